From an optimization exercise on the open Yosys and OpenROAD flow, aimed at small area; shortcuts taken in it are not production practice. RTL that was checked went through simulation tests only; none was proved equivalent to the original. Runs are listed by start time; runs that overlapped did not see each other's results, and the first one shown may already differ from the original design. Some runs may be left out. An edit can pass the tests and still lose a function that they never use. Only the layout flow was run in runs 6, 7, 24 to 26 and 29; the RTL was not checked for function there. In runs 10 to 15 and 17 to 29 the design's own scripts or RTL, not TritonCTS, make the clock network. No driver is modelled on the clock port, so clock power and skew are understated where the tree is cut down; a real chip needs a root buffer or a tree.

==> flow/config.mk <==
export PLATFORM = sky130hd
export DESIGN_NAME = psram_controller
export DESIGN_NICKNAME = psram_controller
export VERILOG_FILES = /design/flow/design.v
export SDC_FILE = /design/flow/constraint.sdc
export NUM_CORES = 4
export LEC_CHECK = 0
export CAP_MARGIN = 20
export CORE_MARGIN = 2
export CORE_UTILIZATION = 40
export PLACE_DENSITY = 0.6
export SLEW_MARGIN = 20
==> flow/constraint.sdc <==
create_clock -name core_clock -period 5.0 [get_ports {ram_clk}]
set_input_delay 1.0000 -clock core_clock [delete_from_list [all_inputs] [get_ports {ram_clk}]]
set_output_delay 1.0000 -clock core_clock [all_outputs]
set_load 0.01 [all_outputs]
==> flow/design.v <==
module psram_controller #(
    parameter PSRAM_FRE  = 200_000_000,
    parameter LATENCY    = 5,
    parameter BIT_WIDTH  = 16,
    parameter BURST_LEN  = 32,
    parameter WARP_MODE  = "Wrap",
    parameter RW_METHOD  = "Linear"
) (
    input                               ram_clk,
    input                               ram_rst,
    input                               ram_en,       
    input                               rw_ctrl,      
    input   [31:0]                      addr_in,      
    input   [BIT_WIDTH * 2 - 1 : 0]     ram_data_in,  
    output  reg                         init_cable_complete,  
    output  reg                         ctrl_idle,    
    output  reg                         psram_clk,
    output  reg                         psram_ce,
    output  reg                         dq_en,
    output  reg [BIT_WIDTH - 1 : 0]     dq_out_hi,  
    output  reg [BIT_WIDTH - 1 : 0]     dq_out_lo,  
    input       [BIT_WIDTH - 1 : 0]     dq_in_hi,   
    input       [BIT_WIDTH - 1 : 0]     dq_in_lo,   
    output  reg                         dm_en,
    output  reg [1 : 0]                 dm_out_hi, 
    output  reg [1 : 0]                 dm_out_lo, 
    input       [1 : 0]                 dm_in_hi,   
    input       [1 : 0]                 dm_in_lo,   
    output  reg [BIT_WIDTH * 2 - 1 : 0] ram_data_out,  
    output  reg                         ram_rd_valid,  
    output                              ram_wr_valid   
);
localparam TPU  = ((PSRAM_FRE / 1000) * 160) / 1000;  
localparam TRST = ((PSRAM_FRE / 1000) * 3) / 1000;  
localparam TCPH = 5;                
localparam IDLE        = 4'd0;
localparam RESET       = 4'd1;
localparam RESET_WAIT  = 4'd2;
localparam CONFIG      = 4'd3;
localparam CONFIG_DONE = 4'd4;
localparam CONFIG_WAIT = 4'd5;
localparam WAIT        = 4'd6;
localparam INIT        = 4'd7;
localparam WRITE       = 4'd8;
localparam READ        = 4'd9;
localparam DONE        = 4'd10;
reg [3:0] state_now;
reg [3:0] state_next;
reg [15:0] init_cnt;    
reg [3:0]  clk_cnt;    
reg [9:0]  rst_cnt;    
reg [2:0]  cph_cnt;    
reg [1:0]  mr_cnt;     
reg [11:0] data_cnt;   
reg        r_psram_clk;
wire [2:0] rlc_config;  
wire [2:0] wlc_config;  
reg  [7:0] command_config;  
wire       bit_config;      
wire       wrap_config;     
wire [1:0] bl_config;       
reg        r_rw_ctrl;
assign     rlc_config = (LATENCY == 3) ? 3'b000 :
                        (LATENCY == 4) ? 3'b001 :
                        (LATENCY == 5) ? 3'b010 :
                        (LATENCY == 6) ? 3'b011 :
                        (LATENCY == 7) ? 3'b100 : 3'b010;
assign     wlc_config = (LATENCY == 3) ? 3'b000 :
                        (LATENCY == 4) ? 3'b100 :
                        (LATENCY == 5) ? 3'b010 :
                        (LATENCY == 6) ? 3'b110 :
                        (LATENCY == 7) ? 3'b001 : 3'b010;
assign     bit_config     = (BIT_WIDTH == 8)        ? 1'b0 : 1'b1;
assign     wrap_config    = (WARP_MODE == "Wrap")   ? 1'b0 : 1'b1;
assign     bl_config      = (BURST_LEN == 16)   ? 2'b00 :
                            (BURST_LEN == 32)   ? 2'b01 :
                            (BURST_LEN == 64)   ? 2'b10 : 
                            (BURST_LEN == 2048) ? 2'b11 : 2'b00;
always @(posedge ram_clk or negedge ram_rst) begin
    if(ram_rst == 1'b0)begin
        r_rw_ctrl <= 1'b0;
    end
    else if(ram_en)begin
        r_rw_ctrl <= rw_ctrl;
    end
    else begin
        r_rw_ctrl <= r_rw_ctrl;
    end
end
generate if(RW_METHOD == "Linear") begin : Linear_rw_config
    always @(posedge ram_clk or negedge ram_rst) begin
        if(ram_rst == 1'b0)begin
            command_config <= 8'hff;
        end
        else if(ram_en)begin
            command_config <= {rw_ctrl,7'b010_0000};
        end
        else begin
            command_config <= command_config;
        end
    end
end
endgenerate
generate if(RW_METHOD == "Sync") begin : Sync_rw_config
    always @(posedge ram_clk or negedge ram_rst) begin
        if(ram_rst == 1'b0)begin
            command_config <= 8'hff;
        end
        else if(ram_en)begin
            command_config <= {rw_ctrl,7'b000_0000};
        end
        else begin
            command_config <= command_config;
        end
    end
end
endgenerate
always @(posedge ram_clk or negedge ram_rst) begin
    if(ram_rst == 1'b0)begin
        init_cnt <= 16'd0;
    end
    else if(init_cnt < TPU - 1'b1)begin
        init_cnt <= init_cnt + 1'b1;
    end
    else begin
        init_cnt <= init_cnt;
    end
end
always @(posedge ram_clk or negedge ram_rst) begin
    if(ram_rst == 1'b0)begin
        clk_cnt <= 4'd0;
    end
    else if(state_now == RESET || state_now == CONFIG || state_now == INIT)begin
        clk_cnt <= clk_cnt + 1'b1;
    end
    else begin
        clk_cnt <= 4'd0;
    end
end
always @(posedge ram_clk or negedge ram_rst) begin
    if(ram_rst == 1'b0)begin
        rst_cnt <= 10'd0;
    end
    else if(state_now == RESET_WAIT)begin
        if(rst_cnt < TRST - 1'b1)begin
            rst_cnt <= rst_cnt + 1'b1;
        end
        else begin
            rst_cnt <= rst_cnt;
        end
    end
    else begin
        rst_cnt <= rst_cnt;
    end
end
always @(posedge ram_clk or negedge ram_rst) begin
    if(ram_rst == 1'b0)begin
        cph_cnt <= 3'd0;
    end
    else if(state_now == CONFIG_WAIT || state_now == DONE)begin
        if(cph_cnt < TCPH - 1'b1)begin
            cph_cnt <= cph_cnt + 1'b1;
        end
        else begin
            cph_cnt <= cph_cnt;
        end
    end
    else begin
        cph_cnt <= 3'd0;
    end
end
always @(posedge ram_clk or negedge ram_rst) begin
    if(ram_rst == 1'b0)begin
        mr_cnt <= 2'd0;
    end
    else if(state_now == CONFIG_DONE)begin
        mr_cnt <= mr_cnt + 1'b1;
    end
    else begin
        mr_cnt <= mr_cnt;
    end
end
always @(posedge ram_clk or negedge ram_rst) begin
    if(ram_rst == 1'b0)begin
        data_cnt <= 12'd0;
    end
    else if(ram_wr_valid | ram_rd_valid)begin
        if(data_cnt < BURST_LEN - 2)begin
            data_cnt <= data_cnt + 2'd2;
        end
        else begin
            data_cnt <= data_cnt;
        end
    end
    else begin
        data_cnt <= 12'd0;
    end
end
always @(posedge ram_clk or negedge ram_rst) begin
    if(ram_rst == 1'b0)begin
        state_now <= IDLE;
    end
    else begin
        state_now <= state_next;
    end
end
always @(*) begin
    if(ram_rst == 1'b0)begin
        state_next <= IDLE;
    end
    else begin
        case(state_now)
            IDLE:begin
                if(init_cnt == TPU - 1'b1)begin
                    state_next <= RESET;
                end
                else begin
                    state_next <= IDLE;
                end
            end
            RESET:begin
                if(clk_cnt == 4'd3)begin
                    state_next <= RESET_WAIT;
                end
                else begin
                    state_next <= RESET;
                end
            end
            RESET_WAIT:begin
                if(rst_cnt == TRST - 1'b1)begin
                    state_next <= CONFIG;
                end
                else begin
                    state_next <= RESET_WAIT;
                end
            end
            CONFIG:begin
                if(clk_cnt == 4'd3)begin
                    state_next <= CONFIG_DONE;
                end
                else begin
                    state_next <= CONFIG;
                end
            end
            CONFIG_DONE:begin
                state_next <= CONFIG_WAIT;
            end
            CONFIG_WAIT:begin
                if(cph_cnt == TCPH - 1'b1 && mr_cnt == 2'd3)begin
                    state_next <= WAIT;
                end
                else if(cph_cnt == TCPH - 1'b1 && mr_cnt < 2'd3)begin
                    state_next <= CONFIG;
                end
                else begin
                    state_next <= CONFIG_WAIT;
                end
            end
            WAIT:begin
                if(ram_en)begin
                    state_next <= INIT;
                end
                else begin
                    state_next <= WAIT;
                end
            end
            INIT:begin
                if(r_rw_ctrl == 1'b1)begin
                    if(clk_cnt == LATENCY + 1)begin
                        state_next <= WRITE;
                    end
                    else begin
                        state_next <= INIT;
                    end
                end
                else begin
                    if(clk_cnt == 4'd2)begin
                        state_next <= READ;
                    end
                    else begin
                        state_next <= INIT;
                    end
                end
            end
            WRITE:begin
                if(data_cnt == BURST_LEN - 2)begin
                    state_next <= DONE;
                end
                else begin
                    state_next <= WRITE;
                end
            end
            READ:begin
                if(data_cnt == BURST_LEN - 2)begin
                    state_next <= DONE;
                end
                else begin
                    state_next <= READ;
                end
            end
            DONE:begin
                if(cph_cnt == TCPH - 1'b1)begin
                    state_next <= WAIT;
                end
                else begin
                    state_next <= DONE;
                end
            end
            default:begin
                state_next <= IDLE;
            end
        endcase
    end
end
always @(posedge ram_clk or negedge ram_rst) begin
    if(ram_rst == 1'b0)begin
        psram_clk <= 1'b0;
    end
    else begin
        psram_clk <= r_psram_clk;
    end
end
always @(posedge ram_clk or negedge ram_rst) begin
    if(ram_rst == 1'b0)begin
        r_psram_clk <= 1'b0;
    end
    else begin
        case(state_now)
            IDLE:begin
                r_psram_clk <= 1'b0;
            end
            CONFIG_DONE:begin
                r_psram_clk <= 1'b0;
            end
            CONFIG_WAIT:begin
                r_psram_clk <= 1'b0;
            end
            WAIT:begin
                r_psram_clk <= 1'b0;
            end
            DONE:begin
                r_psram_clk <= 1'b0;
            end
            default:begin
                r_psram_clk <= 1'b1;
            end
        endcase
    end
end
always @(posedge ram_clk or negedge ram_rst) begin
    if(ram_rst == 1'b0)begin
        dq_en <= 1'b0;
    end
    else begin
        case(state_now)
            RESET:begin
                if(clk_cnt == 4'd0)begin
                    dq_en <= 1'b1;
                end
                else begin
                    dq_en <= 1'b0;
                end
            end
            CONFIG:begin
                dq_en <= 1'b1;
            end
            INIT:begin
                if(clk_cnt <= 4'd2)begin
                    dq_en <= 1'b1;
                end
                else begin
                    dq_en <= 1'b0;
                end
            end
            WRITE:begin
                dq_en <= 1'b1;
            end
            default:begin
                dq_en <= 1'b0;
            end
        endcase
    end
end
always @(posedge ram_clk or negedge ram_rst) begin
    if(ram_rst == 1'b0)begin
        dm_en <= 1'b0;
    end
    else if(state_now == WRITE)begin
        dm_en <= 1'b1; 
    end
    else begin
        dm_en <= 1'b0;
    end
end
always @(posedge ram_clk or negedge ram_rst) begin
    if(ram_rst == 1'b0)begin
        dq_out_hi <= 8'h00;
        dq_out_lo <= 8'h00;
    end
    else begin
        case(state_now)
            IDLE:begin
                dq_out_hi <= 8'h00;
                dq_out_lo <= 8'h00;
            end
            RESET:begin
                dq_out_hi <= 8'hff;
                dq_out_lo <= 8'hff;
            end
            RESET_WAIT:begin
                dq_out_hi <= dq_out_hi;
                dq_out_lo <= dq_out_lo;
            end
            CONFIG:begin
                case(mr_cnt)
                    2'd0:begin
                        case(clk_cnt)
                            4'd0:begin
                                dq_out_hi <= 8'hc0;
                                dq_out_lo <= 8'hc0;
                            end
                            4'd1:begin
                                dq_out_hi <= 8'h00;
                                dq_out_lo <= 8'h00;
                            end
                            4'd2:begin
                                dq_out_hi <= 8'h00;
                                dq_out_lo <= 8'h00;
                            end
                            4'd3:begin
                                dq_out_hi <= {3'b000,rlc_config,2'b01};
                                dq_out_lo <= {3'b000,rlc_config,2'b01};
                            end
                            default:begin
                                dq_out_hi <= 8'h00;
                                dq_out_lo <= 8'h00;
                            end
                        endcase
                    end
                    2'd1:begin
                        case(clk_cnt)
                            4'd0:begin
                                dq_out_hi <= 8'hc0;
                                dq_out_lo <= 8'hc0;
                            end
                            4'd1:begin
                                dq_out_hi <= 8'h00;
                                dq_out_lo <= 8'h00;
                            end
                            4'd2:begin
                                dq_out_hi <= 8'h04;
                                dq_out_lo <= 8'h04;
                            end
                            4'd3:begin
                                dq_out_hi <= {wlc_config,2'b00,3'b000};
                                dq_out_lo <= {wlc_config,2'b00,3'b000};
                            end
                            default:begin
                                dq_out_hi <= 8'h00;
                                dq_out_lo <= 8'h00;
                            end
                        endcase
                    end
                    2'd2:begin
                        case(clk_cnt)
                            4'd0:begin
                                dq_out_hi <= 8'hc0;
                                dq_out_lo <= 8'hc0;
                            end
                            4'd1:begin
                                dq_out_hi <= 8'h00;
                                dq_out_lo <= 8'h00;
                            end
                            4'd2:begin
                                dq_out_hi <= 8'h08;
                                dq_out_lo <= 8'h08;
                            end
                            4'd3:begin
                                dq_out_hi <= {1'b0,bit_config,2'b00,1'b0,wrap_config,bl_config};
                                dq_out_lo <= {1'b0,bit_config,2'b00,1'b0,wrap_config,bl_config};
                            end
                            default:begin
                                dq_out_hi <= 8'h00;
                                dq_out_lo <= 8'h00;
                            end
                        endcase
                    end
                    default:begin
                        dq_out_hi <= 8'h00;
                        dq_out_lo <= 8'h00;
                    end
                endcase
                end
            CONFIG_DONE:begin
                dq_out_hi <= 8'h00;
                dq_out_lo <= 8'h00;
            end
            CONFIG_WAIT:begin
                dq_out_hi <= 8'h00;
                dq_out_lo <= 8'h00;
            end
            WAIT:begin
                dq_out_hi <= 8'h00;
                dq_out_lo <= 8'h00;
            end
            INIT:begin
                case(clk_cnt)
                    4'd0:begin
                        dq_out_hi <= command_config;
                        dq_out_lo <= command_config;
                    end
                    4'd1:begin
                        dq_out_hi <= addr_in[31:24];
                        dq_out_lo <= addr_in[23:16];
                    end
                    4'd2:begin
                        dq_out_hi <= addr_in[15:8];
                        dq_out_lo <= addr_in[7:0];
                    end
                    default:begin
                        dq_out_hi <= 8'h00;
                        dq_out_lo <= 8'h00;
                    end
                endcase
                end
            WRITE:begin
                dq_out_hi <= ram_data_in[BIT_WIDTH * 2 - 1 : BIT_WIDTH];
                dq_out_lo <= ram_data_in[BIT_WIDTH - 1 : 0];
            end
            READ:begin
                dq_out_hi <= 8'h00;
                dq_out_lo <= 8'h00;
            end
            DONE:begin
                dq_out_hi <= 8'h00;
                dq_out_lo <= 8'h00;
            end
            default:begin
                dq_out_hi <= 8'h00;
                dq_out_lo <= 8'h00;
            end
        endcase
    end
end
always @(posedge ram_clk or negedge ram_rst) begin
    if(ram_rst == 1'b0)begin
        dm_out_hi <= 2'b00;
        dm_out_lo <= 2'b00;
    end
    else begin
        dm_out_hi <= 2'b00;
        dm_out_lo <= 2'b00;
    end
end
always @(posedge ram_clk or negedge ram_rst) begin
    if(ram_rst == 1'b0)begin
        psram_ce <= 1'b1;
    end
    else begin
        case(state_now)
            IDLE:begin
                psram_ce <= 1'b1;
            end
            RESET:begin
                psram_ce <= 1'b0;
            end
            RESET_WAIT:begin
                psram_ce <= 1'b1;
            end
            CONFIG:begin
                psram_ce <= 1'b0;
            end
            CONFIG_DONE:begin
                psram_ce <= 1'b1;
            end
            CONFIG_WAIT:begin
                psram_ce <= 1'b1;
            end
            WAIT:begin
                psram_ce <= 1'b1;
            end
            INIT:begin
                psram_ce <= 1'b0;
            end
            WRITE:begin
                psram_ce <= 1'b0;
            end
            READ:begin
                psram_ce <= 1'b0;
            end
            DONE:begin
                psram_ce <= 1'b1;
            end
            default:begin
                psram_ce <= 1'b1;
            end
        endcase
    end
end
always @(posedge ram_clk or negedge ram_rst) begin
    if(ram_rst == 1'b0)begin
        init_cable_complete <= 1'b0;
    end
    else if(state_now == WAIT)begin
        init_cable_complete <= 1'b1;
    end
    else begin
        init_cable_complete <= init_cable_complete;
    end
end
always @(posedge ram_clk or negedge ram_rst) begin
    if(ram_rst == 1'b0)begin
        ctrl_idle <= 1'b1;
    end
    else if(state_now == INIT || state_now == WRITE || state_now == READ || state_now == DONE)begin
        ctrl_idle <= 1'b0;
    end
    else begin
        ctrl_idle <= 1'b1;
    end
end
assign ram_wr_valid = (state_now == WRITE) ? 1'b1 : 1'b0;
always @(posedge ram_clk or negedge ram_rst) begin
    if(ram_rst == 1'b0)begin
        ram_rd_valid <= 1'b0;
    end
    else if(state_now == READ)begin
        if(dm_in_lo[0] ^ dm_in_lo[1])begin
            ram_rd_valid <= 1'b1;
        end
        else begin
            ram_rd_valid <= 1'b0;
        end
    end
    else begin
        ram_rd_valid <= 1'b0;
    end
end
always @(posedge ram_clk or negedge ram_rst) begin
    if(ram_rst == 1'b0)begin
        ram_data_out <= 1'b0;
    end
    else if(state_now == READ)begin
        if(dm_in_lo[0] ^ dm_in_lo[1])begin
            ram_data_out <= {dq_in_hi,dq_in_lo};
        end
        else begin
            ram_data_out <= ram_data_out;
        end
    end
    else begin
        ram_data_out <= ram_data_out;
    end
end
endmodule   
==> flow/run.sh <==
#!/bin/bash
# synth_recipe.tcl (not shown) runs the flow's synth.tcl, then flattens the netlist and writes it again
# the make line also repeats each setting of config.mk as NAME=value (left out here)
make -C /OpenROAD-flow-scripts/flow DESIGN_CONFIG=/design/flow/config.mk WORK_HOME=/design/flow/orfs CLKGATE_MAP_FILE= SYNTH_SCRIPT=/design/flow/synth_recipe.tcl finish
==> results of run 1 <==
==> area by class of cell <==
class,count,area (um^2),area share (%)
clock inverters,11,119,1.43
multi-input cells,349,2540,30.6
flip-flops and latches,125,3130,37.8
repair buffers,178,1770,21.3
clock buffers,19,453,5.46
inverters,14,52.6,0.634
well taps,184,230,2.78
==> routing by layer <==
| layer | wire length (um) | global-route usage, % |
|---|---|---|
| met3 | 787 | 4.94 |
| met5 | 0 | 0 |
| met4 | 439 | 8.82 |
| met1 | 6950 | 26.8 |
| met2 | 8230 | 36.6 |
==> worst max-delay path: cells and delay by family, from the launching register on <==
family / cells / cell delay, ns
buffers and inverters: 1 / 0.62
DFF: 1 / 0.59
and+or+nand+nor: 2 / 0.48
==> logic make-up after synthesis <==
family	count (synthesis)	synth area share, %
AND/OR/NAND/NOR	142	13.4
AO/OA/AOI/OAI	126	15.6
flip-flops	125	53.6
buffers and inverters	43	3.49
multiplexers	36	6.89
XOR/XNOR	28	4.19
adder cells (fa/ha/maj)	13	2.78
other	1	0.0641
==> sequential cells by signal (all words and copies together), names as in the netlist, 2 cells and up <==
| name | cells |
|---|---|
| data_cnt | 11 |
| dq_out_hi | 16 |
| init_cnt | 16 |
| state_now | 4 |
| cph_cnt | 3 |
| mr_cnt | 2 |
| clk_cnt | 4 |
| rst_cnt | 10 |
| dq_out_lo | 16 |
| command_config | 2 |
| ram_data_out | 32 |
==> cell usage in the layout (no fill, tap or decap), types with 4 or more instances in the layout <==
cell,netlist,routed
clkdlybuf4s50_1,0,172
dfrtp_1,121,121
nor2_1,38,38
mux2_2,34,34
nand2_1,26,26
a22o_1,23,23
o21ai_0,18,18
xor2_1,18,18
a21oi_1,17,17
clkbuf_16,0,17
inv_1,14,14
ha_1,13,13
nor2b_1,11,11
nor3_1,11,11
nand4_1,11,11
a22oi_1,11,11
xnor2_1,10,10
a31oi_1,9,9
a221oi_1,9,9
nand3_1,8,8
o211ai_1,8,8
and3_1,7,7
and2_1,6,6
buf_4,6,6
clkinv_2,0,5
and4_1,4,4
conb_1,1,4
dfstp_2,4,4
==> worst min path at each step <==
stage	slack, ns	depth (start not counted)	endpoint
finish	0.35	0	psram_clk$_DFF_PN0_
global route	0.37	0	psram_clk$_DFF_PN0_
CTS	0.36	0	psram_clk$_DFF_PN0_
detailed placement	0.35	0	psram_clk$_DFF_PN0_
global placement	0.34	0	psram_clk$_DFF_PN0_
floorplan	0.33	0	psram_clk$_DFF_PN0_
==> per-stage QoR <==
stage               instance area (um^2)  setup WS (ns)  hold WS (ns)  std cells  utilization, %
global route                        8290           1.78         0.365        880            57.5
CTS                                 8280           1.87         0.357        880            57.4
global placement                    7710           2.11         0.344        850            53.5
floorplan                           5860           2.75         0.331        517               -
finish                              8290           1.89         0.355        880            57.5
detailed placement                  7710           2.09         0.347        850            53.5
==> summary.md, run 1 <==
| Metric | Value |
|---|---|
| Post-CTS sizing | 0 |
| Max cap viols | 0 |
| Vias post-DR | 4766 |
| Status | complete, no violations |
| Worst-path clk slew | 0.06 ns |
| Predominant post-synthesis flop cell | dfrtp_1 |
| Top cell type's share of synthesized area | 51.8% |
| Clock Sinks | 125 |
| Initial antenna violation count | 0 |
| Initial DRC count | 278 |
| Final cycle utilization of the critical path | 62.1% |
| CP Capture Type | output port |
| Total Wirelength | 16400 um |
| Final worst path period need | 3.11 ns |
| Vias per cell | 5.42 |
| Endpoints failing setup | 0 |
| Worst flop-to-flop path startpoint | clk_cnt[0]$_DFF_PN0_ |
| Fin nets | 802 |
| Top-count cell post-synth | dfrtp_1 |
| Mapped Cells | 514 |
| Yosys reg bits | 125 |
| Antenna fix cells | 0 |
| Die area | 15600 um^2 |
| Post-CTS Setup Inserts | 0 |
| CP Capture Point | ram_wr_valid |
| Synthesized area | 5850 um^2 |
| Reg-to-reg endpoint | dq_out_lo[2]$_DFFE_PN0N_ |
| Site Rows | 44 |
| Fin. Hold Viols | 0 |
| IO Port Bufs | 173 |
| Initial core utilization | 40.5% |
| Crit path launch | state_now[2]$_DFF_PN0_ |
| Crit-path max FO | 18 |
| Clock buffer depth | 2 |
| Sequential share of the synthesized area | 53.6% |
| Wirelength per Cell | 18.6 um |
| Worst skew pair latency | 0.41 ns |
| Gpl congestion | 0.857 |
| Ys Warns | 1 |
| Startpoint types | register |
| Cells along the critical path | nand2b_1 -> nor3_4 -> clkdlybuf4s50_1 |
| Area leader, netlist | dfrtp_1 |
| Die outline height | 125 um |
| Setup TNS | 0 ns |
| Cts-stage hold buffer count | 0 |
| I/O Pins | 180 |
| Area delta synth->final | 41.8% |
| Number of global-route vias before repair | 4873 |
| Slew @ Worst Pin | 0.805 ns |
| Post-DRT Antenna Nets | 0 |
| Core box area | 14400 um^2 |
| GR Overflow Total | 0 |
| Largest net degree at the start of global routing | 67 |
| Most frequent cells after synthesis | dfrtp_1 (121), nor2_1 (38), mux2_2 (34) |
| Post-detail-place hpwl | 12200 um |
| Die width | 125 um |
| Hold Crit Start | r_psram_clk$_DFF_PN0_ |
| Drt drc | 0 |
| Filler cells | 1220 |
| Fmax | 0.322 GHz |
| Min-delay worst type | reg -> reg |
| Slew Viols, Final | 0 |
| Synth cell types | 59 |
| CTS Root Cell | clkbuf_16 |
| Required time of the critical path | 4.00 ns |
| WP data arrival | 2.11 ns |
| RSZ-0062 raised after global routing | false |
| R2R depth | 6 |
| CTS Buf Count | 17 |
| Mapped Avg Cell Area | 11.4 um^2 |
| Kind of critical path | reg -> out |
| All-Layer GR Usage | 21.6% |
| Crit path largest cell delay | 0.62 ns |
| Layout cells sized above 1 | 12.4% |
| Ranking of synthesized cells by area | dfrtp_1 (52%), mux2_2 (6.5%), a22o_1 (3.4%) |
| Final Skew | 0.00595 ns |
| R2R setup slack | 2.60 ns |
| CTS tree | yes |
| First-pass GRT wire length | 26400 um |
| Relative slew margins | 46.3% |
| Post-synth EDFFs | 0 |
| Async set or reset register ratio after synthesis | 100% |
| TritonRoute pass-1 iters | 5 |
| CP max-delay cell | clkdlybuf4s50_1 |
| H-tree lvl count | 4 |
Power of run 1 is not shown: the default activity estimate is doubtful for this run.
==> inputs of run 2 (changes only) <==
==> flow/design.v (replaced) <==
module psram_controller #(
    parameter PSRAM_FRE  = 200_000_000,
    parameter LATENCY    = 5,
    parameter BIT_WIDTH  = 16,
    parameter BURST_LEN  = 32,
    parameter WARP_MODE  = "Wrap",
    parameter RW_METHOD  = "Linear"
) (
    input                               ram_clk,
    input                               ram_rst,
    input                               ram_en,
    input                               rw_ctrl,
    input   [31:0]                      addr_in,
    input   [BIT_WIDTH * 2 - 1 : 0]     ram_data_in,
    output  reg                         init_cable_complete,
    output  reg                         ctrl_idle,
    output  reg                         psram_clk,
    output  reg                         psram_ce,
    output  reg                         dq_en,
    output  reg [BIT_WIDTH - 1 : 0]     dq_out_hi,
    output  reg [BIT_WIDTH - 1 : 0]     dq_out_lo,
    input       [BIT_WIDTH - 1 : 0]     dq_in_hi,
    input       [BIT_WIDTH - 1 : 0]     dq_in_lo,
    output  reg                         dm_en,
    output      [1 : 0]                 dm_out_hi,
    output      [1 : 0]                 dm_out_lo,
    input       [1 : 0]                 dm_in_hi,
    input       [1 : 0]                 dm_in_lo,
    output  reg [BIT_WIDTH * 2 - 1 : 0] ram_data_out,
    output  reg                         ram_rd_valid,
    output                              ram_wr_valid
);
localparam [14:0] L_RST = 15'h7db6;
localparam [3:0] S_IDLE = 4'd0;
localparam [3:0] S_RST  = 4'd1;
localparam [3:0] S_RW   = 4'd2;
localparam [3:0] S_C0   = 4'd4;
localparam [3:0] S_C1   = 4'd5;
localparam [3:0] S_C2   = 4'd6;
localparam [3:0] S_WAIT = 4'd3;
localparam [3:0] S_INIT = 4'd8;
localparam [3:0] S_WR   = 4'd10;
localparam [3:0] S_RD   = 4'd11;
localparam [3:0] S_DONE = 4'd9;
reg [3:0]  st;
reg [14:0] lf;
reg        rw;
reg        r_psram_clk;
wire idle_s = (st == S_IDLE);
wire rst_s  = (st == S_RST);
wire rw_s   = (st == S_RW);
wire c0_s   = (st == S_C0);
wire c1_s   = (st == S_C1);
wire c2_s   = (st == S_C2);
wire cfg_s  = c0_s | c1_s | c2_s;
wire wait_s = (st == S_WAIT);
wire init_s = (st == S_INIT);
wire wr_s   = (st == S_WR);
wire rd_s   = (st == S_RD);
wire done_s = (st == S_DONE);
wire idle_end = idle_s & (&lf[11:0]);
wire rst_end  = rst_s & ~lf[1];
wire rw_end   = rw_s & ((lf & 15'h2c83) == 15'h0481);
wire cfg_end  = cfg_s & lf[8];
wire init_end = init_s & (rw ? lf[5] : lf[1]);
wire xfer_end = (wr_s | rd_s) & lf[14];
wire done_end = done_s & lf[3];
wire lf_clr = rw_end | cfg_end | wait_s | init_end | xfer_end | done_end |
              (rd_s & ~ram_rd_valid);
wire [14:0] lf_step = {lf[13:0], ~(lf[14] ^ lf[13])};
reg [3:0] st_nx;
always @(*) begin
    st_nx = st;
    case (st)
        S_IDLE: if (idle_end) st_nx = S_RST;
        S_RST:  if (rst_end)  st_nx = S_RW;
        S_RW:   if (rw_end)   st_nx = S_C0;
        S_C0:   if (cfg_end)  st_nx = S_C1;
        S_C1:   if (cfg_end)  st_nx = S_C2;
        S_C2:   if (cfg_end)  st_nx = S_WAIT;
        S_WAIT: if (ram_en)   st_nx = S_INIT;
        S_INIT: if (init_end) st_nx = rw ? S_WR : S_RD;
        S_WR:   if (xfer_end) st_nx = S_DONE;
        S_RD:   if (xfer_end) st_nx = S_DONE;
        S_DONE: if (done_end) st_nx = S_WAIT;
        default: st_nx = S_IDLE;
    endcase
end
wire cs0 = ~lf[0];
wire cs1 = lf[0] & ~lf[1];
wire cs2 = lf[1] & ~lf[2];
wire cs3 = lf[2] & ~lf[3];
wire cfg_act = cfg_s & ~lf[3];
wire [7:0] kbyte =
    ({8{rst_s | rw_s}} & 8'hff) |
    ({8{cfg_s & cs0}} & 8'hc0) |
    ({8{c1_s & cs2}} & 8'h04) |
    ({8{c2_s & cs2}} & 8'h08) |
    ({8{c0_s & cs3}} & 8'h09) |
    ({8{c1_s & cs3}} & 8'h40) |
    ({8{c2_s & cs3}} & 8'h41) |
    ({8{init_s & cs0}} & {rw, 7'h20});
wire a1 = init_s & cs1;
wire a2 = init_s & cs2;
wire [15:0] dqh_nx = {ram_data_in[31:24] & {8{wr_s}},
                      kbyte | ({8{a1}} & addr_in[31:24]) | ({8{a2}} & addr_in[15:8]) |
                      ({8{wr_s}} & ram_data_in[23:16])};
wire [15:0] dql_nx = {ram_data_in[15:8] & {8{wr_s}},
                      kbyte | ({8{a1}} & addr_in[23:16]) | ({8{a2}} & addr_in[7:0]) |
                      ({8{wr_s}} & ram_data_in[7:0])};
wire beat = rd_s & (dm_in_lo[0] ^ dm_in_lo[1]);
always @(posedge ram_clk or negedge ram_rst) begin
    if (!ram_rst) begin
        st <= S_IDLE;
        lf <= L_RST;
        rw <= 1'b0;
        init_cable_complete <= 1'b0;
        ctrl_idle <= 1'b1;
        psram_clk <= 1'b0;
        psram_ce <= 1'b1;
        dq_en <= 1'b0;
        dm_en <= 1'b0;
        dq_out_hi <= 16'd0;
        dq_out_lo <= 16'd0;
        ram_rd_valid <= 1'b0;
    end else begin
        st <= st_nx;
        lf <= lf_clr ? 15'd0 : lf_step;
        if (ram_en) rw <= rw_ctrl;
        init_cable_complete <= init_cable_complete | wait_s;
        ctrl_idle <= ~(init_s | wr_s | rd_s | done_s);
        psram_clk <= r_psram_clk;
        psram_ce <= ~(rst_s | cfg_act | init_s | wr_s | rd_s);
        dq_en <= (rst_s & ~lf[13]) | cfg_act | (init_s & ~lf[2]) | wr_s;
        dm_en <= wr_s;
        dq_out_hi <= dqh_nx;
        dq_out_lo <= dql_nx;
        ram_rd_valid <= beat;
    end
end
always @(posedge ram_clk or negedge ram_rst) begin
    if (!ram_rst) r_psram_clk <= 1'b0;
    else r_psram_clk <= rst_s | rw_s | cfg_act | init_s | wr_s | rd_s;
end
always @(posedge ram_clk or negedge ram_rst) begin
    if (!ram_rst) ram_data_out <= 32'd0;
    else if (beat) ram_data_out <= {dq_in_hi, dq_in_lo};
end
assign ram_wr_valid = wr_s;
assign dm_out_hi = 2'b00;
assign dm_out_lo = 2'b00;
endmodule
==> run 2 against run 1 <==
Against the previous run: first-iteration DRC count decreased by 14%; design area decreased by 28%; largest cell class unchanged; maximum frequency shrank 19%; die area down 31%; sequential cell count fell by 33; still clean; routed wire length down 29%; via count down 32%.
==> summary.md, run 2 <==
| Metric | Value |
|---|---|
| I/O Pins | 180 (unchanged) |
| Wl on met1 | 4940 um (was 6950 um) |
| Post-DRT Antenna Nets | 0 (unchanged) |
| Area leader, netlist | dfrtp_1 (unchanged) |
| Reg-to-reg endpoint | dq_out_hi[7]$_DFF_PN0_ (was dq_out_lo[2]$_DFFE_PN0N_) |
| Status | complete, no violations (unchanged) |
| Synth Area in XOR/XNOR | 0.443% (was 4.19%) |
| Filler cells | 789 (was 1220) |
| RSZ-0062 raised after global routing | false (unchanged) |
| Fmax | 0.262 GHz (was 0.322 GHz) |
| All-Layer GR Usage | 21.6% (about the same) |
| Biggest register | ram_data_out (unchanged) |
| CTS tree | yes (unchanged) |
| Initial core utilization | 40.9% (was 40.5%) |
| Die outline height | 103 um (was 125 um) |
| Vias per cell | 5.03 (was 5.42) |
| Mapped Avg Cell Area | 11.5 um^2 (was 11.4 um^2) |
| CTS Buf Count | 9 (was 17) |
| Yosys reg bits | 92 (was 125) |
| Die area | 10700 um^2 (was 15600 um^2) |
| Highest Signal Layer | met4 (unchanged) |
| Main combinational cell family by area after synthesis | simple AND/OR/NAND/NOR gates (was compound AO/OA/AOI/OAI gates) |
| Post-detail-place hpwl | 8470 um (was 12200 um) |
| Hold Path Depth | 0 (unchanged) |
| WP data arrival | 2.82 ns (was 2.11 ns) |
| Post-synth EDFFs | 0 (unchanged) |
| H-tree lvl count | 3 (was 4) |
| Top cell type's share of synthesized area | 50.0% (was 51.8%) |
| Wirelength per Cell | 17.9 um (was 18.6 um) |
| Predominant post-synthesis flop cell | dfrtp_1 (unchanged) |
| Register area | 2320 um^2 (was 3130 um^2) |
| Met2 wire length | 5560 um (was 8230 um) |
| Synthesized area | 3960 um^2 (was 5850 um^2) |
| Largest net degree at the start of global routing | 61 (was 67) |
| Proportion of synthesized area in mux cells | 9.93% (was 6.89%) |
| Worst-path clk slew | 0.09 ns (was 0.06 ns) |
| GR Overflow Total | 0 (unchanged) |
| Startpoint types | register (unchanged) |
| Max cap viols | 0 (unchanged) |
| Async set or reset register ratio after synthesis | 100% (unchanged) |
| Multi-input gate area | 1500 um^2 (was 2540 um^2) |
| Metal3 WL | 820 um (was 787 um) |
| Final WS setup | 1.18 ns (was 1.89 ns) |
| Gpl congestion | 0.876 (was 0.857) |
| Synth cell types | 52 (was 59) |
| CTS Root Cell | clkbuf_8 (was clkbuf_16) |
| Most frequent cells in the layout | clkdlybuf4s50_1 (172), dfrtp_1 (79), nand2_1 (42) (was clkdlybuf4s50_1 (172), dfrtp_1 (121), nor2_1 (38)) |
| Hold Crit Start | r_psram_clk$_DFF_PN0_ (unchanged) |
| Worst slack, placed | 1.58 ns (was 2.09 ns) |
| Kind of critical path | reg -> out (unchanged) |
| Total Wirelength | 11600 um (was 16400 um) |
| Fin. Hold Viols | 0 (unchanged) |
| Clock buffer depth | 2 (unchanged) |
| Final worst path period need | 3.82 ns (was 3.11 ns) |
| Initial antenna violation count | 0 (unchanged) |
| IO Port Bufs | 173 (unchanged) |
| Die width | 103 um (was 125 um) |
| Fin nets | 613 (was 802) |
| Crit-path max FO | 24 (was 18) |
| Post-CTS sizing | 0 (unchanged) |
| Final Skew | 0.00697 ns (was 0.00595 ns) |
| First-pass GRT wire length | 17200 um (was 26400 um) |
| Area delta synth->final | 51.4% (was 41.8%) |
| Final cycle utilization of the critical path | 76.4% (was 62.1%) |
| R2R depth | 5 (was 6) |
| Drt drc | 0 (unchanged) |
| Slew @ Worst Pin | 0.784 ns (was 0.805 ns) |
| Leading cell type in the layout, fill and taps excluded | clkdlybuf4s50_1 (unchanged) |
| Vias post-DR | 3254 (was 4766) |
| Endpoints failing setup | 0 (unchanged) |
| Initial DRC count | 239 (was 278) |
| Core box area | 9680 um^2 (was 14400 um^2) |
| Cts-stage hold buffer count | 0 (unchanged) |
| Required time of the critical path | 4.00 ns (about the same) |
| Antenna fix cells | 0 (unchanged) |
| Most frequent cells after synthesis | dfrtp_1 (79), nand2_1 (42), mux2_2 (34) (was dfrtp_1 (121), nor2_1 (38), mux2_2 (34)) |
| Site Rows | 36 (was 44) |
| Layout cells sized above 1 | 15.6% (was 12.4%) |
| Mapped Cells | 343 (was 514) |
| CP Capture Type | output port (unchanged) |
| Min-delay worst type | reg -> reg (unchanged) |
| Hold Path End | psram_clk$_DFF_PN0_ (unchanged) |
| Number of global-route vias before repair | 3201 (was 4873) |
| Simple-gate share of the synthesized area | 14.7% (was 13.4%) |
| Sequential share of the synthesized area | 58.6% (was 53.6%) |
| Relative slew margins | 47.7% (was 46.3%) |
| TritonRoute pass-1 iters | 5 (unchanged) |
| Max reg flops | 32 (unchanged) |
| Slew Viols, Final | 0 (unchanged) |
| R2R setup slack | 2.24 ns (was 2.60 ns) |
| Largest registers | ram_data_out x32, dq_out_hi x16, dq_out_lo x16 |
| Ys Warns | 1 (unchanged) |
| Worst flop-to-flop path startpoint | st[2]$_DFFE_PN0P_ (was clk_cnt[0]$_DFF_PN0_) |
| Post-CTS Setup Inserts | 0 (unchanged) |
| Setup TNS | 0 ns (unchanged) |
| Ranking of synthesized cells by area | dfrtp_1 (50%), mux2_2 (9.7%), dfstp_2 (8.6%) (was dfrtp_1 (52%), mux2_2 (6.5%), a22o_1 (3.4%)) |
| Compound-Gate Fraction of Synth Area | 12.3% (was 15.6%) |
| Synth Area in Adders | 0% (was 2.78%) |
| Top-count cell post-synth | dfrtp_1 (unchanged) |
| Clock Sinks | 92 (was 125) |
| Worst skew pair latency | 0.36 ns (was 0.41 ns) |
==> run 2: layout make-up <==
cell class              count  area share, %
clock buffers              10           2.30
clock inverters             6           1.46
inverters                   5          0.313
multi-input cells         223           25.0
flip-flops and latches     92           38.7
well taps                 133           2.78
repair buffers            178           29.5
==> run 2: critical path, stage by stage, from the launching register on <==
cell	delay [ns]
dfrtp_1	0.67
and2b_1	0.81
and2_1	0.22
buf_4	0.19
clkdlybuf4s50_1	0.56
==> run 2: logic make-up (layout without fill, tap and decap cells) <==
group	count (synthesis)	in the layout
muxes	35	35
other	1	4
and+or+nand+nor	117	117
DFF	92	92
xor gates and xnor gates	2	2
AOI/OAI and AO/OA	65	65
buffers and inverters	31	199
==> run 2: routing by layer <==
layer | global-route usage (%) | vias to the layer above
li1 | - | 1536
met2 | 33.9 | 135
met1 | 29.4 | 1565
met5 | 0 | -
met4 | 7.29 | 0
met3 | 5.44 | 18
==> run 2: worst max path at each step <==
stage | startpoint | endpoint | slack (ns)
finish | st[2]$_DFFE_PN0P_ | ram_wr_valid | 1.18
detailed placement | st[2]$_DFFE_PN0P_ | ram_wr_valid | 1.58
floorplan | st[3]$_DFFE_PN0P_ | ram_wr_valid | 2.74
global route | st[2]$_DFFE_PN0P_ | ram_wr_valid | 1.01
global placement | st[2]$_DFFE_PN0P_ | ram_wr_valid | 1.59
CTS | st[2]$_DFFE_PN0P_ | ram_wr_valid | 1.18
==> run 2: per-stage QoR <==
| stage | hold slack, ns | utilization, % | instance area, um^2 | instances |
|---|---|---|---|---|
| 2_1_floorplan | 0.331 | - | 3970 | 346 |
| 3_3_place_gp | 0.333 | 59.5 | 5760 | 631 |
| 3_5_place_dp | 0.343 | 59.5 | 5770 | 631 |
| 4_1_cts | 0.361 | 61.9 | 5990 | 647 |
| 5_1_grt | 0.384 | 61.9 | 5990 | 647 |
| 6_report | 0.359 | 61.9 | 5990 | 647 |
Power of run 2 is not shown: the default activity estimate is doubtful for this run.
==> inputs of run 3 (changes only) <==
==> flow/flow/run.sh (new file) <==
#!/bin/bash
# Standard ORFS layout, with the I/O port buffers made from buf_1 cells and a
# clock tree built from smaller buffers without dummy loads.
set -euo pipefail
bash standard.sh \
  "BUFFER_PORTS_ARGS=-buffer_cell sky130_fd_sc_hd__buf_1" \
  "CTS_ARGS=-sink_clustering_enable -repair_clock_nets -dont_use_dummy_load -buf_list sky130_fd_sc_hd__clkbuf_8 -sink_clustering_size 30 -sink_clustering_max_diameter 60" \
  finish > make_finish.log 2>&1
==> flow/standard.sh (new file) <==
#!/bin/bash
# synth_recipe.tcl (not shown) runs the flow's synth.tcl, then flattens the netlist and writes it again
# the make line also repeats each setting of config.mk as NAME=value (left out here)
make -C /OpenROAD-flow-scripts/flow DESIGN_CONFIG=/design/flow/config.mk WORK_HOME=/design/flow/orfs CLKGATE_MAP_FILE= SYNTH_SCRIPT=/design/flow/synth_recipe.tcl "${@:-finish}"
removed: flow/run.sh
==> run 3 against run 2 <==
Against the previous run: critical path depth is 1 lower; maximum frequency up 7.8%; non-clock buffer count unchanged; core utilization fell by 12 points; design area is 20% lower; sequential cell count did not move; clock skew increased by 0.019 ns; area after synthesis did not move; routed wire length is 12% lower; first-iteration DRC count up 2.5%; setup slack better by 0.28 ns; critical path type unchanged; highest routed layer unchanged.
==> summary.md, run 3 <==
| Metric | Value |
|---|---|
| Area leader, netlist | dfrtp_1 (unchanged) |
| Die area | 10700 um^2 (unchanged) |
| Initial core utilization | 40.9% (unchanged) |
| Layout cells sized above 1 | 14.2% (was 15.6%) |
| Fin nets | 613 (unchanged) |
| Kind of critical path | reg -> out (unchanged) |
| Slew Viols, Final | 0 (unchanged) |
| Hold Crit Start | r_psram_clk$_DFF_PN0_ (unchanged) |
| Final cycle utilization of the critical path | 70.9% (was 76.4%) |
| Biggest register | ram_data_out (unchanged) |
| Crit path launch | st[2]$_DFFE_PN0P_ (unchanged) |
| Final worst path period need | 3.54 ns (was 3.82 ns) |
| H-tree lvl count | 3 (unchanged) |
| TritonRoute pass-1 iters | 7 (was 5) |
| CTS tree | yes (unchanged) |
| Wirelength per Cell | 16.0 um (was 17.9 um) |
| Synth cell types | 52 (unchanged) |
| Post-synth EDFFs | 0 (unchanged) |
| Cts-stage hold buffer count | 0 (unchanged) |
| Drt drc | 0 (unchanged) |
| Number of global-route vias before repair | 2970 (was 3201) |
| Endpoints failing setup | 0 (unchanged) |
| Mapped Avg Cell Area | 11.5 um^2 (unchanged) |
| Leading cell type in the layout, fill and taps excluded | buf_1 (was clkdlybuf4s50_1) |
| Vias post-DR | 3299 (was 3254) |
| Post-CTS Setup Inserts | 0 (unchanged) |
| Worst skew pair latency | 0.36 ns (about the same) |
| Relative slew margins | 48.3% (was 47.7%) |
| Status | complete, no violations (unchanged) |
| Largest registers | ram_data_out x32, dq_out_hi x16, dq_out_lo x16 (unchanged) |
| Worst-path clk slew | 0.09 ns (about the same) |
| Gpl congestion | 0.828 (was 0.876) |
| Post-CTS sizing | 0 (unchanged) |
| Clock Sinks | 92 (unchanged) |
| Die outline height | 103 um (unchanged) |
| Initial antenna violation count | 0 (unchanged) |
| GR Overflow Total | 0 (unchanged) |
| Antenna fix cells | 0 (unchanged) |
| Worst flop-to-flop path startpoint | st[2]$_DFFE_PN0P_ (unchanged) |
| Post-DRT Antenna Nets | 0 (unchanged) |
| CTS Buf Count | 9 (unchanged) |
| Min-delay worst type | reg -> reg (unchanged) |
| Area delta synth->final | 21.7% (was 51.4%) |
| Most frequent cells in the layout | buf_1 (172), dfrtp_1 (79), nand2_1 (42) (was clkdlybuf4s50_1 (172), dfrtp_1 (79), nand2_1 (42)) |
| Mapped Cells | 343 (unchanged) |
| Max cap viols | 0 (unchanged) |
| Max reg flops | 32 (unchanged) |
| Fin. Hold Viols | 0 (unchanged) |
| WP data arrival | 2.54 ns (was 2.82 ns) |
| Register area | 2320 um^2 (unchanged) |
| CP Capture Type | output port (unchanged) |
| Die width | 103 um (unchanged) |
| Synthesized area | 3960 um^2 (unchanged) |
| Top cell type's share of synthesized area | 50.0% (unchanged) |
| Clock buffer depth | 2 (unchanged) |
| Largest net degree at the start of global routing | 50 (was 61) |
| IO Port Bufs | 173 (unchanged) |
| Top-count cell post-synth | dfrtp_1 (unchanged) |
| Ranking of synthesized cells by area | dfrtp_1 (50%), mux2_2 (9.7%), dfstp_2 (8.6%) (unchanged) |
| Setup TNS | 0 ns (unchanged) |
| Async set or reset register ratio after synthesis | 100% (unchanged) |
| Core box area | 9680 um^2 (unchanged) |
| Slew @ Worst Pin | 0.773 ns (was 0.784 ns) |
| Required time of the critical path | 4.00 ns (about the same) |
| Startpoint types | register (unchanged) |
| All-Layer GR Usage | 18.3% (was 21.6%) |
| RSZ-0062 raised after global routing | false (unchanged) |
| Yosys reg bits | 92 (unchanged) |
| Multi-input gate area | 1490 um^2 (was 1500 um^2) |
| Vias per cell | 5.15 (was 5.03) |
| First-pass GRT wire length | 15000 um (was 17200 um) |
| Site Rows | 36 (unchanged) |
| Ys Warns | 1 (unchanged) |
| Sequential share of the synthesized area | 58.6% (unchanged) |
| Filler cells | 937 (was 789) |
| Fmax | 0.282 GHz (was 0.262 GHz) |
| Total Wirelength | 10200 um (was 11600 um) |
| Predominant post-synthesis flop cell | dfrtp_1 (unchanged) |
| Post-detail-place hpwl | 7530 um (was 8470 um) |
| Crit-path max FO | 24 (unchanged) |
| Final Skew | 0.0258 ns (was 0.00697 ns) |
| Initial DRC count | 245 (was 239) |
| CTS Root Cell | clkbuf_8 (unchanged) |
| Most frequent cells after synthesis | dfrtp_1 (79), nand2_1 (42), mux2_2 (34) (unchanged) |
| I/O Pins | 180 (unchanged) |
==> run 3: cell counts after synthesis <==
Identical to the previous run, type by type.
==> run 3: stage by stage <==
stage | area (um^2) | hold WS (ns) | cells | utilization (%) | worst slack [ns]
after global placement | 4680 | 0.334 | 630 | 48.3 | 1.89
final | 4820 | 0.386 | 640 | 49.7 | 1.46
after CTS | 4820 | 0.396 | 640 | 49.7 | 1.41
after global routing | 4820 | 0.404 | 640 | 49.7 | 1.27
after floorplan | 3970 | 0.331 | 346 | - | 2.74
after detailed placement | 4690 | 0.350 | 631 | 48.4 | 1.85
==> run 3: kinds of logic (layout without fill, tap and decap cells) <==
family	after synthesis	in the layout	share of synthesized area (%)
buffers and inverters	31	192	3.95
AND/OR/NAND/NOR	117	117	14.7
flip-flops	92	92	58.6
XOR/XNOR	2	2	0.443
multiplexers	35	35	9.93
AO/OA/AOI/OAI	65	65	12.3
other	1	4	0.0948
==> run 3: metal layers <==
layer	wire, um	GRT usage [%]	share of wire (%)
met2	4990	29.7	49
met4	196	6.58	1.9
met3	923	4.77	9.0
met5	0	0	0
met1	4120	23.8	40
==> run 3: final cells by class <==
cell class                 instances  share of cell area, %
clock buffer                       9                   2.57
multi-input combinational        223                   31.0
tap                              133                   3.46
sequential                        92                   48.1
inverter                           5                  0.390
timing repair buffer             178                   14.4
==> run 3: critical path, cell delays in order (launching register included) <==
cell     delay [ns]
dfrtp_1        0.67
and2b_1        0.77
and2_1         0.54
buf_1          0.20
==> run 3: worst paths after layout <==
| check | to | slack, ns | cells after the start |
|---|---|---|---|
| hold reg to reg | psram_clk$_DFF_PN0_ | 0.39 | 0 |
| setup reg to reg | dq_out_hi[7]$_DFF_PN0_ | 2.24 | 6 |
| max in group asynchronous | lf[1]$_DFF_PN1_ | 3.28 | 2 |
| setup / recovery | ram_wr_valid | 1.46 | 3 |
| hold / removal | psram_clk$_DFF_PN0_ | 0.39 | 0 |
| min in group asynchronous | ram_data_out[30]$_DFFE_PN0P_ | 0.69 | 1 |
Power of run 3 is not shown: the default activity estimate is doubtful for this run.
==> inputs of run 4 (changes only) <==
==> flow/design.v (replaced) <==
module psram_controller #(
    parameter PSRAM_FRE  = 200_000_000,
    parameter LATENCY    = 5,
    parameter BIT_WIDTH  = 16,
    parameter BURST_LEN  = 32,
    parameter WARP_MODE  = "Wrap",
    parameter RW_METHOD  = "Linear"
) (
    input                               ram_clk,
    input                               ram_rst,
    input                               ram_en,
    input                               rw_ctrl,
    input   [31:0]                      addr_in,
    input   [BIT_WIDTH * 2 - 1 : 0]     ram_data_in,
    output                              init_cable_complete,
    output                              ctrl_idle,
    output  reg                         psram_clk,
    output                              psram_ce,
    output                              dq_en,
    output      [BIT_WIDTH - 1 : 0]     dq_out_hi,
    output      [BIT_WIDTH - 1 : 0]     dq_out_lo,
    input       [BIT_WIDTH - 1 : 0]     dq_in_hi,
    input       [BIT_WIDTH - 1 : 0]     dq_in_lo,
    output                              dm_en,
    output      [1 : 0]                 dm_out_hi,
    output      [1 : 0]                 dm_out_lo,
    input       [1 : 0]                 dm_in_hi,
    input       [1 : 0]                 dm_in_lo,
    output  reg [BIT_WIDTH * 2 - 1 : 0] ram_data_out,
    output  reg                         ram_rd_valid,
    output                              ram_wr_valid
);
localparam [14:0] L_RST = 15'h3edb;
localparam [3:0] S_IDLE  = 4'b0000;
localparam [3:0] S_RST   = 4'b0001;
localparam [3:0] S_RW    = 4'b0011;
localparam [3:0] S_C0    = 4'b0100;
localparam [3:0] S_C1    = 4'b0101;
localparam [3:0] S_C2    = 4'b0110;
localparam [3:0] S_WAIT  = 4'b0111;
localparam [3:0] S_INITR = 4'b1100;
localparam [3:0] S_INITW = 4'b1101;
localparam [3:0] S_RD    = 4'b1110;
localparam [3:0] S_WR    = 4'b1111;
localparam [3:0] S_DONE  = 4'b1000;
reg [3:0]  st;
reg [14:0] lf;
reg        en_d, rw_d, v_d;
reg [31:0] wd;
wire idle_s  = (st == S_IDLE);
wire rst_s   = (st == S_RST);
wire rw_s    = (st == S_RW);
wire c0_s    = (st == S_C0);
wire c1_s    = (st == S_C1);
wire c2_s    = (st == S_C2);
wire cfg_s   = c0_s | c1_s | c2_s;
wire wait_s  = (st == S_WAIT);
wire initr_s = (st == S_INITR);
wire initw_s = (st == S_INITW);
wire init_s  = initr_s | initw_s;
wire wr_s    = (st == S_WR);
wire rd_s    = (st == S_RD);
wire done_s  = (st == S_DONE);
wire idle_end = idle_s & (&lf[11:0]);
wire rst_end  = rst_s & ~lf[1];
wire rw_end   = rw_s & ((lf & 15'h2c83) == 15'h0481);
wire cfg_end  = cfg_s & lf[8];
wire init_end = (initw_s & lf[5]) | (initr_s & lf[1]);
wire xfer_end = (wr_s | rd_s) & lf[14];
wire done_end = done_s & lf[3];
wire lf_clr = rw_end | cfg_end | wait_s | init_end | xfer_end | done_end |
              (rd_s & ~v_d);
wire [14:0] lf_nx = lf_clr ? 15'd0 : {lf[13:0], ~(lf[14] ^ lf[13])};
reg [3:0] st_nx;
always @(*) begin
    st_nx = st;
    case (st)
        S_IDLE:  if (idle_end) st_nx = S_RST;
        S_RST:   if (rst_end)  st_nx = S_RW;
        S_RW:    if (rw_end)   st_nx = S_C0;
        S_C0:    if (cfg_end)  st_nx = S_C1;
        S_C1:    if (cfg_end)  st_nx = S_C2;
        S_C2:    if (cfg_end)  st_nx = S_WAIT;
        S_WAIT:  if (en_d)     st_nx = rw_d ? S_INITW : S_INITR;
        S_INITR: if (init_end) st_nx = S_RD;
        S_INITW: if (init_end) st_nx = S_WR;
        S_WR:    if (xfer_end) st_nx = S_DONE;
        S_RD:    if (xfer_end) st_nx = S_DONE;
        S_DONE:  if (done_end) st_nx = S_WAIT;
        default: st_nx = S_IDLE;
    endcase
end
wire cs0 = ~lf[0];
wire cs1 = lf[0] & ~lf[1];
wire cs2 = lf[1] & ~lf[2];
wire cs3 = lf[2] & ~lf[3];
wire cfg_act = cfg_s & ~lf[3];
wire [7:0] kbyte =
    ({8{rst_s | rw_s}} & 8'hff) |
    ({8{cfg_s & cs0}} & 8'hc0) |
    ({8{c1_s & cs2}} & 8'h04) |
    ({8{c2_s & cs2}} & 8'h08) |
    ({8{c0_s & cs3}} & 8'h09) |
    ({8{c1_s & cs3}} & 8'h40) |
    ({8{c2_s & cs3}} & 8'h41) |
    ({8{init_s & cs0}} & 8'h20) |
    ({8{initw_s & cs0}} & 8'h80);
wire a1 = init_s & cs1;
wire a2 = init_s & cs2;
assign dm_en = wr_s;
assign dq_out_hi = {wd[31:24] & {8{dm_en}},
                    (wd[23:16] & {8{dm_en}}) | kbyte |
                    ({8{a1}} & addr_in[31:24]) | ({8{a2}} & addr_in[15:8])};
assign dq_out_lo = {wd[15:8] & {8{dm_en}},
                    (wd[7:0] & {8{dm_en}}) | kbyte |
                    ({8{a1}} & addr_in[23:16]) | ({8{a2}} & addr_in[7:0])};
assign ctrl_idle = ~(init_s | wr_s | rd_s | done_s);
assign init_cable_complete = wait_s | ~ctrl_idle;
assign psram_ce = ~(rst_s | cfg_act | init_s | wr_s | rd_s);
assign dq_en = (rst_s & ~lf[13]) | cfg_act | (init_s & ~lf[2]) | wr_s;
wire rd_nx = (st_nx == S_RD);
assign ram_wr_valid = (st_nx == S_WR);
wire beat = rd_nx & (dm_in_lo[0] ^ dm_in_lo[1]);
always @(posedge ram_clk or negedge ram_rst) begin
    if (!ram_rst) begin
        st <= S_IDLE;
        lf <= L_RST;
        psram_clk <= 1'b0;
        ram_rd_valid <= 1'b0;
    end else begin
        st <= st_nx;
        lf <= lf_nx;
        psram_clk <= ~psram_ce | rw_s;
        ram_rd_valid <= beat;
    end
end
always @(posedge ram_clk) begin
    en_d <= ram_en;
    rw_d <= rw_ctrl;
    v_d  <= ram_rd_valid;
    wd   <= ram_data_in;
end
always @(posedge ram_clk or negedge ram_rst) begin
    if (!ram_rst) ram_data_out <= 32'd0;
    else if (beat) ram_data_out <= {dq_in_hi, dq_in_lo};
end
assign dm_out_hi = 2'b00;
assign dm_out_lo = 2'b00;
endmodule
==> run 4 against run 3 <==
Against the previous run: critical path type unchanged; still clean; die area shrank 9.5%; via count shrank 10%; largest cell class unchanged; critical endpoint unchanged; maximum frequency shrank 4.9%; routed wire length shrank 12%.
==> summary.md, run 4 <==
| Metric | Value |
|---|---|
| Fmax | 0.268 GHz (was 0.282 GHz) |
| IO Port Bufs | 173 (unchanged) |
| Post-DRT Antenna Nets | 0 (unchanged) |
| Hold Path End | v_d$_DFF_P_ (was psram_clk$_DFF_PN0_) |
| Gpl congestion | 0.901 (was 0.828) |
| Wirelength per Cell | 15.3 um (was 16.0 um) |
| Ys Warns | 1 (unchanged) |
| Sequential share of the synthesized area | 57.2% (was 58.6%) |
| Final cell count without fillers | 591 (was 640) |
| R2R setup slack | 1.76 ns (was 2.24 ns) |
| Post-CTS Setup Inserts | 0 (unchanged) |
| H-tree lvl count | 3 (unchanged) |
| Clock Sinks | 88 (was 92) |
| Area delta synth->final | 23.2% (was 21.7%) |
| CTS tree | yes (unchanged) |
| Final cycle utilization of the critical path | 74.6% (was 70.9%) |
| Fin nets | 589 (was 613) |
| Worst path top cell family by delay | simple AND/OR/NAND/NOR gates (unchanged) |
| All-Layer GR Usage | 18.5% (was 18.3%) |
| Ranking of synthesized cells by area | dfrtp_1 (29%), dfxtp_1 (20%), mux2_2 (9.2%) (was dfrtp_1 (50%), mux2_2 (9.7%), dfstp_2 (8.6%)) |
| Fin. Hold Viols | 0 (unchanged) |
| CTS Buf Count | 9 (unchanged) |
| Min-delay worst type | reg -> reg (unchanged) |
| Post-synth EDFFs | 0 (unchanged) |
| First-pass GRT wire length | 14400 um (was 15000 um) |
| Most common cell on crit path | nor2b_1 |
| Initial DRC count | 155 (was 245) |
| Synthesized area | 3570 um^2 (was 3960 um^2) |
| Synth cell types | 44 (was 52) |
| CP Capture Type | output port (unchanged) |
| Most frequent cells in the layout | buf_1 (172), dfrtp_1 (42), dfxtp_1 (35) (was buf_1 (172), dfrtp_1 (79), nand2_1 (42)) |
| RSZ-0062 raised after global routing | false (unchanged) |
| Relative slew margins | 48.2% (was 48.3%) |
| Largest registers | ram_data_out x32, wd x32, lf x15 (was ram_data_out x32, dq_out_hi x16, dq_out_lo x16) |
| Kind of critical path | reg -> out (unchanged) |
| WP data arrival | 2.73 ns (was 2.54 ns) |
| Top cell type's share of synthesized area | 29.5% (was 50.0%) |
| Crit-path max FO | 18 (was 24) |
| Hold Path Depth | 0 (unchanged) |
| Post-CTS sizing | 0 (unchanged) |
| Hold slack | 0.411 ns (was 0.386 ns) |
| Top-count cell post-synth | dfrtp_1 (unchanged) |
| Worst-path clk slew | 0.09 ns (about the same) |
| Required time of the critical path | 4.00 ns (about the same) |
| CP Buf/Inv Count | 1 (unchanged) |
| Cells along the critical path | nor2b_1 -> nand2_1 -> o31ai_1 -> a2111o_1 -> nor2b_1 -> buf_1 (was and2b_1 -> and2_1 -> buf_1) |
| Area leader, netlist | dfrtp_1 (unchanged) |
| Drt drc | 0 (unchanged) |
| Crit path largest cell delay | 0.73 ns (was 0.77 ns) |
| Clock buffer depth | 2 (unchanged) |
| Filler cells | 867 (was 937) |
| Async set or reset register ratio after synthesis | 60.2% (was 100%) |
| Worst flop-to-flop path startpoint | st[0]$_DFF_PN0_ (was st[2]$_DFFE_PN0P_) |
| Cts-stage hold buffer count | 0 (unchanged) |
| Register area | 2040 um^2 (was 2320 um^2) |
| Yosys reg bits | 88 (was 92) |
| CTS Root Cell | clkbuf_8 (unchanged) |
| Status | complete, no violations (unchanged) |
| Die area | 9690 um^2 (was 10700 um^2) |
| Placed cells | 582 (was 631) |
| Number of global-route vias before repair | 2979 (was 2970) |
| Total Wirelength | 9050 um (was 10200 um) |
| Endpoints failing setup | 0 (unchanged) |
| R2R depth | 7 (was 6) |
| Final Skew | 0.0259 ns (was 0.0258 ns) |
| Worst skew pair latency | 0.34 ns (was 0.36 ns) |
| Initial core utilization | 41.1% (was 40.9%) |
| Mapped Cells | 314 (was 343) |
| Initial antenna violation count | 0 (unchanged) |
| GR Overflow Total | 0 (unchanged) |
| TritonRoute pass-1 iters | 7 (unchanged) |
| Most frequent cells after synthesis | dfrtp_1 (42), dfxtp_1 (35), nand2_1 (32) (was dfrtp_1 (79), nand2_1 (42), mux2_2 (34)) |
| Crit path launch | st[0]$_DFF_PN0_ (was st[2]$_DFFE_PN0P_) |
| Max cap viols | 0 (unchanged) |
| Multi-input gate area | 1370 um^2 (was 1490 um^2) |
| CP max-delay cell | dfrtp_1 (was and2b_1) |
| Slew @ Worst Pin | 0.777 ns (was 0.773 ns) |
| Vias per cell | 5.02 (was 5.15) |
| Leading cell type in the layout, fill and taps excluded | buf_1 (unchanged) |
| Site Rows | 34 (was 36) |
| Largest net degree at the start of global routing | 54 (was 50) |
| Final worst path period need | 3.73 ns (was 3.54 ns) |
| Hold Crit Start | ram_rd_valid$_DFF_PN0_ (was r_psram_clk$_DFF_PN0_) |
| Die width | 98.4 um (was 103 um) |
| Antenna fix cells | 0 (unchanged) |
| I/O Pins | 180 (unchanged) |
| Predominant post-synthesis flop cell | dfrtp_1 (unchanged) |
| Slew Viols, Final | 0 (unchanged) |
| Post-detail-place hpwl | 6650 um (was 7530 um) |
| Die outline height | 98.4 um (was 103 um) |
| Core box area | 8680 um^2 (was 9680 um^2) |
| Setup TNS | 0 ns (unchanged) |
| Layout cells sized above 1 | 12.2% (was 14.2%) |
| Vias post-DR | 2967 (was 3299) |
| Startpoint types | register (unchanged) |
| Reg-to-reg endpoint | ram_data_out[21]$_DFFE_PN0P_ (was dq_out_hi[7]$_DFF_PN0_) |
| Mapped Avg Cell Area | 11.4 um^2 (was 11.5 um^2) |
run 4: through the flow:
| step | util [%] | setup WS [ns] | instance area (um^2) |
|---|---|---|---|
| after floorplan | - | 2.30 | 3580 |
| after global placement | 49.2 | 1.73 | 4270 |
| after detailed placement | 49.2 | 1.70 | 4270 |
| after CTS | 50.6 | 1.30 | 4400 |
| after global routing | 50.6 | 0.965 | 4400 |
| final | 50.6 | 1.27 | 4400 |
run 4: worst register-to-register path, stage by stage (launching register included):
cell and delay, ns:
dfrtp_1 0.73, nor2b_1 0.42, nand2_1 0.25, o31ai_1 0.43, o31ai_1 0.23, nor4b_4 0.28
buf_4 0.40, mux2_1 0.38
run 4: area by class of cell:
class	count	share of cell area, %
sequential	88	46.4
timing repair buffer	178	15.7
tap	108	3.07
multi-input combinational	199	31.3
inverter	9	0.769
clock buffer	9	2.82
run 4: kinds of logic (layout without fill, tap and decap cells):
family | count (synthesis) | after routing | share of synthesized area [%]
AO/OA/AOI/OAI | 52 | 52 | 10.3
buffers and inverters | 30 | 196 | 4.73
XOR/XNOR | 2 | 2 | 0.491
flip-flops | 88 | 88 | 57.2
other | 1 | 4 | 0.105
multiplexers | 34 | 34 | 10.7
AND/OR/NAND/NOR | 107 | 107 | 16.5
run 4: how the worst max path moves through the flow:
stage	to	cells past startpoint	slack, ns
floorplan	dq_out_hi[0]	6	2.30
global placement	ram_wr_valid	6	1.73
detailed placement	ram_wr_valid	6	1.70
CTS	ram_wr_valid	6	1.30
global route	ram_wr_valid	6	0.96
finish	ram_wr_valid	6	1.27
run 4: layer usage:
metal | wire, um | GRT usage, % | part of all wire (%)
met5 | 0 | 0 | 0
met4 | 39 | 4.32 | 0.43
met3 | 864 | 8.01 | 9.5
met2 | 4340 | 28.6 | 48
met1 | 3810 | 24.4 | 42
Power of run 4 is not shown: the default activity estimate is doubtful for this run.
==> inputs of run 5 (changes only) <==
==> flow/flow/run.sh (replaced) <==
#!/bin/bash
set -euo pipefail
bash standard.sh \
  "BUFFER_PORTS_ARGS=-buffer_cell sky130_fd_sc_hd__buf_1" \
  "CTS_ARGS=-sink_clustering_enable -repair_clock_nets -dont_use_dummy_load -buf_list sky130_fd_sc_hd__clkbuf_16 -sink_clustering_size 100 -sink_clustering_max_diameter 1000" \
  finish > make_finish.log 2>&1
==> run 5 against run 4 <==
Against the previous run: area after synthesis is the same; sequential cell count is the same; sequential share of layout area shrank 1.0 points; clock skew fell by 0.0082 ns; still clean; non-clock buffer count is the same; critical path type unchanged; global-route usage is 0.34 points higher.
==> summary.md, run 5 <==
| Metric | Value |
|---|---|
| Crit-path max FO | 18 (unchanged) |
| Setup TNS | 0 ns (unchanged) |
| Largest registers | ram_data_out x32, wd x32, lf x15 (unchanged) |
| Initial DRC count | 142 (was 155) |
| Area leader, netlist | dfrtp_1 (unchanged) |
| Final WS setup | 1.29 ns (was 1.27 ns) |
| H-tree lvl count | 3 (unchanged) |
| Hold Path Depth | 0 (unchanged) |
| Final Skew | 0.0177 ns (was 0.0259 ns) |
| Fmax | 0.269 GHz (was 0.268 GHz) |
| Post-DRT Antenna Nets | 0 (unchanged) |
| CTS Root Cell | clkbuf_16 (was clkbuf_8) |
| Post-CTS Setup Inserts | 0 (unchanged) |
| Relative slew margins | 44.0% (was 48.2%) |
| First-pass GRT wire length | 14600 um (was 14400 um) |
| Compound-Gate Fraction of Synth Area | 10.3% (unchanged) |
| Main combinational cell family by area after synthesis | simple AND/OR/NAND/NOR gates (unchanged) |
| Ranking of synthesized cells by area | dfrtp_1 (29%), dfxtp_1 (20%), mux2_2 (9.2%) (unchanged) |
| Initial core utilization | 41.1% (unchanged) |
| Gpl congestion | 0.901 (unchanged) |
| R2R depth | 7 (unchanged) |
| Slew Viols, Final | 0 (unchanged) |
| WP data arrival | 2.71 ns (was 2.73 ns) |
| Mapped Cells | 314 (unchanged) |
| Hold slack | 0.394 ns (was 0.411 ns) |
| Kind of critical path | reg -> out (unchanged) |
| Predominant post-synthesis flop cell | dfrtp_1 (unchanged) |
| Die outline height | 98.4 um (unchanged) |
| I/O Pins | 180 (unchanged) |
| Sequential share of the synthesized area | 57.2% (unchanged) |
| Die width | 98.4 um (unchanged) |
| Fin nets | 589 (unchanged) |
| Antenna fix cells | 0 (unchanged) |
| Yosys reg bits | 88 (unchanged) |
| Top-count cell post-synth | dfrtp_1 (unchanged) |
| Fin. Hold Viols | 0 (unchanged) |
| Drt drc | 0 (unchanged) |
| CTS Buf Count | 9 (unchanged) |
| Largest net degree at the start of global routing | 54 (unchanged) |
| Die area | 9690 um^2 (unchanged) |
| Vias post-DR | 3002 (was 2967) |
| Worst-path clk slew | 0.06 ns (was 0.09 ns) |
| TritonRoute pass-1 iters | 5 (was 7) |
| Worst slack, placed | 1.70 ns (unchanged) |
| Worst skew pair latency | 0.33 ns (was 0.34 ns) |
| Post-synth EDFFs | 0 (unchanged) |
| Proportion of synthesized area in mux cells | 10.7% (unchanged) |
| Crit path launch | st[0]$_DFF_PN0_ (unchanged) |
| CTS tree | yes (unchanged) |
| Clock Sinks | 88 (unchanged) |
| Clock buffer depth | 2 (unchanged) |
| Simple-gate share of the synthesized area | 16.5% (unchanged) |
| Synthesized area | 3570 um^2 (unchanged) |
| CP Capture Type | output port (unchanged) |
| Most frequent cells in the layout | buf_1 (172), dfrtp_1 (42), dfxtp_1 (35) (unchanged) |
| Initial antenna violation count | 0 (unchanged) |
| Worst flop-to-flop path startpoint | st[0]$_DFF_PN0_ (unchanged) |
| IO Port Bufs | 173 (unchanged) |
| GR Overflow Total | 0 (unchanged) |
| Cts-stage hold buffer count | 0 (unchanged) |
| Core box area | 8680 um^2 (unchanged) |
| Vias per cell | 5.08 (was 5.02) |
| RSZ-0062 raised after global routing | false (unchanged) |
| Synth cell types | 44 (unchanged) |
| Max cap viols | 0 (unchanged) |
| Status | complete, no violations (unchanged) |
| Async set or reset register ratio after synthesis | 60.2% (unchanged) |
| Mapped Avg Cell Area | 11.4 um^2 (unchanged) |
| Final cycle utilization of the critical path | 74.3% (was 74.6%) |
| Most frequent cells after synthesis | dfrtp_1 (42), dfxtp_1 (35), nand2_1 (32) (unchanged) |
| Site Rows | 34 (unchanged) |
| Post-detail-place hpwl | 6650 um (unchanged) |
| Wirelength per Cell | 15.6 um (was 15.3 um) |
| Slew @ Worst Pin | 0.840 ns (was 0.777 ns) |
| Min-delay worst type | reg -> reg (unchanged) |
| Startpoint types | register (unchanged) |
| Final worst path period need | 3.71 ns (was 3.73 ns) |
| Number of global-route vias before repair | 3025 (was 2979) |
| Total Wirelength | 9200 um (was 9050 um) |
| Leading cell type in the layout, fill and taps excluded | buf_1 (unchanged) |
| Top cell type's share of synthesized area | 29.5% (unchanged) |
| Synth Area in Adders | 0% (unchanged) |
| Hold Crit Start | ram_rd_valid$_DFF_PN0_ (unchanged) |
| Post-CTS sizing | 0 (unchanged) |
| All-Layer GR Usage | 18.9% (was 18.5%) |
| Layout cells sized above 1 | 12.2% (unchanged) |
| Ys Warns | 1 (unchanged) |
| Synth Area in XOR/XNOR | 0.491% (unchanged) |
| Area delta synth->final | 26.1% (was 23.2%) |
| Endpoints failing setup | 0 (unchanged) |
| Required time of the critical path | 4.00 ns (about the same) |
[run 5: path summary, 6_finish.rpt]
| check | to | slack (ns) |
|---|---|---|
| min in group asynchronous | ram_data_out[10]$_DFFE_PN0P_ | 0.77 |
| min reg2reg | v_d$_DFF_P_ | 0.39 |
| max | ram_wr_valid | 1.29 |
| max in group asynchronous | st[1]$_DFF_PN0_ | 3.79 |
| max reg2reg | ram_data_out[18]$_DFFE_PN0P_ | 1.78 |
| min | v_d$_DFF_P_ | 0.39 |
[run 5: cell families after synthesis]
family,after synthesis
compound gates,52
simple gates,107
xor+xnor,2
other cells,1
flops,88
buf+inv,30
mux,34
[run 5: layout make-up]
cell class	count	area (um^2)
clock buffers	9	225
multi-input cells	199	1370
repair buffers	178	688
flip-flops and latches	88	2040
inverters	9	33.8
well taps	108	135
fillers	854	4180
[run 5: worst max-delay path, stage by stage (launching register included)]
cell,delay [ns]
dfrtp_1,0.72
nor2b_1,0.42
nand2_1,0.25
o31ai_1,0.42
a2111o_1,0.23
nor2b_1,0.14
buf_1,0.19
[run 5: through the flow]
step                      std cells  utilization [%]  area (um^2)
after floorplan                 317                -         3580
after global placement          582             49.2         4270
after detailed placement        582             49.2         4270
after CTS                       591             51.8         4500
after global routing            591             51.8         4500
final                           591             51.8         4500
[run 5: per-layer routing]
layer / up-vias / global-route usage [%] / part of all wire, %
li1: 1427 / - / -
met4: 0 / 7.27 / 1.2
met3: 9 / 7.16 / 8.9
met1: 1439 / 24.6 / 43
met2: 127 / 28.8 / 47
met5: - / 0 / 0
Power of run 5 is not shown: the default activity estimate is doubtful for this run.
==> inputs of run 6 (changes only) <==
--- a/flow/design.v
+++ b/flow/design.v
@@ -37,15 +37,17 @@
 localparam [3:0] S_C0    = 4'b0100;
 localparam [3:0] S_C1    = 4'b0101;
 localparam [3:0] S_C2    = 4'b0110;
-localparam [3:0] S_WAIT  = 4'b0111;
-localparam [3:0] S_INITR = 4'b1100;
-localparam [3:0] S_INITW = 4'b1101;
-localparam [3:0] S_RD    = 4'b1110;
-localparam [3:0] S_WR    = 4'b1111;
-localparam [3:0] S_DONE  = 4'b1000;
+localparam [3:0] S_WAIT  = 4'b1000;
+localparam [3:0] S_W2IR  = 4'b1010;
+localparam [3:0] S_W2IW  = 4'b1011;
+localparam [3:0] S_INITR = 4'b1110;
+localparam [3:0] S_INITW = 4'b1111;
+localparam [3:0] S_RD    = 4'b1100;
+localparam [3:0] S_WR    = 4'b1101;
+localparam [3:0] S_DONE  = 4'b1001;
 reg [3:0]  st;
 reg [14:0] lf;
-reg        en_d, rw_d, v_d;
+reg        v_d;
 reg [31:0] wd;
 wire idle_s  = (st == S_IDLE);
 wire rst_s   = (st == S_RST);
@@ -55,6 +57,8 @@
 wire c2_s    = (st == S_C2);
 wire cfg_s   = c0_s | c1_s | c2_s;
 wire wait_s  = (st == S_WAIT);
+wire w2ir_s  = (st == S_W2IR);
+wire w2iw_s  = (st == S_W2IW);
 wire initr_s = (st == S_INITR);
 wire initw_s = (st == S_INITW);
 wire init_s  = initr_s | initw_s;
@@ -68,7 +72,7 @@
 wire init_end = (initw_s & lf[5]) | (initr_s & lf[1]);
 wire xfer_end = (wr_s | rd_s) & lf[14];
 wire done_end = done_s & lf[3];
-wire lf_clr = rw_end | cfg_end | wait_s | init_end | xfer_end | done_end |
+wire lf_clr = rw_end | cfg_end | wait_s | w2ir_s | w2iw_s | init_end | xfer_end | done_end |
               (rd_s & ~v_d);
 wire [14:0] lf_nx = lf_clr ? 15'd0 : {lf[13:0], ~(lf[14] ^ lf[13])};
 reg [3:0] st_nx;
@@ -81,7 +85,9 @@
         S_C0:    if (cfg_end)  st_nx = S_C1;
         S_C1:    if (cfg_end)  st_nx = S_C2;
         S_C2:    if (cfg_end)  st_nx = S_WAIT;
-        S_WAIT:  if (en_d)     st_nx = rw_d ? S_INITW : S_INITR;
+        S_WAIT:  if (ram_en)   st_nx = rw_ctrl ? S_W2IW : S_W2IR;
+        S_W2IR:  st_nx = S_INITR;
+        S_W2IW:  st_nx = S_INITW;
         S_INITR: if (init_end) st_nx = S_RD;
         S_INITW: if (init_end) st_nx = S_WR;
         S_WR:    if (xfer_end) st_nx = S_DONE;
@@ -115,7 +121,7 @@
                     (wd[7:0] & {8{dm_en}}) | kbyte |
                     ({8{a1}} & addr_in[23:16]) | ({8{a2}} & addr_in[7:0])};
 assign ctrl_idle = ~(init_s | wr_s | rd_s | done_s);
-assign init_cable_complete = wait_s | ~ctrl_idle;
+assign init_cable_complete = wait_s | w2ir_s | w2iw_s | ~ctrl_idle;
 assign psram_ce = ~(rst_s | cfg_act | init_s | wr_s | rd_s);
 assign dq_en = (rst_s & ~lf[13]) | cfg_act | (init_s & ~lf[2]) | wr_s;
 wire rd_nx = (st_nx == S_RD);
@@ -135,8 +141,6 @@
     end
 end
 always @(posedge ram_clk) begin
-    en_d <= ram_en;
-    rw_d <= rw_ctrl;
     v_d  <= ram_rd_valid;
     wd   <= ram_data_in;
 end
==> flow/flow/run.sh (replaced) <==
#!/bin/bash
# Standard ORFS layout, with the I/O port buffers made from buf_1 cells, a
# clock tree built from clkbuf_8 cells without dummy loads, and non-critical
# gates downsized after global routing.
set -euo pipefail
bash standard.sh \
  "BUFFER_PORTS_ARGS=-buffer_cell sky130_fd_sc_hd__buf_1" \
  "CTS_ARGS=-sink_clustering_enable -repair_clock_nets -dont_use_dummy_load -buf_list sky130_fd_sc_hd__clkbuf_8" \
  "RECOVER_POWER=100" \
  finish > make_finish.log 2>&1
--- a/flow/config.mk
+++ b/flow/config.mk
@@ -7,6 +7,6 @@
 export LEC_CHECK = 0
 export CAP_MARGIN = 20
 export CORE_MARGIN = 2
-export CORE_UTILIZATION = 40
-export PLACE_DENSITY = 0.6
+export CORE_UTILIZATION = 70
+export PLACE_DENSITY = 0.8
 export SLEW_MARGIN = 20
==> run 6 against run 5 <==
Against the previous run: die area fell by 42%; clock skew rose by 0.012 ns; now fails the layout checks on max-capacitance violations, max-slew violations; design area fell by 4.8%; sequential share of layout area rose by 1.3 points; critical path depth did not move; core utilization rose by 37 points; non-clock buffer count fell by 1; setup slack got worse by 0.35 ns; maximum frequency fell by 8.6%; sequential cell count fell by 2.
==> summary.md, run 6 <==
| Metric | Value |
|---|---|
| Slew @ Worst Pin | 2.75 ns (was 0.840 ns) |
| Vias post-DR | 3337 (was 3002) |
| Mapped Cells | 314 (unchanged) |
| Post-CTS Setup Inserts | 0 (unchanged) |
| Gpl congestion | 0.846 (was 0.901) |
| Hold Crit Start | ram_rd_valid$_DFF_PN0_ (unchanged) |
| Wirelength per Cell | 20.9 um (was 15.6 um) |
| Clock Sinks | 86 (was 88) |
| Slew Viols, Final | 88 (was 0) |
| Initial antenna violation count | 0 (unchanged) |
| Setup TNS | 0 ns (unchanged) |
| CP Buf/Inv Count | 2 (was 1) |
| Cts-stage hold buffer count | 0 (unchanged) |
| Final Skew | 0.0299 ns (was 0.0177 ns) |
| IO Port Bufs | 173 (unchanged) |
| Post-CTS sizing | 0 (unchanged) |
| Clock buffer depth | 2 (unchanged) |
| Final worst path period need | 4.06 ns (was 3.71 ns) |
| Mapped Avg Cell Area | 11.3 um^2 (was 11.4 um^2) |
| Initial core utilization | 73.6% (was 41.1%) |
| Worst-path clk slew | 0.07 ns (was 0.06 ns) |
| Predominant post-synthesis flop cell | dfrtp_1 (unchanged) |
| Synth cell types | 46 (was 44) |
| Post-synth EDFFs | 0 (unchanged) |
| Fin nets | 585 (was 589) |
| Ranking of synthesized cells by area | dfrtp_1 (30%), dfxtp_1 (19%), mux2_2 (8.6%) (was dfrtp_1 (29%), dfxtp_1 (20%), mux2_2 (9.2%)) |
| Crit path launch | st[2]$_DFF_PN0_ (was st[0]$_DFF_PN0_) |
| Status | finished with violations (was complete, no violations) |
| Crit-path max FO | 31 (was 18) |
| Worst path top cell family by delay | buffers and inverters (was simple AND/OR/NAND/NOR gates) |
| Final cycle utilization of the critical path | 81.3% (was 74.3%) |
| CP max-delay cell | dfrtp_1 (unchanged) |
| Number of global-route vias before repair | 3239 (was 3025) |
| Synthesized area | 3540 um^2 (was 3570 um^2) |
| Min-delay worst type | reg -> reg (unchanged) |
| Crit path largest cell delay | 0.89 ns (was 0.72 ns) |
| Site Rows | 25 (was 34) |
| Cells along the critical path | nand2_1 -> nor2_1 -> clkbuf_1 -> a222oi_1 -> nand2b_1 -> buf_1 (was nor2b_1 -> nand2_1 -> o31ai_1 -> a2111o_1 -> nor2b_1 -> buf_1) |
| Worst flop-to-flop path startpoint | st[2]$_DFF_PN0_ (was st[0]$_DFF_PN0_) |
| Vias per cell | 6.11 (was 5.08) |
| Most frequent cells in the layout | buf_1 (172), dfrtp_1 (42), dfxtp_1 (33) (was buf_1 (172), dfrtp_1 (42), dfxtp_1 (35)) |
| CTS Root Cell | clkbuf_8 (was clkbuf_16) |
| Post-DRT Antenna Nets | 0 (unchanged) |
| Largest net degree at the start of global routing | 54 (unchanged) |
| Die width | 75.1 um (was 98.4 um) |
| H-tree lvl count | 3 (unchanged) |
| Area leader, netlist | dfrtp_1 (unchanged) |
| Top-count cell post-synth | dfrtp_1 (unchanged) |
| Post-detail-place hpwl | 7210 um (was 6650 um) |
| Largest registers | ram_data_out x32, wd x32, lf x15 (unchanged) |
| CTS Buf Count | 9 (unchanged) |
| TritonRoute pass-1 iters | 6 (was 5) |
| Worst skew pair latency | 0.35 ns (was 0.33 ns) |
| Drt drc | 0 (unchanged) |
| RSZ-0062 raised after global routing | false (unchanged) |
| Max cap viols | 2 (was 0) |
| Antenna fix cells | 0 (unchanged) |
| Ys Warns | 1 (unchanged) |
| Async set or reset register ratio after synthesis | 61.6% (was 60.2%) |
| Most frequent cells after synthesis | dfrtp_1 (42), dfxtp_1 (33), and2_1 (31) (was dfrtp_1 (42), dfxtp_1 (35), nand2_1 (32)) |
| Layout cells sized above 1 | 10.2% (was 12.2%) |
| Die area | 5650 um^2 (was 9690 um^2) |
| Endpoints failing setup | 0 (unchanged) |
| Fin. Hold Viols | 0 (unchanged) |
| Area delta synth->final | 20.9% (was 26.1%) |
| Top cell type's share of synthesized area | 29.7% (was 29.5%) |
| GR Overflow Total | 0 (unchanged) |
| Relative slew margins | -83.5% (was 44.0%) |
| I/O Pins | 180 (unchanged) |
| First-pass GRT wire length | 16200 um (was 14600 um) |
| Die outline height | 75.1 um (was 98.4 um) |
| Required time of the critical path | 4.00 ns (about the same) |
| Total Wirelength | 11400 um (was 9200 um) |
| CTS tree | yes (unchanged) |
| R2R setup slack | 1.04 ns (was 1.78 ns) |
| Core box area | 4820 um^2 (was 8680 um^2) |
| Leading cell type in the layout, fill and taps excluded | buf_1 (unchanged) |
| All-Layer GR Usage | 40.3% (was 18.9%) |
| Kind of critical path | reg -> out (unchanged) |
| CP Capture Type | output port (unchanged) |
| Initial DRC count | 384 (was 142) |
| WP data arrival | 3.06 ns (was 2.71 ns) |
| Startpoint types | register (unchanged) |
| Layout check failures | max-capacitance violations, max-slew violations |
| Sequential share of the synthesized area | 56.5% (was 57.2%) |
| Fmax | 0.246 GHz (was 0.269 GHz) |
| Yosys reg bits | 86 (was 88) |
run 6: final timing paths:
path | end | cells past startpoint
setup / recovery | dq_out_lo[7] | 6
hold / removal | v_d$_DFF_P_ | 0
setup reg to reg | ram_data_out[27]$_DFFE_PN0P_ | 7
hold reg to reg | v_d$_DFF_P_ | 0
max in group asynchronous | lf[14]$_DFF_PN0_ | 2
min in group asynchronous | ram_data_out[23]$_DFFE_PN0P_ | 2
run 6: kinds of logic (layout without fill, tap and decap cells):
family	after synthesis	in the layout	synth area share [%]
buf+inv	26	188	3.99
mux	34	34	10.8
flops	86	86	56.5
compound gates	55	55	10.4
other cells	1	4	0.106
simple gates	110	110	17.8
xor+xnor	2	2	0.494
run 6: layout make-up:
| cell class | count | area (um^2) |
|---|---|---|
| Tap cell | 67 | 83.8 |
| Timing Repair Buffer | 177 | 669 |
| Inverter | 2 | 7.51 |
| Sequential cell | 86 | 2000 |
| Clock buffer | 9 | 124 |
| Multi-Input combinational cell | 205 | 1400 |
| Fill cell | 229 | 534 |
run 6: through the flow:
stage	setup WS, ns	util, %	instance area (um^2)	hold slack (ns)	std cells
6_report	0.935	88.9	4280	0.385	546
5_1_grt	0.657	88.9	4280	0.396	546
4_1_cts	1.17	89.5	4310	0.389	546
3_5_place_dp	1.55	86.9	4190	0.374	537
3_3_place_gp	1.62	86.9	4190	0.351	537
2_1_floorplan	2.27	-	3550	0.410	317
run 6: metal layers:
metal / wire (um) / GRT usage [%] / share of wire, % / vias up
met4: 672 / 29.0 / 5.9 / 0
li1: - / - / - / 1431
met1: 3820 / 43.5 / 34 / 1594
met2: 5900 / 67.3 / 52 / 252
met5: 0 / 0 / 0 / -
met3: 994 / 11.9 / 8.7 / 60
run 6: worst register-to-register path: cells and delay by family, from the launching register on:
family	cells	cell delay, ns
AOI/OAI and AO/OA	1	0.18
DFF	1	0.89
and+or+nand+nor	4	0.99
muxes	1	0.47
buffers and inverters	1	1.33
Power of run 6 is not shown: the default activity estimate is doubtful for this run.
==> inputs of run 7 (changes only) <==
--- a/flow/config.mk
+++ b/flow/config.mk
@@ -7,6 +7,6 @@
 export LEC_CHECK = 0
 export CAP_MARGIN = 20
 export CORE_MARGIN = 2
-export CORE_UTILIZATION = 70
-export PLACE_DENSITY = 0.8
+export CORE_UTILIZATION = 40
+export PLACE_DENSITY = 0.6
 export SLEW_MARGIN = 20
==> run 7 against run 6 <==
Against the previous run: the layout still fails its checks (max-capacitance violations, max-slew violations); synthesized cell count unchanged; hold slack better by 0.0086 ns; non-clock buffer count rose by 2; die area is 70% higher; setup slack better by 0.19 ns.
==> summary.md, run 7 <==
| Metric | Value |
|---|---|
| Fmax | 0.258 GHz (was 0.246 GHz) |
| Clock buffer depth | 2 (unchanged) |
| Worst slack, placed | 1.51 ns (was 1.55 ns) |
| Status | finished with violations (unchanged) |
| Synth cell types | 46 (unchanged) |
| Relative slew margins | -80.1% (was -83.5%) |
| Crit-path max FO | 24 (was 31) |
| Slew Viols, Final | 54 (was 88) |
| First-pass GRT wire length | 14400 um (was 16200 um) |
| Leading cell type in the layout, fill and taps excluded | buf_1 (unchanged) |
| CTS tree | yes (unchanged) |
| Die width | 98.1 um (was 75.1 um) |
| Post-CTS Setup Inserts | 0 (unchanged) |
| WP data arrival | 2.88 ns (was 3.06 ns) |
| Post-DRT Antenna Nets | 0 (unchanged) |
| Slew @ Worst Pin | 2.70 ns (was 2.75 ns) |
| CTS Buf Count | 9 (unchanged) |
| Initial DRC count | 177 (was 384) |
| Ranking of synthesized cells by area | dfrtp_1 (30%), dfxtp_1 (19%), mux2_2 (8.6%) (unchanged) |
| Wirelength per Cell | 15.3 um (was 20.9 um) |
| Layout check failures | max-capacitance violations, max-slew violations (unchanged) |
| Layout cells sized above 1 | 11.4% (was 10.2%) |
| Top cell type's share of synthesized area | 29.7% (unchanged) |
| Async set or reset register ratio after synthesis | 61.6% (unchanged) |
| Mapped Cells | 314 (unchanged) |
| Yosys reg bits | 86 (unchanged) |
| Largest registers | ram_data_out x32, wd x32, lf x15 (unchanged) |
| Clock Sinks | 86 (unchanged) |
| Mapped Avg Cell Area | 11.3 um^2 (unchanged) |
| Vias per cell | 5.07 (was 6.11) |
| Startpoint types | register (unchanged) |
| Setup TNS | 0 ns (unchanged) |
| Post-detail-place hpwl | 6560 um (was 7210 um) |
| R2R depth | 8 (was 7) |
| Worst skew pair latency | 0.34 ns (was 0.35 ns) |
| TritonRoute pass-1 iters | 5 (was 6) |
| Predominant post-synthesis flop cell | dfrtp_1 (unchanged) |
| Worst-path clk slew | 0.08 ns (was 0.07 ns) |
| IO Port Bufs | 173 (unchanged) |
| All-Layer GR Usage | 18.7% (was 40.3%) |
| H-tree lvl count | 3 (unchanged) |
| Die area | 9630 um^2 (was 5650 um^2) |
| Drt drc | 0 (unchanged) |
| Core box area | 8640 um^2 (was 4820 um^2) |
| Min-delay worst type | reg -> reg (unchanged) |
| Initial antenna violation count | 0 (unchanged) |
| Largest net degree at the start of global routing | 54 (unchanged) |
| Number of global-route vias before repair | 2975 (was 3239) |
| Most frequent cells after synthesis | dfrtp_1 (42), dfxtp_1 (33), and2_1 (31) (unchanged) |
| Area leader, netlist | dfrtp_1 (unchanged) |
| I/O Pins | 180 (unchanged) |
| Post-synth EDFFs | 0 (unchanged) |
| Final worst path period need | 3.88 ns (was 4.06 ns) |
| Final WS setup | 1.12 ns (was 0.935 ns) |
| RSZ-0062 raised after global routing | false (unchanged) |
| Fin nets | 587 (was 585) |
| GR Overflow Total | 0 (unchanged) |
| Required time of the critical path | 4.00 ns (about the same) |
| Endpoints failing setup | 0 (unchanged) |
| Die outline height | 98.1 um (was 75.1 um) |
| Max cap viols | 1 (was 2) |
| Sequential share of the synthesized area | 56.5% (unchanged) |
| R2R setup slack | 1.82 ns (was 1.04 ns) |
| Filler cells | 831 (was 229) |
| Hold Path Depth | 0 (unchanged) |
| Initial core utilization | 41.0% (was 73.6%) |
| Final cycle utilization of the critical path | 77.6% (was 81.3%) |
| Gpl congestion | 0.814 (was 0.846) |
| Kind of critical path | reg -> out (unchanged) |
| CTS Root Cell | clkbuf_8 (unchanged) |
| Vias post-DR | 2989 (was 3337) |
| Cts-stage hold buffer count | 0 (unchanged) |
| CP Capture Type | output port (unchanged) |
| Antenna fix cells | 0 (unchanged) |
| Site Rows | 34 (was 25) |
| Most frequent cells in the layout | buf_1 (172), dfrtp_1 (42), dfxtp_1 (33) (unchanged) |
| Area delta synth->final | 22.8% (was 20.9%) |
| Total Wirelength | 9030 um (was 11400 um) |
| Ys Warns | 1 (unchanged) |
| Fin. Hold Viols | 0 (unchanged) |
| Final Skew | 0.0156 ns (was 0.0299 ns) |
| Top-count cell post-synth | dfrtp_1 (unchanged) |
| Post-CTS sizing | 0 (unchanged) |
| Synthesized area | 3540 um^2 (unchanged) |
-- run 7: cell counts after synthesis --
Identical to the previous run, type by type.
-- run 7: final timing paths --
path                                        startpoint                      endpoint
worst max-delay path                   st[1]$_DFF_PN0_                  dq_out_hi[1]
worst min-delay path            ram_rd_valid$_DFF_PN0_                   v_d$_DFF_P_
worst max register to register         st[3]$_DFF_PN0_  ram_data_out[25]$_DFFE_PN0P_
worst min register to register  ram_rd_valid$_DFF_PN0_                   v_d$_DFF_P_
max in group asynchronous                      ram_rst  ram_data_out[25]$_DFFE_PN0P_
min in group asynchronous                      ram_rst  ram_data_out[13]$_DFFE_PN0P_
-- run 7: kinds of logic after synthesis --
group,synth area share (%)
AND/OR/NAND/NOR,17.8
flip-flops,56.5
AO/OA/AOI/OAI,10.4
multiplexers,10.8
buffers and inverters,3.99
XOR/XNOR,0.494
other,0.106
-- run 7: through the flow --
step	utilization, %	std cells	area [um^2]	hold WS, ns
2_1_floorplan	-	317	3550	0.410
3_3_place_gp	49.2	580	4250	0.358
3_5_place_dp	49.2	580	4250	0.364
4_1_cts	50.7	589	4380	0.392
5_1_grt	50.4	589	4350	0.411
6_report	50.4	589	4350	0.393
-- run 7: cell type report --
type                    count  area (um^2)  area share [%]
clock buffers               9          124            2.85
flip-flops and latches     86         2000            46.0
repair buffers            179          688            15.8
inverters                   2         7.51           0.172
multi-input cells         205         1400            32.1
well taps                 108          135            3.10
-- run 7: per-layer routing --
layer / vias to the layer above / global-route usage [%] / share of wire, %
li1: 1435 / - / -
met1: 1432 / 24.7 / 43
met2: 114 / 29.2 / 48
met3: 8 / 5.37 / 7.6
met4: 0 / 7.05 / 1.0
met5: - / 0 / 0
-- run 7: worst max-delay path, cell delays in order, from the launching register on --
cell and delay [ns]:
dfrtp_1 0.81, nand3_1 0.26, nor2_1 0.92, a22oi_1 0.25
o21ai_0 0.13, buf_1 0.17
Power of run 7 is not shown: the default activity estimate is doubtful for this run.
==> inputs of run 8 (changes only) <==
--- a/flow/design.v
+++ b/flow/design.v
@@ -31,6 +31,7 @@
     output                              ram_wr_valid
 );
 localparam [14:0] L_RST = 15'h3edb;
+localparam [14:0] L_INV = 15'h2aaa;
 localparam [3:0] S_IDLE  = 4'b0000;
 localparam [3:0] S_RST   = 4'b0001;
 localparam [3:0] S_RW    = 4'b0011;
@@ -46,7 +47,8 @@
 localparam [3:0] S_WR    = 4'b1101;
 localparam [3:0] S_DONE  = 4'b1001;
 reg [3:0]  st;
-reg [14:0] lf;
+reg [14:0] lq;
+wire [14:0] lf = lq ^ L_INV;
 reg        v_d;
 reg [31:0] wd;
 wire idle_s  = (st == S_IDLE);
@@ -130,12 +132,12 @@
 always @(posedge ram_clk or negedge ram_rst) begin
     if (!ram_rst) begin
         st <= S_IDLE;
-        lf <= L_RST;
+        lq <= L_RST ^ L_INV;
         psram_clk <= 1'b0;
         ram_rd_valid <= 1'b0;
     end else begin
         st <= st_nx;
-        lf <= lf_nx;
+        lq <= lf_nx ^ L_INV;
         psram_clk <= ~psram_ce | rw_s;
         ram_rd_valid <= beat;
     end
==> flow/flow/run.sh (replaced) <==
#!/bin/bash
# Layout flow: the standard ORFS flow (standard.sh) with three changes.
#  1. Synthesis is the standard one, except that ABC maps the logic with the
#     area-only script in flow/abc_area.script (no timing-driven buffering or
#     upsizing). It runs from a copy of the ORFS scripts folder that differs
#     only in that file.
#  2. The I/O port buffers are buf_1 cells.
#  3. The clock tree is built from clkbuf_8 cells, without dummy loads.
# Each make run writes its full output to a log file in this folder; the
# tools' own logs are under orfs/logs/.
set -euo pipefail
here=$(pwd)
rm -rf "$here/orfs_scripts"
cp -r "$FLOW_HOME/scripts" "$here/orfs_scripts"
cp "$here/flow/abc_area.script" "$here/orfs_scripts/abc_area.script"
bash standard.sh "SCRIPTS_DIR=$here/orfs_scripts" ABC_AREA=1 synth > make_synth.log 2>&1
bash standard.sh \
  "BUFFER_PORTS_ARGS=-buffer_cell sky130_fd_sc_hd__buf_1" \
  "CTS_ARGS=-sink_clustering_enable -repair_clock_nets -dont_use_dummy_load -buf_list sky130_fd_sc_hd__clkbuf_8" \
  finish > make_finish.log 2>&1
==> flow/flow/abc_area.script (new file) <==
strash
dc2
dc2
dc2
dch -f
amap
topo
--- a/flow/config.mk
+++ b/flow/config.mk
@@ -7,6 +7,6 @@
 export LEC_CHECK = 0
 export CAP_MARGIN = 20
 export CORE_MARGIN = 2
-export CORE_UTILIZATION = 40
-export PLACE_DENSITY = 0.6
+export CORE_UTILIZATION = 70
+export PLACE_DENSITY = 0.8
 export SLEW_MARGIN = 20
==> run 8 against run 7 <==
Against the previous run: the run now finishes clean; routed wire length rose by 32%; via count rose by 16%; design area fell by 6.9%; sequential cell count did not move; clock-buffer cell count did not move; clock skew rose by 0.0076 ns; die area fell by 47%; maximum frequency fell by 7.7%.
==> summary.md, run 8 <==
| Metric | Value |
|---|---|
| Hold Crit Start | ram_rd_valid$_DFF_PN0_ (unchanged) |
| Core box area | 4380 um^2 (was 8640 um^2) |
| Clock buffer depth | 2 (unchanged) |
| CP Capture Type | output port (unchanged) |
| Drt drc | 0 (unchanged) |
| WP data arrival | 3.20 ns (was 2.88 ns) |
| IO Port Bufs | 173 (unchanged) |
| Mapped Cells | 287 (was 314) |
| Largest registers | ram_data_out x32, wd x32, lq x15 (was ram_data_out x32, wd x32, lf x15) |
| Endpoints failing setup | 0 (unchanged) |
| CP Buf/Inv Count | 3 (was 1) |
| Ranking of synthesized cells by area | dfrtp_1 (37%), dfxtp_1 (21%), a22o_1 (8.8%) (was dfrtp_1 (30%), dfxtp_1 (19%), mux2_2 (8.6%)) |
| Worst slack, placed | 1.45 ns (was 1.51 ns) |
| Leading cell type in the layout, fill and taps excluded | buf_1 (unchanged) |
| Cts-stage hold buffer count | 0 (unchanged) |
| Area delta synth->final | 27.2% (was 22.8%) |
| Fin nets | 577 (was 587) |
| Worst path top cell family by delay | simple AND/OR/NAND/NOR gates (unchanged) |
| Top cell type's share of synthesized area | 36.9% (was 29.7%) |
| Initial antenna violation count | 0 (unchanged) |
| Final cycle utilization of the critical path | 84.0% (was 77.6%) |
| Worst-path clk slew | 0.07 ns (was 0.08 ns) |
| Final Skew | 0.0232 ns (was 0.0156 ns) |
| I/O Pins | 180 (unchanged) |
| First-pass GRT wire length | 18200 um (was 14400 um) |
| CTS Buf Count | 9 (unchanged) |
| Status | complete, no violations (was finished with violations) |
| Die outline height | 71.5 um (was 98.1 um) |
| Final WS setup | 0.798 ns (was 1.12 ns) |
| Setup TNS | 0 ns (unchanged) |
| Site Rows | 24 (was 34) |
| CP max-delay cell | nor2_1 (unchanged) |
| Final worst path period need | 4.20 ns (was 3.88 ns) |
| Top-count cell post-synth | dfrtp_1 (unchanged) |
| Min-delay worst type | reg -> reg (unchanged) |
| Layout cells sized above 1 | 4.46% (was 11.4%) |
| Most frequent cells after synthesis | dfrtp_1 (47), dfxtp_1 (33), a22o_1 (32) (was dfrtp_1 (42), dfxtp_1 (33), and2_1 (31)) |
| TritonRoute pass-1 iters | 5 (unchanged) |
| Predominant post-synthesis flop cell | dfrtp_1 (unchanged) |
| Yosys reg bits | 86 (unchanged) |
| Worst skew pair latency | 0.36 ns (was 0.34 ns) |
| Worst flop-to-flop path startpoint | st[3]$_DFF_PN0_ (unchanged) |
| Die width | 71.5 um (was 98.1 um) |
| Sequential share of the synthesized area | 62.6% (was 56.5%) |
| Mapped Avg Cell Area | 11.1 um^2 (was 11.3 um^2) |
| Die area | 5110 um^2 (was 9630 um^2) |
| Post-CTS Setup Inserts | 0 (unchanged) |
| Total Wirelength | 11900 um (was 9030 um) |
| H-tree lvl count | 3 (unchanged) |
| Crit path largest cell delay | 0.59 ns (was 0.92 ns) |
| Slew @ Worst Pin | 1.03 ns (was 2.70 ns) |
| Crit path launch | st[0]$_DFF_PN0_ (was st[1]$_DFF_PN0_) |
| Initial DRC count | 482 (was 177) |
| Fin. Hold Viols | 0 (unchanged) |
| Final cell count without fillers | 523 (was 589) |
| Initial core utilization | 72.7% (was 41.0%) |
| Required time of the critical path | 4.00 ns (about the same) |
| Ys Warns | 1 (unchanged) |
| Clock Sinks | 86 (unchanged) |
| Vias per cell | 6.65 (was 5.07) |
| Crit-path max FO | 9 (was 24) |
| Antenna fix cells | 0 (unchanged) |
| Async set or reset register ratio after synthesis | 61.6% (unchanged) |
| Startpoint types | register (unchanged) |
| Slew Viols, Final | 0 (was 54) |
| All-Layer GR Usage | 47.7% (was 18.7%) |
| Number of global-route vias before repair | 3498 (was 2975) |
| Post-synth EDFFs | 0 (unchanged) |
| Post-CTS sizing | 0 (unchanged) |
| Fmax | 0.238 GHz (was 0.258 GHz) |
| Most frequent cells in the layout | buf_1 (172), dfrtp_1 (47), dfxtp_1 (33) (was buf_1 (172), dfrtp_1 (42), dfxtp_1 (33)) |
| CTS tree | yes (unchanged) |
| Synth cell types | 37 (was 46) |
| Kind of critical path | reg -> out (unchanged) |
| RSZ-0062 raised after global routing | false (unchanged) |
| Post-detail-place hpwl | 7310 um (was 6560 um) |
| Synthesized area | 3190 um^2 (was 3540 um^2) |
| Relative slew margins | 31.1% (was -80.1%) |
| Post-DRT Antenna Nets | 0 (unchanged) |
| Max cap viols | 0 (was 1) |
| CTS Root Cell | clkbuf_8 (unchanged) |
| Cells along the critical path | clkinv_1 -> nor2_1 -> clkinv_1 -> nor2_1 -> a21oi_1 -> or4b_1 -> nand3b_1 -> nor2b_1 -> buf_1 (was nand3_1 -> nor2_1 -> a22oi_1 -> o21ai_0 -> buf_1) |
| Gpl congestion | 0.921 (was 0.814) |
| Placed cells | 514 (was 580) |
| Largest net degree at the start of global routing | 54 (unchanged) |
| GR Overflow Total | 0 (unchanged) |
| Area leader, netlist | dfrtp_1 (unchanged) |
| Vias post-DR | 3476 (was 2989) |
| Wirelength per Cell | 22.8 um (was 15.3 um) |
run 8: cell count changes after synthesis, sizes merged, moves of 10 or more:
cell and delta:
a22o +32, and2 -32, clkbuf -11, clkinv +19
mux2 -33, nor2 +10, nor2b +13
run 8: worst paths after layout:
path	end	slack [ns]	cells after the start
worst max-delay path	ram_wr_valid	0.80	9
worst min-delay path	v_d$_DFF_P_	0.37	0
worst max register to register	ram_data_out[2]$_DFFE_PN0P_	1.10	12
worst min register to register	v_d$_DFF_P_	0.37	0
max in group asynchronous	ram_data_out[0]$_DFFE_PN0P_	3.80	2
min in group asynchronous	lq[13]$_DFF_PN0_	0.76	2
run 8: kinds of logic after synthesis:
logic type	after synthesis	synth area share [%]
AO/OA/AOI/OAI	85	20.1
flip-flops	86	62.6
other	1	0.118
AND/OR/NAND/NOR	91	13.9
buffers and inverters	24	3.30
run 8: through the flow:
step / hold WS, ns / instance area, um^2 / utilization [%]
2_1_floorplan: 0.370 / 3220 / -
5_1_grt: 0.390 / 4050 / 92.5
3_3_place_gp: 0.352 / 3930 / 89.6
4_1_cts: 0.371 / 4050 / 92.5
6_report: 0.369 / 4050 / 92.5
3_5_place_dp: 0.353 / 3930 / 89.6
run 8: final cells by class:
type	instances	area (um^2)
Sequential cell	86	1990
Tap cell	52	65.1
Fill cell	160	330
Timing Repair Buffer	177	681
Clock buffer	9	124
Inverter	19	71.3
Multi-Input combinational cell	180	1120
run 8: metal layers:
metal  routed length, um  GRT usage [%]  share of wire [%]  vias up
met5                   0              0                  0        -
met4                 905           29.4                7.6        0
met3                1270           12.1                 11      104
met2                5910           80.0                 50      383
met1                3840           54.9                 32     1592
li1                    -              -                  -     1397
Power of run 8 is not shown: the default activity estimate is doubtful for this run.
==> inputs of run 9 (changes only) <==
--- a/flow/config.mk
+++ b/flow/config.mk
@@ -7,6 +7,6 @@
 export LEC_CHECK = 0
 export CAP_MARGIN = 20
 export CORE_MARGIN = 2
-export CORE_UTILIZATION = 70
-export PLACE_DENSITY = 0.8
+export CORE_UTILIZATION = 40
+export PLACE_DENSITY = 0.6
 export SLEW_MARGIN = 20
==> run 9 against run 8 <==
Against the previous run: via count fell by 17%; clock-buffer cell count did not move; sequential share of layout area fell by 0.66 points; critical path depth fell by 2; first-iteration DRC count fell by 69%; highest routed layer unchanged.
==> summary.md, run 9 <==
| Metric | Value |
|---|---|
| I/O Pins | 180 (unchanged) |
| Register area | 1990 um^2 (unchanged) |
| Post-DRT Antenna Nets | 0 (unchanged) |
| Endpoints failing setup | 0 (unchanged) |
| H-tree lvl count | 3 (unchanged) |
| Gpl congestion | 0.937 (was 0.921) |
| Fmax | 0.249 GHz (was 0.238 GHz) |
| Slew Viols, Final | 0 (unchanged) |
| Clock Sinks | 86 (unchanged) |
| Vias per cell | 5.06 (was 6.65) |
| Clock buffer depth | 2 (unchanged) |
| Mapped Avg Cell Area | 11.1 um^2 (unchanged) |
| Total Wirelength | 8070 um (was 11900 um) |
| Synthesized area | 3190 um^2 (unchanged) |
| Worst-path clk slew | 0.07 ns (about the same) |
| Relative slew margins | 30.2% (was 31.1%) |
| Async set or reset register ratio after synthesis | 61.6% (unchanged) |
| Antenna fix cells | 0 (unchanged) |
| Sequential share of the synthesized area | 62.6% (unchanged) |
| Crit path largest cell delay | 0.83 ns (was 0.59 ns) |
| Crit-path max FO | 15 (was 9) |
| Die area | 8700 um^2 (was 5110 um^2) |
| CTS Root Cell | clkbuf_8 (unchanged) |
| Worst path top cell family by delay | simple AND/OR/NAND/NOR gates (unchanged) |
| Initial antenna violation count | 0 (unchanged) |
| Filler cells | 754 (was 160) |
| CP Buf/Inv Count | 4 (was 3) |
| Initial DRC count | 151 (was 482) |
| Die width | 93.3 um (was 71.5 um) |
| Highest Signal Layer | met4 (unchanged) |
| Met2 wire length | 4040 um (was 5910 um) |
| Cells along the critical path | clkinv_1 -> nor2_1 -> clkinv_1 -> nor2_1 -> clkinv_1 -> o21ai_0 -> buf_1 (was clkinv_1 -> nor2_1 -> clkinv_1 -> nor2_1 -> a21oi_1 -> or4b_1 -> nand3b_1 -> nor2b_1 -> buf_1) |
| CP Capture Type | output port (unchanged) |
| Metal3 WL | 503 um (was 1270 um) |
| Multi-input gate area | 1120 um^2 (unchanged) |
| Leading cell type in the layout, fill and taps excluded | buf_1 (unchanged) |
| Cts-stage hold buffer count | 0 (unchanged) |
| Worst skew pair latency | 0.34 ns (was 0.36 ns) |
| Mapped Cells | 287 (unchanged) |
| Core box area | 7730 um^2 (was 4380 um^2) |
| Initial core utilization | 41.3% (was 72.7%) |
| Number of global-route vias before repair | 2750 (was 3498) |
| Post-CTS Setup Inserts | 0 (unchanged) |
| Most frequent cells after synthesis | dfrtp_1 (47), dfxtp_1 (33), a22o_1 (32) (unchanged) |
| Largest net degree at the start of global routing | 54 (unchanged) |
| CTS Buf Count | 9 (unchanged) |
| Required time of the critical path | 4.00 ns (about the same) |
| Vias post-DR | 2895 (was 3476) |
| Fin. Hold Viols | 0 (unchanged) |
| Placed cells | 563 (was 514) |
| Die outline height | 93.3 um (was 71.5 um) |
| Max cap viols | 0 (unchanged) |
| Final cell count without fillers | 572 (was 523) |
| TritonRoute pass-1 iters | 4 (was 5) |
| WP data arrival | 3.02 ns (was 3.20 ns) |
| Min-delay worst type | reg -> reg (unchanged) |
| Largest registers | ram_data_out x32, wd x32, lq x15 (unchanged) |
| IO Port Bufs | 173 (unchanged) |
| Most common cell on crit path | clkinv_1 |
| Synth cell types | 37 (unchanged) |
| Wirelength per Cell | 14.1 um (was 22.8 um) |
| Layout cells sized above 1 | 4.26% (was 4.46%) |
| Yosys reg bits | 86 (unchanged) |
| CTS tree | yes (unchanged) |
| Predominant post-synthesis flop cell | dfrtp_1 (unchanged) |
| Kind of critical path | reg -> out (unchanged) |
| All-Layer GR Usage | 18.9% (was 47.7%) |
| Fin nets | 576 (was 577) |
| Ranking of synthesized cells by area | dfrtp_1 (37%), dfxtp_1 (21%), a22o_1 (8.8%) (unchanged) |
| Drt drc | 0 (unchanged) |
| CP max-delay cell | nor2_1 (unchanged) |
| First-pass GRT wire length | 12800 um (was 18200 um) |
| Area delta synth->final | 28.9% (was 27.2%) |
| RSZ-0062 raised after global routing | false (unchanged) |
| Site Rows | 32 (was 24) |
| Wl on met1 | 3440 um (was 3840 um) |
| Ys Warns | 1 (unchanged) |
| Top cell type's share of synthesized area | 36.9% (unchanged) |
| Post-detail-place hpwl | 5870 um (was 7310 um) |
| Top-count cell post-synth | dfrtp_1 (unchanged) |
| Post-synth EDFFs | 0 (unchanged) |
| Startpoint types | register (unchanged) |
| Post-CTS sizing | 0 (unchanged) |
| Final Skew | 0.0215 ns (was 0.0232 ns) |
| Final worst path period need | 4.02 ns (was 4.20 ns) |
| Setup TNS | 0 ns (unchanged) |
| Slew @ Worst Pin | 1.04 ns (was 1.03 ns) |
| Most frequent cells in the layout | buf_1 (172), dfrtp_1 (47), dfxtp_1 (33) (unchanged) |
| Status | complete, no violations (unchanged) |
| Area leader, netlist | dfrtp_1 (unchanged) |
| GR Overflow Total | 0 (unchanged) |
| Final cycle utilization of the critical path | 80.3% (was 84.0%) |
==> run 9: changes by cell type in the layout (fill, tap and decap cells not counted), sizes merged <==
cell,delta
buf,-1
==> run 9: logic make-up after synthesis <==
family | count (synthesis) | share of synthesized area [%]
flip-flops | 86 | 62.6
other | 1 | 0.118
AND/OR/NAND/NOR | 91 | 13.9
buffers and inverters | 24 | 3.30
AO/OA/AOI/OAI | 85 | 20.1
==> run 9: layout make-up <==
class | count | share of cell area, %
inverters | 19 | 1.74
well taps | 102 | 3.11
repair buffers | 176 | 16.4
clock buffers | 9 | 3.01
flip-flops and latches | 86 | 48.5
multi-input cells | 180 | 27.2
==> run 9: metal layers <==
layer / vias to the layer above / global-route usage [%]
li1: 1396 / -
met1: 1382 / 24.2
met2: 110 / 31.4
met3: 7 / 3.71
met4: 0 / 7.72
met5: - / 0
==> run 9: worst register-to-register path: cells and delay by family, from the launching register on <==
| kind | cells | cell delay (ns) |
|---|---|---|
| DFF | 1 | 0.50 |
| and+or+nand+nor | 4 | 1.15 |
| AOI/OAI and AO/OA | 2 | 0.71 |
| buffers and inverters | 3 | 1.27 |
==> run 9: path summary, 6_finish.rpt <==
| kind | start | end | slack, ns | cells past startpoint |
|---|---|---|---|---|
| worst max-delay path | st[1]$_DFF_PN0_ | dq_out_hi[4] | 0.98 | 7 |
| worst min-delay path | ram_rd_valid$_DFF_PN0_ | v_d$_DFF_P_ | 0.39 | 0 |
| worst max register to register | st[0]$_DFF_PN0_ | ram_data_out[8]$_DFFE_PN0P_ | 1.26 | 9 |
| worst min register to register | ram_rd_valid$_DFF_PN0_ | v_d$_DFF_P_ | 0.39 | 0 |
| max in group asynchronous | ram_rst | psram_clk$_DFF_PN0_ | 3.77 | 2 |
| min in group asynchronous | ram_rst | ram_data_out[18]$_DFFE_PN0P_ | 0.77 | 2 |
==> run 9: stage by stage <==
step                instance area, um^2  worst slack (ns)  util [%]  hold slack (ns)
floorplan                          3220             0.781         -            0.370
global placement                   3990              1.26      51.6            0.353
detailed placement                 3990              1.26      51.6            0.362
CTS                                4110              1.01      53.2            0.385
global route                       4110             0.692      53.2            0.394
finish                             4110             0.985      53.2            0.385
Power of run 9 is not shown: the default activity estimate is doubtful for this run.
==> inputs of run 10 (changes only) <==
==> flow/flow/run.sh (replaced) <==
#!/bin/bash
# Layout flow: the standard ORFS flow (standard.sh), run from a copy of
# the ORFS scripts folder with two files changed:
#  - abc_area.script (from flow/abc_area.script): ABC maps the logic for
#    area only, with no timing-driven buffering or upsizing;
#  - cts.tcl: instead of TritonCTS, flow/clock_tree.tcl builds a two-level
#    clock tree (one root buffer, leaf buffers each driving a group of
#    nearby registers); the rest of the CTS step (legalisation, timing
#    repair) is unchanged.
# The I/O port buffers are buf_1 cells. Each make run writes its full output
# to a log file in this folder; the tools' own logs are under orfs/logs/.
set -euo pipefail
here=$(pwd)
s="$here/orfs_scripts"
rm -rf "$s"
cp -r "$FLOW_HOME/scripts" "$s"
cp "$here/flow/abc_area.script" "$s/abc_area.script"
cp "$here/flow/clock_tree.tcl" "$s/my_clock_tree.tcl"
sed -i 's|^log_cmd clock_tree_synthesis .*$|source $::env(SCRIPTS_DIR)/my_clock_tree.tcl|' "$s/cts.tcl"
grep -q '^source $::env(SCRIPTS_DIR)/my_clock_tree.tcl$' "$s/cts.tcl"
bash standard.sh "SCRIPTS_DIR=$s" ABC_AREA=1 synth > make_synth.log 2>&1
bash standard.sh "SCRIPTS_DIR=$s" \
  "BUFFER_PORTS_ARGS=-buffer_cell sky130_fd_sc_hd__buf_1" \
  finish > make_finish.log 2>&1
==> flow/flow/clock_tree.tcl (new file) <==
# A two-level clock tree: the registers are split into groups by position
# (k-means on their locations), each group driven by one leaf buffer at its
# centre, and the leaf buffers driven by one root buffer at their centre.
proc my_new_buf { block master name x y } {
  set b [odb::dbInst_create $block $master $name]
  $b setLocation [expr {int($x)}] [expr {int($y)}]
  $b setPlacementStatus PLACED
  return $b
}
proc my_clock_tree { root_cell leaf_cell k } {
  set block [ord::get_db_block]
  set clk [$block findNet ram_clk]
  set db [ord::get_db]
  set sinks {}
  foreach it [$clk getITerms] {
    set inst [$it getInst]
    set b [$inst getBBox]
    lappend sinks [list $it [expr {([$b xMin] + [$b xMax]) / 2.0}] [expr {([$b yMin] + [$b yMax]) / 2.0}]]
  }
  set n [llength $sinks]
  # k-means, seeded with evenly spaced sinks sorted by x
  set sorted [lsort -real -index 1 $sinks]
  set cents {}
  for {set i 0} {$i < $k} {incr i} {
    set s [lindex $sorted [expr {int(($i + 0.5) * $n / $k)}]]
    lappend cents [list [lindex $s 1] [lindex $s 2]]
  }
  for {set iter 0} {$iter < 50} {incr iter} {
    set assign {}
    foreach s $sinks {
      set best 0; set bd 1e30
      for {set i 0} {$i < $k} {incr i} {
        set c [lindex $cents $i]
        set d [expr {abs([lindex $s 1] - [lindex $c 0]) + abs([lindex $s 2] - [lindex $c 1])}]
        if {$d < $bd} { set bd $d; set best $i }
      }
      lappend assign $best
    }
    set new {}
    for {set i 0} {$i < $k} {incr i} {
      set sx 0; set sy 0; set m 0
      foreach s $sinks a $assign { if {$a == $i} { set sx [expr {$sx + [lindex $s 1]}]; set sy [expr {$sy + [lindex $s 2]}]; incr m } }
      if {$m == 0} { lappend new [lindex $cents $i] } else { lappend new [list [expr {$sx / $m}] [expr {$sy / $m}]] }
    }
    set cents $new
  }
  $clk setSigType CLOCK
  if {$root_cell eq "none"} {
    set root_net $clk
  } else {
    set root_net [odb::dbNet_create $block clknet_root]
    $root_net setSigType CLOCK
  }
  set rx 0; set ry 0
  foreach c $cents { set rx [expr {$rx + [lindex $c 0] / $k}]; set ry [expr {$ry + [lindex $c 1] / $k}] }
  if {$root_cell ne "none"} {
    set root [my_new_buf $block [$db findMaster $root_cell] clkbuf_root $rx $ry]
  }
  for {set i 0} {$i < $k} {incr i} {
    set c [lindex $cents $i]
    set leaf [my_new_buf $block [$db findMaster $leaf_cell] clkbuf_leaf_$i [lindex $c 0] [lindex $c 1]]
    set net [odb::dbNet_create $block clknet_leaf_$i]
    $net setSigType CLOCK
    foreach s $sinks a $assign {
      if {$a == $i} { set it [lindex $s 0]; $it disconnect; $it connect $net }
    }
    [$leaf findITerm A] connect $root_net
    [$leaf findITerm X] connect $net
  }
  if {$root_cell ne "none"} {
    [$root findITerm A] connect $clk
    [$root findITerm X] connect $root_net
  }
  global_connect
  puts "clock tree: $root_cell root, $k $leaf_cell leaves, $n sinks"
}

my_clock_tree sky130_fd_sc_hd__clkbuf_4 sky130_fd_sc_hd__clkbuf_8 6
==> run 10 against run 9 <==
Against the previous run: clock skew down 0.0068 ns; design area down 0.82%; routed wire length down 0.71%; core utilization shrank 0.44 points; maximum frequency down 2.1%; global-route usage shrank 1.3 points; synthesized cell count unchanged; setup slack got worse by 0.086 ns; first-iteration DRC count down 26%; die area stayed put; register-to-register slack about the same.
==> summary.md, run 10 <==
| Metric | Value |
|---|---|
| Kind of critical path | reg -> out (unchanged) |
| Drt drc | 0 (unchanged) |
| First-pass GRT wire length | 12800 um (about the same) |
| Startpoint types | register (unchanged) |
| R2R setup slack | 1.27 ns (was 1.26 ns) |
| Gpl congestion | 0.937 (unchanged) |
| Multi-input gate area | 1120 um^2 (unchanged) |
| Crit path largest cell delay | 0.81 ns (was 0.83 ns) |
| Register area | 1990 um^2 (unchanged) |
| Largest net degree at the start of global routing | 54 (unchanged) |
| Most common cell on crit path | clkinv_1 (unchanged) |
| Site Rows | 32 (unchanged) |
| Cells along the critical path | clkinv_1 -> nor2_1 -> clkinv_1 -> nor2_1 -> clkinv_1 -> o21ai_0 -> buf_1 (unchanged) |
| Worst-path clk slew | 0.10 ns (was 0.07 ns) |
| Status | complete, no violations (unchanged) |
| All-Layer GR Usage | 17.6% (was 18.9%) |
| RSZ-0062 raised after global routing | false (unchanged) |
| Core box area | 7730 um^2 (unchanged) |
| I/O Pins | 180 (unchanged) |
| Crit-path max FO | 15 (unchanged) |
| IO Port Bufs | 173 (unchanged) |
| Mapped Cells | 287 (unchanged) |
| Vias per cell | 5.03 (was 5.06) |
| WP data arrival | 3.10 ns (was 3.02 ns) |
| Slew @ Worst Pin | 1.02 ns (was 1.04 ns) |
| Sequential share of the synthesized area | 62.6% (unchanged) |
| Fin nets | 574 (was 576) |
| Total Wirelength | 8020 um (was 8070 um) |
| Worst path top cell family by delay | simple AND/OR/NAND/NOR gates (unchanged) |
| Largest registers | ram_data_out x32, wd x32, lq x15 (unchanged) |
| Cts-stage hold buffer count | 0 (unchanged) |
| Post-synth EDFFs | 0 (unchanged) |
| Endpoints failing setup | 0 (unchanged) |
| Filler cells | 753 (was 754) |
| Vias post-DR | 2869 (was 2895) |
| Leading cell type in the layout, fill and taps excluded | buf_1 (unchanged) |
| Async set or reset register ratio after synthesis | 61.6% (unchanged) |
| CP Capture Type | output port (unchanged) |
| Setup TNS | 0 ns (unchanged) |
| Ys Warns | 1 (unchanged) |
| Top cell type's share of synthesized area | 36.9% (unchanged) |
| Area leader, netlist | dfrtp_1 (unchanged) |
| Final worst path period need | 4.10 ns (was 4.02 ns) |
| Initial core utilization | 41.3% (unchanged) |
| Final cycle utilization of the critical path | 82.0% (was 80.3%) |
| Antenna fix cells | 0 (unchanged) |
| Top-count cell post-synth | dfrtp_1 (unchanged) |
| Post-CTS sizing | 0 (unchanged) |
| Min-delay worst type | reg -> reg (unchanged) |
| Die area | 8700 um^2 (unchanged) |
| Layout cells sized above 1 | 3.85% (was 4.26%) |
| Initial DRC count | 112 (was 151) |
| Most frequent cells after synthesis | dfrtp_1 (47), dfxtp_1 (33), a22o_1 (32) (unchanged) |
| Max cap viols | 0 (unchanged) |
| Initial antenna violation count | 0 (unchanged) |
| Area delta synth->final | 27.8% (was 28.9%) |
| Die outline height | 93.3 um (unchanged) |
| TritonRoute pass-1 iters | 4 (unchanged) |
| GR Overflow Total | 0 (unchanged) |
| Yosys reg bits | 86 (unchanged) |
| Number of global-route vias before repair | 2710 (was 2750) |
| Mapped Avg Cell Area | 11.1 um^2 (unchanged) |
| Final Skew | 0.0146 ns (was 0.0215 ns) |
| Die width | 93.3 um (unchanged) |
| Post-CTS Setup Inserts | 0 (unchanged) |
| Synthesized area | 3190 um^2 (unchanged) |
| Slew Viols, Final | 0 (unchanged) |
| Wirelength per Cell | 14.1 um (about the same) |
| Predominant post-synthesis flop cell | dfrtp_1 (unchanged) |
| CP Buf/Inv Count | 4 (unchanged) |
| Synth cell types | 37 (unchanged) |
| Required time of the critical path | 4.00 ns (about the same) |
| Hold slack | 0.379 ns (was 0.385 ns) |
| CP max-delay cell | nor2_1 (unchanged) |
| Worst skew pair latency | 0.42 ns (was 0.34 ns) |
| Most frequent cells in the layout | buf_1 (172), dfrtp_1 (47), dfxtp_1 (33) (unchanged) |
| Post-DRT Antenna Nets | 0 (unchanged) |
| Fin. Hold Viols | 0 (unchanged) |
| Fmax | 0.244 GHz (was 0.249 GHz) |
| Post-detail-place hpwl | 5870 um (unchanged) |
| Relative slew margins | 31.7% (was 30.2%) |
| Ranking of synthesized cells by area | dfrtp_1 (37%), dfxtp_1 (21%), a22o_1 (8.8%) (unchanged) |
run 10: cell counts after synthesis:
No cell type changed its count.
run 10: worst paths after layout:
check / start / endpoint / depth (start not counted)
setup / recovery: st[1]$_DFF_PN0_ / dq_out_hi[4] / 7
hold / removal: ram_rd_valid$_DFF_PN0_ / v_d$_DFF_P_ / 0
setup reg to reg: st[0]$_DFF_PN0_ / ram_data_out[17]$_DFFE_PN0P_ / 9
hold reg to reg: ram_rd_valid$_DFF_PN0_ / v_d$_DFF_P_ / 0
max in group asynchronous: ram_rst / psram_clk$_DFF_PN0_ / 2
min in group asynchronous: ram_rst / ram_data_out[14]$_DFFE_PN0P_ / 2
run 10: area by class of cell:
type                            count  share of cell area [%]
Tap cell                          102                    3.13
Inverter                           19                    1.75
Multi-Input combinational cell    180                    27.4
Buffer                              7                    2.21
Sequential cell                    86                    48.9
Timing Repair Buffer              176                    16.5
run 10: metrics by stage:
step / setup slack (ns) / area (um^2) / utilization [%] / instances
2_1_floorplan: 0.781 / 3220 / - / 290
3_3_place_gp: 1.26 / 3990 / 51.6 / 563
3_5_place_dp: 1.26 / 3990 / 51.6 / 563
4_1_cts: 1.23 / 4080 / 52.7 / 570
5_1_grt: 0.577 / 4080 / 52.7 / 570
6_report: 0.898 / 4080 / 52.7 / 570
run 10: metal layers:
metal	vias up	track usage, %	share of wire, %
met3	7	2.50	7.5
met5	-	0	0
li1	1394	-	-
met1	1354	23.3	42
met4	0	2.33	1.4
met2	114	31.5	49
run 10: kinds of logic (layout without fill, tap and decap cells):
family,count (synthesis),count (layout),share of synthesized area [%]
other,1,4,0.118
AO/OA/AOI/OAI,85,85,20.1
flip-flops,86,86,62.6
buffers and inverters,24,202,3.30
AND/OR/NAND/NOR,91,91,13.9
run 10: worst reg2reg max path: cells and delay by family, from the launching register on:
family | cells | cell delay, ns
flip-flops | 1 | 0.50
AND/OR/NAND/NOR | 4 | 1.12
AO/OA/AOI/OAI | 2 | 0.72
buffers and inverters | 3 | 1.28
Power of run 10 is not shown: the default activity estimate is doubtful for this run.
==> inputs of run 11 (changes only) <==
--- a/flow/flow/run.sh
+++ b/flow/flow/run.sh
@@ -20,5 +20,5 @@
 grep -q '^source $::env(SCRIPTS_DIR)/my_clock_tree.tcl$' "$s/cts.tcl"
 bash standard.sh "SCRIPTS_DIR=$s" ABC_AREA=1 synth > make_synth.log 2>&1
 bash standard.sh "SCRIPTS_DIR=$s" \
-  "BUFFER_PORTS_ARGS=-buffer_cell sky130_fd_sc_hd__buf_1" \
+  "BUFFER_PORTS_ARGS=-buffer_cell sky130_fd_sc_hd__buf_1" SKIP_REPAIR_TIE_FANOUT=1 \
   finish > make_finish.log 2>&1
==> flow/flow/abc_area.script (replaced) <==
strash
dc2
dc2
dc2
dch -f
amap -m -F 10 -A 10
topo
--- a/flow/flow/clock_tree.tcl
+++ b/flow/flow/clock_tree.tcl
@@ -58,7 +58,12 @@
   }
   for {set i 0} {$i < $k} {incr i} {
     set c [lindex $cents $i]
-    set leaf [my_new_buf $block [$db findMaster $leaf_cell] clkbuf_leaf_$i [lindex $c 0] [lindex $c 1]]
+    set m 0
+    foreach a $assign { if {$a == $i} { incr m } }
+    set cell $leaf_cell
+    if {[info exists ::my_small_leaf] && $m <= [lindex $::my_small_leaf 1]} { set cell [lindex $::my_small_leaf 0] }
+    set leaf [my_new_buf $block [$db findMaster $cell] clkbuf_leaf_$i [lindex $c 0] [lindex $c 1]]
+    puts "leaf $i: $cell, $m sinks"
     set net [odb::dbNet_create $block clknet_leaf_$i]
     $net setSigType CLOCK
     foreach s $sinks a $assign {
@@ -74,5 +79,4 @@
   global_connect
   puts "clock tree: $root_cell root, $k $leaf_cell leaves, $n sinks"
 }
-
-my_clock_tree sky130_fd_sc_hd__clkbuf_4 sky130_fd_sc_hd__clkbuf_8 6
+my_clock_tree sky130_fd_sc_hd__clkbuf_4 sky130_fd_sc_hd__clkbuf_8 5
==> run 11 against run 10 <==
Against the previous run: synthesized cell count decreased by 2.1%; via count grew 0.49%; critical path depth grew 2; maximum frequency is 4.8% lower; area after synthesis fell by 0.67%; hold slack hardly changed; die area shrank 0.64%; design area shrank 0.83%; sequential share of layout area increased by 0.41 points; sequential cell count unchanged; core utilization decreased by 0.16 points; global-route usage is 0.48 points higher; largest cell class unchanged.
==> summary.md, run 11 <==
| Metric | Value |
|---|---|
| CP Capture Type | output port (unchanged) |
| Most frequent cells after synthesis | dfrtp_1 (47), dfxtp_1 (33), a22o_1 (32) (unchanged) |
| Hold slack | 0.380 ns (was 0.379 ns) |
| Max cap viols | 0 (unchanged) |
| Leading cell type in the layout, fill and taps excluded | buf_1 (unchanged) |
| Mapped Cells | 281 (was 287) |
| Crit-path max FO | 16 (was 15) |
| Slew Viols, Final | 0 (unchanged) |
| Ys Warns | 1 (unchanged) |
| Die area | 8640 um^2 (was 8700 um^2) |
| Endpoints failing setup | 0 (unchanged) |
| First-pass GRT wire length | 13000 um (was 12800 um) |
| Initial DRC count | 152 (was 112) |
| Vias post-DR | 2883 (was 2869) |
| Filler cells | 760 (was 753) |
| Min-delay worst type | reg -> reg (unchanged) |
| Final WS setup | 0.690 ns (was 0.898 ns) |
| Sequential share of the synthesized area | 63.0% (was 62.6%) |
| GR Overflow Total | 0 (unchanged) |
| Final cycle utilization of the critical path | 86.2% (was 82.0%) |
| RSZ-0062 raised after global routing | false (unchanged) |
| R2R depth | 14 (was 9) |
| Post-DRT Antenna Nets | 0 (unchanged) |
| Worst slack, placed | 1.10 ns (was 1.26 ns) |
| Initial core utilization | 41.2% (was 41.3%) |
| Gpl congestion | 0.960 (was 0.937) |
| Setup TNS | 0 ns (unchanged) |
| Kind of critical path | reg -> out (unchanged) |
| WP data arrival | 3.31 ns (was 3.10 ns) |
| Status | complete, no violations (unchanged) |
| Core box area | 7690 um^2 (was 7730 um^2) |
| Layout cells sized above 1 | 4.14% (was 3.85%) |
| Register area | 1990 um^2 (unchanged) |
| Post-CTS Setup Inserts | 0 (unchanged) |
| Largest registers | ram_data_out x32, wd x32, lq x15 (unchanged) |
| Initial antenna violation count | 0 (unchanged) |
| Fin nets | 565 (was 574) |
| Vias per cell | 5.14 (was 5.03) |
| Antenna fix cells | 0 (unchanged) |
| Mapped Avg Cell Area | 11.3 um^2 (was 11.1 um^2) |
| Worst skew pair latency | 0.41 ns (was 0.42 ns) |
| Synth cell types | 30 (was 37) |
| Async set or reset register ratio after synthesis | 61.6% (unchanged) |
| Synthesized area | 3170 um^2 (was 3190 um^2) |
| Relative slew margins | 33.0% (was 31.7%) |
| Die outline height | 93.0 um (was 93.3 um) |
| Final worst path period need | 4.31 ns (was 4.10 ns) |
| All-Layer GR Usage | 18.1% (was 17.6%) |
| Top cell type's share of synthesized area | 37.1% (was 36.9%) |
| Hold Path Depth | 0 (unchanged) |
| TritonRoute pass-1 iters | 5 (was 4) |
| Top-count cell post-synth | dfrtp_1 (unchanged) |
| I/O Pins | 180 (unchanged) |
| IO Port Bufs | 173 (unchanged) |
| Most frequent cells in the layout | buf_1 (172), dfrtp_1 (47), dfxtp_1 (33) (unchanged) |
| Predominant post-synthesis flop cell | dfrtp_1 (unchanged) |
| Largest net degree at the start of global routing | 54 (unchanged) |
| Area leader, netlist | dfrtp_1 (unchanged) |
| Post-detail-place hpwl | 6240 um (was 5870 um) |
| Fmax | 0.232 GHz (was 0.244 GHz) |
| Slew @ Worst Pin | 1.00 ns (was 1.02 ns) |
| Worst-path clk slew | 0.12 ns (was 0.10 ns) |
| Final Skew | 0.0359 ns (was 0.0146 ns) |
| Post-synth EDFFs | 0 (unchanged) |
| Yosys reg bits | 86 (unchanged) |
| Multi-input gate area | 1090 um^2 (was 1120 um^2) |
| Wirelength per Cell | 14.7 um (was 14.1 um) |
| Startpoint types | register (unchanged) |
| Ranking of synthesized cells by area | dfrtp_1 (37%), dfxtp_1 (21%), a22o_1 (8.9%) (was dfrtp_1 (37%), dfxtp_1 (21%), a22o_1 (8.8%)) |
| Post-CTS sizing | 0 (unchanged) |
| Die width | 93.0 um (was 93.3 um) |
| Required time of the critical path | 4.00 ns (about the same) |
| Area delta synth->final | 27.6% (was 27.8%) |
| Site Rows | 32 (unchanged) |
| Fin. Hold Viols | 0 (unchanged) |
| Total Wirelength | 8220 um (was 8020 um) |
| Drt drc | 0 (unchanged) |
| Number of global-route vias before repair | 2765 (was 2710) |
| Cts-stage hold buffer count | 0 (unchanged) |
run 11: changes by cell type after synthesis, sizes merged, moves of 5 or more:
cell	previous run	this run
nand3	3	12
o21ai	14	6
nand2	29	22
a222oi	3	9
nor3	5	11
a21oi	9	4
a221oi	6	1
or2	2	7
run 11: stage by stage:
stage	instance area (um^2)	util (%)	instances
6_report	4040	52.6	561
2_1_floorplan	3190	-	281
3_3_place_gp	3970	51.6	555
5_1_grt	4040	52.6	561
3_5_place_dp	3970	51.6	555
4_1_cts	4040	52.6	561
run 11: kinds of logic (layout without fill, tap and decap cells):
group | count (synthesis) | count (layout) | share of synthesized area, %
flip-flops | 86 | 86 | 63.0
other | 1 | 1 | 0.118
AO/OA/AOI/OAI | 73 | 73 | 18.8
buffers and inverters | 25 | 203 | 3.44
AND/OR/NAND/NOR | 96 | 96 | 14.7
run 11: cell type report:
class                           instances  share of cell area [%]
Buffer                                  6                    1.89
Inverter                               20                    1.86
Multi-Input combinational cell        170                    26.9
Sequential cell                        86                    49.3
Tap cell                              102                    3.16
Timing Repair Buffer                  177                    16.8
run 11: critical path, cell delays in order, from the launching register on:
cell      delay [ns]
dfrtp_1         0.45
clkinv_1        0.15
nor2_1          0.31
clkinv_1        0.18
nor2_1          0.29
clkinv_1        0.20
nor3_2          0.78
a222oi_1        0.26
nand2_1         0.14
buf_1           0.17
run 11: final timing paths:
check	from	end	slack [ns]
worst max-delay path	st[3]$_DFF_PN0_	dq_out_hi[7]	0.69
worst min-delay path	ram_rd_valid$_DFF_PN0_	v_d$_DFF_P_	0.38
worst max register to register	lq[10]$_DFF_PN1_	ram_data_out[0]$_DFFE_PN0P_	1.39
worst min register to register	ram_rd_valid$_DFF_PN0_	v_d$_DFF_P_	0.38
max in group asynchronous	ram_rst	lq[8]$_DFF_PN0_	3.85
min in group asynchronous	ram_rst	lq[11]$_DFF_PN0_	0.70
run 11: metal layers:
layer  wire length, um  up-vias  GRT usage, %
met2              3950      144          31.2
li1                  -     1382             -
met1              3350     1336          23.9
met5                 0        -             0
met3               735       21          3.63
met4               178        0          3.31
Power of run 11 is not shown: the default activity estimate is doubtful for this run.
==> inputs of run 12 (changes only) <==
==> flow/flow/abc_area.script (replaced) <==
strash
dc2
dc2
dc2
dch -f
if -K 4 -a
mfs2 -a
strash
dch -f
amap
topo
==> run 12 against run 11 <==
Against the previous run: clock skew shrank 0.0043 ns; critical path depth grew 2; global-route usage grew 0.34 points; routed wire length grew 2.3%; sequential share of layout area grew 0.28 points; die area is essentially flat; final cell count grew 1.6%.
==> summary.md, run 12 <==
| Metric | Value |
|---|---|
| Total Wirelength | 8410 um (was 8220 um) |
| Async set or reset register ratio after synthesis | 61.6% (unchanged) |
| All-Layer GR Usage | 18.4% (was 18.1%) |
| Final cycle utilization of the critical path | 76.8% (was 86.2%) |
| Core box area | 7690 um^2 (unchanged) |
| Die outline height | 93.0 um (about the same) |
| Area delta synth->final | 27.0% (was 27.6%) |
| Post-synth EDFFs | 0 (unchanged) |
| Site Rows | 32 (unchanged) |
| WP data arrival | 4.10 ns (was 3.31 ns) |
| Vias per cell | 5.09 (was 5.14) |
| R2R setup slack | 1.16 ns (was 1.39 ns) |
| Fin nets | 574 (was 565) |
| Crit path largest cell delay | 0.79 ns (was 0.78 ns) |
| CP max-delay cell | clkinv_1 (was nor3_2) |
| Hold Path Depth | 0 (unchanged) |
| Post-DRT Antenna Nets | 0 (unchanged) |
| Worst flop-to-flop path startpoint | st[0]$_DFF_PN0_ (was lq[10]$_DFF_PN1_) |
| R2R depth | 11 (was 14) |
| Die area | 8640 um^2 (about the same) |
| First-pass GRT wire length | 13400 um (was 13000 um) |
| Setup TNS | 0 ns (unchanged) |
| Initial DRC count | 107 (was 152) |
| GR Overflow Total | 0 (unchanged) |
| Die width | 93.0 um (about the same) |
| Gpl congestion | 0.828 (was 0.960) |
| Fmax | 0.260 GHz (was 0.232 GHz) |
| Slew @ Worst Pin | 0.888 ns (was 1.00 ns) |
| I/O Pins | 180 (unchanged) |
| Wirelength per Cell | 14.8 um (was 14.7 um) |
| Top cell type's share of synthesized area | 37.2% (was 37.1%) |
| Mapped Avg Cell Area | 10.9 um^2 (was 11.3 um^2) |
| Startpoint types | register (unchanged) |
| Cts-stage hold buffer count | 0 (unchanged) |
| Most frequent cells in the layout | buf_1 (172), dfrtp_1 (47), nor2_1 (33), dfxtp_1 (33) (was buf_1 (172), dfrtp_1 (47), dfxtp_1 (33)) |
| Synthesized area | 3170 um^2 (about the same) |
| Drt drc | 0 (unchanged) |
| Cells along the critical path | clkinv_1 -> nor2_1 -> clkinv_1 -> nor2_1 -> nor2_1 -> o211ai_1 -> a211oi_1 -> nand3_1 -> buf_4 -> clkinv_1 -> o22a_1 (was clkinv_1 -> nor2_1 -> clkinv_1 -> nor2_1 -> clkinv_1 -> nor3_2 -> a222oi_1 -> nand2_1 -> buf_1) |
| Antenna fix cells | 0 (unchanged) |
| Relative slew margins | 40.4% (was 33.0%) |
| Final Util | 52.3% (was 52.6%) |
| Max cap viols | 0 (unchanged) |
| Worst-path clk slew | 0.12 ns (about the same) |
| Final cell count without fillers | 570 (was 561) |
| IO Port Bufs | 173 (unchanged) |
| RSZ-0062 raised after global routing | false (unchanged) |
| Post-CTS Setup Inserts | 0 (unchanged) |
| Hold Crit Start | ram_rd_valid$_DFF_PN0_ (unchanged) |
| Status | complete, no violations (unchanged) |
| Reg-to-reg endpoint | ram_data_out[6]$_DFFE_PN0P_ (was ram_data_out[0]$_DFFE_PN0P_) |
| Crit-path max FO | 33 (was 16) |
| Mapped Cells | 290 (was 281) |
| Sequential share of the synthesized area | 63.0% (about the same) |
| TritonRoute pass-1 iters | 6 (was 5) |
| Top-count cell post-synth | dfrtp_1 (unchanged) |
| Post-CTS sizing | 0 (unchanged) |
| Min-delay worst type | reg -> reg (unchanged) |
| Placed cells | 564 (was 555) |
| Final Skew | 0.0316 ns (was 0.0359 ns) |
| Leading cell type in the layout, fill and taps excluded | buf_1 (unchanged) |
| Synth cell types | 34 (was 30) |
| Required time of the critical path | 5.26 ns (was 4.00 ns) |
| Worst skew pair latency | 0.41 ns (about the same) |
| CP Buf/Inv Count | 4 (unchanged) |
| Layout cells sized above 1 | 3.85% (was 4.14%) |
| Largest registers | ram_data_out x32, wd x32, lq x15 (unchanged) |
| Hold Path End | v_d$_DFF_P_ (unchanged) |
| Vias post-DR | 2899 (was 2883) |
| Yosys reg bits | 86 (unchanged) |
| Ranking of synthesized cells by area | dfrtp_1 (37%), dfxtp_1 (21%), o22a_1 (8.9%) (was dfrtp_1 (37%), dfxtp_1 (21%), a22o_1 (8.9%)) |
| Final worst path period need | 3.84 ns (was 4.31 ns) |
| Post-detail-place hpwl | 6300 um (was 6240 um) |
| CP Capture Type | register (was output port) |
| Kind of critical path | reg -> reg (was reg -> out) |
| Most frequent cells after synthesis | dfrtp_1 (47), nor2_1 (34), dfxtp_1 (33) (was dfrtp_1 (47), dfxtp_1 (33), a22o_1 (32)) |
| Endpoints failing setup | 0 (unchanged) |
| Initial antenna violation count | 0 (unchanged) |
| Fin. Hold Viols | 0 (unchanged) |
| Worst path top cell family by delay | buffers and inverters (was simple AND/OR/NAND/NOR gates) |
| Ys Warns | 1 (unchanged) |
| Largest net degree at the start of global routing | 54 (unchanged) |
| Area leader, netlist | dfrtp_1 (unchanged) |
| Slew Viols, Final | 0 (unchanged) |
| Number of global-route vias before repair | 2852 (was 2765) |
| Predominant post-synthesis flop cell | dfrtp_1 (unchanged) |
| Initial core utilization | 41.2% (about the same) |
==> run 12: cell count changes in the layout (fill, tap and decap cells not counted), sizes merged, moves of 5 or more <==
cell    delta
a22o      -32
or2        -5
o22a      +32
nor3       -7
a21oi      +5
clkinv     -6
nor2      +13
nand2     +10
a222oi     -5
==> run 12: worst max path at each step <==
| stage | from | endpoint | slack [ns] | cells past startpoint |
|---|---|---|---|---|
| floorplan | st[0]$_DFF_PN0_ | ram_data_out[0]$_DFFE_PN0P_ | 1.11 | 12 |
| global placement | st[3]$_DFF_PN0_ | ram_data_out[21]$_DFFE_PN0P_ | 1.24 | 12 |
| detailed placement | st[3]$_DFF_PN0_ | ram_data_out[1]$_DFFE_PN0P_ | 1.20 | 12 |
| CTS | st[3]$_DFF_PN0_ | ram_data_out[1]$_DFFE_PN0P_ | 1.19 | 12 |
| global route | st[0]$_DFF_PN0_ | ram_data_out[7]$_DFFE_PN0P_ | 0.69 | 11 |
| finish | st[0]$_DFF_PN0_ | ram_data_out[6]$_DFFE_PN0P_ | 1.16 | 11 |
==> run 12: area by class of cell <==
cell class / count / area [um^2]
Sequential cell: 86 / 1990
Tap cell: 102 / 128
Timing Repair Buffer: 177 / 681
Fill cell: 777 / 3670
Buffer: 6 / 76.3
Multi-Input combinational cell: 185 / 1090
Inverter: 14 / 52.6
==> run 12: through the flow <==
| stage | hold slack (ns) | setup WS (ns) | instance area (um^2) |
|---|---|---|---|
| global placement | 0.355 | 1.24 | 3940 |
| floorplan | 0.360 | 1.11 | 3170 |
| detailed placement | 0.358 | 1.20 | 3940 |
| global route | 0.403 | 0.691 | 4020 |
| finish | 0.376 | 1.16 | 4020 |
| CTS | 0.358 | 1.19 | 4020 |
==> run 12: kinds of logic after synthesis <==
group | Yosys count | synth area share (%)
other | 1 | 0.118
buffers and inverters | 19 | 2.73
flip-flops | 86 | 63.0
AO/OA/AOI/OAI | 72 | 17.8
AND/OR/NAND/NOR | 112 | 16.4
==> run 12: routing by layer <==
layer	vias to the layer above	wire length (um)	track usage, %
met2	138	3960	30.7
met3	20	752	4.31
met4	0	189	4.04
met5	-	0	0
li1	1393	-	-
met1	1348	3510	24.5
==> run 12: worst reg2reg max path, cell delays in order, from the launching register on <==
cell,delay (ns)
dfrtp_1,0.44
clkinv_1,0.19
nor2_1,0.33
clkinv_1,0.35
nor2_1,0.36
nor2_1,0.10
o211ai_1,0.14
a211oi_1,0.07
nand3_1,0.09
buf_4,0.32
clkinv_1,0.80
o22a_1,0.50
Power of run 12 is not shown: the default activity estimate is doubtful for this run.
==> inputs of run 13 (changes only) <==
--- a/flow/flow/clock_tree.tcl
+++ b/flow/flow/clock_tree.tcl
@@ -79,4 +79,4 @@
   global_connect
   puts "clock tree: $root_cell root, $k $leaf_cell leaves, $n sinks"
 }
-my_clock_tree sky130_fd_sc_hd__clkbuf_4 sky130_fd_sc_hd__clkbuf_8 5
+my_clock_tree sky130_fd_sc_hd__clkbuf_4 sky130_fd_sc_hd__clkbuf_8 6
--- a/flow/config.mk
+++ b/flow/config.mk
@@ -5,8 +5,8 @@
 export SDC_FILE = /design/flow/constraint.sdc
 export NUM_CORES = 4
 export LEC_CHECK = 0
-export CAP_MARGIN = 20
+export CAP_MARGIN = 0
 export CORE_MARGIN = 2
 export CORE_UTILIZATION = 40
 export PLACE_DENSITY = 0.6
-export SLEW_MARGIN = 20
+export SLEW_MARGIN = 0
==> run 13 against run 12 <==
Against the previous run: final cell count increased by 0.18%; critical path depth decreased by 4; global-route usage increased by 0.12 points; setup slack got worse by 0.11 ns.
==> summary.md, run 13 <==
| Metric | Value |
|---|---|
| Hold Path Depth | 0 (unchanged) |
| Fin nets | 575 (was 574) |
| Final worst path period need | 3.95 ns (was 3.84 ns) |
| Worst-path clk slew | 0.09 ns (was 0.12 ns) |
| All-Layer GR Usage | 18.5% (was 18.4%) |
| Initial antenna violation count | 0 (unchanged) |
| Final cycle utilization of the critical path | 79.1% (was 76.8%) |
| Die area | 8640 um^2 (unchanged) |
| Setup TNS | 0 ns (unchanged) |
| Top cell type's share of synthesized area | 37.2% (unchanged) |
| CP max-delay cell | nor2_1 (was clkinv_1) |
| Fin. Hold Viols | 0 (unchanged) |
| Hold slack | 0.376 ns (about the same) |
| Gpl congestion | 0.828 (unchanged) |
| Crit-path max FO | 16 (was 33) |
| Fin area | 4030 um^2 (was 4020 um^2) |
| Initial core utilization | 41.2% (unchanged) |
| Post-CTS sizing | 0 (unchanged) |
| Die outline height | 93.0 um (unchanged) |
| Cts-stage hold buffer count | 0 (unchanged) |
| Sequential share of the synthesized area | 63.0% (unchanged) |
| Placed instance area | 3940 um^2 (unchanged) |
| Post-CTS Setup Inserts | 0 (unchanged) |
| Yosys reg bits | 86 (unchanged) |
| Most common cell on crit path | nor2_1 |
| Endpoints failing setup | 0 (unchanged) |
| Post-detail-place hpwl | 6300 um (unchanged) |
| GR Overflow Total | 0 (unchanged) |
| Synthesized area | 3170 um^2 (unchanged) |
| WP data arrival | 2.95 ns (was 4.10 ns) |
| Area leader, netlist | dfrtp_1 (unchanged) |
| Slew @ Worst Pin | 1.12 ns (was 0.888 ns) |
| Cells along the critical path | nand2_1 -> nor2_1 -> clkinv_1 -> nor2_1 -> a222oi_1 -> nand3_1 -> buf_1 (was clkinv_1 -> nor2_1 -> clkinv_1 -> nor2_1 -> nor2_1 -> o211ai_1 -> a211oi_1 -> nand3_1 -> buf_4 -> clkinv_1 -> o22a_1) |
| Placed cells | 564 (unchanged) |
| RSZ-0062 raised after global routing | false (unchanged) |
| Initial DRC count | 104 (was 107) |
| Post-DRT Antenna Nets | 0 (unchanged) |
| IO Port Bufs | 173 (unchanged) |
| Startpoint types | register (unchanged) |
| Mapped Avg Cell Area | 10.9 um^2 (unchanged) |
| Final Skew | 0.0394 ns (was 0.0316 ns) |
| Number of global-route vias before repair | 2861 (was 2852) |
| Top-count cell post-synth | dfrtp_1 (unchanged) |
| Relative slew margins | 25.4% (was 40.4%) |
| I/O Pins | 180 (unchanged) |
| Site Rows | 32 (unchanged) |
| Vias post-DR | 2911 (was 2899) |
| Worst skew pair latency | 0.42 ns (was 0.41 ns) |
| Core box area | 7690 um^2 (unchanged) |
| Async set or reset register ratio after synthesis | 61.6% (unchanged) |
| Mapped Cells | 290 (unchanged) |
| Antenna fix cells | 0 (unchanged) |
| Ys Warns | 1 (unchanged) |
| TritonRoute pass-1 iters | 4 (was 6) |
| Required time of the critical path | 4.00 ns (was 5.26 ns) |
| Predominant post-synthesis flop cell | dfrtp_1 (unchanged) |
| Status | complete, no violations (unchanged) |
| CP Capture Type | output port (was register) |
| Largest registers | ram_data_out x32, wd x32, lq x15 (unchanged) |
| Ranking of synthesized cells by area | dfrtp_1 (37%), dfxtp_1 (21%), o22a_1 (8.9%) (unchanged) |
| Most frequent cells after synthesis | dfrtp_1 (47), nor2_1 (34), dfxtp_1 (33) (unchanged) |
| Most frequent cells in the layout | buf_1 (172), dfrtp_1 (47), nor2_1 (34) (was buf_1 (172), dfrtp_1 (47), nor2_1 (33), dfxtp_1 (33)) |
| Drt drc | 0 (unchanged) |
| Fmax | 0.253 GHz (was 0.260 GHz) |
| Wirelength per Cell | 14.7 um (was 14.8 um) |
| Filler cells | 775 (was 777) |
| Die width | 93.0 um (unchanged) |
| Kind of critical path | reg -> out (was reg -> reg) |
| Total Wirelength | 8420 um (was 8410 um) |
| Largest net degree at the start of global routing | 54 (unchanged) |
| Vias per cell | 5.10 (was 5.09) |
| Layout cells sized above 1 | 3.84% (was 3.85%) |
| Final cell count without fillers | 571 (was 570) |
| Crit path largest cell delay | 0.87 ns (was 0.79 ns) |
| Area delta synth->final | 27.3% (was 27.0%) |
| Leading cell type in the layout, fill and taps excluded | buf_1 (unchanged) |
| Slew Viols, Final | 0 (unchanged) |
| Max cap viols | 0 (unchanged) |
| R2R depth | 11 (unchanged) |
| First-pass GRT wire length | 13500 um (was 13400 um) |
| Min-delay worst type | reg -> reg (unchanged) |
| Post-synth EDFFs | 0 (unchanged) |
| Synth cell types | 34 (unchanged) |
-- run 13: cell types whose count changed in the layout (fill, tap and decap cells not counted), sizes merged --
cell / before / now
clkbuf: 7 / 8
-- run 13: cell families (layout without fill, tap and decap cells) --
group / after synthesis / count (layout) / share of synthesized area [%]
and+or+nand+nor: 112 / 112 / 16.4
DFF: 86 / 86 / 63.0
AOI/OAI and AO/OA: 72 / 72 / 17.8
buffers and inverters: 19 / 198 / 2.73
other: 1 / 1 / 0.118
-- run 13: stage by stage --
stage / worst slack (ns) / utilization, %
2_1_floorplan: 1.11 / -
3_3_place_gp: 1.24 / 51.3
3_5_place_dp: 1.20 / 51.3
4_1_cts: 1.19 / 52.4
5_1_grt: 0.685 / 52.4
6_report: 1.05 / 52.4
-- run 13: final timing paths --
kind                                        start                           to  slack, ns
max                               st[3]$_DFF_PN0_                 dq_out_lo[7]       1.05
min                        ram_rd_valid$_DFF_PN0_                  v_d$_DFF_P_       0.38
max reg2reg                       st[0]$_DFF_PN0_  ram_data_out[7]$_DFFE_PN0P_       1.17
min reg2reg                ram_rd_valid$_DFF_PN0_                  v_d$_DFF_P_       0.38
max in group asynchronous                 ram_rst  ram_data_out[9]$_DFFE_PN0P_       3.85
min in group asynchronous                 ram_rst              st[0]$_DFF_PN0_       0.67
-- run 13: worst max-delay path: cells and delay by family (launching register included) --
| family | cells | cell delay, ns |
|---|---|---|
| and+or+nand+nor | 4 | 1.47 |
| AOI/OAI and AO/OA | 1 | 0.27 |
| buffers and inverters | 2 | 0.33 |
| DFF | 1 | 0.49 |
-- run 13: area by class of cell --
type,instances,area [um^2],share of cell area (%)
Tap cell,102,128,3.17
Inverter,14,52.6,1.30
Multi-Input combinational cell,185,1080,26.9
Sequential cell,86,1990,49.5
Buffer,7,90.1,2.24
Timing Repair Buffer,177,681,16.9
-- run 13: per-layer routing --
| metal | part of all wire [%] | vias to the layer above | routed length [um] | GRT usage (%) |
|---|---|---|---|---|
| met5 | 0 | - | 0 | 0 |
| met4 | 1.8 | 0 | 150 | 3.80 |
| met3 | 9.8 | 12 | 826 | 4.80 |
| met2 | 47 | 143 | 3980 | 30.7 |
| met1 | 41 | 1357 | 3470 | 24.7 |
| li1 | - | 1399 | - | - |
Power of run 13 is not shown: the default activity estimate is doubtful for this run.
==> inputs of run 14 (changes only) <==
--- a/flow/flow/run.sh
+++ b/flow/flow/run.sh
@@ -20,5 +20,5 @@
 grep -q '^source $::env(SCRIPTS_DIR)/my_clock_tree.tcl$' "$s/cts.tcl"
 bash standard.sh "SCRIPTS_DIR=$s" ABC_AREA=1 synth > make_synth.log 2>&1
 bash standard.sh "SCRIPTS_DIR=$s" \
-  "BUFFER_PORTS_ARGS=-buffer_cell sky130_fd_sc_hd__buf_1" SKIP_REPAIR_TIE_FANOUT=1 \
+  "BUFFER_PORTS_ARGS=-buffer_cell sky130_fd_sc_hd__buf_1" SKIP_REPAIR_TIE_FANOUT=1 MATCH_CELL_FOOTPRINT=0 \
   finish > make_finish.log 2>&1
==> run 14 against run 13 <==
Against the previous run: synthesized cell count unchanged; routed wire length unchanged; clock skew unchanged; hold slack unchanged; first-iteration DRC count unchanged; maximum frequency unchanged; sequential cell count unchanged; still clean on timing, DRC and antenna; via count unchanged; sequential share of layout area unchanged.
==> summary.md, run 14 <==
| Metric | Value |
|---|---|
| CP Capture Type | output port (unchanged) |
| Status | complete, no violations (unchanged) |
| Crit-path max FO | 16 (unchanged) |
| Top cell type's share of synthesized area | 37.2% (unchanged) |
| Most frequent cells in the layout | buf_1 (172), dfrtp_1 (47), nor2_1 (34) (unchanged) |
| Synthesized area | 3170 um^2 (unchanged) |
| Vias post-DR | 2911 (unchanged) |
| Core box area | 7690 um^2 (unchanged) |
| Area delta synth->final | 27.3% (unchanged) |
| Ys Warns | 1 (unchanged) |
| Max cap viols | 0 (unchanged) |
| Number of global-route vias before repair | 2861 (unchanged) |
| Predominant post-synthesis flop cell | dfrtp_1 (unchanged) |
| Post-synth EDFFs | 0 (unchanged) |
| Slew @ Worst Pin | 1.12 ns (unchanged) |
| Post-CTS sizing | 0 (unchanged) |
| Post-detail-place hpwl | 6300 um (unchanged) |
| Gpl congestion | 0.828 (unchanged) |
| Largest net degree at the start of global routing | 54 (unchanged) |
| Wirelength per Cell | 14.7 um (unchanged) |
| Die area | 8640 um^2 (unchanged) |
| First-pass GRT wire length | 13500 um (unchanged) |
| Die width | 93.0 um (unchanged) |
| TritonRoute pass-1 iters | 4 (unchanged) |
| Kind of critical path | reg -> out (unchanged) |
| Slew Viols, Final | 0 (unchanged) |
| Total Wirelength | 8420 um (unchanged) |
| I/O Pins | 180 (unchanged) |
| Layout cells sized above 1 | 3.84% (unchanged) |
| Min-delay worst type | reg -> reg (unchanged) |
| Worst skew pair latency | 0.42 ns (about the same) |
| WP data arrival | 2.95 ns (about the same) |
| GR Overflow Total | 0 (unchanged) |
| Synth cell types | 34 (unchanged) |
| Area leader, netlist | dfrtp_1 (unchanged) |
| Fin. Hold Viols | 0 (unchanged) |
| Setup TNS | 0 ns (unchanged) |
| Initial core utilization | 41.2% (unchanged) |
| Worst-path clk slew | 0.09 ns (about the same) |
| Vias per cell | 5.10 (unchanged) |
| Final Skew | 0.0394 ns (unchanged) |
| Hold slack | 0.376 ns (unchanged) |
| Final Util | 52.4% (unchanged) |
| Top-count cell post-synth | dfrtp_1 (unchanged) |
| Ranking of synthesized cells by area | dfrtp_1 (37%), dfxtp_1 (21%), o22a_1 (8.9%) (unchanged) |
| Fmax | 0.253 GHz (unchanged) |
| Die outline height | 93.0 um (unchanged) |
| Mapped Avg Cell Area | 10.9 um^2 (unchanged) |
| Post-DRT Antenna Nets | 0 (unchanged) |
| Fin nets | 575 (unchanged) |
| Sequential share of the synthesized area | 63.0% (unchanged) |
| Endpoints failing setup | 0 (unchanged) |
| Placed cells | 564 (unchanged) |
| Required time of the critical path | 4.00 ns (about the same) |
| Leading cell type in the layout, fill and taps excluded | buf_1 (unchanged) |
| Final worst path period need | 3.95 ns (unchanged) |
| Async set or reset register ratio after synthesis | 61.6% (unchanged) |
| Mapped Cells | 290 (unchanged) |
| Drt drc | 0 (unchanged) |
| IO Port Bufs | 173 (unchanged) |
| Most frequent cells after synthesis | dfrtp_1 (47), nor2_1 (34), dfxtp_1 (33) (unchanged) |
| Cts-stage hold buffer count | 0 (unchanged) |
| RSZ-0062 raised after global routing | false (unchanged) |
| Startpoint types | register (unchanged) |
| Final cycle utilization of the critical path | 79.1% (unchanged) |
| Initial antenna violation count | 0 (unchanged) |
| Antenna fix cells | 0 (unchanged) |
| Site Rows | 32 (unchanged) |
| Initial DRC count | 104 (unchanged) |
| Final cell count without fillers | 571 (unchanged) |
| Post-CTS Setup Inserts | 0 (unchanged) |
| Largest registers | ram_data_out x32, wd x32, lq x15 (unchanged) |
| Yosys reg bits | 86 (unchanged) |
| All-Layer GR Usage | 18.5% (unchanged) |
| Relative slew margins | 25.4% (unchanged) |
==> run 14: cell counts in the layout (fill, tap and decap cells not counted) <==
Identical to the previous run, type by type.
==> run 14: cell type report <==
type                            instances  area [um^2]
Multi-Input combinational cell        185         1080
Buffer                                  7         90.1
Fill cell                             775         3660
Inverter                               14         52.6
Tap cell                              102          128
Sequential cell                        86         1990
Timing Repair Buffer                  177          681
==> run 14: path summary, 6_finish.rpt <==
| path | start | end | slack (ns) | depth (start not counted) |
|---|---|---|---|---|
| setup / recovery | st[3]$_DFF_PN0_ | dq_out_lo[7] | 1.05 | 7 |
| hold / removal | ram_rd_valid$_DFF_PN0_ | v_d$_DFF_P_ | 0.38 | 0 |
| setup reg to reg | st[0]$_DFF_PN0_ | ram_data_out[7]$_DFFE_PN0P_ | 1.17 | 11 |
| hold reg to reg | ram_rd_valid$_DFF_PN0_ | v_d$_DFF_P_ | 0.38 | 0 |
| max in group asynchronous | ram_rst | ram_data_out[9]$_DFFE_PN0P_ | 3.85 | 2 |
| min in group asynchronous | ram_rst | st[0]$_DFF_PN0_ | 0.67 | 2 |
==> run 14: stage by stage <==
stage	setup slack, ns	instance area [um^2]
final	1.05	4030
after global routing	0.685	4030
after CTS	1.19	4030
after detailed placement	1.20	3940
after global placement	1.24	3940
after floorplan	1.11	3170
==> run 14: cell families (layout without fill, tap and decap cells) <==
group | Yosys count | count (layout) | synth area share [%]
other | 1 | 1 | 0.118
AND/OR/NAND/NOR | 112 | 112 | 16.4
flip-flops | 86 | 86 | 63.0
buffers and inverters | 19 | 198 | 2.73
AO/OA/AOI/OAI | 72 | 72 | 17.8
==> run 14: layer usage <==
metal  vias to the layer above  global-route usage (%)  routed length (um)
li1                       1399                       -                   -
met1                      1357                    24.7                3470
met5                         -                       0                   0
met3                        12                    4.80                 826
met2                       143                    30.7                3980
met4                         0                    3.80                 150
==> run 14: worst max-delay path, cell delays in order, from the launching register on <==
cell	delay (ns)
dfrtp_1	0.49
nand2_1	0.23
nor2_1	0.23
clkinv_1	0.16
nor2_1	0.87
a222oi_1	0.27
nand3_1	0.14
buf_1	0.17
Power of run 14 is not shown: the default activity estimate is doubtful for this run.
==> inputs of run 15 (changes only) <==
--- a/flow/flow/run.sh
+++ b/flow/flow/run.sh
@@ -20,5 +20,5 @@
 grep -q '^source $::env(SCRIPTS_DIR)/my_clock_tree.tcl$' "$s/cts.tcl"
 bash standard.sh "SCRIPTS_DIR=$s" ABC_AREA=1 synth > make_synth.log 2>&1
 bash standard.sh "SCRIPTS_DIR=$s" \
-  "BUFFER_PORTS_ARGS=-buffer_cell sky130_fd_sc_hd__buf_1" SKIP_REPAIR_TIE_FANOUT=1 MATCH_CELL_FOOTPRINT=0 \
+  "BUFFER_PORTS_ARGS=-buffer_cell sky130_fd_sc_hd__buf_1" SKIP_REPAIR_TIE_FANOUT=1 \
   finish > make_finish.log 2>&1
==> flow/flow/abc_area.script (replaced) <==
strash
dc2
dc2
dc2
dch -f
if -K 4 -a
mfs2 -a
strash
dch -f
amap -m -F 10 -A 10
topo
--- a/flow/flow/clock_tree.tcl
+++ b/flow/flow/clock_tree.tcl
@@ -26,15 +26,25 @@
     lappend cents [list [lindex $s 1] [lindex $s 2]]
   }
   for {set iter 0} {$iter < 50} {incr iter} {
-    set assign {}
+    # assign sinks to the nearest centre with room left (at most
+    # ceil(n / k) sinks per centre), closest pairs first
+    set cap [expr {($n + $k - 1) / $k}]
+    set pairs {}
+    set j 0
     foreach s $sinks {
-      set best 0; set bd 1e30
       for {set i 0} {$i < $k} {incr i} {
         set c [lindex $cents $i]
-        set d [expr {abs([lindex $s 1] - [lindex $c 0]) + abs([lindex $s 2] - [lindex $c 1])}]
-        if {$d < $bd} { set bd $d; set best $i }
+        lappend pairs [list [expr {abs([lindex $s 1] - [lindex $c 0]) + abs([lindex $s 2] - [lindex $c 1])}] $j $i]
       }
-      lappend assign $best
+      incr j
+    }
+    set assign [lrepeat $n -1]
+    set load [lrepeat $k 0]
+    foreach p [lsort -real -index 0 $pairs] {
+      lassign $p d j i
+      if {[lindex $assign $j] >= 0 || [lindex $load $i] >= $cap} continue
+      lset assign $j $i
+      lset load $i [expr {[lindex $load $i] + 1}]
     }
     set new {}
     for {set i 0} {$i < $k} {incr i} {
@@ -79,4 +89,5 @@
   global_connect
   puts "clock tree: $root_cell root, $k $leaf_cell leaves, $n sinks"
 }
+
 my_clock_tree sky130_fd_sc_hd__clkbuf_4 sky130_fd_sc_hd__clkbuf_8 6
--- a/flow/config.mk
+++ b/flow/config.mk
@@ -5,8 +5,8 @@
 export SDC_FILE = /design/flow/constraint.sdc
 export NUM_CORES = 4
 export LEC_CHECK = 0
-export CAP_MARGIN = 0
+export CAP_MARGIN = 20
 export CORE_MARGIN = 2
 export CORE_UTILIZATION = 40
 export PLACE_DENSITY = 0.6
-export SLEW_MARGIN = 0
+export SLEW_MARGIN = 20
==> run 15 against run 14 <==
Against the previous run: sequential cell count unchanged; routed wire length up 0.86%; final cell count is 1.8% lower; global-route usage grew 0.55 points; critical path depth rose by 2; area after synthesis down 0.36%; first-iteration DRC count grew 68%; design area barely moved; core utilization barely moved; clock skew fell by 0.030 ns.
==> summary.md, run 15 <==
| Metric | Value |
|---|---|
| I/O Pins | 180 (unchanged) |
| Final Skew | 0.00973 ns (was 0.0394 ns) |
| Synthesized area | 3150 um^2 (was 3170 um^2) |
| All-Layer GR Usage | 19.1% (was 18.5%) |
| Post-detail-place hpwl | 6250 um (was 6300 um) |
| Startpoint types | register (unchanged) |
| Most frequent cells after synthesis | dfrtp_1 (47), dfxtp_1 (33), o22a_1 (32) (was dfrtp_1 (47), nor2_1 (34), dfxtp_1 (33)) |
| Hold Path End | v_d$_DFF_P_ (unchanged) |
| Initial antenna violation count | 0 (unchanged) |
| Final worst path period need | 4.18 ns (was 3.95 ns) |
| Post-CTS Setup Inserts | 0 (unchanged) |
| Setup TNS | 0 ns (unchanged) |
| Post-synth EDFFs | 0 (unchanged) |
| Reg-to-reg endpoint | ram_data_out[4]$_DFFE_PN0P_ (was ram_data_out[7]$_DFFE_PN0P_) |
| WP data arrival | 3.18 ns (was 2.95 ns) |
| Initial DRC count | 175 (was 104) |
| Min-delay worst type | reg -> reg (unchanged) |
| Predominant post-synthesis flop cell | dfrtp_1 (unchanged) |
| Placed instance area | 3940 um^2 (about the same) |
| Top-count cell post-synth | dfrtp_1 (unchanged) |
| R2R depth | 10 (was 11) |
| Area delta synth->final | 27.9% (was 27.3%) |
| IO Port Bufs | 173 (unchanged) |
| Async set or reset register ratio after synthesis | 61.6% (unchanged) |
| Hold slack | 0.377 ns (was 0.376 ns) |
| Die width | 92.8 um (was 93.0 um) |
| Crit path launch | st[0]$_DFF_PN0_ (was st[3]$_DFF_PN0_) |
| Post-CTS sizing | 0 (unchanged) |
| Fin area | 4030 um^2 (about the same) |
| Mapped Cells | 278 (was 290) |
| Kind of critical path | reg -> out (unchanged) |
| Worst skew pair latency | 0.41 ns (was 0.42 ns) |
| Slew @ Worst Pin | 0.963 ns (was 1.12 ns) |
| Layout cells sized above 1 | 4.36% (was 3.84%) |
| Filler cells | 778 (was 775) |
| Die outline height | 92.8 um (was 93.0 um) |
| Crit-path max FO | 8 (was 16) |
| Final cell count without fillers | 561 (was 571) |
| Final cycle utilization of the critical path | 83.6% (was 79.1%) |
| Top cell type's share of synthesized area | 37.3% (was 37.2%) |
| Max cap viols | 0 (unchanged) |
| R2R setup slack | 1.03 ns (was 1.17 ns) |
| Wl on met1 | 3520 um (was 3470 um) |
| TritonRoute pass-1 iters | 5 (was 4) |
| Ranking of synthesized cells by area | dfrtp_1 (37%), dfxtp_1 (21%), o22a_1 (8.9%) (unchanged) |
| Total Wirelength | 8490 um (was 8420 um) |
| Metal3 WL | 816 um (was 826 um) |
| Fin. Hold Viols | 0 (unchanged) |
| Antenna fix cells | 0 (unchanged) |
| Largest registers | ram_data_out x32, wd x32, lq x15 (unchanged) |
| Status | complete, no violations (unchanged) |
| Met2 wire length | 3960 um (was 3980 um) |
| Yosys reg bits | 86 (unchanged) |
| First-pass GRT wire length | 13600 um (was 13500 um) |
| Wirelength per Cell | 15.1 um (was 14.7 um) |
| Slew Viols, Final | 0 (unchanged) |
| Post-DRT Antenna Nets | 0 (unchanged) |
| Fin nets | 565 (was 575) |
| Die area | 8610 um^2 (was 8640 um^2) |
| Site Rows | 32 (unchanged) |
| Highest Signal Layer | met4 (unchanged) |
| RSZ-0062 raised after global routing | false (unchanged) |
| Leading cell type in the layout, fill and taps excluded | buf_1 (unchanged) |
| Largest net degree at the start of global routing | 54 (unchanged) |
| Sequential share of the synthesized area | 63.2% (was 63.0%) |
| Vias post-DR | 2929 (was 2911) |
| Ys Warns | 1 (unchanged) |
| Relative slew margins | 35.3% (was 25.4%) |
| Fmax | 0.239 GHz (was 0.253 GHz) |
| Hold Path Depth | 0 (unchanged) |
| Drt drc | 0 (unchanged) |
| Gpl congestion | 0.910 (was 0.828) |
| Hold Crit Start | ram_rd_valid$_DFF_PN0_ (unchanged) |
| CP Capture Type | output port (unchanged) |
| Most frequent cells in the layout | buf_1 (172), dfrtp_1 (47), dfxtp_1 (33) (was buf_1 (172), dfrtp_1 (47), nor2_1 (34)) |
| Synth cell types | 32 (was 34) |
| Required time of the critical path | 4.00 ns (about the same) |
| Cts-stage hold buffer count | 0 (unchanged) |
| Worst flop-to-flop path startpoint | st[0]$_DFF_PN0_ (unchanged) |
| Mapped Avg Cell Area | 11.3 um^2 (was 10.9 um^2) |
| Worst-path clk slew | 0.09 ns (about the same) |
| Number of global-route vias before repair | 2837 (was 2861) |
| GR Overflow Total | 0 (unchanged) |
| Endpoints failing setup | 0 (unchanged) |
| Vias per cell | 5.22 (was 5.10) |
| Core box area | 7690 um^2 (unchanged) |
| Placed cells | 554 (was 564) |
| Initial core utilization | 41.0% (was 41.2%) |
| Area leader, netlist | dfrtp_1 (unchanged) |
## run 15: critical path, stage by stage, from the launching register on
cell	delay [ns]
dfrtp_1	0.44
clkinv_1	0.24
nor3_1	0.65
clkinv_1	0.46
nor2_1	0.32
a22oi_1	0.13
o2111ai_1	0.13
nor2_1	0.10
and3_1	0.17
buf_1	0.12
## run 15: per-layer routing
layer	up-vias	global-route usage (%)
met5	-	0
met3	23	4.64
met1	1369	26.5
met2	147	30.5
met4	0	4.29
li1	1390	-
## run 15: how the worst max path moves through the flow
stage / to
global route: ram_wr_valid
global placement: ram_data_out[21]$_DFFE_PN0P_
CTS: ram_data_out[5]$_DFFE_PN0P_
floorplan: ram_data_out[0]$_DFFE_PN0P_
detailed placement: ram_data_out[5]$_DFFE_PN0P_
finish: ram_wr_valid
## run 15: per-stage QoR
step / setup slack [ns] / utilization (%)
2_1_floorplan: 1.18 / -
3_3_place_gp: 1.05 / 51.3
3_5_place_dp: 1.08 / 51.3
4_1_cts: 1.08 / 52.5
5_1_grt: 0.480 / 52.5
6_report: 0.821 / 52.5
## run 15: kinds of logic after synthesis
group                  share of synthesized area [%]
AO/OA/AOI/OAI                                   19.2
buffers and inverters                           3.57
flip-flops                                      63.2
other                                          0.119
AND/OR/NAND/NOR                                 13.9
## run 15: layout make-up
cell class,count,area (um^2),area share [%]
Tap cell,102,128,3.16
Timing Repair Buffer,179,696,17.2
Buffer,7,90.1,2.23
Sequential cell,86,1990,49.4
Inverter,21,78.8,1.95
Multi-Input combinational cell,166,1050,26.0
Power of run 15 is not shown: the default activity estimate is doubtful for this run.
==> inputs of run 16 (changes only) <==
--- a/flow/flow/run.sh
+++ b/flow/flow/run.sh
@@ -1,8 +1,11 @@
 #!/bin/bash
 # Layout flow: the standard ORFS flow (standard.sh), run from a copy of
-# the ORFS scripts folder with two files changed:
+# the ORFS scripts folder with three files changed:
 #  - abc_area.script (from flow/abc_area.script): ABC maps the logic for
 #    area only, with no timing-driven buffering or upsizing;
+#  - global_place.tcl: after the port buffers are added, the reset port's
+#    buffer is made a buf_4 (flow/reset_buffer.tcl) so that it drives the
+#    registers' reset pins without a buffer tree;
 #  - cts.tcl: instead of TritonCTS, flow/clock_tree.tcl builds a two-level
 #    clock tree (one root buffer, leaf buffers each driving a group of
 #    nearby registers); the rest of the CTS step (legalisation, timing
@@ -18,6 +21,9 @@
 cp "$here/flow/clock_tree.tcl" "$s/my_clock_tree.tcl"
 sed -i 's|^log_cmd clock_tree_synthesis .*$|source $::env(SCRIPTS_DIR)/my_clock_tree.tcl|' "$s/cts.tcl"
 grep -q '^source $::env(SCRIPTS_DIR)/my_clock_tree.tcl$' "$s/cts.tcl"
+cp "$here/flow/reset_buffer.tcl" "$s/my_reset_buffer.tcl"
+sed -i 's|^\( *\)buffer_ports {\*}\[env_var_or_empty BUFFER_PORTS_ARGS\]$|&\n\1source $::env(SCRIPTS_DIR)/my_reset_buffer.tcl|' "$s/global_place.tcl"
+grep -q 'source $::env(SCRIPTS_DIR)/my_reset_buffer.tcl$' "$s/global_place.tcl"
 bash standard.sh "SCRIPTS_DIR=$s" ABC_AREA=1 synth > make_synth.log 2>&1
 bash standard.sh "SCRIPTS_DIR=$s" \
   "BUFFER_PORTS_ARGS=-buffer_cell sky130_fd_sc_hd__buf_1" SKIP_REPAIR_TIE_FANOUT=1 \
==> flow/flow/reset_buffer.tcl (new file) <==
# The input buffer of the reset port drives every register's reset pin:
# make it a buf_4 so that it can drive them without a buffer tree.
foreach pin [get_pins -of_objects [get_nets -of_objects [get_ports ram_rst]]] {
  set inst [get_cells -of_objects $pin]
  set cell [get_property $inst ref_name]
  if {[string match "sky130_fd_sc_hd__buf_*" $cell]} {
    puts "reset port buffer [get_full_name $inst]: $cell -> sky130_fd_sc_hd__buf_4"
    replace_cell $inst sky130_fd_sc_hd__buf_4
  }
}
==> run 16 against run 15 <==
Against the previous run: the flow now stops in global placement; synthesized cell count stayed put; area after synthesis stayed put.
==> summary.md, run 16 <==
| Metric | Value |
|---|---|
| Status | did not finish (was complete, no violations) |
| Failing step | global placement |
| Stop err | [ERROR STA-0100] unsupported object type Port. |
| Async set or reset register ratio after synthesis | 61.6% (unchanged) |
| Area leader, netlist | dfrtp_1 (unchanged) |
| Ranking of synthesized cells by area | dfrtp_1 (37%), dfxtp_1 (21%), o22a_1 (8.9%) (unchanged) |
| Synth cell types | 32 (unchanged) |
| IO Port Bufs | 173 (unchanged) |
| Die outline height | 92.8 um (unchanged) |
| I/O Pins | 180 (unchanged) |
| Die width | 92.8 um (unchanged) |
| Site Rows | 32 (unchanged) |
| Mapped Avg Cell Area | 11.3 um^2 (unchanged) |
| Top cell type's share of synthesized area | 37.3% (unchanged) |
| Ys Warns | 1 (unchanged) |
| Predominant post-synthesis flop cell | dfrtp_1 (unchanged) |
| Post-synth EDFFs | 0 (unchanged) |
| Sequential share of the synthesized area | 63.2% (unchanged) |
| Synthesized area | 3150 um^2 (unchanged) |
| Mapped Cells | 278 (unchanged) |
| Initial core utilization | 41.0% (unchanged) |
| Top-count cell post-synth | dfrtp_1 (unchanged) |
| Yosys reg bits | 86 (unchanged) |
| Most frequent cells after synthesis | dfrtp_1 (47), dfxtp_1 (33), o22a_1 (32) (unchanged) |
run 16: cells by family after synthesis:
kind of cell / after synthesis / synth area share (%)
buffers and inverters: 26 / 3.57
AOI/OAI and AO/OA: 74 / 19.2
other: 1 / 0.119
DFF: 86 / 63.2
and+or+nand+nor: 91 / 13.9
==> inputs of run 17 (changes only) <==
==> flow/flow/reset_buffer.tcl (replaced) <==
# The input buffer of the reset port drives every register's reset pin:
# make it a buf_4 so that it can drive them without a buffer tree.
set my_rst_net [[[ord::get_db_block] findBTerm ram_rst] getNet]
foreach my_it [$my_rst_net getITerms] {
  set my_inst [$my_it getInst]
  set my_cell [[$my_inst getMaster] getName]
  if {[string match "sky130_fd_sc_hd__buf_*" $my_cell]} {
    puts "reset port buffer [$my_inst getName]: $my_cell -> sky130_fd_sc_hd__buf_4"
    replace_cell [$my_inst getName] sky130_fd_sc_hd__buf_4
  }
}
==> run 17 against run 16 <==
Against the previous run: the run now finishes clean; synthesized cell count unchanged; area after synthesis unchanged.
==> summary.md, run 17 <==
| Metric | Value |
|---|---|
| Status | complete, no violations (was did not finish) |
| Site Rows | 32 (unchanged) |
| Worst skew pair latency | 0.40 ns |
| RSZ-0062 raised after global routing | false |
| Area delta synth->final | 27.7% |
| Vias per cell | 5.11 |
| Core box area | 7690 um^2 |
| Mapped Avg Cell Area | 11.3 um^2 (unchanged) |
| All-Layer GR Usage | 18.9% |
| Startpoint types | register |
| Die outline height | 92.8 um (unchanged) |
| Busiest layer in global routing | met2 |
| Final Skew | 0.00278 ns |
| Cells along the critical path | clkinv_1 -> nor3_1 -> clkinv_1 -> nor2_1 -> a22oi_1 -> o2111ai_1 -> nor2_1 -> and3_1 -> buf_1 |
| Most frequent cells in the layout | buf_1 (172), dfrtp_1 (47), dfxtp_1 (33) |
| Antenna fix cells | 0 |
| Final cycle utilization of the critical path | 83.4% |
| Number of global-route vias before repair | 2806 |
| TritonRoute pass-1 iters | 5 |
| Predominant post-synthesis flop cell | dfrtp_1 (unchanged) |
| Post-CTS sizing | 0 |
| First-pass GRT wire length | 13600 um |
| Final worst path period need | 4.17 ns |
| Gpl congestion | 0.896 |
| Filler cells | 746 |
| Fin. Hold Viols | 0 |
| Leading cell type in the layout, fill and taps excluded | buf_1 |
| Die area | 8610 um^2 |
| Post-CTS Setup Inserts | 0 |
| Post-synth EDFFs | 0 (unchanged) |
| Most frequent cells after synthesis | dfrtp_1 (47), dfxtp_1 (33), o22a_1 (32) (unchanged) |
| Total Wirelength | 8460 um |
| Global-route met1 utilization | 26.4% |
| Min-delay worst type | reg -> reg |
| Synth cell types | 32 (unchanged) |
| Mapped Cells | 278 (unchanged) |
| IO Port Bufs | 173 (unchanged) |
| Async set or reset register ratio after synthesis | 61.6% (unchanged) |
| Vias post-DR | 2863 |
| Endpoints failing setup | 0 |
| Wirelength per Cell | 15.1 um |
| Largest net degree at the start of global routing | 54 |
| Top-count cell post-synth | dfrtp_1 (unchanged) |
| Kind of critical path | reg -> out |
| Required time of the critical path | 4.00 ns |
| Drt drc | 0 |
| Ranking of synthesized cells by area | dfrtp_1 (37%), dfxtp_1 (21%), o22a_1 (8.9%) (unchanged) |
| Area leader, netlist | dfrtp_1 (unchanged) |
| Yosys reg bits | 86 (unchanged) |
| Relative slew margins | 34.9% |
| Initial core utilization | 41.0% (unchanged) |
| Layout cells sized above 1 | 4.15% |
| Fmax | 0.240 GHz |
| Initial antenna violation count | 0 |
| WP data arrival | 3.17 ns |
| Slew Viols, Final | 0 |
| Crit-path max FO | 8 |
| Setup TNS | 0 ns |
| Crit path largest cell delay | 0.66 ns |
| I/O Pins | 180 (unchanged) |
| Post-DRT Antenna Nets | 0 |
| Cts-stage hold buffer count | 0 |
| GR Util met2 | 30.4% |
| Synthesized area | 3150 um^2 (unchanged) |
| Fin nets | 564 |
| Sequential share of the synthesized area | 63.2% (unchanged) |
| Largest registers | ram_data_out x32, wd x32, lq x15 |
| Initial DRC count | 153 |
| Met3 Usage GRT | 5.21% |
| Ys Warns | 1 (unchanged) |
| Die width | 92.8 um (unchanged) |
| CP Capture Type | output port |
| CP max-delay cell | nor3_1 |
| Top cell type's share of synthesized area | 37.3% (unchanged) |
| GR Overflow Total | 0 |
| Max cap viols | 0 |
| Worst-path clk slew | 0.08 ns |
| Post-detail-place hpwl | 6230 um |
| Slew @ Worst Pin | 0.969 ns |
run 17: cell counts after synthesis:
No cell type changed its count.
run 17: worst max-delay path: cells and delay by family (launching register included):
kind | cells | cell delay, ns
AOI/OAI and AO/OA | 2 | 0.28
buffers and inverters | 3 | 0.81
and+or+nand+nor | 4 | 1.23
DFF | 1 | 0.44
run 17: final cells by class:
class	instances	area [um^2]	area share, %
Sequential cell	86	1990	49.5
Buffer	7	90.1	2.24
Multi-Input combinational cell	166	1050	26.0
Timing Repair Buffer	178	691	17.1
Inverter	21	78.8	1.96
Tap cell	102	128	3.17
run 17: kinds of logic (layout without fill, tap and decap cells):
| kind of cell | after synthesis | count (layout) | synth area share, % |
|---|---|---|---|
| and+or+nand+nor | 91 | 91 | 13.9 |
| DFF | 86 | 86 | 63.2 |
| AOI/OAI and AO/OA | 74 | 74 | 19.2 |
| buffers and inverters | 26 | 206 | 3.57 |
| other | 1 | 1 | 0.119 |
run 17: per-stage QoR:
stage	setup WS, ns	instance area [um^2]	hold slack [ns]	utilization (%)	std cells
after floorplan	1.18	3150	0.370	-	278
after global placement	1.06	3940	0.351	51.2	553
after detailed placement	1.10	3940	0.363	51.2	553
after CTS	1.08	4030	0.363	52.4	560
after global routing	0.448	4030	0.404	52.4	560
final	0.832	4030	0.380	52.4	560
run 17: path summary, 6_finish.rpt:
kind                                        start                           end  slack [ns]  cells after the start
hold / removal             ram_rd_valid$_DFF_PN0_                   v_d$_DFF_P_        0.38                      0
min in group asynchronous                 ram_rst  ram_data_out[19]$_DFFE_PN0P_        0.62                      1
setup / recovery                  st[0]$_DFF_PN0_                  ram_wr_valid        0.83                      9
setup reg to reg                  st[0]$_DFF_PN0_  ram_data_out[17]$_DFFE_PN0P_        1.03                     10
hold reg to reg            ram_rd_valid$_DFF_PN0_                   v_d$_DFF_P_        0.38                      0
max in group asynchronous                 ram_rst  ram_data_out[11]$_DFFE_PN0P_        3.95                      1
run 17: per-layer routing:
metal / part of all wire (%) / routed length [um]
met5: 0 / 0
met2: 47 / 3930
met4: 1.2 / 99
met1: 42 / 3570
met3: 10 / 850
Power of run 17 is not shown: the default activity estimate is doubtful for this run.
==> inputs of run 18 (changes only) <==
==> flow/flow/abc_area.script (replaced) <==
strash
dc2
dc2
dc2
dc2
dc2
dch -f
if -K 4 -a
mfs2 -a
strash
dch -f
if -K 4 -a
mfs2 -a
strash
dch
amap -m -F 10 -A 10
topo
==> run 18 against run 17 <==
Against the previous run: global-route usage is 0.77 points lower; clock skew is 0.0082 ns higher; final cell count is 0.71% higher; hold slack better by 0.013 ns; setup slack better by 0.31 ns; critical path depth is 1 higher; synthesized cell count is 1.1% higher; core utilization is 0.27 points higher; critical path type unchanged.
==> summary.md, run 18 <==
| Metric | Value |
|---|---|
| Total Wirelength | 8190 um (was 8460 um) |
| Relative slew margins | 56.6% (was 34.9%) |
| Setup TNS | 0 ns (unchanged) |
| Synthesized area | 3140 um^2 (was 3150 um^2) |
| Top-count cell post-synth | dfrtp_1 (unchanged) |
| Initial core utilization | 41.0% (about the same) |
| Ranking of synthesized cells by area | dfrtp_1 (37%), dfxtp_1 (21%), a22o_1 (8.9%) (was dfrtp_1 (37%), dfxtp_1 (21%), o22a_1 (8.9%)) |
| Startpoint types | register (unchanged) |
| Final worst path period need | 3.86 ns (was 4.17 ns) |
| Predominant post-synthesis flop cell | dfrtp_1 (unchanged) |
| Post-DRT Antenna Nets | 0 (unchanged) |
| Gpl congestion | 0.807 (was 0.896) |
| Required time of the critical path | 4.00 ns (about the same) |
| Crit path launch | st[3]$_DFF_PN0_ (was st[0]$_DFF_PN0_) |
| Max cap viols | 0 (unchanged) |
| Vias per cell | 5.11 (about the same) |
| Fin. Hold Viols | 0 (unchanged) |
| Filler cells | 751 (was 746) |
| Wirelength per Cell | 14.5 um (was 15.1 um) |
| Slew Viols, Final | 0 (unchanged) |
| Post-synth EDFFs | 0 (unchanged) |
| Most frequent cells in the layout | buf_1 (172), dfrtp_1 (47), dfxtp_1 (33) (unchanged) |
| Endpoints failing setup | 0 (unchanged) |
| Hold Path End | v_d$_DFF_P_ (unchanged) |
| Crit-path max FO | 16 (was 8) |
| Layout cells sized above 1 | 4.76% (was 4.15%) |
| Status | complete, no violations (unchanged) |
| Reg-to-reg endpoint | ram_data_out[30]$_DFFE_PN0P_ (was ram_data_out[17]$_DFFE_PN0P_) |
| Busiest layer in global routing | met2 (unchanged) |
| Register area | 1990 um^2 (unchanged) |
| All-Layer GR Usage | 18.1% (was 18.9%) |
| IO Port Bufs | 173 (unchanged) |
| Worst skew pair latency | 0.40 ns (about the same) |
| R2R setup slack | 1.65 ns (was 1.03 ns) |
| Fin nets | 568 (was 564) |
| TritonRoute pass-1 iters | 6 (was 5) |
| Ys Warns | 1 (unchanged) |
| Final Skew | 0.0110 ns (was 0.00278 ns) |
| Area leader, netlist | dfrtp_1 (unchanged) |
| Initial antenna violation count | 0 (unchanged) |
| Largest net degree at the start of global routing | 54 (unchanged) |
| GR Util met2 | 29.7% (was 30.4%) |
| First-pass GRT wire length | 12900 um (was 13600 um) |
| Antenna fix cells | 0 (unchanged) |
| Leading cell type in the layout, fill and taps excluded | buf_1 (unchanged) |
| CP Capture Type | output port (unchanged) |
| Synth cell types | 27 (was 32) |
| Slew @ Worst Pin | 0.651 ns (was 0.969 ns) |
| Yosys reg bits | 86 (unchanged) |
| I/O Pins | 180 (unchanged) |
| Fmax | 0.259 GHz (was 0.240 GHz) |
| RSZ-0062 raised after global routing | false (unchanged) |
| Sequential share of the synthesized area | 63.6% (was 63.2%) |
| Post-detail-place hpwl | 6010 um (was 6230 um) |
| Mapped Avg Cell Area | 11.2 um^2 (was 11.3 um^2) |
| Top cell type's share of synthesized area | 37.5% (was 37.3%) |
| Met3 Usage GRT | 3.58% (was 5.21%) |
| WP data arrival | 2.86 ns (was 3.17 ns) |
| Mapped Cells | 281 (was 278) |
| Most frequent cells after synthesis | dfrtp_1 (47), dfxtp_1 (33), a22o_1 (32) (was dfrtp_1 (47), dfxtp_1 (33), o22a_1 (32)) |
| Hold Path Depth | 0 (unchanged) |
| R2R depth | 12 (was 10) |
| Kind of critical path | reg -> out (unchanged) |
| Vias post-DR | 2882 (was 2863) |
| Final cycle utilization of the critical path | 77.1% (was 83.4%) |
| Min-delay worst type | reg -> reg (unchanged) |
| Cts-stage hold buffer count | 0 (unchanged) |
| Fin area | 4030 um^2 (unchanged) |
| GR Overflow Total | 0 (unchanged) |
| Multi-input gate area | 1020 um^2 (was 1050 um^2) |
| Drt drc | 0 (unchanged) |
| Placed instance area | 3940 um^2 (unchanged) |
| Number of global-route vias before repair | 2726 (was 2806) |
| Largest registers | ram_data_out x32, wd x32, lq x15 (unchanged) |
| Hold Crit Start | ram_rd_valid$_DFF_PN0_ (unchanged) |
| Global-route met1 utilization | 25.5% (was 26.4%) |
| Async set or reset register ratio after synthesis | 61.6% (unchanged) |
| Worst-path clk slew | 0.09 ns (was 0.08 ns) |
| Core box area | 7650 um^2 (was 7690 um^2) |
| Post-CTS Setup Inserts | 0 (unchanged) |
| Initial DRC count | 150 (was 153) |
| Die outline height | 92.6 um (was 92.8 um) |
| Post-CTS sizing | 0 (unchanged) |
| Die width | 92.6 um (was 92.8 um) |
| Area delta synth->final | 28.4% (was 27.7%) |
| Worst flop-to-flop path startpoint | st[0]$_DFF_PN0_ (unchanged) |
| Die area | 8570 um^2 (was 8610 um^2) |
| Site Rows | 32 (unchanged) |
-- run 18: worst max-delay path, stage by stage, from the launching register on --
cell      delay [ns]
dfrtp_1         0.49
clkinv_1        0.20
nor2_1          0.30
clkinv_1        0.18
nor2_1          0.28
clkinv_1        0.20
nor3_2          0.18
buf_4           0.24
a22oi_1         0.12
nand3_1         0.09
buf_1           0.17
-- run 18: through the flow --
stage               utilization [%]  std cells  hold slack [ns]  worst slack, ns
finish                         52.7        564            0.393             1.14
global route                   52.7        564            0.419            0.850
detailed placement             51.5        557            0.375             1.60
CTS                            52.7        564            0.377             1.59
floorplan                         -        281            0.370             1.41
global placement               51.5        557            0.353             1.57
-- run 18: logic make-up (layout without fill, tap and decap cells) --
logic type	after synthesis	after routing	share of synthesized area (%)
compound gates	73	73	18.8
buf+inv	31	212	4.19
flops	86	86	63.6
other cells	1	1	0.120
simple gates	90	90	13.3
-- run 18: layout make-up --
type | instances | area share, %
timing repair buffer | 179 | 17.3
tap | 102 | 3.17
inverter | 26 | 2.42
multi-input combinational | 164 | 25.3
buffer | 7 | 2.24
sequential | 86 | 49.5
-- run 18: layer usage --
layer  vias to the layer above  routed length, um
li1                       1381                  -
met1                      1332               3440
met2                       159               3860
met3                        10                789
met4                         0                109
met5                         -                  0
-- run 18: how the worst max path moves through the flow --
stage                          endpoint  cells after the start
after CTS                  dq_out_hi[5]                     10
after global routing      dq_out_lo[12]                      8
after floorplan            dq_out_hi[4]                      8
final                      dq_out_hi[5]                     10
after global placement     ram_wr_valid                      8
after detailed placement   dq_out_hi[5]                     10
Power of run 18 is not shown: the default activity estimate is doubtful for this run.
==> inputs of run 19 (changes only) <==
--- a/flow/config.mk
+++ b/flow/config.mk
@@ -5,8 +5,9 @@
 export SDC_FILE = /design/flow/constraint.sdc
 export NUM_CORES = 4
 export LEC_CHECK = 0
-export CAP_MARGIN = 20
+export CAP_MARGIN = 0
 export CORE_MARGIN = 2
 export CORE_UTILIZATION = 40
+export GPL_TIMING_DRIVEN = 0
 export PLACE_DENSITY = 0.6
-export SLEW_MARGIN = 20
+export SLEW_MARGIN = 0
==> run 19 against run 18 <==
Against the previous run: still clean on timing, DRC and antenna; register-to-register slack worse by 0.59 ns; first-iteration DRC count is 27% higher; global-route usage shrank 0.070 points; final cell count increased by 0.18%.
==> summary.md, run 19 <==
| Metric | Value |
|---|---|
| Startpoint types | register (unchanged) |
| Initial antenna violation count | 0 (unchanged) |
| TritonRoute pass-1 iters | 6 (unchanged) |
| Crit-path max FO | 16 (unchanged) |
| Fin area | 4050 um^2 (was 4030 um^2) |
| Kind of critical path | reg -> out (unchanged) |
| Die outline height | 92.6 um (unchanged) |
| Fin nets | 569 (was 568) |
| Gpl congestion | 0.840 (was 0.807) |
| Worst slack, placed | 0.0297 ns (was 1.60 ns) |
| Site Rows | 32 (unchanged) |
| Fin. Hold Viols | 0 (unchanged) |
| Slew @ Worst Pin | 1.00 ns (was 0.651 ns) |
| Post-detail-place hpwl | 6100 um (was 6010 um) |
| Final worst path period need | 4.46 ns (was 3.86 ns) |
| Multi-input gate area | 1030 um^2 (was 1020 um^2) |
| Required time of the critical path | 4.00 ns (about the same) |
| Fmax | 0.224 GHz (was 0.259 GHz) |
| Status | complete, no violations (unchanged) |
| I/O Pins | 180 (unchanged) |
| Max cap viols | 0 (unchanged) |
| Post-DRT Antenna Nets | 0 (unchanged) |
| Core box area | 7650 um^2 (unchanged) |
| RSZ-0062 raised after global routing | false (unchanged) |
| Vias per cell | 5.07 (was 5.11) |
| Post-CTS sizing | 0 (unchanged) |
| CP Capture Type | output port (unchanged) |
| Ranking of synthesized cells by area | dfrtp_1 (37%), dfxtp_1 (21%), a22o_1 (8.9%) (unchanged) |
| Slew Viols, Final | 0 (unchanged) |
| Worst-path clk slew | 0.08 ns (was 0.09 ns) |
| Synth cell types | 27 (unchanged) |
| Filler cells | 730 (was 751) |
| Yosys reg bits | 86 (unchanged) |
| First-pass GRT wire length | 12900 um (about the same) |
| Initial DRC count | 191 (was 150) |
| Largest net degree at the start of global routing | 54 (unchanged) |
| Sequential share of the synthesized area | 63.6% (unchanged) |
| Layout cells sized above 1 | 5.40% (was 4.76%) |
| Leading cell type in the layout, fill and taps excluded | buf_1 (unchanged) |
| Wirelength per Cell | 14.6 um (was 14.5 um) |
| Register area | 1990 um^2 (unchanged) |
| Drt drc | 0 (unchanged) |
| Die width | 92.6 um (unchanged) |
| Mapped Cells | 281 (unchanged) |
| Final cell count without fillers | 565 (was 564) |
| Crit path launch | st[3]$_DFF_PN0_ (unchanged) |
| Endpoints failing setup | 0 (unchanged) |
| Area leader, netlist | dfrtp_1 (unchanged) |
| R2R setup slack | 1.06 ns (was 1.65 ns) |
| Total Wirelength | 8250 um (was 8190 um) |
| Final Skew | 0.0210 ns (was 0.0110 ns) |
| Worst flop-to-flop path startpoint | st[0]$_DFF_PN0_ (unchanged) |
| Post-synth EDFFs | 0 (unchanged) |
| Worst skew pair latency | 0.41 ns (was 0.40 ns) |
| Async set or reset register ratio after synthesis | 61.6% (unchanged) |
| Relative slew margins | 32.9% (was 56.6%) |
| All-Layer GR Usage | 18.1% (about the same) |
| Number of global-route vias before repair | 2682 (was 2726) |
| Antenna fix cells | 0 (unchanged) |
| Synthesized area | 3140 um^2 (unchanged) |
| Reg-to-reg endpoint | ram_data_out[1]$_DFFE_PN0P_ (was ram_data_out[30]$_DFFE_PN0P_) |
| WP data arrival | 3.46 ns (was 2.86 ns) |
| Final cycle utilization of the critical path | 89.2% (was 77.1%) |
| Mapped Avg Cell Area | 11.2 um^2 (unchanged) |
| Min-delay worst type | reg -> reg (unchanged) |
| Vias post-DR | 2864 (was 2882) |
| Placed cells | 557 (unchanged) |
| Ys Warns | 1 (unchanged) |
| Predominant post-synthesis flop cell | dfrtp_1 (unchanged) |
| Setup TNS | 0 ns (unchanged) |
| Top-count cell post-synth | dfrtp_1 (unchanged) |
| Initial core utilization | 41.0% (unchanged) |
| GR Overflow Total | 0 (unchanged) |
| Cts-stage hold buffer count | 0 (unchanged) |
| Most frequent cells after synthesis | dfrtp_1 (47), dfxtp_1 (33), a22o_1 (32) (unchanged) |
| Final WS setup | 0.541 ns (was 1.14 ns) |
| Largest registers | ram_data_out x32, wd x32, lq x15 (unchanged) |
| Placed instance area | 3950 um^2 (was 3940 um^2) |
| CP Capture Point | dq_out_lo[1] (was dq_out_hi[5]) |
| Top cell type's share of synthesized area | 37.5% (unchanged) |
| Post-CTS Setup Inserts | 0 (unchanged) |
| Die area | 8570 um^2 (unchanged) |
| R2R depth | 10 (was 12) |
| Area delta synth->final | 29.0% (was 28.4%) |
| Most frequent cells in the layout | buf_1 (173), dfrtp_1 (47), dfxtp_1 (33) (was buf_1 (172), dfrtp_1 (47), dfxtp_1 (33)) |
| IO Port Bufs | 173 (unchanged) |
[run 19: cell types whose count changed in the layout (fill, tap and decap cells not counted), sizes merged]
| cell | delta |
|---|---|
| clkinvlp | +1 |
[run 19: cell families after synthesis]
logic type | count (synthesis) | share of synthesized area [%]
AOI/OAI and AO/OA | 73 | 18.8
DFF | 86 | 63.6
buffers and inverters | 31 | 4.19
other | 1 | 0.120
and+or+nand+nor | 90 | 13.3
[run 19: worst min path at each step]
stage                            end                    from  cells past startpoint  slack, ns
finish                   v_d$_DFF_P_  ram_rd_valid$_DFF_PN0_                      0       0.39
global route        lq[10]$_DFF_PN1_         lq[9]$_DFF_PN0_                      1       0.41
CTS                      v_d$_DFF_P_  ram_rd_valid$_DFF_PN0_                      0       0.37
detailed placement       v_d$_DFF_P_  ram_rd_valid$_DFF_PN0_                      0       0.37
global placement         v_d$_DFF_P_  ram_rd_valid$_DFF_PN0_                      0       0.35
floorplan           lq[10]$_DFF_PN1_         lq[9]$_DFF_PN0_                      1       0.37
[run 19: final cells by class]
type                    count  area share [%]
repair buffers            174            16.4
inverters                  26            2.41
repair inverters            1           0.124
multi-input cells         164            25.6
well taps                 102            3.15
flip-flops and latches     86            49.3
plain buffers              12            3.06
[run 19: metal layers]
layer	vias to the layer above	wire (um)	track usage, %	part of all wire (%)
li1	1389	-	-	-
met1	1316	3440	25.0	42
met2	147	3900	29.5	47
met3	12	812	4.23	9.8
met4	0	99	3.11	1.2
met5	-	0	0	0
[run 19: through the flow]
step	hold slack, ns	utilization, %
2_1_floorplan	0.370	-
3_3_place_gp	0.352	51.2
3_5_place_dp	0.368	51.6
4_1_cts	0.369	52.8
5_1_grt	0.411	52.9
6_report	0.393	52.9
[run 19: worst max-delay path: stages (launching register included)]
cell and delay [ns]:
dfrtp_1 0.49, clkinv_1 0.19, nor2_1 0.31, clkinv_1 0.20
nor2_1 0.33, clkinv_1 0.21, nor3_2 0.79, a222oi_1 0.28
nand2_1 0.11, buf_1 0.15
Power of run 19 is not shown: the default activity estimate is doubtful for this run.
==> inputs of run 20 (changes only) <==
--- a/flow/config.mk
+++ b/flow/config.mk
@@ -5,9 +5,9 @@
 export SDC_FILE = /design/flow/constraint.sdc
 export NUM_CORES = 4
 export LEC_CHECK = 0
-export CAP_MARGIN = 0
+export CAP_MARGIN = 20
 export CORE_MARGIN = 2
 export CORE_UTILIZATION = 40
 export GPL_TIMING_DRIVEN = 0
 export PLACE_DENSITY = 0.6
-export SLEW_MARGIN = 0
+export SLEW_MARGIN = 20
==> run 20 against run 19 <==
Against the previous run: sequential share of layout area about the same; setup slack better by 0.23 ns; core utilization about the same; clock skew down 0.0083 ns; highest routed layer unchanged.
==> summary.md, run 20 <==
| Metric | Value |
|---|---|
| GR Overflow Total | 0 (unchanged) |
| Startpoint types | register (unchanged) |
| Worst flop-to-flop path startpoint | st[0]$_DFF_PN0_ (unchanged) |
| Gpl congestion | 0.840 (unchanged) |
| Required time of the critical path | 4.00 ns (about the same) |
| Initial DRC count | 157 (was 191) |
| All-Layer GR Usage | 18.3% (was 18.1%) |
| Reg-to-reg endpoint | ram_data_out[25]$_DFFE_PN0P_ (was ram_data_out[1]$_DFFE_PN0P_) |
| Synthesized area | 3140 um^2 (unchanged) |
| Most frequent cells after synthesis | dfrtp_1 (47), dfxtp_1 (33), a22o_1 (32) (unchanged) |
| Status | complete, no violations (unchanged) |
| Yosys reg bits | 86 (unchanged) |
| Drt drc | 0 (unchanged) |
| Min-delay worst type | reg -> reg (unchanged) |
| Filler cells | 737 (was 730) |
| Die area | 8570 um^2 (unchanged) |
| Mapped Cells | 281 (unchanged) |
| Final Skew | 0.0127 ns (was 0.0210 ns) |
| Ranking of synthesized cells by area | dfrtp_1 (37%), dfxtp_1 (21%), a22o_1 (8.9%) (unchanged) |
| Largest net degree at the start of global routing | 54 (unchanged) |
| Most frequent cells in the layout | buf_1 (173), dfrtp_1 (47), dfxtp_1 (33) (unchanged) |
| Vias per cell | 5.03 (was 5.07) |
| Top cell type's share of synthesized area | 37.5% (unchanged) |
| Fin nets | 570 (was 569) |
| Site Rows | 32 (unchanged) |
| Worst skew pair latency | 0.40 ns (was 0.41 ns) |
| IO Port Bufs | 173 (unchanged) |
| Number of global-route vias before repair | 2734 (was 2682) |
| Relative slew margins | 40.4% (was 32.9%) |
| Initial core utilization | 41.0% (unchanged) |
| Fin. Hold Viols | 0 (unchanged) |
| Hold slack | 0.391 ns (was 0.393 ns) |
| Endpoints failing setup | 0 (unchanged) |
| Top-count cell post-synth | dfrtp_1 (unchanged) |
| Async set or reset register ratio after synthesis | 61.6% (unchanged) |
| First-pass GRT wire length | 13100 um (was 12900 um) |
| TritonRoute pass-1 iters | 8 (was 6) |
| Predominant post-synthesis flop cell | dfrtp_1 (unchanged) |
| Initial antenna violation count | 0 (unchanged) |
| Leading cell type in the layout, fill and taps excluded | buf_1 (unchanged) |
| Core box area | 7650 um^2 (unchanged) |
| Area leader, netlist | dfrtp_1 (unchanged) |
| Wirelength per Cell | 14.3 um (was 14.6 um) |
| WP data arrival | 3.23 ns (was 3.46 ns) |
| Crit-path max FO | 18 (was 16) |
| Area delta synth->final | 29.2% (was 29.0%) |
| Post-CTS Setup Inserts | 0 (unchanged) |
| Mapped Avg Cell Area | 11.2 um^2 (unchanged) |
| R2R depth | 10 (unchanged) |
| Layout cells sized above 1 | 5.60% (was 5.40%) |
| Placed cells | 559 (was 557) |
| Kind of critical path | reg -> out (unchanged) |
| Die outline height | 92.6 um (unchanged) |
| CP Capture Type | output port (unchanged) |
| Worst-path clk slew | 0.09 ns (was 0.08 ns) |
| Antenna fix cells | 0 (unchanged) |
| Post-detail-place hpwl | 6140 um (was 6100 um) |
| Max cap viols | 0 (unchanged) |
| Post-CTS sizing | 0 (unchanged) |
| I/O Pins | 180 (unchanged) |
| Synth cell types | 27 (unchanged) |
| Slew Viols, Final | 0 (unchanged) |
| RSZ-0062 raised after global routing | false (unchanged) |
| Cts-stage hold buffer count | 0 (unchanged) |
| Hold Path End | v_d$_DFF_P_ (unchanged) |
| Die width | 92.6 um (unchanged) |
| Final cycle utilization of the critical path | 84.6% (was 89.2%) |
| Total Wirelength | 8100 um (was 8250 um) |
| Ys Warns | 1 (unchanged) |
| Post-DRT Antenna Nets | 0 (unchanged) |
| Vias post-DR | 2845 (was 2864) |
| Sequential share of the synthesized area | 63.6% (unchanged) |
| R2R setup slack | 0.77 ns (was 1.06 ns) |
| Hold Crit Start | ram_rd_valid$_DFF_PN0_ (unchanged) |
| Slew @ Worst Pin | 0.888 ns (was 1.00 ns) |
| Fmax | 0.236 GHz (was 0.224 GHz) |
| Final cell count without fillers | 566 (was 565) |
| Post-synth EDFFs | 0 (unchanged) |
| Largest registers | ram_data_out x32, wd x32, lq x15 (unchanged) |
| Final worst path period need | 4.23 ns (was 4.46 ns) |
| Hold Path Depth | 0 (unchanged) |
run 20: stage by stage:
step | utilization [%] | area (um^2) | setup slack, ns | setup TNS, ns
2_1_floorplan | - | 3140 | 1.41 | 0
3_3_place_gp | 51.2 | 3920 | -0.00992 | -0.0367
3_5_place_dp | 51.8 | 3960 | 0.709 | 0
4_1_cts | 53.0 | 4050 | 0.735 | 0
5_1_grt | 53.0 | 4050 | 0.295 | 0
6_report | 53.0 | 4050 | 0.771 | 0
run 20: cell families after synthesis:
group | after synthesis | share of synthesized area, %
flops | 86 | 63.6
simple gates | 90 | 13.3
buf+inv | 31 | 4.19
other cells | 1 | 0.120
compound gates | 73 | 18.8
run 20: worst max path at each step:
stage,endpoint,from
CTS,ram_data_out[25]$_DFFE_PN0P_,st[0]$_DFF_PN0_
global route,ram_data_out[13]$_DFFE_PN0P_,st[0]$_DFF_PN0_
floorplan,dq_out_hi[4],st[3]$_DFF_PN0_
finish,dq_out_lo[15],st[3]$_DFF_PN0_
global placement,ram_data_out[0]$_DFFE_PN0P_,st[0]$_DFF_PN0_
detailed placement,ram_data_out[2]$_DFFE_PN0P_,st[0]$_DFF_PN0_
run 20: area by class of cell:
cell class                      count  area [um^2]  share of cell area (%)
Buffer                             12          124                    3.06
Sequential cell                    86         1990                    49.2
Inverter                           26         97.6                    2.41
Tap cell                          102          128                    3.15
Multi-Input combinational cell    164         1030                    25.5
Timing Repair Buffer              176          673                    16.6
run 20: worst max-delay path: stages (launching register included):
cell and delay (ns):
dfrtp_1 0.49, clkinv_1 0.19, nor2_1 0.30, clkinv_1 0.19, nor2_2 0.63, clkinv_1 0.61, nor2b_1 0.23, buf_1 0.19
run 20: routing by layer:
layer | vias up | share of wire [%] | wire [um] | track usage (%)
met5 | - | 0 | 0 | 0
met3 | 7 | 9.3 | 752 | 4.23
met4 | 0 | 0.91 | 74 | 2.49
li1 | 1391 | - | - | -
met2 | 133 | 47 | 3820 | 30.5
met1 | 1314 | 43 | 3450 | 25.0
Power of run 20 is not shown: the default activity estimate is doubtful for this run.
==> inputs of run 21 (changes only) <==
--- a/flow/flow/run.sh
+++ b/flow/flow/run.sh
@@ -26,5 +26,5 @@
 grep -q 'source $::env(SCRIPTS_DIR)/my_reset_buffer.tcl$' "$s/global_place.tcl"
 bash standard.sh "SCRIPTS_DIR=$s" ABC_AREA=1 synth > make_synth.log 2>&1
 bash standard.sh "SCRIPTS_DIR=$s" \
-  "BUFFER_PORTS_ARGS=-buffer_cell sky130_fd_sc_hd__buf_1" SKIP_REPAIR_TIE_FANOUT=1 \
+  "BUFFER_PORTS_ARGS=-buffer_cell sky130_fd_sc_hd__buf_1" SKIP_REPAIR_TIE_FANOUT=1 REMOVE_ABC_BUFFERS=1 \
   finish > make_finish.log 2>&1
==> run 21 against run 20 <==
Against the previous run: maximum frequency is 2.9% lower; synthesized cell count is the same; die area did not move; still clean on timing, DRC and antenna; final cell count is 0.88% lower.
==> summary.md, run 21 <==
| Metric | Value |
|---|---|
| Initial antenna violation count | 0 (unchanged) |
| Fin. Hold Viols | 0 (unchanged) |
| Top cell type's share of synthesized area | 37.5% (unchanged) |
| Die width | 92.6 um (unchanged) |
| Worst-path clk slew | 0.09 ns (about the same) |
| Total Wirelength | 8240 um (was 8100 um) |
| Die area | 8570 um^2 (unchanged) |
| Wirelength per Cell | 14.7 um (was 14.3 um) |
| Synth Area in XOR/XNOR | 0% (unchanged) |
| Max cap viols | 0 (unchanged) |
| Vias per cell | 5.08 (was 5.03) |
| Site Rows | 32 (unchanged) |
| Post-synth EDFFs | 0 (unchanged) |
| Kind of critical path | reg -> out (unchanged) |
| Filler cells | 736 (was 737) |
| GR Overflow Total | 0 (unchanged) |
| Post-CTS sizing | 0 (unchanged) |
| WP data arrival | 3.36 ns (was 3.23 ns) |
| Fmax | 0.229 GHz (was 0.236 GHz) |
| Sequential share of the synthesized area | 63.6% (unchanged) |
| Required time of the critical path | 4.00 ns (about the same) |
| Final Util | 52.5% (was 53.0%) |
| Post-detail-place hpwl | 6050 um (was 6140 um) |
| Post-CTS Setup Inserts | 0 (unchanged) |
| Area leader, netlist | dfrtp_1 (unchanged) |
| Mapped Avg Cell Area | 11.2 um^2 (unchanged) |
| Multi-input gate area | 1030 um^2 (unchanged) |
| Cts-stage hold buffer count | 0 (unchanged) |
| Final Skew | 0.0160 ns (was 0.0127 ns) |
| Min-delay worst type | reg -> reg (unchanged) |
| Synth Area in Adders | 0% (unchanged) |
| All-Layer GR Usage | 18.2% (was 18.3%) |
| Compound-Gate Fraction of Synth Area | 18.8% (unchanged) |
| Synthesized area | 3140 um^2 (unchanged) |
| Initial core utilization | 41.0% (unchanged) |
| Register area | 1990 um^2 (unchanged) |
| Slew @ Worst Pin | 0.900 ns (was 0.888 ns) |
| Crit-path max FO | 9 (was 18) |
| Most frequent cells after synthesis | dfrtp_1 (47), dfxtp_1 (33), a22o_1 (32) (unchanged) |
| Die outline height | 92.6 um (unchanged) |
| Ys Warns | 1 (unchanged) |
| I/O Pins | 180 (unchanged) |
| Most frequent cells in the layout | buf_1 (172), dfrtp_1 (47), dfxtp_1 (33) (was buf_1 (173), dfrtp_1 (47), dfxtp_1 (33)) |
| Slew Viols, Final | 0 (unchanged) |
| Ranking of synthesized cells by area | dfrtp_1 (37%), dfxtp_1 (21%), a22o_1 (8.9%) (unchanged) |
| Endpoints failing setup | 0 (unchanged) |
| Yosys reg bits | 86 (unchanged) |
| Core box area | 7650 um^2 (unchanged) |
| Synth cell types | 27 (unchanged) |
| First-pass GRT wire length | 13000 um (was 13100 um) |
| CP Capture Type | output port (unchanged) |
| Fin nets | 565 (was 570) |
| Proportion of synthesized area in mux cells | 0% (unchanged) |
| Antenna fix cells | 0 (unchanged) |
| Final worst path period need | 4.36 ns (was 4.23 ns) |
| Top-count cell post-synth | dfrtp_1 (unchanged) |
| Status | complete, no violations (unchanged) |
| Main combinational cell family by area after synthesis | compound AO/OA/AOI/OAI gates (unchanged) |
| Drt drc | 0 (unchanged) |
| Mapped Cells | 281 (unchanged) |
| Post-DRT Antenna Nets | 0 (unchanged) |
| Startpoint types | register (unchanged) |
| RSZ-0062 raised after global routing | false (unchanged) |
| Layout cells sized above 1 | 4.79% (was 5.60%) |
| Leading cell type in the layout, fill and taps excluded | buf_1 (unchanged) |
| TritonRoute pass-1 iters | 6 (was 8) |
| Async set or reset register ratio after synthesis | 61.6% (unchanged) |
| Number of global-route vias before repair | 2702 (was 2734) |
| Gpl congestion | 0.819 (was 0.840) |
| Largest net degree at the start of global routing | 54 (unchanged) |
| Vias post-DR | 2850 (was 2845) |
| Relative slew margins | 39.7% (was 40.4%) |
| Simple-gate share of the synthesized area | 13.3% (unchanged) |
| Predominant post-synthesis flop cell | dfrtp_1 (unchanged) |
| Worst skew pair latency | 0.40 ns (about the same) |
| IO Port Bufs | 173 (unchanged) |
| Final cycle utilization of the critical path | 87.2% (was 84.6%) |
| Area delta synth->final | 28.1% (was 29.2%) |
| Initial DRC count | 192 (was 157) |
| Largest registers | ram_data_out x32, wd x32, lq x15 (unchanged) |
## run 21: changes by cell type in the layout (fill, tap and decap cells not counted), sizes merged
cell / change
buf: -5
## run 21: final cells by class
cell class	instances	share of cell area (%)
timing repair buffer	176	16.8
buffer	7	2.24
tap	102	3.18
sequential	86	49.6
multi-input combinational	164	25.8
inverter	26	2.43
## run 21: metrics by stage
stage	std cells	worst slack [ns]	setup TNS [ns]	hold slack, ns	instance area [um^2]
CTS	561	0.672	0	0.357	4020
global placement	551	-0.0870	-2.51	0.353	3880
finish	561	0.642	0	0.376	4020
detailed placement	554	0.689	0	0.356	3930
floorplan	276	1.34	0	0.370	3100
global route	561	0.229	0	0.407	4020
## run 21: worst paths after layout
kind / startpoint / end / slack (ns) / cells after the start
max: st[3]$_DFF_PN0_ / dq_out_hi[5] / 0.64 / 10
min: ram_rd_valid$_DFF_PN0_ / v_d$_DFF_P_ / 0.38 / 0
max reg2reg: st[0]$_DFF_PN0_ / ram_data_out[29]$_DFFE_PN0P_ / 0.67 / 10
min reg2reg: ram_rd_valid$_DFF_PN0_ / v_d$_DFF_P_ / 0.38 / 0
max in group asynchronous: ram_rst / lq[7]$_DFF_PN0_ / 3.94 / 1
min in group asynchronous: ram_rst / psram_clk$_DFF_PN0_ / 0.62 / 1
## run 21: routing by layer
layer | track usage (%) | up-vias | routed length [um]
li1 | - | 1379 | -
met1 | 25.4 | 1308 | 3550
met2 | 30.5 | 153 | 3820
met3 | 3.09 | 10 | 765
met4 | 2.49 | 0 | 99
met5 | 0 | - | 0
## run 21: cells by family (layout without fill, tap and decap cells)
family	Yosys count	count (layout)
AO/OA/AOI/OAI	73	73
buffers and inverters	31	209
flip-flops	86	86
other	1	1
AND/OR/NAND/NOR	90	90
## run 21: worst max-delay path, cell delays in order, from the launching register on
cell and delay [ns]:
dfrtp_1 0.50, clkinv_1 0.20, nor2_1 0.30, clkinv_1 0.20, nor2_1 0.34, clkinv_1 0.23
nor3_2 0.51, buf_4 0.26, a22oi_1 0.12, nand3_1 0.12, buf_1 0.18
Power of run 21 is not shown: the default activity estimate is doubtful for this run.
==> inputs of run 22 (changes only) <==
--- a/flow/flow/run.sh
+++ b/flow/flow/run.sh
@@ -6,12 +6,6 @@
 #  - global_place.tcl: after the port buffers are added, the reset port's
 #    buffer is made a buf_4 (flow/reset_buffer.tcl) so that it drives the
 #    registers' reset pins without a buffer tree;
-#  - cts.tcl: instead of TritonCTS, flow/clock_tree.tcl builds a two-level
-#    clock tree (one root buffer, leaf buffers each driving a group of
-#    nearby registers); the rest of the CTS step (legalisation, timing
-#    repair) is unchanged.
-# The I/O port buffers are buf_1 cells. Each make run writes its full output
-# to a log file in this folder; the tools' own logs are under orfs/logs/.
 set -euo pipefail
 here=$(pwd)
 s="$here/orfs_scripts"
--- a/flow/flow/clock_tree.tcl
+++ b/flow/flow/clock_tree.tcl
@@ -90,4 +90,4 @@
   puts "clock tree: $root_cell root, $k $leaf_cell leaves, $n sinks"
 }
 
-my_clock_tree sky130_fd_sc_hd__clkbuf_4 sky130_fd_sc_hd__clkbuf_8 6
+my_clock_tree sky130_fd_sc_hd__clkbuf_2 sky130_fd_sc_hd__clkbuf_8 5
==> run 22 against run 21 <==
Against the previous run: sequential cell count did not move; global-route usage rose by 0.24 points; sequential share of layout area rose by 0.20 points; via count fell by 0.18%; clock skew fell by 0.0072 ns; area after synthesis did not move; setup slack got worse by 0.060 ns; hold slack barely moved; maximum frequency fell by 1.4%; final cell count fell by 0.18%; routed wire length rose by 2.1%; critical path type unchanged; highest routed layer unchanged.
==> summary.md, run 22 <==
| Metric | Value |
|---|---|
| Status | complete, no violations (unchanged) |
| Vias per cell | 5.08 (about the same) |
| CP Capture Type | output port (unchanged) |
| IO Port Bufs | 173 (unchanged) |
| Die outline height | 92.6 um (unchanged) |
| Drt drc | 0 (unchanged) |
| Initial antenna violation count | 0 (unchanged) |
| I/O Pins | 180 (unchanged) |
| Worst flop-to-flop path startpoint | st[0]$_DFF_PN0_ (unchanged) |
| Min-delay worst type | reg -> reg (unchanged) |
| Area leader, netlist | dfrtp_1 (unchanged) |
| Worst slack, placed | 0.689 ns (unchanged) |
| GR Overflow Total | 0 (unchanged) |
| RSZ-0062 raised after global routing | false (unchanged) |
| Synth cell types | 27 (unchanged) |
| First-pass GRT wire length | 13100 um (was 13000 um) |
| R2R depth | 10 (unchanged) |
| Top-count cell post-synth | dfrtp_1 (unchanged) |
| Wl on met1 | 3610 um (was 3550 um) |
| Register area | 1990 um^2 (unchanged) |
| Leading cell type in the layout, fill and taps excluded | buf_1 (unchanged) |
| Final cycle utilization of the critical path | 88.4% (was 87.2%) |
| Reg-to-reg endpoint | ram_data_out[19]$_DFFE_PN0P_ (was ram_data_out[29]$_DFFE_PN0P_) |
| Required time of the critical path | 4.00 ns (about the same) |
| Initial DRC count | 162 (was 192) |
| Top cell type's share of synthesized area | 37.5% (unchanged) |
| Kind of critical path | reg -> out (unchanged) |
| Worst-path clk slew | 0.11 ns (was 0.09 ns) |
| Endpoints failing setup | 0 (unchanged) |
| CP max-delay cell | dfrtp_1 (was nor3_2) |
| Fmax | 0.226 GHz (was 0.229 GHz) |
| Metal3 WL | 791 um (was 765 um) |
| Slew Viols, Final | 0 (unchanged) |
| Hold Path Depth | 0 (unchanged) |
| TritonRoute pass-1 iters | 5 (was 6) |
| Ranking of synthesized cells by area | dfrtp_1 (37%), dfxtp_1 (21%), a22o_1 (8.9%) (unchanged) |
| Mapped Avg Cell Area | 11.2 um^2 (unchanged) |
| Die width | 92.6 um (unchanged) |
| Met2 wire length | 3920 um (was 3820 um) |
| Site Rows | 32 (unchanged) |
| Ys Warns | 1 (unchanged) |
| Antenna fix cells | 0 (unchanged) |
| Mapped Cells | 281 (unchanged) |
| Cells along the critical path | clkinv_1 -> nor2_1 -> clkinv_1 -> nor2_1 -> clkinv_1 -> nor3_2 -> buf_4 -> a22oi_1 -> nand3_1 -> buf_1 (unchanged) |
| Placed instance area | 3930 um^2 (unchanged) |
| Layout cells sized above 1 | 4.59% (was 4.79%) |
| Post-synth EDFFs | 0 (unchanged) |
| Core box area | 7650 um^2 (unchanged) |
| R2R setup slack | 0.63 ns (was 0.67 ns) |
| Post-detail-place hpwl | 6050 um (unchanged) |
| Final worst path period need | 4.42 ns (was 4.36 ns) |
| Most frequent cells in the layout | buf_1 (172), dfrtp_1 (47), dfxtp_1 (33) (unchanged) |
| Highest Signal Layer | met4 (unchanged) |
| Wirelength per Cell | 15.0 um (was 14.7 um) |
| Slew @ Worst Pin | 0.909 ns (was 0.900 ns) |
| Cts-stage hold buffer count | 0 (unchanged) |
| Final WS setup | 0.582 ns (was 0.642 ns) |
| Hold Crit Start | ram_rd_valid$_DFF_PN0_ (unchanged) |
| Most frequent cells after synthesis | dfrtp_1 (47), dfxtp_1 (33), a22o_1 (32) (unchanged) |
| Fin area | 4000 um^2 (was 4020 um^2) |
| Number of global-route vias before repair | 2732 (was 2702) |
| Multi-input gate area | 1030 um^2 (unchanged) |
| Predominant post-synthesis flop cell | dfrtp_1 (unchanged) |
| Most common cell on crit path | clkinv_1 (unchanged) |
| Hold Path End | v_d$_DFF_P_ (unchanged) |
| Worst path top cell family by delay | simple AND/OR/NAND/NOR gates (unchanged) |
| CP Buf/Inv Count | 5 (unchanged) |
| Fin nets | 564 (was 565) |
| Post-CTS Setup Inserts | 0 (unchanged) |
| Post-DRT Antenna Nets | 0 (unchanged) |
| Async set or reset register ratio after synthesis | 61.6% (unchanged) |
| Sequential share of the synthesized area | 63.6% (unchanged) |
| Startpoint types | register (unchanged) |
| Largest net degree at the start of global routing | 54 (unchanged) |
| Worst skew pair latency | 0.47 ns (was 0.40 ns) |
| Total Wirelength | 8420 um (was 8240 um) |
| Area delta synth->final | 27.6% (was 28.1%) |
| Max cap viols | 0 (unchanged) |
| Fin. Hold Viols | 0 (unchanged) |
| Yosys reg bits | 86 (unchanged) |
| All-Layer GR Usage | 18.4% (was 18.2%) |
| Relative slew margins | 39.0% (was 39.7%) |
| Initial core utilization | 41.0% (unchanged) |
| Die area | 8570 um^2 (unchanged) |
| Vias post-DR | 2845 (was 2850) |
| Post-CTS sizing | 0 (unchanged) |
| Synthesized area | 3140 um^2 (unchanged) |
| WP data arrival | 3.42 ns (was 3.36 ns) |
| Gpl congestion | 0.819 (unchanged) |
| Final Skew | 0.00882 ns (was 0.0160 ns) |
| Filler cells | 735 (was 736) |
| Crit-path max FO | 9 (unchanged) |
| Largest registers | ram_data_out x32, wd x32, lq x15 (unchanged) |
| Crit path largest cell delay | 0.52 ns (was 0.51 ns) |
[run 22: cell types whose count changed in the layout (fill, tap and decap cells not counted)]
cell,change
clkbuf_2,+1
clkbuf_4,-1
clkbuf_8,-1
[run 22: metrics by stage]
step	instances	TNS [ns]	hold slack [ns]	utilization [%]
after detailed placement	554	0	0.356	51.3
after floorplan	276	0	0.370	-
final	560	0	0.376	52.3
after global placement	551	-2.51	0.353	50.8
after CTS	560	0	0.357	52.3
after global routing	560	0	0.405	52.3
[run 22: worst max-delay path by stage]
stage,startpoint,to,cells past startpoint
finish,st[3]$_DFF_PN0_,dq_out_hi[5],10
global route,st[0]$_DFF_PN0_,ram_data_out[28]$_DFFE_PN0P_,10
CTS,st[3]$_DFF_PN0_,dq_out_lo[12],7
detailed placement,st[0]$_DFF_PN0_,ram_data_out[12]$_DFFE_PN0P_,10
global placement,st[0]$_DFF_PN0_,ram_data_out[19]$_DFFE_PN0P_,10
floorplan,st[3]$_DFF_PN0_,dq_out_hi[4],8
[run 22: metal layers]
metal  vias up  GRT usage [%]
met1      1296           25.4
met2       164           31.5
met5         -              0
li1       1377              -
met4         0           2.49
met3         8           2.85
[run 22: logic make-up after synthesis]
group                  Yosys count  share of synthesized area (%)
and+or+nand+nor                 90                           13.3
DFF                             86                           63.6
AOI/OAI and AO/OA               73                           18.8
buffers and inverters           31                           4.19
other                            1                          0.120
[run 22: final cells by class]
type                            instances  share of cell area [%]
Buffer                                  6                    1.84
Inverter                               26                    2.44
Multi-Input combinational cell        164                    25.9
Sequential cell                        86                    49.8
Tap cell                              102                    3.19
Timing Repair Buffer                  176                    16.8
[run 22: worst register-to-register path, cell delays in order (launching register included)]
cell       delay [ns]
dfrtp_1          0.49
clkinv_1         0.20
nor3_1           0.51
clkinv_1         0.39
nor2_1           0.34
nor3_1           0.12
o2111ai_1        0.16
a211oi_1         0.10
nand3_2          0.49
clkinv_1         0.95
a22o_1           0.52
Power of run 22 is not shown: the default activity estimate is doubtful for this run.
==> inputs of run 23 (changes only) <==
--- a/flow/config.mk
+++ b/flow/config.mk
@@ -7,7 +7,7 @@
 export LEC_CHECK = 0
 export CAP_MARGIN = 20
 export CORE_MARGIN = 2
-export CORE_UTILIZATION = 40
+export CORE_UTILIZATION = 70
 export GPL_TIMING_DRIVEN = 0
-export PLACE_DENSITY = 0.6
+export PLACE_DENSITY = 0.85
 export SLEW_MARGIN = 20
==> run 23 against run 22 <==
Against the previous run: clock skew increased by 0.0049 ns; die area decreased by 41%; sequential share of layout area increased by 0.79 points; via count increased by 9.3%; hold slack improved by 0.013 ns; global-route usage increased by 18 points; sequential cell count unchanged; setup slack got worse by 0.064 ns; synthesized cell count unchanged; final cell count decreased by 8.9%; first-iteration DRC count increased by 110%; critical endpoint is now dq_out_hi[8].
==> summary.md, run 23 <==
| Metric | Value |
|---|---|
| Synthesized area | 3140 um^2 (unchanged) |
| Gpl congestion | 1.01 (was 0.819) |
| Most frequent cells in the layout | buf_1 (172), dfrtp_1 (47), dfxtp_1 (33) (unchanged) |
| Max cap viols | 0 (unchanged) |
| Hold Path End | v_d$_DFF_P_ (unchanged) |
| TritonRoute pass-1 iters | 8 (was 5) |
| Worst skew pair latency | 0.44 ns (was 0.47 ns) |
| Worst-path clk slew | 0.10 ns (was 0.11 ns) |
| Mapped Cells | 281 (unchanged) |
| Worst slack, placed | 0.193 ns (was 0.689 ns) |
| Startpoint types | register (unchanged) |
| Wirelength per Cell | 18.9 um (was 15.0 um) |
| R2R setup slack | 0.64 ns (was 0.63 ns) |
| I/O Pins | 180 (unchanged) |
| CP Capture Type | output port (unchanged) |
| Ys Warns | 1 (unchanged) |
| Setup TNS | 0 ns (unchanged) |
| R2R depth | 10 (unchanged) |
| Initial core utilization | 72.5% (was 41.0%) |
| Ranking of synthesized cells by area | dfrtp_1 (37%), dfxtp_1 (21%), a22o_1 (8.9%) (unchanged) |
| Sequential share of the synthesized area | 63.6% (unchanged) |
| Total Wirelength | 9620 um (was 8420 um) |
| Slew @ Worst Pin | 0.907 ns (was 0.909 ns) |
| Drt drc | 0 (unchanged) |
| Required time of the critical path | 4.00 ns (about the same) |
| Async set or reset register ratio after synthesis | 61.6% (unchanged) |
| Synth Area in Adders | 0% (unchanged) |
| Yosys reg bits | 86 (unchanged) |
| First-pass GRT wire length | 14700 um (was 13100 um) |
| Simple-gate share of the synthesized area | 13.3% (unchanged) |
| Post-synth EDFFs | 0 (unchanged) |
| Slew Viols, Final | 0 (unchanged) |
| Vias post-DR | 3110 (was 2845) |
| Largest registers | ram_data_out x32, wd x32, lq x15 (unchanged) |
| IO Port Bufs | 173 (unchanged) |
| Crit-path max FO | 18 (was 9) |
| Min-delay worst type | reg -> reg (unchanged) |
| Hold Path Depth | 0 (unchanged) |
| Post-DRT Antenna Nets | 0 (unchanged) |
| All-Layer GR Usage | 36.7% (was 18.4%) |
| Filler cells | 183 (was 735) |
| Leading cell type in the layout, fill and taps excluded | buf_1 (unchanged) |
| Site Rows | 24 (was 32) |
| Final Util | 91.1% (was 52.3%) |
| Most frequent cells after synthesis | dfrtp_1 (47), dfxtp_1 (33), a22o_1 (32) (unchanged) |
| Largest net degree at the start of global routing | 54 (unchanged) |
| Number of global-route vias before repair | 3056 (was 2732) |
| GR Overflow Total | 0 (unchanged) |
| Proportion of synthesized area in mux cells | 0% (unchanged) |
| Initial antenna violation count | 0 (unchanged) |
| Die area | 5030 um^2 (was 8570 um^2) |
| Reg-to-reg endpoint | ram_data_out[10]$_DFFE_PN0P_ (was ram_data_out[19]$_DFFE_PN0P_) |
| Hold slack | 0.389 ns (was 0.376 ns) |
| Fin. Hold Viols | 0 (unchanged) |
| Compound-Gate Fraction of Synth Area | 18.8% (unchanged) |
| WP data arrival | 3.48 ns (was 3.42 ns) |
| Cts-stage hold buffer count | 0 (unchanged) |
| Core box area | 4320 um^2 (was 7650 um^2) |
| Final Skew | 0.0138 ns (was 0.00882 ns) |
| Vias per cell | 6.10 (was 5.08) |
| Relative slew margins | 39.2% (was 39.0%) |
| Post-detail-place hpwl | 6850 um (was 6050 um) |
| RSZ-0062 raised after global routing | false (unchanged) |
| Worst flop-to-flop path startpoint | st[0]$_DFF_PN0_ (unchanged) |
| Post-CTS sizing | 0 (unchanged) |
| Mapped Avg Cell Area | 11.2 um^2 (unchanged) |
| Layout cells sized above 1 | 4.59% (unchanged) |
| Top-count cell post-synth | dfrtp_1 (unchanged) |
| Die width | 70.9 um (was 92.6 um) |
| Post-CTS Setup Inserts | 0 (unchanged) |
| Kind of critical path | reg -> out (unchanged) |
| Synth Area in XOR/XNOR | 0% (unchanged) |
| Status | complete, no violations (unchanged) |
| Initial DRC count | 340 (was 162) |
| Top cell type's share of synthesized area | 37.5% (unchanged) |
| Final cycle utilization of the critical path | 89.6% (was 88.4%) |
| Endpoints failing setup | 0 (unchanged) |
| Predominant post-synthesis flop cell | dfrtp_1 (unchanged) |
| Die outline height | 70.9 um (was 92.6 um) |
| Antenna fix cells | 0 (unchanged) |
| Fmax | 0.223 GHz (was 0.226 GHz) |
| Final worst path period need | 4.48 ns (was 4.42 ns) |
| Hold Crit Start | ram_rd_valid$_DFF_PN0_ (unchanged) |
| Area delta synth->final | 25.6% (was 27.6%) |
| Synth cell types | 27 (unchanged) |
| Main combinational cell family by area after synthesis | compound AO/OA/AOI/OAI gates (unchanged) |
| Final WS setup | 0.518 ns (was 0.582 ns) |
| Area leader, netlist | dfrtp_1 (unchanged) |
| Fin nets | 564 (unchanged) |
[run 23: cell counts after synthesis]
Identical to the previous run, type by type.
[run 23: final cells by class]
type / instances / area (um^2) / area share [%]
tap: 52 / 65.1 / 1.65
inverter: 26 / 97.6 / 2.48
buffer: 6 / 73.8 / 1.87
sequential: 86 / 1990 / 50.6
multi-input combinational: 164 / 1030 / 26.3
timing repair buffer: 176 / 673 / 17.1
[run 23: layer usage]
metal | vias up | routed length [um] | track usage [%]
li1 | 1371 | - | -
met1 | 1450 | 3440 | 46.9
met2 | 250 | 4980 | 64.6
met3 | 39 | 926 | 6.84
met4 | 0 | 278 | 10.5
met5 | - | 0 | 0
[run 23: worst max path at each step]
stage | startpoint | endpoint | slack (ns) | cells past startpoint
global placement | st[0]$_DFF_PN0_ | ram_data_out[31]$_DFFE_PN0P_ | 0.46 | 10
detailed placement | st[0]$_DFF_PN0_ | ram_data_out[7]$_DFFE_PN0P_ | 0.19 | 10
finish | st[3]$_DFF_PN0_ | dq_out_hi[8] | 0.52 | 7
global route | st[3]$_DFF_PN0_ | dq_out_hi[8] | 0.29 | 7
CTS | st[0]$_DFF_PN0_ | ram_data_out[10]$_DFFE_PN0P_ | 0.11 | 10
floorplan | st[3]$_DFF_PN0_ | dq_out_hi[4] | 1.34 | 8
[run 23: logic make-up (layout without fill, tap and decap cells)]
logic type | after synthesis | count (layout)
buf+inv | 31 | 208
other cells | 1 | 1
flops | 86 | 86
compound gates | 73 | 73
simple gates | 90 | 90
[run 23: worst max-delay path, cell delays in order, from the launching register on]
cell and delay, ns:
dfrtp_1 0.51, clkinv_1 0.20, nor2_1 0.31, clkinv_1 0.21, nor2_2 0.60, clkinv_1 0.64, nor2b_1 0.34, buf_1 0.24
[run 23: per-stage QoR]
stage / instances / area (um^2)
after floorplan: 276 / 3100
after global placement: 501 / 3820
after detailed placement: 504 / 3860
after CTS: 510 / 3930
after global routing: 510 / 3940
final: 510 / 3940
Power of run 23 is not shown: the default activity estimate is doubtful for this run.
==> inputs of run 24 (changes only) <==
--- a/flow/design.v
+++ b/flow/design.v
@@ -74,7 +74,7 @@
 wire init_end = (initw_s & lf[5]) | (initr_s & lf[1]);
 wire xfer_end = (wr_s | rd_s) & lf[14];
 wire done_end = done_s & lf[3];
-wire lf_clr = rw_end | cfg_end | wait_s | w2ir_s | w2iw_s | init_end | xfer_end | done_end |
+wire lf_clr = rw_end | cfg_end | w2ir_s | w2iw_s | init_end | xfer_end |
               (rd_s & ~v_d);
 wire [14:0] lf_nx = lf_clr ? 15'd0 : {lf[13:0], ~(lf[14] ^ lf[13])};
 reg [3:0] st_nx;
--- a/flow/config.mk
+++ b/flow/config.mk
@@ -7,7 +7,7 @@
 export LEC_CHECK = 0
 export CAP_MARGIN = 20
 export CORE_MARGIN = 2
-export CORE_UTILIZATION = 70
+export CORE_UTILIZATION = 40
 export GPL_TIMING_DRIVEN = 0
-export PLACE_DENSITY = 0.85
+export PLACE_DENSITY = 0.6
 export SLEW_MARGIN = 20
==> run 24 against run 23 <==
Against the previous run: final cell count up 9.6%; critical endpoint is now dq_out_hi[5]; global-route usage fell by 17 points; design area grew 2.5%; setup slack better by 0.14 ns; register-to-register slack better by 0.24 ns; largest cell class unchanged; via count down 6.5%; still clean on timing, DRC and antenna; maximum frequency rose by 3.3%.
==> summary.md, run 24 <==
| Metric | Value |
|---|---|
| Status | complete, no violations (unchanged) |
| GR Overflow Total | 0 (unchanged) |
| Startpoint types | register (unchanged) |
| CP max-delay cell | nor3_2 (was clkinv_1) |
| Reg-to-reg endpoint | ram_data_out[18]$_DFFE_PN0P_ (was ram_data_out[10]$_DFFE_PN0P_) |
| Kind of critical path | reg -> out (unchanged) |
| All-Layer GR Usage | 19.3% (was 36.7%) |
| Cells along the critical path | clkinv_1 -> nor2_1 -> clkinv_1 -> nor2_1 -> clkinv_1 -> nor3_2 -> buf_4 -> a222oi_1 -> nand2_1 -> buf_1 (was clkinv_1 -> nor2_1 -> clkinv_1 -> nor2_2 -> clkinv_1 -> nor2b_1 -> buf_1) |
| Endpoints failing setup | 0 (unchanged) |
| Post-detail-place hpwl | 6630 um (was 6850 um) |
| CP Capture Type | output port (unchanged) |
| IO Port Bufs | 173 (unchanged) |
| Mapped Cells | 275 (was 281) |
| Initial DRC count | 176 (was 340) |
| Ranking of synthesized cells by area | dfrtp_1 (37%), dfxtp_1 (21%), a22o_1 (8.9%) (unchanged) |
| Post-CTS Setup Inserts | 0 (unchanged) |
| Min-delay worst type | reg -> reg (unchanged) |
| Gpl congestion | 0.906 (was 1.01) |
| Hold Path End | v_d$_DFF_P_ (unchanged) |
| Drt drc | 0 (unchanged) |
| Fin. Hold Viols | 0 (unchanged) |
| Worst-path clk slew | 0.10 ns (about the same) |
| Top-count cell post-synth | dfrtp_1 (unchanged) |
| Top cell type's share of synthesized area | 37.5% (about the same) |
| Largest net degree at the start of global routing | 54 (unchanged) |
| Number of global-route vias before repair | 2744 (was 3056) |
| Fin nets | 563 (was 564) |
| Fmax | 0.231 GHz (was 0.223 GHz) |
| Yosys reg bits | 86 (unchanged) |
| Area leader, netlist | dfrtp_1 (unchanged) |
| Hold Crit Start | ram_rd_valid$_DFF_PN0_ (unchanged) |
| Most frequent cells in the layout | buf_1 (172), dfrtp_1 (47), dfxtp_1 (33) (unchanged) |
| Mapped Avg Cell Area | 11.4 um^2 (was 11.2 um^2) |
| Final cycle utilization of the critical path | 86.7% (was 89.6%) |
| Filler cells | 735 (was 183) |
| Site Rows | 32 (was 24) |
| Antenna fix cells | 0 (unchanged) |
| Post-synth EDFFs | 0 (unchanged) |
| Cts-stage hold buffer count | 0 (unchanged) |
| Die area | 8580 um^2 (was 5030 um^2) |
| Predominant post-synthesis flop cell | dfrtp_1 (unchanged) |
| Sequential share of the synthesized area | 63.5% (was 63.6%) |
| Placed instance area | 3960 um^2 (was 3860 um^2) |
| Die outline height | 92.6 um (was 70.9 um) |
| Vias post-DR | 2907 (was 3110) |
| Core box area | 7650 um^2 (was 4320 um^2) |
| R2R depth | 13 (was 10) |
| Crit path launch | st[3]$_DFF_PN0_ (unchanged) |
| Largest registers | ram_data_out x32, wd x32, lq x15 (unchanged) |
| First-pass GRT wire length | 13600 um (was 14700 um) |
| Layout cells sized above 1 | 5.69% (was 4.59%) |
| Initial core utilization | 41.1% (was 72.5%) |
| Most common cell on crit path | clkinv_1 (unchanged) |
| Worst skew pair latency | 0.47 ns (was 0.44 ns) |
| RSZ-0062 raised after global routing | false (unchanged) |
| Ys Warns | 1 (unchanged) |
| Relative slew margins | 46.7% (was 39.2%) |
| Worst flop-to-flop path startpoint | st[0]$_DFF_PN0_ (unchanged) |
| Vias per cell | 5.20 (was 6.10) |
| Post-DRT Antenna Nets | 0 (unchanged) |
| Die width | 92.6 um (was 70.9 um) |
| Hold Path Depth | 0 (unchanged) |
| I/O Pins | 180 (unchanged) |
| Most frequent cells after synthesis | dfrtp_1 (47), dfxtp_1 (33), a22o_1 (32) (unchanged) |
| Synthesized area | 3140 um^2 (about the same) |
| Synth cell types | 32 (was 27) |
| Required time of the critical path | 4.00 ns (about the same) |
| TritonRoute pass-1 iters | 8 (unchanged) |
| Max cap viols | 0 (unchanged) |
| Total Wirelength | 8670 um (was 9620 um) |
| Area delta synth->final | 28.5% (was 25.6%) |
| R2R setup slack | 0.88 ns (was 0.64 ns) |
| Crit-path max FO | 9 (was 18) |
| Final Skew | 0.0131 ns (was 0.0138 ns) |
| Post-CTS sizing | 0 (unchanged) |
| Leading cell type in the layout, fill and taps excluded | buf_1 (unchanged) |
| Async set or reset register ratio after synthesis | 61.6% (unchanged) |
| WP data arrival | 3.34 ns (was 3.48 ns) |
| Slew Viols, Final | 0 (unchanged) |
| Slew @ Worst Pin | 0.795 ns (was 0.907 ns) |
| Wirelength per Cell | 15.5 um (was 18.9 um) |
| Crit path largest cell delay | 0.57 ns (was 0.64 ns) |
| Final worst path period need | 4.34 ns (was 4.48 ns) |
| Fin area | 4040 um^2 (was 3940 um^2) |
| Initial antenna violation count | 0 (unchanged) |
-- run 24: changes by cell type in the layout (fill, tap and decap cells not counted), sizes merged, moves of 2 or more --
cell,before,now
nand2b,0,2
nand3,5,2
clkinv,26,23
o21ai,7,3
buf,176,181
nor2,23,20
-- run 24: how the worst max path moves through the flow --
stage | end | slack [ns] | depth (start not counted)
6_report | dq_out_hi[5] | 0.66 | 10
5_1_grt | dq_out_lo[5] | 0.33 | 10
4_1_cts | ram_data_out[18]$_DFFE_PN0P_ | 0.73 | 12
3_5_place_dp | ram_data_out[0]$_DFFE_PN0P_ | 0.73 | 12
3_3_place_gp | ram_data_out[24]$_DFFE_PN0P_ | -7.57 | 9
2_1_floorplan | ram_data_out[0]$_DFFE_PN0P_ | -3.93 | 8
-- run 24: metal layers --
layer  vias to the layer above  global-route usage (%)  routed length (um)
li1                       1374                       -                   -
met1                      1391                    28.3                3720
met2                       132                    31.2                4130
met3                        10                    2.77                 714
met4                         0                    2.74                 108
met5                         -                       0                   0
-- run 24: logic make-up (layout without fill, tap and decap cells) --
kind of cell	Yosys count	in the layout	share of synthesized area, %
AOI/OAI and AO/OA	74	74	19.6
buffers and inverters	28	210	3.82
DFF	86	86	63.5
other	1	1	0.119
and+or+nand+nor	86	86	12.9
-- run 24: final cells by class --
| type | count | area (um^2) | share of cell area (%) |
|---|---|---|---|
| inverter | 23 | 86.3 | 2.14 |
| timing repair buffer | 181 | 701 | 17.4 |
| sequential | 86 | 1990 | 49.4 |
| buffer | 6 | 73.8 | 1.83 |
| multi-input combinational | 161 | 1050 | 26.1 |
| tap | 102 | 128 | 3.16 |
-- run 24: worst max-delay path: cells and delay by family, from the launching register on --
| kind | cells | cell delay (ns) |
|---|---|---|
| flip-flops | 1 | 0.47 |
| AO/OA/AOI/OAI | 1 | 0.07 |
| buffers and inverters | 5 | 1.06 |
| AND/OR/NAND/NOR | 4 | 1.28 |
-- run 24: per-stage QoR --
step                      util, %  hold slack [ns]  std cells  TNS [ns]  setup WS [ns]
final                        52.8            0.394        559         0          0.663
after global routing         52.8            0.418        559         0          0.327
after CTS                    52.8            0.379        559         0          0.733
after detailed placement     51.8            0.378        553         0          0.735
after global placement       50.8            0.360        545   -245.91          -7.57
after floorplan                 -            0.370        270   -126.99          -3.93
Power of run 24 is not shown: the default activity estimate is doubtful for this run.
==> inputs of run 25 (changes only) <==
--- a/flow/design.v
+++ b/flow/design.v
@@ -31,7 +31,6 @@
     output                              ram_wr_valid
 );
 localparam [14:0] L_RST = 15'h3edb;
-localparam [14:0] L_INV = 15'h2aaa;
 localparam [3:0] S_IDLE  = 4'b0000;
 localparam [3:0] S_RST   = 4'b0001;
 localparam [3:0] S_RW    = 4'b0011;
@@ -47,8 +46,7 @@
 localparam [3:0] S_WR    = 4'b1101;
 localparam [3:0] S_DONE  = 4'b1001;
 reg [3:0]  st;
-reg [14:0] lq;
-wire [14:0] lf = lq ^ L_INV;
+reg [14:0] lf;
 reg        v_d;
 reg [31:0] wd;
 wire idle_s  = (st == S_IDLE);
@@ -74,7 +72,7 @@
 wire init_end = (initw_s & lf[5]) | (initr_s & lf[1]);
 wire xfer_end = (wr_s | rd_s) & lf[14];
 wire done_end = done_s & lf[3];
-wire lf_clr = rw_end | cfg_end | w2ir_s | w2iw_s | init_end | xfer_end |
+wire lf_clr = rw_end | cfg_end | wait_s | w2ir_s | w2iw_s | init_end | xfer_end | done_end |
               (rd_s & ~v_d);
 wire [14:0] lf_nx = lf_clr ? 15'd0 : {lf[13:0], ~(lf[14] ^ lf[13])};
 reg [3:0] st_nx;
@@ -132,12 +130,12 @@
 always @(posedge ram_clk or negedge ram_rst) begin
     if (!ram_rst) begin
         st <= S_IDLE;
-        lq <= L_RST ^ L_INV;
+        lf <= L_RST;
         psram_clk <= 1'b0;
         ram_rd_valid <= 1'b0;
     end else begin
         st <= st_nx;
-        lq <= lf_nx ^ L_INV;
+        lf <= lf_nx;
         psram_clk <= ~psram_ce | rw_s;
         ram_rd_valid <= beat;
     end
==> run 25 against run 24 <==
Against the previous run: core utilization hardly changed; maximum frequency is 3.5% lower; routed wire length is 1.8% higher; critical endpoint is now dq_out_hi[11]; final cell count is 0.54% higher; design area is 0.47% higher; via count is 0.10% lower; still clean; die area is 0.69% higher.
==> summary.md, run 25 <==
| Metric | Value |
|---|---|
| Status | complete, no violations (unchanged) |
| Area leader, netlist | dfrtp_1 (unchanged) |
| Async set or reset register ratio after synthesis | 61.6% (unchanged) |
| Mapped Avg Cell Area | 11.4 um^2 (about the same) |
| I/O Pins | 180 (unchanged) |
| Core box area | 7690 um^2 (was 7650 um^2) |
| Startpoint types | register (unchanged) |
| Post-detail-place hpwl | 6630 um (about the same) |
| Mapped Cells | 278 (was 275) |
| Top-count cell post-synth | dfrtp_1 (unchanged) |
| Worst slack, placed | 0.822 ns (was 0.735 ns) |
| IO Port Bufs | 173 (unchanged) |
| Slew Viols, Final | 0 (unchanged) |
| Synth cell types | 31 (was 32) |
| Yosys reg bits | 86 (unchanged) |
| Area delta synth->final | 28.2% (was 28.5%) |
| Endpoints failing setup | 0 (unchanged) |
| Worst flop-to-flop path startpoint | st[0]$_DFF_PN0_ (unchanged) |
| Largest registers | ram_data_out x32, wd x32, lf x15 (was ram_data_out x32, wd x32, lq x15) |
| Top cell type's share of synthesized area | 33.2% (was 37.5%) |
| Largest net degree at the start of global routing | 54 (unchanged) |
| Final WS setup | 0.505 ns (was 0.663 ns) |
| Initial antenna violation count | 0 (unchanged) |
| Number of global-route vias before repair | 2660 (was 2744) |
| Hold Path Depth | 0 (unchanged) |
| Drt drc | 0 (unchanged) |
| Antenna fix cells | 0 (unchanged) |
| Initial core utilization | 41.1% (about the same) |
| Relative slew margins | 46.0% (was 46.7%) |
| Fin nets | 566 (was 563) |
| Required time of the critical path | 4.00 ns (about the same) |
| Slew @ Worst Pin | 0.806 ns (was 0.795 ns) |
| Predominant post-synthesis flop cell | dfrtp_1 (unchanged) |
| Placed cells | 555 (was 553) |
| Ranking of synthesized cells by area | dfrtp_1 (33%), dfxtp_1 (21%), dfstp_2 (9.1%) (was dfrtp_1 (37%), dfxtp_1 (21%), a22o_1 (8.9%)) |
| Final Skew | 0.00843 ns (was 0.0131 ns) |
| Final Util | 52.8% (about the same) |
| Leading cell type in the layout, fill and taps excluded | buf_1 (unchanged) |
| Die width | 92.9 um (was 92.6 um) |
| Die area | 8640 um^2 (was 8580 um^2) |
| Synthesized area | 3160 um^2 (was 3140 um^2) |
| Ys Warns | 1 (unchanged) |
| Fin. Hold Viols | 0 (unchanged) |
| Hold Path End | v_d$_DFF_P_ (unchanged) |
| Most frequent cells in the layout | buf_1 (172), dfrtp_1 (42), dfxtp_1 (33) (was buf_1 (172), dfrtp_1 (47), dfxtp_1 (33)) |
| Crit-path max FO | 17 (was 9) |
| Final cycle utilization of the critical path | 89.9% (was 86.7%) |
| All-Layer GR Usage | 19.3% (about the same) |
| WP data arrival | 3.50 ns (was 3.34 ns) |
| First-pass GRT wire length | 13600 um (about the same) |
| Post-CTS sizing | 0 (unchanged) |
| Hold slack | 0.384 ns (was 0.394 ns) |
| Worst skew pair latency | 0.47 ns (about the same) |
| Filler cells | 771 (was 735) |
| Most frequent cells after synthesis | dfrtp_1 (42), dfxtp_1 (33), a22o_1 (32) (was dfrtp_1 (47), dfxtp_1 (33), a22o_1 (32)) |
| Cts-stage hold buffer count | 0 (unchanged) |
| Die outline height | 92.9 um (was 92.6 um) |
| Post-CTS Setup Inserts | 0 (unchanged) |
| Kind of critical path | reg -> out (unchanged) |
| Initial DRC count | 212 (was 176) |
| R2R depth | 12 (was 13) |
| RSZ-0062 raised after global routing | false (unchanged) |
| Vias post-DR | 2904 (was 2907) |
| Total Wirelength | 8820 um (was 8670 um) |
| Final worst path period need | 4.50 ns (was 4.34 ns) |
| Fmax | 0.222 GHz (was 0.231 GHz) |
| CP Capture Type | output port (unchanged) |
| R2R setup slack | 0.82 ns (was 0.88 ns) |
| GR Overflow Total | 0 (unchanged) |
| TritonRoute pass-1 iters | 6 (was 8) |
| Reg-to-reg endpoint | ram_data_out[20]$_DFFE_PN0P_ (was ram_data_out[18]$_DFFE_PN0P_) |
| Sequential share of the synthesized area | 63.3% (was 63.5%) |
| Hold Crit Start | ram_rd_valid$_DFF_PN0_ (unchanged) |
| Wirelength per Cell | 15.7 um (was 15.5 um) |
| Post-synth EDFFs | 0 (unchanged) |
| Min-delay worst type | reg -> reg (unchanged) |
| Layout cells sized above 1 | 6.52% (was 5.69%) |
| Post-DRT Antenna Nets | 0 (unchanged) |
| Site Rows | 32 (unchanged) |
| Gpl congestion | 0.921 (was 0.906) |
| Worst-path clk slew | 0.11 ns (was 0.10 ns) |
| Max cap viols | 0 (unchanged) |
| Final cell count without fillers | 562 (was 559) |
| Vias per cell | 5.17 (was 5.20) |
-- run 25: kinds of logic after synthesis --
family / Yosys count / synth area share [%]
simple gates: 88 / 13.5
flops: 86 / 63.3
compound gates: 73 / 19.1
buf+inv: 30 / 4.03
other cells: 1 / 0.119
-- run 25: worst max-delay path by stage --
stage | from | end | slack [ns] | depth (start not counted)
after global routing | st[3]$_DFF_PN0_ | dq_out_hi[11] | 0.08 | 7
after global placement | st[0]$_DFF_PN0_ | ram_data_out[14]$_DFFE_PN0P_ | -7.04 | 10
final | st[3]$_DFF_PN0_ | dq_out_hi[11] | 0.50 | 7
after detailed placement | st[3]$_DFF_PN0_ | ram_data_out[11]$_DFFE_PN0P_ | 0.82 | 9
after floorplan | ram_en | ram_data_out[0]$_DFFE_PN0P_ | -3.65 | 6
after CTS | st[0]$_DFF_PN0_ | ram_data_out[11]$_DFFE_PN0P_ | 0.81 | 12
-- run 25: per-stage QoR --
step           setup TNS (ns)  cell area [um^2]
3_3_place_gp          -231.72              3910
3_5_place_dp                0              3970
4_1_cts                     0              4050
5_1_grt                     0              4060
2_1_floorplan         -118.03              3130
6_report                    0              4060
-- run 25: layout make-up --
| cell class | instances | area (um^2) | share of cell area, % |
|---|---|---|---|
| multi-input cells | 162 | 1060 | 26.0 |
| well taps | 102 | 128 | 3.15 |
| repair buffers | 181 | 703 | 17.3 |
| inverters | 25 | 93.8 | 2.31 |
| flip-flops and latches | 86 | 2000 | 49.3 |
| plain buffers | 6 | 73.8 | 1.82 |
-- run 25: layer usage --
layer,wire [um],GRT usage [%],up-vias
met3,818,3.91,7
met5,0,0,-
met1,3690,27.0,1372
met2,4240,32.1,142
li1,-,-,1383
met4,82,1.96,0
-- run 25: critical path, cell delays in order (launching register included) --
cell and delay [ns]:
dfrtp_1 0.46, clkinv_1 0.17, nor2_1 0.42, clkinv_1 0.26, nor3_2 0.66, clkinv_1 0.62
nor2b_1 0.24, buf_1 0.19
Power of run 25 is not shown: the default activity estimate is doubtful for this run.
==> inputs of run 26 (changes only) <==
--- a/flow/design.v
+++ b/flow/design.v
@@ -30,8 +30,14 @@
     output  reg                         ram_rd_valid,
     output                              ram_wr_valid
 );
-localparam [14:0] L_RST = 15'h3edb;
+localparam [13:0] IDLE_MSK = 14'h17ff;
+localparam [13:0] IDLE_PAT = 14'h031f;
+localparam [13:0] RW_MSK   = 14'h30b8;
+localparam [13:0] RW_PAT   = 14'h1088;
+localparam [13:0] L_INV = 14'h2aaa;
 localparam [3:0] S_IDLE  = 4'b0000;
+localparam [3:0] S_IDLB  = 4'b0010;
+localparam [3:0] S_IDLC  = 4'b0111;
 localparam [3:0] S_RST   = 4'b0001;
 localparam [3:0] S_RW    = 4'b0011;
 localparam [3:0] S_C0    = 4'b0100;
@@ -46,10 +52,11 @@
 localparam [3:0] S_WR    = 4'b1101;
 localparam [3:0] S_DONE  = 4'b1001;
 reg [3:0]  st;
-reg [14:0] lf;
+reg [13:0] lq;
+wire [13:0] lf = lq ^ L_INV;
 reg        v_d;
 reg [31:0] wd;
-wire idle_s  = (st == S_IDLE);
+wire idle_s  = (st == S_IDLE) | (st == S_IDLB) | (st == S_IDLC);
 wire rst_s   = (st == S_RST);
 wire rw_s    = (st == S_RW);
 wire c0_s    = (st == S_C0);
@@ -65,21 +72,23 @@
 wire wr_s    = (st == S_WR);
 wire rd_s    = (st == S_RD);
 wire done_s  = (st == S_DONE);
-wire idle_end = idle_s & (&lf[11:0]);
-wire rst_end  = rst_s & ~lf[1];
-wire rw_end   = rw_s & ((lf & 15'h2c83) == 15'h0481);
+wire idle_end = idle_s & ((lf & IDLE_MSK) == IDLE_PAT);
+wire rst_end  = rst_s & lf[2];
+wire rw_end   = rw_s & ((lf & RW_MSK) == RW_PAT);
 wire cfg_end  = cfg_s & lf[8];
 wire init_end = (initw_s & lf[5]) | (initr_s & lf[1]);
-wire xfer_end = (wr_s | rd_s) & lf[14];
+wire xfer_end = (wr_s | rd_s) & lf[13] & ~lf[1];
 wire done_end = done_s & lf[3];
-wire lf_clr = rw_end | cfg_end | wait_s | w2ir_s | w2iw_s | init_end | xfer_end | done_end |
+wire lf_clr = idle_end | rw_end | cfg_end | wait_s | w2ir_s | w2iw_s | init_end | xfer_end | done_end |
               (rd_s & ~v_d);
-wire [14:0] lf_nx = lf_clr ? 15'd0 : {lf[13:0], ~(lf[14] ^ lf[13])};
+wire [13:0] lf_nx = lf_clr ? 14'd0 : {lf[12:0], ~(lf[13] ^ lf[12])};
 reg [3:0] st_nx;
 always @(*) begin
     st_nx = st;
     case (st)
-        S_IDLE:  if (idle_end) st_nx = S_RST;
+        S_IDLE:  if (idle_end) st_nx = S_IDLB;
+        S_IDLB:  if (idle_end) st_nx = S_IDLC;
+        S_IDLC:  if (idle_end) st_nx = S_RST;
         S_RST:   if (rst_end)  st_nx = S_RW;
         S_RW:    if (rw_end)   st_nx = S_C0;
         S_C0:    if (cfg_end)  st_nx = S_C1;
@@ -123,19 +132,19 @@
 assign ctrl_idle = ~(init_s | wr_s | rd_s | done_s);
 assign init_cable_complete = wait_s | w2ir_s | w2iw_s | ~ctrl_idle;
 assign psram_ce = ~(rst_s | cfg_act | init_s | wr_s | rd_s);
-assign dq_en = (rst_s & ~lf[13]) | cfg_act | (init_s & ~lf[2]) | wr_s;
+assign dq_en = (rst_s & ~lf[0]) | cfg_act | (init_s & ~lf[2]) | wr_s;
 wire rd_nx = (st_nx == S_RD);
 assign ram_wr_valid = (st_nx == S_WR);
 wire beat = rd_nx & (dm_in_lo[0] ^ dm_in_lo[1]);
 always @(posedge ram_clk or negedge ram_rst) begin
     if (!ram_rst) begin
         st <= S_IDLE;
-        lf <= L_RST;
+        lq <= L_INV;
         psram_clk <= 1'b0;
         ram_rd_valid <= 1'b0;
     end else begin
         st <= st_nx;
-        lf <= lf_nx;
+        lq <= lf_nx ^ L_INV;
         psram_clk <= ~psram_ce | rw_s;
         ram_rd_valid <= beat;
     end
==> run 26 against run 25 <==
Against the previous run: final cell count down 0.71%; sequential cell count decreased by 1; core utilization shrank 0.26 points; still clean; area after synthesis shrank 0.32%; sequential share of layout area fell by 0.50 points; design area is 0.49% lower; register-to-register slack got worse by 0.08 ns; clock skew is 0.0050 ns higher; synthesized cell count shrank 1.1%; via count is 0.17% lower; first-iteration DRC count is 5.7% higher; critical endpoint is now dq_en.
==> summary.md, run 26 <==
| Metric | Value |
|---|---|
| Initial core utilization | 41.0% (was 41.1%) |
| Layout cells sized above 1 | 5.48% (was 6.52%) |
| RSZ-0062 raised after global routing | false (unchanged) |
| Yosys reg bits | 85 (was 86) |
| Area delta synth->final | 28.0% (was 28.2%) |
| Site Rows | 32 (unchanged) |
| Post-synth EDFFs | 0 (unchanged) |
| Largest net degree at the start of global routing | 53 (was 54) |
| Die outline height | 92.8 um (was 92.9 um) |
| CP Capture Type | output port (unchanged) |
| Most frequent cells in the layout | buf_1 (172), dfrtp_1 (45), dfxtp_1 (33) (was buf_1 (172), dfrtp_1 (42), dfxtp_1 (33)) |
| Post-DRT Antenna Nets | 0 (unchanged) |
| Crit-path max FO | 18 (was 17) |
| All-Layer GR Usage | 18.6% (was 19.3%) |
| Fmax | 0.220 GHz (was 0.222 GHz) |
| Status | complete, no violations (unchanged) |
| Final cell count without fillers | 558 (was 562) |
| Post-CTS sizing | 0 (unchanged) |
| Fin nets | 563 (was 566) |
| R2R depth | 10 (was 12) |
| Area leader, netlist | dfrtp_1 (unchanged) |
| Worst-path clk slew | 0.11 ns (about the same) |
| GR Overflow Total | 0 (unchanged) |
| Final cycle utilization of the critical path | 91.0% (was 89.9%) |
| TritonRoute pass-1 iters | 6 (unchanged) |
| Mapped Cells | 275 (was 278) |
| Startpoint types | register (unchanged) |
| Fin. Hold Viols | 0 (unchanged) |
| Synth cell types | 37 (was 31) |
| Most frequent cells after synthesis | dfrtp_1 (45), dfxtp_1 (33), a22o_1 (32) (was dfrtp_1 (42), dfxtp_1 (33), a22o_1 (32)) |
| IO Port Bufs | 173 (unchanged) |
| I/O Pins | 180 (unchanged) |
| Slew @ Worst Pin | 0.830 ns (was 0.806 ns) |
| CP max-delay cell | nor2_2 (was nor3_2) |
| Crit path largest cell delay | 0.62 ns (was 0.66 ns) |
| WP data arrival | 3.55 ns (was 3.50 ns) |
| Final Skew | 0.0134 ns (was 0.00843 ns) |
| Die width | 92.8 um (was 92.9 um) |
| Final worst path period need | 4.55 ns (was 4.50 ns) |
| Relative slew margins | 44.3% (was 46.0%) |
| Wirelength per Cell | 14.9 um (was 15.7 um) |
| Endpoints failing setup | 0 (unchanged) |
| Vias per cell | 5.20 (was 5.17) |
| Cts-stage hold buffer count | 0 (unchanged) |
| Hold slack | 0.364 ns (was 0.384 ns) |
| Post-detail-place hpwl | 6330 um (was 6630 um) |
| Number of global-route vias before repair | 2719 (was 2660) |
| Core box area | 7690 um^2 (unchanged) |
| Antenna fix cells | 0 (unchanged) |
| Predominant post-synthesis flop cell | dfrtp_1 (unchanged) |
| Post-CTS Setup Inserts | 0 (unchanged) |
| Vias post-DR | 2899 (was 2904) |
| Drt drc | 0 (unchanged) |
| Hold Path Depth | 0 (unchanged) |
| Async set or reset register ratio after synthesis | 61.2% (was 61.6%) |
| Top cell type's share of synthesized area | 35.7% (was 33.2%) |
| Ys Warns | 1 (unchanged) |
| Synthesized area | 3150 um^2 (was 3160 um^2) |
| Register area | 1970 um^2 (was 2000 um^2) |
| Mapped Avg Cell Area | 11.5 um^2 (was 11.4 um^2) |
| Kind of critical path | reg -> out (unchanged) |
| Initial DRC count | 224 (was 212) |
| Sequential share of the synthesized area | 62.5% (was 63.3%) |
| Filler cells | 734 (was 771) |
| Largest registers | ram_data_out x32, wd x32, lq x14 (was ram_data_out x32, wd x32, lf x15) |
| Min-delay worst type | reg -> reg (unchanged) |
| Required time of the critical path | 4.00 ns (about the same) |
| Multi-input gate area | 1100 um^2 (was 1060 um^2) |
| Total Wirelength | 8300 um (was 8820 um) |
| Die area | 8610 um^2 (was 8640 um^2) |
| R2R setup slack | 0.74 ns (was 0.82 ns) |
| Slew Viols, Final | 0 (unchanged) |
| Placed cells | 552 (was 555) |
| Ranking of synthesized cells by area | dfrtp_1 (36%), dfxtp_1 (21%), a22o_1 (8.9%) (was dfrtp_1 (33%), dfxtp_1 (21%), dfstp_2 (9.1%)) |
| Leading cell type in the layout, fill and taps excluded | buf_1 (unchanged) |
| Initial antenna violation count | 0 (unchanged) |
| Max cap viols | 0 (unchanged) |
| Cells along the critical path | clkinv_1 -> nor2_1 -> clkinv_1 -> nor2_2 -> clkinv_1 -> o311ai_0 -> buf_1 (was clkinv_1 -> nor2_1 -> clkinv_1 -> nor3_2 -> clkinv_1 -> nor2b_1 -> buf_1) |
| First-pass GRT wire length | 13300 um (was 13600 um) |
| Gpl congestion | 0.920 (was 0.921) |
| Worst skew pair latency | 0.47 ns (about the same) |
| Top-count cell post-synth | dfrtp_1 (unchanged) |
| Most common cell on crit path | clkinv_1 (unchanged) |
## run 26: cell count changes after synthesis, moves of 3 or more
| cell | change |
|---|---|
| nor2b_1 | -3 |
| or2_0 | +4 |
| nor2_1 | -4 |
| dfrtp_1 | +3 |
| nand2_1 | +6 |
| clkinv_1 | -6 |
| nand2b_1 | +3 |
| nor3_1 | -6 |
| dfstp_2 | -4 |
## run 26: final timing paths
kind,start,to
worst min register to register,ram_rd_valid$_DFF_PN0_,v_d$_DFF_P_
worst max register to register,lq[12]$_DFF_PN0_,ram_data_out[9]$_DFFE_PN0P_
worst max-delay path,st[0]$_DFF_PN0_,dq_en
max in group asynchronous,ram_rst,lq[2]$_DFF_PN0_
min in group asynchronous,ram_rst,st[1]$_DFF_PN0_
worst min-delay path,ram_rd_valid$_DFF_PN0_,v_d$_DFF_P_
## run 26: layout make-up
| cell class | instances | area share (%) |
|---|---|---|
| sequential | 85 | 48.8 |
| multi-input combinational | 166 | 27.2 |
| timing repair buffer | 180 | 17.2 |
| tap | 102 | 3.16 |
| buffer | 6 | 1.83 |
| inverter | 19 | 1.77 |
## run 26: routing by layer
metal	part of all wire [%]	up-vias	routed length, um	global-route usage (%)
met3	9.1	15	753	3.82
met2	48	156	3970	31.2
met4	1.6	0	129	2.82
met1	42	1351	3450	25.7
met5	0	-	0	0
li1	-	1377	-	-
## run 26: critical path, delay by kind of cell, from the launching register on
kind	cells	cell delay, ns
flip-flops	1	0.54
AO/OA/AOI/OAI	1	0.32
buffers and inverters	4	1.26
AND/OR/NAND/NOR	2	0.96
## run 26: through the flow
stage	TNS [ns]	cell area, um^2	utilization, %	setup slack [ns]
after floorplan	-123.42	3120	-	-3.82
after global placement	-237.65	3900	50.7	-7.32
after detailed placement	0	3960	51.5	0.543
after CTS	0	4030	52.5	0.497
after global routing	0	4040	52.5	0.130
final	0	4040	52.5	0.448
## run 26: logic make-up after synthesis
kind of cell	share of synthesized area (%)
buffers and inverters	3.33
other	0.119
AND/OR/NAND/NOR	13.8
AO/OA/AOI/OAI	19.8
adder cells (fa/ha/maj)	0.397
flip-flops	62.5
Power of run 26 is not shown: the default activity estimate is doubtful for this run.
==> inputs of run 27 (changes only) <==
==> flow/design.v: back to that of run 8 <==
--- a/flow/config.mk
+++ b/flow/config.mk
@@ -5,9 +5,9 @@
 export SDC_FILE = /design/flow/constraint.sdc
 export NUM_CORES = 4
 export LEC_CHECK = 0
-export CAP_MARGIN = 20
+export CAP_MARGIN = 0
 export CORE_MARGIN = 2
 export CORE_UTILIZATION = 40
 export GPL_TIMING_DRIVEN = 0
 export PLACE_DENSITY = 0.6
-export SLEW_MARGIN = 20
+export SLEW_MARGIN = 0
==> run 27 against run 26 <==
Against the previous run: critical path depth grew 2; sequential share of layout area increased by 1.1 points; area after synthesis is 0.52% lower; still clean on timing, DRC and antenna; setup slack got worse by 0.055 ns; hold slack gained 0.024 ns; core utilization decreased by 0.23 points; synthesized cell count increased by 2.2%; critical path type unchanged; clock skew down 0.0083 ns; die area fell by 0.50%; first-iteration DRC count is 16% lower.
==> summary.md, run 27 <==
| Metric | Value |
|---|---|
| Status | complete, no violations (unchanged) |
| Required time of the critical path | 4.00 ns (about the same) |
| Die width | 92.6 um (was 92.8 um) |
| Fin nets | 564 (was 563) |
| Synthesized area | 3140 um^2 (was 3150 um^2) |
| Predominant post-synthesis flop cell | dfrtp_1 (unchanged) |
| Most common cell on crit path | clkinv_1 (unchanged) |
| Min-delay worst type | reg -> reg (unchanged) |
| Crit path launch | st[3]$_DFF_PN0_ (was st[0]$_DFF_PN0_) |
| Crit path largest cell delay | 0.83 ns (was 0.62 ns) |
| Slew @ Worst Pin | 1.37 ns (was 0.830 ns) |
| Fmax | 0.217 GHz (was 0.220 GHz) |
| Layout cells sized above 1 | 4.37% (was 5.48%) |
| Top cell type's share of synthesized area | 37.5% (was 35.7%) |
| Most frequent cells after synthesis | dfrtp_1 (47), dfxtp_1 (33), a22o_1 (32) (was dfrtp_1 (45), dfxtp_1 (33), a22o_1 (32)) |
| Most frequent cells in the layout | buf_1 (172), dfrtp_1 (47), dfxtp_1 (33) (was buf_1 (172), dfrtp_1 (45), dfxtp_1 (33)) |
| Max cap viols | 0 (unchanged) |
| Gpl congestion | 0.819 (was 0.920) |
| Top-count cell post-synth | dfrtp_1 (unchanged) |
| R2R depth | 11 (was 10) |
| Fin area | 4000 um^2 (was 4040 um^2) |
| Yosys reg bits | 86 (was 85) |
| All-Layer GR Usage | 18.4% (was 18.6%) |
| Total Wirelength | 8430 um (was 8300 um) |
| Number of global-route vias before repair | 2695 (was 2719) |
| Largest registers | ram_data_out x32, wd x32, lq x15 (was ram_data_out x32, wd x32, lq x14) |
| Final cycle utilization of the critical path | 92.1% (was 91.0%) |
| CP Capture Type | output port (unchanged) |
| CP Buf/Inv Count | 4 (unchanged) |
| Setup TNS | 0 ns (unchanged) |
| Relative slew margins | 8.39% (was 44.3%) |
| Area leader, netlist | dfrtp_1 (unchanged) |
| IO Port Bufs | 173 (unchanged) |
| Ranking of synthesized cells by area | dfrtp_1 (37%), dfxtp_1 (21%), a22o_1 (8.9%) (was dfrtp_1 (36%), dfxtp_1 (21%), a22o_1 (8.9%)) |
| Slew Viols, Final | 0 (unchanged) |
| Endpoints failing setup | 0 (unchanged) |
| Post-detail-place hpwl | 5990 um (was 6330 um) |
| Die outline height | 92.6 um (was 92.8 um) |
| Cells along the critical path | clkinv_1 -> nor2_1 -> clkinv_1 -> nor2_1 -> clkinv_1 -> nor3_2 -> a22oi_1 -> nand3_1 -> buf_1 (was clkinv_1 -> nor2_1 -> clkinv_1 -> nor2_2 -> clkinv_1 -> o311ai_0 -> buf_1) |
| Fin. Hold Viols | 0 (unchanged) |
| Hold Crit Start | ram_rd_valid$_DFF_PN0_ (unchanged) |
| Drt drc | 0 (unchanged) |
| Placed instance area | 3900 um^2 (was 3960 um^2) |
| Site Rows | 32 (unchanged) |
| Hold Path Depth | 0 (unchanged) |
| Final worst path period need | 4.61 ns (was 4.55 ns) |
| Leading cell type in the layout, fill and taps excluded | buf_1 (unchanged) |
| TritonRoute pass-1 iters | 5 (was 6) |
| Kind of critical path | reg -> out (unchanged) |
| Mapped Avg Cell Area | 11.2 um^2 (was 11.5 um^2) |
| Worst-path clk slew | 0.10 ns (was 0.11 ns) |
| Initial core utilization | 41.0% (about the same) |
| Worst path top cell family by delay | simple AND/OR/NAND/NOR gates (was buffers and inverters) |
| Initial DRC count | 189 (was 224) |
| Startpoint types | register (unchanged) |
| Largest net degree at the start of global routing | 54 (was 53) |
| Sequential share of the synthesized area | 63.6% (was 62.5%) |
| RSZ-0062 raised after global routing | false (unchanged) |
| Crit-path max FO | 16 (was 18) |
| Area delta synth->final | 27.4% (was 28.0%) |
| Ys Warns | 1 (unchanged) |
| Worst skew pair latency | 0.47 ns (about the same) |
| GR Overflow Total | 0 (unchanged) |
| Wirelength per Cell | 15.1 um (was 14.9 um) |
| WP data arrival | 3.61 ns (was 3.55 ns) |
| Mapped Cells | 281 (was 275) |
| Post-synth EDFFs | 0 (unchanged) |
| Initial antenna violation count | 0 (unchanged) |
| Final Skew | 0.00515 ns (was 0.0134 ns) |
| Antenna fix cells | 0 (unchanged) |
| I/O Pins | 180 (unchanged) |
| Vias per cell | 5.16 (was 5.20) |
| Vias post-DR | 2890 (was 2899) |
| Async set or reset register ratio after synthesis | 61.6% (was 61.2%) |
| Worst flop-to-flop path startpoint | st[0]$_DFF_PN0_ (was lq[12]$_DFF_PN0_) |
| CP max-delay cell | nor3_2 (was nor2_2) |
| Core box area | 7650 um^2 (was 7690 um^2) |
| Die area | 8570 um^2 (was 8610 um^2) |
| Synth cell types | 27 (was 37) |
| Final Util | 52.3% (was 52.5%) |
| Post-DRT Antenna Nets | 0 (unchanged) |
| First-pass GRT wire length | 13100 um (was 13300 um) |
| CP Depth | 9 (was 7) |
## run 27: area by class of cell
type / instances / area (um^2)
Timing Repair inverter: 1 / 5.00
Tap cell: 102 / 128
Multi-Input combinational cell: 164 / 1030
Sequential cell: 86 / 1990
Fill cell: 762 / 3650
Timing Repair Buffer: 175 / 668
Buffer: 6 / 73.8
Inverter: 26 / 97.6
## run 27: final timing paths
| check | slack [ns] | end |
|---|---|---|
| hold reg to reg | 0.39 | v_d$_DFF_P_ |
| min in group asynchronous | 0.55 | st[3]$_DFF_PN0_ |
| hold / removal | 0.39 | v_d$_DFF_P_ |
| setup / recovery | 0.39 | dq_out_hi[5] |
| max in group asynchronous | 4.02 | lq[1]$_DFF_PN0_ |
| setup reg to reg | 0.71 | ram_data_out[27]$_DFFE_PN0P_ |
## run 27: routing by layer
layer  part of all wire [%]  track usage, %
met2                     47            31.1
met5                      0               0
met1                     41            24.9
met4                    1.9            3.11
met3                    9.7            3.99
## run 27: cell families (layout without fill, tap and decap cells)
kind of cell	after synthesis	after routing	synth area share, %
AO/OA/AOI/OAI	73	73	18.8
buffers and inverters	31	208	4.19
flip-flops	86	86	63.6
other	1	1	0.120
AND/OR/NAND/NOR	90	90	13.3
## run 27: per-stage QoR
stage,hold slack (ns),worst slack (ns),std cells
2_1_floorplan,0.370,1.34,276
3_3_place_gp,0.353,-0.0870,551
3_5_place_dp,0.378,0.0175,551
4_1_cts,0.379,0.0282,557
5_1_grt,0.426,0.0552,560
6_report,0.388,0.393,560
## run 27: what timing repair did
item / in CTS / in global routing
hold buffers: 0 / 0
resized for setup: 0 / 1
buffers inserted: 0 / 2
setup endpoints to repair: 0 / 50
Power of run 27 is not shown: the default activity estimate is doubtful for this run.
==> inputs of run 28 (changes only) <==
==> flow/flow/abc_area.script (replaced) <==
strash
dc2
dc2
dc2
dch -f
if -K 4 -a
mfs2 -a
strash
dch -f
amap -m -F 10 -A 10
topo
--- a/flow/config.mk
+++ b/flow/config.mk
@@ -5,9 +5,9 @@
 export SDC_FILE = /design/flow/constraint.sdc
 export NUM_CORES = 4
 export LEC_CHECK = 0
-export CAP_MARGIN = 0
+export CAP_MARGIN = 20
 export CORE_MARGIN = 2
 export CORE_UTILIZATION = 40
 export GPL_TIMING_DRIVEN = 0
 export PLACE_DENSITY = 0.6
-export SLEW_MARGIN = 0
+export SLEW_MARGIN = 20
==> run 28 against run 27 <==
Against the previous run: register-to-register slack worse by 0.04 ns; routed wire length up 3.0%; die area up 0.53%; design area up 0.38%; synthesized cell count down 1.1%; sequential cell count unchanged; critical path depth unchanged; still clean on timing, DRC and antenna; global-route usage up 0.71 points.
==> summary.md, run 28 <==
| Metric | Value |
|---|---|
| Die width | 92.8 um (was 92.6 um) |
| Site Rows | 32 (unchanged) |
| Gpl congestion | 0.942 (was 0.819) |
| Antenna fix cells | 0 (unchanged) |
| Mapped Cells | 278 (was 281) |
| Largest net degree at the start of global routing | 54 (unchanged) |
| Initial DRC count | 221 (was 189) |
| Post-DRT Antenna Nets | 0 (unchanged) |
| Crit path largest cell delay | 0.68 ns (was 0.83 ns) |
| Yosys reg bits | 86 (unchanged) |
| Most frequent cells after synthesis | dfrtp_1 (47), dfxtp_1 (33), o22a_1 (32) (was dfrtp_1 (47), dfxtp_1 (33), a22o_1 (32)) |
| Endpoints failing setup | 0 (unchanged) |
| Total Wirelength | 8680 um (was 8430 um) |
| Number of global-route vias before repair | 2717 (was 2695) |
| CP Capture Type | output port (unchanged) |
| Final Skew | 0.00666 ns (was 0.00515 ns) |
| Hold Path Depth | 0 (unchanged) |
| Predominant post-synthesis flop cell | dfrtp_1 (unchanged) |
| Min-delay worst type | reg -> reg (unchanged) |
| Fin area | 4010 um^2 (was 4000 um^2) |
| GR Overflow Total | 0 (unchanged) |
| Slew Viols, Final | 0 (unchanged) |
| Core box area | 7690 um^2 (was 7650 um^2) |
| Die area | 8610 um^2 (was 8570 um^2) |
| WP data arrival | 3.34 ns (was 3.61 ns) |
| Synth cell types | 32 (was 27) |
| First-pass GRT wire length | 13600 um (was 13100 um) |
| Leading cell type in the layout, fill and taps excluded | buf_1 (unchanged) |
| RSZ-0062 raised after global routing | false (unchanged) |
| Most frequent cells in the layout | buf_1 (172), dfrtp_1 (47), dfxtp_1 (33) (unchanged) |
| Cells along the critical path | clkinv_1 -> nor3_1 -> clkinv_1 -> nor2_1 -> a22oi_1 -> o2111ai_1 -> nor2_1 -> and3_1 -> buf_1 (was clkinv_1 -> nor2_1 -> clkinv_1 -> nor2_1 -> clkinv_1 -> nor3_2 -> a22oi_1 -> nand3_1 -> buf_1) |
| Required time of the critical path | 4.00 ns (about the same) |
| Async set or reset register ratio after synthesis | 61.6% (unchanged) |
| R2R depth | 10 (was 11) |
| Area delta synth->final | 27.2% (was 27.4%) |
| Synthesized area | 3150 um^2 (was 3140 um^2) |
| Initial core utilization | 41.0% (about the same) |
| Final cycle utilization of the critical path | 86.8% (was 92.1%) |
| Kind of critical path | reg -> out (unchanged) |
| Placed instance area | 3930 um^2 (was 3900 um^2) |
| Final worst path period need | 4.34 ns (was 4.61 ns) |
| Max cap viols | 0 (unchanged) |
| Status | complete, no violations (unchanged) |
| Layout cells sized above 1 | 4.41% (was 4.37%) |
| IO Port Bufs | 173 (unchanged) |
| Initial antenna violation count | 0 (unchanged) |
| Die outline height | 92.8 um (was 92.6 um) |
| Largest registers | ram_data_out x32, wd x32, lq x15 (unchanged) |
| Worst skew pair latency | 0.49 ns (was 0.47 ns) |
| Vias per cell | 5.20 (was 5.16) |
| Top cell type's share of synthesized area | 37.3% (was 37.5%) |
| Ys Warns | 1 (unchanged) |
| Fin nets | 560 (was 564) |
| I/O Pins | 180 (unchanged) |
| Post-detail-place hpwl | 6480 um (was 5990 um) |
| TritonRoute pass-1 iters | 6 (was 5) |
| All-Layer GR Usage | 19.1% (was 18.4%) |
| CP max-delay cell | nor3_1 (was nor3_2) |
| Startpoint types | register (unchanged) |
| Fmax | 0.230 GHz (was 0.217 GHz) |
| Relative slew margins | 35.1% (was 8.39%) |
| Drt drc | 0 (unchanged) |
| Top-count cell post-synth | dfrtp_1 (unchanged) |
| Mapped Avg Cell Area | 11.3 um^2 (was 11.2 um^2) |
| Crit-path max FO | 8 (was 16) |
| Worst path top cell family by delay | simple AND/OR/NAND/NOR gates (unchanged) |
| Fin. Hold Viols | 0 (unchanged) |
| Vias post-DR | 2891 (was 2890) |
| Sequential share of the synthesized area | 63.2% (was 63.6%) |
| Wirelength per Cell | 15.6 um (was 15.1 um) |
| Ranking of synthesized cells by area | dfrtp_1 (37%), dfxtp_1 (21%), o22a_1 (8.9%) (was dfrtp_1 (37%), dfxtp_1 (21%), a22o_1 (8.9%)) |
| Slew @ Worst Pin | 0.973 ns (was 1.37 ns) |
| CP Buf/Inv Count | 3 (was 4) |
| Cts-stage hold buffer count | 0 (unchanged) |
| Area leader, netlist | dfrtp_1 (unchanged) |
| CP Depth | 9 (unchanged) |
| Filler cells | 742 (was 762) |
| Worst-path clk slew | 0.10 ns (about the same) |
| Post-synth EDFFs | 0 (unchanged) |
[run 28: cell count changes in the layout (fill, tap and decap cells not counted), moves of 2 or more]
cell | previous run | this run
a21oi_1 | 6 | 2
a222oi_1 | 15 | 13
a22o_1 | 32 | 0
a22oi_1 | 1 | 6
clkinv_1 | 26 | 20
nand2_1 | 26 | 23
nand3_1 | 5 | 14
nor2_1 | 22 | 16
o22a_1 | 0 | 32
[run 28: area by class of cell]
| class | count | area [um^2] | share of cell area (%) |
|---|---|---|---|
| Sequential cell | 86 | 1990 | 49.7 |
| Multi-Input combinational cell | 166 | 1060 | 26.5 |
| Tap cell | 102 | 128 | 3.18 |
| Timing Repair Buffer | 175 | 668 | 16.7 |
| Inverter | 21 | 82.6 | 2.06 |
| Buffer | 6 | 73.8 | 1.84 |
[run 28: logic make-up (layout without fill, tap and decap cells)]
group	Yosys count	after routing	synth area share (%)
AO/OA/AOI/OAI	74	74	19.2
buffers and inverters	26	202	3.57
flip-flops	86	86	63.2
other	1	1	0.119
AND/OR/NAND/NOR	91	91	13.9
[run 28: through the flow]
step           worst slack (ns)  std cells  setup TNS (ns)  util, %  hold slack [ns]
5_1_grt                   0.148        556               0     52.2            0.392
3_3_place_gp             -0.230        548           -7.29     50.7            0.351
2_1_floorplan              1.18        273               0        -            0.370
6_report                  0.659        556               0     52.2            0.372
4_1_cts                   0.439        556               0     52.1            0.354
3_5_place_dp              0.458        550               0     51.2            0.354
[run 28: per-layer routing]
metal	part of all wire [%]	track usage, %	routed length [um]
met1	43	27.5	3730
met4	1.5	3.19	130
met2	47	31.1	4070
met3	8.6	3.09	750
met5	0	0	0
[run 28: final timing paths]
check	start	slack (ns)	to
worst max-delay path	st[0]$_DFF_PN0_	0.66	ram_wr_valid
worst min-delay path	ram_rd_valid$_DFF_PN0_	0.37	v_d$_DFF_P_
worst max register to register	st[0]$_DFF_PN0_	0.67	ram_data_out[12]$_DFFE_PN0P_
min in group asynchronous	ram_rst	0.53	psram_clk$_DFF_PN0_
worst min register to register	ram_rd_valid$_DFF_PN0_	0.37	v_d$_DFF_P_
max in group asynchronous	ram_rst	4.03	ram_data_out[31]$_DFFE_PN0P_
[run 28: repair_timing]
| action | in CTS | in global routing |
|---|---|---|
| setup buffers | 0 | 0 |
| endpoints found under the setup margin | 0 | 32 |
| gates resized for setup | 0 | 1 |
Power of run 28 is not shown: the default activity estimate is doubtful for this run.
==> inputs of run 29 (changes only) <==
--- a/flow/design.v
+++ b/flow/design.v
@@ -39,17 +39,17 @@
 localparam [3:0] S_C1    = 4'b0101;
 localparam [3:0] S_C2    = 4'b0110;
 localparam [3:0] S_WAIT  = 4'b1000;
-localparam [3:0] S_W2IR  = 4'b1010;
-localparam [3:0] S_W2IW  = 4'b1011;
+localparam [3:0] S_W2IR  = 4'b0010;
+localparam [3:0] S_W2IW  = 4'b0111;
 localparam [3:0] S_INITR = 4'b1110;
 localparam [3:0] S_INITW = 4'b1111;
 localparam [3:0] S_RD    = 4'b1100;
 localparam [3:0] S_WR    = 4'b1101;
 localparam [3:0] S_DONE  = 4'b1001;
+localparam [3:0] S_RDL   = 4'b1010;
 reg [3:0]  st;
 reg [14:0] lq;
 wire [14:0] lf = lq ^ L_INV;
-reg        v_d;
 reg [31:0] wd;
 wire idle_s  = (st == S_IDLE);
 wire rst_s   = (st == S_RST);
@@ -66,6 +66,7 @@
 wire init_s  = initr_s | initw_s;
 wire wr_s    = (st == S_WR);
 wire rd_s    = (st == S_RD);
+wire rdl_s   = (st == S_RDL);
 wire done_s  = (st == S_DONE);
 wire idle_end = idle_s & (&lf[11:0]);
 wire rst_end  = rst_s & ~lf[1];
@@ -75,7 +76,7 @@
 wire xfer_end = (wr_s | rd_s) & lf[14];
 wire done_end = done_s & lf[3];
 wire lf_clr = rw_end | cfg_end | wait_s | w2ir_s | w2iw_s | init_end | xfer_end | done_end |
-              (rd_s & ~v_d);
+              rdl_s | (rd_s & ~ram_rd_valid);
 wire [14:0] lf_nx = lf_clr ? 15'd0 : {lf[13:0], ~(lf[14] ^ lf[13])};
 reg [3:0] st_nx;
 always @(*) begin
@@ -93,7 +94,8 @@
         S_INITR: if (init_end) st_nx = S_RD;
         S_INITW: if (init_end) st_nx = S_WR;
         S_WR:    if (xfer_end) st_nx = S_DONE;
-        S_RD:    if (xfer_end) st_nx = S_DONE;
+        S_RD:    if (xfer_end) st_nx = S_RDL;
+        S_RDL:   st_nx = S_DONE;
         S_DONE:  if (done_end) st_nx = S_WAIT;
         default: st_nx = S_IDLE;
     endcase
@@ -122,11 +124,11 @@
 assign dq_out_lo = {wd[15:8] & {8{dm_en}},
                     (wd[7:0] & {8{dm_en}}) | kbyte |
                     ({8{a1}} & addr_in[23:16]) | ({8{a2}} & addr_in[7:0])};
-assign ctrl_idle = ~(init_s | wr_s | rd_s | done_s);
+assign ctrl_idle = ~(init_s | wr_s | rd_s | rdl_s | done_s);
 assign init_cable_complete = wait_s | w2ir_s | w2iw_s | ~ctrl_idle;
-assign psram_ce = ~(rst_s | cfg_act | init_s | wr_s | rd_s);
+assign psram_ce = ~(rst_s | cfg_act | init_s | wr_s | rd_s | rdl_s);
 assign dq_en = (rst_s & ~lf[13]) | cfg_act | (init_s & ~lf[2]) | wr_s;
-wire rd_nx = (st_nx == S_RD);
+wire rd_nx = (st_nx == S_RD) | (st_nx == S_RDL);
 assign ram_wr_valid = (st_nx == S_WR);
 wire beat = rd_nx & (dm_in_lo[0] ^ dm_in_lo[1]);
 always @(posedge ram_clk or negedge ram_rst) begin
@@ -143,7 +145,6 @@
     end
 end
 always @(posedge ram_clk) begin
-    v_d  <= ram_rd_valid;
     wd   <= ram_data_in;
 end
 always @(posedge ram_clk or negedge ram_rst) begin
==> flow/flow/abc_area.script (replaced) <==
strash
dc2
dc2
dc2
dc2
dc2
dch -f
if -K 4 -a
mfs2 -a
strash
dch -f
if -K 4 -a
mfs2 -a
strash
dch
amap -m -F 10 -A 10
topo
==> run 29 against run 28 <==
Against the previous run: register-to-register slack got worse by 0.05 ns; first-iteration DRC count down 29%; setup slack got worse by 0.18 ns; die area is 0.99% higher; critical path depth decreased by 1; final cell count rose by 2.0%; via count is 0.73% higher; still clean on timing, DRC and antenna; sequential cell count shrank 1; routed wire length is 3.8% lower.
==> summary.md, run 29 <==
| Metric | Value |
|---|---|
| Sequential share of the synthesized area | 62.0% (was 63.2%) |
| Status | complete, no violations (unchanged) |
| Register area | 1970 um^2 (was 1990 um^2) |
| Top cell type's share of synthesized area | 36.9% (was 37.3%) |
| Most frequent cells after synthesis | dfrtp_1 (47), a22o_1 (32), dfxtp_1 (32) (was dfrtp_1 (47), dfxtp_1 (33), o22a_1 (32)) |
| GR Overflow Total | 0 (unchanged) |
| Most common cell on crit path | clkinv_1 |
| Post-DRT Antenna Nets | 0 (unchanged) |
| I/O Pins | 180 (unchanged) |
| CP Capture Type | output port (unchanged) |
| Area leader, netlist | dfrtp_1 (unchanged) |
| Kind of critical path | reg -> out (unchanged) |
| Slew Viols, Final | 0 (unchanged) |
| Number of global-route vias before repair | 2849 (was 2717) |
| Vias per cell | 5.14 (was 5.20) |
| Vias post-DR | 2912 (was 2891) |
| Startpoint types | register (unchanged) |
| First-pass GRT wire length | 13100 um (was 13600 um) |
| Largest registers | ram_data_out x32, wd x32, lq x15 (unchanged) |
| Mapped Cells | 285 (was 278) |
| Post-CTS Setup Inserts | 0 (unchanged) |
| Drt drc | 0 (unchanged) |
| Layout cells sized above 1 | 5.16% (was 4.41%) |
| Fin area | 4070 um^2 (was 4010 um^2) |
| Fin. Hold Viols | 0 (unchanged) |
| Async set or reset register ratio after synthesis | 62.4% (was 61.6%) |
| Relative slew margins | 45.3% (was 35.1%) |
| Site Rows | 32 (unchanged) |
| RSZ-0062 raised after global routing | false (unchanged) |
| All-Layer GR Usage | 18.1% (was 19.1%) |
| Worst skew pair latency | 0.45 ns (was 0.49 ns) |
| Die area | 8700 um^2 (was 8610 um^2) |
| Most frequent cells in the layout | buf_1 (172), dfrtp_1 (47), a22o_1 (32), dfxtp_1 (32), nand2_1 (26) (was buf_1 (172), dfrtp_1 (47), dfxtp_1 (33)) |
| Crit-path max FO | 18 (was 8) |
| Synthesized area | 3190 um^2 (was 3150 um^2) |
| Worst path top cell family by delay | buffers and inverters (was simple AND/OR/NAND/NOR gates) |
| CP max-delay cell | nor2_2 (was nor3_1) |
| Final worst path period need | 4.52 ns (was 4.34 ns) |
| Endpoints failing setup | 0 (unchanged) |
| Filler cells | 729 (was 742) |
| Post-synth EDFFs | 0 (unchanged) |
| Worst-path clk slew | 0.10 ns (about the same) |
| Fin nets | 571 (was 560) |
| Fmax | 0.221 GHz (was 0.230 GHz) |
| Predominant post-synthesis flop cell | dfrtp_1 (unchanged) |
| Yosys reg bits | 85 (was 86) |
| Required time of the critical path | 4.00 ns (about the same) |
| Wirelength per Cell | 14.7 um (was 15.6 um) |
| Ys Warns | 1 (unchanged) |
| Final cycle utilization of the critical path | 90.3% (was 86.8%) |
| CP Buf/Inv Count | 4 (was 3) |
| Cells along the critical path | clkinv_1 -> nor2_1 -> clkinv_1 -> nor2_2 -> clkinv_1 -> o21ai_0 -> a221o_1 -> buf_1 (was clkinv_1 -> nor3_1 -> clkinv_1 -> nor2_1 -> a22oi_1 -> o2111ai_1 -> nor2_1 -> and3_1 -> buf_1) |
| Multi-input gate area | 1110 um^2 (was 1060 um^2) |
| Final Skew | 0.0263 ns (was 0.00666 ns) |
| Hold Crit Start | lq[9]$_DFF_PN0_ (was ram_rd_valid$_DFF_PN0_) |
| Core box area | 7730 um^2 (was 7690 um^2) |
| Worst slack, placed | 0.380 ns (was 0.458 ns) |
| Post-detail-place hpwl | 6320 um (was 6480 um) |
| Antenna fix cells | 0 (unchanged) |
| Synth cell types | 34 (was 32) |
| Area delta synth->final | 27.6% (was 27.2%) |
| Leading cell type in the layout, fill and taps excluded | buf_1 (unchanged) |
| Largest net degree at the start of global routing | 54 (unchanged) |
| WP data arrival | 3.52 ns (was 3.34 ns) |
| Max cap viols | 0 (unchanged) |
| Crit path largest cell delay | 0.66 ns (was 0.68 ns) |
| Cts-stage hold buffer count | 0 (unchanged) |
| TritonRoute pass-1 iters | 8 (was 6) |
| Total Wirelength | 8350 um (was 8680 um) |
| Slew @ Worst Pin | 0.813 ns (was 0.973 ns) |
| Top-count cell post-synth | dfrtp_1 (unchanged) |
| Hold slack | 0.410 ns (was 0.372 ns) |
| Die outline height | 93.3 um (was 92.8 um) |
| Ranking of synthesized cells by area | dfrtp_1 (37%), dfxtp_1 (20%), a22o_1 (8.8%) (was dfrtp_1 (37%), dfxtp_1 (21%), o22a_1 (8.9%)) |
| Initial DRC count | 157 (was 221) |
| Die width | 93.3 um (was 92.8 um) |
| Min-delay worst type | reg -> reg (unchanged) |
| Initial core utilization | 41.2% (was 41.0%) |
| Gpl congestion | 0.874 (was 0.942) |
| Crit path launch | st[0]$_DFF_PN0_ (unchanged) |
| Worst flop-to-flop path startpoint | st[0]$_DFF_PN0_ (unchanged) |
| Final WS setup | 0.483 ns (was 0.659 ns) |
| IO Port Bufs | 173 (unchanged) |
| Placed instance area | 3990 um^2 (was 3930 um^2) |
| Mapped Avg Cell Area | 11.2 um^2 (was 11.3 um^2) |
| Initial antenna violation count | 0 (unchanged) |
## run 29: cell count changes after synthesis, moves of 3 or more
cell	before	now
nand3_1	15	6
a21oi_1	2	5
nor2_1	17	26
o22a_1	32	0
nand2_1	23	26
clkinv_1	21	24
a22o_1	0	32
a22oi_1	6	2
nor3_1	13	6
## run 29: what timing repair did
item / in CTS / in global routing
endpoints found under the setup margin: 0 / 32
gates resized for setup: 0 / 1
endpoints found under the hold margin: 0 / 0
## run 29: cell type report
cell class / instances / area share, %
Timing Repair Buffer: 178 / 16.8
Sequential cell: 85 / 48.5
Buffer: 6 / 1.81
Tap cell: 102 / 3.14
Multi-Input combinational cell: 172 / 27.4
Inverter: 24 / 2.31
## run 29: stage by stage
| step | cells | setup TNS (ns) | utilization [%] |
|---|---|---|---|
| after floorplan | 281 | -58.59 | - |
| after global placement | 556 | -157.19 | 51.0 |
| after detailed placement | 561 | 0 | 51.6 |
| after CTS | 567 | 0 | 52.6 |
| after global routing | 567 | 0 | 52.6 |
| final | 567 | 0 | 52.6 |
## run 29: logic make-up (layout without fill, tap and decap cells)
| logic type | after synthesis | count (layout) | synth area share [%] |
|---|---|---|---|
| AOI/OAI and AO/OA | 78 | 78 | 20.3 |
| buffers and inverters | 28 | 208 | 3.77 |
| DFF | 85 | 85 | 62.0 |
| other | 1 | 1 | 0.118 |
| and+or+nand+nor | 93 | 93 | 13.9 |
## run 29: routing by layer
metal | up-vias | GRT usage [%] | wire length (um) | share of wire [%]
met5 | - | 0 | 0 | 0
met4 | 0 | 3.06 | 87 | 1.0
met3 | 7 | 2.98 | 641 | 7.7
met2 | 129 | 30.8 | 4150 | 50
met1 | 1365 | 24.8 | 3470 | 42
li1 | 1411 | - | - | -
## run 29: worst paths after layout
kind	to	cells after the start	slack (ns)
setup / recovery	dq_en	8	0.48
hold / removal	lq[10]$_DFF_PN1_	1	0.41
setup reg to reg	ram_data_out[27]$_DFFE_PN0P_	12	0.62
hold reg to reg	lq[10]$_DFF_PN1_	1	0.41
max in group asynchronous	lq[13]$_DFF_PN0_	1	3.98
min in group asynchronous	ram_data_out[23]$_DFFE_PN0P_	1	0.58
Power of run 29 is not shown: the default activity estimate is doubtful for this run.

[separate check: timing with driven ports]
In the flow no input, the clock included, has a driving cell. The finished layouts below were timed again as built, in two steps. Step 1 assumes that a clkbuf_16 drives the clock port and a buf_2 every other input. Step 2 times the ports against the registers' clock, not the clock port: input delays grow and output delays shrink by t, the midpoint of the rising clock arrivals with the driver on. a / b / c = no drivers / after step 1 / after step 2; a / b = the first two.
run	shift t [ns]	slack for setup (ns)	slew at the worst register clock pin (ns)
run 1	0.449	1.893 / 1.852 / 2.103	0.06 / 0.06
run 2	0.387	1.179 / 1.145 / 1.532	0.09 / 0.09
run 3	0.378	1.455 / 1.425 / 1.803	0.09 / 0.09
run 4	0.366	1.271 / 1.236 / 1.602	0.09 / 0.09
run 5	0.364	1.286 / 1.247 / 1.611	0.06 / 0.06
run 6	0.369	0.935 / 0.905 / 1.036	0.09 / 0.09
run 7	0.362	1.120 / 1.091 / 1.453	0.08 / 0.08
run 8	0.377	0.798 / 0.768 / 1.100	0.09 / 0.09
run 9	0.362	0.985 / 0.953 / 1.264	0.08 / 0.08
run 10	0.440	0.898 / 0.871 / 1.271	0.10 / 0.10
run 11	0.419	0.690 / 0.662 / 1.082	0.12 / 0.12
run 12	0.417	1.160 / 1.160 / 1.160	0.12 / 0.12
run 13	0.430	1.045 / 1.020 / 1.174	0.12 / 0.12
run 14	0.430	1.045 / 1.020 / 1.174	0.12 / 0.12
run 15	0.435	0.821 / 0.794 / 1.026	0.09 / 0.09
run 17	0.431	0.832 / 0.806 / 1.027	0.10 / 0.10
run 18	0.422	1.144 / 1.118 / 1.540	0.09 / 0.09
run 19	0.422	0.541 / 0.514 / 0.937	0.10 / 0.10
run 20	0.416	0.771 / 0.745 / 0.775	0.09 / 0.09
run 21	0.420	0.642 / 0.616 / 0.673	0.09 / 0.09
run 22	0.486	0.582 / 0.557 / 0.632	0.11 / 0.11
run 23	0.463	0.518 / 0.491 / 0.643	0.12 / 0.12
run 24	0.491	0.663 / 0.635 / 0.779	0.11 / 0.11
run 25	0.497	0.505 / 0.478 / 0.815	0.11 / 0.11
run 26	0.493	0.448 / 0.423 / 0.745	0.11 / 0.11
run 27	0.495	0.393 / 0.367 / 0.708	0.10 / 0.10
run 28	0.512	0.659 / 0.631 / 0.674	0.10 / 0.10
run 29	0.464	0.483 / 0.456 / 0.616	0.12 / 0.12
